This is an optimization exercise on Yosys and OpenROAD, whose aim is small area and a short achievable clock period, not a production implementation.
Where RTL was checked, it was by simulation tests only, not by an equivalence proof against the original.
The runs stand in the order in which they began. Some may have run side by side, so a run need not build on the results above it, and the first need not be the original design.
Not every run is shown, and edits may drop behaviour that the tests do not exercise.
For runs 2 to 5, 9 to 11, 13 to 15, 18 to 20, 25 to 27 and 42, only the layout was checked, not whether the RTL still works.
No activity file was given, so power comes from the tool's default toggle rates.

## flow/design.v

```verilog
`timescale 1ns / 1ps
module vga_controller(
    input clk_148MHz,
    input reset,     
    input [11:0] sw,  
    input btnU,       
    input btnD,       
    input btnR,     
    input btnL,       
    output hsync,     
    output vsync,    
    output video_on,  
    output reg [11:0] h_count_reg,  
    output reg [11:0] v_count_reg,  
    output reg [3:0] vgaRed,      
    output reg [3:0] vgaGreen,    
    output reg [3:0] vgaBlue      
);
    parameter HD       = 1920;  
    parameter HF       = 88;    
    parameter HR       = 44;    
    parameter HB       = 148;   
    parameter HMAX     = HD+HF+HB+HR;  
    parameter VD       = 1080;  
    parameter VF       = 4;     
    parameter VR       = 5;     
    parameter VB       = 36;    
    parameter VMAX     = VD+VF+VB+VR;  
    parameter R                  = 100;  
    parameter R_SQ               = R*R;  
    parameter CIRC_WIDTH         = 2 * R;  
    parameter ONE_THIRD_CIRC_WIDTH = CIRC_WIDTH / 3;  
    parameter TWO_THIRDS_CIRC_WIDTH = ONE_THIRD_CIRC_WIDTH * 2;  
    parameter BUTTON_MOVE_INTERVAL = 1000;  
    parameter SQUARE_X_START = 1400;
    parameter SQUARE_Y_START = 0;
    parameter SQUARE_LENGTH  = 200;  
    parameter SQUARE_WIDTH   = 1080;  
    parameter SQUARE_X_END   = SQUARE_X_START + SQUARE_LENGTH;  
    parameter SQUARE_Y_END   = SQUARE_Y_START + SQUARE_WIDTH;  
    reg [25:0] button_move_counter;  
    reg [11:0] circ_center_h;  
    reg [11:0] circ_center_v;  
    wire reset_circ_collision;        
    wire [11:0] circ_center_h_reset_val;  
    wire [11:0] circ_center_v_reset_val;  
    wire signed [12:0] dx_circ       = h_count_reg - circ_center_h;  
    wire signed [12:0] dy_circ       = v_count_reg - circ_center_v;  
    wire [25:0] dist_sq_circ         = dx_circ*dx_circ + dy_circ*dy_circ;  
    wire signed [12:0] relative_h    = h_count_reg - (circ_center_h - R);  
    always @(posedge clk_148MHz or posedge reset) begin
        if(reset)
            h_count_reg <= 0;
        else if(h_count_reg == HMAX)
            h_count_reg <= 0;
        else
            h_count_reg <= h_count_reg + 1;
    end
    always @(posedge clk_148MHz or posedge reset) begin
        if(reset)
            v_count_reg <= 0;
        else if (h_count_reg == HMAX) begin  
            if(v_count_reg == VMAX)
                v_count_reg <= 0;
            else
                v_count_reg <= v_count_reg + 1;
        end
    end
    always @(posedge clk_148MHz or posedge reset) begin
        if (reset) begin
            button_move_counter <= 0;
        end else if (sw[2]) begin  
            if (button_move_counter >= BUTTON_MOVE_INTERVAL) begin
                button_move_counter <= 0;  
            end else begin
                button_move_counter <= button_move_counter + 1;  
            end
        end
    end
    always @(posedge clk_148MHz or posedge reset) begin
        if (reset) begin
            circ_center_h <= HD/2;  
        end else if (sw[2]) begin  
            if (reset_circ_collision) begin  
                circ_center_h <= circ_center_h_reset_val;
            end else if (button_move_counter >= BUTTON_MOVE_INTERVAL) begin  
                if (btnL && circ_center_h > R)  
                    circ_center_h <= circ_center_h - 1;
                else if (btnR && circ_center_h < (HD - R))  
                    circ_center_h <= circ_center_h + 1;
            end
        end
    end
    always @(posedge clk_148MHz or posedge reset) begin
        if (reset) begin
            circ_center_v <= VD/2;  
        end else if (sw[2]) begin  
            if (reset_circ_collision) begin  
                circ_center_v <= circ_center_v_reset_val;
            end else if (button_move_counter >= BUTTON_MOVE_INTERVAL) begin  
                if (btnU && circ_center_v > R)  
                    circ_center_v <= circ_center_v - 1;
                else if (btnD && circ_center_v < (VD - R))  
                    circ_center_v <= circ_center_v + 1;
            end
        end
    end
    always @(posedge clk_148MHz or posedge reset) begin
        if(reset) begin
            vgaRed   <= 4'b0000;
            vgaGreen <= 4'b0000;
            vgaBlue  <= 4'b0000;
        end else begin
            if(video_on) begin  
                if(sw[0]) begin  
                    if(h_count_reg < HD/3) begin
                        vgaRed   <= 4'b0000;
                        vgaGreen <= 4'b0000;
                        vgaBlue  <= 4'b1111;  
                    end else if (h_count_reg < (HD*2)/3) begin
                        vgaRed   <= 4'b1111;
                        vgaGreen <= 4'b1100;
                        vgaBlue  <= 4'b0000;  
                    end else begin
                        vgaRed   <= 4'b1111;
                        vgaGreen <= 4'b0000;
                        vgaBlue  <= 4'b0000;  
                    end
                end else if(sw[1]) begin  
                    if(v_count_reg < VD/3) begin
                        vgaRed   <= 4'b0000;
                        vgaGreen <= 4'b0000;
                        vgaBlue  <= 4'b0000;  
                    end else if (v_count_reg < (VD*2)/3) begin
                        vgaRed   <= 4'b1111;
                        vgaGreen <= 4'b0000;
                        vgaBlue  <= 4'b0000;  
                    end else begin
                        vgaRed   <= 4'b1111;
                        vgaGreen <= 4'b1100;
                        vgaBlue  <= 4'b0000;  
                    end
                end else if(sw[2]) begin  
                    if(dist_sq_circ <= R_SQ) begin  
                        if(relative_h < ONE_THIRD_CIRC_WIDTH) begin
                            vgaRed   <= 4'b0000;
                            vgaGreen <= 4'b0000;
                            vgaBlue  <= 4'b1111;  
                        end else if (relative_h < TWO_THIRDS_CIRC_WIDTH) begin
                            vgaRed   <= 4'b1111;
                            vgaGreen <= 4'b1100;
                            vgaBlue  <= 4'b0000;  
                        end else begin
                            vgaRed   <= 4'b1111;
                            vgaGreen <= 4'b0000;
                            vgaBlue  <= 4'b0000;  
                        end
                    end else if(h_count_reg >= SQUARE_X_START && h_count_reg <= SQUARE_X_END &&
                                 ( (v_count_reg >= SQUARE_Y_START && v_count_reg <= 600) ||
                                   (v_count_reg >= 850 && v_count_reg <= SQUARE_Y_END) )
                                ) begin  
                        vgaRed   <= 4'b0110;
                        vgaGreen <= 4'b1000;
                        vgaBlue  <= 4'b1101;  
                    end else begin
                        vgaRed   <= 4'b1111;
                        vgaGreen <= 4'b1111;
                        vgaBlue  <= 4'b1111;  
                    end
                end else begin  
                    vgaRed   <= 4'b1111;
                    vgaGreen <= 4'b0011;
                    vgaBlue  <= 4'b1100;  
                end
            end else begin  
                vgaRed   <= 4'b0000;
                vgaGreen <= 4'b0000;
                vgaBlue  <= 4'b0000;
            end
        end
    end
    assign hsync      = (h_count_reg >= (HD+HF) && h_count_reg <= (HD+HF+HR));
    assign vsync      = (v_count_reg >= (VD+VF) && v_count_reg <= (VD+VF+VR));
    assign video_on   = (h_count_reg < HD) && (v_count_reg < VD);
    assign reset_circ_collision = ( (circ_center_h + R >= SQUARE_X_START && circ_center_h - R <= SQUARE_X_END &&
                                     ( (circ_center_v + R >= SQUARE_Y_START && circ_center_v - R <= 600) ||
                                       (circ_center_v + R >= 850 && circ_center_v - R <= SQUARE_Y_END) ) ) ||
                                   (circ_center_h - R <= 0) ||    
                                   (circ_center_h + R >= HD) ||   
                                   (circ_center_v - R <= 0) ||    
                                   (circ_center_v + R >= VD) );   
    assign circ_center_h_reset_val = HD/2;
    assign circ_center_v_reset_val = VD/2;
endmodule
```

## flow/run.sh

```bash
#!/bin/bash
# synth_recipe.tcl (not shown) runs the flow's synth.tcl, then flattens the netlist and writes it again
# the make line also repeats each setting of config.mk as NAME=value (left out here)
make -C /OpenROAD-flow-scripts/flow DESIGN_CONFIG=/design/flow/config.mk WORK_HOME=/design/flow/orfs CLKGATE_MAP_FILE= SYNTH_SCRIPT=/design/flow/synth_recipe.tcl finish
```

## flow/config.mk

```make
export PLATFORM = sky130hd
export DESIGN_NAME = vga_controller
export DESIGN_NICKNAME = vga_controller
export VERILOG_FILES = /design/flow/design.v
export SDC_FILE = /design/flow/constraint.sdc
export NUM_CORES = 4
export LEC_CHECK = 0
export CAP_MARGIN = 20
export CORE_MARGIN = 2
export CORE_UTILIZATION = 40
export SLEW_MARGIN = 20
```

## flow/constraint.sdc

```tcl
create_clock -name core_clock -period 10.0 [get_ports {clk_148MHz}]
set_input_delay 2.0000 -clock core_clock [delete_from_list [all_inputs] [get_ports {clk_148MHz}]]
set_output_delay 2.0000 -clock core_clock [all_outputs]
set_load 0.01 [all_outputs]
```

==> flow_metrics.py, run 1 <==
metrics = {
    "run_status": {
        "status": "timing/DRC/antenna clean",
    },
    "power_and_ir_drop": {
        "combPwrFrac_pct": 87.2,
        "p_per_area_mw_per_mm2": 249,
        "vdd.ir_drop.worst_v": 0.000769,
        "p_int_uw": 2630,
        "p_leak_uw": 0.0107,
        "p_switching_uw": 2860,
        "seq_power_share_pct": 6.6,
        "swShare_pct": 52.1,
        "clockPowerShare_pct": 6.2,
    },
    "cts": {
        "cts_buffer_depth": 2,
        "cts_root_buf": "clkbuf_16",
        "cts_made_buffers": 9,
        "htree_levels": 3,
        "clk_latency_ps": 350,
        "cts.sinks": 82,
        "cts_hold_buffers": 0,
        "cts_tree": "built",
        "clk_pin_slew_ps": 80,
    },
    "global_routing": {
        "gr-total-overflow": 0,
        "grt_pass1_wl_um": 85700,
        "grt_pass1_vias": 17071,
        "track_usage_pct": 20.3,
        "antenna_found_initial": 0,
        "grt_max_degree": 83,
    },
    "finish": {
        "n_antenna_cell": 0,
        "syn_to_final_growth_pct": 10.1,
        "largest_reg_flops": 26,
        "fill_cells": 4965,
        "final_nets": 2868,
        "drive_gt1_share_pct": 9.20,
        "fin_area_sq_mm": 0.0221,
    },
    "worst_setup_path": {
        "critPathMaxStageDelay_ps": 650,
        "cp_max_fo": 11,
        "cp_common_cell": "fa_1",
        "cpMaxStageDelayCell": "fa_2",
        "crit_arrival_ps": 9730,
        "path_class": "reg2reg",
        "worstReg2RegStart": "circ_center_v[2]$_DFFE_PP1P_",
        "start_kind": "register",
        "end_kind": "register",
        "required_ps": 10220,
        "critPathLaunch": "circ_center_v[2]$_DFFE_PP1P_",
    },
    "placement": {
        "globalplace.congestion": 0.909,
        "hpwl_um": 42800,
        "post-place-ws_ps": -5.60,
        "port_buffers": 47,
        "place_area_sq_mm": 0.0217,
    },
    "synthesis": {
        "synth_edf_count": 0,
        "yosysWarnings": 1,
        "syn_inst": 2264,
        "seq_area_frac_synth_pct": 10.3,
        "synth_cell_type_count": 101,
        "avgSynthCellArea_sq_um": 8.86,
        "synth.cell_area_sq_mm": 0.0201,
        "synth-seq-cells": 82,
        "synth_ff_type": "dfrtp_1",
        "synth_async_sr_flop_share_pct": 100,
    },
    "route": {
        "drt_iter0_markers": 1022,
        "drt_first_pass_iters": 6,
        "via_per_inst": 5.33,
        "post-route-drc-count": 0,
        "wire_per_inst_um": 16.9,
        "drt_wl_total_um": 50800,
        "num_vias": 16033,
        "antenna_left": 0,
    },
    "hold_path": {
        "hp-class": "reg2reg",
        "hp-start": "button_move_counter[25]$_DFFE_PP0P_",
    },
    "sta": {
        "worst-slew-pin-transition_ps": 1070,
        "fmax_ghz": 0.105,
        "maxSlewViolCount": 0,
        "period_minus_slack_ps": 9500,
        "finClkSkew_ps": 15.1,
        "setup_viol": 0,
        "slew-limit-headroom_pct": 28.1,
        "finalWorstSetupSlack_ps": 498,
        "hold_viol": 0,
        "fin_crit_sh_pct": 95.0,
        "setup-tns-final_ps": 0,
    },
    "floorplanning": {
        "dieArea_sq_mm": 0.0519,
        "core_area_sq_mm": 0.0499,
        "die_h_um": 228,
        "rows": 82,
        "die_w_um": 228,
        "initial_core_util_pct": 40.2,
        "io_pins": 57,
    },
    "flow_run": {
        "cap_violations": 0,
    },
}
-- logic make-up (layout without fill, tap and decap cells) --
kind of cell / Yosys count / after routing / synth area share, %
AND/OR/NAND/NOR: 576 / 576 / 14.2
flip-flops: 82 / 82 / 10.3
multiplexers: 7 / 7 / 0.349
adder cells (fa/ha/maj): 518 / 518 / 45.2
AO/OA/AOI/OAI: 390 / 390 / 14.0
XOR/XNOR: 107 / 107 / 4.75
buffers and inverters: 584 / 657 / 11.2
-- through the flow --
| stage | std cells | hold WS [ps] | utilization, % | power, uW |
|---|---|---|---|---|
| after global placement | 2989 | 481 | 43.5 | 5030 |
| after floorplan | 2264 | 463 | - | 3910 |
| after CTS | 3005 | 512 | 44.1 | 5420 |
| after detailed placement | 2989 | 495 | 43.5 | 5050 |
| final | 3009 | 506 | 44.3 | 5490 |
| after global routing | 3009 | 538 | 44.3 | 6150 |
-- cell type report --
cell class,instances,area (sq um),share of cell area [%]
Inverter,499,1880,8.50
Timing Repair Buffer,142,1200,5.43
Clock inverter,7,81.3,0.368
Tap cell,672,841,3.81
Sequential cell,82,2060,9.35
Multi-Input combinational cell,1598,15800,71.5
Clock buffer,9,225,1.02
-- metal layers --
| layer | track usage, % | wire length [um] |
|---|---|---|
| met5 | 0 | 0 |
| met4 | 6.96 | 1610 |
| met3 | 2.45 | 2690 |
| met2 | 35.5 | 25400 |
| met1 | 26.0 | 21100 |
-- worst paths after layout --
check | to | slack (ps) | cells after the start
hold reg to reg | button_move_counter[25]$_DFFE_PP0P_ | 510 | 2
min in group asynchronous | circ_center_v[5]$_DFFE_PP0P_ | 2180 | 3
max in group asynchronous | circ_center_h[0]$_DFFE_PP0P_ | 7220 | 3
setup reg to reg | vgaGreen[2]$_DFF_PP0_ | 500 | 34
setup / recovery | vgaGreen[2]$_DFF_PP0_ | 500 | 34
hold / removal | button_move_counter[25]$_DFFE_PP0P_ | 510 | 2
-- power by group through the flow --
stage / clock network [uW] / registers [uW] / logic [uW]
after CTS: 351 / 362 / 4710
after floorplan: 0 / 362 / 3550
after detailed placement: 0 / 368 / 4680
final: 342 / 362 / 4790
after global routing: 364 / 365 / 5420
after global placement: 0 / 367 / 4660
-- Yosys cell counts, types with 6 or more instances --
| cell | instances | share of area, % |
|---|---|---|
| nor3_1 | 45 | 1.1 |
| xnor2_1 | 72 | 3.1 |
| nor2_1 | 191 | 3.6 |
| a211oi_1 | 16 | 0.60 |
| o21ai_0 | 70 | 1.7 |
| a21o_1 | 28 | 1.0 |
| clkbuf_1 | 53 | 0.99 |
| buf_4 | 7 | 0.26 |
| o2bb2ai_1 | 7 | 0.31 |
| o31ai_1 | 11 | 0.41 |
| ha_1 | 173 | 11 |
| nor4_1 | 15 | 0.47 |
| fa_1 | 345 | 34 |
| inv_1 | 492 | 9.2 |
| and3_1 | 13 | 0.41 |
| nor3b_1 | 10 | 0.37 |
| a21boi_0 | 10 | 0.37 |
| and2_1 | 13 | 0.41 |
| o21a_1 | 9 | 0.34 |
| or3_1 | 16 | 0.50 |
| or2_2 | 27 | 0.84 |
| a41oi_1 | 7 | 0.31 |
| nand2_1 | 113 | 2.1 |
| o2111ai_1 | 7 | 0.31 |
| a31oi_1 | 21 | 0.66 |
| nand2b_1 | 22 | 0.69 |
| xor2_1 | 33 | 1.4 |
| dfstp_2 | 8 | 1.0 |
| o21bai_1 | 6 | 0.22 |
| o211ai_1 | 10 | 0.37 |
| mux2i_1 | 7 | 0.35 |
| buf_2 | 22 | 0.55 |
| a21oi_1 | 82 | 2.0 |
| o21ai_1 | 9 | 0.22 |
| nand4_1 | 16 | 0.50 |
| nor2b_1 | 14 | 0.44 |
| nand3_1 | 50 | 1.2 |
| dfrtp_1 | 74 | 9.2 |
-- placed cells by master, fill, tap and decap left out, drive strengths merged, types with 47 or more instances in the layout --
master / instances
a21oi: 84
nand2: 113
nor3: 48
nor2: 193
nand3: 53
o21ai: 80
dfrtp: 74
fa: 345
ha: 173
xnor2: 72
buf: 95
inv: 497
clkdlybuf4s50: 47
-- critical path: cells and delay by family (launching register included) --
kind	cells	cell delay, ps
fa+ha+maj	9	4530
compound gates	10	2160
simple gates	7	1030
buf+inv	7	920
flops	1	540
xor+xnor	1	160
-- repair_timing --
action	CTS	global route
gates resized for setup	1	22
pin swaps	0	6
setup endpoints to repair	2	8
buffers inserted	0	4
==> run 2: changes to the inputs <==
==> flow/design.v (replaced) <==
`timescale 1ns / 1ps
module vga_controller(
    input clk_148MHz,
    input reset,
    input [11:0] sw,
    input btnU,
    input btnD,
    input btnR,
    input btnL,
    output hsync,
    output vsync,
    output video_on,
    output reg [11:0] h_count_reg,
    output [11:0] v_count_reg,
    output [3:0] vgaRed,
    output [3:0] vgaGreen,
    output [3:0] vgaBlue
);
    function lt12;
        input [11:0] x;
        input [11:0] k;
        integer i;
        reg r;
        begin
            r = 1'b0;
            for (i = 0; i < 12; i = i + 1)
                r = k[i] ? (~x[i] | r) : (~x[i] & r);
            lt12 = r;
        end
    endfunction
    reg [10:0] v;           
    reg [9:0]  lfsr;        
    reg [10:0] ch;          
    reg [9:0]  cv;          
    reg [7:0]  col;
    wire [11:0] h = h_count_reg;
    assign v_count_reg = {1'b0, v};
    wire h_end = h[11] & h[7] & h[4] & h[3];               
    wire v_end = v[10] & v[6] & v[5] & v[2] & v[0];        
    wire move  = (lfsr == 10'b0101100100);
    always @(posedge clk_148MHz or posedge reset) begin
        if (reset)
            h_count_reg <= 12'd0;
        else if (h_end)
            h_count_reg <= 12'd0;
        else
            h_count_reg <= h + 12'd1;
    end
    always @(posedge clk_148MHz or posedge reset) begin
        if (reset)
            v <= 11'd0;
        else if (h_end) begin
            if (v_end)
                v <= 11'd0;
            else
                v <= v + 11'd1;
        end
    end
    always @(posedge clk_148MHz or posedge reset) begin
        if (reset)
            lfsr <= 10'd0;
        else if (sw[2]) begin
            if (move)
                lfsr <= 10'd0;
            else
                lfsr <= {lfsr[8:0], ~(lfsr[9] ^ lfsr[6])};
        end
    end
    wire ch_lo  = lt12({1'b0, ch}, 12'd101);                        
    wire ch_hi  = ~lt12({1'b0, ch}, 12'd1820);
    wire ch_bar = ~lt12({1'b0, ch}, 12'd1300) & lt12({1'b0, ch}, 12'd1701);
    wire cv_lo  = lt12({2'b0, cv}, 12'd101);                        
    wire cv_hi  = ~lt12({2'b0, cv}, 12'd980);
    wire cv_gap = ~lt12({2'b0, cv}, 12'd701) & lt12({2'b0, cv}, 12'd750);
    wire coll = ch_lo | ch_hi | cv_lo | cv_hi | (ch_bar & ~cv_gap);
    always @(posedge clk_148MHz or posedge reset) begin
        if (reset) begin
            ch <= 11'd960;
            cv <= 10'd540;
        end else if (sw[2]) begin
            if (coll) begin
                ch <= 11'd960;
                cv <= 10'd540;
            end else if (move) begin
                if (btnL)
                    ch <= ch - 11'd1;
                else if (btnR)
                    ch <= ch + 11'd1;
                if (btnU)
                    cv <= cv - 10'd1;
                else if (btnD)
                    cv <= cv + 10'd1;
            end
        end
    end
    wire vis = lt12(h, 12'd1920) & lt12({1'b0, v}, 12'd1080);
    wire [11:0] s = {1'b0, h[10:0]} + ~{1'b0, ch};
    wire [10:0] t = v + ~{1'b0, cv};
    wire [10:0] mx = s[10:0] ^ {11{s[11]}};    
    wire [9:0]  my = t[9:0] ^ {10{t[10]}};     
    wire [6:0]  ay = my[6:0] + {6'd0, ~t[10]};  
    reg  [6:0]  wtab;
    always @* begin
        case (ay)
            7'd0  : wtab = 7'd100;
            7'd1  : wtab = 7'd99;
            7'd2  : wtab = 7'd99;
            7'd3  : wtab = 7'd99;
            7'd4  : wtab = 7'd99;
            7'd5  : wtab = 7'd99;
            7'd6  : wtab = 7'd99;
            7'd7  : wtab = 7'd99;
            7'd8  : wtab = 7'd99;
            7'd9  : wtab = 7'd99;
            7'd10 : wtab = 7'd99;
            7'd11 : wtab = 7'd99;
            7'd12 : wtab = 7'd99;
            7'd13 : wtab = 7'd99;
            7'd14 : wtab = 7'd99;
            7'd15 : wtab = 7'd98;
            7'd16 : wtab = 7'd98;
            7'd17 : wtab = 7'd98;
            7'd18 : wtab = 7'd98;
            7'd19 : wtab = 7'd98;
            7'd20 : wtab = 7'd97;
            7'd21 : wtab = 7'd97;
            7'd22 : wtab = 7'd97;
            7'd23 : wtab = 7'd97;
            7'd24 : wtab = 7'd97;
            7'd25 : wtab = 7'd96;
            7'd26 : wtab = 7'd96;
            7'd27 : wtab = 7'd96;
            7'd28 : wtab = 7'd96;
            7'd29 : wtab = 7'd95;
            7'd30 : wtab = 7'd95;
            7'd31 : wtab = 7'd95;
            7'd32 : wtab = 7'd94;
            7'd33 : wtab = 7'd94;
            7'd34 : wtab = 7'd94;
            7'd35 : wtab = 7'd93;
            7'd36 : wtab = 7'd93;
            7'd37 : wtab = 7'd92;
            7'd38 : wtab = 7'd92;
            7'd39 : wtab = 7'd92;
            7'd40 : wtab = 7'd91;
            7'd41 : wtab = 7'd91;
            7'd42 : wtab = 7'd90;
            7'd43 : wtab = 7'd90;
            7'd44 : wtab = 7'd89;
            7'd45 : wtab = 7'd89;
            7'd46 : wtab = 7'd88;
            7'd47 : wtab = 7'd88;
            7'd48 : wtab = 7'd87;
            7'd49 : wtab = 7'd87;
            7'd50 : wtab = 7'd86;
            7'd51 : wtab = 7'd86;
            7'd52 : wtab = 7'd85;
            7'd53 : wtab = 7'd84;
            7'd54 : wtab = 7'd84;
            7'd55 : wtab = 7'd83;
            7'd56 : wtab = 7'd82;
            7'd57 : wtab = 7'd82;
            7'd58 : wtab = 7'd81;
            7'd59 : wtab = 7'd80;
            7'd60 : wtab = 7'd80;
            7'd61 : wtab = 7'd79;
            7'd62 : wtab = 7'd78;
            7'd63 : wtab = 7'd77;
            7'd64 : wtab = 7'd76;
            7'd65 : wtab = 7'd75;
            7'd66 : wtab = 7'd75;
            7'd67 : wtab = 7'd74;
            7'd68 : wtab = 7'd73;
            7'd69 : wtab = 7'd72;
            7'd70 : wtab = 7'd71;
            7'd71 : wtab = 7'd70;
            7'd72 : wtab = 7'd69;
            7'd73 : wtab = 7'd68;
            7'd74 : wtab = 7'd67;
            7'd75 : wtab = 7'd66;
            7'd76 : wtab = 7'd64;
            7'd77 : wtab = 7'd63;
            7'd78 : wtab = 7'd62;
            7'd79 : wtab = 7'd61;
            7'd80 : wtab = 7'd60;
            7'd81 : wtab = 7'd58;
            7'd82 : wtab = 7'd57;
            7'd83 : wtab = 7'd55;
            7'd84 : wtab = 7'd54;
            7'd85 : wtab = 7'd52;
            7'd86 : wtab = 7'd51;
            7'd87 : wtab = 7'd49;
            7'd88 : wtab = 7'd47;
            7'd89 : wtab = 7'd45;
            7'd90 : wtab = 7'd43;
            7'd91 : wtab = 7'd41;
            7'd92 : wtab = 7'd39;
            7'd93 : wtab = 7'd36;
            7'd94 : wtab = 7'd34;
            7'd95 : wtab = 7'd31;
            7'd96 : wtab = 7'd28;
            7'd97 : wtab = 7'd24;
            7'd98 : wtab = 7'd19;
            7'd99 : wtab = 7'd14;
            7'd100: wtab = 7'd0;
            default: wtab = 7'bx;
        endcase
    end
    wire neary = (my[9:7] == 3'd0) & (t[10] ? lt12({5'd0, my[6:0]}, 12'd101) : lt12({5'd0, my[6:0]}, 12'd100));
    wire nearx = (mx[10:7] == 4'd0);
    wire cmpx  = s[11] ? (mx[6:0] <= wtab) : (mx[6:0] < wtab);
    wire in_circ = nearx & neary & cmpx;
    wire left3  = s[11] & ~lt12({5'd0, mx[6:0]}, 12'd35);    
    wire right3 = ~s[11] & ~lt12({5'd0, mx[6:0]}, 12'd31);   
    wire bar = ~lt12(h, 12'd1400) & lt12(h, 12'd1601) &
               (lt12({1'b0, v}, 12'd601) | ~lt12({1'b0, v}, 12'd850));
    localparam [7:0] C_BLACK  = 8'b00000000,
                     C_BLUE   = 8'b00000111,
                     C_YELLOW = 8'b11110000,
                     C_RED    = 8'b11000000,
                     C_BAR    = 8'b01100101,
                     C_WHITE  = 8'b11111111,
                     C_PURPLE = 8'b11001100;
    reg [7:0] col_n;
    always @* begin
        if (!vis)
            col_n = C_BLACK;
        else if (sw[0])
            col_n = lt12(h, 12'd640) ? C_BLUE : lt12(h, 12'd1280) ? C_YELLOW : C_RED;
        else if (sw[1])
            col_n = lt12({1'b0, v}, 12'd360) ? C_BLACK : lt12({1'b0, v}, 12'd720) ? C_RED : C_YELLOW;
        else if (sw[2]) begin
            if (in_circ)
                col_n = left3 ? C_BLUE : right3 ? C_RED : C_YELLOW;
            else if (bar)
                col_n = C_BAR;
            else
                col_n = C_WHITE;
        end else
            col_n = C_PURPLE;
    end
    always @(posedge clk_148MHz or posedge reset) begin
        if (reset)
            col <= 8'd0;
        else
            col <= col_n;
    end
    assign vgaRed   = {col[7], col[6], col[6], col[7]};
    assign vgaGreen = {col[5], col[4], col[3], col[3]};
    assign vgaBlue  = {col[2], col[2], col[1], col[0]};
    assign hsync    = ~lt12(h, 12'd2008) & lt12(h, 12'd2053);
    assign vsync    = ~lt12({1'b0, v}, 12'd1084) & lt12({1'b0, v}, 12'd1090);
    assign video_on = vis;
endmodule
==> run 2 against run 1 <==
Still clean on timing, DRC and antenna. Critical path depth down 6. Die area is 66% lower. Area after synthesis is 67% lower. Register-to-register slack gained 1500 ps. Sequential share of layout area increased by 11 points. Clock power down 5%. Worst hold slack improved by 23 ps. Largest cell class unchanged.
==> flow_metrics.py, run 2 <==
metrics = {
    "cts": {
        "cts_hold_buffers": 0,
        "cts_root_buf": "clkbuf_16",
        "cts.sinks": 62,
        "clk_latency_ps": 340,
        "cts_made_buffers": 9,
        "htree_levels": 3,
        "cts-resized-gates": 0,
        "cts_buffer_depth": 2,
        "cts_tree": "built",
        "postCtsSetupRepairBufs": 0,
        "clk_pin_slew_ps": 60,
    },
    "synthesis": {
        "synthTopCellsByArea": "dfrtp_1, ha_1, xnor2_1",
        "synth_ff_type": "dfrtp_1",
        "seq_area_frac_synth_pct": 23.6,
        "syn_inst": 819,
        "synth_cell_type_count": 90,
        "synth.cell_area_sq_mm": 0.00661,
        "synth.largest_area_cell": "dfrtp_1",
        "yosysWarnings": 1,
        "synthTopCellsByCount": "a21oi_1, inv_1, nor2_1",
        "synth_edf_count": 0,
        "synth_async_sr_flop_share_pct": 100,
        "avgSynthCellArea_sq_um": 8.07,
        "synth.top_cell.area_share_pct": 20.4,
        "synth-seq-cells": 62,
    },
    "worst_setup_path": {
        "crit_arrival_ps": 8170,
        "cp_common_cell": "ha_1",
        "required_ps": 10220,
        "start_kind": "register",
        "cpMaxStageDelayCell": "or4_1",
        "critPathMaxStageDelay_ps": 510,
        "cp_max_fo": 12,
        "end_kind": "register",
        "path_class": "reg2reg",
    },
    "global_routing": {
        "gr-usage-met1_pct": 28.5,
        "grt_max_degree": 63,
        "gr-total-overflow": 0,
        "use_met2_pct": 29.6,
        "grt_pass1_vias": 5503,
        "use_met3_pct": 3.10,
        "busiest_layer": "met2",
        "track_usage_pct": 19.2,
        "grt_pass1_wl_um": 28000,
        "antenna_found_initial": 0,
    },
    "placement": {
        "port_buffers": 46,
        "place_area_sq_mm": 0.00720,
        "globalplace.congestion": 0.843,
        "hpwl_um": 12400,
    },
    "sta": {
        "finClkSkew_ps": 5.52,
        "hold_viol": 0,
        "worst-slew-pin-transition_ps": 854,
        "rsz0062_at_grt": "false",
        "fmax_ghz": 0.126,
        "slew-limit-headroom_pct": 43.0,
        "setup-tns-final_ps": 0,
        "fin_crit_sh_pct": 79.5,
        "period_minus_slack_ps": 7950,
        "setup_viol": 0,
        "maxSlewViolCount": 0,
    },
    "floorplanning": {
        "rows": 46,
        "io_pins": 57,
        "dieArea_sq_mm": 0.0176,
        "initial_core_util_pct": 41.3,
        "core_area_sq_mm": 0.0160,
        "die_w_um": 133,
        "die_h_um": 133,
    },
    "finish": {
        "final_cell_mix": "a21oi_1, inv_1, nor2_1",
        "fin_area_sq_mm": 0.00750,
        "syn_to_final_growth_pct": 13.5,
        "largest_reg_flops": 12,
        "drive_gt1_share_pct": 6.86,
        "final_nets": 920,
        "layout_commonest_cell": "a21oi_1",
        "n_antenna_cell": 0,
    },
    "route": {
        "post-route-drc-count": 0,
        "drt_wl_total_um": 16900,
        "via_per_inst": 5.76,
        "drt_first_pass_iters": 5,
        "wire_per_inst_um": 16.0,
        "drt_iter0_markers": 462,
        "antenna_left": 0,
        "num_vias": 6110,
    },
    "power_and_ir_drop": {
        "vdd.ir_drop.worst_v": 0.000117,
        "p_per_area_mw_per_mm2": 238,
        "p_leak_uw": 0.00319,
    },
    "hold_path": {
        "hp-class": "reg2reg",
    },
    "flow_run": {
        "cap_violations": 0,
    },
    "run_status": {
        "status": "timing/DRC/antenna clean",
    },
}
run 2: cell type report:
cell class	count	area, sq um
multi-input combinational	649	4610
clock buffer	13	260
sequential	62	1560
tap	216	270
inverter	64	240
timing repair buffer	54	520
clock inverter	3	42.5
fill	1621	8500
run 2: critical path, delay by kind of cell, from the launching register on:
family	cells	cell delay [ps]
AOI/OAI and AO/OA	14	3080
adders and majority gates	5	1860
buffers and inverters	4	800
DFF	1	450
and+or+nand+nor	5	1640
run 2: per-stage QoR:
| stage | power (uW) | util [%] | cells | hold WS [ps] | worst slack, ps |
|---|---|---|---|---|---|
| after floorplan | 1230 | - | 819 | 472 | 3290 |
| after global placement | 1450 | 45.0 | 1045 | 499 | 2140 |
| after detailed placement | 1460 | 45.0 | 1045 | 515 | 2150 |
| after CTS | 1790 | 46.9 | 1061 | 524 | 2090 |
| after global routing | 1950 | 46.9 | 1061 | 533 | 1370 |
| final | 1790 | 46.9 | 1061 | 529 | 2050 |
run 2: routing by layer:
layer | wire (um) | part of all wire [%] | vias up
met5 | 0 | 0 | -
met2 | 7520 | 44 | 115
met1 | 8700 | 51 | 2903
li1 | - | - | 3080
met4 | 163 | 0.96 | 0
met3 | 556 | 3.3 | 12
run 2: kinds of logic (layout without fill, tap and decap cells):
| kind of cell | count (synthesis) | in the layout | share of synthesized area [%] |
|---|---|---|---|
| muxes | 9 | 9 | 1.50 |
| adders and majority gates | 62 | 62 | 12.2 |
| other | 1 | 1 | 0.0567 |
| buffers and inverters | 108 | 134 | 6.68 |
| and+or+nand+nor | 257 | 257 | 20.2 |
| DFF | 62 | 62 | 23.6 |
| xor gates and xnor gates | 57 | 57 | 7.78 |
| AOI/OAI and AO/OA | 263 | 263 | 28.0 |
run 2: final timing paths:
check / startpoint / endpoint / slack (ps) / cells past startpoint
max in group asynchronous: reset / h_count_reg[3]$_DFF_PP0_ / 7270 / 3
min in group asynchronous: reset / cv[5]$_DFFE_PP0P_ / 2210 / 3
hold / removal: lfsr[7]$_DFFE_PP0P_ / lfsr[7]$_DFFE_PP0P_ / 530 / 1
setup reg to reg: cv[0]$_DFFE_PP0P_ / col[6]$_DFF_PP0_ / 2050 / 28
setup / recovery: cv[0]$_DFFE_PP0P_ / col[6]$_DFF_PP0_ / 2050 / 28
hold reg to reg: lfsr[7]$_DFFE_PP0P_ / lfsr[7]$_DFFE_PP0P_ / 530 / 1
run 2: power breakdown:
| group | total, uW | leakage (uW) | internal (uW) | switching, uW |
|---|---|---|---|---|
| combinational | 1090 | 0.00227 | 455 | 632 |
| clock | 324 | 0.000146 | 206 | 117 |
| sequential | 375 | 0.000777 | 315 | 60.3 |
==> run 3: changes to the inputs <==
--- a/flow/config.mk
+++ b/flow/config.mk
@@ -5,7 +5,10 @@
 export SDC_FILE = /design/flow/constraint.sdc
 export NUM_CORES = 4
 export LEC_CHECK = 0
+export ABC_CLOCK_PERIOD_IN_PS = 2500
 export CAP_MARGIN = 20
 export CORE_MARGIN = 2
-export CORE_UTILIZATION = 40
+export CORE_UTILIZATION = 60
+export CTS_BUF_LIST = sky130_fd_sc_hd__clkbuf_4 sky130_fd_sc_hd__clkbuf_8
+export CTS_CLUSTER_SIZE = 40
 export SLEW_MARGIN = 20
==> run 3 against run 2 <==
Combinational power hardly changed. Largest power group unchanged. Die area is 32% lower. Critical path depth stayed put. Worst hold slack better by 11 ps.
==> flow_metrics.py, run 3 <==
metrics = {
    "placement": {
        "hpwl_um": 12600,
        "globalplace.congestion": 0.939,
        "dp_cells": 967,
        "place_area_sq_mm": 0.00709,
        "port_buffers": 46,
    },
    "cts": {
        "cts-resized-gates": 0,
        "clk_pin_slew_ps": 80,
        "cts_buffer_depth": 2,
        "cts_root_buf": "clkbuf_8",
        "postCtsSetupRepairBufs": 0,
        "cts_hold_buffers": 0,
        "cts.sinks": 62,
        "cts_tree": "built",
        "cts_made_buffers": 9,
        "htree_levels": 3,
        "clk_latency_ps": 370,
    },
    "hold_path": {
        "hp-class": "reg2reg",
        "hold_path_depth": 1,
    },
    "sta": {
        "setup_viol": 0,
        "hold_viol": 0,
        "rsz0062_at_grt": "false",
        "fmax_ghz": 0.121,
        "slew-limit-headroom_pct": 27.9,
        "setup-tns-final_ps": 0,
        "period_minus_slack_ps": 8230,
        "maxSlewViolCount": 0,
        "worst-slew-pin-transition_ps": 1070,
        "fin_crit_sh_pct": 82.3,
        "finClkSkew_ps": 22.8,
    },
    "synthesis": {
        "yosysWarnings": 1,
        "avgSynthCellArea_sq_um": 8.07,
        "synth.largest_area_cell": "dfrtp_1",
        "synth_async_sr_flop_share_pct": 100,
        "synth_edf_count": 0,
        "synth.cell_area_sq_mm": 0.00661,
        "synth.top_cell.area_share_pct": 20.4,
        "synthTopCellsByArea": "dfrtp_1, ha_1, xnor2_1",
        "synth-seq-cells": 62,
        "synthTopCellsByCount": "a21oi_1, inv_1, nor2_1",
        "seq_area_frac_synth_pct": 23.6,
        "synth_cell_type_count": 90,
        "synth_ff_type": "dfrtp_1",
        "syn_inst": 819,
    },
    "finish": {
        "largest_reg_flops": 12,
        "final_cell_mix": "a21oi_1, inv_1, nor2_1",
        "syn_to_final_growth_pct": 10.6,
        "stdcell_count": 983,
        "layout_commonest_cell": "a21oi_1",
        "fin_util_pct": 67.7,
        "fin_area_sq_mm": 0.00731,
        "final_nets": 918,
        "n_antenna_cell": 0,
        "drive_gt1_share_pct": 6.88,
        "fill_cells": 929,
    },
    "route": {
        "antenna_left": 0,
        "wire_per_inst_um": 17.4,
        "num_vias": 6390,
        "drt_iter0_markers": 546,
        "drt_wl_total_um": 17100,
        "drt_first_pass_iters": 7,
        "via_per_inst": 6.50,
        "post-route-drc-count": 0,
    },
    "worst_setup_path": {
        "cp_max_fo": 13,
        "cpMaxStageDelayCell": "xnor2_1",
        "reg2regPathDepth": 28,
        "start_kind": "register",
        "end_kind": "register",
        "cp_common_cell": "ha_1",
        "path_class": "reg2reg",
        "crit_arrival_ps": 8450,
        "critPathMaxStageDelay_ps": 850,
        "required_ps": 10220,
    },
    "floorplanning": {
        "dieArea_sq_mm": 0.0119,
        "initial_core_util_pct": 61.2,
        "rows": 38,
        "core_area_sq_mm": 0.0108,
        "die_w_um": 109,
        "die_h_um": 109,
        "io_pins": 57,
    },
    "global_routing": {
        "grt_max_degree": 63,
        "gr-total-overflow": 0,
        "antenna_found_initial": 0,
        "grt_pass1_vias": 5874,
        "grt_pass1_wl_um": 28300,
        "track_usage_pct": 29.8,
    },
    "power_and_ir_drop": {
        "p_per_area_mw_per_mm2": 236,
        "p_leak_uw": 0.00315,
        "power_uw": 1720,
        "vdd.ir_drop.worst_v": 0.000166,
    },
    "flow_run": {
        "cap_violations": 0,
    },
    "run_status": {
        "status": "timing/DRC/antenna clean",
    },
}
## run 3: cells by family after synthesis
group           after synthesis  synth area share (%)
buf+inv                     108                  6.68
simple gates                257                  20.2
flops                        62                  23.6
fa+ha+maj                    62                  12.2
other cells                   1                0.0567
compound gates              263                  28.0
mux                           9                  1.50
xor+xnor                     57                  7.78
## run 3: critical path, delay by kind of cell, from the launching register on
| kind | cells | cell delay, ps |
|---|---|---|
| compound gates | 12 | 2550 |
| fa+ha+maj | 5 | 1850 |
| simple gates | 5 | 1310 |
| xor+xnor | 2 | 1120 |
| buf+inv | 4 | 740 |
| flops | 1 | 470 |
## run 3: routing by layer
layer / up-vias / GRT usage [%] / wire (um)
li1: 3068 / - / -
met1: 3087 / 40.0 / 7740
met2: 208 / 49.5 / 8210
met3: 27 / 4.12 / 856
met4: 0 / 10.1 / 326
met5: - / 0 / 0
## run 3: path summary, 6_finish.rpt
kind                                      from                   to  slack, ps
max in group asynchronous                reset     col[5]$_DFF_PP0_       7260
hold reg to reg            lfsr[5]$_DFFE_PP0P_  lfsr[5]$_DFFE_PP0P_        540
min in group asynchronous                reset     v[1]$_DFFE_PP0P_       2200
setup / recovery             cv[0]$_DFFE_PP0P_     col[6]$_DFF_PP0_       1770
setup reg to reg             cv[0]$_DFFE_PP0P_     col[6]$_DFF_PP0_       1770
hold / removal             lfsr[5]$_DFFE_PP0P_  lfsr[5]$_DFFE_PP0P_        540
## run 3: final cells by class
| cell class | instances | area, sq um | share of cell area (%) |
|---|---|---|---|
| Multi-Input combinational cell | 649 | 4610 | 63.0 |
| Sequential cell | 62 | 1560 | 21.4 |
| Timing Repair Buffer | 52 | 505 | 6.92 |
| Inverter | 64 | 240 | 3.29 |
| Tap cell | 140 | 175 | 2.40 |
| Clock buffer | 9 | 124 | 1.69 |
| Clock inverter | 7 | 96.3 | 1.32 |
## run 3: per-stage QoR
| step | hold WS, ps | worst slack (ps) |
|---|---|---|
| floorplan | 472 | 3290 |
| finish | 539 | 1770 |
| global placement | 494 | 2100 |
| global route | 557 | 1220 |
| detailed placement | 519 | 1930 |
| CTS | 537 | 1890 |
## run 3: report_power, final
| group | internal (uW) | total, uW | switching (uW) |
|---|---|---|---|
| Clock | 141 | 255 | 114 |
| Sequential | 314 | 376 | 61.4 |
| Combinational | 452 | 1090 | 642 |
==> run 4: changes to the inputs <==
--- a/flow/config.mk
+++ b/flow/config.mk
@@ -9,6 +9,5 @@
 export CAP_MARGIN = 20
 export CORE_MARGIN = 2
 export CORE_UTILIZATION = 60
-export CTS_BUF_LIST = sky130_fd_sc_hd__clkbuf_4 sky130_fd_sc_hd__clkbuf_8
-export CTS_CLUSTER_SIZE = 40
+export SETUP_SLACK_MARGIN = 5
 export SLEW_MARGIN = 20
==> run 4 against run 3 <==
Synthesized cell count did not move. Fmax rose by 34%. Sequential power fell by 1%. Register-to-register slack improved by 2100 ps. Via count rose by 4.2%. Combinational power rose by 17%. Clock-buffer cell count did not move. Die area did not move. Critical path type unchanged. Critical endpoint unchanged. Largest power group unchanged.
==> flow_metrics.py, run 4 <==
metrics = {
    "finish": {
        "final_cell_mix": "nor2_1, a21oi_1, inv_1",
        "fin_area_sq_mm": 0.00796,
        "n_antenna_cell": 0,
        "final_nets": 951,
        "drive_gt1_share_pct": 16.8,
        "syn_to_final_growth_pct": 20.4,
        "largest_reg_flops": 12,
    },
    "power_and_ir_drop": {
        "vdd.ir_drop.worst_v": 0.000159,
        "p_per_area_mw_per_mm2": 239,
        "p_leak_uw": 0.00338,
    },
    "global_routing": {
        "gr-total-overflow": 0,
        "grt_pass1_wl_um": 29900,
        "grt_max_degree": 63,
        "antenna_found_initial": 0,
        "grt_pass1_vias": 6191,
        "track_usage_pct": 31.5,
    },
    "synthesis": {
        "seq_area_frac_synth_pct": 23.6,
        "avgSynthCellArea_sq_um": 8.07,
        "synth_cell_type_count": 90,
        "yosysWarnings": 1,
        "synth.cell_area_sq_mm": 0.00661,
        "synth_ff_type": "dfrtp_1",
        "synthTopCellsByArea": "dfrtp_1, ha_1, xnor2_1",
        "synth.top_cell.area_share_pct": 20.4,
        "synthTopCellsByCount": "a21oi_1, inv_1, nor2_1",
        "synth.largest_area_cell": "dfrtp_1",
        "synth_edf_count": 0,
        "syn_inst": 819,
        "synth_async_sr_flop_share_pct": 100,
        "synth-seq-cells": 62,
    },
    "floorplanning": {
        "initial_core_util_pct": 61.2,
        "rows": 38,
        "dieArea_sq_mm": 0.0119,
        "die_h_um": 109,
        "die_w_um": 109,
        "core_area_sq_mm": 0.0108,
        "io_pins": 57,
    },
    "run_status": {
        "status": "timing/DRC/antenna clean",
    },
    "worst_setup_path": {
        "crit_arrival_ps": 6380,
        "path_class": "reg2reg",
        "start_kind": "register",
        "critPathMaxStageDelay_ps": 530,
        "end_kind": "register",
        "cpMaxStageDelayCell": "or4_4",
        "cp_max_fo": 7,
        "required_ps": 10220,
    },
    "sta": {
        "finClkSkew_ps": 12.3,
        "finalWorstSetupSlack_ps": 3840,
        "setup_viol": 0,
        "slew-limit-headroom_pct": 45.8,
        "hold_viol": 0,
        "worst-slew-pin-transition_ps": 803,
        "setup-tns-final_ps": 0,
        "maxSlewViolCount": 0,
        "fmax_ghz": 0.162,
        "fin_crit_sh_pct": 61.6,
        "period_minus_slack_ps": 6160,
        "rsz0062_at_grt": "true",
        "whs_ps": 529,
    },
    "cts": {
        "htree_levels": 3,
        "cts_hold_buffers": 0,
        "cts.sinks": 62,
        "clk_pin_slew_ps": 80,
        "clk_latency_ps": 370,
        "cts_tree": "built",
        "cts_made_buffers": 9,
        "cts_root_buf": "clkbuf_8",
        "cts_buffer_depth": 2,
    },
    "placement": {
        "port_buffers": 46,
        "place_area_sq_mm": 0.00721,
        "globalplace.congestion": 0.919,
        "hpwl_um": 12700,
        "post-place-ws_ps": 2580,
    },
    "hold_path": {
        "hp-class": "reg2reg",
    },
    "route": {
        "post-route-drc-count": 0,
        "num_vias": 6659,
        "drt_iter0_markers": 575,
        "via_per_inst": 6.55,
        "antenna_left": 0,
        "drt_first_pass_iters": 6,
        "drt_wl_total_um": 18500,
        "wire_per_inst_um": 18.2,
    },
    "flow_run": {
        "cap_violations": 0,
    },
}
-- run 4: cell counts after synthesis --
No cell type changed its count.
-- run 4: layout make-up --
| type | count | area (sq um) |
|---|---|---|
| clock buffer | 9 | 124 |
| clock inverter | 7 | 96.3 |
| fill | 823 | 2830 |
| inverter | 64 | 255 |
| multi-input combinational | 649 | 4970 |
| sequential | 62 | 1570 |
| tap | 140 | 175 |
| timing repair buffer | 85 | 763 |
-- run 4: per-layer routing --
layer	track usage, %	share of wire, %
met1	41.0	43
met2	52.3	48
met4	11.6	2.7
met3	5.32	6.1
met5	0	0
-- run 4: where the power goes --
part / switching (uW) / total, uW / internal (uW)
sequential: 55.7 / 371 / 315
clock: 112 / 253 / 141
combinational: 731 / 1280 / 552
-- run 4: repair_timing --
item | CTS | global route
hold endpoints to repair | 0 | 0
endpoints found under the setup margin | 8 | 9
pin swaps | 24 | 16
buffers inserted | 27 | 8
gates resized for setup | 34 | 25
-- run 4: final timing paths --
path / endpoint / slack (ps) / cells past startpoint / startpoint
worst max-delay path: col[6]$_DFF_PP0_ / 3840 / 28 / v[0]$_DFFE_PP0P_
worst min-delay path: lfsr[7]$_DFFE_PP0P_ / 530 / 1 / lfsr[7]$_DFFE_PP0P_
worst max register to register: col[6]$_DFF_PP0_ / 3840 / 28 / v[0]$_DFFE_PP0P_
worst min register to register: lfsr[7]$_DFFE_PP0P_ / 530 / 1 / lfsr[7]$_DFFE_PP0P_
max in group asynchronous: v[6]$_DFFE_PP0P_ / 7230 / 3 / reset
min in group asynchronous: cv[7]$_DFFE_PP0P_ / 2220 / 3 / reset
-- run 4: cells by family (layout without fill, tap and decap cells) --
family,after synthesis,count (layout),share of synthesized area [%]
AOI/OAI and AO/OA,263,263,28.0
xor gates and xnor gates,57,57,7.78
adders and majority gates,62,62,12.2
buffers and inverters,108,165,6.68
DFF,62,62,23.6
muxes,9,9,1.50
other,1,1,0.0567
and+or+nand+nor,257,257,20.2
-- run 4: worst max-delay path: cells and delay by family, from the launching register on --
kind,cells,cell delay [ps]
XOR/XNOR,1,160
AO/OA/AOI/OAI,14,2630
buffers and inverters,3,260
adder cells (fa/ha/maj),4,1090
AND/OR/NAND/NOR,6,1480
flip-flops,1,430
-- run 4: per-stage QoR --
| stage | power, uW | instances | utilization [%] |
|---|---|---|---|
| final | 1910 | 1016 | 73.8 |
| after global routing | 2060 | 1016 | 73.8 |
| after CTS | 1840 | 1008 | 72.2 |
| after detailed placement | 1490 | 965 | 66.8 |
| after global placement | 1440 | 965 | 66.8 |
| after floorplan | 1270 | 819 | - |
## Run 5: large edit since run 4, in outline
flow/design.v: 254 -> 2050 lines; modules unchanged: 0
  vga_controller: edited, 253 -> 2050 lines, shown in part
  code outside the modules changed too, not shown
==> module vga_controller as of run 5, first 77 of 2050 lines <==
module vga_controller(clk_148MHz, reset, sw, btnU, btnD, btnR, btnL, hsync, vsync, video_on, h_count_reg, v_count_reg, vgaRed, vgaGreen, vgaBlue);
  input clk_148MHz;
  wire clk_148MHz;
  input reset;
  wire reset;
  input [11:0] sw;
  wire [11:0] sw;
  input btnU;
  wire btnU;
  input btnD;
  wire btnD;
  input btnR;
  wire btnR;
  input btnL;
  wire btnL;
  output hsync;
  wire hsync;
  output vsync;
  wire vsync;
  output video_on;
  wire video_on;
  output [11:0] h_count_reg;
  reg [11:0] h_count_reg;
  output [11:0] v_count_reg;
  wire [11:0] v_count_reg;
  output [3:0] vgaRed;
  wire [3:0] vgaRed;
  output [3:0] vgaGreen;
  wire [3:0] vgaGreen;
  output [3:0] vgaBlue;
  wire [3:0] vgaBlue;
  wire _0000_;
  wire _0001_;
  wire _0002_;
  wire _0003_;
  wire _0004_;
  wire _0005_;
  wire _0006_;
  wire _0007_;
  wire _0008_;
  wire _0009_;
  wire _0010_;
  wire _0011_;
  wire _0012_;
  wire _0013_;
  wire _0014_;
  wire _0015_;
  wire _0016_;
  wire _0017_;
  wire _0018_;
  wire _0019_;
  wire _0020_;
  wire _0021_;
  wire _0022_;
  wire _0023_;
  wire _0024_;
  wire _0025_;
  wire _0026_;
  wire _0027_;
  wire _0028_;
  wire _0029_;
  wire _0030_;
  wire _0031_;
  wire _0032_;
  wire _0033_;
  wire _0034_;
  wire _0035_;
  wire _0036_;
  wire _0037_;
  wire _0038_;
  wire _0039_;
  wire _0040_;
  wire _0041_;
  wire _0042_;
  wire _0043_;
  wire _0044_;
  wire _0045_;
--- a/flow/config.mk
+++ b/flow/config.mk
@@ -5,7 +5,7 @@
 export SDC_FILE = /design/flow/constraint.sdc
 export NUM_CORES = 4
 export LEC_CHECK = 0
-export ABC_CLOCK_PERIOD_IN_PS = 2500
+export ABC_AREA = 1
 export CAP_MARGIN = 20
 export CORE_MARGIN = 2
 export CORE_UTILIZATION = 60
==> run 5 against run 4 <==
Largest power group unchanged. Still clean on timing, DRC and antenna. Final cell count increased by 5.7%. Synthesized cell count increased by 8.1%. Register-to-register slack improved by 1200 ps. Utilization decreased by 2.1 points. First-iteration DRC count decreased by 29%. Worst setup slack improved by 1200 ps. Routed wire length decreased by 7.5%. Global-route usage decreased by 2.3 points. Area after synthesis decreased by 3.5%. Critical path depth increased by 1.
==> flow_metrics.py, run 5 <==
metrics = {
    "floorplanning": {
        "initial_core_util_pct": 61.8,
        "rows": 37,
        "core_area_sq_mm": 0.0103,
        "io_pins": 57,
        "die_w_um": 107,
        "dieArea_sq_mm": 0.0115,
        "die_h_um": 107,
    },
    "power_and_ir_drop": {
        "vdd.ir_drop.worst_v": 0.0000941,
        "p_switching_uw": 588,
        "clockPowerShare_pct": 22.9,
        "p_leak_uw": 0.00364,
        "p_per_area_mw_per_mm2": 177,
        "combPwrFrac_pct": 50.2,
        "p_int_uw": 724,
        "seq_power_share_pct": 27.0,
        "swShare_pct": 44.8,
    },
    "sta": {
        "hold_viol": 0,
        "finClkSkew_ps": 8.99,
        "finalWorstSetupSlack_ps": 5010,
        "fin_crit_sh_pct": 49.9,
        "fmax_ghz": 0.200,
        "setup-tns-final_ps": 0,
        "rsz0062_at_grt": "true",
        "setup_viol": 0,
        "slew-limit-headroom_pct": 41.8,
        "worst-slew-pin-transition_ps": 873,
        "maxSlewViolCount": 0,
        "period_minus_slack_ps": 4990,
    },
    "synthesis": {
        "synth_ff_type": "dfrtp_1",
        "synth_edf_count": 0,
        "yosysMostFrequentCell": "nand2_1",
        "synth_async_sr_flop_share_pct": 100,
        "synth.largest_area_cell": "dfrtp_1",
        "synthTopCellsByCount": "nand2_1, inv_1, nor2_1",
        "seq_area_frac_synth_pct": 27.0,
        "synth.top_cell.area_share_pct": 20.8,
        "synthTopCellsByArea": "dfrtp_1, nand2_1, ha_1",
        "yosysWarnings": 1,
        "synth.cell_area_sq_mm": 0.00638,
        "avgSynthCellArea_sq_um": 7.21,
        "synth_cell_type_count": 59,
        "syn_inst": 885,
        "synth-seq-cells": 68,
    },
    "global_routing": {
        "antenna_found_initial": 0,
        "gr-total-overflow": 0,
        "grt_pass1_vias": 5807,
        "track_usage_pct": 29.2,
        "grt_pass1_wl_um": 26800,
        "grt_max_degree": 69,
    },
    "route": {
        "drt_first_pass_iters": 6,
        "drt_wl_total_um": 17100,
        "antenna_left": 0,
        "wire_per_inst_um": 15.9,
        "post-route-drc-count": 0,
        "num_vias": 6210,
        "drt_iter0_markers": 410,
        "via_per_inst": 5.78,
    },
    "cts": {
        "cts.sinks": 68,
        "clk_pin_slew_ps": 80,
        "cts_made_buffers": 9,
        "htree_levels": 3,
        "clk_latency_ps": 360,
        "cts_root_buf": "clkbuf_8",
        "cts_tree": "built",
        "cts_buffer_depth": 2,
        "cts_hold_buffers": 0,
    },
    "placement": {
        "hpwl_um": 12300,
        "globalplace.congestion": 0.954,
        "post-place-ws_ps": 3740,
        "port_buffers": 46,
    },
    "hold_path": {
        "hold_path_depth": 2,
        "hp-class": "reg2reg",
    },
    "worst_setup_path": {
        "cp_max_fo": 6,
        "critPathMaxStageDelay_ps": 430,
        "path_class": "reg2reg",
        "end_kind": "register",
        "reg2regPathDepth": 29,
        "critPathLaunch": "h_count_reg[0]$_DFF_PP0_",
        "crit_arrival_ps": 5280,
        "worstReg2RegStart": "h_count_reg[0]$_DFF_PP0_",
        "required_ps": 10290,
        "r2r-end": "r3$_DFF_PP0_",
        "cp_common_cell": "fa_2",
        "start_kind": "register",
        "cpMaxStageDelayCell": "dfrtp_1",
        "r2r_slack_ps": 5010,
        "endpoint": "r3$_DFF_PP0_",
    },
    "finish": {
        "drive_gt1_share_pct": 15.2,
        "final_cell_mix": "nand2_1, inv_1, nor2_1",
        "n_antenna_cell": 0,
        "syn_to_final_growth_pct": 15.9,
        "final_nets": 1011,
        "layout_commonest_cell": "nand2_1",
        "largest_reg_flops": 12,
    },
    "run_status": {
        "status": "timing/DRC/antenna clean",
    },
    "flow_run": {
        "cap_violations": 0,
    },
}
==> run 5: cell type report <==
type | instances | area, sq um
sequential | 68 | 1720
tap | 136 | 170
clock buffer | 11 | 151
inverter | 156 | 601
fill | 815 | 2930
timing repair buffer | 71 | 657
clock inverter | 5 | 106
multi-input combinational | 627 | 3990
==> run 5: worst max-delay path: cells and delay by family (launching register included) <==
kind,cells,cell delay [ps]
compound gates,3,480
simple gates,8,530
fa+ha+maj,10,2700
buf+inv,7,590
xor+xnor,1,220
flops,1,430
==> run 5: cells by family (layout without fill, tap and decap cells) <==
kind of cell | after synthesis | in the layout | share of synthesized area [%]
AOI/OAI and AO/OA | 137 | 137 | 12.8
xor gates and xnor gates | 26 | 26 | 4.45
adders and majority gates | 60 | 60 | 13.1
buffers and inverters | 190 | 243 | 13.0
DFF | 68 | 68 | 27.0
other | 1 | 1 | 0.0588
and+or+nand+nor | 403 | 403 | 29.6
==> run 5: stage by stage <==
step           cell area [sq um]  instances  total power, uW  hold WS, ps  util (%)
3_5_place_dp                6820       1036              973          493      66.1
2_1_floorplan               6410        885              855          453         -
4_1_cts                     7150       1058             1270          510      69.3
6_report                    7400       1074             1310          505      71.7
5_1_grt                     7400       1074             1400          560      71.7
3_3_place_gp                6820       1036              962          482      66.1
==> run 5: how the worst min path moves through the flow <==
stage                                   start                  end  slack (ps)
after floorplan           lfsr[7]$_DFFE_PP0P_  lfsr[8]$_DFFE_PP0P_         450
after global placement    lfsr[7]$_DFFE_PP0P_  lfsr[8]$_DFFE_PP0P_         480
after detailed placement  lfsr[7]$_DFFE_PP0P_  lfsr[8]$_DFFE_PP0P_         490
after CTS                 lfsr[7]$_DFFE_PP0P_  lfsr[8]$_DFFE_PP0P_         510
after global routing      lfsr[1]$_DFFE_PP0P_  lfsr[2]$_DFFE_PP0P_         560
final                     lfsr[7]$_DFFE_PP0P_  lfsr[8]$_DFFE_PP0P_         510
==> run 5: what timing repair did <==
item	CTS	global route
setup endpoints to repair	12	4
setup buffers	6	16
resized for setup	20	28
pin swaps	8	10
==> run 5: power groups by stage <==
stage / clock network [uW] / logic (uW) / registers (uW)
after floorplan: 0 / 515 / 339
after global placement: 0 / 607 / 356
after detailed placement: 0 / 616 / 357
after CTS: 299 / 622 / 352
after global routing: 309 / 730 / 357
final: 300 / 659 / 354
==> run 5: layer usage <==
layer / GRT usage (%) / part of all wire (%) / routed length (um) / up-vias
met3: 4.50 / 5.9 / 1010 / 40
met1: 36.9 / 43 / 7290 / 2931
li1: - / - / - / 2990
met2: 50.9 / 49 / 8420 / 249
met4: 9.46 / 2.3 / 388 / 0
met5: 0 / 0 / 0 / -
==> run 6: changes to the inputs <==
==> flow/design.v (replaced) <==
`timescale 1ns / 1ps
module vga_controller(
    input clk_148MHz,
    input reset,
    input [11:0] sw,
    input btnU,
    input btnD,
    input btnR,
    input btnL,
    output hsync,
    output vsync,
    output video_on,
    output reg [11:0] h_count_reg,
    output [11:0] v_count_reg,
    output [3:0] vgaRed,
    output [3:0] vgaGreen,
    output [3:0] vgaBlue
);
    function lt12;
        input [11:0] x;
        input [11:0] k;
        integer i;
        reg r;
        begin
            r = 1'b0;
            for (i = 0; i < 12; i = i + 1)
                r = k[i] ? (~x[i] | r) : (~x[i] & r);
            lt12 = r;
        end
    endfunction
    reg [10:0] v;           
    reg [9:0]  lfsr;        
    reg [10:0] ch;          
    reg [9:0]  cv;          
    reg [10:0] y;           
    reg        r3, g3, b3;
    wire [11:0] h = h_count_reg;
    assign v_count_reg = {1'b0, v};
    wire h_end  = h[11] & h[7] & h[4] & h[3];              
    wire v_end  = v[10] & v[6] & v[5] & v[2] & v[0];       
    wire f_end  = h_end & v_end;
    wire move   = (lfsr == 10'b0101100100);
    wire [11:0] h_inc = h + 12'd1;
    wire [11:0] h_n = h_inc & ~({12{h_end}} & 12'b100010011001);
    wire [10:0] v_inc = v + 11'd1;
    wire [10:0] v_n = h_end ? (v_inc & ~({11{v_end}} & 11'b10001100110)) : v;
    always @(posedge clk_148MHz or posedge reset) begin
        if (reset) begin
            h_count_reg <= 12'd0;
            v <= 11'd0;
        end else begin
            h_count_reg <= h_n;
            v <= v_n;
        end
    end
    always @(posedge clk_148MHz or posedge reset) begin
        if (reset)
            lfsr <= 10'd0;
        else if (sw[2]) begin
            if (move)
                lfsr <= 10'd0;
            else
                lfsr <= {lfsr[8:0], ~(lfsr[9] ^ lfsr[6])};
        end
    end
    wire ch_lo  = lt12({1'b0, ch}, 12'd101);                        
    wire ch_hi  = ~lt12({1'b0, ch}, 12'd1820);
    wire ch_bar = ~lt12({1'b0, ch}, 12'd1300) & lt12({1'b0, ch}, 12'd1701);
    wire cv_lo  = lt12({2'b0, cv}, 12'd101);                        
    wire cv_hi  = ~lt12({2'b0, cv}, 12'd980);
    wire cv_gap = ~lt12({2'b0, cv}, 12'd701) & lt12({2'b0, cv}, 12'd750);
    wire coll = ch_lo | ch_hi | cv_lo | cv_hi | (ch_bar & ~cv_gap);
    wire go_home = sw[2] & coll;
    wire step    = sw[2] & ~coll & move;
    wire up      = step & btnU;              
    wire down    = step & ~btnU & btnD;      
    wire left    = step & btnL;
    wire right   = step & ~btnL & btnR;
    wire [9:0]  cv_n = go_home ? 10'd540 : up ? cv - 10'd1 : down ? cv + 10'd1 : cv;
    wire [10:0] ch_n = go_home ? 11'd960 : left ? ch - 11'd1 : right ? ch + 11'd1 : ch;
    wire [10:0] y_v  = y + {10'd0, h_end};                          
    wire [10:0] y_st = up ? y_v + 11'd1 : down ? y_v - 11'd1 : y_v;  
    wire [10:0] y_n  = go_home ? v_n - 11'd541 : f_end ? ~{1'b0, cv_n} : y_st;
    always @(posedge clk_148MHz or posedge reset) begin
        if (reset) begin
            ch <= 11'd960;
            cv <= 10'd540;
            y  <= 11'd1507;             
        end else begin
            ch <= ch_n;
            cv <= cv_n;
            y  <= y_n;
        end
    end
    wire vis = lt12(h, 12'd1920) & lt12({1'b0, v}, 12'd1080);
    wire [11:0] s = {1'b0, h[10:0]} + ~{1'b0, ch};
    wire [10:0] mx = s[10:0] ^ {11{s[11]}};    
    wire [9:0]  my = y[9:0] ^ {10{y[10]}};     
    wire [6:0]  ay = my[6:0] + {6'd0, ~y[10]};  
    reg  [6:0]  wtab;
    always @* begin
        case (ay)
            7'd0  : wtab = 7'd100;
            7'd1  : wtab = 7'd99;
            7'd2  : wtab = 7'd99;
            7'd3  : wtab = 7'd99;
            7'd4  : wtab = 7'd99;
            7'd5  : wtab = 7'd99;
            7'd6  : wtab = 7'd99;
            7'd7  : wtab = 7'd99;
            7'd8  : wtab = 7'd99;
            7'd9  : wtab = 7'd99;
            7'd10 : wtab = 7'd99;
            7'd11 : wtab = 7'd99;
            7'd12 : wtab = 7'd99;
            7'd13 : wtab = 7'd99;
            7'd14 : wtab = 7'd99;
            7'd15 : wtab = 7'd98;
            7'd16 : wtab = 7'd98;
            7'd17 : wtab = 7'd98;
            7'd18 : wtab = 7'd98;
            7'd19 : wtab = 7'd98;
            7'd20 : wtab = 7'd97;
            7'd21 : wtab = 7'd97;
            7'd22 : wtab = 7'd97;
            7'd23 : wtab = 7'd97;
            7'd24 : wtab = 7'd97;
            7'd25 : wtab = 7'd96;
            7'd26 : wtab = 7'd96;
            7'd27 : wtab = 7'd96;
            7'd28 : wtab = 7'd96;
            7'd29 : wtab = 7'd95;
            7'd30 : wtab = 7'd95;
            7'd31 : wtab = 7'd95;
            7'd32 : wtab = 7'd94;
            7'd33 : wtab = 7'd94;
            7'd34 : wtab = 7'd94;
            7'd35 : wtab = 7'd93;
            7'd36 : wtab = 7'd93;
            7'd37 : wtab = 7'd92;
            7'd38 : wtab = 7'd92;
            7'd39 : wtab = 7'd92;
            7'd40 : wtab = 7'd91;
            7'd41 : wtab = 7'd91;
            7'd42 : wtab = 7'd90;
            7'd43 : wtab = 7'd90;
            7'd44 : wtab = 7'd89;
            7'd45 : wtab = 7'd89;
            7'd46 : wtab = 7'd88;
            7'd47 : wtab = 7'd88;
            7'd48 : wtab = 7'd87;
            7'd49 : wtab = 7'd87;
            7'd50 : wtab = 7'd86;
            7'd51 : wtab = 7'd86;
            7'd52 : wtab = 7'd85;
            7'd53 : wtab = 7'd84;
            7'd54 : wtab = 7'd84;
            7'd55 : wtab = 7'd83;
            7'd56 : wtab = 7'd82;
            7'd57 : wtab = 7'd82;
            7'd58 : wtab = 7'd81;
            7'd59 : wtab = 7'd80;
            7'd60 : wtab = 7'd80;
            7'd61 : wtab = 7'd79;
            7'd62 : wtab = 7'd78;
            7'd63 : wtab = 7'd77;
            7'd64 : wtab = 7'd76;
            7'd65 : wtab = 7'd75;
            7'd66 : wtab = 7'd75;
            7'd67 : wtab = 7'd74;
            7'd68 : wtab = 7'd73;
            7'd69 : wtab = 7'd72;
            7'd70 : wtab = 7'd71;
            7'd71 : wtab = 7'd70;
            7'd72 : wtab = 7'd69;
            7'd73 : wtab = 7'd68;
            7'd74 : wtab = 7'd67;
            7'd75 : wtab = 7'd66;
            7'd76 : wtab = 7'd64;
            7'd77 : wtab = 7'd63;
            7'd78 : wtab = 7'd62;
            7'd79 : wtab = 7'd61;
            7'd80 : wtab = 7'd60;
            7'd81 : wtab = 7'd58;
            7'd82 : wtab = 7'd57;
            7'd83 : wtab = 7'd55;
            7'd84 : wtab = 7'd54;
            7'd85 : wtab = 7'd52;
            7'd86 : wtab = 7'd51;
            7'd87 : wtab = 7'd49;
            7'd88 : wtab = 7'd47;
            7'd89 : wtab = 7'd45;
            7'd90 : wtab = 7'd43;
            7'd91 : wtab = 7'd41;
            7'd92 : wtab = 7'd39;
            7'd93 : wtab = 7'd36;
            7'd94 : wtab = 7'd34;
            7'd95 : wtab = 7'd31;
            7'd96 : wtab = 7'd28;
            7'd97 : wtab = 7'd24;
            7'd98 : wtab = 7'd19;
            7'd99 : wtab = 7'd14;
            7'd100: wtab = 7'd0;
            default: wtab = 7'bx;
        endcase
    end
    wire neary = (my[9:7] == 3'd0) & (y[10] ? lt12({5'd0, my[6:0]}, 12'd101) : lt12({5'd0, my[6:0]}, 12'd100));
    wire nearx = (mx[10:7] == 4'd0);
    wire cmpx  = s[11] ? (mx[6:0] <= wtab) : (mx[6:0] < wtab);
    wire in_circ = nearx & neary & cmpx;
    wire left3  = s[11] & ~lt12({5'd0, mx[6:0]}, 12'd35);    
    wire right3 = ~s[11] & ~lt12({5'd0, mx[6:0]}, 12'd31);   
    wire bar = ~lt12(h, 12'd1400) & lt12(h, 12'd1601) &
               (lt12({1'b0, v}, 12'd601) | ~lt12({1'b0, v}, 12'd850));
    localparam [2:0] C_BLACK  = 3'b000,
                     C_BLUE   = 3'b001,
                     C_YELLOW = 3'b110,
                     C_RED    = 3'b100,
                     C_BAR    = 3'b011,
                     C_WHITE  = 3'b111,
                     C_PURPLE = 3'b101;
    reg [2:0] col_n;
    always @* begin
        if (!vis)
            col_n = C_BLACK;
        else if (sw[0])
            col_n = lt12(h, 12'd640) ? C_BLUE : lt12(h, 12'd1280) ? C_YELLOW : C_RED;
        else if (sw[1])
            col_n = lt12({1'b0, v}, 12'd360) ? C_BLACK : lt12({1'b0, v}, 12'd720) ? C_RED : C_YELLOW;
        else if (sw[2]) begin
            if (in_circ)
                col_n = left3 ? C_BLUE : right3 ? C_RED : C_YELLOW;
            else if (bar)
                col_n = C_BAR;
            else
                col_n = C_WHITE;
        end else
            col_n = C_PURPLE;
    end
    always @(posedge clk_148MHz or posedge reset) begin
        if (reset)
            {r3, g3, b3} <= 3'b000;
        else
            {r3, g3, b3} <= col_n;
    end
    wire r2 = r3 | (g3 & b3);
    wire g2 = r3 & g3;
    wire g1 = r3 & b3;
    wire b1 = b3 & ~(r3 ^ g3);
    wire b0 = b3 & (~r3 | g3);
    assign vgaRed   = {r3, r2, r2, r3};
    assign vgaGreen = {g3, g2, g1, g1};
    assign vgaBlue  = {b3, b3, b1, b0};
    assign hsync    = ~lt12(h, 12'd2008) & lt12(h, 12'd2053);
    assign vsync    = ~lt12({1'b0, v}, 12'd1084) & lt12({1'b0, v}, 12'd1090);
    assign video_on = vis;
endmodule
==> flow/flow/run.sh (new file) <==
#!/bin/bash
# Standard ORFS layout with a tighter timing-repair target (the SDC is unchanged).
bash standard.sh SETUP_SLACK_MARGIN=7 ABC_CLOCK_PERIOD_IN_PS=3000 finish > standard_run.log 2>&1
==> flow/standard.sh (new file) <==
#!/bin/bash
# synth_recipe.tcl (not shown) runs the flow's synth.tcl, then flattens the netlist and writes it again
# the make line also repeats each setting of config.mk as NAME=value (left out here)
make -C /OpenROAD-flow-scripts/flow DESIGN_CONFIG=/design/flow/config.mk WORK_HOME=/design/flow/orfs CLKGATE_MAP_FILE= SYNTH_SCRIPT=/design/flow/synth_recipe.tcl "${@:-finish}"
--- a/flow/config.mk
+++ b/flow/config.mk
@@ -5,9 +5,7 @@
 export SDC_FILE = /design/flow/constraint.sdc
 export NUM_CORES = 4
 export LEC_CHECK = 0
-export ABC_AREA = 1
 export CAP_MARGIN = 20
 export CORE_MARGIN = 2
 export CORE_UTILIZATION = 60
-export SETUP_SLACK_MARGIN = 5
 export SLEW_MARGIN = 20
removed: flow/run.sh
==> run 6 against run 5 <==
Fmax is 11% higher. Combinational power is 2% lower. Largest power group unchanged. Critical path type is now in2reg. Routed wire length is 59% higher. Final cell count is 9.7% higher. Design area is 35% higher. Synthesized cell count is 0.34% higher. Clock skew hardly changed. First-iteration DRC count grew to 2.7 times the previous value. Critical path depth is 13 lower. Still clean.
==> flow_metrics.py, run 6 <==
metrics = {
    "route": {
        "wire_per_inst_um": 23.1,
        "drt_wl_total_um": 27200,
        "drt_iter0_markers": 1099,
        "num_vias": 8303,
        "post-route-drc-count": 0,
        "antenna_left": 0,
        "via_per_inst": 7.05,
        "drt_first_pass_iters": 8,
    },
    "synthesis": {
        "synth_edf_count": 0,
        "synthSimpleGateAreaFrac_pct": 23.1,
        "seq_area_frac_synth_pct": 24.5,
        "syn_inst": 888,
        "synth_xor_area_share_pct": 9.72,
        "synth_compound_area_share_pct": 23.2,
        "synth.cell_area_sq_mm": 0.00703,
        "synth_top_family_by_area": "compound AO/OA/AOI/OAI gates",
        "synth_ff_type": "dfrtp_1",
        "avgSynthCellArea_sq_um": 7.91,
        "synth.top_cell.area_share_pct": 18.9,
        "synthTopCellsByArea": "dfrtp_1, ha_1, xnor2_1",
        "synth_cell_type_count": 87,
        "synth_async_sr_flop_share_pct": 100,
        "synth-seq-cells": 68,
        "synth.largest_area_cell": "dfrtp_1",
        "yosysWarnings": 1,
        "yosys.area_share.adder_pct": 8.58,
        "synthTopCellsByCount": "nand2_1, nor2_1, a21oi_1",
        "yosysMostFrequentCell": "nand2_1",
        "synth_mux_area_share_pct": 3.31,
    },
    "worst_setup_path": {
        "required_ps": 10280,
        "cp_max_fo": 7,
        "path_class": "in2reg",
        "end_kind": "register",
        "crit_arrival_ps": 4780,
        "start_kind": "input port",
    },
    "finish": {
        "stdcell_count": 1178,
        "drive_gt1_share_pct": 38.6,
        "syn_to_final_growth_pct": 42.4,
        "final_cell_mix": "buf_4, buf_6, nand2_1",
        "layout_commonest_cell": "buf_4",
        "final_nets": 1095,
        "largest_reg_flops": 12,
        "n_antenna_cell": 0,
    },
    "power_and_ir_drop": {
        "p_per_area_mw_per_mm2": 137,
        "vdd.ir_drop.worst_v": 0.000122,
        "p_leak_uw": 0.00401,
    },
    "sta": {
        "finalWorstSetupSlack_ps": 5510,
        "setup-tns-final_ps": 0,
        "setup_viol": 0,
        "fin_crit_sh_pct": 44.9,
        "rsz0062_at_grt": "true",
        "slew-limit-headroom_pct": 22.7,
        "worst-slew-pin-transition_ps": 1150,
        "fmax_ghz": 0.223,
        "finClkSkew_ps": 9.12,
        "hold_viol": 0,
        "maxSlewViolCount": 0,
        "period_minus_slack_ps": 4490,
    },
    "cts": {
        "clk_latency_ps": 350,
        "htree_levels": 3,
        "cts_tree": "built",
        "cts_made_buffers": 9,
        "clk_pin_slew_ps": 70,
        "cts_hold_buffers": 0,
        "cts.sinks": 68,
        "cts_root_buf": "clkbuf_16",
        "cts_buffer_depth": 2,
    },
    "placement": {
        "port_buffers": 46,
        "dp_cells": 1016,
        "globalplace.congestion": 0.927,
        "post-place-ws_ps": 4190,
        "hpwl_um": 13800,
    },
    "global_routing": {
        "grt_max_degree": 69,
        "gr-total-overflow": 0,
        "grt_pass1_vias": 7408,
        "antenna_found_initial": 0,
        "grt_pass1_wl_um": 37800,
        "track_usage_pct": 37.0,
    },
    "hold_path": {
        "hp-class": "reg2reg",
    },
    "floorplanning": {
        "core_area_sq_mm": 0.0114,
        "die_h_um": 112,
        "initial_core_util_pct": 61.5,
        "dieArea_sq_mm": 0.0126,
        "die_w_um": 112,
        "rows": 39,
        "io_pins": 57,
    },
    "flow_run": {
        "cap_violations": 0,
    },
    "run_status": {
        "status": "timing/DRC/antenna clean",
    },
}
run 6: cell types whose count changed in the layout (fill, tap and decap cells not counted), moves of 12 or more:
cell	delta
buf_4	+60
buf_6	+77
clkdlybuf4s50_1	-40
dfrtp_1	-23
dfrtp_2	+23
inv_1	-93
inv_2	-15
mux2i_1	+12
nand2_1	-115
nand3_1	-19
xnor2_1	+33
run 6: stage by stage:
step	total power [uW]	utilization, %	hold WS (ps)	cell area, sq um
after floorplan	785	-	487	7350
after global placement	868	66.4	508	7580
after detailed placement	888	66.4	517	7580
after CTS	1280	82.0	526	9360
after global routing	1430	87.7	559	10000
final	1370	87.7	536	10000
run 6: metal layers:
metal	up-vias	part of all wire [%]	GRT usage, %
li1	3541	-	-
met3	196	10	6.05
met5	-	0	0
met4	0	5.9	14.1
met1	3892	37	48.5
met2	674	47	61.8
run 6: worst paths after layout:
| path | start | to | slack (ps) | cells after the start |
|---|---|---|---|---|
| setup / recovery | sw[2] | ch[10]$_DFFE_PP0P_ | 5510 | 16 |
| hold / removal | lfsr[5]$_DFFE_PP0P_ | lfsr[5]$_DFFE_PP0P_ | 540 | 1 |
| setup reg to reg | y[10]$_DFF_PP1_ | g3$_DFF_PP0_ | 5610 | 17 |
| hold reg to reg | lfsr[5]$_DFFE_PP0P_ | lfsr[5]$_DFFE_PP0P_ | 540 | 1 |
| max in group asynchronous | reset | v[10]$_DFF_PP0_ | 7290 | 3 |
| min in group asynchronous | reset | lfsr[9]$_DFFE_PP0P_ | 2220 | 3 |
run 6: repair_timing:
item / 4_1_cts / 5_1_grt
gates resized for setup: 345 / 77
pin swaps: 60 / 39
setup buffers: 102 / 38
endpoints found under the setup margin: 83 / 125
gates cloned: 4 / 1
run 6: logic make-up after synthesis:
group,count (synthesis)
simple gates,323
xor+xnor,78
fa+ha+maj,47
flops,68
mux,21
compound gates,237
other cells,1
buf+inv,113
run 6: cell type report:
class	instances	area (sq um)
clock buffer	10	239
clock inverter	6	47.5
fill	524	1410
inverter	49	208
multi-input combinational	711	5770
sequential	68	1750
tap	143	179
timing repair buffer	191	1810
run 6: critical path, cell delays in order:
cell      delay [ps]
buf_16           110
nand2_8           60
nor3_4           230
and4_4           260
o2111a_2         260
nand2_4          100
inv_8            100
ha_4             210
nor2b_4          130
o21ai_2          150
a21oi_2           90
o21ai_2          200
a21oi_2          110
a31oi_2          290
mux2i_1          300
o22a_1           190
run 6: report_power, final:
part | internal, uW | switching [uW]
sequential | 326 | 79.6
combinational | 294 | 354
clock | 176 | 139
==> run 7: changes to the inputs <==
==> flow/flow/run.sh (replaced) <==
#!/bin/bash
# Standard ORFS layout with a tighter timing-repair target (the SDC is unchanged).
bash standard.sh SETUP_SLACK_MARGIN=6 finish > standard_run.log 2>&1
==> run 7 against run 6 <==
Sequential share of layout area is 3.0 points higher. First-iteration DRC count is 38% lower. Combinational power is 6.6% lower. Fmax is 4.2% higher. Worst hold slack worse by 0.59 ps. Clock skew is 4.0 ps lower. Die area stayed put. Synthesized cell count stayed put. Clock power is 11% higher. Design area is 16% lower. Total power is 1.1% lower. Critical path type is now reg2reg.
==> flow_metrics.py, run 7 <==
metrics = {
    "sta": {
        "finClkSkew_ps": 5.10,
        "setup-tns-final_ps": 0,
        "period_minus_slack_ps": 4310,
        "maxSlewViolCount": 0,
        "slew-limit-headroom_pct": 38.3,
        "worst-slew-pin-transition_ps": 918,
        "fmax_ghz": 0.232,
        "whs_ps": 535,
        "fin_crit_sh_pct": 43.1,
        "hold_viol": 0,
        "rsz0062_at_grt": "true",
        "setup_viol": 0,
    },
    "global_routing": {
        "grt_pass1_vias": 6680,
        "grt_max_degree": 69,
        "antenna_found_initial": 0,
        "track_usage_pct": 31.3,
        "gr-total-overflow": 0,
        "grt_pass1_wl_um": 32600,
    },
    "synthesis": {
        "syn_inst": 888,
        "avgSynthCellArea_sq_um": 7.91,
        "synth.cell_area_sq_mm": 0.00703,
        "synthTopCellsByCount": "nand2_1, nor2_1, a21oi_1",
        "synth-seq-cells": 68,
        "synth.largest_area_cell": "dfrtp_1",
        "synth_edf_count": 0,
        "yosysMostFrequentCell": "nand2_1",
        "synth_ff_type": "dfrtp_1",
        "synth_async_sr_flop_share_pct": 100,
        "synth_cell_type_count": 87,
        "seq_area_frac_synth_pct": 24.5,
        "yosysWarnings": 1,
        "synthTopCellsByArea": "dfrtp_1, ha_1, xnor2_1",
        "synth.top_cell.area_share_pct": 18.9,
    },
    "floorplanning": {
        "initial_core_util_pct": 61.5,
        "die_h_um": 112,
        "die_w_um": 112,
        "core_area_sq_mm": 0.0114,
        "io_pins": 57,
        "dieArea_sq_mm": 0.0126,
        "rows": 39,
    },
    "hold_path": {
        "hold_path_depth": 1,
        "hp-start": "lfsr[5]$_DFFE_PP0P_",
        "hold_end": "lfsr[5]$_DFFE_PP0P_",
        "hp-class": "reg2reg",
    },
    "worst_setup_path": {
        "worstReg2RegStart": "y[10]$_DFF_PP1_",
        "end_kind": "register",
        "required_ps": 10210,
        "path_class": "reg2reg",
        "r2r-end": "b3$_DFF_PP0_",
        "crit_arrival_ps": 4520,
        "start_kind": "register",
        "critPathMaxStageDelay_ps": 670,
        "cpMaxStageDelayCell": "dfstp_4",
        "r2r_slack_ps": 5690,
        "cp_max_fo": 8,
        "reg2regPathDepth": 20,
        "path_cells": "inv_4 -> ha_4 -> ha_4 -> nand2b_4 -> a21oi_2 -> or3_4 -> and2_4 -> a211oi_4 -> o221ai_2 -> o311ai_2 -> o31ai_2 -> ha_1 -> nor2b_4 -> o21ai_2 -> a21oi_2 -> nor4b_4 -> o2111ai_2 -> nor3_2 -> or2_4 -> a41oi_2",
    },
    "cts": {
        "cts_tree": "built",
        "cts_made_buffers": 9,
        "cts_root_buf": "clkbuf_16",
        "clk_latency_ps": 350,
        "cts_buffer_depth": 2,
        "cts.sinks": 68,
        "htree_levels": 3,
        "clk_pin_slew_ps": 60,
    },
    "route": {
        "drt_wl_total_um": 20000,
        "drt_first_pass_iters": 5,
        "post-route-drc-count": 0,
        "num_vias": 7036,
        "wire_per_inst_um": 18.8,
        "drt_iter0_markers": 683,
        "antenna_left": 0,
        "via_per_inst": 6.60,
    },
    "finish": {
        "largest_reg_flops": 12,
        "fill_cells": 884,
        "n_antenna_cell": 0,
        "final_nets": 983,
        "layout_commonest_cell": "nand2_1",
        "final_cell_mix": "nand2_1, nor2_1, xnor2_1, a21oi_1, nand3_1",
        "syn_to_final_growth_pct": 20.2,
        "drive_gt1_share_pct": 19.7,
    },
    "power_and_ir_drop": {
        "p_per_area_mw_per_mm2": 160,
        "vdd.ir_drop.worst_v": 0.000142,
        "p_leak_uw": 0.00325,
    },
    "placement": {
        "port_buffers": 46,
        "globalplace.congestion": 0.946,
        "hpwl_um": 13800,
    },
    "run_status": {
        "status": "timing/DRC/antenna clean",
    },
    "flow_run": {
        "cap_violations": 0,
    },
}
run 7: cell counts after synthesis:
No cell type changed its count.
run 7: critical path, delay by kind of cell, from the launching register on:
kind	cells	cell delay, ps
DFF	1	670
AOI/OAI and AO/OA	9	1180
buffers and inverters	1	50
adders and majority gates	3	680
and+or+nand+nor	7	1580
run 7: worst max path at each step:
stage	cells after the start	endpoint	slack (ps)	startpoint
after detailed placement	16	ch[10]$_DFFE_PP0P_	4110	sw[2]
after floorplan	16	ch[10]$_DFFE_PP0P_	5530	sw[2]
final	20	b3$_DFF_PP0_	5690	y[10]$_DFF_PP1_
after CTS	20	b3$_DFF_PP0_	5660	y[10]$_DFF_PP1_
after global placement	16	ch[10]$_DFFE_PP0P_	4210	sw[2]
after global routing	20	b3$_DFF_PP0_	5490	y[10]$_DFF_PP1_
run 7: cell type report:
cell class              instances  area [sq um]  area share, %
inverters                      49           201           2.38
well taps                     143           179           2.12
clock buffers                  10           229           2.71
clock inverters                 6          88.8           1.05
repair buffers                 83           756           8.95
multi-input cells             707          5260           62.2
flip-flops and latches         68          1740           20.6
run 7: what timing repair did:
item                                    in CTS  in global routing
pin swaps                                   27                 18
cloned                                       1                  0
resized for setup                           64                 36
buffers inserted                            20                 13
endpoints found under the setup margin      38                 19
hold buffers                                 0                  0
run 7: per-stage QoR:
step,setup slack [ps],total power [uW],util [%],instances,area [sq um]
global placement,4210,870,65.4,1016,7470
floorplan,5530,781,-,888,7180
global route,5490,1430,74.0,1066,8450
finish,5690,1350,74.0,1066,8450
CTS,5660,1300,71.7,1053,8190
detailed placement,4110,890,65.4,1016,7470
run 7: per-layer routing:
| layer | wire [um] | vias up | GRT usage [%] |
|---|---|---|---|
| met1 | 8740 | 3380 | 41.3 |
| met4 | 348 | 0 | 7.40 |
| met5 | 0 | - | 0 |
| li1 | - | 3313 | - |
| met3 | 1200 | 42 | 4.86 |
| met2 | 9700 | 301 | 54.4 |
run 7: power breakdown:
part	internal, uW	switching [uW]
Clock	219	131
Sequential	327	74.0
Combinational	276	329
Total	821	534
run 7: kinds of logic after synthesis:
group	synth area share, %
compound gates	23.2
xor+xnor	9.72
fa+ha+maj	8.58
buf+inv	7.50
flops	24.5
mux	3.31
other cells	0.0534
simple gates	23.1
==> run 8: changes to the inputs <==
==> flow/run.sh (new file) <==
#!/bin/bash
# synth_recipe.tcl (not shown) runs the flow's synth.tcl, then flattens the netlist and writes it again
# the make line also repeats each setting of config.mk as NAME=value (left out here)
make -C /OpenROAD-flow-scripts/flow DESIGN_CONFIG=/design/flow/config.mk WORK_HOME=/design/flow/orfs CLKGATE_MAP_FILE= SYNTH_SCRIPT=/design/flow/synth_recipe.tcl finish
--- a/flow/config.mk
+++ b/flow/config.mk
@@ -8,4 +8,5 @@
 export CAP_MARGIN = 20
 export CORE_MARGIN = 2
 export CORE_UTILIZATION = 60
+export SETUP_SLACK_MARGIN = 5
 export SLEW_MARGIN = 20
removed: flow/flow/run.sh
removed: flow/standard.sh
==> run 8 against run 7 <==
Still clean on timing, DRC and antenna. Design area is 7.7% lower. Global-route usage is 1.0 points lower. Utilization is 5.7 points lower. Flip-flop and latch count stayed put. Worst setup slack worse by 450 ps. Clock-buffer cell count stayed put. Clock skew is 2.6 ps higher. First-iteration DRC count is 21% lower. Clock power is 1% higher. Non-clock buffer count is 30 lower. Sequential power is 1% lower. Critical endpoint is now ch[10]$_DFFE_PP0P_. Largest cell class unchanged.
==> flow_metrics.py, run 8 <==
metrics = {
    "run_status": {
        "status": "timing/DRC/antenna clean",
    },
    "global_routing": {
        "gr-usage-met1_pct": 42.1,
        "grt_pass1_wl_um": 31500,
        "grt_max_degree": 69,
        "track_usage_pct": 30.3,
        "use_met2_pct": 47.3,
        "busiest_layer": "met2",
        "antenna_found_initial": 0,
        "gr-total-overflow": 0,
        "grt_pass1_vias": 6456,
        "use_met3_pct": 5.18,
    },
    "worst_setup_path": {
        "start_kind": "input port",
        "path_class": "in2reg",
        "end_kind": "register",
        "crit_arrival_ps": 5040,
        "cp_max_fo": 17,
        "r2r_slack_ps": 5380,
        "required_ps": 10280,
    },
    "finish": {
        "n_antenna_cell": 0,
        "multi_input_comb_area_sq_mm": 0.00485,
        "syn_to_final_growth_pct": 10.9,
        "fin_util_pct": 68.3,
        "drive_gt1_share_pct": 9.85,
        "final_cell_mix": "nand2_1, nor2_1, a21oi_1",
        "final_nets": 953,
        "fill_cells": 927,
        "layout_commonest_cell": "nand2_1",
        "ff_latch_area_sq_mm": 0.00172,
        "stdcell_count": 1036,
        "largest_reg_flops": 12,
    },
    "cts": {
        "cts_root_buf": "clkbuf_16",
        "htree_levels": 3,
        "cts_made_buffers": 9,
        "clk_pin_slew_ps": 60,
        "cts.sinks": 68,
        "clk_latency_ps": 340,
        "cts_tree": "built",
        "cts_buffer_depth": 2,
    },
    "route": {
        "drt_wl_total_um": 19100,
        "num_vias": 6807,
        "drt_iter0_markers": 540,
        "antenna_left": 0,
        "drt_first_pass_iters": 5,
        "via_per_inst": 6.57,
        "wire_per_inst_um": 18.4,
        "post-route-drc-count": 0,
    },
    "synthesis": {
        "synthTopCellsByArea": "dfrtp_1, ha_1, xnor2_1",
        "synth.top_cell.area_share_pct": 18.9,
        "synthTopCellsByCount": "nand2_1, nor2_1, a21oi_1",
        "synth_cell_type_count": 87,
        "synth_edf_count": 0,
        "synth-seq-cells": 68,
        "seq_area_frac_synth_pct": 24.5,
        "synth.cell_area_sq_mm": 0.00703,
        "synth_async_sr_flop_share_pct": 100,
        "synth_ff_type": "dfrtp_1",
        "yosysMostFrequentCell": "nand2_1",
        "yosysWarnings": 1,
        "synth.largest_area_cell": "dfrtp_1",
        "avgSynthCellArea_sq_um": 7.91,
        "syn_inst": 888,
    },
    "sta": {
        "setup_viol": 0,
        "slew-limit-headroom_pct": 23.3,
        "finClkSkew_ps": 7.66,
        "fmax_ghz": 0.210,
        "hold_viol": 0,
        "whs_ps": 526,
        "rsz0062_at_grt": "false",
        "period_minus_slack_ps": 4760,
        "worst-slew-pin-transition_ps": 1140,
        "fin_crit_sh_pct": 47.6,
        "maxSlewViolCount": 0,
        "setup-tns-final_ps": 0,
    },
    "power_and_ir_drop": {
        "swShare_pct": 38.7,
        "p_int_uw": 766,
        "p_switching_uw": 484,
        "clockPowerShare_pct": 28.4,
        "vdd.ir_drop.worst_v": 0.000192,
        "combPwrFrac_pct": 40.0,
        "p_leak_uw": 0.00306,
        "p_per_area_mw_per_mm2": 160,
        "seq_power_share_pct": 31.6,
    },
    "floorplanning": {
        "dieArea_sq_mm": 0.0126,
        "core_area_sq_mm": 0.0114,
        "die_h_um": 112,
        "rows": 39,
        "die_w_um": 112,
        "initial_core_util_pct": 61.5,
        "io_pins": 57,
    },
    "placement": {
        "globalplace.congestion": 0.961,
        "port_buffers": 46,
        "hpwl_um": 14000,
        "dp_cells": 1017,
    },
    "flow_run": {
        "cap_violations": 0,
    },
    "hold_path": {
        "hp-class": "reg2reg",
    },
}
## run 8: critical path: stages
cell and delay [ps]:
buf_6 170, nand2_1 100, nor3_2 140, and4_4 300, o2111a_2 260, nand2_2 140, inv_4 150, ha_1 270
nor2b_1 140, o21ai_0 210, a21oi_1 130, o21ai_1 210, a21oi_1 150, a31oi_2 280, mux2i_1 230, o22a_1 160
## run 8: routing by layer
metal,vias to the layer above,wire length [um]
met4,0,560
met5,-,0
met3,45,1300
met2,260,8730
met1,3242,8520
li1,3260,-
## run 8: final timing paths
kind	startpoint	to	cells after the start
worst max-delay path	sw[2]	ch[10]$_DFFE_PP0P_	16
worst min-delay path	lfsr[8]$_DFFE_PP0P_	lfsr[8]$_DFFE_PP0P_	1
worst max register to register	y[10]$_DFF_PP1_	g3$_DFF_PP0_	18
worst min register to register	lfsr[8]$_DFFE_PP0P_	lfsr[8]$_DFFE_PP0P_	1
max in group asynchronous	reset	v[8]$_DFF_PP0_	3
min in group asynchronous	reset	lfsr[0]$_DFFE_PP0P_	3
## run 8: cells by family after synthesis
group	share of synthesized area, %
AOI/OAI and AO/OA	23.2
xor gates and xnor gates	9.72
adders and majority gates	8.58
buffers and inverters	7.50
DFF	24.5
muxes	3.31
other	0.0534
and+or+nand+nor	23.1
## run 8: repair_timing
| action | in CTS | in global routing |
|---|---|---|
| hold endpoints to repair | 0 | 0 |
| hold buffers | 0 | 0 |
| buffers inserted | 0 | 3 |
| pin swaps | 0 | 3 |
| setup endpoints to repair | 18 | 6 |
| resized for setup | 18 | 13 |
## run 8: power by group through the flow
stage	Combinational (uW)	Sequential (uW)	Clock (uW)
6_report	500	395	355
5_1_grt	551	402	369
4_1_cts	483	392	360
3_5_place_dp	478	395	0
3_3_place_gp	464	392	0
2_1_floorplan	404	360	0
## run 8: stage by stage
stage               worst slack, ps  power, uW  cell area (sq um)
global route                   4960       1320               7790
detailed placement             3300        873               7350
CTS                            5000       1230               7700
global placement               3540        856               7350
floorplan                      5020        764               7030
finish                         5240       1250               7790
## run 8: cell type report
type,count,share of cell area (%)
tap,143,2.30
clock buffer,10,3.07
inverter,49,2.39
multi-input combinational,707,62.3
sequential,68,22.1
clock inverter,6,1.11
timing repair buffer,53,6.76
==> run 9: changes to the inputs <==
==> flow/design.v (replaced) <==
`timescale 1ns / 1ps
module vga_incdec #(parameter W = 11) (
    input  [W-1:0] x,
    output [W-1:0] inc,
    output [W-1:0] dec
);
    assign inc = x + 1'b1;
    assign dec = x - 1'b1;
endmodule
module vga_count (
    input  [11:0] h,
    input  [10:0] v,
    input  [10:0] y,
    output        h_end,
    output        f_end,
    output [11:0] h_n,
    output [10:0] v_n,
    output [10:0] yv,        
    output [10:0] yv_p,      
    output [10:0] yv_m,      
    output [10:0] yh         
);
    assign h_end = h[11] & h[7] & h[4] & h[3];              
    wire   v_end = v[10] & v[6] & v[5] & v[2] & v[0];       
    assign f_end = h_end & v_end;
    wire [11:0] h_inc = h + 12'd1;
    assign h_n = h_inc & ~({12{h_end}} & 12'b100010011001);
    wire [10:0] v_inc = v + 11'd1;
    assign v_n = h_end ? (v_inc & ~({11{v_end}} & 11'b10001100110)) : v;
    wire [10:0] y1 = y + 11'd1;
    assign yv   = h_end ? y1 : y;
    assign yv_p = h_end ? y + 11'd2 : y1;
    assign yv_m = h_end ? y : y - 11'd1;
    assign yh   = v_n - 11'd541;
endmodule
module vga_circle (
    input  [10:0] h,
    input  [10:0] ch,
    input  [10:0] y,
    output        in_circ,
    output        left3,
    output        right3
);
    wire [11:0] s = {1'b0, h} + ~{1'b0, ch};
    wire [6:0]  mx = s[6:0] ^ {7{s[11]}};          
    wire        nearx = (s[11:7] == 5'b00000) | (s[11:7] == 5'b11111);
    wire [9:0]  my = y[9:0] ^ {10{y[10]}};         
    wire [6:0]  ay = my[6:0] + {6'd0, ~y[10]};     
    reg  [6:0]  wtab;
    always @* begin
        case (ay)
            7'd0  : wtab = 7'd100;
            7'd1  : wtab = 7'd99;
            7'd2  : wtab = 7'd99;
            7'd3  : wtab = 7'd99;
            7'd4  : wtab = 7'd99;
            7'd5  : wtab = 7'd99;
            7'd6  : wtab = 7'd99;
            7'd7  : wtab = 7'd99;
            7'd8  : wtab = 7'd99;
            7'd9  : wtab = 7'd99;
            7'd10 : wtab = 7'd99;
            7'd11 : wtab = 7'd99;
            7'd12 : wtab = 7'd99;
            7'd13 : wtab = 7'd99;
            7'd14 : wtab = 7'd99;
            7'd15 : wtab = 7'd98;
            7'd16 : wtab = 7'd98;
            7'd17 : wtab = 7'd98;
            7'd18 : wtab = 7'd98;
            7'd19 : wtab = 7'd98;
            7'd20 : wtab = 7'd97;
            7'd21 : wtab = 7'd97;
            7'd22 : wtab = 7'd97;
            7'd23 : wtab = 7'd97;
            7'd24 : wtab = 7'd97;
            7'd25 : wtab = 7'd96;
            7'd26 : wtab = 7'd96;
            7'd27 : wtab = 7'd96;
            7'd28 : wtab = 7'd96;
            7'd29 : wtab = 7'd95;
            7'd30 : wtab = 7'd95;
            7'd31 : wtab = 7'd95;
            7'd32 : wtab = 7'd94;
            7'd33 : wtab = 7'd94;
            7'd34 : wtab = 7'd94;
            7'd35 : wtab = 7'd93;
            7'd36 : wtab = 7'd93;
            7'd37 : wtab = 7'd92;
            7'd38 : wtab = 7'd92;
            7'd39 : wtab = 7'd92;
            7'd40 : wtab = 7'd91;
            7'd41 : wtab = 7'd91;
            7'd42 : wtab = 7'd90;
            7'd43 : wtab = 7'd90;
            7'd44 : wtab = 7'd89;
            7'd45 : wtab = 7'd89;
            7'd46 : wtab = 7'd88;
            7'd47 : wtab = 7'd88;
            7'd48 : wtab = 7'd87;
            7'd49 : wtab = 7'd87;
            7'd50 : wtab = 7'd86;
            7'd51 : wtab = 7'd86;
            7'd52 : wtab = 7'd85;
            7'd53 : wtab = 7'd84;
            7'd54 : wtab = 7'd84;
            7'd55 : wtab = 7'd83;
            7'd56 : wtab = 7'd82;
            7'd57 : wtab = 7'd82;
            7'd58 : wtab = 7'd81;
            7'd59 : wtab = 7'd80;
            7'd60 : wtab = 7'd80;
            7'd61 : wtab = 7'd79;
            7'd62 : wtab = 7'd78;
            7'd63 : wtab = 7'd77;
            7'd64 : wtab = 7'd76;
            7'd65 : wtab = 7'd75;
            7'd66 : wtab = 7'd75;
            7'd67 : wtab = 7'd74;
            7'd68 : wtab = 7'd73;
            7'd69 : wtab = 7'd72;
            7'd70 : wtab = 7'd71;
            7'd71 : wtab = 7'd70;
            7'd72 : wtab = 7'd69;
            7'd73 : wtab = 7'd68;
            7'd74 : wtab = 7'd67;
            7'd75 : wtab = 7'd66;
            7'd76 : wtab = 7'd64;
            7'd77 : wtab = 7'd63;
            7'd78 : wtab = 7'd62;
            7'd79 : wtab = 7'd61;
            7'd80 : wtab = 7'd60;
            7'd81 : wtab = 7'd58;
            7'd82 : wtab = 7'd57;
            7'd83 : wtab = 7'd55;
            7'd84 : wtab = 7'd54;
            7'd85 : wtab = 7'd52;
            7'd86 : wtab = 7'd51;
            7'd87 : wtab = 7'd49;
            7'd88 : wtab = 7'd47;
            7'd89 : wtab = 7'd45;
            7'd90 : wtab = 7'd43;
            7'd91 : wtab = 7'd41;
            7'd92 : wtab = 7'd39;
            7'd93 : wtab = 7'd36;
            7'd94 : wtab = 7'd34;
            7'd95 : wtab = 7'd31;
            7'd96 : wtab = 7'd28;
            7'd97 : wtab = 7'd24;
            7'd98 : wtab = 7'd19;
            7'd99 : wtab = 7'd14;
            7'd100: wtab = 7'd0;
            default: wtab = 7'bx;
        endcase
    end
    wire neary = (my[9:7] == 3'd0) & (y[10] ? (my[6:0] <= 7'd100) : (my[6:0] <= 7'd99));
    wire cmpx  = s[11] ? (mx <= wtab) : (mx < wtab);
    assign in_circ = nearx & neary & cmpx;
    assign left3  = s[11] & (mx >= 7'd35);          
    assign right3 = ~s[11] & (mx >= 7'd31);         
endmodule
module vga_controller(
    input clk_148MHz,
    input reset,
    input [11:0] sw,
    input btnU,
    input btnD,
    input btnR,
    input btnL,
    output reg hsync,
    output reg vsync,
    output reg video_on,
    output reg [11:0] h_count_reg,
    output [11:0] v_count_reg,
    output [3:0] vgaRed,
    output [3:0] vgaGreen,
    output [3:0] vgaBlue
);
    reg [10:0] v;           
    reg [9:0]  lfsr;        
    reg [10:0] ch;          
    reg [9:0]  cv;          
    reg [10:0] y;           
    reg        r3, g3, b3;
    wire [11:0] h = h_count_reg;
    assign v_count_reg = {1'b0, v};
    wire        h_end, f_end;
    wire [11:0] h_n;
    wire [10:0] v_n, yv, yv_p, yv_m, yh;
    vga_count cnt (.h(h), .v(v), .y(y), .h_end(h_end), .f_end(f_end), .h_n(h_n), .v_n(v_n),
                   .yv(yv), .yv_p(yv_p), .yv_m(yv_m), .yh(yh));
    wire [10:0] ch_p, ch_m;
    wire [9:0]  cv_p, cv_m;
    vga_incdec #(11) chid (.x(ch), .inc(ch_p), .dec(ch_m));
    vga_incdec #(10) cvid (.x(cv), .inc(cv_p), .dec(cv_m));
    wire in_circ, left3, right3;
    vga_circle circ (.h(h[10:0]), .ch(ch), .y(y), .in_circ(in_circ), .left3(left3), .right3(right3));
    wire move = (lfsr == 10'b0101100100);
    wire ch_lo  = (ch <= 11'd100);
    wire ch_hi  = (ch >= 11'd1820);
    wire ch_bar = (ch >= 11'd1300) & (ch <= 11'd1700);
    wire cv_lo  = (cv <= 10'd100);
    wire cv_hi  = (cv >= 10'd980);
    wire cv_gap = (cv >= 10'd701) & (cv <= 10'd749);
    wire coll = ch_lo | ch_hi | cv_lo | cv_hi | (ch_bar & ~cv_gap);
    wire go_home = sw[2] & coll;
    wire step    = sw[2] & ~coll & move;
    wire up      = step & btnU;              
    wire down    = step & ~btnU & btnD;      
    wire left    = step & btnL;
    wire right   = step & ~btnL & btnR;
    wire [9:0]  cv_n = go_home ? 10'd540 : up ? cv_m : down ? cv_p : cv;
    wire [10:0] ch_n = go_home ? 11'd960 : left ? ch_m : right ? ch_p : ch;
    wire [10:0] y_n  = go_home ? yh : f_end ? ~{1'b0, cv_n} : up ? yv_p : down ? yv_m : yv;
    always @(posedge clk_148MHz or posedge reset) begin
        if (reset) begin
            h_count_reg <= 12'd0;
            v <= 11'd0;
        end else begin
            h_count_reg <= h_n;
            v <= v_n;
        end
    end
    always @(posedge clk_148MHz or posedge reset) begin
        if (reset)
            lfsr <= 10'd0;
        else if (sw[2]) begin
            if (move)
                lfsr <= 10'd0;
            else
                lfsr <= {lfsr[8:0], ~(lfsr[9] ^ lfsr[6])};
        end
    end
    always @(posedge clk_148MHz or posedge reset) begin
        if (reset) begin
            ch <= 11'd960;
            cv <= 10'd540;
            y  <= 11'd1507;             
        end else begin
            ch <= ch_n;
            cv <= cv_n;
            y  <= y_n;
        end
    end
    always @(posedge clk_148MHz or posedge reset) begin
        if (reset) begin
            hsync    <= 1'b0;
            vsync    <= 1'b0;
            video_on <= 1'b1;
        end else begin
            hsync    <= (h_n >= 12'd2008) & (h_n <= 12'd2052);
            vsync    <= (v_n >= 11'd1084) & (v_n <= 11'd1089);
            video_on <= (h_n < 12'd1920) & (v_n < 11'd1080);
        end
    end
    wire bar = (h >= 12'd1400) & (h <= 12'd1600) & ((v <= 11'd600) | (v >= 11'd850));
    localparam [2:0] C_BLACK  = 3'b000,
                     C_BLUE   = 3'b001,
                     C_YELLOW = 3'b110,
                     C_RED    = 3'b100,
                     C_BAR    = 3'b011,
                     C_WHITE  = 3'b111,
                     C_PURPLE = 3'b101;
    wire [2:0] c_band_h = (h < 12'd640) ? C_BLUE : (h < 12'd1280) ? C_YELLOW : C_RED;
    wire [2:0] c_band_v = (v < 11'd360) ? C_BLACK : (v < 11'd720) ? C_RED : C_YELLOW;
    wire [2:0] c_circ   = in_circ ? (left3 ? C_BLUE : right3 ? C_RED : C_YELLOW) :
                          bar ? C_BAR : C_WHITE;
    reg [2:0] col_n;
    always @* begin
        if (!video_on)
            col_n = C_BLACK;
        else if (sw[0])
            col_n = c_band_h;
        else if (sw[1])
            col_n = c_band_v;
        else if (sw[2])
            col_n = c_circ;
        else
            col_n = C_PURPLE;
    end
    always @(posedge clk_148MHz or posedge reset) begin
        if (reset)
            {r3, g3, b3} <= 3'b000;
        else
            {r3, g3, b3} <= col_n;
    end
    wire r2 = r3 | (g3 & b3);
    wire g2 = r3 & g3;
    wire g1 = r3 & b3;
    wire b1 = b3 & ~(r3 ^ g3);
    wire b0 = b3 & (~r3 | g3);
    assign vgaRed   = {r3, r2, r2, r3};
    assign vgaGreen = {g3, g2, g1, g1};
    assign vgaBlue  = {b3, b3, b1, b0};
endmodule
--- a/flow/config.mk
+++ b/flow/config.mk
@@ -10,3 +10,5 @@
 export CORE_UTILIZATION = 60
 export SETUP_SLACK_MARGIN = 5
 export SLEW_MARGIN = 20
+export SYNTH_HIERARCHICAL = 1
+export SYNTH_MINIMUM_KEEP_SIZE = 0
==> run 9 against run 8 <==
Still clean on timing, DRC and antenna. Clock-buffer cell count unchanged. Sequential share of layout area shrank 1.8 points. Critical path depth increased by 9. Clock power shrank 9.9%. Sequential power increased by 3%. Design area grew 14%. Synthesized cell count increased by 12%. Worst hold slack got worse by 7.6 ps. Critical endpoint is now g3$_DFF_PP0_.
==> flow_metrics.py, run 9 <==
metrics = {
    "finish": {
        "layout_commonest_cell": "nor2_1",
        "final_nets": 1059,
        "multi_input_comb_area_sq_mm": 0.00572,
        "n_antenna_cell": 0,
        "final_cell_mix": "nor2_1, nand2_1, dfrtp_1",
        "fill_cells": 1082,
        "largest_reg_flops": 12,
        "syn_to_final_growth_pct": 11.8,
        "drive_gt1_share_pct": 12.4,
        "fin_util_pct": 67.8,
        "ff_latch_area_sq_mm": 0.00180,
    },
    "power_and_ir_drop": {
        "vdd.ir_drop.worst_v": 0.000117,
        "p_leak_uw": 0.00358,
        "power_uw": 1200,
        "p_per_area_mw_per_mm2": 135,
    },
    "cts": {
        "htree_levels": 3,
        "cts_buffer_depth": 2,
        "clk_pin_slew_ps": 70,
        "cts_hold_buffers": 0,
        "cts_tree": "built",
        "clk_latency_ps": 350,
        "cts.sinks": 71,
        "cts_made_buffers": 9,
        "cts_root_buf": "clkbuf_16",
    },
    "worst_setup_path": {
        "cpMaxStageDelayCell": "dfstp_4",
        "r2r-end": "g3$_DFF_PP0_",
        "reg2regPathDepth": 25,
        "crit_family": "compound AO/OA/AOI/OAI gates",
        "crit_arrival_ps": 5140,
        "cp_max_fo": 8,
        "start_kind": "register",
        "cp_common_cell": "a21oi_1",
        "r2r_slack_ps": 5100,
        "worstReg2RegStart": "y[10]$_DFF_PP1_",
        "required_ps": 10240,
        "path_class": "reg2reg",
        "timing.critical_path.buf_inv": 0,
        "end_kind": "register",
        "critPathMaxStageDelay_ps": 690,
    },
    "sta": {
        "setup-tns-final_ps": 0,
        "finClkSkew_ps": 10.9,
        "worst-slew-pin-transition_ps": 918,
        "period_minus_slack_ps": 4900,
        "setup_viol": 0,
        "hold_viol": 0,
        "fin_crit_sh_pct": 49.0,
        "rsz0062_at_grt": "true",
        "fmax_ghz": 0.204,
        "slew-limit-headroom_pct": 38.8,
        "maxSlewViolCount": 0,
        "whs_ps": 518,
    },
    "route": {
        "post-route-drc-count": 0,
        "num_vias": 7648,
        "drt_first_pass_iters": 5,
        "drt_wl_total_um": 21200,
        "drt_iter0_markers": 798,
        "wire_per_inst_um": 18.0,
        "via_per_inst": 6.46,
        "antenna_left": 0,
    },
    "synthesis": {
        "synth_cell_type_count": 100,
        "synth_edf_count": 0,
        "synthTopCellsByCount": "nor2_1, nand2_1, xnor2_1",
        "synth.cell_area_sq_mm": 0.00794,
        "synth.top_cell.area_share_pct": 17.3,
        "syn_inst": 991,
        "seq_area_frac_synth_pct": 22.6,
        "synth_async_sr_flop_share_pct": 100,
        "yosys.area_share.adder_pct": 6.24,
        "synth_top_family_by_area": "simple AND/OR/NAND/NOR gates",
        "synth_compound_area_share_pct": 22.2,
        "synth_mux_area_share_pct": 5.09,
        "synth_ff_type": "dfrtp_1",
        "synthTopCellsByArea": "dfrtp_1, xnor2_1, ha_1",
        "synthSimpleGateAreaFrac_pct": 25.3,
        "synth_xor_area_share_pct": 11.2,
        "yosysWarnings": 8,
        "avgSynthCellArea_sq_um": 8.01,
        "synth.largest_area_cell": "dfrtp_1",
        "synth-seq-cells": 71,
        "yosysMostFrequentCell": "nor2_1",
    },
    "hold_path": {
        "hp-start": "video_on$_DFF_PP1_",
        "hold_end": "r3$_DFF_PP0_",
        "hold_path_depth": 2,
        "hp-class": "reg2reg",
    },
    "floorplanning": {
        "die_h_um": 119,
        "io_pins": 57,
        "initial_core_util_pct": 60.7,
        "die_w_um": 119,
        "core_area_sq_mm": 0.0131,
        "rows": 42,
        "dieArea_sq_mm": 0.0142,
    },
    "global_routing": {
        "gr-total-overflow": 0,
        "track_usage_pct": 29.9,
        "grt_max_degree": 72,
        "grt_pass1_wl_um": 34800,
        "antenna_found_initial": 0,
        "grt_pass1_vias": 6966,
    },
    "run_status": {
        "status": "timing/DRC/antenna clean",
    },
    "placement": {
        "port_buffers": 46,
        "hpwl_um": 15000,
        "globalplace.congestion": 0.911,
    },
    "flow_run": {
        "cap_violations": 0,
    },
}
run 9: cell count changes after synthesis, sizes merged, moves of 7 or more:
cell,before,now
a311oi,9,0
ha,45,38
mux2i,12,22
nand2,72,80
nor2,67,97
o211ai,6,16
o21ai,56,42
o22ai,5,14
or4,3,10
xor2,26,44
run 9: power by group:
part / internal [uW] / switching, uW
sequential: 333 / 73.6
combinational: 214 / 259
clock: 178 / 141
total: 726 / 474
run 9: worst register-to-register path, cell delays in order (launching register included):
cell and delay (ps):
dfstp_4 690, xor2_2 190, ha_4 220, or4b_4 510, a211o_1 320, o211a_4 190
xnor2_1 140, nor3_1 60, a21oi_1 140, nor2_1 60, a21oi_1 110, nand2_1 70
o21ai_2 120, ha_2 300, nor3b_1 140, o41ai_1 80, a21boi_1 120, a311o_1 380
a221oi_4 370, o21ai_1 120, nand2_1 80, nor2_1 50, a21oi_1 110, nor2_1 50
a21oi_1 120, nor2b_1 50
run 9: worst max path at each step:
stage	start	end	slack (ps)	cells after the start
after floorplan	y[10]$_DFF_PP1_	g3$_DFF_PP0_	5020	29
after global placement	y[10]$_DFF_PP1_	g3$_DFF_PP0_	4150	23
after detailed placement	y[10]$_DFF_PP1_	g3$_DFF_PP0_	3970	23
after CTS	y[10]$_DFF_PP1_	g3$_DFF_PP0_	4900	27
after global routing	y[10]$_DFF_PP1_	g3$_DFF_PP0_	4830	25
final	y[10]$_DFF_PP1_	g3$_DFF_PP0_	5100	25
run 9: metal layers:
layer	vias to the layer above	share of wire, %	track usage [%]
li1	3620	-	-
met1	3695	45	41.8
met2	305	47	48.6
met3	28	5.8	3.11
met4	0	1.9	9.52
met5	-	0	0
run 9: logic make-up (layout without fill, tap and decap cells):
kind of cell	after synthesis	after routing
AO/OA/AOI/OAI	244	244
XOR/XNOR	101	101
adder cells (fa/ha/maj)	39	39
buffers and inverters	122	138
flip-flops	71	71
multiplexers	37	37
other	1	1
AND/OR/NAND/NOR	376	376
run 9: per-module statistics from Yosys (local to each module, per instance), excerpt:
module          flip-flops and latches  times used
vga_count                            0           1
vga_circle                           0           1
vga_controller                      71           1
run 9: timing repair:
item,in CTS,in global routing
buffers inserted,3,9
cloned,0,1
pin swaps,2,7
resized for setup,18,9
endpoints found under the setup margin,14,14
run 9: metrics by stage:
| step | instances | instance area [sq um] | setup WS (ps) |
|---|---|---|---|
| final | 1183 | 8870 | 5100 |
| after global routing | 1183 | 8870 | 4830 |
| after CTS | 1173 | 8770 | 4900 |
| after detailed placement | 1154 | 8320 | 3970 |
| after global placement | 1154 | 8320 | 4150 |
| after floorplan | 991 | 7940 | 5020 |
run 9: layout make-up:
| type | count | share of cell area [%] |
|---|---|---|
| Clock inverter | 6 | 0.578 |
| Multi-Input combinational cell | 798 | 64.5 |
| Sequential cell | 71 | 20.3 |
| Timing Repair Buffer | 67 | 7.07 |
| Inverter | 55 | 2.37 |
| Clock buffer | 10 | 2.69 |
| Tap cell | 176 | 2.48 |
==> run 10: changes to the inputs <==
==> flow/design.v (replaced) <==
`timescale 1ns / 1ps
module vga_prefix #(parameter W = 11) (
    input  [W-1:0] x,
    output [W-1:0] ones,
    output [W-1:0] zeros
);
    genvar i;
    assign ones[0] = 1'b1;
    assign zeros[0] = 1'b1;
    generate
        for (i = 1; i < W; i = i + 1) begin : g
            assign ones[i]  = &x[i-1:0];
            assign zeros[i] = ~|x[i-1:0];
        end
    endgenerate
endmodule
module vga_count (
    input  [11:0] h,
    input  [10:0] v,
    input  [10:0] y,
    output        h_end,
    output        v_end,
    output [11:0] h_n,
    output [10:0] v_n,
    output [10:0] yv,        
    output [10:0] yh         
);
    assign h_end = h[11] & h[7] & h[4] & h[3];              
    assign v_end = v[10] & v[6] & v[5] & v[2] & v[0];       
    wire [11:0] h_inc = h + 12'd1;
    assign h_n = h_inc & ~({12{h_end}} & 12'b100010011001);
    wire [10:0] v_inc = v + 11'd1;
    assign v_n = h_end ? (v_inc & ~({11{v_end}} & 11'b10001100110)) : v;
    assign yv  = h_end ? y + 11'd1 : y;
    assign yh  = v_n - 11'd541;
endmodule
module vga_circle (
    input  [10:0] h,
    input  [10:0] v,
    input  [10:0] ch,
    input  [10:0] y,
    output [2:0]  c_circ
);
    function lt7;
        input [6:0] a, b;
        integer i;
        reg r;
        begin
            r = 1'b0;
            for (i = 0; i < 7; i = i + 1)
                r = (~a[i] & b[i]) | (~(a[i] & ~b[i]) & r);
            lt7 = r;
        end
    endfunction
    wire [11:0] s = {1'b0, h} + ~{1'b0, ch};
    wire [6:0]  mx = s[6:0] ^ {7{s[11]}};          
    wire        nearx = (s[11:7] == 5'b00000) | (s[11:7] == 5'b11111);
    wire [9:0]  my = y[9:0] ^ {10{y[10]}};         
    reg  [6:0]  wtab;
    always @* begin
        case ({y[10], my[6:0]})
            8'd0  : wtab = 7'd99;
            8'd1  : wtab = 7'd99;
            8'd2  : wtab = 7'd99;
            8'd3  : wtab = 7'd99;
            8'd4  : wtab = 7'd99;
            8'd5  : wtab = 7'd99;
            8'd6  : wtab = 7'd99;
            8'd7  : wtab = 7'd99;
            8'd8  : wtab = 7'd99;
            8'd9  : wtab = 7'd99;
            8'd10 : wtab = 7'd99;
            8'd11 : wtab = 7'd99;
            8'd12 : wtab = 7'd99;
            8'd13 : wtab = 7'd99;
            8'd14 : wtab = 7'd98;
            8'd15 : wtab = 7'd98;
            8'd16 : wtab = 7'd98;
            8'd17 : wtab = 7'd98;
            8'd18 : wtab = 7'd98;
            8'd19 : wtab = 7'd97;
            8'd20 : wtab = 7'd97;
            8'd21 : wtab = 7'd97;
            8'd22 : wtab = 7'd97;
            8'd23 : wtab = 7'd97;
            8'd24 : wtab = 7'd96;
            8'd25 : wtab = 7'd96;
            8'd26 : wtab = 7'd96;
            8'd27 : wtab = 7'd96;
            8'd28 : wtab = 7'd95;
            8'd29 : wtab = 7'd95;
            8'd30 : wtab = 7'd95;
            8'd31 : wtab = 7'd94;
            8'd32 : wtab = 7'd94;
            8'd33 : wtab = 7'd94;
            8'd34 : wtab = 7'd93;
            8'd35 : wtab = 7'd93;
            8'd36 : wtab = 7'd92;
            8'd37 : wtab = 7'd92;
            8'd38 : wtab = 7'd92;
            8'd39 : wtab = 7'd91;
            8'd40 : wtab = 7'd91;
            8'd41 : wtab = 7'd90;
            8'd42 : wtab = 7'd90;
            8'd43 : wtab = 7'd89;
            8'd44 : wtab = 7'd89;
            8'd45 : wtab = 7'd88;
            8'd46 : wtab = 7'd88;
            8'd47 : wtab = 7'd87;
            8'd48 : wtab = 7'd87;
            8'd49 : wtab = 7'd86;
            8'd50 : wtab = 7'd86;
            8'd51 : wtab = 7'd85;
            8'd52 : wtab = 7'd84;
            8'd53 : wtab = 7'd84;
            8'd54 : wtab = 7'd83;
            8'd55 : wtab = 7'd82;
            8'd56 : wtab = 7'd82;
            8'd57 : wtab = 7'd81;
            8'd58 : wtab = 7'd80;
            8'd59 : wtab = 7'd80;
            8'd60 : wtab = 7'd79;
            8'd61 : wtab = 7'd78;
            8'd62 : wtab = 7'd77;
            8'd63 : wtab = 7'd76;
            8'd64 : wtab = 7'd75;
            8'd65 : wtab = 7'd75;
            8'd66 : wtab = 7'd74;
            8'd67 : wtab = 7'd73;
            8'd68 : wtab = 7'd72;
            8'd69 : wtab = 7'd71;
            8'd70 : wtab = 7'd70;
            8'd71 : wtab = 7'd69;
            8'd72 : wtab = 7'd68;
            8'd73 : wtab = 7'd67;
            8'd74 : wtab = 7'd66;
            8'd75 : wtab = 7'd64;
            8'd76 : wtab = 7'd63;
            8'd77 : wtab = 7'd62;
            8'd78 : wtab = 7'd61;
            8'd79 : wtab = 7'd60;
            8'd80 : wtab = 7'd58;
            8'd81 : wtab = 7'd57;
            8'd82 : wtab = 7'd55;
            8'd83 : wtab = 7'd54;
            8'd84 : wtab = 7'd52;
            8'd85 : wtab = 7'd51;
            8'd86 : wtab = 7'd49;
            8'd87 : wtab = 7'd47;
            8'd88 : wtab = 7'd45;
            8'd89 : wtab = 7'd43;
            8'd90 : wtab = 7'd41;
            8'd91 : wtab = 7'd39;
            8'd92 : wtab = 7'd36;
            8'd93 : wtab = 7'd34;
            8'd94 : wtab = 7'd31;
            8'd95 : wtab = 7'd28;
            8'd96 : wtab = 7'd24;
            8'd97 : wtab = 7'd19;
            8'd98 : wtab = 7'd14;
            8'd99 : wtab = 7'd0;
            8'd128: wtab = 7'd100;
            8'd129: wtab = 7'd99;
            8'd130: wtab = 7'd99;
            8'd131: wtab = 7'd99;
            8'd132: wtab = 7'd99;
            8'd133: wtab = 7'd99;
            8'd134: wtab = 7'd99;
            8'd135: wtab = 7'd99;
            8'd136: wtab = 7'd99;
            8'd137: wtab = 7'd99;
            8'd138: wtab = 7'd99;
            8'd139: wtab = 7'd99;
            8'd140: wtab = 7'd99;
            8'd141: wtab = 7'd99;
            8'd142: wtab = 7'd99;
            8'd143: wtab = 7'd98;
            8'd144: wtab = 7'd98;
            8'd145: wtab = 7'd98;
            8'd146: wtab = 7'd98;
            8'd147: wtab = 7'd98;
            8'd148: wtab = 7'd97;
            8'd149: wtab = 7'd97;
            8'd150: wtab = 7'd97;
            8'd151: wtab = 7'd97;
            8'd152: wtab = 7'd97;
            8'd153: wtab = 7'd96;
            8'd154: wtab = 7'd96;
            8'd155: wtab = 7'd96;
            8'd156: wtab = 7'd96;
            8'd157: wtab = 7'd95;
            8'd158: wtab = 7'd95;
            8'd159: wtab = 7'd95;
            8'd160: wtab = 7'd94;
            8'd161: wtab = 7'd94;
            8'd162: wtab = 7'd94;
            8'd163: wtab = 7'd93;
            8'd164: wtab = 7'd93;
            8'd165: wtab = 7'd92;
            8'd166: wtab = 7'd92;
            8'd167: wtab = 7'd92;
            8'd168: wtab = 7'd91;
            8'd169: wtab = 7'd91;
            8'd170: wtab = 7'd90;
            8'd171: wtab = 7'd90;
            8'd172: wtab = 7'd89;
            8'd173: wtab = 7'd89;
            8'd174: wtab = 7'd88;
            8'd175: wtab = 7'd88;
            8'd176: wtab = 7'd87;
            8'd177: wtab = 7'd87;
            8'd178: wtab = 7'd86;
            8'd179: wtab = 7'd86;
            8'd180: wtab = 7'd85;
            8'd181: wtab = 7'd84;
            8'd182: wtab = 7'd84;
            8'd183: wtab = 7'd83;
            8'd184: wtab = 7'd82;
            8'd185: wtab = 7'd82;
            8'd186: wtab = 7'd81;
            8'd187: wtab = 7'd80;
            8'd188: wtab = 7'd80;
            8'd189: wtab = 7'd79;
            8'd190: wtab = 7'd78;
            8'd191: wtab = 7'd77;
            8'd192: wtab = 7'd76;
            8'd193: wtab = 7'd75;
            8'd194: wtab = 7'd75;
            8'd195: wtab = 7'd74;
            8'd196: wtab = 7'd73;
            8'd197: wtab = 7'd72;
            8'd198: wtab = 7'd71;
            8'd199: wtab = 7'd70;
            8'd200: wtab = 7'd69;
            8'd201: wtab = 7'd68;
            8'd202: wtab = 7'd67;
            8'd203: wtab = 7'd66;
            8'd204: wtab = 7'd64;
            8'd205: wtab = 7'd63;
            8'd206: wtab = 7'd62;
            8'd207: wtab = 7'd61;
            8'd208: wtab = 7'd60;
            8'd209: wtab = 7'd58;
            8'd210: wtab = 7'd57;
            8'd211: wtab = 7'd55;
            8'd212: wtab = 7'd54;
            8'd213: wtab = 7'd52;
            8'd214: wtab = 7'd51;
            8'd215: wtab = 7'd49;
            8'd216: wtab = 7'd47;
            8'd217: wtab = 7'd45;
            8'd218: wtab = 7'd43;
            8'd219: wtab = 7'd41;
            8'd220: wtab = 7'd39;
            8'd221: wtab = 7'd36;
            8'd222: wtab = 7'd34;
            8'd223: wtab = 7'd31;
            8'd224: wtab = 7'd28;
            8'd225: wtab = 7'd24;
            8'd226: wtab = 7'd19;
            8'd227: wtab = 7'd14;
            8'd228: wtab = 7'd0;
            default: wtab = 7'bx;
        endcase
    end
    wire neary = (my[9:7] == 3'd0) & (y[10] ? lt7(my[6:0], 7'd101) : lt7(my[6:0], 7'd100));
    wire cmpx  = s[11] ? ~lt7(wtab, mx) : lt7(mx, wtab);
    wire in_circ = nearx & neary & cmpx;
    wire left3  = s[11] & ~lt7(mx, 7'd35);         
    wire right3 = ~s[11] & ~lt7(mx, 7'd31);        
    wire bar = (h >= 11'd1400) & (h <= 11'd1600) & ((v <= 11'd600) | (v >= 11'd850));
    assign c_circ = in_circ ? (left3 ? 3'b001 : right3 ? 3'b100 : 3'b110) :
                    bar ? 3'b011 : 3'b111;
endmodule
module vga_controller(
    input clk_148MHz,
    input reset,
    input [11:0] sw,
    input btnU,
    input btnD,
    input btnR,
    input btnL,
    output reg hsync,
    output reg vsync,
    output reg video_on,
    output reg [11:0] h_count_reg,
    output [11:0] v_count_reg,
    output [3:0] vgaRed,
    output [3:0] vgaGreen,
    output [3:0] vgaBlue
);
    reg [10:0] v;           
    reg [9:0]  lfsr;        
    reg [10:0] ch;          
    reg [9:0]  cv;          
    reg [10:0] y;           
    reg        r3, g3, b3;
    wire [11:0] h = h_count_reg;
    assign v_count_reg = {1'b0, v};
    wire        h_end, v_end;
    wire [11:0] h_n;
    wire [10:0] v_n, yv, yh;
    vga_count cnt (.h(h), .v(v), .y(y), .h_end(h_end), .v_end(v_end), .h_n(h_n), .v_n(v_n),
                   .yv(yv), .yh(yh));
    wire f_end = h_end & v_end;
    wire [10:0] ch_1, ch_0, y_1, y_0;
    wire [9:0]  cv_1, cv_0;
    vga_prefix #(11) chp (.x(ch), .ones(ch_1), .zeros(ch_0));
    vga_prefix #(10) cvp (.x(cv), .ones(cv_1), .zeros(cv_0));
    vga_prefix #(11) yp  (.x(yv), .ones(y_1), .zeros(y_0));
    wire [2:0] c_circ;
    vga_circle circ (.h(h[10:0]), .v(v), .ch(ch), .y(y), .c_circ(c_circ));
    wire move = (lfsr == 10'b0101100100);
    wire ch_lo  = (ch <= 11'd100);
    wire ch_hi  = (ch >= 11'd1820);
    wire ch_bar = (ch >= 11'd1300) & (ch <= 11'd1700);
    wire cv_lo  = (cv <= 10'd100);
    wire cv_hi  = (cv >= 10'd980);
    wire cv_gap = (cv >= 10'd701) & (cv <= 10'd749);
    wire coll = ch_lo | ch_hi | cv_lo | cv_hi | (ch_bar & ~cv_gap);
    wire go_home = sw[2] & coll;
    wire step    = sw[2] & ~coll & move;
    wire up      = step & btnU;              
    wire down    = step & ~btnU & btnD;      
    wire left    = step & btnL;
    wire right   = step & ~btnL & btnR;
    wire [9:0]  cv_n = go_home ? 10'd540 : cv ^ (({10{down}} & cv_1) | ({10{up}} & cv_0));
    wire [10:0] ch_n = go_home ? 11'd960 : ch ^ (({11{right}} & ch_1) | ({11{left}} & ch_0));
    wire [10:0] y_st = yv ^ (({11{up}} & y_1) | ({11{down}} & y_0));
    wire [10:0] y_n  = go_home ? yh : f_end ? ~{1'b0, cv_n} : y_st;
    always @(posedge clk_148MHz or posedge reset) begin
        if (reset) begin
            h_count_reg <= 12'd0;
            v <= 11'd0;
        end else begin
            h_count_reg <= h_n;
            v <= v_n;
        end
    end
    always @(posedge clk_148MHz or posedge reset) begin
        if (reset)
            lfsr <= 10'd0;
        else if (sw[2]) begin
            if (move)
                lfsr <= 10'd0;
            else
                lfsr <= {lfsr[8:0], ~(lfsr[9] ^ lfsr[6])};
        end
    end
    always @(posedge clk_148MHz or posedge reset) begin
        if (reset) begin
            ch <= 11'd960;
            cv <= 10'd540;
            y  <= 11'd1507;             
        end else begin
            ch <= ch_n;
            cv <= cv_n;
            y  <= y_n;
        end
    end
    always @(posedge clk_148MHz or posedge reset) begin
        if (reset) begin
            hsync    <= 1'b0;
            vsync    <= 1'b0;
            video_on <= 1'b1;
        end else begin
            hsync    <= (h >= 12'd2007) & (h <= 12'd2051);
            vsync    <= h_end ? ((v >= 11'd1083) & (v <= 11'd1088)) : vsync;
            video_on <= ((h < 12'd1919) | h_end) & (h_end ? ((v < 11'd1079) | v_end) : (v < 11'd1080));
        end
    end
    localparam [2:0] C_BLACK  = 3'b000,
                     C_BLUE   = 3'b001,
                     C_YELLOW = 3'b110,
                     C_RED    = 3'b100,
                     C_BAR    = 3'b011,
                     C_WHITE  = 3'b111,
                     C_PURPLE = 3'b101;
    wire [2:0] c_band_h = (h < 12'd640) ? C_BLUE : (h < 12'd1280) ? C_YELLOW : C_RED;
    wire [2:0] c_band_v = (v < 11'd360) ? C_BLACK : (v < 11'd720) ? C_RED : C_YELLOW;
    reg [2:0] col_n;
    always @* begin
        if (!video_on)
            col_n = C_BLACK;
        else if (sw[0])
            col_n = c_band_h;
        else if (sw[1])
            col_n = c_band_v;
        else if (sw[2])
            col_n = c_circ;
        else
            col_n = C_PURPLE;
    end
    always @(posedge clk_148MHz or posedge reset) begin
        if (reset)
            {r3, g3, b3} <= 3'b000;
        else
            {r3, g3, b3} <= col_n;
    end
    wire r2 = r3 | (g3 & b3);
    wire g2 = r3 & g3;
    wire g1 = r3 & b3;
    wire b1 = b3 & ~(r3 ^ g3);
    wire b0 = b3 & (~r3 | g3);
    assign vgaRed   = {r3, r2, r2, r3};
    assign vgaGreen = {g3, g2, g1, g1};
    assign vgaBlue  = {b3, b3, b1, b0};
endmodule
==> run 10 against run 9 <==
Still clean on timing, DRC and antenna. Synthesized cell count up 9.2%. Global-route usage increased by 1.1 points. Final cell count increased by 5.8%. Fmax increased by 1.2%. Critical path depth decreased by 7. Clock-buffer cell count up 2. Combinational power increased by 44%. Non-clock buffer count down 9. Flip-flop and latch count did not move. Sequential power up 6.6%. Critical path type unchanged.
==> flow_metrics.py, run 10 <==
metrics = {
    "route": {
        "drt_first_pass_iters": 6,
        "num_vias": 8277,
        "drt_wl_total_um": 24400,
        "post-route-drc-count": 0,
        "via_per_inst": 6.61,
        "drt_iter0_markers": 1020,
        "wire_per_inst_um": 19.5,
        "antenna_left": 0,
    },
    "cts": {
        "htree_levels": 3,
        "cts_root_buf": "clkbuf_16",
        "clk_latency_ps": 340,
        "cts_tree": "built",
        "clk_pin_slew_ps": 60,
        "cts_buffer_depth": 2,
        "cts_made_buffers": 9,
        "cts.sinks": 71,
    },
    "finish": {
        "fill_cells": 1273,
        "syn_to_final_growth_pct": 6.40,
        "final_cell_mix": "nand2_1, nor2_1, inv_1",
        "drive_gt1_share_pct": 12.5,
        "layout_commonest_cell": "nand2_1",
        "largest_reg_flops": 12,
        "n_antenna_cell": 0,
        "final_nets": 1107,
    },
    "floorplanning": {
        "dieArea_sq_mm": 0.0158,
        "die_h_um": 126,
        "initial_core_util_pct": 61.3,
        "core_area_sq_mm": 0.0145,
        "io_pins": 57,
        "die_w_um": 126,
        "rows": 44,
    },
    "sta": {
        "setup_viol": 0,
        "fmax_ghz": 0.206,
        "period_minus_slack_ps": 4840,
        "finalWorstSetupSlack_ps": 5160,
        "fin_crit_sh_pct": 48.4,
        "hold_viol": 0,
        "rsz0062_at_grt": "true",
        "worst-slew-pin-transition_ps": 936,
        "setup-tns-final_ps": 0,
        "maxSlewViolCount": 0,
        "slew-limit-headroom_pct": 37.6,
        "finClkSkew_ps": 5.91,
        "whs_ps": 535,
    },
    "flow_run": {
        "cap_violations": 0,
    },
    "global_routing": {
        "grt_max_degree": 72,
        "gr-total-overflow": 0,
        "track_usage_pct": 30.9,
        "grt_pass1_wl_um": 40100,
        "grt_pass1_vias": 7640,
        "antenna_found_initial": 0,
    },
    "power_and_ir_drop": {
        "combPwrFrac_pct": 47.6,
        "p_per_area_mw_per_mm2": 151,
        "seq_power_share_pct": 30.4,
        "swShare_pct": 44.0,
        "p_leak_uw": 0.00364,
        "vdd.ir_drop.worst_v": 0.000149,
        "clockPowerShare_pct": 22.0,
        "p_switching_uw": 629,
        "p_int_uw": 800,
    },
    "synthesis": {
        "synth_edf_count": 0,
        "synthTopCellsByCount": "nand2_1, nor2_1, inv_1",
        "yosysMostFrequentCell": "nand2_1",
        "yosysWarnings": 8,
        "synth.largest_area_cell": "dfrtp_1",
        "synthTopCellsByArea": "dfrtp_1, dfstp_2, xnor2_1",
        "syn_inst": 1082,
        "synth-seq-cells": 71,
        "seq_area_frac_synth_pct": 20.3,
        "avgSynthCellArea_sq_um": 8.20,
        "synth_ff_type": "dfrtp_1",
        "synth_async_sr_flop_share_pct": 100,
        "synth.cell_area_sq_mm": 0.00887,
        "synth.top_cell.area_share_pct": 15.5,
        "synth_cell_type_count": 109,
    },
    "worst_setup_path": {
        "end_kind": "register",
        "path_class": "reg2reg",
        "cp_max_fo": 25,
        "start_kind": "register",
        "crit_arrival_ps": 5080,
        "required_ps": 10230,
    },
    "hold_path": {
        "hp-class": "reg2reg",
    },
    "placement": {
        "port_buffers": 46,
        "hpwl_um": 16700,
        "globalplace.congestion": 0.927,
        "post-place-ws_ps": 4450,
    },
    "run_status": {
        "status": "timing/DRC/antenna clean",
    },
}
==> run 10: logic make-up (layout without fill, tap and decap cells) <==
group / count (synthesis) / in the layout / share of synthesized area (%)
AOI/OAI and AO/OA: 307 / 307 / 29.0
other: 4 / 7 / 0.169
buffers and inverters: 151 / 134 / 9.48
xor gates and xnor gates: 90 / 90 / 8.89
muxes: 31 / 31 / 3.65
adders and majority gates: 26 / 26 / 3.75
and+or+nand+nor: 402 / 402 / 24.8
DFF: 71 / 71 / 20.3
==> run 10: path summary, 6_finish.rpt <==
check | slack (ps) | cells after the start | endpoint | startpoint
max in group asynchronous | 7070 | 3 | y[2]$_DFF_PP0_ | reset
max | 5160 | 18 | r3$_DFF_PP0_ | y[10]$_DFF_PP1_
min | 530 | 1 | lfsr[1]$_DFFE_PP0P_ | lfsr[0]$_DFFE_PP0P_
min in group asynchronous | 2240 | 3 | ch[0]$_DFF_PP0_ | reset
max reg2reg | 5160 | 18 | r3$_DFF_PP0_ | y[10]$_DFF_PP1_
min reg2reg | 530 | 1 | lfsr[1]$_DFFE_PP0P_ | lfsr[0]$_DFFE_PP0P_
==> run 10: power by group through the flow <==
stage	clock [uW]	sequential (uW)	combinational, uW
2_1_floorplan	0	375	563
3_3_place_gp	0	435	633
3_5_place_dp	0	436	637
4_1_cts	318	431	666
5_1_grt	327	444	735
6_report	315	434	680
==> run 10: worst max-delay path, cell delays in order (launching register included) <==
cell and delay, ps:
dfstp_4 720, buf_6 250, nor2b_1 100, or2_2 390, ha_2 460, inv_1 160, a222oi_1 430, o221ai_1 200
o41ai_2 80, buf_4 200, a21boi_2 60, a2111oi_2 380, o311ai_1 170, nor3_2 340, mux2_4 330, nor3b_1 200
a311oi_1 80, a21oi_1 140, nor2b_1 50
==> run 10: stage by stage <==
stage | area (sq um) | util [%] | std cells | total power [uW]
after global placement | 9050 | 62.5 | 1233 | 1070
final | 9440 | 65.2 | 1252 | 1430
after floorplan | 8880 | - | 1085 | 939
after CTS | 9420 | 65.0 | 1251 | 1410
after detailed placement | 9050 | 62.5 | 1233 | 1070
after global routing | 9440 | 65.2 | 1252 | 1510
==> run 10: what timing repair did <==
| action | in CTS | in global routing |
|---|---|---|
| resized for setup | 11 | 2 |
| setup endpoints to repair | 3 | 13 |
| pin swaps | 1 | 1 |
| hold buffers | 0 | 0 |
| setup buffers | 2 | 1 |
==> run 10: cell type report <==
type,instances,area (sq um),area share (%)
well taps,184,230,2.44
clock buffers,12,267,2.82
clock inverters,4,28.8,0.305
repair buffers,58,558,5.91
multi-input cells,863,6330,67.0
flip-flops and latches,71,1800,19.1
inverters,60,225,2.39
==> run 10: routing by layer <==
layer | part of all wire, % | routed length, um | track usage [%] | vias up
met2 | 45 | 11000 | 46.6 | 331
li1 | - | - | - | 3939
met3 | 6.4 | 1560 | 5.35 | 57
met1 | 45 | 11100 | 44.4 | 3950
met5 | 0 | 0 | 0 | -
met4 | 3.0 | 724 | 11.6 | 0
==> run 10: Yosys stat by module, one instance, submodules excluded, a selection <==
module | cells | flops+latches | area, sq um | copies in the design
vga_circle | 471 | 0 | 3280 | 1
vga_controller | 380 | 71 | 4110 | 1
vga_count | 139 | 0 | 923 | 1
==> run 11: changes to the inputs <==
==> flow/flow/run.sh (new file) <==
#!/bin/bash
# Standard ORFS layout with a tighter timing-repair target (the SDC is unchanged).
bash standard.sh SETUP_SLACK_MARGIN=6.5 finish > standard_run.log 2>&1
==> flow/standard.sh (new file) <==
#!/bin/bash
# synth_recipe.tcl (not shown) runs the flow's synth.tcl, then flattens the netlist and writes it again
# the make line also repeats each setting of config.mk as NAME=value (left out here)
make -C /OpenROAD-flow-scripts/flow DESIGN_CONFIG=/design/flow/config.mk WORK_HOME=/design/flow/orfs CLKGATE_MAP_FILE= SYNTH_SCRIPT=/design/flow/synth_recipe.tcl "${@:-finish}"
removed: flow/run.sh
==> run 11 against run 10 <==
Sequential power about the same. Worst hold slack got worse by 5.0 ps. Clock-buffer cell count unchanged. Design area grew 12%. Fmax up 16%. Largest cell class unchanged. Register-to-register slack better by 650 ps. Sequential share of layout area decreased by 1.8 points. Critical endpoint unchanged. Utilization increased by 8.1 points. Die area is the same. Routed wire length is 8.8% higher.
==> flow_metrics.py, run 11 <==
metrics = {
    "run_status": {
        "status": "timing/DRC/antenna clean",
    },
    "floorplanning": {
        "rows": 44,
        "io_pins": 57,
        "die_w_um": 126,
        "die_h_um": 126,
        "initial_core_util_pct": 61.3,
        "core_area_sq_mm": 0.0145,
        "dieArea_sq_mm": 0.0158,
    },
    "cts": {
        "cts_tree": "built",
        "clk_pin_slew_ps": 60,
        "cts_root_buf": "clkbuf_16",
        "cts_hold_buffers": 0,
        "clk_latency_ps": 340,
        "cts_buffer_depth": 2,
        "cts_made_buffers": 9,
        "cts.sinks": 71,
        "htree_levels": 3,
    },
    "finish": {
        "final_cell_mix": "nand2_1, nor2_1, buf_4",
        "drive_gt1_share_pct": 23.6,
        "fin_area_sq_mm": 0.0106,
        "n_antenna_cell": 0,
        "layout_commonest_cell": "nand2_1",
        "largest_reg_flops": 12,
        "syn_to_final_growth_pct": 19.6,
        "final_nets": 1169,
    },
    "placement": {
        "globalplace.congestion": 0.924,
        "place_area_sq_mm": 0.00916,
        "port_buffers": 46,
        "post-place-ws_ps": 4900,
        "hpwl_um": 16600,
    },
    "worst_setup_path": {
        "crit_arrival_ps": 4410,
        "worstReg2RegStart": "y[10]$_DFF_PP1_",
        "cpMaxStageDelayCell": "dfstp_2",
        "end_kind": "register",
        "critPathMaxStageDelay_ps": 560,
        "path_class": "reg2reg",
        "path_cells": "buf_12 -> nor2b_4 -> or2_4 -> inv_4 -> ha_1 -> inv_1 -> a222oi_1 -> a21oi_1 -> o21bai_2 -> nand2_1 -> a2111oi_4 -> o311ai_1 -> nor3_2 -> buf_4 -> mux2_4 -> nor3b_2 -> a311oi_1 -> a21oi_1 -> nor2b_1",
        "required_ps": 10220,
        "crit_family": "compound AO/OA/AOI/OAI gates",
        "critPathLaunch": "y[10]$_DFF_PP1_",
        "cp_common_cell": "a21oi_1",
        "start_kind": "register",
        "timing.critical_path.buf_inv": 4,
        "cp_max_fo": 6,
    },
    "synthesis": {
        "yosysWarnings": 8,
        "avgSynthCellArea_sq_um": 8.20,
        "synth_edf_count": 0,
        "synthTopCellsByCount": "nand2_1, nor2_1, inv_1",
        "synth.top_cell.area_share_pct": 15.5,
        "yosysMostFrequentCell": "nand2_1",
        "synth.largest_area_cell": "dfrtp_1",
        "synth_async_sr_flop_share_pct": 100,
        "synth.cell_area_sq_mm": 0.00887,
        "synth-seq-cells": 71,
        "synthTopCellsByArea": "dfrtp_1, dfstp_2, xnor2_1",
        "synth_ff_type": "dfrtp_1",
        "synth_cell_type_count": 109,
        "seq_area_frac_synth_pct": 20.3,
        "syn_inst": 1082,
    },
    "route": {
        "antenna_left": 0,
        "via_per_inst": 6.65,
        "drt_wl_total_um": 26500,
        "num_vias": 8742,
        "wire_per_inst_um": 20.2,
        "drt_first_pass_iters": 6,
        "post-route-drc-count": 0,
        "drt_iter0_markers": 1048,
    },
    "sta": {
        "finalWorstSetupSlack_ps": 5810,
        "setup_viol": 0,
        "slew-limit-headroom_pct": 37.0,
        "fmax_ghz": 0.239,
        "hold_viol": 0,
        "finClkSkew_ps": 5.58,
        "worst-slew-pin-transition_ps": 944,
        "fin_crit_sh_pct": 41.9,
        "period_minus_slack_ps": 4190,
        "maxSlewViolCount": 0,
        "rsz0062_at_grt": "true",
        "whs_ps": 530,
        "setup-tns-final_ps": 0,
    },
    "global_routing": {
        "antenna_found_initial": 0,
        "track_usage_pct": 32.4,
        "grt_max_degree": 72,
        "grt_pass1_vias": 7804,
        "grt_pass1_wl_um": 42000,
        "gr-total-overflow": 0,
    },
    "power_and_ir_drop": {
        "vdd.ir_drop.worst_v": 0.000142,
        "seq_power_share_pct": 25.8,
        "p_int_uw": 969,
        "p_per_area_mw_per_mm2": 160,
        "p_switching_uw": 725,
        "clockPowerShare_pct": 20.3,
        "combPwrFrac_pct": 53.9,
        "p_leak_uw": 0.00422,
        "swShare_pct": 42.8,
    },
    "hold_path": {
        "hp-class": "reg2reg",
        "hp-start": "vsync$_DFFE_PP0P_",
    },
    "flow_run": {
        "cap_violations": 0,
    },
}
## run 11: cell counts after synthesis
No cell type changed its count.
## run 11: Yosys stat by module (local to each module, per instance), a selection
module	cells inside	flops+latches	times used
vga_circle	471	0	1
vga_controller	380	71	1
vga_count	139	0	1
## run 11: final timing paths
check / to / slack, ps / depth (start not counted)
worst min-delay path: vsync$_DFFE_PP0P_ / 530 / 2
worst min register to register: vsync$_DFFE_PP0P_ / 530 / 2
max in group asynchronous: h_count_reg[5]$_DFF_PP0_ / 7010 / 3
min in group asynchronous: ch[0]$_DFF_PP0_ / 2300 / 3
worst max register to register: r3$_DFF_PP0_ / 5810 / 19
worst max-delay path: r3$_DFF_PP0_ / 5810 / 19
## run 11: worst min-delay path: stages, from the launching register on
cell     delay (ps)
dfrtp_1         370
inv_1            50
o32ai_1          70
## run 11: cells by family after synthesis
family | Yosys count | synth area share [%]
AND/OR/NAND/NOR | 402 | 24.8
XOR/XNOR | 90 | 8.89
buffers and inverters | 151 | 9.48
adder cells (fa/ha/maj) | 26 | 3.75
multiplexers | 31 | 3.65
flip-flops | 71 | 20.3
other | 4 | 0.169
AO/OA/AOI/OAI | 307 | 29.0
## run 11: power by group through the flow
| stage | Sequential, uW | Clock (uW) | Combinational, uW |
|---|---|---|---|
| 2_1_floorplan | 375 | 0 | 595 |
| 3_3_place_gp | 439 | 0 | 663 |
| 4_1_cts | 427 | 347 | 807 |
| 5_1_grt | 445 | 361 | 968 |
| 3_5_place_dp | 440 | 0 | 665 |
| 6_report | 437 | 344 | 913 |
## run 11: area by class of cell
| class | instances | area (sq um) |
|---|---|---|
| inverter | 60 | 244 |
| fill | 1138 | 3870 |
| timing repair buffer | 119 | 1240 |
| sequential | 71 | 1840 |
| multi-input combinational | 863 | 6720 |
| clock buffer | 12 | 267 |
| timing repair inverter | 1 | 8.76 |
| tap | 184 | 230 |
| clock inverter | 4 | 51.3 |
## run 11: timing repair
action,4_1_cts,5_1_grt
gates cloned,2,5
resized for setup,65,69
pin swaps,28,40
setup endpoints to repair,50,40
setup buffers,28,29
## run 11: per-stage QoR
| stage | util (%) | power (uW) | cells |
|---|---|---|---|
| 2_1_floorplan | - | 971 | 1085 |
| 6_report | 73.3 | 1690 | 1314 |
| 5_1_grt | 73.3 | 1770 | 1314 |
| 3_5_place_dp | 63.2 | 1110 | 1234 |
| 3_3_place_gp | 63.2 | 1100 | 1234 |
| 4_1_cts | 69.0 | 1580 | 1280 |
## run 11: per-layer routing
| layer | GRT usage [%] | vias up | part of all wire, % |
|---|---|---|---|
| met5 | 0 | - | 0 |
| met3 | 6.20 | 72 | 7.5 |
| met2 | 50.6 | 395 | 47 |
| met1 | 45.1 | 4201 | 43 |
| li1 | - | 4074 | - |
| met4 | 10.9 | 0 | 3.2 |
==> run 12: changes to the inputs <==
==> flow/design.v: back to that of run 6 <==
==> flow/flow/run.sh (replaced) <==
#!/bin/bash
# Standard ORFS layout; smaller port buffers, a smaller clock tree without dummy loads,
# and a tighter timing-repair target (the SDC is unchanged).
bash standard.sh SETUP_SLACK_MARGIN=5 \
  "BUFFER_PORTS_ARGS=-buffer_cell sky130_fd_sc_hd__buf_2" \
  "CTS_ARGS=-sink_clustering_enable -repair_clock_nets -dont_use_dummy_load -buf_list sky130_fd_sc_hd__clkbuf_8 -sink_clustering_size 30" \
  finish > standard_run.log 2>&1
--- a/flow/config.mk
+++ b/flow/config.mk
@@ -8,7 +8,4 @@
 export CAP_MARGIN = 20
 export CORE_MARGIN = 2
 export CORE_UTILIZATION = 60
-export SETUP_SLACK_MARGIN = 5
 export SLEW_MARGIN = 20
-export SYNTH_HIERARCHICAL = 1
-export SYNTH_MINIMUM_KEEP_SIZE = 0
==> run 12 against run 11 <==
Still clean on timing, DRC and antenna. Clock-buffer cell count fell by 3. Via count shrank 23%. Synthesized cell count is 18% lower. Clock skew up 16 ps. Total power decreased by 37%. Non-clock buffer count fell by 68. Critical endpoint is now ch[10]$_DFFE_PP0P_. Largest power group unchanged.
==> flow_metrics.py, run 12 <==
metrics = {
    "power_and_ir_drop": {
        "swShare_pct": 41.7,
        "p_per_area_mw_per_mm2": 144,
        "power_uw": 1060,
        "clockPowerShare_pct": 16.7,
        "p_leak_uw": 0.00300,
        "seq_power_share_pct": 37.1,
        "vdd.ir_drop.worst_v": 0.0000970,
        "p_switching_uw": 441,
        "p_int_uw": 618,
        "combPwrFrac_pct": 46.2,
    },
    "worst_setup_path": {
        "end_kind": "register",
        "reg2regPathDepth": 20,
        "start_kind": "input port",
        "required_ps": 10300,
        "crit_arrival_ps": 5060,
        "cp_max_fo": 17,
        "path_class": "in2reg",
    },
    "global_routing": {
        "use_met3_pct": 4.54,
        "busiest_layer": "met2",
        "grt_max_degree": 69,
        "use_met2_pct": 47.6,
        "track_usage_pct": 29.8,
        "gr-usage-met1_pct": 41.6,
        "grt_pass1_wl_um": 31000,
        "antenna_found_initial": 0,
        "grt_pass1_vias": 6255,
        "gr-total-overflow": 0,
    },
    "sta": {
        "hold_viol": 0,
        "fin_crit_sh_pct": 47.6,
        "finalWorstSetupSlack_ps": 5240,
        "slew-limit-headroom_pct": 32.1,
        "period_minus_slack_ps": 4760,
        "setup_viol": 0,
        "maxSlewViolCount": 0,
        "whs_ps": 510,
        "rsz0062_at_grt": "true",
        "finClkSkew_ps": 21.3,
        "worst-slew-pin-transition_ps": 1010,
        "fmax_ghz": 0.210,
        "setup-tns-final_ps": 0,
    },
    "synthesis": {
        "synth_async_sr_flop_share_pct": 100,
        "synth_ff_type": "dfrtp_1",
        "synth-seq-cells": 68,
        "synthTopCellsByCount": "nand2_1, nor2_1, a21oi_1",
        "syn_inst": 888,
        "synth.largest_area_cell": "dfrtp_1",
        "yosysWarnings": 1,
        "synth.cell_area_sq_mm": 0.00703,
        "seq_area_frac_synth_pct": 24.5,
        "synth.top_cell.area_share_pct": 18.9,
        "synth_edf_count": 0,
        "avgSynthCellArea_sq_um": 7.91,
        "synth_cell_type_count": 87,
        "synthTopCellsByArea": "dfrtp_1, ha_1, xnor2_1",
        "yosysMostFrequentCell": "nand2_1",
    },
    "cts": {
        "cts.sinks": 68,
        "cts_root_buf": "clkbuf_8",
        "cts_made_buffers": 9,
        "htree_levels": 3,
        "cts_buffer_depth": 2,
        "cts_tree": "built",
        "clk_pin_slew_ps": 60,
        "cts_hold_buffers": 0,
        "clk_latency_ps": 370,
    },
    "finish": {
        "fill_cells": 1021,
        "n_antenna_cell": 0,
        "syn_to_final_growth_pct": 4.70,
        "final_cell_mix": "nand2_1, nor2_1, a21oi_1",
        "fin_util_pct": 64.4,
        "largest_reg_flops": 12,
        "drive_gt1_share_pct": 14.3,
        "final_nets": 951,
        "layout_commonest_cell": "nand2_1",
    },
    "floorplanning": {
        "die_h_um": 112,
        "rows": 39,
        "initial_core_util_pct": 61.5,
        "die_w_um": 112,
        "dieArea_sq_mm": 0.0126,
        "core_area_sq_mm": 0.0114,
        "io_pins": 57,
    },
    "run_status": {
        "status": "timing/DRC/antenna clean",
    },
    "route": {
        "post-route-drc-count": 0,
        "via_per_inst": 6.52,
        "drt_iter0_markers": 681,
        "drt_first_pass_iters": 5,
        "num_vias": 6698,
        "drt_wl_total_um": 18700,
        "wire_per_inst_um": 18.2,
        "antenna_left": 0,
    },
    "hold_path": {
        "hold_path_depth": 1,
        "hp-class": "reg2reg",
    },
    "placement": {
        "globalplace.congestion": 0.913,
        "hpwl_um": 13800,
        "post-place-ws_ps": 4140,
        "port_buffers": 46,
    },
    "flow_run": {
        "cap_violations": 0,
    },
}
## run 12: cell types whose count changed in the layout (fill, tap and decap cells not counted), moves of 15 or more
cell,before,now
buf_2,1,45
a21oi_1,33,54
nand3_1,25,46
xor2_1,41,26
o21ai_0,27,47
dfrtp_2,25,0
a22oi_1,28,7
nor2_1,86,64
ha_1,21,44
nand2_1,90,70
buf_4,53,6
a2111oi_4,16,1
clkdlybuf4s50_1,36,0
dfrtp_1,30,53
## run 12: cell type report
type	instances	area (sq um)	area share, %
flip-flops and latches	68	1720	23.4
multi-input cells	707	4870	66.2
clock buffers	9	124	1.68
repair buffers	51	270	3.67
inverters	49	186	2.53
well taps	143	179	2.43
## run 12: path summary, 6_finish.rpt
check / slack (ps) / to / start
worst max register to register: 5310 / b3$_DFF_PP0_ / y[10]$_DFF_PP1_
min in group asynchronous: 1910 / y[4]$_DFF_PP0_ / reset
worst max-delay path: 5240 / ch[10]$_DFFE_PP0P_ / sw[2]
worst min register to register: 510 / lfsr[8]$_DFFE_PP0P_ / lfsr[8]$_DFFE_PP0P_
max in group asynchronous: 7520 / v[9]$_DFF_PP0_ / reset
worst min-delay path: 510 / lfsr[8]$_DFFE_PP0P_ / lfsr[8]$_DFFE_PP0P_
## run 12: kinds of logic after synthesis
family,Yosys count,synth area share [%]
adders and majority gates,47,8.58
buffers and inverters,113,7.50
DFF,68,24.5
AOI/OAI and AO/OA,237,23.2
xor gates and xnor gates,78,9.72
other,1,0.0534
and+or+nand+nor,323,23.1
muxes,21,3.31
## run 12: critical path, stage by stage
cell and delay (ps):
buf_4 230, nand2_1 110, nor3_1 200, and4_2 340
o2111a_2 260, nand2_2 130, inv_4 130, ha_1 270
nor2b_1 150, o21ai_1 160, a21oi_1 110, o21ai_1 170
a21oi_1 130, a31oi_2 280, mux2i_1 230, o22a_1 150
## run 12: metal layers
metal  routed length (um)  vias to the layer above
li1                     -                     3236
met1                 8660                     3229
met2                 8590                      204
met3                 1060                       29
met4                  353                        0
met5                    0                        -
## run 12: power groups by stage
stage | clock (uW) | combinational [uW] | sequential (uW)
3_3_place_gp | 0 | 454 | 392
4_1_cts | 182 | 474 | 390
5_1_grt | 191 | 545 | 402
6_report | 177 | 490 | 393
2_1_floorplan | 0 | 404 | 360
3_5_place_dp | 0 | 467 | 394
## run 12: metrics by stage
stage	instances	area, sq um
floorplan	888	7030
global placement	1016	7120
detailed placement	1016	7120
CTS	1025	7280
global route	1027	7360
finish	1027	7360
## run 12: what timing repair did
action,in CTS,in global routing
gates resized for setup,15,14
pin swaps,0,1
buffers inserted,0,2
endpoints found under the setup margin,8,5
gates cloned,0,0
## Run 13: large edit since run 12, in outline
flow/design.v: 257 -> 1722 lines; modules unchanged: 0
  vga_controller: edited, 256 -> 1722 lines, shown in part
  code outside the modules changed too, not shown
==> module vga_controller as of run 13, first 53 of 1722 lines <==
module vga_controller(clk_148MHz, reset, sw, btnU, btnD, btnR, btnL, hsync, vsync, video_on, h_count_reg, v_count_reg, vgaRed, vgaGreen, vgaBlue);
  input clk_148MHz;
  wire clk_148MHz;
  input reset;
  wire reset;
  input [11:0] sw;
  wire [11:0] sw;
  input btnU;
  wire btnU;
  input btnD;
  wire btnD;
  input btnR;
  wire btnR;
  input btnL;
  wire btnL;
  output hsync;
  wire hsync;
  output vsync;
  wire vsync;
  output video_on;
  wire video_on;
  output [11:0] h_count_reg;
  reg [11:0] h_count_reg;
  output [11:0] v_count_reg;
  wire [11:0] v_count_reg;
  output [3:0] vgaRed;
  wire [3:0] vgaRed;
  output [3:0] vgaGreen;
  wire [3:0] vgaGreen;
  output [3:0] vgaBlue;
  wire [3:0] vgaBlue;
  wire [10:0] _0000_;
  wire [9:0] _0001_;
  wire _0002_;
  wire _0003_;
  wire _0004_;
  wire _0005_;
  wire _0006_;
  wire _0007_;
  wire _0008_;
  wire _0009_;
  wire _0010_;
  wire _0011_;
  wire _0012_;
  wire _0013_;
  wire _0014_;
  wire _0015_;
  wire _0016_;
  wire _0017_;
  wire _0018_;
  wire _0019_;
  wire _0020_;
  wire _0021_;
==> flow/flow/run.sh (replaced) <==
#!/bin/bash
# Standard ORFS layout; smaller port buffers, a smaller clock tree without dummy loads,
# and a timing-repair margin of 3 ns (the SDC is unchanged).
bash standard.sh SETUP_SLACK_MARGIN=3 \
  "BUFFER_PORTS_ARGS=-buffer_cell sky130_fd_sc_hd__buf_2" \
  "CTS_ARGS=-sink_clustering_enable -repair_clock_nets -dont_use_dummy_load -buf_list sky130_fd_sc_hd__clkbuf_8 -sink_clustering_size 30" \
  finish > standard_run.log 2>&1
--- a/flow/config.mk
+++ b/flow/config.mk
@@ -5,6 +5,7 @@
 export SDC_FILE = /design/flow/constraint.sdc
 export NUM_CORES = 4
 export LEC_CHECK = 0
+export ABC_AREA = 1
 export CAP_MARGIN = 20
 export CORE_MARGIN = 2
 export CORE_UTILIZATION = 60
==> run 13 against run 12 <==
Largest power group is now registers. First-iteration DRC count fell by 65%. Via count is 30% lower. Fmax decreased by 27%. Critical path type is now reg2reg. Area after synthesis decreased by 27%.
==> flow_metrics.py, run 13 <==
metrics = {
    "floorplanning": {
        "core_area_sq_mm": 0.00826,
        "dieArea_sq_mm": 0.00936,
        "io_pins": 57,
        "die_w_um": 96.7,
        "rows": 33,
        "die_h_um": 96.7,
        "initial_core_util_pct": 62.5,
    },
    "sta": {
        "fin_crit_sh_pct": 65.0,
        "fmax_ghz": 0.154,
        "worst-slew-pin-transition_ps": 708,
        "hold_viol": 0,
        "period_minus_slack_ps": 6500,
        "finClkSkew_ps": 22.0,
        "maxSlewViolCount": 0,
        "setup_viol": 0,
        "setup-tns-final_ps": 0,
        "slew-limit-headroom_pct": 52.8,
        "rsz0062_at_grt": "false",
    },
    "synthesis": {
        "synth.top_cell.area_share_pct": 23.8,
        "synth_compound_area_share_pct": 12.3,
        "yosysWarnings": 1,
        "yosys.area_share.adder_pct": 14.6,
        "synth_xor_area_share_pct": 2.35,
        "synth_cell_type_count": 49,
        "syn_inst": 718,
        "avgSynthCellArea_sq_um": 7.19,
        "synth.cell_area_sq_mm": 0.00516,
        "synthTopCellsByCount": "nand2_1, inv_1, nor2_1",
        "synth_top_family_by_area": "simple AND/OR/NAND/NOR gates",
        "synthSimpleGateAreaFrac_pct": 29.8,
        "synth.largest_area_cell": "dfrtp_1",
        "synthTopCellsByArea": "dfrtp_1, nand2_1, inv_1",
        "seq_area_frac_synth_pct": 27.8,
        "synth_ff_type": "dfrtp_1",
        "synth-seq-cells": 57,
        "synth_edf_count": 0,
        "yosysMostFrequentCell": "nand2_1",
        "synth_async_sr_flop_share_pct": 100,
        "synth_mux_area_share_pct": 0,
    },
    "global_routing": {
        "track_usage_pct": 27.8,
        "grt_pass1_vias": 4636,
        "grt_max_degree": 58,
        "gr-total-overflow": 0,
        "antenna_found_initial": 0,
        "grt_pass1_wl_um": 21400,
    },
    "worst_setup_path": {
        "reg2regPathDepth": 41,
        "r2r_slack_ps": 3500,
        "cp_max_fo": 6,
        "crit_arrival_ps": 6720,
        "cp_common_cell": "nand2_1",
        "path_class": "reg2reg",
        "cpMaxStageDelayCell": "dfrtp_1",
        "start_kind": "register",
        "end_kind": "register",
        "critPathMaxStageDelay_ps": 400,
        "required_ps": 10220,
    },
    "route": {
        "antenna_left": 0,
        "drt_first_pass_iters": 5,
        "wire_per_inst_um": 14.5,
        "drt_iter0_markers": 236,
        "num_vias": 4716,
        "drt_wl_total_um": 12300,
        "via_per_inst": 5.55,
        "post-route-drc-count": 0,
    },
    "cts": {
        "cts_root_buf": "clkbuf_8",
        "cts_made_buffers": 9,
        "clk_pin_slew_ps": 70,
        "postCtsSetupRepairBufs": 0,
        "cts_buffer_depth": 2,
        "htree_levels": 3,
        "cts.sinks": 57,
        "cts_tree": "built",
        "clk_latency_ps": 340,
    },
    "finish": {
        "syn_to_final_growth_pct": 6.62,
        "layout_commonest_cell": "nand2_1",
        "largest_reg_flops": 12,
        "final_nets": 814,
        "stdcell_count": 850,
        "n_antenna_cell": 0,
        "final_cell_mix": "nand2_1, inv_1, nor2_1",
        "fill_cells": 753,
        "drive_gt1_share_pct": 13.8,
    },
    "flow_run": {
        "cap_violations": 0,
    },
    "hold_path": {
        "hp-class": "reg2reg",
        "hold_path_depth": 2,
    },
    "power_and_ir_drop": {
        "power_uw": 656,
        "vdd.ir_drop.worst_v": 0.0000823,
        "p_leak_uw": 0.00293,
        "p_per_area_mw_per_mm2": 119,
    },
    "placement": {
        "globalplace.congestion": 0.921,
        "dp_cells": 841,
        "hpwl_um": 9770,
        "port_buffers": 46,
    },
    "run_status": {
        "status": "timing/DRC/antenna clean",
    },
}
==> run 13: cell count changes in the layout (fill, tap and decap cells not counted), moves of 11 or more <==
cell      previous run  this run
inv_1               47       117
fa_1                 2        17
ha_1                44        29
xnor2_1             50         2
a21oi_1             54        32
xor2_1              26         8
mux2i_1             12         0
nor3_1              36        15
nand2b_1            11         0
nand2_1             70       156
==> run 13: stage by stage <==
| step | worst slack, ps | util [%] | cell area, sq um | hold slack (ps) |
|---|---|---|---|---|
| global placement | 3280 | 64.5 | 5330 | 487 |
| global route | 3030 | 66.6 | 5500 | 523 |
| floorplan | 3940 | - | 5160 | 453 |
| detailed placement | 3200 | 64.5 | 5330 | 486 |
| CTS | 3180 | 66.0 | 5450 | 502 |
| finish | 3500 | 66.6 | 5500 | 502 |
==> run 13: final timing paths <==
| path | start | to |
|---|---|---|
| worst max-delay path | cv[0]$_DFF_PP0_ | r3$_DFF_PP0_ |
| max in group asynchronous | reset | r3$_DFF_PP0_ |
| worst min register to register | lfsr[4]$_DFFE_PP0P_ | lfsr[5]$_DFFE_PP0P_ |
| worst min-delay path | lfsr[4]$_DFFE_PP0P_ | lfsr[5]$_DFFE_PP0P_ |
| worst max register to register | cv[0]$_DFF_PP0_ | r3$_DFF_PP0_ |
| min in group asynchronous | reset | lfsr[8]$_DFFE_PP0P_ |
==> run 13: where the power goes <==
group,switching (uW),internal [uW]
logic,143,71.7
registers,21.6,254
clock network,85.5,80.0
total,250,405
==> run 13: cells by family (layout without fill, tap and decap cells) <==
group           after synthesis  count (layout)
simple gates                336             336
buf+inv                     152             179
compound gates              110             110
flops                        57              57
fa+ha+maj                    49              49
xor+xnor                     13              13
other cells                   1               1
==> run 13: area by class of cell <==
class / count / area [sq um] / share of cell area [%]
clock buffers: 9 / 124 / 2.25
inverters: 122 / 460 / 8.37
multi-input cells: 509 / 3110 / 56.4
flip-flops and latches: 57 / 1440 / 26.1
well taps: 105 / 131 / 2.39
repair buffers: 48 / 245 / 4.46
==> run 13: worst max-delay path, delay by kind of cell (launching register included) <==
kind	cells	cell delay, ps
AND/OR/NAND/NOR	20	1580
flip-flops	1	400
adder cells (fa/ha/maj)	11	3490
buffers and inverters	7	540
AO/OA/AOI/OAI	3	340
==> run 13: timing repair <==
item | CTS | global route
hold buffers | 0 | 0
setup endpoints to repair | 0 | 3
gates resized for setup | 0 | 15
==> run 13: per-layer routing <==
layer / track usage, % / part of all wire [%] / vias up
met5: 0 / 0 / -
met4: 8.45 / 2.1 / 0
met3: 6.21 / 6.5 / 18
met2: 44.2 / 47 / 159
met1: 38.0 / 45 / 2170
li1: - / - / 2369
==> run 14: changes to the inputs <==
==> flow/flow/run.sh (replaced) <==
#!/bin/bash
# Standard ORFS layout; smaller port buffers, a smaller clock tree without dummy loads,
# and a timing-repair margin of 0 ns (the SDC is unchanged).
bash standard.sh SETUP_SLACK_MARGIN=0 \
  "BUFFER_PORTS_ARGS=-buffer_cell sky130_fd_sc_hd__buf_2" \
  "CTS_ARGS=-sink_clustering_enable -repair_clock_nets -dont_use_dummy_load -buf_list sky130_fd_sc_hd__clkbuf_8 -sink_clustering_size 30" \
  finish > standard_run.log 2>&1
==> run 14 against run 13 <==
Largest power group unchanged. Total power is 0.39% lower. Critical endpoint unchanged. Non-clock buffer count stayed put. Via count hardly changed. Sequential power hardly changed.
==> flow_metrics.py, run 14 <==
metrics = {
    "worst_setup_path": {
        "required_ps": 10220,
        "cp_common_cell": "nand2_1",
        "start_kind": "register",
        "critPathMaxStageDelay_ps": 400,
        "end_kind": "register",
        "cpMaxStageDelayCell": "fa_1",
        "crit_arrival_ps": 7090,
        "cp_max_fo": 6,
        "r2r_slack_ps": 3130,
        "crit_family": "adder cells",
        "path_class": "reg2reg",
        "timing.critical_path.buf_inv": 9,
    },
    "global_routing": {
        "grt_pass1_vias": 4636,
        "gr-total-overflow": 0,
        "track_usage_pct": 27.8,
        "grt_max_degree": 58,
        "use_met3_pct": 6.21,
        "grt_pass1_wl_um": 21400,
        "antenna_found_initial": 0,
        "use_met2_pct": 44.2,
        "busiest_layer": "met2",
        "gr-usage-met1_pct": 38.0,
    },
    "sta": {
        "setup-tns-final_ps": 0,
        "setup_viol": 0,
        "finalWorstSetupSlack_ps": 3130,
        "maxSlewViolCount": 0,
        "slew-limit-headroom_pct": 52.9,
        "fmax_ghz": 0.146,
        "finClkSkew_ps": 22.6,
        "rsz0062_at_grt": "false",
        "fin_crit_sh_pct": 68.7,
        "period_minus_slack_ps": 6870,
        "hold_viol": 0,
        "worst-slew-pin-transition_ps": 706,
    },
    "placement": {
        "port_buffers": 46,
        "dp_cells": 841,
        "post-place-ws_ps": 3200,
        "hpwl_um": 9770,
        "globalplace.congestion": 0.921,
    },
    "synthesis": {
        "synthTopCellsByArea": "dfrtp_1, nand2_1, inv_1",
        "seq_area_frac_synth_pct": 27.8,
        "avgSynthCellArea_sq_um": 7.19,
        "synth-seq-cells": 57,
        "synth.cell_area_sq_mm": 0.00516,
        "synth_cell_type_count": 49,
        "synth_edf_count": 0,
        "synth_async_sr_flop_share_pct": 100,
        "yosysMostFrequentCell": "nand2_1",
        "synth_ff_type": "dfrtp_1",
        "yosysWarnings": 1,
        "synth.largest_area_cell": "dfrtp_1",
        "synth.top_cell.area_share_pct": 23.8,
        "synthTopCellsByCount": "nand2_1, inv_1, nor2_1",
        "syn_inst": 718,
    },
    "power_and_ir_drop": {
        "vdd.ir_drop.worst_v": 0.0000822,
        "power_uw": 653,
        "p_int_uw": 405,
        "swShare_pct": 38.1,
        "p_switching_uw": 249,
        "combPwrFrac_pct": 32.6,
        "p_per_area_mw_per_mm2": 120,
        "clockPowerShare_pct": 25.3,
        "seq_power_share_pct": 42.1,
        "p_leak_uw": 0.00292,
    },
    "flow_run": {
        "cap_violations": 0,
    },
    "route": {
        "wire_per_inst_um": 14.5,
        "antenna_left": 0,
        "via_per_inst": 5.55,
        "post-route-drc-count": 0,
        "num_vias": 4714,
        "drt_wl_total_um": 12300,
        "drt_iter0_markers": 265,
        "drt_first_pass_iters": 5,
    },
    "hold_path": {
        "hp-class": "reg2reg",
    },
    "cts": {
        "cts.sinks": 57,
        "cts-resized-gates": 0,
        "cts_made_buffers": 9,
        "cts_root_buf": "clkbuf_8",
        "cts_buffer_depth": 2,
        "postCtsSetupRepairBufs": 0,
        "cts_hold_buffers": 0,
        "htree_levels": 3,
        "clk_pin_slew_ps": 60,
        "cts_tree": "built",
        "clk_latency_ps": 350,
    },
    "finish": {
        "layout_commonest_cell": "nand2_1",
        "n_antenna_cell": 0,
        "largest_reg_flops": 12,
        "syn_to_final_growth_pct": 5.60,
        "stdcell_count": 850,
        "final_nets": 814,
        "final_cell_mix": "nand2_1, inv_1, nor2_1",
        "drive_gt1_share_pct": 12.3,
        "fill_cells": 760,
    },
    "floorplanning": {
        "initial_core_util_pct": 62.5,
        "dieArea_sq_mm": 0.00936,
        "rows": 33,
        "die_w_um": 96.7,
        "core_area_sq_mm": 0.00826,
        "io_pins": 57,
        "die_h_um": 96.7,
    },
    "run_status": {
        "status": "timing/DRC/antenna clean",
    },
}
-- run 14: layout make-up --
type                       instances  area (sq um)  share of cell area, %
inverter                         122           460                   8.45
clock buffer                       9           124                   2.27
timing repair buffer              48           245                   4.50
sequential                        57          1440                   26.4
tap                              105           131                   2.41
multi-input combinational        509          3050                   56.0
-- run 14: routing by layer --
metal | vias up | part of all wire, %
met5 | - | 0
li1 | 2361 | -
met4 | 0 | 2.2
met2 | 157 | 47
met3 | 21 | 6.6
met1 | 2175 | 45
-- run 14: per-stage QoR --
step | cell area, sq um | hold WS [ps] | utilization (%)
5_1_grt | 5450 | 523 | 66.0
2_1_floorplan | 5160 | 453 | -
3_5_place_dp | 5330 | 486 | 64.5
3_3_place_gp | 5330 | 487 | 64.5
4_1_cts | 5450 | 502 | 66.0
6_report | 5450 | 503 | 66.0
-- run 14: cell families (layout without fill, tap and decap cells) --
| group | Yosys count | in the layout | synth area share (%) |
|---|---|---|---|
| flops | 57 | 57 | 27.8 |
| fa+ha+maj | 49 | 49 | 14.6 |
| simple gates | 336 | 336 | 29.8 |
| compound gates | 110 | 110 | 12.3 |
| other cells | 1 | 1 | 0.0727 |
| xor+xnor | 13 | 13 | 2.35 |
| buf+inv | 152 | 179 | 13.0 |
-- run 14: tightest hold or removal path, delay by kind of cell (launching register included) --
kind          cells  cell delay [ps]
flops             1              360
simple gates      2              110
-- run 14: final timing paths --
| check | startpoint | endpoint | depth (start not counted) |
|---|---|---|---|
| worst min register to register | lfsr[1]$_DFFE_PP0P_ | lfsr[1]$_DFFE_PP0P_ | 2 |
| worst max register to register | cv[0]$_DFF_PP0_ | r3$_DFF_PP0_ | 43 |
| max in group asynchronous | reset | r3$_DFF_PP0_ | 3 |
| worst min-delay path | lfsr[1]$_DFFE_PP0P_ | lfsr[1]$_DFFE_PP0P_ | 2 |
| min in group asynchronous | reset | lfsr[8]$_DFFE_PP0P_ | 3 |
| worst max-delay path | cv[0]$_DFF_PP0_ | r3$_DFF_PP0_ | 43 |
-- run 14: power groups by stage --
stage	logic (uW)	clock network [uW]	registers, uW
finish	213	165	275
global route	248	178	278
CTS	212	169	275
detailed placement	212	0	279
global placement	209	0	278
floorplan	170	0	274
==> run 15: changes to the inputs <==
==> flow/flow/run.sh (replaced) <==
#!/bin/bash
# Standard ORFS layout; smaller port buffers, a smaller clock tree without dummy loads,
# and a timing-repair margin of 5 ns (the SDC is unchanged).
bash standard.sh SETUP_SLACK_MARGIN=5 \
  "BUFFER_PORTS_ARGS=-buffer_cell sky130_fd_sc_hd__buf_2" \
  "CTS_ARGS=-sink_clustering_enable -repair_clock_nets -dont_use_dummy_load -buf_list sky130_fd_sc_hd__clkbuf_8 -sink_clustering_size 30" \
  finish > standard_run.log 2>&1
==> run 15 against run 14 <==
Still clean. Worst setup slack improved by 940 ps. Clock-buffer cell count did not move. Worst hold slack got worse by 18 ps. Combinational power rose by 11%. Die area did not move. Area after synthesis did not move. Clock skew fell by 1.5 ps. Sequential power barely moved. Highest routed layer unchanged.
==> flow_metrics.py, run 15 <==
metrics = {
    "worst_setup_path": {
        "cpMaxStageDelayCell": "dfrtp_1",
        "r2r-end": "r3$_DFF_PP0_",
        "path_class": "reg2reg",
        "crit_arrival_ps": 6180,
        "endpoint": "r3$_DFF_PP0_",
        "worstReg2RegStart": "cv[0]$_DFF_PP0_",
        "start_kind": "register",
        "critPathMaxStageDelay_ps": 400,
        "cp_common_cell": "nand2_1",
        "end_kind": "register",
        "critPathLaunch": "cv[0]$_DFF_PP0_",
        "r2r_slack_ps": 4070,
        "reg2regPathDepth": 40,
        "cp_max_fo": 6,
        "required_ps": 10250,
    },
    "synthesis": {
        "synth_async_sr_flop_share_pct": 100,
        "synth_ff_type": "dfrtp_1",
        "syn_inst": 718,
        "synth_edf_count": 0,
        "synthTopCellsByArea": "dfrtp_1, nand2_1, inv_1",
        "yosysWarnings": 1,
        "synth_cell_type_count": 49,
        "synthTopCellsByCount": "nand2_1, inv_1, nor2_1",
        "synth.cell_area_sq_mm": 0.00516,
        "yosysMostFrequentCell": "nand2_1",
        "seq_area_frac_synth_pct": 27.8,
        "synth.largest_area_cell": "dfrtp_1",
        "avgSynthCellArea_sq_um": 7.19,
        "synth.top_cell.area_share_pct": 23.8,
        "synth-seq-cells": 57,
    },
    "sta": {
        "hold_viol": 0,
        "rsz0062_at_grt": "true",
        "fin_crit_sh_pct": 59.3,
        "worst-slew-pin-transition_ps": 754,
        "finClkSkew_ps": 21.1,
        "maxSlewViolCount": 0,
        "period_minus_slack_ps": 5930,
        "finalWorstSetupSlack_ps": 4070,
        "setup-tns-final_ps": 0,
        "setup_viol": 0,
        "slew-limit-headroom_pct": 49.5,
        "fmax_ghz": 0.169,
    },
    "finish": {
        "largest_reg_flops": 12,
        "n_antenna_cell": 0,
        "fin_area_sq_mm": 0.00582,
        "final_nets": 826,
        "fin_util_pct": 70.5,
        "final_cell_mix": "nand2_1, inv_1, nor2_1",
        "syn_to_final_growth_pct": 12.7,
        "layout_commonest_cell": "nand2_1",
        "drive_gt1_share_pct": 21.3,
    },
    "floorplanning": {
        "dieArea_sq_mm": 0.00936,
        "die_h_um": 96.7,
        "initial_core_util_pct": 62.5,
        "core_area_sq_mm": 0.00826,
        "io_pins": 57,
        "rows": 33,
        "die_w_um": 96.7,
    },
    "power_and_ir_drop": {
        "p_per_area_mw_per_mm2": 116,
        "p_leak_uw": 0.00302,
        "vdd.ir_drop.worst_v": 0.0000753,
    },
    "hold_path": {
        "hp-class": "reg2reg",
        "hold_path_depth": 2,
    },
    "route": {
        "drt_first_pass_iters": 5,
        "antenna_left": 0,
        "post-route-drc-count": 0,
        "wire_per_inst_um": 14.2,
        "via_per_inst": 5.56,
        "drt_iter0_markers": 215,
        "num_vias": 4794,
        "drt_wl_total_um": 12200,
    },
    "placement": {
        "place_area_sq_mm": 0.00542,
        "globalplace.congestion": 0.977,
        "port_buffers": 46,
        "post-place-ws_ps": 3880,
        "hpwl_um": 9480,
    },
    "flow_run": {
        "cap_violations": 0,
    },
    "cts": {
        "cts_hold_buffers": 0,
        "cts_tree": "built",
        "clk_pin_slew_ps": 70,
        "cts.sinks": 57,
        "cts_made_buffers": 9,
        "clk_latency_ps": 330,
        "cts_root_buf": "clkbuf_8",
        "cts_buffer_depth": 2,
        "htree_levels": 3,
    },
    "global_routing": {
        "antenna_found_initial": 0,
        "gr-total-overflow": 0,
        "grt_max_degree": 58,
        "grt_pass1_wl_um": 20700,
        "track_usage_pct": 26.7,
        "grt_pass1_vias": 4551,
    },
    "run_status": {
        "status": "timing/DRC/antenna clean",
    },
}
[run 15: changes by cell type in the layout (fill, tap and decap cells not counted), moves of 5 or more]
cell	before	now
fa_2	0	10
inv_2	2	10
fa_1	19	9
nand2_4	5	12
nand2_2	8	13
nand3_1	50	44
inv_1	119	109
nand2_1	159	145
buf_4	2	13
nand3_2	1	7
nor2_1	63	58
[run 15: logic make-up after synthesis]
logic type      synth area share [%]
buf+inv                         13.0
fa+ha+maj                       14.6
xor+xnor                        2.35
simple gates                    29.8
flops                           27.8
other cells                   0.0727
compound gates                  12.3
[run 15: area by class of cell]
| type | instances | area [sq um] |
|---|---|---|
| fill | 724 | 2440 |
| tap | 105 | 131 |
| timing repair buffer | 60 | 339 |
| inverter | 122 | 475 |
| clock buffer | 9 | 124 |
| multi-input combinational | 509 | 3310 |
| sequential | 57 | 1440 |
[run 15: worst min-delay path by stage]
| stage | from | slack, ps | end |
|---|---|---|---|
| finish | lfsr[4]$_DFFE_PP0P_ | 490 | lfsr[5]$_DFFE_PP0P_ |
| CTS | lfsr[4]$_DFFE_PP0P_ | 490 | lfsr[5]$_DFFE_PP0P_ |
| global placement | lfsr[4]$_DFFE_PP0P_ | 470 | lfsr[5]$_DFFE_PP0P_ |
| global route | lfsr[4]$_DFFE_PP0P_ | 530 | lfsr[5]$_DFFE_PP0P_ |
| detailed placement | lfsr[4]$_DFFE_PP0P_ | 490 | lfsr[5]$_DFFE_PP0P_ |
| floorplan | lfsr[4]$_DFFE_PP0P_ | 450 | lfsr[5]$_DFFE_PP0P_ |
[run 15: repair_timing]
action,in CTS,in global routing
pin swaps,14,15
gates resized for setup,26,22
buffers inserted,10,3
setup endpoints to repair,3,3
cloned,0,0
[run 15: metal layers]
metal | wire length, um | track usage (%)
met5 | 0 | 0
met2 | 5660 | 42.9
met1 | 5630 | 36.3
met3 | 643 | 5.13
met4 | 270 | 9.32
[run 15: metrics by stage]
| stage | hold WS, ps | instances | power (uW) |
|---|---|---|---|
| floorplan | 453 | 718 | 448 |
| global placement | 471 | 840 | 487 |
| detailed placement | 488 | 840 | 494 |
| CTS | 487 | 859 | 669 |
| global route | 529 | 862 | 728 |
| finish | 485 | 862 | 674 |
[run 15: where the power goes]
group | total, uW | internal (uW) | leakage, uW | switching (uW)
registers | 275 | 254 | 0.000733 | 21.1
logic | 237 | 82.6 | 0.00222 | 155
clock network | 162 | 80.0 | 0.0000647 | 82.4
total | 674 | 416 | 0.00302 | 258
[run 15: worst max-delay path, delay by kind of cell (launching register included)]
kind | cells | cell delay [ps]
buffers and inverters | 7 | 440
adder cells (fa/ha/maj) | 11 | 3210
AO/OA/AOI/OAI | 3 | 410
flip-flops | 1 | 400
AND/OR/NAND/NOR | 19 | 1370
==> run 16: changes to the inputs <==
==> flow/design.v (replaced) <==
`timescale 1ns / 1ps
module vga_controller(
    input clk_148MHz,
    input reset,
    input [11:0] sw,
    input btnU,
    input btnD,
    input btnR,
    input btnL,
    output hsync,
    output vsync,
    output video_on,
    output reg [11:0] h_count_reg,
    output [11:0] v_count_reg,
    output [3:0] vgaRed,
    output [3:0] vgaGreen,
    output [3:0] vgaBlue
);
    function lt12;
        input [11:0] x;
        input [11:0] k;
        integer i;
        reg r;
        begin
            r = 1'b0;
            for (i = 0; i < 12; i = i + 1)
                r = k[i] ? (~x[i] | r) : (~x[i] & r);
            lt12 = r;
        end
    endfunction
    reg [10:0] v;           
    reg [9:0]  lfsr;        
    reg [10:0] ch;          
    reg [9:0]  cv;          
    reg [9:0]  ya;          
    reg        ys;          
    reg        r3, g3, b3;
    wire [11:0] h = h_count_reg;
    assign v_count_reg = {1'b0, v};
    wire h_end  = h[11] & h[7] & h[4] & h[3];              
    wire v_end  = v[10] & v[6] & v[5] & v[2] & v[0];       
    wire f_end  = h_end & v_end;
    wire move   = (lfsr == 10'b0101100100);
    wire [11:0] h_inc = h + 12'd1;
    wire [11:0] h_n = h_inc & ~({12{h_end}} & 12'b100010011001);
    wire [10:0] v_inc = v + 11'd1;
    wire [10:0] v_n = h_end ? (v_inc & ~({11{v_end}} & 11'b10001100110)) : v;
    always @(posedge clk_148MHz or posedge reset) begin
        if (reset) begin
            h_count_reg <= 12'd0;
            v <= 11'd0;
        end else begin
            h_count_reg <= h_n;
            v <= v_n;
        end
    end
    always @(posedge clk_148MHz or posedge reset) begin
        if (reset)
            lfsr <= 10'd0;
        else if (sw[2]) begin
            if (move)
                lfsr <= 10'd0;
            else
                lfsr <= {lfsr[8:0], ~(lfsr[9] ^ lfsr[6])};
        end
    end
    wire ch_lo  = lt12({1'b0, ch}, 12'd101);                        
    wire ch_hi  = ~lt12({1'b0, ch}, 12'd1820);
    wire ch_bar = ~lt12({1'b0, ch}, 12'd1300) & lt12({1'b0, ch}, 12'd1701);
    wire cv_lo  = lt12({2'b0, cv}, 12'd101);                        
    wire cv_hi  = ~lt12({2'b0, cv}, 12'd980);
    wire cv_gap = ~lt12({2'b0, cv}, 12'd701) & lt12({2'b0, cv}, 12'd750);
    wire coll = ch_lo | ch_hi | cv_lo | cv_hi | (ch_bar & ~cv_gap);
    wire go_home = sw[2] & coll;
    wire step    = sw[2] & ~coll & move;
    wire up      = step & btnU;              
    wire down    = step & ~btnU & btnD;      
    wire left    = step & btnL;              
    wire right   = step & ~btnL & btnR;      
    function [10:0] ones11;
        input [10:0] x;
        integer i;
        begin
            ones11[0] = 1'b1;
            for (i = 1; i < 11; i = i + 1)
                ones11[i] = ones11[i-1] & x[i-1];
        end
    endfunction
    wire [10:0] ch_1 = ones11(ch);
    wire [10:0] ch_0 = ones11(~ch);
    wire [9:0]  cv_1 = ones11({1'b0, cv});
    wire [9:0]  cv_0 = ones11({1'b0, ~cv});
    wire [9:0]  cv_n = go_home ? 10'd540 : cv ^ (({10{down}} & cv_1) | ({10{up}} & cv_0));
    wire [10:0] ch_n = go_home ? 11'd960 : ch ^ (({11{right}} & ch_1) | ({11{left}} & ch_0));
    wire [9:0]  ya_1 = ones11({1'b0, ya});
    wire [9:0]  ya_0 = ones11({1'b0, ~ya});
    wire [9:0]  yv_a = ya ^ ({10{h_end}} & (ys ? ya_0 : ya_1));
    wire        yv_s = ys & ~(h_end & (ya == 10'd1));
    wire [9:0]  yv_1 = ones11({1'b0, yv_a});
    wire [9:0]  yv_0 = ones11({1'b0, ~yv_a});
    wire        yv_z = (yv_a == 10'd0);
    wire        yv_o = (yv_a == 10'd1);
    wire        mag_inc = (up & ~yv_s) | (down & (yv_s | yv_z));
    wire        mag_dec = (up & yv_s) | (down & ~yv_s & ~yv_z);
    wire [9:0]  st_a = yv_a ^ (({10{mag_inc}} & yv_1) | ({10{mag_dec}} & yv_0));
    wire        st_s = up ? (yv_s & ~yv_o) : down ? (yv_s | yv_z) : yv_s;
    wire [11:0] dh = {1'b0, v_n} - 12'd540;
    wire [9:0]  hm_a = dh[11] ? 10'd540 - v_n[9:0] : dh[9:0];
    wire [9:0]  ya_n = f_end ? cv_n : go_home ? hm_a : st_a;
    wire        ys_n = f_end ? 1'b1 : go_home ? dh[11] : st_s;
    always @(posedge clk_148MHz or posedge reset) begin
        if (reset) begin
            ch <= 11'd960;
            cv <= 10'd540;
            ya <= 10'd540;              
            ys <= 1'b1;
        end else begin
            ch <= ch_n;
            cv <= cv_n;
            ya <= ya_n;
            ys <= ys_n;
        end
    end
    wire vis = lt12(h, 12'd1920) & lt12({1'b0, v}, 12'd1080);
    wire [11:0] s = {1'b0, h[10:0]} + ~{1'b0, ch};
    wire [10:0] mx = s[10:0] ^ {11{s[11]}};    
    wire [6:0]  ay = ya[6:0];
    reg  [6:0]  wtab;
    always @* begin
        case (ay)
            7'd0  : wtab = 7'd100;
            7'd1  : wtab = 7'd99;
            7'd2  : wtab = 7'd99;
            7'd3  : wtab = 7'd99;
            7'd4  : wtab = 7'd99;
            7'd5  : wtab = 7'd99;
            7'd6  : wtab = 7'd99;
            7'd7  : wtab = 7'd99;
            7'd8  : wtab = 7'd99;
            7'd9  : wtab = 7'd99;
            7'd10 : wtab = 7'd99;
            7'd11 : wtab = 7'd99;
            7'd12 : wtab = 7'd99;
            7'd13 : wtab = 7'd99;
            7'd14 : wtab = 7'd99;
            7'd15 : wtab = 7'd98;
            7'd16 : wtab = 7'd98;
            7'd17 : wtab = 7'd98;
            7'd18 : wtab = 7'd98;
            7'd19 : wtab = 7'd98;
            7'd20 : wtab = 7'd97;
            7'd21 : wtab = 7'd97;
            7'd22 : wtab = 7'd97;
            7'd23 : wtab = 7'd97;
            7'd24 : wtab = 7'd97;
            7'd25 : wtab = 7'd96;
            7'd26 : wtab = 7'd96;
            7'd27 : wtab = 7'd96;
            7'd28 : wtab = 7'd96;
            7'd29 : wtab = 7'd95;
            7'd30 : wtab = 7'd95;
            7'd31 : wtab = 7'd95;
            7'd32 : wtab = 7'd94;
            7'd33 : wtab = 7'd94;
            7'd34 : wtab = 7'd94;
            7'd35 : wtab = 7'd93;
            7'd36 : wtab = 7'd93;
            7'd37 : wtab = 7'd92;
            7'd38 : wtab = 7'd92;
            7'd39 : wtab = 7'd92;
            7'd40 : wtab = 7'd91;
            7'd41 : wtab = 7'd91;
            7'd42 : wtab = 7'd90;
            7'd43 : wtab = 7'd90;
            7'd44 : wtab = 7'd89;
            7'd45 : wtab = 7'd89;
            7'd46 : wtab = 7'd88;
            7'd47 : wtab = 7'd88;
            7'd48 : wtab = 7'd87;
            7'd49 : wtab = 7'd87;
            7'd50 : wtab = 7'd86;
            7'd51 : wtab = 7'd86;
            7'd52 : wtab = 7'd85;
            7'd53 : wtab = 7'd84;
            7'd54 : wtab = 7'd84;
            7'd55 : wtab = 7'd83;
            7'd56 : wtab = 7'd82;
            7'd57 : wtab = 7'd82;
            7'd58 : wtab = 7'd81;
            7'd59 : wtab = 7'd80;
            7'd60 : wtab = 7'd80;
            7'd61 : wtab = 7'd79;
            7'd62 : wtab = 7'd78;
            7'd63 : wtab = 7'd77;
            7'd64 : wtab = 7'd76;
            7'd65 : wtab = 7'd75;
            7'd66 : wtab = 7'd75;
            7'd67 : wtab = 7'd74;
            7'd68 : wtab = 7'd73;
            7'd69 : wtab = 7'd72;
            7'd70 : wtab = 7'd71;
            7'd71 : wtab = 7'd70;
            7'd72 : wtab = 7'd69;
            7'd73 : wtab = 7'd68;
            7'd74 : wtab = 7'd67;
            7'd75 : wtab = 7'd66;
            7'd76 : wtab = 7'd64;
            7'd77 : wtab = 7'd63;
            7'd78 : wtab = 7'd62;
            7'd79 : wtab = 7'd61;
            7'd80 : wtab = 7'd60;
            7'd81 : wtab = 7'd58;
            7'd82 : wtab = 7'd57;
            7'd83 : wtab = 7'd55;
            7'd84 : wtab = 7'd54;
            7'd85 : wtab = 7'd52;
            7'd86 : wtab = 7'd51;
            7'd87 : wtab = 7'd49;
            7'd88 : wtab = 7'd47;
            7'd89 : wtab = 7'd45;
            7'd90 : wtab = 7'd43;
            7'd91 : wtab = 7'd41;
            7'd92 : wtab = 7'd39;
            7'd93 : wtab = 7'd36;
            7'd94 : wtab = 7'd34;
            7'd95 : wtab = 7'd31;
            7'd96 : wtab = 7'd28;
            7'd97 : wtab = 7'd24;
            7'd98 : wtab = 7'd19;
            7'd99 : wtab = 7'd14;
            7'd100: wtab = 7'd0;
            default: wtab = 7'bx;
        endcase
    end
    wire neary = lt12({2'd0, ya}, 12'd101);
    wire nearx = (mx[10:7] == 4'd0);
    wire cmpx  = s[11] ? (mx[6:0] <= wtab) : (mx[6:0] < wtab);
    wire in_circ = nearx & neary & cmpx;
    wire left3  = s[11] & ~lt12({5'd0, mx[6:0]}, 12'd35);    
    wire right3 = ~s[11] & ~lt12({5'd0, mx[6:0]}, 12'd31);   
    wire bar = ~lt12(h, 12'd1400) & lt12(h, 12'd1601) &
               (lt12({1'b0, v}, 12'd601) | ~lt12({1'b0, v}, 12'd850));
    localparam [2:0] C_BLACK  = 3'b000,
                     C_BLUE   = 3'b001,
                     C_YELLOW = 3'b110,
                     C_RED    = 3'b100,
                     C_BAR    = 3'b011,
                     C_WHITE  = 3'b111,
                     C_PURPLE = 3'b101;
    reg [2:0] col_n;
    always @* begin
        if (!vis)
            col_n = C_BLACK;
        else if (sw[0])
            col_n = lt12(h, 12'd640) ? C_BLUE : lt12(h, 12'd1280) ? C_YELLOW : C_RED;
        else if (sw[1])
            col_n = lt12({1'b0, v}, 12'd360) ? C_BLACK : lt12({1'b0, v}, 12'd720) ? C_RED : C_YELLOW;
        else if (sw[2]) begin
            if (in_circ)
                col_n = left3 ? C_BLUE : right3 ? C_RED : C_YELLOW;
            else if (bar)
                col_n = C_BAR;
            else
                col_n = C_WHITE;
        end else
            col_n = C_PURPLE;
    end
    always @(posedge clk_148MHz or posedge reset) begin
        if (reset)
            {r3, g3, b3} <= 3'b000;
        else
            {r3, g3, b3} <= col_n;
    end
    wire r2 = r3 | (g3 & b3);
    wire g2 = r3 & g3;
    wire g1 = r3 & b3;
    wire b1 = b3 & ~(r3 ^ g3);
    wire b0 = b3 & (~r3 | g3);
    assign vgaRed   = {r3, r2, r2, r3};
    assign vgaGreen = {g3, g2, g1, g1};
    assign vgaBlue  = {b3, b3, b1, b0};
    assign hsync    = ~lt12(h, 12'd2008) & lt12(h, 12'd2053);
    assign vsync    = ~lt12({1'b0, v}, 12'd1084) & lt12({1'b0, v}, 12'd1090);
    assign video_on = vis;
endmodule
==> flow/flow/run.sh (replaced) <==
#!/bin/bash
# Standard ORFS layout; smaller port buffers, a smaller clock tree without dummy loads,
# and a timing-repair margin of 6 ns (the SDC is unchanged).
bash standard.sh SETUP_SLACK_MARGIN=6 \
  "BUFFER_PORTS_ARGS=-buffer_cell sky130_fd_sc_hd__buf_2" \
  "CTS_ARGS=-sink_clustering_enable -repair_clock_nets -dont_use_dummy_load -buf_list sky130_fd_sc_hd__clkbuf_8 -sink_clustering_size 30" \
  finish > standard_run.log 2>&1
--- a/flow/config.mk
+++ b/flow/config.mk
@@ -5,7 +5,6 @@
 export SDC_FILE = /design/flow/constraint.sdc
 export NUM_CORES = 4
 export LEC_CHECK = 0
-export ABC_AREA = 1
 export CAP_MARGIN = 20
 export CORE_MARGIN = 2
 export CORE_UTILIZATION = 60
==> run 16 against run 15 <==
Synthesized cell count is 17% higher. Sequential power is 33% higher. Fmax is 43% higher. Still clean. First-iteration DRC count grew to 2.8 times the previous value. Highest routed layer unchanged.
==> flow_metrics.py, run 16 <==
metrics = {
    "cts": {
        "clk_latency_ps": 380,
        "cts_buffer_depth": 2,
        "clk_pin_slew_ps": 80,
        "cts.sinks": 68,
        "htree_levels": 3,
        "cts_root_buf": "clkbuf_8",
        "cts_tree": "built",
        "cts_hold_buffers": 0,
        "cts_made_buffers": 9,
    },
    "worst_setup_path": {
        "path_class": "reg2reg",
        "timing.critical_path.buf_inv": 3,
        "crit_arrival_ps": 4430,
        "end_kind": "register",
        "path_cells": "inv_4 -> ha_4 -> a211oi_2 -> nor2_2 -> or4_4 -> a2111oi_4 -> o31ai_4 -> buf_6 -> buf_6 -> xnor2_2 -> ha_2 -> a21o_1 -> a21o_1 -> a211oi_2 -> o21bai_1 -> or4_4 -> a21oi_4 -> mux2i_1",
        "crit_family": "compound AO/OA/AOI/OAI gates",
        "cpMaxStageDelayCell": "or4_4",
        "start_kind": "register",
        "required_ps": 10280,
        "cp_max_fo": 5,
        "critPathMaxStageDelay_ps": 440,
    },
    "floorplanning": {
        "dieArea_sq_mm": 0.0118,
        "core_area_sq_mm": 0.0108,
        "rows": 38,
        "io_pins": 57,
        "die_h_um": 109,
        "initial_core_util_pct": 61.0,
        "die_w_um": 109,
    },
    "synthesis": {
        "synth_async_sr_flop_share_pct": 100,
        "synth-seq-cells": 68,
        "synth_edf_count": 0,
        "synth_ff_type": "dfrtp_1",
        "synthTopCellsByArea": "dfrtp_1, xnor2_1, ha_1",
        "yosysMostFrequentCell": "nor2_1",
        "yosysWarnings": 1,
        "synth_cell_type_count": 79,
        "avgSynthCellArea_sq_um": 7.85,
        "synth.top_cell.area_share_pct": 20.9,
        "seq_area_frac_synth_pct": 26.1,
        "synthTopCellsByCount": "nor2_1, nand2_1, a21oi_1",
        "synth.largest_area_cell": "dfrtp_1",
        "synth.cell_area_sq_mm": 0.00659,
        "syn_inst": 839,
    },
    "run_status": {
        "status": "timing/DRC/antenna clean",
    },
    "finish": {
        "layout_commonest_cell": "nor2_1",
        "syn_to_final_growth_pct": 9.88,
        "final_nets": 909,
        "stdcell_count": 994,
        "drive_gt1_share_pct": 18.0,
        "n_antenna_cell": 0,
        "final_cell_mix": "nor2_1, nand2_1, a21oi_1",
        "largest_reg_flops": 12,
    },
    "global_routing": {
        "gr-total-overflow": 0,
        "antenna_found_initial": 0,
        "grt_pass1_wl_um": 28600,
        "grt_max_degree": 69,
        "track_usage_pct": 30.8,
        "grt_pass1_vias": 5937,
    },
    "sta": {
        "slew-limit-headroom_pct": 35.0,
        "hold_viol": 0,
        "rsz0062_at_grt": "true",
        "finClkSkew_ps": 21.0,
        "fin_crit_sh_pct": 41.4,
        "maxSlewViolCount": 0,
        "fmax_ghz": 0.241,
        "period_minus_slack_ps": 4140,
        "setup-tns-final_ps": 0,
        "setup_viol": 0,
        "worst-slew-pin-transition_ps": 967,
    },
    "route": {
        "wire_per_inst_um": 17.9,
        "antenna_left": 0,
        "drt_first_pass_iters": 7,
        "num_vias": 6375,
        "via_per_inst": 6.41,
        "post-route-drc-count": 0,
        "drt_wl_total_um": 17800,
        "drt_iter0_markers": 598,
    },
    "power_and_ir_drop": {
        "p_per_area_mw_per_mm2": 116,
        "p_leak_uw": 0.00294,
        "vdd.ir_drop.worst_v": 0.000131,
    },
    "flow_run": {
        "cap_violations": 0,
    },
    "placement": {
        "globalplace.congestion": 0.955,
        "port_buffers": 46,
        "dp_cells": 966,
        "hpwl_um": 12600,
    },
    "hold_path": {
        "hp-class": "reg2reg",
    },
}
run 16: cell types whose count changed after synthesis, moves of 11 or more:
cell      delta
nand2_1     -91
inv_1       -82
xnor2_1     +55
clkbuf_1    +40
a21oi_1     +28
nand3_1     -20
fa_1        -18
or3_1       +18
a211oi_1    +16
nor2_1      +13
mux2i_1     +12
buf_4       -11
nor2b_1     +11
run 16: final timing paths:
| kind | from | endpoint | slack (ps) | cells past startpoint |
|---|---|---|---|---|
| worst min register to register | lfsr[5]$_DFFE_PP0P_ | lfsr[6]$_DFFE_PP0P_ | 490 | 1 |
| max in group asynchronous | reset | h_count_reg[2]$_DFF_PP0_ | 7480 | 3 |
| worst max-delay path | ch[1]$_DFF_PP0_ | r3$_DFF_PP0_ | 5860 | 18 |
| worst min-delay path | lfsr[5]$_DFFE_PP0P_ | lfsr[6]$_DFFE_PP0P_ | 490 | 1 |
| worst max register to register | ch[1]$_DFF_PP0_ | r3$_DFF_PP0_ | 5860 | 18 |
| min in group asynchronous | reset | ya[0]$_DFF_PP0_ | 1890 | 3 |
run 16: final cells by class:
cell class	instances	area (sq um)
Timing Repair Buffer	71	428
Sequential cell	68	1730
Clock buffer	9	124
Multi-Input combinational cell	666	4630
Inverter	40	153
Tap cell	140	175
Fill cell	919	3560
run 16: layer usage:
metal,vias to the layer above,global-route usage (%),wire length [um],part of all wire [%]
li1,3072,-,-,-
met1,3042,40.5,7830,44
met2,224,50.3,8340,47
met3,37,3.89,1040,5.8
met4,0,14.1,570,3.2
met5,-,0,0,0
run 16: repair_timing:
item                       CTS  global route
setup buffers               17             2
gates resized for setup     26            11
pin swaps                    6             2
setup endpoints to repair    5             6
run 16: cells by family (layout without fill, tap and decap cells):
kind of cell	count (synthesis)	count (layout)	synth area share, %
AO/OA/AOI/OAI	232	232	23.6
AND/OR/NAND/NOR	302	302	23.4
XOR/XNOR	76	76	10.1
buffers and inverters	105	120	6.78
multiplexers	20	20	3.19
flip-flops	68	68	26.1
other	1	1	0.0569
adder cells (fa/ha/maj)	35	35	6.76
run 16: worst register-to-register path: cells and delay by family (launching register included):
kind                       cells  cell delay [ps]
AOI/OAI and AO/OA              8             1590
and+or+nand+nor                3              960
DFF                            1              430
adders and majority gates      2              380
buffers and inverters          3              360
muxes                          1              210
xor gates and xnor gates       1              130
run 16: where the power goes:
part | internal, uW | switching [uW]
clock | 80.1 | 98.6
sequential | 307 | 58.2
combinational | 134 | 161
total | 521 | 318
run 16: metrics by stage:
| stage | total power (uW) | utilization [%] | setup WS (ps) | cell area, sq um | hold slack [ps] |
|---|---|---|---|---|---|
| 3_3_place_gp | 629 | 63.0 | 5450 | 6800 | 485 |
| 5_1_grt | 887 | 67.1 | 5710 | 7240 | 513 |
| 3_5_place_dp | 641 | 63.0 | 5380 | 6800 | 495 |
| 2_1_floorplan | 577 | - | 5860 | 6640 | 472 |
| 4_1_cts | 828 | 66.3 | 5800 | 7150 | 493 |
| 6_report | 839 | 67.1 | 5860 | 7240 | 490 |
==> run 17: changes to the inputs <==
==> flow/flow/run.sh (replaced) <==
#!/bin/bash
# Standard ORFS layout; smaller port buffers, a smaller clock tree without dummy loads,
# and a timing-repair margin of 7 ns (the SDC is unchanged).
bash standard.sh SETUP_SLACK_MARGIN=7 \
  "BUFFER_PORTS_ARGS=-buffer_cell sky130_fd_sc_hd__buf_2" \
  "CTS_ARGS=-sink_clustering_enable -repair_clock_nets -dont_use_dummy_load -buf_list sky130_fd_sc_hd__clkbuf_8 -sink_clustering_size 30" \
  finish > standard_run.log 2>&1
==> run 17 against run 16 <==
Sequential share of layout area down 2.6 points. Total power up 5.1%. Clock power up 2%. Still clean. Synthesized cell count unchanged. Critical path type unchanged. Clock skew up 11 ps. Global-route usage up 3.5 points. Utilization up 9.8 points.
==> flow_metrics.py, run 17 <==
metrics = {
    "cts": {
        "clk_latency_ps": 370,
        "htree_levels": 3,
        "cts_root_buf": "clkbuf_8",
        "cts.sinks": 68,
        "clk_pin_slew_ps": 90,
        "cts_hold_buffers": 0,
        "cts_made_buffers": 9,
        "cts_buffer_depth": 2,
        "cts_tree": "built",
    },
    "hold_path": {
        "hp-class": "reg2reg",
        "hold_path_depth": 1,
        "hold_end": "lfsr[9]$_DFFE_PP0P_",
        "hp-start": "lfsr[8]$_DFFE_PP0P_",
    },
    "route": {
        "via_per_inst": 6.50,
        "drt_wl_total_um": 20700,
        "drt_first_pass_iters": 5,
        "num_vias": 6897,
        "post-route-drc-count": 0,
        "drt_iter0_markers": 633,
        "antenna_left": 0,
        "wire_per_inst_um": 19.5,
    },
    "power_and_ir_drop": {
        "p_leak_uw": 0.00334,
        "power_uw": 881,
        "vdd.ir_drop.worst_v": 0.000128,
        "p_per_area_mw_per_mm2": 106,
    },
    "sta": {
        "finClkSkew_ps": 31.8,
        "fmax_ghz": 0.242,
        "hold_viol": 0,
        "setup-tns-final_ps": 0,
        "slew-limit-headroom_pct": 36.7,
        "whs_ps": 525,
        "period_minus_slack_ps": 4130,
        "finalWorstSetupSlack_ps": 5870,
        "setup_viol": 0,
        "maxSlewViolCount": 0,
        "fin_crit_sh_pct": 41.3,
        "worst-slew-pin-transition_ps": 942,
        "rsz0062_at_grt": "true",
    },
    "synthesis": {
        "synth_top_family_by_area": "compound AO/OA/AOI/OAI gates",
        "synth_async_sr_flop_share_pct": 100,
        "synth_compound_area_share_pct": 23.6,
        "synth_xor_area_share_pct": 10.1,
        "yosysWarnings": 1,
        "synth_cell_type_count": 79,
        "synth.largest_area_cell": "dfrtp_1",
        "yosysMostFrequentCell": "nor2_1",
        "synth.top_cell.area_share_pct": 20.9,
        "synth.cell_area_sq_mm": 0.00659,
        "syn_inst": 839,
        "synth_mux_area_share_pct": 3.19,
        "synthTopCellsByCount": "nor2_1, nand2_1, a21oi_1",
        "synth_edf_count": 0,
        "avgSynthCellArea_sq_um": 7.85,
        "synthTopCellsByArea": "dfrtp_1, xnor2_1, ha_1",
        "synth-seq-cells": 68,
        "synthSimpleGateAreaFrac_pct": 23.4,
        "seq_area_frac_synth_pct": 26.1,
        "synth_ff_type": "dfrtp_1",
        "yosys.area_share.adder_pct": 6.76,
    },
    "finish": {
        "fill_cells": 792,
        "final_cell_mix": "nor2_1, nand2_1, buf_4",
        "final_nets": 976,
        "syn_to_final_growth_pct": 26.0,
        "n_antenna_cell": 0,
        "fin_util_pct": 76.9,
        "layout_commonest_cell": "nor2_1",
        "largest_reg_flops": 12,
        "drive_gt1_share_pct": 31.5,
    },
    "floorplanning": {
        "initial_core_util_pct": 61.0,
        "die_w_um": 109,
        "rows": 38,
        "dieArea_sq_mm": 0.0118,
        "io_pins": 57,
        "die_h_um": 109,
        "core_area_sq_mm": 0.0108,
    },
    "worst_setup_path": {
        "r2r_slack_ps": 5870,
        "critPathLaunch": "ch[1]$_DFF_PP0_",
        "path_class": "reg2reg",
        "end_kind": "register",
        "crit_arrival_ps": 4420,
        "reg2regPathDepth": 17,
        "start_kind": "register",
        "required_ps": 10290,
        "r2r-end": "r3$_DFF_PP0_",
        "cp_max_fo": 5,
        "worstReg2RegStart": "ch[1]$_DFF_PP0_",
    },
    "placement": {
        "post-place-ws_ps": 5380,
        "globalplace.congestion": 0.951,
        "hpwl_um": 13100,
        "port_buffers": 46,
    },
    "global_routing": {
        "gr-total-overflow": 0,
        "antenna_found_initial": 0,
        "track_usage_pct": 34.3,
        "grt_max_degree": 69,
        "grt_pass1_wl_um": 31500,
        "grt_pass1_vias": 6181,
    },
    "run_status": {
        "status": "timing/DRC/antenna clean",
    },
    "flow_run": {
        "cap_violations": 0,
    },
}
==> run 17: per-stage QoR <==
step | cells | cell area [sq um]
floorplan | 839 | 6850
finish | 1061 | 8300
CTS | 1024 | 7830
global route | 1061 | 8300
global placement | 965 | 6930
detailed placement | 965 | 6930
==> run 17: per-layer routing <==
metal / up-vias / track usage (%) / part of all wire (%)
met2: 325 / 53.5 / 46
met1: 3318 / 46.7 / 43
met5: - / 0 / 0
li1: 3206 / - / -
met4: 0 / 12.7 / 2.8
met3: 48 / 7.53 / 7.8
==> run 17: area by class of cell <==
| cell class | instances | area (sq um) | area share (%) |
|---|---|---|---|
| repair buffers | 138 | 1160 | 14.0 |
| well taps | 140 | 175 | 2.11 |
| flip-flops and latches | 68 | 1770 | 21.3 |
| inverters | 40 | 156 | 1.88 |
| clock buffers | 9 | 124 | 1.49 |
| multi-input cells | 666 | 4910 | 59.2 |
==> run 17: cell families (layout without fill, tap and decap cells) <==
kind of cell / Yosys count / count (layout)
DFF: 68 / 68
muxes: 20 / 20
xor gates and xnor gates: 76 / 76
buffers and inverters: 105 / 187
and+or+nand+nor: 302 / 302
other: 1 / 1
AOI/OAI and AO/OA: 232 / 232
adders and majority gates: 35 / 35
==> run 17: worst max-delay path by stage <==
stage	end	depth (start not counted)
2_1_floorplan	ya[9]$_DFF_PP1_	8
3_3_place_gp	ya[9]$_DFF_PP1_	9
3_5_place_dp	ya[9]$_DFF_PP1_	9
4_1_cts	r3$_DFF_PP0_	17
5_1_grt	r3$_DFF_PP0_	16
6_report	r3$_DFF_PP0_	17
==> run 17: critical path: stages, from the launching register on <==
cell,delay (ps)
dfrtp_2,430
inv_4,80
ha_4,200
a211oi_2,180
nor2_1,80
or4_4,450
a2111oi_4,360
o31ai_2,110
buf_4,170
xnor2_1,130
ha_1,300
a21o_1,180
a21o_1,170
a211oi_2,250
o21bai_1,120
or4_1,430
a21oi_2,210
mux2i_1,210
==> run 17: report_power, final <==
part	total, uW	switching, uW	internal (uW)
Clock	183	102	80.3
Combinational	341	188	153
Sequential	358	48.5	309
Total	881	339	543
==> run 17: repair_timing <==
| item | in CTS | in global routing |
|---|---|---|
| gates resized for setup | 100 | 47 |
| setup endpoints to repair | 64 | 61 |
| pin swaps | 13 | 14 |
| hold endpoints to repair | 0 | 0 |
| gates cloned | 1 | 0 |
| buffers inserted | 49 | 37 |
==> run 18: changes to the inputs <==
--- a/flow/design.v
+++ b/flow/design.v
@@ -32,6 +32,8 @@
     reg [9:0]  lfsr;        
     reg [10:0] ch;          
     reg [9:0]  cv;          
+    reg [11:0] xa;          
+    reg        xs;          
     reg [9:0]  ya;          
     reg        ys;          
     reg        r3, g3, b3;
@@ -77,27 +79,27 @@
     wire down    = step & ~btnU & btnD;      
     wire left    = step & btnL;              
     wire right   = step & ~btnL & btnR;      
-    function [10:0] ones11;
-        input [10:0] x;
+    function [11:0] ones12;
+        input [11:0] x;
         integer i;
         begin
-            ones11[0] = 1'b1;
-            for (i = 1; i < 11; i = i + 1)
-                ones11[i] = ones11[i-1] & x[i-1];
+            ones12[0] = 1'b1;
+            for (i = 1; i < 12; i = i + 1)
+                ones12[i] = ones12[i-1] & x[i-1];
         end
     endfunction
-    wire [10:0] ch_1 = ones11(ch);
-    wire [10:0] ch_0 = ones11(~ch);
-    wire [9:0]  cv_1 = ones11({1'b0, cv});
-    wire [9:0]  cv_0 = ones11({1'b0, ~cv});
+    wire [10:0] ch_1 = ones12({1'b0, ch});
+    wire [10:0] ch_0 = ones12({1'b0, ~ch});
+    wire [9:0]  cv_1 = ones12({2'b0, cv});
+    wire [9:0]  cv_0 = ones12({2'b0, ~cv});
     wire [9:0]  cv_n = go_home ? 10'd540 : cv ^ (({10{down}} & cv_1) | ({10{up}} & cv_0));
     wire [10:0] ch_n = go_home ? 11'd960 : ch ^ (({11{right}} & ch_1) | ({11{left}} & ch_0));
-    wire [9:0]  ya_1 = ones11({1'b0, ya});
-    wire [9:0]  ya_0 = ones11({1'b0, ~ya});
+    wire [9:0]  ya_1 = ones12({2'b0, ya});
+    wire [9:0]  ya_0 = ones12({2'b0, ~ya});
     wire [9:0]  yv_a = ya ^ ({10{h_end}} & (ys ? ya_0 : ya_1));
     wire        yv_s = ys & ~(h_end & (ya == 10'd1));
-    wire [9:0]  yv_1 = ones11({1'b0, yv_a});
-    wire [9:0]  yv_0 = ones11({1'b0, ~yv_a});
+    wire [9:0]  yv_1 = ones12({2'b0, yv_a});
+    wire [9:0]  yv_0 = ones12({2'b0, ~yv_a});
     wire        yv_z = (yv_a == 10'd0);
     wire        yv_o = (yv_a == 10'd1);
     wire        mag_inc = (up & ~yv_s) | (down & (yv_s | yv_z));
@@ -108,13 +110,33 @@
     wire [9:0]  hm_a = dh[11] ? 10'd540 - v_n[9:0] : dh[9:0];
     wire [9:0]  ya_n = f_end ? cv_n : go_home ? hm_a : st_a;
     wire        ys_n = f_end ? 1'b1 : go_home ? dh[11] : st_s;
+    wire [11:0] xa_1 = ones12(xa);
+    wire [11:0] xa_0 = ones12(~xa);
+    wire [11:0] xh_a = xa ^ (xs ? xa_0 : xa_1);
+    wire        xh_s = xs & ~(xa == 12'd1);
+    wire [11:0] xh_1 = ones12(xh_a);
+    wire [11:0] xh_0 = ones12(~xh_a);
+    wire        xh_z = (xh_a == 12'd0);
+    wire        xh_o = (xh_a == 12'd1);
+    wire        xmag_inc = (left & ~xh_s) | (right & (xh_s | xh_z));
+    wire        xmag_dec = (left & xh_s) | (right & ~xh_s & ~xh_z);
+    wire [11:0] xst_a = xh_a ^ (({12{xmag_inc}} & xh_1) | ({12{xmag_dec}} & xh_0));
+    wire        xst_s = left ? (xh_s & ~xh_o) : right ? (xh_s | xh_z) : xh_s;
+    wire        xhm_s = (h < 12'd959);
+    wire [11:0] xhm_a = xhm_s ? 12'd959 - h : h - 12'd959;
+    wire [11:0] xa_n = h_end ? {1'b0, ch_n} : go_home ? xhm_a : xst_a;
+    wire        xs_n = h_end ? 1'b1 : go_home ? xhm_s : xst_s;
     always @(posedge clk_148MHz or posedge reset) begin
         if (reset) begin
             ch <= 11'd960;
             cv <= 10'd540;
             ya <= 10'd540;              
             ys <= 1'b1;
+            xa <= 12'd960;              
+            xs <= 1'b1;
         end else begin
+            xa <= xa_n;
+            xs <= xs_n;
             ch <= ch_n;
             cv <= cv_n;
             ya <= ya_n;
@@ -122,8 +144,6 @@
         end
     end
     wire vis = lt12(h, 12'd1920) & lt12({1'b0, v}, 12'd1080);
-    wire [11:0] s = {1'b0, h[10:0]} + ~{1'b0, ch};
-    wire [10:0] mx = s[10:0] ^ {11{s[11]}};    
     wire [6:0]  ay = ya[6:0];
     reg  [6:0]  wtab;
     always @* begin
@@ -233,11 +253,11 @@
         endcase
     end
     wire neary = lt12({2'd0, ya}, 12'd101);
-    wire nearx = (mx[10:7] == 4'd0);
-    wire cmpx  = s[11] ? (mx[6:0] <= wtab) : (mx[6:0] < wtab);
+    wire nearx = (xa[11:7] == 5'd0);
+    wire cmpx  = (xa[6:0] <= wtab);
     wire in_circ = nearx & neary & cmpx;
-    wire left3  = s[11] & ~lt12({5'd0, mx[6:0]}, 12'd35);    
-    wire right3 = ~s[11] & ~lt12({5'd0, mx[6:0]}, 12'd31);   
+    wire left3  = xs & (xa[6:0] >= 7'd35);       
+    wire right3 = ~xs & (xa[6:0] >= 7'd32);      
     wire bar = ~lt12(h, 12'd1400) & lt12(h, 12'd1601) &
                (lt12({1'b0, v}, 12'd601) | ~lt12({1'b0, v}, 12'd850));
     localparam [2:0] C_BLACK  = 3'b000,
==> run 18 against run 17 <==
Final cell count grew 21%. Die area grew 20%. Design area grew 26%. Sequential power grew 59%. Clock skew grew 0.77 ps. Fmax grew 3.4%. Routed wire length grew 37%. Via count grew 29%. Critical endpoint is now xa[9]$_DFF_PP1_.
==> flow_metrics.py, run 18 <==
metrics = {
    "global_routing": {
        "track_usage_pct": 36.5,
        "grt_max_degree": 78,
        "gr-total-overflow": 0,
        "grt_pass1_wl_um": 41700,
        "grt_pass1_vias": 8066,
        "antenna_found_initial": 0,
    },
    "floorplanning": {
        "dieArea_sq_mm": 0.0141,
        "io_pins": 57,
        "die_w_um": 119,
        "initial_core_util_pct": 62.0,
        "core_area_sq_mm": 0.0128,
        "rows": 41,
        "die_h_um": 119,
    },
    "finish": {
        "final_cell_mix": "nand2_1, nor2_1, buf_4",
        "stdcell_count": 1287,
        "syn_to_final_growth_pct": 31.6,
        "final_nets": 1160,
        "layout_commonest_cell": "nand2_1",
        "n_antenna_cell": 0,
        "drive_gt1_share_pct": 34.2,
        "fill_cells": 773,
    },
    "worst_setup_path": {
        "required_ps": 10290,
        "start_kind": "input port",
        "path_class": "in2reg",
        "critPathMaxStageDelay_ps": 460,
        "crit_arrival_ps": 4280,
        "cp_common_cell": "or3_4",
        "path_cells": "buf_12 -> or4b_4 -> or3_4 -> nand2b_4 -> or3_4 -> mux2i_1 -> nand2_1 -> buf_4 -> xor2_2 -> a31o_2 -> nor2_2",
        "r2r_slack_ps": 6310,
        "cpMaxStageDelayCell": "or4b_4",
        "end_kind": "register",
        "cp_max_fo": 3,
        "reg2regPathDepth": 18,
    },
    "route": {
        "wire_per_inst_um": 22.1,
        "post-route-drc-count": 0,
        "antenna_left": 0,
        "num_vias": 8898,
        "drt_first_pass_iters": 6,
        "drt_iter0_markers": 1234,
        "via_per_inst": 6.91,
        "drt_wl_total_um": 28400,
    },
    "synthesis": {
        "synth_async_sr_flop_share_pct": 100,
        "synth-seq-cells": 81,
        "synth.cell_area_sq_mm": 0.00792,
        "synthTopCellsByArea": "dfrtp_1, xnor2_1, dfstp_2",
        "synth_edf_count": 0,
        "yosysWarnings": 1,
        "syn_inst": 1026,
        "synthTopCellsByCount": "nand2_1, nor2_1, clkbuf_1, dfrtp_1",
        "yosysMostFrequentCell": "nand2_1",
        "synth.largest_area_cell": "dfrtp_1",
        "synth_ff_type": "dfrtp_1",
        "seq_area_frac_synth_pct": 25.9,
        "synth_cell_type_count": 83,
        "synth.top_cell.area_share_pct": 19.9,
        "avgSynthCellArea_sq_um": 7.72,
    },
    "placement": {
        "dp_cells": 1161,
        "port_buffers": 46,
        "globalplace.congestion": 0.940,
        "hpwl_um": 16100,
    },
    "hold_path": {
        "hold_path_depth": 1,
        "hp-class": "reg2reg",
    },
    "flow_run": {
        "cap_violations": 0,
    },
    "sta": {
        "setup-tns-final_ps": 0,
        "setup_viol": 0,
        "rsz0062_at_grt": "true",
        "worst-slew-pin-transition_ps": 867,
        "fin_crit_sh_pct": 39.9,
        "hold_viol": 0,
        "fmax_ghz": 0.250,
        "period_minus_slack_ps": 3990,
        "maxSlewViolCount": 0,
        "finClkSkew_ps": 32.6,
        "slew-limit-headroom_pct": 41.4,
    },
    "cts": {
        "cts_buffer_depth": 2,
        "cts.sinks": 81,
        "clk_latency_ps": 390,
        "clk_pin_slew_ps": 80,
        "cts_tree": "built",
        "cts_made_buffers": 9,
        "cts_root_buf": "clkbuf_8",
        "htree_levels": 3,
    },
    "power_and_ir_drop": {
        "vdd.ir_drop.worst_v": 0.000141,
        "p_int_uw": 849,
        "p_switching_uw": 699,
        "clockPowerShare_pct": 13.2,
        "seq_power_share_pct": 36.8,
        "swShare_pct": 45.2,
        "p_per_area_mw_per_mm2": 148,
        "p_leak_uw": 0.00411,
        "combPwrFrac_pct": 50.0,
    },
    "run_status": {
        "status": "timing/DRC/antenna clean",
    },
}
run 18: critical path, delay by kind of cell:
kind / cells / cell delay [ps]
buf+inv: 2 / 240
xor+xnor: 1 / 170
mux: 1 / 140
simple gates: 6 / 1510
compound gates: 1 / 230
run 18: path summary, 6_finish.rpt:
kind,to,from
setup / recovery,xa[9]$_DFF_PP1_,btnL
hold / removal,h_count_reg[0]$_DFF_PP0_,h_count_reg[0]$_DFF_PP0_
setup reg to reg,r3$_DFF_PP0_,ya[3]$_DFF_PP1_
hold reg to reg,h_count_reg[0]$_DFF_PP0_,h_count_reg[0]$_DFF_PP0_
max in group asynchronous,v[2]$_DFF_PP0_,reset
min in group asynchronous,xa[11]$_DFF_PP0_,reset
run 18: through the flow:
stage	instance area [sq um]	worst slack (ps)	hold slack, ps	utilization, %	total power, uW
6_report	10400	6010	538	81.7	1550
5_1_grt	10400	5970	560	81.7	1630
4_1_cts	9720	6080	540	76.1	1460
3_5_place_dp	8310	5300	530	65.1	1190
3_3_place_gp	8310	5340	505	65.1	1150
2_1_floorplan	8430	5720	494	-	1050
run 18: layout make-up:
| type | instances | area (sq um) | area share, % |
|---|---|---|---|
| sequential | 81 | 2090 | 20.1 |
| inverter | 37 | 163 | 1.56 |
| multi-input combinational | 818 | 6210 | 59.5 |
| timing repair buffer | 170 | 1630 | 15.6 |
| clock buffer | 9 | 124 | 1.19 |
| tap | 172 | 215 | 2.06 |
run 18: timing repair:
item	in CTS	in global routing
buffers inserted	76	40
endpoints found under the setup margin	83	86
pin swaps	46	37
gates cloned	0	1
resized for setup	164	78
hold buffers	0	0
run 18: power groups by stage:
stage	Sequential (uW)	Combinational, uW	Clock (uW)
2_1_floorplan	462	586	0
3_3_place_gp	564	589	0
3_5_place_dp	573	612	0
4_1_cts	556	701	202
5_1_grt	582	833	214
6_report	569	774	205
run 18: layer usage:
| layer | GRT usage, % | vias up | share of wire, % |
|---|---|---|---|
| li1 | - | 3893 | - |
| met1 | 48.1 | 4344 | 39 |
| met2 | 59.3 | 543 | 49 |
| met3 | 6.27 | 118 | 8.3 |
| met4 | 15.0 | 0 | 4.2 |
| met5 | 0 | - | 0 |
run 18: cell families (layout without fill, tap and decap cells):
family | after synthesis | after routing | synth area share, %
and+or+nand+nor | 417 | 417 | 27.4
AOI/OAI and AO/OA | 249 | 249 | 21.2
buffers and inverters | 127 | 216 | 6.81
xor gates and xnor gates | 89 | 89 | 9.84
DFF | 81 | 81 | 25.9
muxes | 37 | 37 | 4.93
adders and majority gates | 25 | 25 | 3.95
other | 1 | 1 | 0.0473
==> run 19: changes to the inputs <==
==> flow/design.v (replaced) <==
`timescale 1ns / 1ps
module vga_early (
    input  [11:0] h,
    input  [10:0] v,
    input  [9:0]  lfsr,
    input  [10:0] ch,
    input  [9:0]  cv,
    input  [11:0] xa,
    input         xs,
    input  [9:0]  ya,
    input         ys,
    output        h_end,
    output        f_end,
    output [11:0] h_n,
    output [10:0] v_n,
    output        move,
    output        coll,
    output [10:0] ch_1, ch_0,      
    output [9:0]  cv_1, cv_0,
    output [11:0] xh_a,            
    output        xh_s, xh_z, xh_o,
    output [11:0] xh_1, xh_0,
    output [11:0] xhm_a,           
    output        xhm_s,
    output [9:0]  yv_a,            
    output        yv_s, yv_z, yv_o,
    output [9:0]  yv_1, yv_0,
    output [9:0]  hm_a,            
    output        hm_s,
    output        vis,
    output [2:0]  c_band_h, c_band_v, c_circ
);
    function lt12;
        input [11:0] x;
        input [11:0] k;
        integer i;
        reg r;
        begin
            r = 1'b0;
            for (i = 0; i < 12; i = i + 1)
                r = k[i] ? (~x[i] | r) : (~x[i] & r);
            lt12 = r;
        end
    endfunction
    function [11:0] ones12;
        input [11:0] x;
        integer i;
        begin
            ones12[0] = 1'b1;
            for (i = 1; i < 12; i = i + 1)
                ones12[i] = ones12[i-1] & x[i-1];
        end
    endfunction
    assign h_end = h[11] & h[7] & h[4] & h[3];              
    wire   v_end = v[10] & v[6] & v[5] & v[2] & v[0];       
    assign f_end = h_end & v_end;
    assign move  = (lfsr == 10'b0101100100);
    wire [11:0] h_inc = h + 12'd1;
    assign h_n = h_inc & ~({12{h_end}} & 12'b100010011001);
    wire [10:0] v_inc = v + 11'd1;
    assign v_n = h_end ? (v_inc & ~({11{v_end}} & 11'b10001100110)) : v;
    wire ch_lo  = lt12({1'b0, ch}, 12'd101);                        
    wire ch_hi  = ~lt12({1'b0, ch}, 12'd1820);
    wire ch_bar = ~lt12({1'b0, ch}, 12'd1300) & lt12({1'b0, ch}, 12'd1701);
    wire cv_lo  = lt12({2'b0, cv}, 12'd101);                        
    wire cv_hi  = ~lt12({2'b0, cv}, 12'd980);
    wire cv_gap = ~lt12({2'b0, cv}, 12'd701) & lt12({2'b0, cv}, 12'd750);
    assign coll = ch_lo | ch_hi | cv_lo | cv_hi | (ch_bar & ~cv_gap);
    assign ch_1 = ones12({1'b0, ch});
    assign ch_0 = ones12({1'b0, ~ch});
    assign cv_1 = ones12({2'b0, cv});
    assign cv_0 = ones12({2'b0, ~cv});
    wire [11:0] xa_1 = ones12(xa);
    wire [11:0] xa_0 = ones12(~xa);
    assign xh_a = xa ^ (xs ? xa_0 : xa_1);
    assign xh_s = xs & ~(xa == 12'd1);
    assign xh_1 = ones12(xh_a);
    assign xh_0 = ones12(~xh_a);
    assign xh_z = (xh_a == 12'd0);
    assign xh_o = (xh_a == 12'd1);
    assign xhm_s = lt12(h, 12'd959);
    assign xhm_a = xhm_s ? 12'd959 - h : h - 12'd959;
    wire [9:0]  ya_1 = ones12({2'b0, ya});
    wire [9:0]  ya_0 = ones12({2'b0, ~ya});
    assign yv_a = ya ^ ({10{h_end}} & (ys ? ya_0 : ya_1));
    assign yv_s = ys & ~(h_end & (ya == 10'd1));
    assign yv_1 = ones12({2'b0, yv_a});
    assign yv_0 = ones12({2'b0, ~yv_a});
    assign yv_z = (yv_a == 10'd0);
    assign yv_o = (yv_a == 10'd1);
    assign hm_s = lt12({1'b0, v_n}, 12'd540);
    assign hm_a = hm_s ? 10'd540 - v_n[9:0] : v_n[9:0] - 10'd540;
    assign vis = lt12(h, 12'd1920) & lt12({1'b0, v}, 12'd1080);
    wire [6:0]  ay = ya[6:0];
    reg  [6:0]  wtab;
    always @* begin
        case (ay)
            7'd0  : wtab = 7'd100;
            7'd1  : wtab = 7'd99;
            7'd2  : wtab = 7'd99;
            7'd3  : wtab = 7'd99;
            7'd4  : wtab = 7'd99;
            7'd5  : wtab = 7'd99;
            7'd6  : wtab = 7'd99;
            7'd7  : wtab = 7'd99;
            7'd8  : wtab = 7'd99;
            7'd9  : wtab = 7'd99;
            7'd10 : wtab = 7'd99;
            7'd11 : wtab = 7'd99;
            7'd12 : wtab = 7'd99;
            7'd13 : wtab = 7'd99;
            7'd14 : wtab = 7'd99;
            7'd15 : wtab = 7'd98;
            7'd16 : wtab = 7'd98;
            7'd17 : wtab = 7'd98;
            7'd18 : wtab = 7'd98;
            7'd19 : wtab = 7'd98;
            7'd20 : wtab = 7'd97;
            7'd21 : wtab = 7'd97;
            7'd22 : wtab = 7'd97;
            7'd23 : wtab = 7'd97;
            7'd24 : wtab = 7'd97;
            7'd25 : wtab = 7'd96;
            7'd26 : wtab = 7'd96;
            7'd27 : wtab = 7'd96;
            7'd28 : wtab = 7'd96;
            7'd29 : wtab = 7'd95;
            7'd30 : wtab = 7'd95;
            7'd31 : wtab = 7'd95;
            7'd32 : wtab = 7'd94;
            7'd33 : wtab = 7'd94;
            7'd34 : wtab = 7'd94;
            7'd35 : wtab = 7'd93;
            7'd36 : wtab = 7'd93;
            7'd37 : wtab = 7'd92;
            7'd38 : wtab = 7'd92;
            7'd39 : wtab = 7'd92;
            7'd40 : wtab = 7'd91;
            7'd41 : wtab = 7'd91;
            7'd42 : wtab = 7'd90;
            7'd43 : wtab = 7'd90;
            7'd44 : wtab = 7'd89;
            7'd45 : wtab = 7'd89;
            7'd46 : wtab = 7'd88;
            7'd47 : wtab = 7'd88;
            7'd48 : wtab = 7'd87;
            7'd49 : wtab = 7'd87;
            7'd50 : wtab = 7'd86;
            7'd51 : wtab = 7'd86;
            7'd52 : wtab = 7'd85;
            7'd53 : wtab = 7'd84;
            7'd54 : wtab = 7'd84;
            7'd55 : wtab = 7'd83;
            7'd56 : wtab = 7'd82;
            7'd57 : wtab = 7'd82;
            7'd58 : wtab = 7'd81;
            7'd59 : wtab = 7'd80;
            7'd60 : wtab = 7'd80;
            7'd61 : wtab = 7'd79;
            7'd62 : wtab = 7'd78;
            7'd63 : wtab = 7'd77;
            7'd64 : wtab = 7'd76;
            7'd65 : wtab = 7'd75;
            7'd66 : wtab = 7'd75;
            7'd67 : wtab = 7'd74;
            7'd68 : wtab = 7'd73;
            7'd69 : wtab = 7'd72;
            7'd70 : wtab = 7'd71;
            7'd71 : wtab = 7'd70;
            7'd72 : wtab = 7'd69;
            7'd73 : wtab = 7'd68;
            7'd74 : wtab = 7'd67;
            7'd75 : wtab = 7'd66;
            7'd76 : wtab = 7'd64;
            7'd77 : wtab = 7'd63;
            7'd78 : wtab = 7'd62;
            7'd79 : wtab = 7'd61;
            7'd80 : wtab = 7'd60;
            7'd81 : wtab = 7'd58;
            7'd82 : wtab = 7'd57;
            7'd83 : wtab = 7'd55;
            7'd84 : wtab = 7'd54;
            7'd85 : wtab = 7'd52;
            7'd86 : wtab = 7'd51;
            7'd87 : wtab = 7'd49;
            7'd88 : wtab = 7'd47;
            7'd89 : wtab = 7'd45;
            7'd90 : wtab = 7'd43;
            7'd91 : wtab = 7'd41;
            7'd92 : wtab = 7'd39;
            7'd93 : wtab = 7'd36;
            7'd94 : wtab = 7'd34;
            7'd95 : wtab = 7'd31;
            7'd96 : wtab = 7'd28;
            7'd97 : wtab = 7'd24;
            7'd98 : wtab = 7'd19;
            7'd99 : wtab = 7'd14;
            7'd100: wtab = 7'd0;
            default: wtab = 7'bx;
        endcase
    end
    wire neary = lt12({2'd0, ya}, 12'd101);
    wire nearx = (xa[11:7] == 5'd0);
    wire cmpx  = (xa[6:0] <= wtab);
    wire in_circ = nearx & neary & cmpx;
    wire left3  = xs & (xa[6:0] >= 7'd35);       
    wire right3 = ~xs & (xa[6:0] >= 7'd32);      
    wire bar = ~lt12(h, 12'd1400) & lt12(h, 12'd1601) &
               (lt12({1'b0, v}, 12'd601) | ~lt12({1'b0, v}, 12'd850));
    assign c_band_h = lt12(h, 12'd640) ? 3'b001 : lt12(h, 12'd1280) ? 3'b110 : 3'b100;
    assign c_band_v = lt12({1'b0, v}, 12'd360) ? 3'b000 : lt12({1'b0, v}, 12'd720) ? 3'b100 : 3'b110;
    assign c_circ   = in_circ ? (left3 ? 3'b001 : right3 ? 3'b100 : 3'b110) :
                      bar ? 3'b011 : 3'b111;
endmodule
module vga_controller(
    input clk_148MHz,
    input reset,
    input [11:0] sw,
    input btnU,
    input btnD,
    input btnR,
    input btnL,
    output hsync,
    output vsync,
    output video_on,
    output reg [11:0] h_count_reg,
    output [11:0] v_count_reg,
    output [3:0] vgaRed,
    output [3:0] vgaGreen,
    output [3:0] vgaBlue
);
    reg [10:0] v;           
    reg [9:0]  lfsr;        
    reg [10:0] ch;          
    reg [9:0]  cv;          
    reg [11:0] xa;          
    reg        xs;          
    reg [9:0]  ya;          
    reg        ys;          
    reg        r3, g3, b3;
    wire [11:0] h = h_count_reg;
    assign v_count_reg = {1'b0, v};
    wire        h_end, f_end, move, coll, vis;
    wire [11:0] h_n;
    wire [10:0] v_n;
    wire [10:0] ch_1, ch_0;
    wire [9:0]  cv_1, cv_0;
    wire [11:0] xh_a, xh_1, xh_0, xhm_a;
    wire        xh_s, xh_z, xh_o, xhm_s;
    wire [9:0]  yv_a, yv_1, yv_0, hm_a;
    wire        yv_s, yv_z, yv_o, hm_s;
    wire [2:0]  c_band_h, c_band_v, c_circ;
    vga_early early (
        .h(h), .v(v), .lfsr(lfsr), .ch(ch), .cv(cv), .xa(xa), .xs(xs), .ya(ya), .ys(ys),
        .h_end(h_end), .f_end(f_end), .h_n(h_n), .v_n(v_n), .move(move), .coll(coll),
        .ch_1(ch_1), .ch_0(ch_0), .cv_1(cv_1), .cv_0(cv_0),
        .xh_a(xh_a), .xh_s(xh_s), .xh_z(xh_z), .xh_o(xh_o), .xh_1(xh_1), .xh_0(xh_0),
        .xhm_a(xhm_a), .xhm_s(xhm_s),
        .yv_a(yv_a), .yv_s(yv_s), .yv_z(yv_z), .yv_o(yv_o), .yv_1(yv_1), .yv_0(yv_0),
        .hm_a(hm_a), .hm_s(hm_s),
        .vis(vis), .c_band_h(c_band_h), .c_band_v(c_band_v), .c_circ(c_circ));
    wire go_home = sw[2] & coll;
    wire step    = sw[2] & ~coll & move;
    wire up      = step & btnU;              
    wire down    = step & ~btnU & btnD;      
    wire left    = step & btnL;              
    wire right   = step & ~btnL & btnR;      
    wire [9:0]  cv_n = go_home ? 10'd540 : cv ^ (({10{down}} & cv_1) | ({10{up}} & cv_0));
    wire [10:0] ch_n = go_home ? 11'd960 : ch ^ (({11{right}} & ch_1) | ({11{left}} & ch_0));
    wire        xmag_inc = (left & ~xh_s) | (right & (xh_s | xh_z));
    wire        xmag_dec = (left & xh_s) | (right & ~xh_s & ~xh_z);
    wire [11:0] xst_a = xh_a ^ (({12{xmag_inc}} & xh_1) | ({12{xmag_dec}} & xh_0));
    wire        xst_s = left ? (xh_s & ~xh_o) : right ? (xh_s | xh_z) : xh_s;
    wire        ymag_inc = (up & ~yv_s) | (down & (yv_s | yv_z));
    wire        ymag_dec = (up & yv_s) | (down & ~yv_s & ~yv_z);
    wire [9:0]  yst_a = yv_a ^ (({10{ymag_inc}} & yv_1) | ({10{ymag_dec}} & yv_0));
    wire        yst_s = up ? (yv_s & ~yv_o) : down ? (yv_s | yv_z) : yv_s;
    wire [11:0] xa_n = h_end ? {1'b0, ch_n} : go_home ? xhm_a : xst_a;
    wire        xs_n = h_end ? 1'b1 : go_home ? xhm_s : xst_s;
    wire [9:0]  ya_n = f_end ? cv_n : go_home ? hm_a : yst_a;
    wire        ys_n = f_end ? 1'b1 : go_home ? hm_s : yst_s;
    always @(posedge clk_148MHz or posedge reset) begin
        if (reset) begin
            h_count_reg <= 12'd0;
            v <= 11'd0;
        end else begin
            h_count_reg <= h_n;
            v <= v_n;
        end
    end
    always @(posedge clk_148MHz or posedge reset) begin
        if (reset)
            lfsr <= 10'd0;
        else if (sw[2]) begin
            if (move)
                lfsr <= 10'd0;
            else
                lfsr <= {lfsr[8:0], ~(lfsr[9] ^ lfsr[6])};
        end
    end
    always @(posedge clk_148MHz or posedge reset) begin
        if (reset) begin
            ch <= 11'd960;
            cv <= 10'd540;
            xa <= 12'd960;              
            xs <= 1'b1;
            ya <= 10'd540;              
            ys <= 1'b1;
        end else begin
            ch <= ch_n;
            cv <= cv_n;
            xa <= xa_n;
            xs <= xs_n;
            ya <= ya_n;
            ys <= ys_n;
        end
    end
    reg [2:0] col_n;
    always @* begin
        if (!vis)
            col_n = 3'b000;
        else if (sw[0])
            col_n = c_band_h;
        else if (sw[1])
            col_n = c_band_v;
        else if (sw[2])
            col_n = c_circ;
        else
            col_n = 3'b101;             
    end
    always @(posedge clk_148MHz or posedge reset) begin
        if (reset)
            {r3, g3, b3} <= 3'b000;
        else
            {r3, g3, b3} <= col_n;
    end
    wire r2 = r3 | (g3 & b3);
    wire g2 = r3 & g3;
    wire g1 = r3 & b3;
    wire b1 = b3 & ~(r3 ^ g3);
    wire b0 = b3 & (~r3 | g3);
    assign vgaRed   = {r3, r2, r2, r3};
    assign vgaGreen = {g3, g2, g1, g1};
    assign vgaBlue  = {b3, b3, b1, b0};
    assign hsync    = (h >= 12'd2008) & (h <= 12'd2052);
    assign vsync    = (v >= 11'd1084) & (v <= 11'd1089);
    assign video_on = vis;
endmodule
==> flow/flow/run.sh (replaced) <==
#!/bin/bash
# Standard ORFS layout; smaller port buffers, a smaller clock tree without dummy loads,
# and a timing-repair margin of 6 ns (the SDC is unchanged).
bash standard.sh SETUP_SLACK_MARGIN=6 \
  "BUFFER_PORTS_ARGS=-buffer_cell sky130_fd_sc_hd__buf_2" \
  "CTS_ARGS=-sink_clustering_enable -repair_clock_nets -dont_use_dummy_load -buf_list sky130_fd_sc_hd__clkbuf_8 -sink_clustering_size 30" \
  finish > standard_run.log 2>&1
--- a/flow/config.mk
+++ b/flow/config.mk
@@ -9,3 +9,5 @@
 export CORE_MARGIN = 2
 export CORE_UTILIZATION = 60
 export SLEW_MARGIN = 20
+export SYNTH_HIERARCHICAL = 1
+export SYNTH_MINIMUM_KEEP_SIZE = 0
==> run 19 against run 18 <==
Combinational power decreased by 54%. Area after synthesis increased by 6.8%. Still clean on timing, DRC and antenna. First-iteration DRC count decreased by 31%. Largest power group is now registers.
==> flow_metrics.py, run 19 <==
metrics = {
    "worst_setup_path": {
        "cp_max_fo": 2,
        "r2r-end": "r3$_DFF_PP0_",
        "end_kind": "output port",
        "r2r_slack_ps": 6170,
        "crit_family": "simple AND/OR/NAND/NOR gates",
        "reg2regPathDepth": 18,
        "start_kind": "register",
        "timing.critical_path.buf_inv": 1,
        "critPathMaxStageDelay_ps": 550,
        "worstReg2RegStart": "ya[1]$_DFF_PP0_",
        "cpMaxStageDelayCell": "or4b_4",
        "path_class": "reg2out",
        "required_ps": 8000,
        "crit_arrival_ps": 1970,
        "path_cells": "or4b_4 -> nor3_4 -> a21oi_2 -> nor4_1 -> buf_2",
    },
    "hold_path": {
        "hold_path_depth": 2,
        "hold_end": "lfsr[6]$_DFFE_PP0P_",
        "hp-class": "reg2reg",
        "hp-start": "lfsr[5]$_DFFE_PP0P_",
    },
    "route": {
        "antenna_left": 0,
        "drt_iter0_markers": 852,
        "drt_first_pass_iters": 6,
        "wire_per_inst_um": 18.0,
        "via_per_inst": 6.27,
        "drt_wl_total_um": 23300,
        "post-route-drc-count": 0,
        "num_vias": 8087,
    },
    "power_and_ir_drop": {
        "p_per_area_mw_per_mm2": 111,
        "p_leak_uw": 0.00382,
        "power_uw": 1020,
        "vdd.ir_drop.worst_v": 0.0000888,
    },
    "synthesis": {
        "synthTopCellsByArea": "dfrtp_1, dfstp_2, nor2_1",
        "synth.cell_area_sq_mm": 0.00846,
        "synth_edf_count": 0,
        "yosysWarnings": 8,
        "yosysMostFrequentCell": "nor2_1",
        "synth-seq-cells": 81,
        "synthTopCellsByCount": "nor2_1, nand2_1, o21ai_0",
        "synth.largest_area_cell": "dfrtp_1",
        "syn_inst": 1102,
        "synth.top_cell.area_share_pct": 18.6,
        "synth_ff_type": "dfrtp_1",
        "synth_cell_type_count": 80,
        "synth_async_sr_flop_share_pct": 100,
        "seq_area_frac_synth_pct": 24.2,
        "avgSynthCellArea_sq_um": 7.68,
    },
    "global_routing": {
        "track_usage_pct": 30.1,
        "grt_max_degree": 82,
        "gr-total-overflow": 0,
        "grt_pass1_vias": 7134,
        "grt_pass1_wl_um": 36200,
        "antenna_found_initial": 0,
    },
    "cts": {
        "cts_buffer_depth": 2,
        "cts_root_buf": "clkbuf_8",
        "cts_tree": "built",
        "clk_pin_slew_ps": 90,
        "cts_hold_buffers": 0,
        "htree_levels": 3,
        "cts_made_buffers": 9,
        "clk_latency_ps": 370,
        "cts.sinks": 81,
    },
    "placement": {
        "globalplace.congestion": 0.921,
        "port_buffers": 46,
        "hpwl_um": 15500,
        "place_area_sq_mm": 0.00849,
    },
    "floorplanning": {
        "dieArea_sq_mm": 0.0151,
        "core_area_sq_mm": 0.0138,
        "rows": 43,
        "die_h_um": 123,
        "io_pins": 57,
        "die_w_um": 123,
        "initial_core_util_pct": 61.2,
    },
    "finish": {
        "drive_gt1_share_pct": 18.8,
        "final_cell_mix": "nor2_1, nand2_1, o21ai_0",
        "final_nets": 1157,
        "fin_util_pct": 66.3,
        "layout_commonest_cell": "nor2_1",
        "fin_area_sq_mm": 0.00916,
        "syn_to_final_growth_pct": 8.33,
        "n_antenna_cell": 0,
    },
    "sta": {
        "setup-tns-final_ps": 0,
        "period_minus_slack_ps": 3970,
        "slew-limit-headroom_pct": 48.5,
        "rsz0062_at_grt": "true",
        "setup_viol": 0,
        "fmax_ghz": 0.252,
        "fin_crit_sh_pct": 39.7,
        "hold_viol": 0,
        "finClkSkew_ps": 28.0,
        "worst-slew-pin-transition_ps": 773,
        "maxSlewViolCount": 0,
    },
    "run_status": {
        "status": "timing/DRC/antenna clean",
    },
    "flow_run": {
        "cap_violations": 0,
    },
}
==> run 19: power by group <==
part | leakage (uW) | total [uW] | switching [uW] | internal, uW
Combinational | 0.00275 | 356 | 190 | 166
Clock | 0.0000647 | 194 | 113 | 80.6
Sequential | 0.00100 | 467 | 90.5 | 376
Total | 0.00382 | 1020 | 394 | 623
==> run 19: cell families after synthesis <==
| logic type | Yosys count | synth area share [%] |
|---|---|---|
| simple gates | 425 | 25.4 |
| compound gates | 280 | 23.6 |
| buf+inv | 163 | 8.98 |
| xor+xnor | 98 | 10.1 |
| flops | 81 | 24.2 |
| fa+ha+maj | 28 | 4.14 |
| mux | 24 | 3.36 |
| other cells | 3 | 0.133 |
==> run 19: what timing repair did <==
item / CTS / global route
gates cloned: 0 / 2
pin swaps: 3 / 15
setup buffers: 12 / 26
setup endpoints to repair: 27 / 26
gates resized for setup: 29 / 38
==> run 19: layout make-up <==
type,instances,area (sq um)
tap,180,225
multi-input combinational,867,5870
fill,1282,4660
timing repair buffer,92,616
inverter,60,245
sequential,81,2080
clock buffer,9,124
==> run 19: worst max path at each step <==
stage | startpoint | depth (start not counted) | end
finish | v[4]$_DFF_PP0_ | 5 | vsync
floorplan | ya[0]$_DFF_PP0_ | 18 | r3$_DFF_PP0_
global placement | h_count_reg[7]$_DFF_PP0_ | 12 | ya[8]$_DFF_PP0_
detailed placement | h_count_reg[7]$_DFF_PP0_ | 14 | ya[4]$_DFF_PP1_
global route | v[4]$_DFF_PP0_ | 5 | vsync
CTS | h_count_reg[3]$_DFF_PP0_ | 14 | ya[4]$_DFF_PP1_
==> run 19: metrics by stage <==
stage               hold slack (ps)  worst slack, ps  std cells
floorplan                       463             5980       1109
global placement                488             5100       1240
detailed placement              497             5250       1240
CTS                             518             5950       1261
global route                    551             5930       1289
finish                          512             6030       1289
==> run 19: per-layer routing <==
metal  wire, um  share of wire, %  vias to the layer above  track usage, %
li1           -                 -                     3929               -
met1      10700                46                     3814            42.8
met2      10700                46                      292            46.7
met3       1330               5.7                       52            4.14
met4        573               2.5                        0            10.9
met5          0                 0                        -               0
==> run 19: tightest hold or removal path: cells and delay by family (launching register included) <==
kind / cells / cell delay, ps
flops: 1 / 360
compound gates: 1 / 70
simple gates: 1 / 50
==> run 19: modules after synthesis, one instance, submodules excluded <==
module / cells / copies in the design / cell area (sq um) / flops+latches
vga_early: 663 / 1 / 4060 / 0
vga_controller: 439 / 1 / 4400 / 81
==> run 20: changes to the inputs <==
==> flow/flow/run.sh (replaced) <==
#!/bin/bash
# Standard ORFS layout; smaller port buffers, a smaller clock tree without dummy loads,
# and a timing-repair margin of 7 ns (the SDC is unchanged).
bash standard.sh SETUP_SLACK_MARGIN=7 \
  "BUFFER_PORTS_ARGS=-buffer_cell sky130_fd_sc_hd__buf_2" \
  "CTS_ARGS=-sink_clustering_enable -repair_clock_nets -dont_use_dummy_load -buf_list sky130_fd_sc_hd__clkbuf_8 -sink_clustering_size 30" \
  finish > standard_run.log 2>&1
==> run 20 against run 19 <==
Non-clock buffer count rose by 109. Total power up 9.0%. Routed wire length rose by 17%. Critical path depth rose by 12. Worst hold slack got worse by 2.0 ps. Largest cell class unchanged. Final cell count grew 8.9%. Flip-flop and latch count stayed put. Via count grew 12%. Critical path type is now reg2reg. Sequential share of layout area down 3.4 points.
==> flow_metrics.py, run 20 <==
metrics = {
    "cts": {
        "cts.sinks": 81,
        "htree_levels": 3,
        "clk_latency_ps": 370,
        "clk_pin_slew_ps": 90,
        "cts_tree": "built",
        "cts_made_buffers": 9,
        "cts_root_buf": "clkbuf_8",
        "cts_buffer_depth": 2,
    },
    "finish": {
        "final_cell_mix": "nor2_1, buf_4, nand2_1",
        "syn_to_final_growth_pct": 29.0,
        "final_nets": 1272,
        "drive_gt1_share_pct": 34.9,
        "n_antenna_cell": 0,
        "multi_input_comb_area_sq_mm": 0.00652,
        "fill_cells": 934,
        "ff_latch_area_sq_mm": 0.00210,
        "fin_area_sq_mm": 0.0109,
    },
    "run_status": {
        "status": "timing/DRC/antenna clean",
    },
    "sta": {
        "finClkSkew_ps": 17.2,
        "fin_crit_sh_pct": 38.2,
        "maxSlewViolCount": 0,
        "rsz0062_at_grt": "true",
        "hold_viol": 0,
        "period_minus_slack_ps": 3820,
        "whs_ps": 510,
        "slew-limit-headroom_pct": 24.4,
        "setup_viol": 0,
        "finalWorstSetupSlack_ps": 6180,
        "fmax_ghz": 0.262,
        "setup-tns-final_ps": 0,
        "worst-slew-pin-transition_ps": 1120,
    },
    "worst_setup_path": {
        "crit_family": "compound AO/OA/AOI/OAI gates",
        "critPathMaxStageDelay_ps": 670,
        "path_class": "reg2reg",
        "end_kind": "register",
        "crit_arrival_ps": 4070,
        "required_ps": 10250,
        "cpMaxStageDelayCell": "dfstp_4",
        "cp_common_cell": "o21ai_1",
        "cp_max_fo": 7,
        "start_kind": "register",
        "path_cells": "nor2_1 -> o21bai_1 -> mux4_2 -> a221oi_2 -> o21ai_1 -> ha_1 -> nor2b_4 -> o21a_1 -> o21a_1 -> o21ai_2 -> a21oi_2 -> nor4_4 -> o21ai_1 -> and3_1 -> a21oi_2 -> o21ai_1 -> and2_1",
        "timing.critical_path.buf_inv": 0,
    },
    "placement": {
        "post-place-ws_ps": 5210,
        "globalplace.congestion": 0.848,
        "hpwl_um": 15300,
        "place_area_sq_mm": 0.00869,
        "port_buffers": 46,
    },
    "synthesis": {
        "synth_async_sr_flop_share_pct": 100,
        "synthTopCellsByCount": "nor2_1, nand2_1, o21ai_0",
        "synth_xor_area_share_pct": 10.1,
        "synth.cell_area_sq_mm": 0.00846,
        "synth_compound_area_share_pct": 23.6,
        "yosysWarnings": 8,
        "synth_top_family_by_area": "simple AND/OR/NAND/NOR gates",
        "synthSimpleGateAreaFrac_pct": 25.4,
        "synth_mux_area_share_pct": 3.36,
        "yosys.area_share.adder_pct": 4.14,
        "synth_cell_type_count": 80,
        "synth_ff_type": "dfrtp_1",
        "avgSynthCellArea_sq_um": 7.68,
        "synthTopCellsByArea": "dfrtp_1, dfstp_2, nor2_1",
        "seq_area_frac_synth_pct": 24.2,
        "synth.largest_area_cell": "dfrtp_1",
        "syn_inst": 1102,
        "synth.top_cell.area_share_pct": 18.6,
        "yosysMostFrequentCell": "nor2_1",
        "synth_edf_count": 0,
        "synth-seq-cells": 81,
    },
    "global_routing": {
        "track_usage_pct": 34.1,
        "gr-total-overflow": 0,
        "grt_pass1_wl_um": 40300,
        "grt_max_degree": 82,
        "grt_pass1_vias": 8030,
        "antenna_found_initial": 0,
    },
    "flow_run": {
        "cap_violations": 0,
    },
    "power_and_ir_drop": {
        "p_per_area_mw_per_mm2": 102,
        "power_uw": 1110,
        "vdd.ir_drop.worst_v": 0.0000755,
        "p_leak_uw": 0.00456,
    },
    "route": {
        "drt_wl_total_um": 27300,
        "post-route-drc-count": 0,
        "num_vias": 9053,
        "via_per_inst": 6.45,
        "drt_first_pass_iters": 5,
        "wire_per_inst_um": 19.5,
        "antenna_left": 0,
        "drt_iter0_markers": 975,
    },
    "floorplanning": {
        "io_pins": 57,
        "die_w_um": 123,
        "core_area_sq_mm": 0.0138,
        "dieArea_sq_mm": 0.0151,
        "die_h_um": 123,
        "initial_core_util_pct": 61.2,
        "rows": 43,
    },
    "hold_path": {
        "hp-class": "reg2reg",
    },
}
==> run 20: repair_timing <==
item	in CTS	in global routing
setup buffers	100	45
hold buffers	0	0
cloned	8	1
pin swaps	56	52
gates resized for setup	131	96
setup endpoints to repair	81	82
endpoints found under the hold margin	0	0
==> run 20: per-layer routing <==
metal | share of wire [%] | track usage [%] | up-vias | routed length, um
met5 | 0 | 0 | - | 0
met4 | 3.8 | 15.2 | 0 | 1040
met3 | 7.1 | 4.32 | 91 | 1940
met2 | 48 | 55.2 | 451 | 13000
met1 | 41 | 45.5 | 4334 | 11300
li1 | - | - | 4177 | -
==> run 20: worst paths after layout <==
| check | start | end | slack, ps | cells past startpoint |
|---|---|---|---|---|
| max | ya[3]$_DFF_PP1_ | g3$_DFF_PP0_ | 6180 | 17 |
| min | lfsr[5]$_DFFE_PP0P_ | lfsr[6]$_DFFE_PP0P_ | 510 | 2 |
| max reg2reg | ya[3]$_DFF_PP1_ | g3$_DFF_PP0_ | 6180 | 17 |
| min reg2reg | lfsr[5]$_DFFE_PP0P_ | lfsr[6]$_DFFE_PP0P_ | 510 | 2 |
| max in group asynchronous | reset | v[8]$_DFF_PP0_ | 7550 | 3 |
| min in group asynchronous | reset | h_count_reg[7]$_DFF_PP0_ | 1820 | 3 |
==> run 20: Yosys stat by module (local to each module, per instance) <==
module,copies in the design,cells,flip-flops and latches
vga_early,1,663,0
vga_controller,1,439,81
==> run 20: area by class of cell <==
type / instances / area share, %
Timing Repair Buffer: 201 / 15.5
Sequential cell: 81 / 19.3
Timing Repair inverter: 1 / 0.0573
Clock buffer: 9 / 1.14
Tap cell: 180 / 2.06
Inverter: 60 / 2.20
Multi-Input combinational cell: 872 / 59.7
==> run 20: where the power goes <==
group / internal, uW / switching [uW] / leakage [uW]
Combinational: 212 / 238 / 0.00352
Sequential: 379 / 84.7 / 0.000979
Clock: 80.6 / 113 / 0.0000647
==> run 20: per-stage QoR <==
| step | utilization (%) | cells |
|---|---|---|
| final | 78.9 | 1404 |
| after global routing | 78.9 | 1404 |
| after CTS | 73.4 | 1358 |
| after detailed placement | 62.8 | 1241 |
| after global placement | 62.8 | 1241 |
| after floorplan | - | 1109 |
==> run 20: logic make-up after synthesis <==
| group | Yosys count |
|---|---|
| AOI/OAI and AO/OA | 280 |
| other | 3 |
| and+or+nand+nor | 425 |
| muxes | 24 |
| adders and majority gates | 28 |
| DFF | 81 |
| buffers and inverters | 163 |
| xor gates and xnor gates | 98 |
==> run 20: worst min-delay path: stages (launching register included) <==
cell     delay, ps
dfrtp_1        360
nand2_1         50
o21ai_0         70
==> run 21: changes to the inputs <==
==> flow/design.v: back to that of run 16 <==
==> flow/flow/run.sh (replaced) <==
#!/bin/bash
# Standard ORFS layout; smaller port buffers, a smaller clock tree without dummy loads,
# and a timing-repair margin of 5 ns (the SDC is unchanged).
bash standard.sh SETUP_SLACK_MARGIN=5 \
  "BUFFER_PORTS_ARGS=-buffer_cell sky130_fd_sc_hd__buf_2" \
  "CTS_ARGS=-sink_clustering_enable -repair_clock_nets -dont_use_dummy_load -buf_list sky130_fd_sc_hd__clkbuf_8 -sink_clustering_size 30" \
  finish > standard_run.log 2>&1
--- a/flow/config.mk
+++ b/flow/config.mk
@@ -9,5 +9,3 @@
 export CORE_MARGIN = 2
 export CORE_UTILIZATION = 60
 export SLEW_MARGIN = 20
-export SYNTH_HIERARCHICAL = 1
-export SYNTH_MINIMUM_KEEP_SIZE = 0
==> run 21 against run 20 <==
Still clean on timing, DRC and antenna. Worst hold slack lost 2.0 ps. Sequential share of layout area rose by 5.6 points. Synthesized cell count shrank 24%. Sequential power is 21% lower. Total power is 26% lower. Utilization is 15 points lower. Routed wire length shrank 35%. Design area is 37% lower. First-iteration DRC count shrank 40%. Clock power down 6%. Clock-buffer cell count did not move. Critical path type unchanged. Largest cell class unchanged. Largest power group unchanged.
==> flow_metrics.py, run 21 <==
metrics = {
    "finish": {
        "layout_commonest_cell": "nor2_1",
        "drive_gt1_share_pct": 12.6,
        "syn_to_final_growth_pct": 4.90,
        "largest_reg_flops": 12,
        "n_antenna_cell": 0,
        "final_cell_mix": "nor2_1, nand2_1, a21oi_1",
        "stdcell_count": 976,
        "final_nets": 891,
    },
    "sta": {
        "maxSlewViolCount": 0,
        "slew-limit-headroom_pct": 39.6,
        "finalWorstSetupSlack_ps": 5250,
        "setup_viol": 0,
        "worst-slew-pin-transition_ps": 906,
        "fin_crit_sh_pct": 47.5,
        "hold_viol": 0,
        "period_minus_slack_ps": 4750,
        "rsz0062_at_grt": "false",
        "finClkSkew_ps": 28.2,
        "fmax_ghz": 0.210,
        "setup-tns-final_ps": 0,
    },
    "floorplanning": {
        "die_h_um": 109,
        "die_w_um": 109,
        "initial_core_util_pct": 61.0,
        "core_area_sq_mm": 0.0108,
        "io_pins": 57,
        "rows": 38,
        "dieArea_sq_mm": 0.0118,
    },
    "power_and_ir_drop": {
        "combPwrFrac_pct": 33.3,
        "p_int_uw": 511,
        "p_leak_uw": 0.00282,
        "vdd.ir_drop.worst_v": 0.0000816,
        "p_switching_uw": 311,
        "clockPowerShare_pct": 22.1,
        "p_per_area_mw_per_mm2": 119,
        "swShare_pct": 37.9,
        "seq_power_share_pct": 44.6,
    },
    "cts": {
        "clk_latency_ps": 380,
        "cts.sinks": 68,
        "htree_levels": 3,
        "cts_buffer_depth": 2,
        "cts_tree": "built",
        "cts_root_buf": "clkbuf_8",
        "clk_pin_slew_ps": 80,
        "cts_made_buffers": 9,
    },
    "worst_setup_path": {
        "path_class": "reg2reg",
        "end_kind": "register",
        "required_ps": 10260,
        "start_kind": "register",
        "path_cells": "inv_1 -> ha_1 -> a211oi_1 -> nor2_1 -> or4_1 -> a2111oi_4 -> o31ai_2 -> buf_4 -> xnor2_1 -> ha_1 -> a21o_1 -> a21o_1 -> a211oi_2 -> o21bai_1 -> or4_1 -> a21oi_2 -> mux2i_1",
        "cpMaxStageDelayCell": "or4_1",
        "crit_arrival_ps": 5020,
        "timing.critical_path.buf_inv": 2,
        "crit_family": "compound AO/OA/AOI/OAI gates",
        "critPathMaxStageDelay_ps": 500,
        "cp_max_fo": 7,
    },
    "synthesis": {
        "synth_ff_type": "dfrtp_1",
        "yosys.area_share.adder_pct": 6.76,
        "synth-seq-cells": 68,
        "synth_cell_type_count": 79,
        "synthTopCellsByCount": "nor2_1, nand2_1, a21oi_1",
        "yosysMostFrequentCell": "nor2_1",
        "synth_top_family_by_area": "compound AO/OA/AOI/OAI gates",
        "synthSimpleGateAreaFrac_pct": 23.4,
        "synth_async_sr_flop_share_pct": 100,
        "synth.top_cell.area_share_pct": 20.9,
        "synth_xor_area_share_pct": 10.1,
        "avgSynthCellArea_sq_um": 7.85,
        "syn_inst": 839,
        "synth.largest_area_cell": "dfrtp_1",
        "synth_mux_area_share_pct": 3.19,
        "seq_area_frac_synth_pct": 26.1,
        "synth.cell_area_sq_mm": 0.00659,
        "synth_edf_count": 0,
        "yosysWarnings": 1,
        "synthTopCellsByArea": "dfrtp_1, xnor2_1, ha_1",
        "synth_compound_area_share_pct": 23.6,
    },
    "route": {
        "wire_per_inst_um": 18.2,
        "via_per_inst": 6.44,
        "antenna_left": 0,
        "num_vias": 6288,
        "drt_iter0_markers": 585,
        "post-route-drc-count": 0,
        "drt_wl_total_um": 17800,
        "drt_first_pass_iters": 5,
    },
    "placement": {
        "port_buffers": 46,
        "dp_cells": 966,
        "hpwl_um": 12800,
        "globalplace.congestion": 0.923,
        "post-place-ws_ps": 4900,
    },
    "global_routing": {
        "grt_pass1_vias": 5738,
        "gr-total-overflow": 0,
        "grt_max_degree": 69,
        "antenna_found_initial": 0,
        "track_usage_pct": 31.1,
        "grt_pass1_wl_um": 28900,
    },
    "hold_path": {
        "hp-class": "reg2reg",
    },
    "flow_run": {
        "cap_violations": 0,
    },
    "run_status": {
        "status": "timing/DRC/antenna clean",
    },
}
==> run 21: cells by family (layout without fill, tap and decap cells) <==
family,after synthesis,count (layout)
and+or+nand+nor,302,302
muxes,20,20
buffers and inverters,105,102
other,1,1
DFF,68,68
AOI/OAI and AO/OA,232,232
xor gates and xnor gates,76,76
adders and majority gates,35,35
==> run 21: final timing paths <==
path	from	endpoint	slack (ps)	cells after the start
setup reg to reg	ch[1]$_DFF_PP0_	r3$_DFF_PP0_	5250	17
setup / recovery	ch[1]$_DFF_PP0_	r3$_DFF_PP0_	5250	17
max in group asynchronous	reset	h_count_reg[7]$_DFF_PP0_	7500	3
min in group asynchronous	reset	ya[1]$_DFF_PP0_	1900	3
hold reg to reg	lfsr[8]$_DFFE_PP0P_	lfsr[9]$_DFFE_PP0P_	510	1
hold / removal	lfsr[8]$_DFFE_PP0P_	lfsr[9]$_DFFE_PP0P_	510	1
==> run 21: what timing repair did <==
item,CTS,global route
endpoints found under the hold margin,0,0
buffers inserted,0,0
endpoints found under the setup margin,3,3
gates resized for setup,3,3
gates cloned,0,0
hold buffers,0,0
==> run 21: stage by stage <==
step	utilization (%)	hold WS [ps]	cell area, sq um	power, uW
finish	64.0	508	6910	822
floorplan	-	472	6590	574
global placement	62.5	488	6750	626
global route	64.0	540	6910	875
detailed placement	62.5	497	6750	637
CTS	63.8	513	6880	822
==> run 21: area by class of cell <==
| cell class | instances | area [sq um] |
|---|---|---|
| Timing Repair Buffer | 53 | 280 |
| Tap cell | 140 | 175 |
| Fill cell | 942 | 3880 |
| Clock buffer | 9 | 124 |
| Multi-Input combinational cell | 666 | 4460 |
| Inverter | 40 | 150 |
| Sequential cell | 68 | 1720 |
==> run 21: layer usage <==
layer	track usage (%)	wire, um	vias up
met5	0	0	-
met4	11.6	486	0
met3	5.56	1020	29
met2	50.4	8430	232
met1	41.3	7840	2989
li1	-	-	3038
==> run 21: power groups by stage <==
stage	Combinational, uW	Sequential [uW]	Clock (uW)
2_1_floorplan	244	331	0
3_3_place_gp	260	367	0
3_5_place_dp	268	369	0
4_1_cts	271	364	187
5_1_grt	309	372	194
6_report	274	366	182
==> run 21: worst register-to-register path, delay by kind of cell, from the launching register on <==
family                     cells  cell delay, ps
buffers and inverters          2             340
and+or+nand+nor                3            1070
xor gates and xnor gates       1             130
AOI/OAI and AO/OA              8            1790
adders and majority gates      2             640
DFF                            1             460
muxes                          1             230
==> run 22: changes to the inputs <==
==> flow/flow/run.sh (replaced) <==
#!/bin/bash
# Standard ORFS layout; smaller port buffers, a smaller clock tree without dummy loads,
# and a timing-repair margin of 7 ns (the SDC is unchanged).
bash standard.sh SETUP_SLACK_MARGIN=7 \
  "BUFFER_PORTS_ARGS=-buffer_cell sky130_fd_sc_hd__buf_2" \
  "CTS_ARGS=-sink_clustering_enable -repair_clock_nets -dont_use_dummy_load -buf_list sky130_fd_sc_hd__clkbuf_8 -sink_clustering_size 30" \
  finish > standard_run.log 2>&1
--- a/flow/config.mk
+++ b/flow/config.mk
@@ -5,6 +5,7 @@
 export SDC_FILE = /design/flow/constraint.sdc
 export NUM_CORES = 4
 export LEC_CHECK = 0
+export ABC_AREA = 1
 export CAP_MARGIN = 20
 export CORE_MARGIN = 2
 export CORE_UTILIZATION = 60
==> run 22 against run 21 <==
Utilization grew 18 points. Worst setup slack better by 1100 ps. Area after synthesis up 5.6%. Clock power about the same. Global-route usage grew 3.3 points. Worst hold slack improved by 1.0 ps. Critical path type is now reg2out.
==> flow_metrics.py, run 22 <==
metrics = {
    "run_status": {
        "status": "timing/DRC/antenna clean",
    },
    "worst_setup_path": {
        "cp_max_fo": 4,
        "r2r_slack_ps": 6400,
        "worstReg2RegStart": "ch[0]$_DFF_PP0_",
        "start_kind": "register",
        "end_kind": "output port",
        "path_cells": "nand2_2 -> inv_2 -> nand2_4 -> nand2_2 -> o21ai_2 -> nand3_2 -> inv_2 -> buf_6",
        "path_class": "reg2out",
        "cpMaxStageDelayCell": "dfrtp_2",
        "r2r-end": "b3$_DFF_PP0_",
        "reg2regPathDepth": 18,
        "crit_family": "flip-flops",
        "crit_arrival_ps": 1650,
        "timing.critical_path.buf_inv": 3,
        "critPathMaxStageDelay_ps": 480,
        "required_ps": 8000,
    },
    "route": {
        "post-route-drc-count": 0,
        "drt_wl_total_um": 23800,
        "num_vias": 8133,
        "antenna_left": 0,
        "drt_iter0_markers": 971,
        "drt_first_pass_iters": 7,
        "via_per_inst": 5.99,
        "wire_per_inst_um": 17.6,
    },
    "sta": {
        "fin_crit_sh_pct": 36.5,
        "period_minus_slack_ps": 3650,
        "slew-limit-headroom_pct": 37.9,
        "finClkSkew_ps": 34.0,
        "setup_viol": 0,
        "whs_ps": 509,
        "fmax_ghz": 0.274,
        "setup-tns-final_ps": 0,
        "maxSlewViolCount": 0,
        "rsz0062_at_grt": "true",
        "worst-slew-pin-transition_ps": 931,
        "hold_viol": 0,
    },
    "finish": {
        "layout_commonest_cell": "nand2_1",
        "n_antenna_cell": 0,
        "syn_to_final_growth_pct": 34.7,
        "fill_cells": 760,
        "largest_reg_flops": 12,
        "final_nets": 1269,
        "drive_gt1_share_pct": 33.5,
        "final_cell_mix": "nand2_1, inv_1, nor2_1",
    },
    "floorplanning": {
        "initial_core_util_pct": 61.2,
        "core_area_sq_mm": 0.0114,
        "die_h_um": 112,
        "rows": 39,
        "dieArea_sq_mm": 0.0125,
        "io_pins": 57,
        "die_w_um": 112,
    },
    "placement": {
        "port_buffers": 46,
        "hpwl_um": 14300,
        "globalplace.congestion": 0.945,
    },
    "cts": {
        "clk_pin_slew_ps": 90,
        "cts_root_buf": "clkbuf_8",
        "cts_buffer_depth": 2,
        "clk_latency_ps": 380,
        "cts_tree": "built",
        "cts_made_buffers": 9,
        "htree_levels": 3,
        "cts.sinks": 68,
        "cts_hold_buffers": 0,
    },
    "global_routing": {
        "antenna_found_initial": 0,
        "gr-total-overflow": 0,
        "track_usage_pct": 34.4,
        "grt_max_degree": 69,
        "grt_pass1_vias": 7283,
        "grt_pass1_wl_um": 35000,
    },
    "hold_path": {
        "hp-class": "reg2reg",
        "hold_path_depth": 2,
        "hp-start": "lfsr[2]$_DFFE_PP0P_",
        "hold_end": "lfsr[3]$_DFFE_PP0P_",
    },
    "synthesis": {
        "yosysMostFrequentCell": "nand2_1",
        "synth_async_sr_flop_share_pct": 100,
        "synth.largest_area_cell": "dfrtp_1",
        "yosysWarnings": 1,
        "seq_area_frac_synth_pct": 24.7,
        "avgSynthCellArea_sq_um": 6.39,
        "synthTopCellsByCount": "nand2_1, inv_1, nor2_1",
        "synth_ff_type": "dfrtp_1",
        "syn_inst": 1089,
        "synthTopCellsByArea": "dfrtp_1, nand2_1, inv_1",
        "synth.top_cell.area_share_pct": 19.8,
        "synth.cell_area_sq_mm": 0.00696,
        "synth_cell_type_count": 58,
        "synth_edf_count": 0,
        "synth-seq-cells": 68,
    },
    "flow_run": {
        "cap_violations": 0,
    },
    "power_and_ir_drop": {
        "p_int_uw": 558,
        "p_per_area_mw_per_mm2": 108,
        "seq_power_share_pct": 36.5,
        "p_switching_uw": 450,
        "clockPowerShare_pct": 18.3,
        "swShare_pct": 44.6,
        "p_leak_uw": 0.00478,
        "vdd.ir_drop.worst_v": 0.0000857,
        "combPwrFrac_pct": 45.2,
    },
}
==> run 22: cells by family (layout without fill, tap and decap cells) <==
logic type | after synthesis | in the layout | share of synthesized area (%)
other cells | 1 | 1 | 0.0539
fa+ha+maj | 35 | 35 | 6.40
xor+xnor | 41 | 41 | 5.27
buf+inv | 202 | 325 | 12.0
compound gates | 170 | 170 | 14.4
flops | 68 | 68 | 24.7
simple gates | 572 | 574 | 37.2
==> run 22: metrics by stage <==
stage / total power, uW / worst slack (ps) / util [%] / cells / instance area (sq um)
after global routing: 1070 / 6220 / 82.4 / 1357 / 9370
final: 1010 / 6350 / 82.4 / 1357 / 9370
after detailed placement: 721 / 5440 / 65.0 / 1247 / 7390
after floorplan: 641 / 6640 / - / 1089 / 7200
after global placement: 720 / 5460 / 65.0 / 1247 / 7390
after CTS: 936 / 6410 / 74.0 / 1313 / 8410
==> run 22: how the worst max path moves through the flow <==
stage | from | end | slack (ps) | depth (start not counted)
6_report | v[3]$_DFF_PP0_ | video_on | 6350 | 8
5_1_grt | h_count_reg[4]$_DFF_PP0_ | ya[9]$_DFF_PP1_ | 6220 | 18
4_1_cts | v[3]$_DFF_PP0_ | vsync | 6410 | 4
3_3_place_gp | sw[2] | ya[1]$_DFF_PP0_ | 5460 | 7
2_1_floorplan | sw[2] | ya[6]$_DFF_PP0_ | 6640 | 14
3_5_place_dp | sw[2] | ya[1]$_DFF_PP0_ | 5440 | 7
==> run 22: worst register-to-register path, delay by kind of cell, from the launching register on <==
family	cells	cell delay [ps]
adder cells (fa/ha/maj)	3	890
AO/OA/AOI/OAI	5	590
flip-flops	1	470
AND/OR/NAND/NOR	6	720
buffers and inverters	2	290
XOR/XNOR	2	460
==> run 22: layout make-up <==
cell class | count | area [sq um] | area share, %
clock buffers | 9 | 124 | 1.32
inverters | 170 | 694 | 7.41
multi-input cells | 821 | 5370 | 57.3
flip-flops and latches | 68 | 1750 | 18.7
well taps | 143 | 179 | 1.91
repair buffers | 146 | 1250 | 13.4
==> run 22: timing repair <==
| item | 4_1_cts | 5_1_grt |
|---|---|---|
| pin swaps | 47 | 59 |
| resized for setup | 127 | 152 |
| buffers inserted | 55 | 44 |
| endpoints found under the setup margin | 59 | 61 |
| gates cloned | 2 | 0 |
==> run 22: power by group through the flow <==
stage	sequential, uW	clock, uW	combinational [uW]
after global placement	367	0	354
after detailed placement	366	0	355
after global routing	372	195	502
final	368	185	455
after floorplan	337	0	304
after CTS	361	185	390
==> run 22: layer usage <==
layer,up-vias,track usage [%],share of wire (%)
met5,-,0,0
met2,421,57.1,48
met1,3813,46.2,40
li1,3819,-,-
met3,80,4.52,8.0
met4,0,12.4,3.3
==> run 23: changes to the inputs <==
==> flow/flow/run.sh (replaced) <==
#!/bin/bash
# Standard ORFS layout; smaller port buffers, a smaller clock tree without dummy loads,
# and a timing-repair margin of 6.5 ns (the SDC is unchanged).
bash standard.sh SETUP_SLACK_MARGIN=6.5 \
  "BUFFER_PORTS_ARGS=-buffer_cell sky130_fd_sc_hd__buf_2" \
  "CTS_ARGS=-sink_clustering_enable -repair_clock_nets -dont_use_dummy_load -buf_list sky130_fd_sc_hd__clkbuf_8 -sink_clustering_size 30" \
  finish > standard_run.log 2>&1
==> run 23 against run 22 <==
Synthesized cell count unchanged. Worst hold slack worse by 8.0 ps. Register-to-register slack improved by 30 ps. Fmax rose by 0.20%. Design area is 15% lower. Via count is 9.0% lower. Final cell count down 5.2%. Still clean. Critical path type unchanged. Flip-flop and latch count unchanged. First-iteration DRC count down 20%. Sequential power down 2%.
==> flow_metrics.py, run 23 <==
metrics = {
    "run_status": {
        "status": "timing/DRC/antenna clean",
    },
    "power_and_ir_drop": {
        "p_leak_uw": 0.00415,
        "p_per_area_mw_per_mm2": 117,
        "vdd.ir_drop.worst_v": 0.0000695,
    },
    "sta": {
        "worst-slew-pin-transition_ps": 913,
        "rsz0062_at_grt": "true",
        "finClkSkew_ps": 29.2,
        "hold_viol": 0,
        "fin_crit_sh_pct": 36.4,
        "fmax_ghz": 0.275,
        "finalWorstSetupSlack_ps": 6360,
        "maxSlewViolCount": 0,
        "setup_viol": 0,
        "slew-limit-headroom_pct": 39.1,
        "period_minus_slack_ps": 3640,
        "setup-tns-final_ps": 0,
    },
    "placement": {
        "hpwl_um": 14200,
        "post-place-ws_ps": 5710,
        "globalplace.congestion": 0.932,
        "port_buffers": 46,
    },
    "cts": {
        "cts_tree": "built",
        "cts_made_buffers": 9,
        "cts.sinks": 68,
        "htree_levels": 3,
        "clk_latency_ps": 390,
        "clk_pin_slew_ps": 90,
        "cts_root_buf": "clkbuf_8",
        "cts_buffer_depth": 2,
    },
    "route": {
        "antenna_left": 0,
        "via_per_inst": 5.75,
        "highest_layer": "met4",
        "num_vias": 7405,
        "drt_iter0_markers": 774,
        "wl_met1_um": 8890,
        "wl_met2_um": 9490,
        "drt_wl_total_um": 20100,
        "post-route-drc-count": 0,
        "dr_wl_met3_um": 1290,
        "drt_first_pass_iters": 7,
        "wire_per_inst_um": 15.6,
    },
    "floorplanning": {
        "rows": 39,
        "initial_core_util_pct": 61.2,
        "die_w_um": 112,
        "io_pins": 57,
        "core_area_sq_mm": 0.0114,
        "dieArea_sq_mm": 0.0125,
        "die_h_um": 112,
    },
    "worst_setup_path": {
        "start_kind": "register",
        "r2r-end": "g3$_DFF_PP0_",
        "r2r_slack_ps": 6430,
        "path_cells": "nor2_2 -> nand2_1 -> a2111oi_4 -> buf_2",
        "end_kind": "output port",
        "cpMaxStageDelayCell": "dfrtp_1",
        "critPathMaxStageDelay_ps": 480,
        "critPathLaunch": "v[5]$_DFF_PP0_",
        "required_ps": 8000,
        "endpoint": "vsync",
        "cp_max_fo": 5,
        "path_class": "reg2out",
        "worstReg2RegStart": "ch[8]$_DFF_PP1_",
        "reg2regPathDepth": 19,
        "crit_arrival_ps": 1640,
    },
    "global_routing": {
        "grt_pass1_wl_um": 32100,
        "antenna_found_initial": 0,
        "track_usage_pct": 31.2,
        "gr-total-overflow": 0,
        "grt_max_degree": 69,
        "grt_pass1_vias": 6574,
    },
    "synthesis": {
        "synth_cell_type_count": 58,
        "synth.top_cell.area_share_pct": 19.8,
        "synthTopCellsByArea": "dfrtp_1, nand2_1, inv_1",
        "syn_inst": 1089,
        "synth.largest_area_cell": "dfrtp_1",
        "synth.cell_area_sq_mm": 0.00696,
        "synth_edf_count": 0,
        "seq_area_frac_synth_pct": 24.7,
        "yosysWarnings": 1,
        "yosysMostFrequentCell": "nand2_1",
        "synthTopCellsByCount": "nand2_1, inv_1, nor2_1",
        "avgSynthCellArea_sq_um": 6.39,
        "synth-seq-cells": 68,
        "synth_async_sr_flop_share_pct": 100,
        "synth_ff_type": "dfrtp_1",
    },
    "finish": {
        "final_nets": 1199,
        "multi_input_comb_area_sq_mm": 0.00474,
        "drive_gt1_share_pct": 19.0,
        "fin_util_pct": 69.8,
        "final_cell_mix": "nand2_1, inv_1, nand3_1",
        "fill_cells": 1004,
        "largest_reg_flops": 12,
        "n_antenna_cell": 0,
        "layout_commonest_cell": "nand2_1",
        "ff_latch_area_sq_mm": 0.00174,
        "syn_to_final_growth_pct": 14.1,
    },
    "flow_run": {
        "cap_violations": 0,
    },
    "hold_path": {
        "hp-class": "reg2reg",
    },
}
-- run 23: metal layers --
| layer | vias to the layer above | track usage, % |
|---|---|---|
| li1 | 3677 | - |
| met1 | 3416 | 44.2 |
| met2 | 275 | 49.8 |
| met3 | 37 | 5.39 |
| met4 | 0 | 7.98 |
| met5 | - | 0 |
-- run 23: layout make-up --
type                    count  share of cell area, %
clock buffers               9                   1.56
inverters                 170                   8.42
multi-input cells         820                   59.8
flip-flops and latches     68                   21.9
well taps                 143                   2.25
repair buffers             77                   6.10
-- run 23: worst max-delay path, delay by kind of cell (launching register included) --
| family | cells | cell delay (ps) |
|---|---|---|
| and+or+nand+nor | 2 | 330 |
| buffers and inverters | 1 | 180 |
| AOI/OAI and AO/OA | 1 | 290 |
| DFF | 1 | 480 |
-- run 23: timing repair --
item,in CTS,in global routing
endpoints found under the setup margin,35,17
hold buffers,0,0
cloned,0,1
pin swaps,4,19
gates resized for setup,40,59
setup buffers,12,17
-- run 23: kinds of logic (layout without fill, tap and decap cells) --
| logic type | Yosys count | after routing | synth area share, % |
|---|---|---|---|
| flip-flops | 68 | 68 | 24.7 |
| other | 1 | 1 | 0.0539 |
| AND/OR/NAND/NOR | 572 | 573 | 37.2 |
| XOR/XNOR | 41 | 41 | 5.27 |
| AO/OA/AOI/OAI | 170 | 170 | 14.4 |
| buffers and inverters | 202 | 256 | 12.0 |
| adder cells (fa/ha/maj) | 35 | 35 | 6.40 |
-- run 23: where the power goes --
part           internal, uW  total [uW]  switching, uW
clock network          80.3         185            105
registers               311         362           51.6
logic                   133         381            248
-- run 23: worst min-delay path by stage --
stage          cells after the start  slack (ps)                 from             endpoint
4_1_cts                            2         500  lfsr[5]$_DFFE_PP0P_  lfsr[6]$_DFFE_PP0P_
3_3_place_gp                       2         470  lfsr[5]$_DFFE_PP0P_  lfsr[6]$_DFFE_PP0P_
5_1_grt                            2         520  lfsr[5]$_DFFE_PP0P_  lfsr[6]$_DFFE_PP0P_
2_1_floorplan                      2         460  lfsr[2]$_DFFE_PP0P_  lfsr[3]$_DFFE_PP0P_
3_5_place_dp                       2         480  lfsr[5]$_DFFE_PP0P_  lfsr[6]$_DFFE_PP0P_
6_report                           2         500  lfsr[5]$_DFFE_PP0P_  lfsr[6]$_DFFE_PP0P_
-- run 23: through the flow --
step | std cells | cell area, sq um | power, uW | hold slack [ps]
after global routing | 1287 | 7940 | 999 | 524
after CTS | 1269 | 7570 | 908 | 498
after detailed placement | 1248 | 7200 | 720 | 477
after floorplan | 1089 | 6970 | 638 | 464
final | 1287 | 7940 | 929 | 501
after global placement | 1248 | 7200 | 719 | 471
==> run 24: changes to the inputs <==
==> flow/flow/run.sh (replaced) <==
#!/bin/bash
# Standard ORFS layout; smaller port buffers, a smaller clock tree without dummy loads,
# and a timing-repair margin of 6 ns (the SDC is unchanged).
bash standard.sh SETUP_SLACK_MARGIN=6 \
  "BUFFER_PORTS_ARGS=-buffer_cell sky130_fd_sc_hd__buf_2" \
  "CTS_ARGS=-sink_clustering_enable -repair_clock_nets -dont_use_dummy_load -buf_list sky130_fd_sc_hd__clkbuf_8 -sink_clustering_size 30" \
  finish > standard_run.log 2>&1
==> run 24 against run 23 <==
Worst hold slack lost 6.7 ps. Clock-buffer cell count did not move. Clock power fell by 3%. Area after synthesis is the same. Clock skew fell by 8.7 ps. Via count down 3.8%. Worst setup slack lost 190 ps. Synthesized cell count stayed put. Die area unchanged. First-iteration DRC count fell by 28%. Largest cell class unchanged.
==> flow_metrics.py, run 24 <==
metrics = {
    "route": {
        "drt_iter0_markers": 558,
        "num_vias": 7127,
        "post-route-drc-count": 0,
        "antenna_left": 0,
        "wire_per_inst_um": 15.0,
        "drt_wl_total_um": 18800,
        "drt_first_pass_iters": 5,
        "via_per_inst": 5.67,
    },
    "cts": {
        "cts_hold_buffers": 0,
        "clk_pin_slew_ps": 80,
        "postCtsSetupRepairBufs": 0,
        "cts.sinks": 68,
        "cts_buffer_depth": 2,
        "cts_made_buffers": 9,
        "htree_levels": 3,
        "cts-resized-gates": 7,
        "cts_root_buf": "clkbuf_8",
        "cts_tree": "built",
        "clk_latency_ps": 380,
    },
    "finish": {
        "multi_input_comb_area_sq_mm": 0.00447,
        "fill_cells": 1117,
        "n_antenna_cell": 0,
        "ff_latch_area_sq_mm": 0.00172,
        "drive_gt1_share_pct": 11.3,
        "syn_to_final_growth_pct": 6.13,
        "largest_reg_flops": 12,
        "final_cell_mix": "nand2_1, inv_1, nor2_1",
        "fin_util_pct": 64.9,
        "final_nets": 1169,
        "layout_commonest_cell": "nand2_1",
    },
    "global_routing": {
        "gr-total-overflow": 0,
        "track_usage_pct": 30.7,
        "grt_max_degree": 69,
        "antenna_found_initial": 0,
        "grt_pass1_wl_um": 31200,
        "grt_pass1_vias": 6461,
    },
    "synthesis": {
        "synth.largest_area_cell": "dfrtp_1",
        "synth_async_sr_flop_share_pct": 100,
        "synth.cell_area_sq_mm": 0.00696,
        "yosysWarnings": 1,
        "syn_inst": 1089,
        "avgSynthCellArea_sq_um": 6.39,
        "synth-seq-cells": 68,
        "seq_area_frac_synth_pct": 24.7,
        "synthTopCellsByCount": "nand2_1, inv_1, nor2_1",
        "synth_ff_type": "dfrtp_1",
        "yosysMostFrequentCell": "nand2_1",
        "synthTopCellsByArea": "dfrtp_1, nand2_1, inv_1",
        "synth.top_cell.area_share_pct": 19.8,
        "synth_cell_type_count": 58,
        "synth_edf_count": 0,
    },
    "floorplanning": {
        "die_h_um": 112,
        "io_pins": 57,
        "core_area_sq_mm": 0.0114,
        "die_w_um": 112,
        "dieArea_sq_mm": 0.0125,
        "initial_core_util_pct": 61.2,
        "rows": 39,
    },
    "sta": {
        "maxSlewViolCount": 0,
        "fmax_ghz": 0.261,
        "worst-slew-pin-transition_ps": 930,
        "period_minus_slack_ps": 3830,
        "fin_crit_sh_pct": 38.3,
        "setup_viol": 0,
        "setup-tns-final_ps": 0,
        "finClkSkew_ps": 20.5,
        "rsz0062_at_grt": "false",
        "hold_viol": 0,
        "slew-limit-headroom_pct": 38.0,
    },
    "power_and_ir_drop": {
        "swShare_pct": 43.3,
        "clockPowerShare_pct": 19.8,
        "seq_power_share_pct": 39.9,
        "combPwrFrac_pct": 40.3,
        "p_int_uw": 515,
        "p_switching_uw": 393,
        "p_leak_uw": 0.00396,
        "vdd.ir_drop.worst_v": 0.000102,
        "power_uw": 908,
        "p_per_area_mw_per_mm2": 123,
    },
    "worst_setup_path": {
        "crit_arrival_ps": 1830,
        "start_kind": "register",
        "end_kind": "output port",
        "required_ps": 8000,
        "path_class": "reg2out",
        "cp_max_fo": 5,
    },
    "placement": {
        "hpwl_um": 14300,
        "globalplace.congestion": 0.949,
        "port_buffers": 46,
    },
    "hold_path": {
        "hp-class": "reg2reg",
    },
    "run_status": {
        "status": "timing/DRC/antenna clean",
    },
    "flow_run": {
        "cap_violations": 0,
    },
}
[run 24: cell counts after synthesis]
No cell type changed its count.
[run 24: power groups by stage]
stage / registers, uW / logic, uW / clock network, uW
floorplan: 337 / 301 / 0
global placement: 367 / 354 / 0
detailed placement: 366 / 355 / 0
CTS: 361 / 357 / 187
global route: 369 / 416 / 193
finish: 362 / 366 / 180
[run 24: layout make-up]
cell class                 instances  area share, %
clock buffer                       9           1.68
multi-input combinational        819           60.5
inverter                         170           8.76
sequential                        68           23.3
tap                              143           2.42
timing repair buffer              48           3.36
[run 24: path summary, 6_finish.rpt]
| check | slack (ps) | to | depth (start not counted) | startpoint |
|---|---|---|---|---|
| worst max-delay path | 6170 | hsync | 5 | h_count_reg[11]$_DFF_PP0_ |
| worst min-delay path | 490 | lfsr[6]$_DFFE_PP0P_ | 2 | lfsr[5]$_DFFE_PP0P_ |
| worst max register to register | 6380 | b3$_DFF_PP0_ | 18 | ch[8]$_DFF_PP1_ |
| worst min register to register | 490 | lfsr[6]$_DFFE_PP0P_ | 2 | lfsr[5]$_DFFE_PP0P_ |
| max in group asynchronous | 7430 | v[4]$_DFF_PP0_ | 3 | reset |
| min in group asynchronous | 1920 | b3$_DFF_PP0_ | 3 | reset |
[run 24: metal layers]
layer	vias to the layer above	track usage, %	share of wire, %
li1	3624	-	-
met1	3250	43.0	47
met2	224	48.6	45
met3	29	5.39	5.7
met4	0	9.47	2.0
met5	-	0	0
[run 24: kinds of logic after synthesis]
family	after synthesis	synth area share, %
other cells	1	0.0539
xor+xnor	41	5.27
fa+ha+maj	35	6.40
flops	68	24.7
buf+inv	202	12.0
compound gates	170	14.4
simple gates	572	37.2
[run 24: through the flow]
| stage | hold slack [ps] | instances | worst slack (ps) | area [sq um] |
|---|---|---|---|---|
| floorplan | 464 | 1089 | 6270 | 6960 |
| global placement | 474 | 1248 | 5230 | 7190 |
| detailed placement | 476 | 1248 | 5240 | 7190 |
| CTS | 497 | 1257 | 6030 | 7330 |
| global route | 532 | 1257 | 6000 | 7380 |
| finish | 494 | 1257 | 6170 | 7380 |
[run 24: worst max-delay path, cell delays in order (launching register included)]
cell and delay [ps]:
dfrtp_1 470, inv_1 140, nor4_1 320, nand3_1 110
o41ai_1 240, buf_2 190
==> run 25: changes to the inputs <==
--- a/flow/design.v
+++ b/flow/design.v
@@ -7,9 +7,9 @@
     input btnD,
     input btnR,
     input btnL,
-    output hsync,
-    output vsync,
-    output video_on,
+    output reg hsync,
+    output reg vsync,
+    output reg video_on,
     output reg [11:0] h_count_reg,
     output [11:0] v_count_reg,
     output [3:0] vgaRed,
@@ -121,7 +121,18 @@
             ys <= ys_n;
         end
     end
-    wire vis = lt12(h, 12'd1920) & lt12({1'b0, v}, 12'd1080);
+    always @(posedge clk_148MHz or posedge reset) begin
+        if (reset) begin
+            hsync    <= 1'b0;
+            vsync    <= 1'b0;
+            video_on <= 1'b1;
+        end else begin
+            hsync    <= ~lt12(h, 12'd2007) & lt12(h, 12'd2052);
+            vsync    <= h_end ? (~lt12({1'b0, v}, 12'd1083) & lt12({1'b0, v}, 12'd1089)) : vsync;
+            video_on <= (lt12(h, 12'd1919) | h_end) & (h_end ? (lt12({1'b0, v}, 12'd1079) | v_end) : lt12({1'b0, v}, 12'd1080));
+        end
+    end
+    wire vis = video_on;
     wire [11:0] s = {1'b0, h[10:0]} + ~{1'b0, ch};
     wire [10:0] mx = s[10:0] ^ {11{s[11]}};    
     wire [6:0]  ay = ya[6:0];
@@ -279,7 +290,4 @@
     assign vgaRed   = {r3, r2, r2, r3};
     assign vgaGreen = {g3, g2, g1, g1};
     assign vgaBlue  = {b3, b3, b1, b0};
-    assign hsync    = ~lt12(h, 12'd2008) & lt12(h, 12'd2053);
-    assign vsync    = ~lt12({1'b0, v}, 12'd1084) & lt12({1'b0, v}, 12'd1090);
-    assign video_on = vis;
 endmodule
==> flow/flow/run.sh (replaced) <==
#!/bin/bash
# Standard ORFS layout; smaller port buffers, a smaller clock tree without dummy loads,
# and a timing-repair margin of 6.5 ns (the SDC is unchanged).
bash standard.sh SETUP_SLACK_MARGIN=6.5 \
  "BUFFER_PORTS_ARGS=-buffer_cell sky130_fd_sc_hd__buf_2" \
  "CTS_ARGS=-sink_clustering_enable -repair_clock_nets -dont_use_dummy_load -buf_list sky130_fd_sc_hd__clkbuf_8 -sink_clustering_size 30" \
  finish > standard_run.log 2>&1
==> run 25 against run 24 <==
Still clean on timing, DRC and antenna. Fmax increased by 7.5%. Sequential share of layout area decreased by 1.2 points. Critical path depth increased by 15. Final cell count increased by 4.5%. Clock-buffer cell count unchanged. Worst setup slack improved by 270 ps. First-iteration DRC count increased by 6.8%. Total power decreased by 6.5%. Global-route usage increased by 0.93 points. Design area increased by 10%. Clock power increased by 4%. Largest power group is now registers. Highest routed layer unchanged.
==> flow_metrics.py, run 25 <==
metrics = {
    "run_status": {
        "status": "timing/DRC/antenna clean",
    },
    "cts": {
        "cts.sinks": 71,
        "clk_pin_slew_ps": 80,
        "cts_tree": "built",
        "cts_buffer_depth": 2,
        "cts_root_buf": "clkbuf_8",
        "cts_made_buffers": 9,
        "clk_latency_ps": 380,
        "htree_levels": 3,
    },
    "synthesis": {
        "yosysMostFrequentCell": "nand2_1",
        "synth_async_sr_flop_share_pct": 100,
        "synth-seq-cells": 71,
        "synth_xor_area_share_pct": 4.70,
        "synth.cell_area_sq_mm": 0.00711,
        "synthTopCellsByArea": "dfrtp_1, nand2_1, inv_1",
        "yosys.area_share.adder_pct": 6.80,
        "yosysWarnings": 1,
        "seq_area_frac_synth_pct": 25.2,
        "synth_compound_area_share_pct": 15.2,
        "synth_edf_count": 0,
        "synth_mux_area_share_pct": 0,
        "synthTopCellsByCount": "nand2_1, inv_1, nor2_1",
        "synth.largest_area_cell": "dfrtp_1",
        "avgSynthCellArea_sq_um": 6.38,
        "synth_cell_type_count": 58,
        "syn_inst": 1114,
        "synth_top_family_by_area": "simple AND/OR/NAND/NOR gates",
        "synthSimpleGateAreaFrac_pct": 36.4,
        "synth.top_cell.area_share_pct": 20.1,
        "synth_ff_type": "dfrtp_1",
    },
    "floorplanning": {
        "die_h_um": 113,
        "core_area_sq_mm": 0.0115,
        "io_pins": 57,
        "dieArea_sq_mm": 0.0127,
        "die_w_um": 113,
        "initial_core_util_pct": 62.0,
        "rows": 39,
    },
    "power_and_ir_drop": {
        "p_leak_uw": 0.00412,
        "p_per_area_mw_per_mm2": 104,
        "power_uw": 850,
        "vdd.ir_drop.worst_v": 0.0000803,
    },
    "placement": {
        "dp_cells": 1273,
        "port_buffers": 46,
        "hpwl_um": 14800,
        "place_area_sq_mm": 0.00739,
        "globalplace.congestion": 0.942,
    },
    "global_routing": {
        "grt_pass1_wl_um": 32700,
        "antenna_found_initial": 0,
        "grt_pass1_vias": 6891,
        "grt_max_degree": 72,
        "gr-total-overflow": 0,
        "track_usage_pct": 31.6,
    },
    "sta": {
        "maxSlewViolCount": 0,
        "rsz0062_at_grt": "true",
        "hold_viol": 0,
        "period_minus_slack_ps": 3570,
        "setup_viol": 0,
        "fin_crit_sh_pct": 35.7,
        "finClkSkew_ps": 28.5,
        "worst-slew-pin-transition_ps": 937,
        "setup-tns-final_ps": 0,
        "slew-limit-headroom_pct": 37.5,
        "whs_ps": 494,
        "fmax_ghz": 0.280,
    },
    "finish": {
        "stdcell_count": 1313,
        "largest_reg_flops": 12,
        "final_cell_mix": "nand2_1, inv_1, nor2_1",
        "syn_to_final_growth_pct": 14.7,
        "n_antenna_cell": 0,
        "layout_commonest_cell": "nand2_1",
        "fin_area_sq_mm": 0.00815,
        "final_nets": 1228,
        "drive_gt1_share_pct": 19.3,
        "fill_cells": 1020,
    },
    "worst_setup_path": {
        "start_kind": "register",
        "path_class": "reg2reg",
        "crit_arrival_ps": 3830,
        "required_ps": 10270,
        "end_kind": "register",
        "cp_max_fo": 5,
    },
    "route": {
        "wire_per_inst_um": 15.6,
        "num_vias": 7621,
        "drt_first_pass_iters": 6,
        "drt_iter0_markers": 596,
        "drt_wl_total_um": 20500,
        "via_per_inst": 5.80,
        "post-route-drc-count": 0,
        "antenna_left": 0,
    },
    "flow_run": {
        "cap_violations": 0,
    },
    "hold_path": {
        "hp-class": "reg2reg",
    },
}
run 25: cell types whose count changed after synthesis, moves of 3 or more:
cell,before,now
o2111ai_1,4,1
clkinv_1,3,6
or2_2,5,9
a21oi_1,57,66
nand2_1,265,244
nor2_1,110,127
nand2_4,4,1
nor3_1,18,22
nand2_2,5,10
a31oi_1,4,8
o211ai_1,14,9
xor2_1,33,28
ha_1,34,37
inv_1,161,158
run 25: repair_timing:
item                                    CTS  global route
setup buffers                            12            18
pin swaps                                 5            28
hold buffers                              0             0
cloned                                    1             0
resized for setup                        32            63
endpoints found under the setup margin   17            17
run 25: cell families after synthesis:
family                     after synthesis
adders and majority gates               38
AOI/OAI and AO/OA                      188
and+or+nand+nor                        577
DFF                                     71
xor gates and xnor gates                36
buffers and inverters                  203
other                                    1
run 25: cell type report:
class	instances	area [sq um]	area share, %
Tap cell	143	179	2.20
Clock buffer	9	124	1.52
Multi-Input combinational cell	841	4870	59.8
Inverter	170	674	8.27
Sequential cell	71	1800	22.1
Timing Repair Buffer	79	497	6.09
run 25: final timing paths:
| path | from | endpoint | slack [ps] | cells after the start |
|---|---|---|---|---|
| min in group asynchronous | reset | r3$_DFF_PP0_ | 1920 | 3 |
| max | ch[8]$_DFF_PP1_ | b3$_DFF_PP0_ | 6430 | 20 |
| max reg2reg | ch[8]$_DFF_PP1_ | b3$_DFF_PP0_ | 6430 | 20 |
| min reg2reg | ch[2]$_DFF_PP0_ | ch[2]$_DFF_PP0_ | 490 | 1 |
| max in group asynchronous | reset | ch[1]$_DFF_PP0_ | 7400 | 3 |
| min | ch[2]$_DFF_PP0_ | ch[2]$_DFF_PP0_ | 490 | 1 |
run 25: layer usage:
metal  wire [um]  track usage, %  vias up
li1            -               -     3774
met1        9070            42.2     3544
met2        9530            52.8      256
met3        1190            4.87       47
met4         678            10.5        0
met5           0               0        -
run 25: through the flow:
stage | utilization (%) | worst slack (ps)
finish | 71.1 | 6430
detailed placement | 64.5 | 5810
global placement | 64.5 | 5810
CTS | 67.8 | 6500
floorplan | - | 6470
global route | 71.1 | 6280
run 25: worst max-delay path: stages (launching register included):
cell and delay (ps):
dfstp_2 590, clkinv_4 100, ha_4 250, a21oi_2 150, o21bai_1 90, a21oi_2 260, buf_4 180, nand3_4 90
or2_2 290, nand2_1 70, ha_1 240, nand2_2 100, o21ai_1 70, nand3_1 90, o211ai_1 140, a21oi_2 170
nand4_1 180, inv_2 110, nand2_2 80, o21ai_1 120, a21boi_0 90
run 25: where the power goes:
group          switching (uW)  total [uW]  leakage [uW]  internal, uW
clock                     107         188     0.0000647          80.3
sequential               40.2         351      0.000895           311
combinational             202         311       0.00316           109
--- run 26: outline of the changes from run 25 ---
flow/design.v: 293 -> 2130 lines; modules unchanged: 0
  vga_controller: edited, 292 -> 2130 lines, shown in part
  code outside the modules changed too, not shown
==> module vga_controller as of run 26, first 69 of 2130 lines <==
module vga_controller(clk_148MHz, reset, sw, btnU, btnD, btnR, btnL, hsync, vsync, video_on, h_count_reg, v_count_reg, vgaRed, vgaGreen, vgaBlue);
  input clk_148MHz;
  wire clk_148MHz;
  input reset;
  wire reset;
  input [11:0] sw;
  wire [11:0] sw;
  input btnU;
  wire btnU;
  input btnD;
  wire btnD;
  input btnR;
  wire btnR;
  input btnL;
  wire btnL;
  output hsync;
  reg hsync;
  output vsync;
  reg vsync;
  output video_on;
  reg video_on;
  output [11:0] h_count_reg;
  reg [11:0] h_count_reg;
  output [11:0] v_count_reg;
  wire [11:0] v_count_reg;
  output [3:0] vgaRed;
  wire [3:0] vgaRed;
  output [3:0] vgaGreen;
  wire [3:0] vgaGreen;
  output [3:0] vgaBlue;
  wire [3:0] vgaBlue;
  wire _0000_;
  wire _0001_;
  wire _0002_;
  wire _0003_;
  wire _0004_;
  wire _0005_;
  wire _0006_;
  wire _0007_;
  wire _0008_;
  wire _0009_;
  wire _0010_;
  wire _0011_;
  wire _0012_;
  wire _0013_;
  wire _0014_;
  wire _0015_;
  wire _0016_;
  wire _0017_;
  wire _0018_;
  wire _0019_;
  wire _0020_;
  wire _0021_;
  wire _0022_;
  wire _0023_;
  wire _0024_;
  wire _0025_;
  wire _0026_;
  wire _0027_;
  wire _0028_;
  wire _0029_;
  wire _0030_;
  wire _0031_;
  wire _0032_;
  wire _0033_;
  wire _0034_;
  wire _0035_;
  wire _0036_;
  wire _0037_;
==> flow/flow/run.sh (replaced) <==
#!/bin/bash
# Standard ORFS layout; smaller port buffers, a smaller clock tree without dummy loads,
# and a timing-repair margin of 6 ns (the SDC is unchanged).
bash standard.sh SETUP_SLACK_MARGIN=6 \
  "BUFFER_PORTS_ARGS=-buffer_cell sky130_fd_sc_hd__buf_2" \
  "CTS_ARGS=-sink_clustering_enable -repair_clock_nets -dont_use_dummy_load -buf_list sky130_fd_sc_hd__clkbuf_8 -sink_clustering_size 30" \
  finish > standard_run.log 2>&1
==> run 26 against run 25 <==
Final cell count decreased by 19%. Via count down 20%. Sequential share of layout area is 4.3 points higher. Critical path depth grew 6. Still clean on timing, DRC and antenna. Highest routed layer unchanged. Die area decreased by 12%. Critical path type unchanged. Fmax shrank 26%.
==> flow_metrics.py, run 26 <==
metrics = {
    "worst_setup_path": {
        "required_ps": 10290,
        "path_class": "reg2reg",
        "cp_max_fo": 5,
        "end_kind": "register",
        "crit_arrival_ps": 5120,
        "start_kind": "register",
    },
    "run_status": {
        "status": "timing/DRC/antenna clean",
    },
    "power_and_ir_drop": {
        "swShare_pct": 47.4,
        "clockPowerShare_pct": 15.1,
        "p_switching_uw": 577,
        "p_leak_uw": 0.00331,
        "combPwrFrac_pct": 48.6,
        "vdd.ir_drop.worst_v": 0.000114,
        "seq_power_share_pct": 36.3,
        "p_per_area_mw_per_mm2": 179,
        "p_int_uw": 639,
    },
    "finish": {
        "final_cell_mix": "nand2_1, inv_1, nor2_1",
        "largest_reg_flops": 12,
        "layout_commonest_cell": "nand2_1",
        "n_antenna_cell": 0,
        "syn_to_final_growth_pct": 8.56,
        "final_nets": 979,
        "drive_gt1_share_pct": 19.7,
        "stdcell_count": 1062,
    },
    "global_routing": {
        "grt_max_degree": 72,
        "track_usage_pct": 30.9,
        "gr-total-overflow": 0,
        "grt_pass1_wl_um": 27800,
        "grt_pass1_vias": 5807,
        "antenna_found_initial": 1,
    },
    "flow_run": {
        "cap_violations": 0,
    },
    "route": {
        "antenna_left": 0,
        "drt_wl_total_um": 16600,
        "via_per_inst": 5.72,
        "wire_per_inst_um": 15.7,
        "num_vias": 6071,
        "post-route-drc-count": 0,
        "drt_first_pass_iters": 5,
        "drt_iter0_markers": 489,
    },
    "floorplanning": {
        "dieArea_sq_mm": 0.0113,
        "die_w_um": 106,
        "initial_core_util_pct": 61.1,
        "core_area_sq_mm": 0.0102,
        "io_pins": 57,
        "die_h_um": 106,
        "rows": 37,
    },
    "placement": {
        "port_buffers": 46,
        "hpwl_um": 12300,
        "post-place-ws_ps": 5010,
        "dp_cells": 1041,
        "globalplace.congestion": 0.953,
    },
    "synthesis": {
        "avgSynthCellArea_sq_um": 6.96,
        "synth_async_sr_flop_share_pct": 100,
        "seq_area_frac_synth_pct": 28.7,
        "synth_ff_type": "dfrtp_1",
        "synth.largest_area_cell": "dfrtp_1",
        "yosysMostFrequentCell": "nand2_1",
        "synth.top_cell.area_share_pct": 22.8,
        "synth-seq-cells": 71,
        "synthTopCellsByArea": "dfrtp_1, nand2_1, inv_1",
        "yosysWarnings": 1,
        "synth.cell_area_sq_mm": 0.00625,
        "synth_cell_type_count": 61,
        "synthTopCellsByCount": "nand2_1, inv_1, nor2_1",
        "syn_inst": 899,
        "synth_edf_count": 0,
    },
    "sta": {
        "finalWorstSetupSlack_ps": 5170,
        "maxSlewViolCount": 0,
        "rsz0062_at_grt": "true",
        "slew-limit-headroom_pct": 37.8,
        "hold_viol": 0,
        "setup_viol": 0,
        "whs_ps": 487,
        "finClkSkew_ps": 26.8,
        "worst-slew-pin-transition_ps": 933,
        "fmax_ghz": 0.207,
        "setup-tns-final_ps": 0,
        "period_minus_slack_ps": 4830,
        "fin_crit_sh_pct": 48.3,
    },
    "hold_path": {
        "hp-class": "reg2reg",
    },
    "cts": {
        "cts_buffer_depth": 2,
        "clk_latency_ps": 370,
        "cts_made_buffers": 9,
        "htree_levels": 3,
        "cts.sinks": 71,
        "clk_pin_slew_ps": 80,
        "cts_root_buf": "clkbuf_8",
        "cts_tree": "built",
    },
}
[run 26: changes by cell type after synthesis, moves of 13 or more]
cell	before	now
nand2_1	244	187
nand3_1	107	64
nor2_1	127	92
inv_1	158	126
a21oi_1	66	38
xor2_1	28	13
ha_1	37	24
[run 26: path summary, 6_finish.rpt]
check | startpoint | end | slack [ps] | cells past startpoint
max | ch[0]$_DFF_PP0_ | r3$_DFF_PP0_ | 5170 | 26
min | vsync$_DFFE_PP0P_ | vsync$_DFFE_PP0P_ | 490 | 2
max reg2reg | ch[0]$_DFF_PP0_ | r3$_DFF_PP0_ | 5170 | 26
min reg2reg | vsync$_DFFE_PP0P_ | vsync$_DFFE_PP0P_ | 490 | 2
max in group asynchronous | reset | lfsr[3]$_DFFE_PP0P_ | 7460 | 3
min in group asynchronous | reset | h_count_reg[7]$_DFF_PP0_ | 1910 | 3
[run 26: area by class of cell]
type | instances | area (sq um)
repair buffers | 59 | 334
multi-input cells | 644 | 3820
clock buffers | 9 | 124
inverters | 143 | 547
fillers | 920 | 3440
well taps | 136 | 170
flip-flops and latches | 71 | 1790
[run 26: timing repair]
action / in CTS / in global routing
setup buffers: 9 / 2
gates cloned: 1 / 0
hold buffers: 0 / 0
pin swaps: 8 / 7
endpoints found under the setup margin: 13 / 11
resized for setup: 20 / 13
[run 26: critical path, stage by stage (launching register included)]
cell and delay [ps]:
dfrtp_1 370, inv_2 70, ha_4 160, fa_2 340, inv_2 70, fa_2 200
inv_2 40, fa_2 330, inv_2 70, fa_2 190, inv_2 40, fa_2 330
fa_2 340, inv_2 70, fa_2 200, fa_2 190, inv_2 40, fa_2 370
nand2_4 110, nand2_8 100, ha_4 260, o21ai_1 140, nor4b_4 280, nand3_2 150
nand3_1 110, nand2_1 60, a21oi_2 150
[run 26: layer usage]
metal / global-route usage, % / wire (um) / vias up
met2: 52.4 / 8040 / 216
li1: - / - / 2977
met1: 39.7 / 7130 / 2836
met5: 0 / 0 / -
met3: 3.86 / 983 / 42
met4: 12.9 / 471 / 0
[run 26: power groups by stage]
| stage | sequential [uW] | combinational, uW | clock, uW |
|---|---|---|---|
| finish | 442 | 591 | 183 |
| floorplan | 391 | 490 | 0 |
| global placement | 443 | 548 | 0 |
| global route | 450 | 671 | 196 |
| CTS | 438 | 578 | 186 |
| detailed placement | 443 | 558 | 0 |
[run 26: cells by family after synthesis]
group           share of synthesized area (%)
compound gates                           15.6
fa+ha+maj                                7.68
buf+inv                                  13.1
xor+xnor                                 4.48
simple gates                             30.4
flops                                    28.7
other cells                            0.0600
[run 26: stage by stage]
step	util (%)	power [uW]	instance area, sq um
after global routing	66.4	1320	6790
final	66.4	1220	6790
after detailed placement	63.1	1000	6450
after global placement	63.1	990	6450
after floorplan	-	881	6320
after CTS	65.9	1200	6740
==> run 27: changes to the inputs <==
==> flow/design.v: back to that of run 25 <==
==> run 27 against run 26 <==
Routed wire length is 18% higher. Fmax rose by 29%. Global-route usage grew 0.099 points. Sequential power decreased by 21%. Clock-buffer cell count is the same. Flip-flop and latch count unchanged. Clock skew shrank 2.7 ps. Utilization barely moved. Area after synthesis grew 14%. Combinational power shrank 52%. First-iteration DRC count rose by 18%. Largest cell class unchanged.
==> flow_metrics.py, run 27 <==
metrics = {
    "run_status": {
        "status": "timing/DRC/antenna clean",
    },
    "worst_setup_path": {
        "required_ps": 10300,
        "crit_arrival_ps": 4050,
        "crit_family": "simple AND/OR/NAND/NOR gates",
        "reg2regPathDepth": 19,
        "path_depth": 13,
        "worstReg2RegStart": "ch[9]$_DFF_PP1_",
        "path_cells": "buf_4 -> inv_4 -> nor4_2 -> nand3_1 -> inv_1 -> nand3_2 -> nor2_4 -> nand2_1 -> or2_1 -> nand3_1 -> nand3_1 -> nor2_1 -> a21oi_1",
        "end_kind": "register",
        "path_class": "in2reg",
        "critPathMaxStageDelay_ps": 250,
        "cpMaxStageDelayCell": "or2_1",
        "endpoint": "ya[4]$_DFF_PP1_",
        "timing.critical_path.buf_inv": 3,
        "r2r-end": "b3$_DFF_PP0_",
        "cp_common_cell": "nand3_1",
        "r2r_slack_ps": 6280,
        "cp_max_fo": 19,
        "start_kind": "input port",
        "critPathLaunch": "sw[2]",
    },
    "power_and_ir_drop": {
        "vdd.ir_drop.worst_v": 0.0000859,
        "p_per_area_mw_per_mm2": 108,
        "clockPowerShare_pct": 22.4,
        "combPwrFrac_pct": 34.9,
        "p_switching_uw": 333,
        "swShare_pct": 40.6,
        "p_int_uw": 488,
        "power_uw": 821,
        "seq_power_share_pct": 42.8,
        "p_leak_uw": 0.00397,
    },
    "cts": {
        "htree_levels": 3,
        "cts_buffer_depth": 2,
        "cts_hold_buffers": 0,
        "cts_tree": "built",
        "cts_root_buf": "clkbuf_8",
        "clk_pin_slew_ps": 70,
        "clk_latency_ps": 380,
        "cts_made_buffers": 9,
        "cts.sinks": 71,
    },
    "sta": {
        "hold_viol": 0,
        "slew-limit-headroom_pct": 31.7,
        "whs_ps": 504,
        "rsz0062_at_grt": "true",
        "setup_viol": 0,
        "fmax_ghz": 0.267,
        "maxSlewViolCount": 0,
        "finClkSkew_ps": 24.0,
        "fin_crit_sh_pct": 37.5,
        "setup-tns-final_ps": 0,
        "period_minus_slack_ps": 3750,
        "worst-slew-pin-transition_ps": 1020,
    },
    "floorplanning": {
        "core_area_sq_mm": 0.0115,
        "initial_core_util_pct": 62.0,
        "io_pins": 57,
        "rows": 39,
        "die_w_um": 113,
        "die_h_um": 113,
        "dieArea_sq_mm": 0.0127,
    },
    "finish": {
        "drive_gt1_share_pct": 12.2,
        "n_antenna_cell": 0,
        "final_cell_mix": "nand2_1, inv_1, nor2_1",
        "final_nets": 1199,
        "largest_reg_flops": 12,
        "stdcell_count": 1284,
        "layout_commonest_cell": "nand2_1",
        "fill_cells": 1090,
        "syn_to_final_growth_pct": 7.15,
    },
    "synthesis": {
        "synth_xor_area_share_pct": 4.70,
        "synth_top_family_by_area": "simple AND/OR/NAND/NOR gates",
        "yosys.area_share.adder_pct": 6.80,
        "seq_area_frac_synth_pct": 25.2,
        "synth.cell_area_sq_mm": 0.00711,
        "yosysWarnings": 1,
        "synth_ff_type": "dfrtp_1",
        "synth_cell_type_count": 58,
        "synthTopCellsByCount": "nand2_1, inv_1, nor2_1",
        "synth-seq-cells": 71,
        "yosysMostFrequentCell": "nand2_1",
        "synthSimpleGateAreaFrac_pct": 36.4,
        "synth_async_sr_flop_share_pct": 100,
        "synth_edf_count": 0,
        "synthTopCellsByArea": "dfrtp_1, nand2_1, inv_1",
        "avgSynthCellArea_sq_um": 6.38,
        "syn_inst": 1114,
        "synth.top_cell.area_share_pct": 20.1,
        "synth.largest_area_cell": "dfrtp_1",
        "synth_mux_area_share_pct": 0,
        "synth_compound_area_share_pct": 15.2,
    },
    "route": {
        "drt_first_pass_iters": 7,
        "drt_wl_total_um": 19600,
        "drt_iter0_markers": 578,
        "post-route-drc-count": 0,
        "via_per_inst": 5.73,
        "num_vias": 7361,
        "wire_per_inst_um": 15.2,
        "antenna_left": 0,
    },
    "hold_path": {
        "hp-class": "reg2reg",
        "hold_path_depth": 1,
    },
    "global_routing": {
        "grt_pass1_wl_um": 31700,
        "antenna_found_initial": 0,
        "grt_max_degree": 72,
        "track_usage_pct": 31.0,
        "grt_pass1_vias": 6513,
        "gr-total-overflow": 0,
    },
    "placement": {
        "hpwl_um": 14800,
        "globalplace.congestion": 0.937,
        "dp_cells": 1272,
        "port_buffers": 46,
    },
    "flow_run": {
        "cap_violations": 0,
    },
}
==> run 27: cell count changes after synthesis, moves of 10 or more <==
cell	before	now
xor2_1	13	28
nand2_1	187	244
a21oi_1	38	66
buf_4	26	14
inv_1	126	158
nand3_1	64	107
nand4_1	15	25
nor2_1	92	127
ha_1	24	37
==> run 27: area by class of cell <==
class | instances | area [sq um] | share of cell area, %
clock buffer | 9 | 124 | 1.63
inverter | 170 | 648 | 8.51
multi-input combinational | 841 | 4600 | 60.5
sequential | 71 | 1800 | 23.6
tap | 143 | 179 | 2.35
timing repair buffer | 50 | 263 | 3.45
==> run 27: per-stage QoR <==
step / utilization [%] / area, sq um / setup WS [ps]
2_1_floorplan: - / 7110 / 6220
3_3_place_gp: 64.0 / 7340 / 5380
3_5_place_dp: 64.0 / 7340 / 5380
4_1_cts: 65.3 / 7480 / 6090
5_1_grt: 66.4 / 7610 / 5910
6_report: 66.4 / 7610 / 6250
==> run 27: how the worst min path moves through the flow <==
stage	start	endpoint	slack [ps]
after floorplan	lfsr[2]$_DFFE_PP0P_	lfsr[3]$_DFFE_PP0P_	460
after global placement	vsync$_DFFE_PP0P_	vsync$_DFFE_PP0P_	480
after detailed placement	lfsr[5]$_DFFE_PP0P_	lfsr[6]$_DFFE_PP0P_	490
after CTS	video_on$_DFF_PP1_	r3$_DFF_PP0_	510
after global routing	vsync$_DFFE_PP0P_	vsync$_DFFE_PP0P_	530
final	vsync$_DFFE_PP0P_	vsync$_DFFE_PP0P_	500
==> run 27: logic make-up after synthesis <==
family,count (synthesis)
AND/OR/NAND/NOR,577
buffers and inverters,203
AO/OA/AOI/OAI,188
flip-flops,71
adder cells (fa/ha/maj),38
XOR/XNOR,36
other,1
==> run 27: worst reg2reg max path, delay by kind of cell, from the launching register on <==
family                   cells  cell delay [ps]
XOR/XNOR                     1              210
AO/OA/AOI/OAI                6              750
buffers and inverters        4              460
adder cells (fa/ha/maj)      2              650
AND/OR/NAND/NOR              6              940
flip-flops                   1              580
==> run 27: power groups by stage <==
stage	Sequential [uW]	Clock (uW)	Combinational (uW)
after floorplan	328	0	242
after global placement	355	0	275
after detailed placement	355	0	277
after CTS	350	190	278
after global routing	355	200	321
final	351	184	286
==> run 27: timing repair <==
item | 4_1_cts | 5_1_grt
gates resized for setup | 6 | 21
cloned | 0 | 1
pin swaps | 0 | 1
buffers inserted | 0 | 2
endpoints found under the hold margin | 0 | 0
endpoints found under the setup margin | 11 | 11
==> run 27: routing by layer <==
metal,wire [um],track usage (%),vias up
li1,-,-,3708
met1,9200,44.0,3360
met2,8710,48.2,245
met3,924,3.59,48
met4,719,12.7,0
met5,0,0,-
==> run 28: changes to the inputs <==
--- a/flow/design.v
+++ b/flow/design.v
@@ -7,9 +7,9 @@
     input btnD,
     input btnR,
     input btnL,
-    output reg hsync,
-    output reg vsync,
-    output reg video_on,
+    output hsync,
+    output vsync,
+    output video_on,
     output reg [11:0] h_count_reg,
     output [11:0] v_count_reg,
     output [3:0] vgaRed,
@@ -121,18 +121,7 @@
             ys <= ys_n;
         end
     end
-    always @(posedge clk_148MHz or posedge reset) begin
-        if (reset) begin
-            hsync    <= 1'b0;
-            vsync    <= 1'b0;
-            video_on <= 1'b1;
-        end else begin
-            hsync    <= ~lt12(h, 12'd2007) & lt12(h, 12'd2052);
-            vsync    <= h_end ? (~lt12({1'b0, v}, 12'd1083) & lt12({1'b0, v}, 12'd1089)) : vsync;
-            video_on <= (lt12(h, 12'd1919) | h_end) & (h_end ? (lt12({1'b0, v}, 12'd1079) | v_end) : lt12({1'b0, v}, 12'd1080));
-        end
-    end
-    wire vis = video_on;
+    wire vis = lt12(h, 12'd1920) & lt12({1'b0, v}, 12'd1080);
     wire [11:0] s = {1'b0, h[10:0]} + ~{1'b0, ch};
     wire [10:0] mx = s[10:0] ^ {11{s[11]}};    
     wire [6:0]  ay = ya[6:0];
@@ -290,4 +279,7 @@
     assign vgaRed   = {r3, r2, r2, r3};
     assign vgaGreen = {g3, g2, g1, g1};
     assign vgaBlue  = {b3, b3, b1, b0};
+    assign hsync    = ~lt12(h, 12'd2008) & lt12(h, 12'd2053);
+    assign vsync    = ~lt12({1'b0, v}, 12'd1084) & lt12({1'b0, v}, 12'd1090);
+    assign video_on = vis;
 endmodule
==> flow/flow/run.sh (replaced) <==
#!/bin/bash
# Standard ORFS layout; smaller port buffers, a smaller clock tree without dummy loads,
# and a timing-repair margin of 6 ns (the SDC is unchanged).
bash standard.sh SETUP_SLACK_MARGIN=6 \
  "BUFFER_PORTS_ARGS=-buffer_cell sky130_fd_sc_hd__buf_2" \
  "CTS_ARGS=-sink_clustering_enable -repair_clock_nets -dont_use_dummy_load -buf_list sky130_fd_sc_hd__clkbuf_16 -sink_clustering_size 100 -sink_clustering_max_diameter 500" \
  finish > standard_run.log 2>&1
==> run 28 against run 27 <==
Still clean. Clock power up 46%. Worst setup slack worse by 95 ps. Die area down 2.0%. Flip-flop and latch count down 3. Area after synthesis down 2.1%. Utilization down 0.60 points. Sequential share of layout area down 0.64 points. Final cell count down 2.1%. Critical path depth down 6. Non-clock buffer count down 2. Total power up 22%. Critical path type is now reg2out. Largest cell class unchanged. Highest routed layer unchanged.
==> flow_metrics.py, run 28 <==
metrics = {
    "worst_setup_path": {
        "cp_common_cell": "nand2_1",
        "cp_max_fo": 5,
        "crit_arrival_ps": 1850,
        "path_cells": "nand2_1 -> inv_1 -> nand2_1 -> nor2_2 -> nor2_1 -> a2111oi_2 -> buf_2",
        "crit_family": "simple AND/OR/NAND/NOR gates",
        "timing.critical_path.buf_inv": 2,
        "start_kind": "register",
        "required_ps": 8000,
        "critPathMaxStageDelay_ps": 460,
        "path_class": "reg2out",
        "end_kind": "output port",
        "cpMaxStageDelayCell": "dfrtp_1",
    },
    "sta": {
        "rsz0062_at_grt": "false",
        "fin_crit_sh_pct": 38.5,
        "finClkSkew_ps": 13.0,
        "slew-limit-headroom_pct": 36.9,
        "period_minus_slack_ps": 3850,
        "setup-tns-final_ps": 0,
        "fmax_ghz": 0.260,
        "hold_viol": 0,
        "maxSlewViolCount": 0,
        "worst-slew-pin-transition_ps": 946,
        "setup_viol": 0,
    },
    "flow_run": {
        "cap_violations": 0,
    },
    "power_and_ir_drop": {
        "combPwrFrac_pct": 36.8,
        "p_leak_uw": 0.00401,
        "p_switching_uw": 407,
        "power_uw": 1000,
        "vdd.ir_drop.worst_v": 0.000112,
        "p_int_uw": 593,
        "p_per_area_mw_per_mm2": 134,
        "seq_power_share_pct": 36.3,
        "clockPowerShare_pct": 26.9,
        "swShare_pct": 40.7,
    },
    "placement": {
        "dp_cells": 1248,
        "hpwl_um": 14300,
        "port_buffers": 46,
        "globalplace.congestion": 0.949,
    },
    "route": {
        "drt_wl_total_um": 19100,
        "antenna_left": 0,
        "drt_first_pass_iters": 5,
        "wire_per_inst_um": 15.2,
        "via_per_inst": 5.70,
        "post-route-drc-count": 0,
        "num_vias": 7169,
        "drt_iter0_markers": 532,
    },
    "finish": {
        "fill_cells": 1104,
        "ff_latch_area_sq_mm": 0.00172,
        "final_cell_mix": "nand2_1, inv_1, nor2_1",
        "drive_gt1_share_pct": 11.1,
        "stdcell_count": 1257,
        "multi_input_comb_area_sq_mm": 0.00447,
        "largest_reg_flops": 12,
        "layout_commonest_cell": "nand2_1",
        "n_antenna_cell": 0,
        "syn_to_final_growth_pct": 7.55,
        "final_nets": 1169,
    },
    "cts": {
        "cts.sinks": 68,
        "clk_pin_slew_ps": 60,
        "cts_buffer_depth": 2,
        "clk_latency_ps": 350,
        "cts_hold_buffers": 0,
        "cts_root_buf": "clkbuf_16",
        "cts_made_buffers": 9,
        "htree_levels": 3,
        "cts_tree": "built",
    },
    "global_routing": {
        "grt_pass1_wl_um": 31500,
        "antenna_found_initial": 0,
        "track_usage_pct": 31.0,
        "gr-total-overflow": 0,
        "grt_pass1_vias": 6524,
        "grt_max_degree": 69,
    },
    "synthesis": {
        "synth.largest_area_cell": "dfrtp_1",
        "synthTopCellsByCount": "nand2_1, inv_1, nor2_1",
        "synth.top_cell.area_share_pct": 19.8,
        "seq_area_frac_synth_pct": 24.7,
        "synth_edf_count": 0,
        "synth-seq-cells": 68,
        "synth_ff_type": "dfrtp_1",
        "syn_inst": 1089,
        "synthTopCellsByArea": "dfrtp_1, nand2_1, inv_1",
        "yosysMostFrequentCell": "nand2_1",
        "avgSynthCellArea_sq_um": 6.39,
        "synth.cell_area_sq_mm": 0.00696,
        "synth_async_sr_flop_share_pct": 100,
        "yosysWarnings": 1,
        "synth_cell_type_count": 58,
    },
    "floorplanning": {
        "io_pins": 57,
        "initial_core_util_pct": 61.2,
        "die_w_um": 112,
        "core_area_sq_mm": 0.0114,
        "rows": 39,
        "dieArea_sq_mm": 0.0125,
        "die_h_um": 112,
    },
    "hold_path": {
        "hp-class": "reg2reg",
    },
    "run_status": {
        "status": "timing/DRC/antenna clean",
    },
}
==> run 28: cell types whose count changed in the layout (fill, tap and decap cells not counted), moves of 5 or more <==
cell	change
clkbuf_16	+9
nor2_1	-18
nand2_1	+20
clkbuf_8	-9
o211ai_1	+5
nand2_2	-5
a21oi_1	-9
==> run 28: repair_timing <==
action / 4_1_cts / 5_1_grt
resized for setup: 6 / 14
buffers inserted: 0 / 0
endpoints found under the setup margin: 18 / 12
endpoints found under the hold margin: 0 / 0
==> run 28: logic make-up after synthesis <==
| logic type | count (synthesis) | share of synthesized area, % |
|---|---|---|
| buffers and inverters | 202 | 12.0 |
| xor gates and xnor gates | 41 | 5.27 |
| and+or+nand+nor | 572 | 37.2 |
| other | 1 | 0.0539 |
| AOI/OAI and AO/OA | 170 | 14.4 |
| DFF | 68 | 24.7 |
| adders and majority gates | 35 | 6.40 |
==> run 28: layout make-up <==
| type | instances | share of cell area [%] |
|---|---|---|
| clock buffers | 9 | 3.01 |
| inverters | 170 | 8.65 |
| multi-input cells | 819 | 59.7 |
| flip-flops and latches | 68 | 23.0 |
| well taps | 143 | 2.39 |
| repair buffers | 48 | 3.31 |
==> run 28: layer usage <==
layer / vias to the layer above / global-route usage (%) / part of all wire [%]
met2: 225 / 49.3 / 46
met1: 3302 / 43.0 / 47
li1: 3616 / - / -
met3: 26 / 5.06 / 5.5
met4: 0 / 10.6 / 1.8
met5: - / 0 / 0
==> run 28: stage by stage <==
stage	hold WS (ps)	worst slack (ps)	area, sq um	utilization [%]
floorplan	464	6270	6960	-
global placement	474	5230	7190	63.2
detailed placement	476	5240	7190	63.2
CTS	491	6030	7430	65.3
global route	525	5990	7480	65.8
finish	489	6150	7480	65.8
==> run 28: worst reg2reg max path: stages (launching register included) <==
cell and delay [ps]:
dfstp_2 580, inv_1 150, ha_1 380, a21oi_2 220
o21bai_1 100, a21oi_2 190, nand2_4 150, xnor2_2 190
inv_1 60, ha_1 290, nand2_1 60, nor2_1 140
nand4_1 80, o21ai_0 190, nand4_1 160, nor3_2 150
nand2_1 120, o21ai_0 180, a21oi_1 100
==> run 28: final timing paths <==
path | from | end | slack, ps | cells after the start
max | v[3]$_DFF_PP0_ | vsync | 6150 | 7
min in group asynchronous | reset | v[8]$_DFF_PP0_ | 1950 | 3
max reg2reg | ch[8]$_DFF_PP1_ | b3$_DFF_PP0_ | 6390 | 18
max in group asynchronous | reset | ch[2]$_DFF_PP0_ | 7450 | 3
min reg2reg | lfsr[5]$_DFFE_PP0P_ | lfsr[6]$_DFFE_PP0P_ | 490 | 2
min | lfsr[5]$_DFFE_PP0P_ | lfsr[6]$_DFFE_PP0P_ | 490 | 2
==> run 28: power groups by stage <==
| stage | registers (uW) | logic [uW] | clock network, uW |
|---|---|---|---|
| 2_1_floorplan | 337 | 301 | 0 |
| 3_3_place_gp | 367 | 354 | 0 |
| 3_5_place_dp | 366 | 355 | 0 |
| 4_1_cts | 361 | 359 | 274 |
| 5_1_grt | 370 | 418 | 280 |
| 6_report | 363 | 368 | 269 |
==> run 29: changes to the inputs <==
==> flow/flow/run.sh (replaced) <==
#!/bin/bash
# Standard ORFS layout; smaller port buffers, a smaller clock tree without dummy loads,
# and a timing-repair margin of 6 ns (the SDC is unchanged).
bash standard.sh SETUP_SLACK_MARGIN=6 \
  "BUFFER_PORTS_ARGS=-buffer_cell sky130_fd_sc_hd__buf_2" \
  "CTS_ARGS=-sink_clustering_enable -repair_clock_nets -dont_use_dummy_load -buf_list sky130_fd_sc_hd__clkbuf_8 -sink_clustering_size 100 -sink_clustering_max_diameter 500" \
  finish > standard_run.log 2>&1
==> run 29 against run 28 <==
Sequential power barely moved. Clock-buffer cell count stayed put. Routed wire length is 1.3% lower.
==> flow_metrics.py, run 29 <==
metrics = {
    "cts": {
        "clk_pin_slew_ps": 80,
        "htree_levels": 3,
        "cts_tree": "built",
        "cts.sinks": 68,
        "clk_latency_ps": 380,
        "cts_buffer_depth": 2,
        "cts_made_buffers": 9,
        "cts_root_buf": "clkbuf_8",
        "postCtsSetupRepairBufs": 0,
        "cts_hold_buffers": 0,
        "cts-resized-gates": 7,
    },
    "synthesis": {
        "synthTopCellsByArea": "dfrtp_1, nand2_1, inv_1",
        "synth-seq-cells": 68,
        "synth_cell_type_count": 58,
        "synth_async_sr_flop_share_pct": 100,
        "avgSynthCellArea_sq_um": 6.39,
        "synthTopCellsByCount": "nand2_1, inv_1, nor2_1",
        "seq_area_frac_synth_pct": 24.7,
        "yosysWarnings": 1,
        "synth.top_cell.area_share_pct": 19.8,
        "synth_edf_count": 0,
        "syn_inst": 1089,
        "yosysMostFrequentCell": "nand2_1",
        "synth.largest_area_cell": "dfrtp_1",
        "synth.cell_area_sq_mm": 0.00696,
        "synth_ff_type": "dfrtp_1",
    },
    "route": {
        "num_vias": 7127,
        "post-route-drc-count": 0,
        "drt_iter0_markers": 558,
        "via_per_inst": 5.67,
        "antenna_left": 0,
        "drt_wl_total_um": 18800,
        "drt_first_pass_iters": 5,
        "wire_per_inst_um": 15.0,
    },
    "power_and_ir_drop": {
        "swShare_pct": 43.3,
        "vdd.ir_drop.worst_v": 0.000102,
        "p_leak_uw": 0.00396,
        "seq_power_share_pct": 39.9,
        "p_per_area_mw_per_mm2": 123,
        "p_switching_uw": 393,
        "combPwrFrac_pct": 40.3,
        "p_int_uw": 515,
        "clockPowerShare_pct": 19.8,
    },
    "sta": {
        "hold_viol": 0,
        "worst-slew-pin-transition_ps": 930,
        "setup-tns-final_ps": 0,
        "fin_crit_sh_pct": 38.3,
        "maxSlewViolCount": 0,
        "period_minus_slack_ps": 3830,
        "slew-limit-headroom_pct": 38.0,
        "setup_viol": 0,
        "whs_ps": 494,
        "rsz0062_at_grt": "false",
        "finClkSkew_ps": 20.5,
        "fmax_ghz": 0.261,
    },
    "finish": {
        "syn_to_final_growth_pct": 6.13,
        "largest_reg_flops": 12,
        "final_cell_mix": "nand2_1, inv_1, nor2_1",
        "drive_gt1_share_pct": 11.3,
        "final_nets": 1169,
        "n_antenna_cell": 0,
        "layout_commonest_cell": "nand2_1",
        "fill_cells": 1117,
    },
    "floorplanning": {
        "initial_core_util_pct": 61.2,
        "core_area_sq_mm": 0.0114,
        "dieArea_sq_mm": 0.0125,
        "die_w_um": 112,
        "die_h_um": 112,
        "io_pins": 57,
        "rows": 39,
    },
    "global_routing": {
        "grt_pass1_wl_um": 31200,
        "gr-total-overflow": 0,
        "grt_pass1_vias": 6461,
        "grt_max_degree": 69,
        "antenna_found_initial": 0,
        "track_usage_pct": 30.7,
    },
    "worst_setup_path": {
        "crit_arrival_ps": 1830,
        "reg2regPathDepth": 18,
        "crit_family": "flip-flops",
        "cpMaxStageDelayCell": "dfrtp_1",
        "critPathMaxStageDelay_ps": 470,
        "timing.critical_path.buf_inv": 2,
        "worstReg2RegStart": "ch[8]$_DFF_PP1_",
        "cp_max_fo": 5,
        "critPathLaunch": "h_count_reg[11]$_DFF_PP0_",
        "path_cells": "inv_1 -> nor4_1 -> nand3_1 -> o41ai_1 -> buf_2",
        "start_kind": "register",
        "end_kind": "output port",
        "r2r-end": "b3$_DFF_PP0_",
        "r2r_slack_ps": 6380,
        "required_ps": 8000,
        "path_class": "reg2out",
    },
    "placement": {
        "globalplace.congestion": 0.949,
        "port_buffers": 46,
        "hpwl_um": 14300,
    },
    "hold_path": {
        "hp-class": "reg2reg",
        "hold_end": "lfsr[6]$_DFFE_PP0P_",
        "hold_path_depth": 2,
        "hp-start": "lfsr[5]$_DFFE_PP0P_",
    },
    "run_status": {
        "status": "timing/DRC/antenna clean",
    },
    "flow_run": {
        "cap_violations": 0,
    },
}
run 29: cell counts after synthesis:
Identical to the previous run, type by type.
run 29: tightest hold or removal path: cells and delay by family (launching register included):
| family | cells | cell delay, ps |
|---|---|---|
| AO/OA/AOI/OAI | 1 | 80 |
| flip-flops | 1 | 350 |
| buffers and inverters | 1 | 40 |
run 29: how the worst max path moves through the flow:
stage,endpoint,slack [ps],cells after the start
after detailed placement,ya[6]$_DFF_PP0_,5240,14
after global placement,ya[6]$_DFF_PP0_,5230,14
after global routing,b3$_DFF_PP0_,6000,21
after floorplan,ya[4]$_DFF_PP1_,6270,14
final,hsync,6170,5
after CTS,vsync,6030,7
run 29: cell families (layout without fill, tap and decap cells):
kind of cell             count (synthesis)  after routing  share of synthesized area, %
AO/OA/AOI/OAI                          170            170                          14.4
XOR/XNOR                                41             41                          5.27
adder cells (fa/ha/maj)                 35             35                          6.40
buffers and inverters                  202            227                          12.0
flip-flops                              68             68                          24.7
other                                    1              1                        0.0539
AND/OR/NAND/NOR                        572            572                          37.2
run 29: cell type report:
| class | instances | area, sq um | share of cell area, % |
|---|---|---|---|
| Inverter | 170 | 647 | 8.76 |
| Sequential cell | 68 | 1720 | 23.3 |
| Multi-Input combinational cell | 819 | 4470 | 60.5 |
| Timing Repair Buffer | 48 | 248 | 3.36 |
| Tap cell | 143 | 179 | 2.42 |
| Clock buffer | 9 | 124 | 1.68 |
run 29: per-layer routing:
layer / track usage, % / routed length [um] / vias up
met5: 0 / 0 / -
met1: 43.0 / 8810 / 3250
met4: 9.47 / 378 / 0
met2: 48.6 / 8550 / 224
li1: - / - / 3624
met3: 5.39 / 1080 / 29
run 29: power groups by stage:
stage	combinational (uW)	sequential (uW)	clock [uW]
2_1_floorplan	301	337	0
3_3_place_gp	354	367	0
3_5_place_dp	355	366	0
4_1_cts	357	361	187
5_1_grt	416	369	193
6_report	366	362	180
run 29: metrics by stage:
step | setup slack (ps) | area (sq um) | total power (uW) | util [%] | instances
2_1_floorplan | 6270 | 6960 | 637 | - | 1089
3_3_place_gp | 5230 | 7190 | 721 | 63.2 | 1248
3_5_place_dp | 5240 | 7190 | 721 | 63.2 | 1248
4_1_cts | 6030 | 7330 | 905 | 64.5 | 1257
5_1_grt | 6000 | 7380 | 978 | 64.9 | 1257
6_report | 6170 | 7380 | 908 | 64.9 | 1257
==> run 30: changes to the inputs <==
==> flow/flow/run.sh (replaced) <==
#!/bin/bash
# Standard ORFS layout; smaller port buffers, a smaller clock tree without dummy loads,
# and a timing-repair margin of 6 ns (the SDC is unchanged).
bash standard.sh SETUP_SLACK_MARGIN=6 \
  "BUFFER_PORTS_ARGS=-buffer_cell sky130_fd_sc_hd__buf_2" \
  "CTS_ARGS=-sink_clustering_enable -repair_clock_nets -dont_use_dummy_load -buf_list sky130_fd_sc_hd__clkbuf_8 -sink_clustering_size 30" \
  finish > standard_run.log 2>&1
--- a/flow/config.mk
+++ b/flow/config.mk
@@ -8,5 +8,5 @@
 export ABC_AREA = 1
 export CAP_MARGIN = 20
 export CORE_MARGIN = 2
-export CORE_UTILIZATION = 60
+export CORE_UTILIZATION = 75
 export SLEW_MARGIN = 20
==> run 30 against run 29 <==
Synthesized cell count did not move. Still clean. Register-to-register slack got worse by 100 ps. Largest cell class unchanged. Worst setup slack got worse by 38 ps. Fmax fell by 0.98%. Die area fell by 19%. Combinational power barely moved. Sequential share of layout area barely moved. Via count rose by 4.2%. Critical path depth rose by 3. Largest power group unchanged. Total power rose by 0.78%. Utilization rose by 16 points.
==> flow_metrics.py, run 30 <==
metrics = {
    "run_status": {
        "status": "timing/DRC/antenna clean",
    },
    "synthesis": {
        "avgSynthCellArea_sq_um": 6.39,
        "synth.top_cell.area_share_pct": 19.8,
        "yosysMostFrequentCell": "nand2_1",
        "synth.cell_area_sq_mm": 0.00696,
        "synth.largest_area_cell": "dfrtp_1",
        "synth_edf_count": 0,
        "synth_top_family_by_area": "simple AND/OR/NAND/NOR gates",
        "synth_mux_area_share_pct": 0,
        "syn_inst": 1089,
        "synthTopCellsByArea": "dfrtp_1, nand2_1, inv_1",
        "synth_cell_type_count": 58,
        "synth-seq-cells": 68,
        "yosysWarnings": 1,
        "synth_compound_area_share_pct": 14.4,
        "synth_async_sr_flop_share_pct": 100,
        "synth_ff_type": "dfrtp_1",
        "synthTopCellsByCount": "nand2_1, inv_1, nor2_1",
        "yosys.area_share.adder_pct": 6.40,
        "seq_area_frac_synth_pct": 24.7,
        "synth_xor_area_share_pct": 5.27,
        "synthSimpleGateAreaFrac_pct": 37.2,
    },
    "worst_setup_path": {
        "required_ps": 8000,
        "path_cells": "nand2_1 -> inv_1 -> nand2_1 -> nand2_1 -> o21ai_0 -> nand3_1 -> inv_1 -> buf_2",
        "end_kind": "output port",
        "cpMaxStageDelayCell": "dfrtp_2",
        "crit_arrival_ps": 1870,
        "critPathMaxStageDelay_ps": 440,
        "start_kind": "register",
        "cp_common_cell": "nand2_1",
        "cp_max_fo": 5,
        "path_class": "reg2out",
    },
    "sta": {
        "setup-tns-final_ps": 0,
        "slew-limit-headroom_pct": 40.1,
        "worst-slew-pin-transition_ps": 899,
        "finClkSkew_ps": 28.2,
        "rsz0062_at_grt": "true",
        "setup_viol": 0,
        "hold_viol": 0,
        "maxSlewViolCount": 0,
        "whs_ps": 501,
        "fin_crit_sh_pct": 38.7,
        "fmax_ghz": 0.258,
        "period_minus_slack_ps": 3870,
    },
    "route": {
        "drt_iter0_markers": 767,
        "drt_first_pass_iters": 6,
        "antenna_left": 0,
        "post-route-drc-count": 0,
        "drt_wl_total_um": 18600,
        "num_vias": 7424,
        "via_per_inst": 6.04,
        "wire_per_inst_um": 15.1,
    },
    "floorplanning": {
        "dieArea_sq_mm": 0.0101,
        "io_pins": 57,
        "core_area_sq_mm": 0.00911,
        "initial_core_util_pct": 76.4,
        "rows": 35,
        "die_w_um": 100,
        "die_h_um": 100,
    },
    "power_and_ir_drop": {
        "p_per_area_mw_per_mm2": 124,
        "combPwrFrac_pct": 40.0,
        "clockPowerShare_pct": 20.3,
        "p_leak_uw": 0.00399,
        "seq_power_share_pct": 39.8,
        "p_int_uw": 516,
        "vdd.ir_drop.worst_v": 0.0000913,
        "p_switching_uw": 400,
        "swShare_pct": 43.7,
    },
    "finish": {
        "syn_to_final_growth_pct": 6.35,
        "final_nets": 1173,
        "drive_gt1_share_pct": 12.0,
        "n_antenna_cell": 0,
        "final_cell_mix": "nand2_1, inv_1, nor2_1",
        "largest_reg_flops": 12,
        "fin_area_sq_mm": 0.00740,
        "layout_commonest_cell": "nand2_1",
        "fin_util_pct": 81.2,
    },
    "cts": {
        "clk_latency_ps": 370,
        "cts_hold_buffers": 0,
        "clk_pin_slew_ps": 90,
        "cts_buffer_depth": 2,
        "cts.sinks": 68,
        "htree_levels": 3,
        "cts_tree": "built",
        "cts_root_buf": "clkbuf_8",
        "cts_made_buffers": 9,
    },
    "global_routing": {
        "gr-total-overflow": 0,
        "track_usage_pct": 38.0,
        "grt_pass1_wl_um": 30800,
        "antenna_found_initial": 0,
        "grt_max_degree": 69,
        "grt_pass1_vias": 6686,
    },
    "placement": {
        "globalplace.congestion": 0.981,
        "hpwl_um": 13700,
        "place_area_sq_mm": 0.00714,
        "port_buffers": 46,
    },
    "flow_run": {
        "cap_violations": 0,
    },
    "hold_path": {
        "hp-class": "reg2reg",
    },
}
==> run 30: worst max-delay path: cells and delay by family (launching register included) <==
family | cells | cell delay (ps)
AND/OR/NAND/NOR | 4 | 440
buffers and inverters | 3 | 360
AO/OA/AOI/OAI | 1 | 280
flip-flops | 1 | 440
==> run 30: path summary, 6_finish.rpt <==
kind	end	startpoint	slack [ps]	cells after the start
setup / recovery	video_on	v[4]$_DFF_PP0_	6130	8
hold / removal	lfsr[6]$_DFFE_PP0P_	lfsr[5]$_DFFE_PP0P_	500	2
setup reg to reg	b3$_DFF_PP0_	ch[2]$_DFF_PP0_	6280	20
hold reg to reg	lfsr[6]$_DFFE_PP0P_	lfsr[5]$_DFFE_PP0P_	500	2
max in group asynchronous	ch[5]$_DFF_PP0_	reset	7460	3
min in group asynchronous	h_count_reg[9]$_DFF_PP0_	reset	1910	3
==> run 30: area by class of cell <==
cell class | instances | area, sq um
clock buffers | 9 | 124
fillers | 696 | 1710
inverters | 170 | 648
multi-input cells | 819 | 4490
flip-flops and latches | 68 | 1720
well taps | 111 | 139
repair buffers | 52 | 278
==> run 30: repair_timing <==
item                       CTS  global route
pin swaps                    0             1
setup endpoints to repair   28            13
gates resized for setup      7            20
buffers inserted             0             5
==> run 30: metal layers <==
layer | wire, um | vias up | global-route usage [%]
met4 | 576 | 0 | 15.2
met5 | 0 | - | 0
li1 | - | 3612 | -
met3 | 1710 | 66 | 6.62
met2 | 8600 | 395 | 61.8
met1 | 7730 | 3351 | 50.4
==> run 30: power groups by stage <==
stage	Clock, uW	Sequential (uW)	Combinational, uW
final	186	364	366
after global routing	196	367	414
after CTS	184	360	352
after detailed placement	0	366	348
after global placement	0	366	341
after floorplan	0	337	301
==> run 30: through the flow <==
| stage | cells | total power [uW] | setup slack [ps] |
|---|---|---|---|
| after detailed placement | 1215 | 714 | 4920 |
| after CTS | 1224 | 897 | 6000 |
| after global placement | 1215 | 707 | 4890 |
| final | 1229 | 915 | 6130 |
| after floorplan | 1089 | 637 | 6270 |
| after global routing | 1229 | 977 | 5930 |
==> run 30: cells by family after synthesis <==
logic type               count (synthesis)
XOR/XNOR                                41
buffers and inverters                  202
AO/OA/AOI/OAI                          170
AND/OR/NAND/NOR                        572
flip-flops                              68
other                                    1
adder cells (fa/ha/maj)                 35
==> run 31: changes to the inputs <==
--- a/flow/config.mk
+++ b/flow/config.mk
@@ -8,5 +8,6 @@
 export ABC_AREA = 1
 export CAP_MARGIN = 20
 export CORE_MARGIN = 2
-export CORE_UTILIZATION = 75
+export CORE_UTILIZATION = 85
+export PLACE_DENSITY = 0.9
 export SLEW_MARGIN = 20
==> run 31 against run 30 <==
The run now fails in global placement without I/O. Area after synthesis is the same. Synthesized cell count is the same.
==> flow_metrics.py, run 31 <==
metrics = {
    "synthesis": {
        "synthTopCellsByArea": "dfrtp_1, nand2_1, inv_1",
        "synth.top_cell.area_share_pct": 19.8,
        "avgSynthCellArea_sq_um": 6.39,
        "synth.largest_area_cell": "dfrtp_1",
        "synth.cell_area_sq_mm": 0.00696,
        "synth-seq-cells": 68,
        "synth_edf_count": 0,
        "synth_ff_type": "dfrtp_1",
        "yosysMostFrequentCell": "nand2_1",
        "syn_inst": 1089,
        "synth_cell_type_count": 58,
        "synthTopCellsByCount": "nand2_1, inv_1, nor2_1",
        "seq_area_frac_synth_pct": 24.7,
        "synth_async_sr_flop_share_pct": 100,
        "yosysWarnings": 1,
    },
    "run_status": {
        "firstError": "[ERROR GPL-0301] Utilization 104.250 % exceeds 100%.",
        "haltStage": "global placement without I/O",
        "status": "stopped before the end",
    },
    "floorplanning": {
        "initial_core_util_pct": 88.6,
        "die_w_um": 94.5,
        "rows": 32,
        "die_h_um": 94.5,
    },
}
==> run 31: cells by family after synthesis <==
| group | after synthesis | synth area share [%] |
|---|---|---|
| flops | 68 | 24.7 |
| fa+ha+maj | 35 | 6.40 |
| simple gates | 572 | 37.2 |
| buf+inv | 202 | 12.0 |
| compound gates | 170 | 14.4 |
| other cells | 1 | 0.0539 |
| xor+xnor | 41 | 5.27 |
## Run 32: large edit since run 31, in outline
flow/design.v: 285 -> 1746 lines; modules unchanged: 0
  vga_controller: edited, 284 -> 1746 lines, shown in part
  code outside the modules changed too, not shown
==> module vga_controller as of run 32, first 75 of 1746 lines <==
module vga_controller(clk_148MHz, reset, sw, btnU, btnD, btnR, btnL, hsync, vsync, video_on, h_count_reg, v_count_reg, vgaRed, vgaGreen, vgaBlue);
  input clk_148MHz;
  wire clk_148MHz;
  input reset;
  wire reset;
  input [11:0] sw;
  wire [11:0] sw;
  input btnU;
  wire btnU;
  input btnD;
  wire btnD;
  input btnR;
  wire btnR;
  input btnL;
  wire btnL;
  output hsync;
  wire hsync;
  output vsync;
  wire vsync;
  output video_on;
  wire video_on;
  output [11:0] h_count_reg;
  reg [11:0] h_count_reg;
  output [11:0] v_count_reg;
  wire [11:0] v_count_reg;
  output [3:0] vgaRed;
  wire [3:0] vgaRed;
  output [3:0] vgaGreen;
  wire [3:0] vgaGreen;
  output [3:0] vgaBlue;
  wire [3:0] vgaBlue;
  wire _0000_;
  wire _0001_;
  wire _0002_;
  wire _0003_;
  wire _0004_;
  wire _0005_;
  wire _0006_;
  wire _0007_;
  wire _0008_;
  wire _0009_;
  wire _0010_;
  wire _0011_;
  wire _0012_;
  wire _0013_;
  wire _0014_;
  wire _0015_;
  wire _0016_;
  wire _0017_;
  wire _0018_;
  wire _0019_;
  wire _0020_;
  wire _0021_;
  wire _0022_;
  wire _0023_;
  wire _0024_;
  wire _0025_;
  wire _0026_;
  wire _0027_;
  wire _0028_;
  wire _0029_;
  wire _0030_;
  wire _0031_;
  wire _0032_;
  wire _0033_;
  wire _0034_;
  wire _0035_;
  wire _0036_;
  wire _0037_;
  wire _0038_;
  wire _0039_;
  wire _0040_;
  wire _0041_;
  wire _0042_;
  wire _0043_;
--- a/flow/config.mk
+++ b/flow/config.mk
@@ -5,9 +5,7 @@
 export SDC_FILE = /design/flow/constraint.sdc
 export NUM_CORES = 4
 export LEC_CHECK = 0
-export ABC_AREA = 1
 export CAP_MARGIN = 20
 export CORE_MARGIN = 2
-export CORE_UTILIZATION = 85
-export PLACE_DENSITY = 0.9
+export CORE_UTILIZATION = 60
 export SLEW_MARGIN = 20
==> run 32 against run 31 <==
Now clean on timing, DRC and antenna. Area after synthesis down 13%. Synthesized cell count decreased by 34%.
==> flow_metrics.py, run 32 <==
metrics = {
    "synthesis": {
        "synth_cell_type_count": 81,
        "synthTopCellsByArea": "dfrtp_1, ha_1, dfstp_2",
        "yosysMostFrequentCell": "nor2_1",
        "synthTopCellsByCount": "nor2_1, dfrtp_1, inv_1",
        "seq_area_frac_synth_pct": 28.3,
        "synth-seq-cells": 68,
        "synth_edf_count": 0,
        "synth.largest_area_cell": "dfrtp_1",
        "synth_async_sr_flop_share_pct": 100,
        "yosysWarnings": 1,
        "avgSynthCellArea_sq_um": 8.44,
        "synth.top_cell.area_share_pct": 22.6,
        "syn_inst": 720,
        "synth.cell_area_sq_mm": 0.00608,
        "synth_ff_type": "dfrtp_1",
    },
    "cts": {
        "clk_pin_slew_ps": 80,
        "cts_buffer_depth": 2,
        "cts_made_buffers": 9,
        "cts_root_buf": "clkbuf_8",
        "htree_levels": 3,
        "cts_tree": "built",
        "clk_latency_ps": 350,
        "cts_hold_buffers": 0,
        "cts.sinks": 68,
    },
    "finish": {
        "fin_util_pct": 72.7,
        "largest_reg_flops": 12,
        "n_antenna_cell": 0,
        "syn_to_final_growth_pct": 17.4,
        "layout_commonest_cell": "nor2_1",
        "drive_gt1_share_pct": 28.3,
        "final_nets": 847,
        "final_cell_mix": "nor2_1, inv_1, dfrtp_1, buf_2, buf_4",
    },
    "route": {
        "post-route-drc-count": 0,
        "drt_first_pass_iters": 4,
        "wire_per_inst_um": 18.2,
        "drt_wl_total_um": 16500,
        "num_vias": 5544,
        "drt_iter0_markers": 350,
        "antenna_left": 0,
        "via_per_inst": 6.12,
    },
    "power_and_ir_drop": {
        "p_leak_uw": 0.00326,
        "p_per_area_mw_per_mm2": 170,
        "vdd.ir_drop.worst_v": 0.000133,
    },
    "worst_setup_path": {
        "cp_common_cell": "fa_2",
        "crit_family": "adder cells",
        "start_kind": "register",
        "path_depth": 18,
        "cpMaxStageDelayCell": "fa_2",
        "reg2regPathDepth": 18,
        "path_class": "reg2reg",
        "path_cells": "inv_2 -> ha_4 -> fa_2 -> inv_2 -> fa_2 -> fa_2 -> fa_2 -> inv_2 -> fa_2 -> fa_2 -> o32ai_2 -> and3_1 -> a21oi_1 -> a31oi_1 -> o211ai_1 -> a21o_1 -> o311a_1 -> a21o_1",
        "critPathMaxStageDelay_ps": 450,
        "crit_arrival_ps": 4550,
        "timing.critical_path.buf_inv": 3,
        "cp_max_fo": 6,
        "end_kind": "register",
        "required_ps": 10240,
    },
    "global_routing": {
        "track_usage_pct": 29.5,
        "antenna_found_initial": 0,
        "grt_max_degree": 69,
        "grt_pass1_vias": 5184,
        "grt_pass1_wl_um": 26100,
        "gr-total-overflow": 0,
    },
    "run_status": {
        "status": "timing/DRC/antenna clean",
    },
    "placement": {
        "port_buffers": 46,
        "globalplace.congestion": 0.921,
        "hpwl_um": 11700,
    },
    "floorplanning": {
        "die_h_um": 105,
        "rows": 36,
        "initial_core_util_pct": 61.9,
        "dieArea_sq_mm": 0.0110,
        "die_w_um": 105,
        "core_area_sq_mm": 0.00982,
        "io_pins": 57,
    },
    "sta": {
        "slew-limit-headroom_pct": 38.1,
        "hold_viol": 0,
        "setup_viol": 0,
        "fin_crit_sh_pct": 43.2,
        "finClkSkew_ps": 30.0,
        "fmax_ghz": 0.232,
        "worst-slew-pin-transition_ps": 929,
        "setup-tns-final_ps": 0,
        "period_minus_slack_ps": 4320,
        "maxSlewViolCount": 0,
        "rsz0062_at_grt": "true",
    },
    "flow_run": {
        "cap_violations": 0,
    },
    "hold_path": {
        "hold_path_depth": 1,
        "hp-class": "reg2reg",
    },
}
[run 32: cell types whose count changed after synthesis, moves of 23 or more]
cell	delta
inv_1	-106
nand2_1	-232
nand3_1	-86
nor2_1	-42
xnor2_1	+27
xor2_1	-23
[run 32: repair_timing]
action | 4_1_cts | 5_1_grt
hold endpoints to repair | 0 | 0
cloned | 0 | 0
buffers inserted | 23 | 24
pin swaps | 24 | 22
gates resized for setup | 40 | 36
setup endpoints to repair | 14 | 11
[run 32: cells by family (layout without fill, tap and decap cells)]
group                      count (synthesis)  in the layout  synth area share [%]
xor gates and xnor gates                  44             44                  6.34
adders and majority gates                 56             56                  12.2
muxes                                     25             25                  4.36
and+or+nand+nor                          233            233                  19.6
other                                      1              1                0.0617
AOI/OAI and AO/OA                        184            184                  20.6
DFF                                       68             68                  28.3
buffers and inverters                    109            162                  8.54
[run 32: area by class of cell]
type,instances,area [sq um]
sequential,68,1730
tap,133,166
multi-input combinational,543,4240
timing repair buffer,96,656
inverter,57,221
clock buffer,9,124
fill,795,2680
[run 32: path summary, 6_finish.rpt]
kind	start	to	slack (ps)
worst max-delay path	ch[0]$_DFF_PP0_	r3$_DFF_PP0_	5680
min in group asynchronous	reset	v_count_reg_reg[3]$_DFF_PP0_	1900
worst min register to register	lfsr[4]$_DFFE_PP0P_	lfsr[5]$_DFFE_PP0P_	530
worst min-delay path	lfsr[4]$_DFFE_PP0P_	lfsr[5]$_DFFE_PP0P_	530
worst max register to register	ch[0]$_DFF_PP0_	r3$_DFF_PP0_	5680
max in group asynchronous	reset	v_count_reg_reg[5]$_DFF_PP0_	7480
[run 32: worst register-to-register path: stages (launching register included)]
cell	delay, ps
dfrtp_2	380
inv_2	60
ha_4	150
fa_2	330
inv_2	60
fa_2	190
fa_2	200
fa_2	190
inv_2	40
fa_2	350
fa_2	450
o32ai_2	410
and3_1	210
a21oi_1	60
a31oi_1	260
o211ai_1	130
a21o_1	210
o311a_1	340
a21o_1	200
[run 32: stage by stage]
step | power, uW | instance area [sq um] | hold WS (ps) | std cells | setup WS (ps)
4_1_cts | 1170 | 6790 | 525 | 882 | 5720
6_report | 1220 | 7140 | 529 | 906 | 5680
3_5_place_dp | 960 | 6300 | 516 | 850 | 4900
3_3_place_gp | 942 | 6300 | 510 | 850 | 4980
5_1_grt | 1290 | 7140 | 545 | 906 | 5590
2_1_floorplan | 841 | 6180 | 486 | 720 | 5750
[run 32: routing by layer]
| layer | GRT usage [%] | up-vias | share of wire, % |
|---|---|---|---|
| li1 | - | 2643 | - |
| met1 | 40.2 | 2697 | 44 |
| met2 | 47.9 | 175 | 48 |
| met3 | 4.99 | 29 | 5.5 |
| met4 | 9.43 | 0 | 1.9 |
| met5 | 0 | - | 0 |
[run 32: report_power, final]
part	internal [uW]	leakage (uW)	switching, uW
sequential	325	0.000836	101
clock	80.2	0.0000647	95.9
combinational	272	0.00236	342
total	677	0.00326	539
==> run 33: changes to the inputs <==
--- a/flow/config.mk
+++ b/flow/config.mk
@@ -5,6 +5,7 @@
 export SDC_FILE = /design/flow/constraint.sdc
 export NUM_CORES = 4
 export LEC_CHECK = 0
+export ABC_AREA = 1
 export CAP_MARGIN = 20
 export CORE_MARGIN = 2
 export CORE_UTILIZATION = 60
==> run 33 against run 32 <==
Final cell count up 11%. Non-clock buffer count down 11. First-iteration DRC count up 20%. Worst setup slack better by 420 ps. Utilization down 1.5 points. Fmax up 11%. Register-to-register slack better by 420 ps. Largest cell class unchanged. Die area down 5.0%. Clock-buffer cell count unchanged. Total power down 20%. Combinational power down 28%. Still clean. Design area down 7.3%.
==> flow_metrics.py, run 33 <==
metrics = {
    "synthesis": {
        "synth_mux_area_share_pct": 0.174,
        "synth_edf_count": 0,
        "synth_compound_area_share_pct": 13.5,
        "yosys.area_share.adder_pct": 12.5,
        "synth.cell_area_sq_mm": 0.00577,
        "synth.top_cell.area_share_pct": 23.9,
        "synth_top_family_by_area": "simple AND/OR/NAND/NOR gates",
        "synthTopCellsByCount": "nand2_1, inv_1, nor2_1",
        "synth-seq-cells": 68,
        "seq_area_frac_synth_pct": 29.8,
        "synthTopCellsByArea": "dfrtp_1, nand2_1, ha_1",
        "avgSynthCellArea_sq_um": 7.04,
        "synth.largest_area_cell": "dfrtp_1",
        "yosysMostFrequentCell": "nand2_1",
        "synth_ff_type": "dfrtp_1",
        "synth_async_sr_flop_share_pct": 100,
        "synth_xor_area_share_pct": 2.43,
        "syn_inst": 819,
        "synth_cell_type_count": 51,
        "synthSimpleGateAreaFrac_pct": 29.2,
        "yosysWarnings": 1,
    },
    "route": {
        "highest_layer": "met4",
        "drt_wl_total_um": 15600,
        "post-route-drc-count": 0,
        "drt_iter0_markers": 421,
        "antenna_left": 0,
        "wl_met2_um": 7510,
        "drt_first_pass_iters": 6,
        "num_vias": 5688,
        "wl_met1_um": 6820,
        "wire_per_inst_um": 15.5,
        "via_per_inst": 5.65,
        "dr_wl_met3_um": 913,
    },
    "sta": {
        "fin_crit_sh_pct": 38.9,
        "finClkSkew_ps": 24.6,
        "setup_viol": 0,
        "maxSlewViolCount": 0,
        "setup-tns-final_ps": 0,
        "slew-limit-headroom_pct": 42.4,
        "fmax_ghz": 0.257,
        "hold_viol": 0,
        "period_minus_slack_ps": 3890,
        "finalWorstSetupSlack_ps": 6110,
        "rsz0062_at_grt": "true",
        "worst-slew-pin-transition_ps": 864,
    },
    "finish": {
        "final_cell_mix": "nand2_1, inv_1, nor2_1",
        "layout_commonest_cell": "nand2_1",
        "drive_gt1_share_pct": 21.0,
        "fill_cells": 803,
        "multi_input_comb_area_sq_mm": 0.00359,
        "final_nets": 951,
        "n_antenna_cell": 0,
        "ff_latch_area_sq_mm": 0.00172,
        "largest_reg_flops": 12,
        "syn_to_final_growth_pct": 14.7,
    },
    "run_status": {
        "status": "timing/DRC/antenna clean",
    },
    "worst_setup_path": {
        "timing.critical_path.buf_inv": 4,
        "r2r_slack_ps": 6110,
        "path_cells": "inv_2 -> ha_4 -> fa_2 -> inv_2 -> fa_2 -> fa_2 -> fa_2 -> inv_2 -> fa_2 -> fa_2 -> xnor2_2 -> a21o_1 -> nand2_2 -> inv_2 -> o21ai_2 -> a32oi_2 -> a2111oi_4 -> nand3_2 -> o21ai_1 -> nand2_1",
        "cp_common_cell": "fa_2",
        "critPathMaxStageDelay_ps": 400,
        "cp_max_fo": 3,
        "crit_arrival_ps": 4130,
        "crit_family": "adder cells",
        "end_kind": "register",
        "start_kind": "register",
        "cpMaxStageDelayCell": "fa_2",
        "required_ps": 10230,
        "path_class": "reg2reg",
    },
    "floorplanning": {
        "core_area_sq_mm": 0.00928,
        "io_pins": 57,
        "die_h_um": 102,
        "rows": 35,
        "die_w_um": 102,
        "dieArea_sq_mm": 0.0104,
        "initial_core_util_pct": 62.1,
    },
    "power_and_ir_drop": {
        "swShare_pct": 44.6,
        "combPwrFrac_pct": 45.1,
        "vdd.ir_drop.worst_v": 0.0000892,
        "clockPowerShare_pct": 18.1,
        "p_leak_uw": 0.00359,
        "p_int_uw": 541,
        "p_per_area_mw_per_mm2": 148,
        "p_switching_uw": 435,
        "seq_power_share_pct": 36.7,
    },
    "global_routing": {
        "grt_max_degree": 69,
        "antenna_found_initial": 0,
        "track_usage_pct": 29.5,
        "grt_pass1_vias": 5242,
        "grt_pass1_wl_um": 24300,
        "gr-total-overflow": 0,
    },
    "cts": {
        "clk_latency_ps": 340,
        "cts_made_buffers": 9,
        "cts.sinks": 68,
        "cts_hold_buffers": 0,
        "cts_buffer_depth": 2,
        "clk_pin_slew_ps": 80,
        "cts_root_buf": "clkbuf_8",
        "htree_levels": 3,
        "cts_tree": "built",
    },
    "placement": {
        "port_buffers": 46,
        "hpwl_um": 11100,
        "post-place-ws_ps": 5150,
        "globalplace.congestion": 0.920,
    },
    "hold_path": {
        "hp-class": "reg2reg",
    },
    "flow_run": {
        "cap_violations": 0,
    },
}
## run 33: cell count changes after synthesis, moves of 15 or more
cell      before  now
clkbuf_1      18    3
inv_1         55  119
nand3_1       20   61
a21oi_1       42   24
nand2_1       33  199
xnor2_1       34    2
nand2b_1      16    0
## run 33: final cells by class
cell class	instances	share of cell area, %
clock buffer	9	1.87
inverter	125	7.19
multi-input combinational	590	54.4
sequential	68	26.0
tap	129	2.44
timing repair buffer	85	8.14
## run 33: power by group through the flow
| stage | registers (uW) | logic (uW) | clock network (uW) |
|---|---|---|---|
| floorplan | 329 | 350 | 0 |
| global placement | 362 | 400 | 0 |
| detailed placement | 362 | 408 | 0 |
| CTS | 357 | 414 | 178 |
| global route | 363 | 507 | 190 |
| finish | 359 | 441 | 177 |
## run 33: what timing repair did
item | CTS | global route
pin swaps | 11 | 31
setup buffers | 13 | 25
gates resized for setup | 21 | 46
setup endpoints to repair | 17 | 12
## run 33: path summary, 6_finish.rpt
kind	start	depth (start not counted)	end
max in group asynchronous	reset	3	h_count_reg[7]$_DFFE_PP0P_
setup / recovery	ch[0]$_DFF_PP0_	20	b3$_DFF_PP0_
hold reg to reg	lfsr[0]$_DFFE_PP0P_	2	lfsr[1]$_DFFE_PP0P_
setup reg to reg	ch[0]$_DFF_PP0_	20	b3$_DFF_PP0_
min in group asynchronous	reset	3	lfsr[2]$_DFFE_PP0P_
hold / removal	lfsr[0]$_DFFE_PP0P_	2	lfsr[1]$_DFFE_PP0P_
## run 33: cells by family (layout without fill, tap and decap cells)
family | Yosys count | after routing
adder cells (fa/ha/maj) | 54 | 54
buffers and inverters | 161 | 219
XOR/XNOR | 16 | 16
flip-flops | 68 | 68
other | 1 | 1
multiplexers | 1 | 1
AND/OR/NAND/NOR | 390 | 390
AO/OA/AOI/OAI | 128 | 128
## run 33: per-layer routing
metal	track usage (%)	up-vias
met5	0	-
met4	9.85	0
met3	3.49	30
met2	48.9	206
met1	40.6	2686
li1	-	2766
## run 33: tightest hold or removal path, stage by stage (launching register included)
cell	delay (ps)
dfrtp_1	350
nand2_1	50
o21ai_0	60
## run 33: through the flow
| step | hold slack, ps | power, uW | utilization (%) | cell area (sq um) | instances |
|---|---|---|---|---|---|
| after detailed placement | 483 | 771 | 63.9 | 5930 | 959 |
| after global placement | 462 | 762 | 63.9 | 5930 | 959 |
| after CTS | 485 | 949 | 67.0 | 6220 | 981 |
| after floorplan | 450 | 679 | - | 5770 | 819 |
| final | 479 | 976 | 71.2 | 6610 | 1006 |
| after global routing | 517 | 1060 | 71.2 | 6610 | 1006 |
==> run 34: changes to the inputs <==
==> flow/flow/run.sh (replaced) <==
#!/bin/bash
# Standard ORFS layout; smaller port buffers, a smaller clock tree without dummy loads,
# and a timing-repair margin of 6.5 ns (the SDC is unchanged).
bash standard.sh SETUP_SLACK_MARGIN=6.5 \
  "BUFFER_PORTS_ARGS=-buffer_cell sky130_fd_sc_hd__buf_2" \
  "CTS_ARGS=-sink_clustering_enable -repair_clock_nets -dont_use_dummy_load -buf_list sky130_fd_sc_hd__clkbuf_8 -sink_clustering_size 30" \
  finish > standard_run.log 2>&1
==> run 34 against run 33 <==
Routed wire length up 2.3%. Still clean. Clock power about the same. Synthesized cell count unchanged. Design area up 5.5%. Die area unchanged. Sequential power about the same. Fmax up 1.8%. Largest cell class unchanged. Utilization up 3.9 points. Clock skew up 4.3 ps.
==> flow_metrics.py, run 34 <==
metrics = {
    "run_status": {
        "status": "timing/DRC/antenna clean",
    },
    "finish": {
        "fill_cells": 731,
        "drive_gt1_share_pct": 28.0,
        "final_nets": 971,
        "n_antenna_cell": 0,
        "layout_commonest_cell": "nand2_1",
        "largest_reg_flops": 12,
        "syn_to_final_growth_pct": 21.0,
        "stdcell_count": 1026,
        "final_cell_mix": "nand2_1, inv_1, nor2_1",
    },
    "worst_setup_path": {
        "critPathMaxStageDelay_ps": 440,
        "cpMaxStageDelayCell": "dfrtp_2",
        "path_class": "reg2reg",
        "worstReg2RegStart": "h_count_reg[0]$_DFF_PP0_",
        "cp_common_cell": "fa_2",
        "timing.critical_path.buf_inv": 3,
        "r2r_slack_ps": 6180,
        "crit_arrival_ps": 4050,
        "end_kind": "register",
        "path_cells": "ha_4 -> fa_2 -> inv_2 -> fa_2 -> fa_2 -> fa_2 -> inv_2 -> fa_2 -> fa_2 -> xnor2_2 -> a21o_1 -> nand2_2 -> inv_4 -> o21ai_4 -> a32oi_2 -> a2111oi_4 -> nand3_2 -> o21ai_1 -> nand2_1",
        "endpoint": "b3$_DFF_PP0_",
        "crit_family": "adder cells",
        "start_kind": "register",
        "reg2regPathDepth": 19,
        "r2r-end": "b3$_DFF_PP0_",
        "critPathLaunch": "h_count_reg[0]$_DFF_PP0_",
        "path_depth": 19,
        "cp_max_fo": 3,
        "required_ps": 10220,
    },
    "sta": {
        "fin_crit_sh_pct": 38.2,
        "maxSlewViolCount": 0,
        "setup-tns-final_ps": 0,
        "finClkSkew_ps": 29.0,
        "worst-slew-pin-transition_ps": 886,
        "period_minus_slack_ps": 3820,
        "fmax_ghz": 0.262,
        "slew-limit-headroom_pct": 41.0,
        "hold_viol": 0,
        "finalWorstSetupSlack_ps": 6180,
        "setup_viol": 0,
        "rsz0062_at_grt": "true",
    },
    "synthesis": {
        "synth-seq-cells": 68,
        "synth.top_cell.area_share_pct": 23.9,
        "synth.cell_area_sq_mm": 0.00577,
        "synth_edf_count": 0,
        "syn_inst": 819,
        "synth_cell_type_count": 51,
        "synth_async_sr_flop_share_pct": 100,
        "synth.largest_area_cell": "dfrtp_1",
        "yosysMostFrequentCell": "nand2_1",
        "synth_ff_type": "dfrtp_1",
        "synthTopCellsByArea": "dfrtp_1, nand2_1, ha_1",
        "synthTopCellsByCount": "nand2_1, inv_1, nor2_1",
        "seq_area_frac_synth_pct": 29.8,
        "yosysWarnings": 1,
        "avgSynthCellArea_sq_um": 7.04,
    },
    "cts": {
        "clk_pin_slew_ps": 70,
        "clk_latency_ps": 350,
        "cts_made_buffers": 9,
        "htree_levels": 3,
        "cts.sinks": 68,
        "cts_buffer_depth": 2,
        "cts_root_buf": "clkbuf_8",
        "cts_tree": "built",
        "cts_hold_buffers": 0,
    },
    "route": {
        "drt_iter0_markers": 341,
        "via_per_inst": 5.57,
        "drt_first_pass_iters": 5,
        "wl_met2_um": 7610,
        "drt_wl_total_um": 15900,
        "dr_wl_met3_um": 857,
        "post-route-drc-count": 0,
        "wire_per_inst_um": 15.5,
        "wl_met1_um": 6960,
        "num_vias": 5714,
        "antenna_left": 0,
        "highest_layer": "met4",
    },
    "global_routing": {
        "grt_pass1_wl_um": 25300,
        "gr-total-overflow": 0,
        "track_usage_pct": 31.2,
        "grt_pass1_vias": 5313,
        "antenna_found_initial": 0,
        "grt_max_degree": 69,
    },
    "placement": {
        "post-place-ws_ps": 5410,
        "globalplace.congestion": 0.953,
        "port_buffers": 46,
        "hpwl_um": 11100,
        "dp_cells": 959,
    },
    "floorplanning": {
        "dieArea_sq_mm": 0.0104,
        "core_area_sq_mm": 0.00928,
        "die_w_um": 102,
        "initial_core_util_pct": 62.1,
        "io_pins": 57,
        "rows": 35,
        "die_h_um": 102,
    },
    "power_and_ir_drop": {
        "vdd.ir_drop.worst_v": 0.0000812,
        "p_leak_uw": 0.00370,
        "p_per_area_mw_per_mm2": 146,
        "power_uw": 1020,
    },
    "flow_run": {
        "cap_violations": 0,
    },
    "hold_path": {
        "hp-class": "reg2reg",
    },
}
==> run 34: report_power, final <==
part | leakage (uW) | switching, uW | internal [uW]
Sequential | 0.000826 | 48.8 | 308
Combinational | 0.00281 | 312 | 172
Clock | 0.0000647 | 97.5 | 80.4
==> run 34: per-stage QoR <==
step                util (%)  instance area (sq um)  hold WS, ps
finish                  75.2                   6980          508
global route            75.2                   6980          545
CTS                     71.1                   6600          507
detailed placement      64.5                   5990          489
global placement        64.5                   5990          464
floorplan                  -                   5830          450
==> run 34: routing by layer <==
metal	up-vias	GRT usage (%)
li1	2818	-
met1	2655	42.3
met2	205	51.0
met3	36	4.51
met4	0	11.5
met5	-	0
==> run 34: logic make-up (layout without fill, tap and decap cells) <==
family,count (synthesis),count (layout),share of synthesized area (%)
xor gates and xnor gates,16,16,2.43
other,1,1,0.0650
muxes,1,1,0.174
adders and majority gates,54,54,12.5
and+or+nand+nor,390,390,29.2
AOI/OAI and AO/OA,128,128,13.5
buffers and inverters,161,239,12.3
DFF,68,68,29.8
==> run 34: final cells by class <==
cell class | instances | area, sq um | area share (%)
clock buffer | 9 | 124 | 1.78
sequential | 68 | 1730 | 24.7
timing repair buffer | 105 | 707 | 10.1
tap | 129 | 161 | 2.31
inverter | 125 | 492 | 7.05
multi-input combinational | 590 | 3770 | 54.0
==> run 34: worst min-delay path by stage <==
stage               slack [ps]                   to  cells past startpoint                 from
floorplan                  450  lfsr[1]$_DFFE_PP0P_                      2  lfsr[0]$_DFFE_PP0P_
global placement           460  lfsr[1]$_DFFE_PP0P_                      2  lfsr[0]$_DFFE_PP0P_
detailed placement         490  lfsr[8]$_DFFE_PP0P_                      2  lfsr[8]$_DFFE_PP0P_
CTS                        510  lfsr[5]$_DFFE_PP0P_                      2  lfsr[5]$_DFFE_PP0P_
global route               540  lfsr[4]$_DFFE_PP0P_                      2  lfsr[4]$_DFFE_PP0P_
finish                     510  lfsr[5]$_DFFE_PP0P_                      2  lfsr[5]$_DFFE_PP0P_
==> run 34: what timing repair did <==
action / in CTS / in global routing
pin swaps: 31 / 40
resized for setup: 60 / 51
buffers inserted: 35 / 23
endpoints found under the setup margin: 22 / 18
==> run 34: worst register-to-register path: cells and delay by family, from the launching register on <==
kind	cells	cell delay, ps
XOR/XNOR	1	160
buffers and inverters	3	140
flip-flops	1	440
AND/OR/NAND/NOR	3	340
adder cells (fa/ha/maj)	7	1780
AO/OA/AOI/OAI	5	860
==> run 35: too many edits to list; what changed since run 34 <==
flow/design.v: 1746 -> 1820 lines; modules unchanged: 0
  vga_controller: edited, 1746 -> 1820 lines, shown in part
==> module vga_controller, changes in run 35, first 70 of 1664 lines <==
@@ -14,11 +14,11 @@
   input btnL;
   wire btnL;
   output hsync;
-  wire hsync;
+  reg hsync;
   output vsync;
-  wire vsync;
+  reg vsync;
   output video_on;
-  wire video_on;
+  reg video_on;
   output [11:0] h_count_reg;
   reg [11:0] h_count_reg;
   output [11:0] v_count_reg;
@@ -722,6 +722,39 @@
   wire _0690_;
   wire _0691_;
   wire _0692_;
+  wire _0693_;
+  wire _0694_;
+  wire _0695_;
+  wire _0696_;
+  wire _0697_;
+  wire _0698_;
+  wire _0699_;
+  wire _0700_;
+  wire _0701_;
+  wire _0702_;
+  wire _0703_;
+  wire _0704_;
+  wire _0705_;
+  wire _0706_;
+  wire _0707_;
+  wire _0708_;
+  wire _0709_;
+  wire _0710_;
+  wire _0711_;
+  wire _0712_;
+  wire _0713_;
+  wire _0714_;
+  wire _0715_;
+  wire _0716_;
+  wire _0717_;
+  wire _0718_;
+  wire _0719_;
+  wire _0720_;
+  wire _0721_;
+  wire _0722_;
+  wire _0723_;
+  wire _0724_;
+  wire _0725_;
   reg [6:0] ay;
   wire b0;
   wire b1;
@@ -735,6 +768,7 @@
   wire g1;
   wire g2;
   reg g3;
+  wire h_end;
   wire [11:0] h_inc;
   wire [11:0] h_n;
   reg [9:0] lfsr;
@@ -745,768 +779,799 @@
   wire [9:0] ya_n;
   reg ys;
   wire ys_n;
-  assign _0005_ = 4'h8 >> h_count_reg[4:3];
-  assign _0006_ = 4'h8 >> { h_count_reg[11], _0005_ };
-  assign _0007_ = 4'h8 >> { h_count_reg[7], _0006_ };
==> flow/flow/run.sh (replaced) <==
#!/bin/bash
# Standard ORFS layout; smaller port buffers, a smaller clock tree without dummy loads,
# and a timing-repair margin of 6 ns (the SDC is unchanged).
bash standard.sh SETUP_SLACK_MARGIN=6 \
  "BUFFER_PORTS_ARGS=-buffer_cell sky130_fd_sc_hd__buf_2" \
  "CTS_ARGS=-sink_clustering_enable -repair_clock_nets -dont_use_dummy_load -buf_list sky130_fd_sc_hd__clkbuf_8 -sink_clustering_size 30" \
  finish > standard_run.log 2>&1
==> run 35 against run 34 <==
Critical endpoint is now ya_reg[7]$_DFF_PP0_. Global-route usage shrank 1.9 points. Area after synthesis increased by 3.4%. Total power rose by 19%. Largest cell class unchanged.
==> flow_metrics.py, run 35 <==
metrics = {
    "run_status": {
        "status": "timing/DRC/antenna clean",
    },
    "synthesis": {
        "yosysWarnings": 1,
        "yosysMostFrequentCell": "nand2_1",
        "synth.largest_area_cell": "dfrtp_1",
        "synth_edf_count": 0,
        "synth_async_sr_flop_share_pct": 100,
        "seq_area_frac_synth_pct": 30.1,
        "syn_inst": 816,
        "avgSynthCellArea_sq_um": 7.31,
        "synthTopCellsByArea": "dfrtp_1, nand2_1, ha_1",
        "synth.cell_area_sq_mm": 0.00597,
        "synth_cell_type_count": 67,
        "synth-seq-cells": 71,
        "synth.top_cell.area_share_pct": 23.9,
        "synthTopCellsByCount": "nand2_1, inv_1, nor2_1",
        "synth_ff_type": "dfrtp_1",
    },
    "route": {
        "post-route-drc-count": 0,
        "via_per_inst": 5.56,
        "drt_first_pass_iters": 7,
        "drt_iter0_markers": 455,
        "wire_per_inst_um": 15.3,
        "num_vias": 5497,
        "antenna_left": 0,
        "drt_wl_total_um": 15100,
    },
    "placement": {
        "globalplace.congestion": 0.942,
        "port_buffers": 46,
        "hpwl_um": 11500,
        "place_area_sq_mm": 0.00613,
    },
    "sta": {
        "setup-tns-final_ps": 0,
        "period_minus_slack_ps": 3800,
        "rsz0062_at_grt": "true",
        "slew-limit-headroom_pct": 38.3,
        "setup_viol": 0,
        "worst-slew-pin-transition_ps": 926,
        "fin_crit_sh_pct": 38.0,
        "maxSlewViolCount": 0,
        "fmax_ghz": 0.263,
        "finClkSkew_ps": 14.6,
        "hold_viol": 0,
    },
    "cts": {
        "cts_tree": "built",
        "cts.sinks": 71,
        "clk_latency_ps": 350,
        "cts_root_buf": "clkbuf_8",
        "clk_pin_slew_ps": 70,
        "cts_buffer_depth": 2,
        "htree_levels": 3,
        "cts_made_buffers": 9,
    },
    "hold_path": {
        "hold_path_depth": 2,
        "hp-class": "reg2reg",
        "hold_end": "lfsr[4]$_DFFE_PP0P_",
        "hp-start": "lfsr[3]$_DFFE_PP0P_",
    },
    "floorplanning": {
        "io_pins": 57,
        "core_area_sq_mm": 0.00973,
        "die_w_um": 104,
        "rows": 36,
        "dieArea_sq_mm": 0.0108,
        "initial_core_util_pct": 61.3,
        "die_h_um": 104,
    },
    "finish": {
        "syn_to_final_growth_pct": 8.77,
        "n_antenna_cell": 0,
        "fin_area_sq_mm": 0.00649,
        "largest_reg_flops": 12,
        "final_cell_mix": "nand2_1, inv_1, nor2_1",
        "layout_commonest_cell": "nand2_1",
        "drive_gt1_share_pct": 18.5,
        "final_nets": 926,
    },
    "worst_setup_path": {
        "r2r_slack_ps": 6200,
        "worstReg2RegStart": "h_count_reg[0]$_DFF_PP0_",
        "cp_max_fo": 23,
        "crit_arrival_ps": 4040,
        "required_ps": 10240,
        "path_class": "in2reg",
        "reg2regPathDepth": 21,
        "end_kind": "register",
        "start_kind": "input port",
        "r2r-end": "r3$_DFF_PP0_",
    },
    "flow_run": {
        "cap_violations": 0,
    },
    "power_and_ir_drop": {
        "clockPowerShare_pct": 15.1,
        "p_leak_uw": 0.00346,
        "seq_power_share_pct": 33.2,
        "p_per_area_mw_per_mm2": 186,
        "p_switching_uw": 575,
        "p_int_uw": 633,
        "vdd.ir_drop.worst_v": 0.0000908,
        "combPwrFrac_pct": 51.7,
        "swShare_pct": 47.6,
    },
    "global_routing": {
        "grt_pass1_wl_um": 25400,
        "grt_pass1_vias": 5293,
        "track_usage_pct": 29.3,
        "antenna_found_initial": 0,
        "grt_max_degree": 72,
        "gr-total-overflow": 0,
    },
}
run 35: timing repair:
| item | in CTS | in global routing |
|---|---|---|
| setup buffers | 1 | 17 |
| resized for setup | 9 | 22 |
| pin swaps | 1 | 7 |
| endpoints found under the setup margin | 13 | 14 |
| hold buffers | 0 | 0 |
run 35: metrics by stage:
stage / hold slack, ps / power, uW / setup WS, ps / cells / util (%)
2_1_floorplan: 464 / 871 / 6210 / 816 / -
3_3_place_gp: 479 / 984 / 5470 / 961 / 63.0
3_5_place_dp: 487 / 1000 / 5430 / 961 / 63.0
4_1_cts: 503 / 1190 / 5970 / 971 / 64.6
5_1_grt: 530 / 1320 / 5980 / 988 / 66.7
6_report: 499 / 1210 / 6200 / 988 / 66.7
run 35: kinds of logic (layout without fill, tap and decap cells):
logic type / Yosys count / count (layout) / synth area share (%)
compound gates: 148 / 148 / 15.3
xor+xnor: 23 / 23 / 3.50
fa+ha+maj: 51 / 51 / 11.5
buf+inv: 175 / 214 / 13.0
flops: 71 / 71 / 30.1
mux: 1 / 1 / 0.189
other cells: 1 / 1 / 0.0629
simple gates: 346 / 346 / 26.4
run 35: metal layers:
layer	global-route usage [%]	part of all wire [%]	wire length, um
met1	39.9	46	6980
met2	46.9	46	6900
met3	5.48	5.4	825
met4	10.3	2.9	446
met5	0	0	0
run 35: area by class of cell:
type / count / area [sq um]
Timing Repair Buffer: 65 / 379
Sequential cell: 71 / 1800
Fill cell: 909 / 3240
Tap cell: 133 / 166
Multi-Input combinational cell: 570 / 3480
Clock buffer: 9 / 124
Inverter: 140 / 537
run 35: critical path, cell delays in order:
cell,delay (ps)
buf_6,180
nand2_4,140
nor2_4,130
nand2_2,100
o21ai_2,110
o21ai_1,80
nand2_2,70
xor2_2,220
xor2_2,260
nand3_1,120
nand2_2,170
nand3_2,100
clkinv_2,70
nand2_1,40
nand2_1,50
nand3_1,60
nand2_1,70
inv_1,30
run 35: how the worst max path moves through the flow:
stage                        startpoint             endpoint  cells past startpoint
4_1_cts                           sw[2]  ya_reg[7]$_DFF_PP0_                     18
3_3_place_gp                      sw[2]      ay[0]$_DFF_PP0_                      7
6_report                          sw[2]  ya_reg[7]$_DFF_PP0_                     18
5_1_grt        h_count_reg[4]$_DFF_PP0_  ya_reg[7]$_DFF_PP0_                     28
2_1_floorplan  h_count_reg[0]$_DFF_PP0_         g3$_DFF_PP0_                     20
3_5_place_dp                      sw[2]  ya_reg[7]$_DFF_PP0_                     18
run 35: power by group through the flow:
stage | sequential [uW] | clock, uW | combinational, uW
after detailed placement | 409 | 0 | 594
after global routing | 409 | 198 | 716
after floorplan | 369 | 0 | 502
final | 401 | 182 | 625
after CTS | 403 | 186 | 600
after global placement | 407 | 0 | 576
==> run 36: changes to the inputs <==
==> flow/flow/run.sh (replaced) <==
#!/bin/bash
# Standard ORFS layout; smaller port buffers, a smaller clock tree without dummy loads,
# and a timing-repair margin of 6.5 ns (the SDC is unchanged).
bash standard.sh SETUP_SLACK_MARGIN=6.5 \
  "BUFFER_PORTS_ARGS=-buffer_cell sky130_fd_sc_hd__buf_2" \
  "CTS_ARGS=-sink_clustering_enable -repair_clock_nets -dont_use_dummy_load -buf_list sky130_fd_sc_hd__clkbuf_8 -sink_clustering_size 30" \
  finish > standard_run.log 2>&1
==> run 36 against run 35 <==
Still clean. Global-route usage increased by 1.9 points. Highest routed layer unchanged. Sequential power barely moved. Worst hold slack gained 7.8 ps.
==> flow_metrics.py, run 36 <==
metrics = {
    "power_and_ir_drop": {
        "clockPowerShare_pct": 13.7,
        "swShare_pct": 48.6,
        "p_leak_uw": 0.00367,
        "vdd.ir_drop.worst_v": 0.000175,
        "seq_power_share_pct": 30.8,
        "p_int_uw": 675,
        "combPwrFrac_pct": 55.5,
        "p_per_area_mw_per_mm2": 184,
        "p_switching_uw": 637,
    },
    "finish": {
        "multi_input_comb_area_sq_mm": 0.00378,
        "largest_reg_flops": 12,
        "fill_cells": 792,
        "final_cell_mix": "nand2_1, inv_1, nor2_1",
        "ff_latch_area_sq_mm": 0.00180,
        "n_antenna_cell": 0,
        "fin_util_pct": 73.2,
        "layout_commonest_cell": "nand2_1",
        "syn_to_final_growth_pct": 19.4,
        "final_nets": 958,
        "drive_gt1_share_pct": 28.7,
    },
    "synthesis": {
        "synth_ff_type": "dfrtp_1",
        "synth.top_cell.area_share_pct": 23.9,
        "synth.cell_area_sq_mm": 0.00597,
        "synth-seq-cells": 71,
        "avgSynthCellArea_sq_um": 7.31,
        "synth_edf_count": 0,
        "yosysWarnings": 1,
        "yosysMostFrequentCell": "nand2_1",
        "synth.largest_area_cell": "dfrtp_1",
        "synthTopCellsByArea": "dfrtp_1, nand2_1, ha_1",
        "synth_async_sr_flop_share_pct": 100,
        "synthTopCellsByCount": "nand2_1, inv_1, nor2_1",
        "synth_cell_type_count": 67,
        "syn_inst": 816,
        "seq_area_frac_synth_pct": 30.1,
    },
    "route": {
        "drt_first_pass_iters": 7,
        "post-route-drc-count": 0,
        "drt_iter0_markers": 445,
        "antenna_left": 0,
        "drt_wl_total_um": 16900,
        "via_per_inst": 5.70,
        "wire_per_inst_um": 16.6,
        "num_vias": 5818,
    },
    "global_routing": {
        "grt_max_degree": 72,
        "track_usage_pct": 31.2,
        "gr-total-overflow": 0,
        "grt_pass1_vias": 5550,
        "antenna_found_initial": 0,
        "grt_pass1_wl_um": 27100,
    },
    "cts": {
        "cts_tree": "built",
        "clk_pin_slew_ps": 70,
        "cts_made_buffers": 9,
        "cts_buffer_depth": 2,
        "clk_latency_ps": 350,
        "cts_hold_buffers": 0,
        "cts.sinks": 71,
        "cts_root_buf": "clkbuf_8",
        "htree_levels": 3,
    },
    "floorplanning": {
        "io_pins": 57,
        "die_w_um": 104,
        "core_area_sq_mm": 0.00973,
        "initial_core_util_pct": 61.3,
        "dieArea_sq_mm": 0.0108,
        "rows": 36,
        "die_h_um": 104,
    },
    "placement": {
        "globalplace.congestion": 0.889,
        "hpwl_um": 11800,
        "port_buffers": 46,
    },
    "worst_setup_path": {
        "start_kind": "register",
        "cp_max_fo": 4,
        "required_ps": 10230,
        "crit_arrival_ps": 3950,
        "cp_common_cell": "fa_2",
        "path_cells": "inv_2 -> nor2_2 -> fa_2 -> fa_2 -> fa_2 -> inv_2 -> fa_2 -> inv_2 -> fa_2 -> fa_2 -> inv_2 -> nand2_1 -> a31oi_4 -> o2111ai_1 -> inv_1 -> nand2_1 -> nand2_2 -> nand2_2 -> o21ai_2 -> a21oi_1",
        "end_kind": "register",
        "path_class": "reg2reg",
        "critPathMaxStageDelay_ps": 430,
        "cpMaxStageDelayCell": "dfrtp_2",
    },
    "run_status": {
        "status": "timing/DRC/antenna clean",
    },
    "sta": {
        "slew-limit-headroom_pct": 38.6,
        "finClkSkew_ps": 23.3,
        "period_minus_slack_ps": 3730,
        "worst-slew-pin-transition_ps": 921,
        "setup-tns-final_ps": 0,
        "hold_viol": 0,
        "setup_viol": 0,
        "maxSlewViolCount": 0,
        "rsz0062_at_grt": "true",
        "fmax_ghz": 0.268,
        "fin_crit_sh_pct": 37.3,
    },
    "hold_path": {
        "hp-class": "reg2reg",
    },
    "flow_run": {
        "cap_violations": 0,
    },
}
[run 36: cell counts after synthesis]
No cell type changed its count.
[run 36: worst paths after layout]
check	start	end	slack, ps	depth (start not counted)
worst max-delay path	h_count_reg[0]$_DFF_PP0_	g3$_DFF_PP0_	6270	20
worst min-delay path	vsync$_DFFE_PP0P_	vsync$_DFFE_PP0P_	510	1
worst max register to register	h_count_reg[0]$_DFF_PP0_	g3$_DFF_PP0_	6270	20
worst min register to register	vsync$_DFFE_PP0P_	vsync$_DFFE_PP0P_	510	1
max in group asynchronous	reset	ay[5]$_DFF_PP0_	7380	3
min in group asynchronous	reset	lfsr[5]$_DFFE_PP0P_	1940	3
[run 36: cells by family after synthesis]
kind of cell | after synthesis | share of synthesized area (%)
compound gates | 148 | 15.3
other cells | 1 | 0.0629
xor+xnor | 23 | 3.50
mux | 1 | 0.189
simple gates | 346 | 26.4
fa+ha+maj | 51 | 11.5
flops | 71 | 30.1
buf+inv | 175 | 13.0
[run 36: power groups by stage]
stage	registers (uW)	logic, uW	clock network (uW)
after floorplan	369	505	0
after global placement	410	591	0
after detailed placement	410	606	0
after CTS	407	645	181
after global routing	410	811	193
final	404	728	179
[run 36: final cells by class]
cell class / instances / share of cell area (%)
multi-input combinational: 570 / 53.0
sequential: 71 / 25.3
timing repair buffer: 97 / 9.80
inverter: 140 / 7.80
tap: 133 / 2.34
clock buffer: 9 / 1.74
[run 36: critical path, delay by kind of cell (launching register included)]
family | cells | cell delay [ps]
buf+inv | 5 | 330
fa+ha+maj | 6 | 1940
flops | 1 | 430
simple gates | 5 | 370
compound gates | 4 | 560
[run 36: stage by stage]
step           total power [uW]  cell area [sq um]  hold WS (ps)  cells  worst slack (ps)
6_report                   1310               7120           507   1020              6270
5_1_grt                    1410               7120           536   1020              6110
4_1_cts                    1230               6780           510    998              6320
3_5_place_dp               1020               6200           495    961              5300
3_3_place_gp               1000               6200           490    961              5300
2_1_floorplan               873               6040           464    816              6410
[run 36: what timing repair did]
item,4_1_cts,5_1_grt
endpoints found under the setup margin,27,16
resized for setup,53,47
pin swaps,18,26
setup buffers,27,22
cloned,1,0
[run 36: layer usage]
layer / track usage, % / wire length, um
met2: 52.0 / 8220
met1: 41.8 / 7250
met5: 0 / 0
met4: 10.6 / 340
met3: 4.72 / 1090
==> run 37: changes to the inputs <==
==> flow/flow/run.sh (replaced) <==
#!/bin/bash
# Standard ORFS layout; smallest port buffers, a clock tree of small buffers without
# dummy loads, and a timing-repair margin of 6 ns (the SDC is unchanged).
bash standard.sh SETUP_SLACK_MARGIN=6 \
  "BUFFER_PORTS_ARGS=-buffer_cell sky130_fd_sc_hd__buf_1" \
  "CTS_ARGS=-sink_clustering_enable -repair_clock_nets -dont_use_dummy_load -buf_list sky130_fd_sc_hd__clkbuf_4 -sink_clustering_size 30" \
  finish > standard_run.log 2>&1
==> run 37 against run 36 <==
Fmax decreased by 2.2%. Clock power decreased by 22%. Final cell count decreased by 3.9%. Worst hold slack improved by 2.8 ps. Flip-flop and latch count unchanged. Critical path depth decreased by 2. Routed wire length decreased by 9.5%. Combinational power decreased by 15%. Area after synthesis unchanged. Total power decreased by 12%. Synthesized cell count unchanged. Sequential power about the same. Critical path type is now in2reg. Critical endpoint is now ya_reg[7]$_DFF_PP0_. Highest routed layer unchanged.
==> flow_metrics.py, run 37 <==
metrics = {
    "run_status": {
        "status": "timing/DRC/antenna clean",
    },
    "synthesis": {
        "yosysWarnings": 1,
        "synth_cell_type_count": 67,
        "synth_ff_type": "dfrtp_1",
        "syn_inst": 816,
        "avgSynthCellArea_sq_um": 7.31,
        "synthTopCellsByCount": "nand2_1, inv_1, nor2_1",
        "seq_area_frac_synth_pct": 30.1,
        "synth-seq-cells": 71,
        "synth.largest_area_cell": "dfrtp_1",
        "synth.top_cell.area_share_pct": 23.9,
        "synth_edf_count": 0,
        "synth_async_sr_flop_share_pct": 100,
        "synth.cell_area_sq_mm": 0.00597,
        "yosysMostFrequentCell": "nand2_1",
        "synthTopCellsByArea": "dfrtp_1, nand2_1, ha_1",
    },
    "worst_setup_path": {
        "cp_max_fo": 23,
        "required_ps": 10300,
        "path_cells": "buf_4 -> nand2_4 -> nor2_4 -> nand2_2 -> o21ai_2 -> o21ai_1 -> nand2_2 -> xor2_2 -> xor2_2 -> nand3_1 -> nand2_2 -> nand3_2 -> clkinv_2 -> nand2_1 -> nand2_1 -> nand3_1 -> nand2_1 -> inv_1",
        "timing.critical_path.buf_inv": 3,
        "end_kind": "register",
        "start_kind": "input port",
        "critPathMaxStageDelay_ps": 250,
        "path_class": "in2reg",
        "crit_family": "simple AND/OR/NAND/NOR gates",
        "crit_arrival_ps": 4110,
        "cpMaxStageDelayCell": "buf_4",
    },
    "power_and_ir_drop": {
        "vdd.ir_drop.worst_v": 0.000100,
        "p_leak_uw": 0.00325,
        "power_uw": 1160,
        "p_per_area_mw_per_mm2": 183,
    },
    "cts": {
        "clk_pin_slew_ps": 110,
        "cts_made_buffers": 9,
        "cts_tree": "built",
        "cts_buffer_depth": 2,
        "clk_latency_ps": 430,
        "htree_levels": 3,
        "cts_root_buf": "clkbuf_4",
        "cts_hold_buffers": 0,
        "cts.sinks": 71,
    },
    "route": {
        "via_per_inst": 5.63,
        "num_vias": 5517,
        "drt_iter0_markers": 439,
        "post-route-drc-count": 0,
        "wire_per_inst_um": 15.6,
        "antenna_left": 0,
        "drt_wl_total_um": 15300,
        "drt_first_pass_iters": 7,
    },
    "sta": {
        "maxSlewViolCount": 0,
        "fmax_ghz": 0.262,
        "finClkSkew_ps": 32.5,
        "setup_viol": 0,
        "fin_crit_sh_pct": 38.1,
        "worst-slew-pin-transition_ps": 921,
        "setup-tns-final_ps": 0,
        "hold_viol": 0,
        "period_minus_slack_ps": 3810,
        "rsz0062_at_grt": "true",
        "slew-limit-headroom_pct": 38.6,
    },
    "finish": {
        "ff_latch_area_sq_mm": 0.00180,
        "multi_input_comb_area_sq_mm": 0.00349,
        "n_antenna_cell": 0,
        "final_nets": 918,
        "fin_area_sq_mm": 0.00631,
        "final_cell_mix": "nand2_1, inv_1, nor2_1",
        "largest_reg_flops": 12,
        "syn_to_final_growth_pct": 5.85,
        "drive_gt1_share_pct": 12.6,
        "layout_commonest_cell": "nand2_1",
        "fill_cells": 923,
    },
    "floorplanning": {
        "die_h_um": 104,
        "io_pins": 57,
        "initial_core_util_pct": 61.3,
        "dieArea_sq_mm": 0.0108,
        "core_area_sq_mm": 0.00973,
        "die_w_um": 104,
        "rows": 36,
    },
    "global_routing": {
        "antenna_found_initial": 0,
        "grt_pass1_wl_um": 25400,
        "gr-total-overflow": 0,
        "grt_pass1_vias": 5230,
        "track_usage_pct": 29.1,
        "grt_max_degree": 72,
    },
    "placement": {
        "port_buffers": 46,
        "globalplace.congestion": 0.956,
        "hpwl_um": 11400,
        "place_area_sq_mm": 0.00607,
    },
    "flow_run": {
        "cap_violations": 0,
    },
    "hold_path": {
        "hp-class": "reg2reg",
    },
}
[run 37: cell counts after synthesis]
Identical to the previous run, type by type.
[run 37: metrics by stage]
stage,hold slack (ps),setup slack (ps),std cells,utilization [%]
2_1_floorplan,464,6210,816,-
3_3_place_gp,480,5020,961,62.4
3_5_place_dp,486,4960,961,62.4
4_1_cts,511,6000,971,63.6
5_1_grt,537,5950,980,64.9
6_report,510,6190,980,64.9
[run 37: power breakdown]
group          switching, uW  internal [uW]
Sequential              69.4            334
Clock                   97.1           41.9
Combinational            406            210
[run 37: what timing repair did]
item | CTS | global route
setup endpoints to repair | 20 | 12
buffers inserted | 1 | 9
resized for setup | 15 | 20
pin swaps | 1 | 8
[run 37: final timing paths]
kind                                           from                       end  slack (ps)  cells after the start
setup / recovery                              sw[2]       ya_reg[7]$_DFF_PP0_        6190                     18
hold / removal                  lfsr[3]$_DFFE_PP0P_       lfsr[4]$_DFFE_PP0P_         510                      2
setup reg to reg           h_count_reg[0]$_DFF_PP0_              r3$_DFF_PP0_        6200                     21
hold reg to reg                 lfsr[3]$_DFFE_PP0P_       lfsr[4]$_DFFE_PP0P_         510                      2
max in group asynchronous                     reset           ch[0]$_DFF_PP0_        7540                      3
min in group asynchronous                     reset  h_count_reg[6]$_DFF_PP0_        1820                      3
[run 37: cell families (layout without fill, tap and decap cells)]
logic type                 count (synthesis)  in the layout  synth area share (%)
AOI/OAI and AO/OA                        148            148                  15.3
xor gates and xnor gates                  23             23                  3.50
adders and majority gates                 51             51                  11.5
buffers and inverters                    175            206                  13.0
DFF                                       71             71                  30.1
muxes                                      1              1                 0.189
other                                      1              1                0.0629
and+or+nand+nor                          346            346                  26.4
[run 37: area by class of cell]
class / count / share of cell area (%)
Multi-Input combinational cell: 570 / 55.3
Inverter: 140 / 8.44
Sequential cell: 71 / 28.5
Clock buffer: 9 / 1.07
Timing Repair Buffer: 57 / 4.10
Tap cell: 133 / 2.64
[run 37: metal layers]
layer	global-route usage (%)	wire (um)	share of wire [%]
met1	40.6	7000	46
met2	45.4	6980	46
met3	3.08	867	5.7
met4	13.8	439	2.9
met5	0	0	0
[run 37: tightest hold or removal path: stages, from the launching register on]
cell and delay (ps):
dfrtp_1 370, nand2_1 50, o21ai_0 60
==> run 38: changes to the inputs <==
==> flow/flow/run.sh (replaced) <==
#!/bin/bash
# Standard ORFS layout; smaller port buffers, a smaller clock tree without dummy loads,
# and a timing-repair margin of 5.5 ns (the SDC is unchanged).
bash standard.sh SETUP_SLACK_MARGIN=5.5 \
  "BUFFER_PORTS_ARGS=-buffer_cell sky130_fd_sc_hd__buf_2" \
  "CTS_ARGS=-sink_clustering_enable -repair_clock_nets -dont_use_dummy_load -buf_list sky130_fd_sc_hd__clkbuf_8 -sink_clustering_size 30" \
  finish > standard_run.log 2>&1
==> run 38 against run 37 <==
Final cell count shrank 1.0%. Routed wire length is 1.8% lower. Register-to-register slack worse by 340 ps. Via count fell by 1.4%. Sequential share of layout area is 0.22 points higher. Critical path depth unchanged. Clock skew decreased by 23 ps. Design area fell by 1.0%. Combinational power shrank 2%. Critical endpoint unchanged. Highest routed layer unchanged.
==> flow_metrics.py, run 38 <==
metrics = {
    "finish": {
        "final_nets": 908,
        "fin_area_sq_mm": 0.00625,
        "final_cell_mix": "nand2_1, inv_1, nor2_1",
        "layout_commonest_cell": "nand2_1",
        "multi_input_comb_area_sq_mm": 0.00339,
        "ff_latch_area_sq_mm": 0.00179,
        "stdcell_count": 970,
        "n_antenna_cell": 0,
        "largest_reg_flops": 12,
        "drive_gt1_share_pct": 14.3,
        "fill_cells": 943,
        "syn_to_final_growth_pct": 4.76,
    },
    "synthesis": {
        "synth-seq-cells": 71,
        "synth.top_cell.area_share_pct": 23.9,
        "synth.largest_area_cell": "dfrtp_1",
        "avgSynthCellArea_sq_um": 7.31,
        "synthTopCellsByArea": "dfrtp_1, nand2_1, ha_1",
        "synth_async_sr_flop_share_pct": 100,
        "seq_area_frac_synth_pct": 30.1,
        "synth.cell_area_sq_mm": 0.00597,
        "syn_inst": 816,
        "synth_cell_type_count": 67,
        "synthTopCellsByCount": "nand2_1, inv_1, nor2_1",
        "synth_edf_count": 0,
        "yosysWarnings": 1,
        "synth_ff_type": "dfrtp_1",
        "yosysMostFrequentCell": "nand2_1",
    },
    "placement": {
        "globalplace.congestion": 0.942,
        "dp_cells": 961,
        "port_buffers": 46,
        "place_area_sq_mm": 0.00613,
        "hpwl_um": 11500,
    },
    "cts": {
        "cts_buffer_depth": 2,
        "cts_root_buf": "clkbuf_8",
        "cts_made_buffers": 9,
        "cts.sinks": 71,
        "clk_pin_slew_ps": 70,
        "clk_latency_ps": 350,
        "htree_levels": 3,
        "postCtsSetupRepairBufs": 0,
        "cts_hold_buffers": 0,
        "cts-resized-gates": 0,
        "cts_tree": "built",
    },
    "power_and_ir_drop": {
        "vdd.ir_drop.worst_v": 0.0000905,
        "p_per_area_mw_per_mm2": 190,
        "p_leak_uw": 0.00337,
        "power_uw": 1190,
    },
    "global_routing": {
        "antenna_found_initial": 0,
        "gr-total-overflow": 0,
        "grt_max_degree": 72,
        "grt_pass1_vias": 5296,
        "track_usage_pct": 29.2,
        "grt_pass1_wl_um": 25400,
    },
    "sta": {
        "fmax_ghz": 0.238,
        "slew-limit-headroom_pct": 37.0,
        "whs_ps": 505,
        "hold_viol": 0,
        "worst-slew-pin-transition_ps": 945,
        "setup_viol": 0,
        "maxSlewViolCount": 0,
        "fin_crit_sh_pct": 42.1,
        "finClkSkew_ps": 9.95,
        "rsz0062_at_grt": "false",
        "setup-tns-final_ps": 0,
        "period_minus_slack_ps": 4210,
    },
    "worst_setup_path": {
        "path_class": "in2reg",
        "reg2regPathDepth": 20,
        "cp_max_fo": 23,
        "critPathMaxStageDelay_ps": 360,
        "end_kind": "register",
        "crit_family": "simple AND/OR/NAND/NOR gates",
        "r2r_slack_ps": 5860,
        "path_cells": "buf_2 -> nand2_2 -> nor2_4 -> nand2_2 -> o21ai_2 -> o21ai_1 -> nand2_2 -> xor2_2 -> xor2_1 -> nand3_1 -> nand2_2 -> nand3_2 -> clkinv_2 -> nand2_1 -> nand2_1 -> nand3_1 -> nand2_1 -> inv_1",
        "r2r-end": "g3$_DFF_PP0_",
        "cpMaxStageDelayCell": "buf_2",
        "cp_common_cell": "nand2_2",
        "start_kind": "input port",
        "timing.critical_path.buf_inv": 3,
        "worstReg2RegStart": "h_count_reg[0]$_DFF_PP0_",
        "required_ps": 10240,
        "crit_arrival_ps": 4450,
    },
    "route": {
        "num_vias": 5442,
        "post-route-drc-count": 0,
        "drt_wl_total_um": 15000,
        "wire_per_inst_um": 15.5,
        "drt_iter0_markers": 421,
        "drt_first_pass_iters": 5,
        "via_per_inst": 5.61,
        "antenna_left": 0,
    },
    "hold_path": {
        "hold_end": "lfsr[4]$_DFFE_PP0P_",
        "hp-start": "lfsr[3]$_DFFE_PP0P_",
        "hp-class": "reg2reg",
        "hold_path_depth": 2,
    },
    "floorplanning": {
        "core_area_sq_mm": 0.00973,
        "rows": 36,
        "dieArea_sq_mm": 0.0108,
        "die_w_um": 104,
        "io_pins": 57,
        "die_h_um": 104,
        "initial_core_util_pct": 61.3,
    },
    "flow_run": {
        "cap_violations": 0,
    },
    "run_status": {
        "status": "timing/DRC/antenna clean",
    },
}
==> run 38: area by class of cell <==
class,instances,area share (%)
well taps,133,2.66
multi-input cells,570,54.3
repair buffers,47,3.80
flip-flops and latches,71,28.7
inverters,140,8.53
clock buffers,9,1.98
==> run 38: worst max-delay path by stage <==
stage / start / end / slack (ps) / cells past startpoint
final: sw[2] / ya_reg[7]$_DFF_PP0_ / 5790 / 18
after global routing: sw[2] / ya_reg[7]$_DFF_PP0_ / 5530 / 18
after CTS: sw[2] / ya_reg[7]$_DFF_PP0_ / 5790 / 18
after global placement: sw[2] / ay[0]$_DFF_PP0_ / 5470 / 7
after detailed placement: sw[2] / ya_reg[7]$_DFF_PP0_ / 5430 / 18
after floorplan: h_count_reg[0]$_DFF_PP0_ / g3$_DFF_PP0_ / 6210 / 20
==> run 38: cell families (layout without fill, tap and decap cells) <==
family / Yosys count / in the layout / synth area share (%)
adders and majority gates: 51 / 51 / 11.5
AOI/OAI and AO/OA: 148 / 148 / 15.3
xor gates and xnor gates: 23 / 23 / 3.50
buffers and inverters: 175 / 196 / 13.0
muxes: 1 / 1 / 0.189
other: 1 / 1 / 0.0629
and+or+nand+nor: 346 / 346 / 26.4
DFF: 71 / 71 / 30.1
==> run 38: worst register-to-register path: cells and delay by family, from the launching register on <==
kind            cells  cell delay [ps]
fa+ha+maj           6             2060
compound gates      4              740
flops               1              420
buf+inv             5              420
simple gates        5              400
==> run 38: metrics by stage <==
step | utilization [%] | worst slack (ps)
3_5_place_dp | 63.0 | 5430
4_1_cts | 64.2 | 5790
6_report | 64.2 | 5790
2_1_floorplan | - | 6210
5_1_grt | 64.2 | 5530
3_3_place_gp | 63.0 | 5470
==> run 38: routing by layer <==
metal | routed length [um] | vias up | global-route usage [%]
met5 | 0 | - | 0
met1 | 6910 | 2541 | 39.8
met4 | 406 | 0 | 10.6
li1 | - | 2686 | -
met3 | 830 | 30 | 5.48
met2 | 6860 | 185 | 46.6
==> run 38: report_power, final <==
| part | total, uW | internal [uW] | switching [uW] |
|---|---|---|---|
| logic | 602 | 206 | 396 |
| clock network | 182 | 80.5 | 102 |
| registers | 406 | 335 | 71.8 |
| total | 1190 | 621 | 570 |
==> run 39: changes to the inputs <==
==> flow/flow/run.sh (replaced) <==
#!/bin/bash
# Standard ORFS layout; smallest port buffers, a smaller clock tree without
# dummy loads, and a timing-repair margin of 6 ns (the SDC is unchanged).
bash standard.sh SETUP_SLACK_MARGIN=6 \
  "BUFFER_PORTS_ARGS=-buffer_cell sky130_fd_sc_hd__buf_1" \
  "CTS_ARGS=-sink_clustering_enable -repair_clock_nets -dont_use_dummy_load -buf_list sky130_fd_sc_hd__clkbuf_8 -sink_clustering_size 30" \
  finish > standard_run.log 2>&1
==> run 39 against run 38 <==
Die area unchanged. Final cell count increased by 1.0%. Clock skew increased by 11 ps. Via count increased by 2.1%. Still clean on timing, DRC and antenna. Clock-buffer cell count unchanged. Fmax increased by 10%. Total power increased by 0.94%. First-iteration DRC count increased by 3.3%.
==> flow_metrics.py, run 39 <==
metrics = {
    "run_status": {
        "status": "timing/DRC/antenna clean",
    },
    "cts": {
        "cts.sinks": 71,
        "cts_root_buf": "clkbuf_8",
        "cts_made_buffers": 9,
        "clk_latency_ps": 350,
        "cts_buffer_depth": 2,
        "cts_tree": "built",
        "clk_pin_slew_ps": 70,
        "htree_levels": 3,
    },
    "synthesis": {
        "synth_cell_type_count": 67,
        "synth_ff_type": "dfrtp_1",
        "synthTopCellsByArea": "dfrtp_1, nand2_1, ha_1",
        "syn_inst": 816,
        "synth_edf_count": 0,
        "yosysMostFrequentCell": "nand2_1",
        "synth_async_sr_flop_share_pct": 100,
        "synthTopCellsByCount": "nand2_1, inv_1, nor2_1",
        "synth.top_cell.area_share_pct": 23.9,
        "synth-seq-cells": 71,
        "yosysWarnings": 1,
        "avgSynthCellArea_sq_um": 7.31,
        "seq_area_frac_synth_pct": 30.1,
        "synth.largest_area_cell": "dfrtp_1",
        "synth.cell_area_sq_mm": 0.00597,
    },
    "hold_path": {
        "hold_path_depth": 2,
        "hp-class": "reg2reg",
    },
    "sta": {
        "fin_crit_sh_pct": 38.1,
        "maxSlewViolCount": 0,
        "finClkSkew_ps": 21.1,
        "worst-slew-pin-transition_ps": 913,
        "finalWorstSetupSlack_ps": 6190,
        "slew-limit-headroom_pct": 39.1,
        "rsz0062_at_grt": "true",
        "hold_viol": 0,
        "setup_viol": 0,
        "setup-tns-final_ps": 0,
        "fmax_ghz": 0.262,
        "period_minus_slack_ps": 3810,
    },
    "floorplanning": {
        "rows": 36,
        "die_w_um": 104,
        "die_h_um": 104,
        "core_area_sq_mm": 0.00973,
        "dieArea_sq_mm": 0.0108,
        "io_pins": 57,
        "initial_core_util_pct": 61.3,
    },
    "power_and_ir_drop": {
        "p_leak_uw": 0.00327,
        "power_uw": 1200,
        "vdd.ir_drop.worst_v": 0.0000996,
        "p_per_area_mw_per_mm2": 188,
    },
    "worst_setup_path": {
        "required_ps": 10230,
        "cp_max_fo": 23,
        "path_class": "in2reg",
        "start_kind": "input port",
        "crit_arrival_ps": 4040,
        "r2r_slack_ps": 6250,
        "end_kind": "register",
        "reg2regPathDepth": 21,
    },
    "finish": {
        "layout_commonest_cell": "nand2_1",
        "n_antenna_cell": 0,
        "final_cell_mix": "nand2_1, inv_1, nor2_1",
        "drive_gt1_share_pct": 12.8,
        "largest_reg_flops": 12,
        "syn_to_final_growth_pct": 6.90,
        "final_nets": 918,
        "stdcell_count": 980,
    },
    "route": {
        "highest_layer": "met4",
        "antenna_left": 0,
        "dr_wl_met3_um": 895,
        "wl_met1_um": 6880,
        "via_per_inst": 5.67,
        "drt_first_pass_iters": 5,
        "drt_wl_total_um": 15200,
        "drt_iter0_markers": 435,
        "wire_per_inst_um": 15.6,
        "wl_met2_um": 6970,
        "post-route-drc-count": 0,
        "num_vias": 5554,
    },
    "placement": {
        "hpwl_um": 11400,
        "dp_cells": 961,
        "port_buffers": 46,
        "globalplace.congestion": 0.956,
        "post-place-ws_ps": 4960,
    },
    "global_routing": {
        "grt_pass1_wl_um": 25400,
        "grt_max_degree": 72,
        "grt_pass1_vias": 5273,
        "antenna_found_initial": 0,
        "gr-total-overflow": 0,
        "track_usage_pct": 29.2,
    },
    "flow_run": {
        "cap_violations": 0,
    },
}
## run 39: cell counts after synthesis
Identical to the previous run, type by type.
## run 39: path summary, 6_finish.rpt
| path | from | end |
|---|---|---|
| max reg2reg | h_count_reg[0]$_DFF_PP0_ | r3$_DFF_PP0_ |
| min in group asynchronous | reset | h_count_reg[6]$_DFF_PP0_ |
| min reg2reg | lfsr[3]$_DFFE_PP0P_ | lfsr[4]$_DFFE_PP0P_ |
| max in group asynchronous | reset | ch[0]$_DFF_PP0_ |
| max | sw[2] | ya_reg[7]$_DFF_PP0_ |
| min | lfsr[3]$_DFFE_PP0P_ | lfsr[4]$_DFFE_PP0P_ |
## run 39: area by class of cell
cell class / instances / area (sq um)
clock buffer: 9 / 124
fill: 912 / 3350
inverter: 140 / 533
multi-input combinational: 570 / 3490
sequential: 71 / 1800
tap: 133 / 166
timing repair buffer: 57 / 263
## run 39: power breakdown
part           leakage [uW]  switching [uW]  internal [uW]
sequential         0.000881            69.2            335
clock             0.0000647             102           80.4
combinational       0.00232             405            210
## run 39: critical path, stage by stage
cell and delay, ps:
buf_6 190, nand2_4 140, nor2_4 120, nand2_2 90, o21ai_2 110, o21ai_1 80, nand2_2 80, xor2_2 220
xor2_2 250, nand3_1 120, nand2_2 160, nand3_2 100, clkinv_2 70, nand2_1 40, nand2_1 60, nand3_1 70
nand2_1 80, inv_1 30
## run 39: what timing repair did
action | CTS | global route
gates resized for setup | 15 | 22
setup buffers | 1 | 9
pin swaps | 1 | 7
endpoints found under the setup margin | 22 | 13
hold buffers | 0 | 0
## run 39: kinds of logic (layout without fill, tap and decap cells)
family,after synthesis,count (layout),share of synthesized area [%]
AOI/OAI and AO/OA,148,148,15.3
buffers and inverters,175,206,13.0
muxes,1,1,0.189
DFF,71,71,30.1
and+or+nand+nor,346,346,26.4
adders and majority gates,51,51,11.5
other,1,1,0.0629
xor gates and xnor gates,23,23,3.50
## run 39: metal layers
layer	GRT usage [%]	up-vias
met1	39.9	2609
li1	-	2702
met2	46.4	207
met4	12.9	0
met5	0	-
met3	4.09	36
## run 39: stage by stage
| step | util (%) | instance area [sq um] | hold WS (ps) |
|---|---|---|---|
| finish | 65.5 | 6380 | 499 |
| global route | 65.5 | 6380 | 541 |
| CTS | 64.2 | 6240 | 502 |
| detailed placement | 62.4 | 6070 | 486 |
| global placement | 62.4 | 6070 | 480 |
| floorplan | - | 5970 | 464 |
==> run 40: changes to the inputs <==
--- a/flow/config.mk
+++ b/flow/config.mk
@@ -9,4 +9,5 @@
 export CAP_MARGIN = 20
 export CORE_MARGIN = 2
 export CORE_UTILIZATION = 60
+export GPL_TIMING_DRIVEN = 0
 export SLEW_MARGIN = 20
==> run 40 against run 39 <==
Clock-buffer cell count unchanged. Global-route usage increased by 0.61 points. Die area unchanged. Fmax decreased by 0.27%. First-iteration DRC count decreased by 22%. Worst setup slack got worse by 10 ps. Total power increased by 1.2%. Sequential share of layout area decreased by 1.1 points. Largest cell class unchanged.
==> flow_metrics.py, run 40 <==
metrics = {
    "global_routing": {
        "grt_pass1_wl_um": 26200,
        "antenna_found_initial": 0,
        "track_usage_pct": 29.8,
        "grt_max_degree": 38,
        "gr-total-overflow": 0,
        "grt_pass1_vias": 5522,
    },
    "worst_setup_path": {
        "r2r-end": "g3$_DFF_PP0_",
        "r2r_slack_ps": 6190,
        "required_ps": 10230,
        "end_kind": "register",
        "reg2regPathDepth": 20,
        "path_class": "in2reg",
        "crit_arrival_ps": 4060,
        "start_kind": "input port",
        "cp_max_fo": 7,
        "worstReg2RegStart": "h_count_reg[0]$_DFF_PP0_",
    },
    "placement": {
        "dp_cells": 996,
        "hpwl_um": 12000,
        "port_buffers": 46,
        "globalplace.congestion": 0.966,
    },
    "finish": {
        "syn_to_final_growth_pct": 11.4,
        "final_nets": 955,
        "final_cell_mix": "nand2_1, inv_1, nor2_1",
        "fin_util_pct": 68.3,
        "n_antenna_cell": 0,
        "drive_gt1_share_pct": 15.8,
        "largest_reg_flops": 12,
        "layout_commonest_cell": "nand2_1",
        "stdcell_count": 1017,
    },
    "floorplanning": {
        "dieArea_sq_mm": 0.0108,
        "initial_core_util_pct": 61.3,
        "die_w_um": 104,
        "core_area_sq_mm": 0.00973,
        "rows": 36,
        "io_pins": 57,
        "die_h_um": 104,
    },
    "synthesis": {
        "synth_cell_type_count": 67,
        "syn_inst": 816,
        "synth.cell_area_sq_mm": 0.00597,
        "synth_async_sr_flop_share_pct": 100,
        "synth_ff_type": "dfrtp_1",
        "synthTopCellsByCount": "nand2_1, inv_1, nor2_1",
        "synth-seq-cells": 71,
        "yosysMostFrequentCell": "nand2_1",
        "synth_edf_count": 0,
        "synth.top_cell.area_share_pct": 23.9,
        "synth.largest_area_cell": "dfrtp_1",
        "synthTopCellsByArea": "dfrtp_1, nand2_1, ha_1",
        "yosysWarnings": 1,
        "avgSynthCellArea_sq_um": 7.31,
        "seq_area_frac_synth_pct": 30.1,
    },
    "route": {
        "post-route-drc-count": 0,
        "antenna_left": 0,
        "num_vias": 5644,
        "drt_wl_total_um": 15600,
        "drt_iter0_markers": 339,
        "wire_per_inst_um": 15.3,
        "via_per_inst": 5.55,
        "drt_first_pass_iters": 5,
    },
    "power_and_ir_drop": {
        "p_per_area_mw_per_mm2": 183,
        "seq_power_share_pct": 31.0,
        "clockPowerShare_pct": 14.7,
        "vdd.ir_drop.worst_v": 0.0000888,
        "combPwrFrac_pct": 54.3,
        "swShare_pct": 47.3,
        "p_switching_uw": 576,
        "p_leak_uw": 0.00344,
        "p_int_uw": 641,
    },
    "sta": {
        "slew-limit-headroom_pct": 61.0,
        "setup-tns-final_ps": 0,
        "worst-slew-pin-transition_ps": 585,
        "fmax_ghz": 0.262,
        "maxSlewViolCount": 0,
        "finClkSkew_ps": 25.6,
        "hold_viol": 0,
        "period_minus_slack_ps": 3820,
        "fin_crit_sh_pct": 38.2,
        "rsz0062_at_grt": "false",
        "setup_viol": 0,
    },
    "cts": {
        "cts.sinks": 71,
        "htree_levels": 3,
        "clk_pin_slew_ps": 50,
        "cts_made_buffers": 9,
        "cts_tree": "built",
        "clk_latency_ps": 360,
        "cts_root_buf": "clkbuf_8",
        "cts_buffer_depth": 2,
        "cts_hold_buffers": 0,
    },
    "hold_path": {
        "hp-class": "reg2reg",
        "hp-start": "vsync$_DFFE_PP0P_",
        "hold_end": "vsync$_DFFE_PP0P_",
        "hold_path_depth": 1,
    },
    "flow_run": {
        "cap_violations": 0,
    },
    "run_status": {
        "status": "timing/DRC/antenna clean",
    },
}
==> run 40: layout make-up <==
cell class | instances | area (sq um)
Tap cell | 133 | 166
Fill cell | 861 | 3090
Timing Repair Buffer | 59 | 284
Sequential cell | 71 | 1800
Inverter | 140 | 536
Multi-Input combinational cell | 570 | 3490
Clock buffer | 9 | 124
Buffer | 35 | 246
==> run 40: worst max-delay path, cell delays in order <==
cell and delay [ps]:
clkbuf_2 170, nand2_4 150, nor2_4 130, nand2_2 90, o21ai_2 120, o21ai_1 80, nand2_2 80, xor2_2 190
xor2_1 280, nand3_1 130, nand2_2 170, nand3_2 100, clkinv_2 70, nand2_1 40, nand2_1 60, nand3_1 80
nand2_1 70, inv_1 30
==> run 40: timing repair <==
item / in CTS / in global routing
buffers inserted: 4 / 8
pin swaps: 2 / 7
resized for setup: 6 / 26
setup endpoints to repair: 8 / 11
==> run 40: per-stage QoR <==
step	hold slack (ps)	power (uW)	cell area, sq um	setup slack (ps)
floorplan	464	871	5970	6210
global placement	484	1010	6300	5350
detailed placement	489	1030	6330	5640
CTS	510	1210	6510	5970
global route	523	1330	6640	5960
finish	512	1220	6640	6180
==> run 40: power by group through the flow <==
stage          logic [uW]  clock network [uW]  registers, uW
3_5_place_dp          644                   0            381
6_report              661                 179            377
3_3_place_gp          632                   0            380
2_1_floorplan         502                   0            369
5_1_grt               754                 192            383
4_1_cts               649                 181            376
==> run 40: kinds of logic (layout without fill, tap and decap cells) <==
logic type	Yosys count	count (layout)	share of synthesized area, %
xor gates and xnor gates	23	23	3.50
AOI/OAI and AO/OA	148	148	15.3
buffers and inverters	175	243	13.0
DFF	71	71	30.1
adders and majority gates	51	51	11.5
other	1	1	0.0629
muxes	1	1	0.189
and+or+nand+nor	346	346	26.4
==> run 40: routing by layer <==
layer  track usage, %  routed length, um  vias up
met5                0                  0        -
met3             4.41                969       34
met4             11.4                358        0
li1                 -                  -     2782
met1             38.5               6760     2629
met2             50.6               7490      199
==> run 40: worst max path at each step <==
stage,from,endpoint,depth (start not counted)
floorplan,h_count_reg[0]$_DFF_PP0_,g3$_DFF_PP0_,20
global placement,reset,ch[0]$_DFF_PP0_,2
detailed placement,sw[2],ya_reg[7]$_DFF_PP0_,18
CTS,ch[0]$_DFF_PP0_,g3$_DFF_PP0_,19
global route,h_count_reg[4]$_DFF_PP0_,ya_reg[8]$_DFF_PP0_,26
finish,sw[2],ya_reg[7]$_DFF_PP0_,18
==> run 41: changes to the inputs <==
--- a/flow/config.mk
+++ b/flow/config.mk
@@ -8,6 +8,5 @@
 export ABC_AREA = 1
 export CAP_MARGIN = 20
 export CORE_MARGIN = 2
-export CORE_UTILIZATION = 60
-export GPL_TIMING_DRIVEN = 0
+export CORE_UTILIZATION = 70
 export SLEW_MARGIN = 20
==> run 41 against run 40 <==
Area after synthesis did not move. Clock skew rose by 13 ps. Combinational power decreased by 6.1%. Non-clock buffer count is 33 lower. Clock power about the same. Largest cell class unchanged. Largest power group unchanged.
==> flow_metrics.py, run 41 <==
metrics = {
    "floorplanning": {
        "die_h_um": 96.3,
        "die_w_um": 96.3,
        "io_pins": 57,
        "initial_core_util_pct": 72.2,
        "dieArea_sq_mm": 0.00928,
        "rows": 33,
        "core_area_sq_mm": 0.00826,
    },
    "synthesis": {
        "synth_top_family_by_area": "simple AND/OR/NAND/NOR gates",
        "synthSimpleGateAreaFrac_pct": 26.4,
        "avgSynthCellArea_sq_um": 7.31,
        "synth_compound_area_share_pct": 15.3,
        "synth_mux_area_share_pct": 0.189,
        "synthTopCellsByCount": "nand2_1, inv_1, nor2_1",
        "yosysMostFrequentCell": "nand2_1",
        "synth_ff_type": "dfrtp_1",
        "synth_xor_area_share_pct": 3.50,
        "yosys.area_share.adder_pct": 11.5,
        "synth_cell_type_count": 67,
        "synth.top_cell.area_share_pct": 23.9,
        "synthTopCellsByArea": "dfrtp_1, nand2_1, ha_1",
        "synth.largest_area_cell": "dfrtp_1",
        "synth_edf_count": 0,
        "yosysWarnings": 1,
        "synth-seq-cells": 71,
        "syn_inst": 816,
        "synth_async_sr_flop_share_pct": 100,
        "seq_area_frac_synth_pct": 30.1,
        "synth.cell_area_sq_mm": 0.00597,
    },
    "global_routing": {
        "gr-total-overflow": 0,
        "antenna_found_initial": 0,
        "grt_max_degree": 72,
        "grt_pass1_wl_um": 24300,
        "grt_pass1_vias": 5173,
        "track_usage_pct": 33.9,
    },
    "finish": {
        "layout_commonest_cell": "nand2_1",
        "n_antenna_cell": 0,
        "final_nets": 922,
        "largest_reg_flops": 12,
        "fin_util_pct": 77.8,
        "stdcell_count": 956,
        "fill_cells": 608,
        "syn_to_final_growth_pct": 7.63,
        "final_cell_mix": "nand2_1, inv_1, nor2_1",
        "drive_gt1_share_pct": 14.0,
    },
    "placement": {
        "globalplace.congestion": 0.977,
        "dp_cells": 933,
        "post-place-ws_ps": 5080,
        "hpwl_um": 11500,
        "port_buffers": 46,
    },
    "power_and_ir_drop": {
        "p_leak_uw": 0.00327,
        "p_per_area_mw_per_mm2": 188,
        "vdd.ir_drop.worst_v": 0.000101,
        "power_uw": 1200,
    },
    "worst_setup_path": {
        "timing.critical_path.buf_inv": 4,
        "cpMaxStageDelayCell": "dfrtp_1",
        "required_ps": 10250,
        "path_class": "reg2reg",
        "cp_max_fo": 4,
        "crit_arrival_ps": 4120,
        "critPathMaxStageDelay_ps": 400,
        "crit_family": "adder cells",
        "worstReg2RegStart": "h_count_reg[0]$_DFF_PP0_",
        "reg2regPathDepth": 20,
        "r2r_slack_ps": 6130,
        "start_kind": "register",
        "cp_common_cell": "fa_2",
        "end_kind": "register",
        "r2r-end": "g3$_DFF_PP0_",
        "path_cells": "inv_2 -> nor2_2 -> fa_2 -> fa_2 -> fa_2 -> inv_2 -> fa_2 -> inv_1 -> fa_2 -> fa_2 -> nand2_2 -> a31oi_4 -> nor4_2 -> o21ai_1 -> inv_1 -> nand2_1 -> nand2_2 -> nand2_2 -> o21ai_2 -> a21oi_2",
    },
    "cts": {
        "cts_buffer_depth": 2,
        "cts_made_buffers": 9,
        "clk_pin_slew_ps": 90,
        "cts.sinks": 71,
        "cts_root_buf": "clkbuf_8",
        "htree_levels": 3,
        "cts_tree": "built",
        "cts_hold_buffers": 0,
        "clk_latency_ps": 350,
    },
    "sta": {
        "slew-limit-headroom_pct": 40.8,
        "finClkSkew_ps": 38.7,
        "fmax_ghz": 0.258,
        "worst-slew-pin-transition_ps": 889,
        "maxSlewViolCount": 0,
        "setup-tns-final_ps": 0,
        "setup_viol": 0,
        "fin_crit_sh_pct": 38.7,
        "rsz0062_at_grt": "true",
        "period_minus_slack_ps": 3870,
        "hold_viol": 0,
        "finalWorstSetupSlack_ps": 6130,
    },
    "route": {
        "drt_wl_total_um": 15500,
        "num_vias": 5581,
        "antenna_left": 0,
        "drt_first_pass_iters": 7,
        "drt_iter0_markers": 393,
        "post-route-drc-count": 0,
        "wire_per_inst_um": 16.3,
        "via_per_inst": 5.84,
    },
    "hold_path": {
        "hold_end": "lfsr[5]$_DFFE_PP0P_",
        "hold_path_depth": 2,
        "hp-start": "lfsr[4]$_DFFE_PP0P_",
        "hp-class": "reg2reg",
    },
    "flow_run": {
        "cap_violations": 0,
    },
    "run_status": {
        "status": "timing/DRC/antenna clean",
    },
}
## run 41: layout make-up
type | instances | area, sq um | area share, %
sequential | 71 | 1800 | 28.0
multi-input combinational | 570 | 3530 | 55.0
timing repair buffer | 61 | 293 | 4.56
tap | 105 | 131 | 2.05
clock buffer | 9 | 124 | 1.93
inverter | 140 | 541 | 8.42
## run 41: where the power goes
| part | switching [uW] | leakage, uW | internal, uW |
|---|---|---|---|
| Combinational | 408 | 0.00232 | 212 |
| Sequential | 72.3 | 0.000881 | 335 |
| Clock | 96.5 | 0.0000647 | 80.2 |
| Total | 577 | 0.00327 | 627 |
## run 41: worst min-delay path, cell delays in order, from the launching register on
cell	delay (ps)
dfrtp_1	370
inv_1	60
a21oi_1	50
## run 41: per-stage QoR
step,hold slack (ps),area (sq um)
floorplan,464,5970
global placement,484,6030
detailed placement,493,6030
CTS,510,6200
global route,529,6420
finish,512,6420
## run 41: cell families after synthesis
group | count (synthesis)
and+or+nand+nor | 346
buffers and inverters | 175
AOI/OAI and AO/OA | 148
DFF | 71
adders and majority gates | 51
xor gates and xnor gates | 23
other | 1
muxes | 1
## run 41: how the worst max path moves through the flow
stage | slack (ps) | cells past startpoint | endpoint | from
CTS | 5910 | 28 | ya_reg[7]$_DFF_PP0_ | h_count_reg[3]$_DFF_PP0_
global route | 5970 | 27 | ya_reg[7]$_DFF_PP0_ | h_count_reg[3]$_DFF_PP0_
global placement | 5160 | 18 | ya_reg[7]$_DFF_PP0_ | sw[2]
floorplan | 6210 | 20 | g3$_DFF_PP0_ | h_count_reg[0]$_DFF_PP0_
detailed placement | 5080 | 18 | ya_reg[7]$_DFF_PP0_ | sw[2]
finish | 6130 | 20 | g3$_DFF_PP0_ | h_count_reg[0]$_DFF_PP0_
## run 41: routing by layer
layer	track usage [%]	part of all wire (%)	wire length, um
met2	57.2	49	7540
met3	5.01	8.2	1270
met4	13.1	2.5	390
met1	43.8	41	6340
met5	0	0	0
## run 41: what timing repair did
action	in CTS	in global routing
pin swaps	0	12
gates resized for setup	10	33
setup endpoints to repair	20	14
buffers inserted	1	13
--- run 42: outline of the changes from run 41 ---
flow/design.v: 1820 -> 1812 lines; modules unchanged: 0
  vga_controller: edited, 1820 -> 1812 lines, shown in part
==> module vga_controller as of run 42, first 82 of 1812 lines <==
module vga_controller(clk_148MHz, reset, sw, btnU, btnD, btnR, btnL, hsync, vsync, video_on, h_count_reg, v_count_reg, vgaRed, vgaGreen, vgaBlue);
  input clk_148MHz;
  wire clk_148MHz;
  input reset;
  wire reset;
  input [11:0] sw;
  wire [11:0] sw;
  input btnU;
  wire btnU;
  input btnD;
  wire btnD;
  input btnR;
  wire btnR;
  input btnL;
  wire btnL;
  output hsync;
  reg hsync;
  output vsync;
  reg vsync;
  output video_on;
  reg video_on;
  output [11:0] h_count_reg;
  reg [11:0] h_count_reg;
  output [11:0] v_count_reg;
  wire [11:0] v_count_reg;
  output [3:0] vgaRed;
  wire [3:0] vgaRed;
  output [3:0] vgaGreen;
  wire [3:0] vgaGreen;
  output [3:0] vgaBlue;
  wire [3:0] vgaBlue;
  wire _0000_;
  wire _0001_;
  wire _0002_;
  wire _0003_;
  wire _0004_;
  wire _0005_;
  wire _0006_;
  wire _0007_;
  wire _0008_;
  wire _0009_;
  wire _0010_;
  wire _0011_;
  wire _0012_;
  wire _0013_;
  wire _0014_;
  wire _0015_;
  wire _0016_;
  wire _0017_;
  wire _0018_;
  wire _0019_;
  wire _0020_;
  wire _0021_;
  wire _0022_;
  wire _0023_;
  wire _0024_;
  wire _0025_;
  wire _0026_;
  wire _0027_;
  wire _0028_;
  wire _0029_;
  wire _0030_;
  wire _0031_;
  wire _0032_;
  wire _0033_;
  wire _0034_;
  wire _0035_;
  wire _0036_;
  wire _0037_;
  wire _0038_;
  wire _0039_;
  wire _0040_;
  wire _0041_;
  wire _0042_;
  wire _0043_;
  wire _0044_;
  wire _0045_;
  wire _0046_;
  wire _0047_;
  wire _0048_;
  wire _0049_;
  wire _0050_;
--- a/flow/config.mk
+++ b/flow/config.mk
@@ -8,5 +8,5 @@
 export ABC_AREA = 1
 export CAP_MARGIN = 20
 export CORE_MARGIN = 2
-export CORE_UTILIZATION = 70
+export CORE_UTILIZATION = 60
 export SLEW_MARGIN = 20
==> run 42 against run 41 <==
Fmax shrank 16%. Highest routed layer unchanged. Flip-flop and latch count is the same. Still clean on timing, DRC and antenna. Total power shrank 35%. First-iteration DRC count shrank 24%. Area after synthesis shrank 0.96%. Clock skew shrank 5.7 ps.
==> flow_metrics.py, run 42 <==
metrics = {
    "finish": {
        "multi_input_comb_area_sq_mm": 0.00355,
        "layout_commonest_cell": "nand2_1",
        "final_nets": 932,
        "final_cell_mix": "nand2_1, inv_1, nor2_1",
        "fill_cells": 865,
        "n_antenna_cell": 0,
        "drive_gt1_share_pct": 18.4,
        "syn_to_final_growth_pct": 11.7,
        "ff_latch_area_sq_mm": 0.00180,
        "fin_area_sq_mm": 0.00660,
        "largest_reg_flops": 12,
        "fin_util_pct": 68.2,
    },
    "sta": {
        "setup_viol": 0,
        "maxSlewViolCount": 0,
        "whs_ps": 510,
        "worst-slew-pin-transition_ps": 902,
        "fin_crit_sh_pct": 45.9,
        "rsz0062_at_grt": "true",
        "hold_viol": 0,
        "fmax_ghz": 0.218,
        "finClkSkew_ps": 33.0,
        "finalWorstSetupSlack_ps": 5410,
        "period_minus_slack_ps": 4590,
        "setup-tns-final_ps": 0,
        "slew-limit-headroom_pct": 39.8,
    },
    "route": {
        "num_vias": 5561,
        "via_per_inst": 5.59,
        "post-route-drc-count": 0,
        "antenna_left": 0,
        "drt_first_pass_iters": 9,
        "drt_wl_total_um": 15800,
        "drt_iter0_markers": 297,
        "wire_per_inst_um": 15.9,
    },
    "worst_setup_path": {
        "required_ps": 10240,
        "path_class": "in2reg",
        "worstReg2RegStart": "ay[4]$_DFF_PP1_",
        "r2r_slack_ps": 5680,
        "start_kind": "input port",
        "cp_max_fo": 3,
        "crit_arrival_ps": 4820,
        "reg2regPathDepth": 20,
        "end_kind": "register",
        "r2r-end": "ya_reg[9]$_DFF_PP1_",
    },
    "hold_path": {
        "hold_end": "lfsr[4]$_DFFE_PP0P_",
        "hp-class": "reg2reg",
        "hp-start": "lfsr[3]$_DFFE_PP0P_",
        "hold_path_depth": 2,
    },
    "synthesis": {
        "yosysWarnings": 1,
        "synth_edf_count": 0,
        "syn_inst": 809,
        "synth-seq-cells": 71,
        "seq_area_frac_synth_pct": 30.4,
        "synth_cell_type_count": 55,
        "synth_ff_type": "dfrtp_1",
        "synth.cell_area_sq_mm": 0.00591,
        "yosysMostFrequentCell": "nand2_1",
        "synth_async_sr_flop_share_pct": 100,
        "synth.top_cell.area_share_pct": 24.1,
        "synthTopCellsByArea": "dfrtp_1, nand2_1, ha_1",
        "synth.largest_area_cell": "dfrtp_1",
        "avgSynthCellArea_sq_um": 7.30,
        "synthTopCellsByCount": "nand2_1, inv_1, nor2_1",
    },
    "global_routing": {
        "grt_max_degree": 72,
        "grt_pass1_vias": 5209,
        "gr-total-overflow": 0,
        "track_usage_pct": 30.4,
        "grt_pass1_wl_um": 25200,
        "antenna_found_initial": 0,
    },
    "floorplanning": {
        "io_pins": 57,
        "dieArea_sq_mm": 0.0107,
        "die_h_um": 103,
        "initial_core_util_pct": 61.0,
        "die_w_um": 103,
        "core_area_sq_mm": 0.00968,
        "rows": 36,
    },
    "cts": {
        "cts_tree": "built",
        "clk_latency_ps": 370,
        "cts.sinks": 71,
        "htree_levels": 3,
        "cts_buffer_depth": 2,
        "cts_made_buffers": 9,
        "cts_hold_buffers": 0,
        "cts_root_buf": "clkbuf_8",
        "clk_pin_slew_ps": 70,
    },
    "placement": {
        "globalplace.congestion": 0.950,
        "post-place-ws_ps": 4260,
        "place_area_sq_mm": 0.00605,
        "hpwl_um": 11600,
        "port_buffers": 46,
    },
    "power_and_ir_drop": {
        "p_leak_uw": 0.00326,
        "p_per_area_mw_per_mm2": 118,
        "vdd.ir_drop.worst_v": 0.0000797,
    },
    "flow_run": {
        "cap_violations": 0,
    },
    "run_status": {
        "status": "timing/DRC/antenna clean",
    },
}
## run 42: cell count changes in the layout (fill, tap and decap cells not counted), moves of 6 or more
cell     previous run  this run
buf_4              15        31
o21ai_0            38        50
inv_1             126       114
nand3_1            48        39
inv_2               8        18
a21oi_1            40        34
nand2_1           154       143
nand2_2             8        18
nor2_1             77        65
## run 42: stage by stage
stage / instances / total power (uW)
5_1_grt: 995 / 831
3_3_place_gp: 955 / 585
3_5_place_dp: 955 / 592
4_1_cts: 983 / 775
2_1_floorplan: 809 / 540
6_report: 995 / 780
## run 42: logic make-up (layout without fill, tap and decap cells)
| family | after synthesis | count (layout) | share of synthesized area (%) |
|---|---|---|---|
| AOI/OAI and AO/OA | 155 | 155 | 15.5 |
| adders and majority gates | 50 | 50 | 11.4 |
| and+or+nand+nor | 334 | 334 | 25.7 |
| xor gates and xnor gates | 26 | 26 | 3.85 |
| muxes | 1 | 1 | 0.169 |
| DFF | 71 | 71 | 30.4 |
| other | 1 | 1 | 0.0635 |
| buffers and inverters | 171 | 224 | 13.0 |
## run 42: power breakdown
group | switching [uW] | internal, uW | total (uW)
clock | 98.6 | 80.3 | 179
sequential | 33.4 | 309 | 342
combinational | 168 | 91.1 | 259
## run 42: how the worst max path moves through the flow
stage                     startpoint             endpoint  slack, ps  cells after the start
final                          sw[2]  ya_reg[9]$_DFF_PP1_       5410                     25
after global routing           sw[2]  ya_reg[9]$_DFF_PP1_       5210                     25
after CTS                      sw[2]  ya_reg[9]$_DFF_PP1_       5210                     25
after detailed placement       sw[2]  ya_reg[9]$_DFF_PP1_       4260                     25
after global placement         sw[2]  ya_reg[9]$_DFF_PP1_       4410                     25
after floorplan                sw[2]  ya_reg[9]$_DFF_PP1_       5320                     25
## run 42: critical path, cell delays in order
cell      delay, ps
buf_12           90
nand2_4          50
nor3_4          120
nand3_2         100
nor2_4          140
nand2_2          60
nor2_2           90
inv_2            70
o21ai_2         110
o21ai_1          80
nand2_1         110
xor2_2          220
xor2_2          120
buf_4           160
o21ai_2         140
ha_2            180
or2_4           120
o21ai_4          50
nor2_2          120
inv_1            60
nor2_2          100
inv_2            60
a211oi_2        180
xnor2_1         160
o221ai_1        150
## run 42: metal layers
layer / up-vias / part of all wire [%] / track usage, %
met3: 31 / 5.8 / 4.17
met4: 0 / 2.2 / 10.6
met2: 191 / 47 / 49.3
met1: 2603 / 45 / 42.1
met5: - / 0 / 0
li1: 2736 / - / -
## run 42: cell type report
class,count,share of cell area (%)
timing repair buffer,79,6.73
tap,133,2.52
sequential,71,27.2
clock buffer,9,1.88
multi-input combinational,567,53.8
inverter,136,7.87
## run 42: timing repair
action,4_1_cts,5_1_grt
gates resized for setup,20,36
buffers inserted,19,12
endpoints found under the setup margin,19,17
pin swaps,19,20
==> run 43: changes to the inputs <==
==> flow/design.v: back to that of run 35 <==
--- a/flow/config.mk
+++ b/flow/config.mk
@@ -5,7 +5,6 @@
 export SDC_FILE = /design/flow/constraint.sdc
 export NUM_CORES = 4
 export LEC_CHECK = 0
-export ABC_AREA = 1
 export CAP_MARGIN = 20
 export CORE_MARGIN = 2
 export CORE_UTILIZATION = 60
==> run 43 against run 42 <==
Still clean. Register-to-register slack better by 440 ps. Clock power hardly changed. Clock skew is 14 ps lower. Critical path depth is 12 lower. Sequential power is 8.8% higher. Fmax is 17% higher. Non-clock buffer count is 1 lower. Die area is 2.0% higher.
==> flow_metrics.py, run 43 <==
metrics = {
    "floorplanning": {
        "rows": 36,
        "die_w_um": 104,
        "core_area_sq_mm": 0.00977,
        "dieArea_sq_mm": 0.0109,
        "die_h_um": 104,
        "io_pins": 57,
        "initial_core_util_pct": 61.7,
    },
    "finish": {
        "ff_latch_area_sq_mm": 0.00181,
        "largest_reg_flops": 12,
        "multi_input_comb_area_sq_mm": 0.00395,
        "n_antenna_cell": 0,
        "drive_gt1_share_pct": 16.8,
        "final_cell_mix": "nor2_1, inv_1, dfrtp_1",
        "final_nets": 828,
        "fin_util_pct": 68.3,
        "layout_commonest_cell": "nor2_1",
        "fill_cells": 831,
        "syn_to_final_growth_pct": 10.7,
        "fin_area_sq_mm": 0.00668,
    },
    "synthesis": {
        "syn_inst": 720,
        "synth_edf_count": 0,
        "yosysWarnings": 1,
        "synth.cell_area_sq_mm": 0.00603,
        "synthTopCellsByArea": "dfrtp_1, ha_1, dfstp_2",
        "synth_ff_type": "dfrtp_1",
        "seq_area_frac_synth_pct": 29.7,
        "synth.top_cell.area_share_pct": 23.6,
        "synth_cell_type_count": 83,
        "synth.largest_area_cell": "dfrtp_1",
        "synth-seq-cells": 71,
        "synthTopCellsByCount": "nor2_1, dfrtp_1, inv_1",
        "yosysMostFrequentCell": "nor2_1",
        "synth_async_sr_flop_share_pct": 100,
        "avgSynthCellArea_sq_um": 8.38,
    },
    "cts": {
        "clk_latency_ps": 360,
        "htree_levels": 3,
        "cts_root_buf": "clkbuf_8",
        "cts.sinks": 71,
        "cts_tree": "built",
        "cts_made_buffers": 9,
        "cts_hold_buffers": 0,
        "cts_buffer_depth": 2,
        "clk_pin_slew_ps": 60,
    },
    "sta": {
        "maxSlewViolCount": 0,
        "period_minus_slack_ps": 3910,
        "slew-limit-headroom_pct": 40.0,
        "fmax_ghz": 0.256,
        "finClkSkew_ps": 19.3,
        "hold_viol": 0,
        "rsz0062_at_grt": "true",
        "setup_viol": 0,
        "fin_crit_sh_pct": 39.1,
        "worst-slew-pin-transition_ps": 900,
        "setup-tns-final_ps": 0,
    },
    "worst_setup_path": {
        "start_kind": "input port",
        "end_kind": "register",
        "worstReg2RegStart": "h_count_reg[0]$_DFF_PP0_",
        "reg2regPathDepth": 16,
        "path_class": "in2reg",
        "required_ps": 10290,
        "r2r-end": "b3$_DFF_PP0_",
        "critPathLaunch": "sw[2]",
        "r2r_slack_ps": 6120,
        "crit_arrival_ps": 4190,
        "cp_max_fo": 4,
        "endpoint": "ya_reg[9]$_DFF_PP1_",
    },
    "route": {
        "drt_iter0_markers": 308,
        "wire_per_inst_um": 17.3,
        "post-route-drc-count": 0,
        "num_vias": 5394,
        "drt_first_pass_iters": 5,
        "via_per_inst": 6.06,
        "antenna_left": 0,
        "drt_wl_total_um": 15400,
    },
    "placement": {
        "globalplace.congestion": 0.920,
        "place_area_sq_mm": 0.00612,
        "hpwl_um": 11000,
        "port_buffers": 46,
    },
    "global_routing": {
        "grt_pass1_wl_um": 25400,
        "gr-total-overflow": 0,
        "antenna_found_initial": 0,
        "track_usage_pct": 29.1,
        "grt_max_degree": 72,
        "grt_pass1_vias": 5134,
    },
    "power_and_ir_drop": {
        "p_leak_uw": 0.00289,
        "vdd.ir_drop.worst_v": 0.000128,
        "p_per_area_mw_per_mm2": 138,
    },
    "run_status": {
        "status": "timing/DRC/antenna clean",
    },
    "flow_run": {
        "cap_violations": 0,
    },
    "hold_path": {
        "hp-class": "reg2reg",
    },
}
-- run 43: kinds of logic (layout without fill, tap and decap cells) --
kind of cell | count (synthesis) | in the layout | synth area share, %
AOI/OAI and AO/OA | 181 | 181 | 20.2
buffers and inverters | 105 | 142 | 8.19
adders and majority gates | 53 | 53 | 11.7
DFF | 71 | 71 | 29.7
xor gates and xnor gates | 46 | 46 | 6.68
other | 1 | 1 | 0.0622
muxes | 14 | 14 | 2.45
and+or+nand+nor | 249 | 249 | 21.0
-- run 43: timing repair --
item,4_1_cts,5_1_grt
gates cloned,0,0
resized for setup,27,29
pin swaps,10,13
setup buffers,12,16
endpoints found under the setup margin,16,11
-- run 43: worst max-delay path: stages --
cell	delay [ps]
buf_1	90
buf_6	110
nand2_4	50
nor4_4	210
nand2_1	140
mux2i_1	210
o21ai_2	90
xnor2_2	160
or4_4	540
a211oi_2	190
xor2_1	210
a22oi_1	90
nand2_1	110
-- run 43: cell type report --
type / count / area share, %
flip-flops and latches: 71 / 27.1
repair buffers: 78 / 6.29
inverters: 55 / 3.17
well taps: 133 / 2.49
clock buffers: 9 / 1.85
multi-input cells: 544 / 59.1
-- run 43: power breakdown --
group	switching (uW)	internal (uW)	total (uW)	leakage, uW
registers	46.0	326	372	0.000877
clock network	98.8	80.3	179	0.0000647
logic	211	157	368	0.00195
total	355	564	919	0.00289
-- run 43: how the worst min path moves through the flow --
stage	startpoint	to	slack, ps	cells after the start
6_report	vsync$_DFFE_PP0P_	vsync$_DFFE_PP0P_	490	2
5_1_grt	vsync$_DFFE_PP0P_	vsync$_DFFE_PP0P_	540	2
4_1_cts	vsync$_DFFE_PP0P_	vsync$_DFFE_PP0P_	490	2
3_5_place_dp	vsync$_DFFE_PP0P_	vsync$_DFFE_PP0P_	480	2
3_3_place_gp	vsync$_DFFE_PP0P_	vsync$_DFFE_PP0P_	470	2
2_1_floorplan	v_count_reg_reg[10]$_DFF_PP0_	video_on$_DFF_PP1_	470	1
-- run 43: per-layer routing --
metal | up-vias | track usage (%) | share of wire, %
met5 | - | 0 | 0
met1 | 2631 | 40.7 | 46
li1 | 2597 | - | -
met3 | 25 | 4.14 | 4.3
met4 | 0 | 10.7 | 2.0
met2 | 141 | 45.8 | 48
-- run 43: metrics by stage --
step | cells | power [uW] | hold WS [ps] | setup slack, ps
floorplan | 720 | 629 | 471 | 6040
global placement | 853 | 692 | 470 | 5000
detailed placement | 853 | 703 | 479 | 4960
CTS | 874 | 901 | 494 | 5970
global route | 890 | 975 | 537 | 5950
finish | 890 | 919 | 490 | 6090
==> run 44: changes to the inputs <==
--- a/flow/config.mk
+++ b/flow/config.mk
@@ -5,7 +5,8 @@
 export SDC_FILE = /design/flow/constraint.sdc
 export NUM_CORES = 4
 export LEC_CHECK = 0
-export CAP_MARGIN = 20
+export ABC_AREA = 1
+export CAP_MARGIN = 0
 export CORE_MARGIN = 2
 export CORE_UTILIZATION = 60
-export SLEW_MARGIN = 20
+export SLEW_MARGIN = 0
==> run 44 against run 43 <==
Still clean on timing, DRC and antenna. Combinational power grew 67%. Via count grew 3.0%. Total power grew 31%. Fmax grew 2.5%. Final cell count grew 10%. Sequential share of layout area grew 1.1 points. Critical path type unchanged. Critical endpoint is now ya_reg[7]$_DFF_PP0_.
==> flow_metrics.py, run 44 <==
metrics = {
    "route": {
        "via_per_inst": 5.67,
        "wire_per_inst_um": 15.6,
        "drt_iter0_markers": 435,
        "antenna_left": 0,
        "post-route-drc-count": 0,
        "drt_first_pass_iters": 5,
        "drt_wl_total_um": 15200,
        "num_vias": 5554,
    },
    "synthesis": {
        "syn_inst": 816,
        "synth-seq-cells": 71,
        "synth.top_cell.area_share_pct": 23.9,
        "synth_async_sr_flop_share_pct": 100,
        "seq_area_frac_synth_pct": 30.1,
        "synth_edf_count": 0,
        "yosysWarnings": 1,
        "yosysMostFrequentCell": "nand2_1",
        "synth_ff_type": "dfrtp_1",
        "avgSynthCellArea_sq_um": 7.31,
        "synth.largest_area_cell": "dfrtp_1",
        "synthTopCellsByArea": "dfrtp_1, nand2_1, ha_1",
        "synthTopCellsByCount": "nand2_1, inv_1, nor2_1",
        "synth_cell_type_count": 67,
        "synth.cell_area_sq_mm": 0.00597,
    },
    "cts": {
        "cts_hold_buffers": 0,
        "cts_root_buf": "clkbuf_8",
        "htree_levels": 3,
        "cts_made_buffers": 9,
        "clk_latency_ps": 350,
        "cts_buffer_depth": 2,
        "clk_pin_slew_ps": 70,
        "cts.sinks": 71,
        "cts_tree": "built",
    },
    "worst_setup_path": {
        "r2r-end": "r3$_DFF_PP0_",
        "worstReg2RegStart": "h_count_reg[0]$_DFF_PP0_",
        "path_class": "in2reg",
        "critPathLaunch": "sw[2]",
        "end_kind": "register",
        "start_kind": "input port",
        "required_ps": 10230,
        "cp_max_fo": 23,
        "crit_arrival_ps": 4040,
        "reg2regPathDepth": 21,
        "r2r_slack_ps": 6250,
        "endpoint": "ya_reg[7]$_DFF_PP0_",
    },
    "finish": {
        "n_antenna_cell": 0,
        "largest_reg_flops": 12,
        "final_nets": 918,
        "drive_gt1_share_pct": 12.8,
        "stdcell_count": 980,
        "layout_commonest_cell": "nand2_1",
        "final_cell_mix": "nand2_1, inv_1, nor2_1",
        "syn_to_final_growth_pct": 6.90,
    },
    "placement": {
        "globalplace.congestion": 0.956,
        "hpwl_um": 11400,
        "dp_cells": 961,
        "port_buffers": 46,
    },
    "global_routing": {
        "busiest_layer": "met2",
        "track_usage_pct": 29.2,
        "gr-total-overflow": 0,
        "use_met3_pct": 4.09,
        "use_met2_pct": 46.4,
        "antenna_found_initial": 0,
        "grt_max_degree": 72,
        "gr-usage-met1_pct": 39.9,
        "grt_pass1_wl_um": 25400,
        "grt_pass1_vias": 5273,
    },
    "power_and_ir_drop": {
        "p_leak_uw": 0.00327,
        "vdd.ir_drop.worst_v": 0.0000996,
        "p_per_area_mw_per_mm2": 188,
    },
    "sta": {
        "hold_viol": 0,
        "period_minus_slack_ps": 3810,
        "maxSlewViolCount": 0,
        "fin_crit_sh_pct": 38.1,
        "slew-limit-headroom_pct": 39.1,
        "worst-slew-pin-transition_ps": 913,
        "fmax_ghz": 0.262,
        "finClkSkew_ps": 21.1,
        "setup_viol": 0,
        "rsz0062_at_grt": "true",
        "setup-tns-final_ps": 0,
    },
    "flow_run": {
        "cap_violations": 0,
    },
    "hold_path": {
        "hold_path_depth": 2,
        "hp-start": "lfsr[3]$_DFFE_PP0P_",
        "hp-class": "reg2reg",
    },
    "run_status": {
        "status": "timing/DRC/antenna clean",
    },
    "floorplanning": {
        "dieArea_sq_mm": 0.0108,
        "core_area_sq_mm": 0.00973,
        "io_pins": 57,
        "die_w_um": 104,
        "initial_core_util_pct": 61.3,
        "rows": 36,
        "die_h_um": 104,
    },
}
[run 44: cell count changes in the layout (fill, tap and decap cells not counted), sizes merged, moves of 19 or more]
cell and change:
buf -21, inv +83, nand2 +121, nand2b -19, nand3 +32, xnor2 -30
[run 44: cells by family (layout without fill, tap and decap cells)]
group	after synthesis	count (layout)	synth area share (%)
buffers and inverters	175	206	13.0
other	1	1	0.0629
AOI/OAI and AO/OA	148	148	15.3
xor gates and xnor gates	23	23	3.50
adders and majority gates	51	51	11.5
muxes	1	1	0.189
DFF	71	71	30.1
and+or+nand+nor	346	346	26.4
[run 44: worst max-delay path, stage by stage]
cell      delay (ps)
buf_6            190
nand2_4          140
nor2_4           120
nand2_2           90
o21ai_2          110
o21ai_1           80
nand2_2           80
xor2_2           220
xor2_2           250
nand3_1          120
nand2_2          160
nand3_2          100
clkinv_2          70
nand2_1           40
nand2_1           60
nand3_1           70
nand2_1           80
inv_1             30
[run 44: metal layers]
metal  routed length [um]  part of all wire [%]
met4                  503                   3.3
met1                 6880                    45
met3                  895                   5.9
met2                 6970                    46
met5                    0                     0
[run 44: where the power goes]
group	leakage [uW]	switching [uW]	internal, uW
clock network	0.0000647	102	80.4
registers	0.000881	69.2	335
logic	0.00232	405	210
[run 44: worst min-delay path by stage]
| stage | end | slack (ps) |
|---|---|---|
| after CTS | lfsr[4]$_DFFE_PP0P_ | 500 |
| after floorplan | lfsr[4]$_DFFE_PP0P_ | 460 |
| final | lfsr[4]$_DFFE_PP0P_ | 500 |
| after detailed placement | lfsr[4]$_DFFE_PP0P_ | 490 |
| after global routing | g3$_DFF_PP0_ | 540 |
| after global placement | lfsr[4]$_DFFE_PP0P_ | 480 |
[run 44: final cells by class]
class | instances | area, sq um
repair buffers | 57 | 263
clock buffers | 9 | 124
fillers | 912 | 3350
inverters | 140 | 533
multi-input cells | 570 | 3490
well taps | 133 | 166
flip-flops and latches | 71 | 1800
[run 44: through the flow]
stage          hold slack [ps]  power [uW]  worst slack [ps]  utilization (%)  cell area (sq um)
3_5_place_dp               486         999              4960             62.4               6070
5_1_grt                    541        1310              5940             65.5               6380
2_1_floorplan              464         871              6210                -               5970
3_3_place_gp               480         984              5020             62.4               6070
4_1_cts                    502        1190              5990             64.2               6240
6_report                   499        1200              6190             65.5               6380
[run 44: repair_timing]
action / CTS / global route
buffers inserted: 1 / 9
resized for setup: 15 / 22
endpoints found under the setup margin: 22 / 13
pin swaps: 1 / 7
==> run 45: changes to the inputs <==
--- a/flow/config.mk
+++ b/flow/config.mk
@@ -6,7 +6,8 @@
 export NUM_CORES = 4
 export LEC_CHECK = 0
 export ABC_AREA = 1
-export CAP_MARGIN = 0
+export CAP_MARGIN = 20
 export CORE_MARGIN = 2
 export CORE_UTILIZATION = 60
-export SLEW_MARGIN = 0
+export PLACE_DENSITY = 0.65
+export SLEW_MARGIN = 20
==> run 45 against run 44 <==
Clock skew unchanged. Utilization unchanged. Fmax unchanged. Critical path depth unchanged. Largest cell class unchanged. Largest power group unchanged.
==> flow_metrics.py, run 45 <==
metrics = {
    "run_status": {
        "status": "timing/DRC/antenna clean",
    },
    "floorplanning": {
        "rows": 36,
        "dieArea_sq_mm": 0.0108,
        "die_h_um": 104,
        "initial_core_util_pct": 61.3,
        "die_w_um": 104,
        "core_area_sq_mm": 0.00973,
        "io_pins": 57,
    },
    "route": {
        "via_per_inst": 5.67,
        "drt_first_pass_iters": 5,
        "post-route-drc-count": 0,
        "drt_iter0_markers": 435,
        "antenna_left": 0,
        "wire_per_inst_um": 15.6,
        "num_vias": 5554,
        "drt_wl_total_um": 15200,
    },
    "worst_setup_path": {
        "cp_max_fo": 23,
        "required_ps": 10230,
        "r2r_slack_ps": 6250,
        "endpoint": "ya_reg[7]$_DFF_PP0_",
        "path_cells": "buf_6 -> nand2_4 -> nor2_4 -> nand2_2 -> o21ai_2 -> o21ai_1 -> nand2_2 -> xor2_2 -> xor2_2 -> nand3_1 -> nand2_2 -> nand3_2 -> clkinv_2 -> nand2_1 -> nand2_1 -> nand3_1 -> nand2_1 -> inv_1",
        "critPathLaunch": "sw[2]",
        "timing.critical_path.buf_inv": 3,
        "reg2regPathDepth": 21,
        "r2r-end": "r3$_DFF_PP0_",
        "crit_arrival_ps": 4040,
        "end_kind": "register",
        "path_depth": 18,
        "start_kind": "input port",
        "cpMaxStageDelayCell": "xor2_2",
        "crit_family": "simple AND/OR/NAND/NOR gates",
        "worstReg2RegStart": "h_count_reg[0]$_DFF_PP0_",
        "critPathMaxStageDelay_ps": 250,
        "path_class": "in2reg",
    },
    "synthesis": {
        "syn_inst": 816,
        "avgSynthCellArea_sq_um": 7.31,
        "yosysWarnings": 1,
        "synth.largest_area_cell": "dfrtp_1",
        "synth-seq-cells": 71,
        "synthTopCellsByArea": "dfrtp_1, nand2_1, ha_1",
        "synth_cell_type_count": 67,
        "seq_area_frac_synth_pct": 30.1,
        "synth.cell_area_sq_mm": 0.00597,
        "yosysMostFrequentCell": "nand2_1",
        "synth_ff_type": "dfrtp_1",
        "synth_async_sr_flop_share_pct": 100,
        "synthTopCellsByCount": "nand2_1, inv_1, nor2_1",
        "synth.top_cell.area_share_pct": 23.9,
        "synth_edf_count": 0,
    },
    "sta": {
        "slew-limit-headroom_pct": 39.1,
        "period_minus_slack_ps": 3810,
        "fin_crit_sh_pct": 38.1,
        "finClkSkew_ps": 21.1,
        "fmax_ghz": 0.262,
        "finalWorstSetupSlack_ps": 6190,
        "setup_viol": 0,
        "maxSlewViolCount": 0,
        "worst-slew-pin-transition_ps": 913,
        "setup-tns-final_ps": 0,
        "rsz0062_at_grt": "true",
        "hold_viol": 0,
    },
    "cts": {
        "cts_root_buf": "clkbuf_8",
        "cts.sinks": 71,
        "cts_made_buffers": 9,
        "clk_latency_ps": 350,
        "htree_levels": 3,
        "clk_pin_slew_ps": 70,
        "cts_tree": "built",
        "cts_buffer_depth": 2,
    },
    "finish": {
        "ff_latch_area_sq_mm": 0.00180,
        "layout_commonest_cell": "nand2_1",
        "final_cell_mix": "nand2_1, inv_1, nor2_1",
        "fill_cells": 912,
        "multi_input_comb_area_sq_mm": 0.00349,
        "n_antenna_cell": 0,
        "final_nets": 918,
        "drive_gt1_share_pct": 12.8,
        "syn_to_final_growth_pct": 6.90,
        "largest_reg_flops": 12,
    },
    "power_and_ir_drop": {
        "vdd.ir_drop.worst_v": 0.0000996,
        "p_leak_uw": 0.00327,
        "p_per_area_mw_per_mm2": 188,
        "power_uw": 1200,
    },
    "global_routing": {
        "grt_pass1_vias": 5273,
        "track_usage_pct": 29.2,
        "gr-total-overflow": 0,
        "grt_max_degree": 72,
        "antenna_found_initial": 0,
        "grt_pass1_wl_um": 25400,
    },
    "placement": {
        "hpwl_um": 11400,
        "port_buffers": 46,
        "globalplace.congestion": 0.956,
        "post-place-ws_ps": 4960,
    },
    "flow_run": {
        "cap_violations": 0,
    },
    "hold_path": {
        "hp-class": "reg2reg",
    },
}
==> run 45: cell counts after synthesis <==
No cell type changed its count.
==> run 45: kinds of logic (layout without fill, tap and decap cells) <==
family          Yosys count  in the layout  synth area share (%)
buf+inv                 175            206                  13.0
flops                    71             71                  30.1
other cells               1              1                0.0629
simple gates            346            346                  26.4
fa+ha+maj                51             51                  11.5
compound gates          148            148                  15.3
mux                       1              1                 0.189
xor+xnor                 23             23                  3.50
==> run 45: layer usage <==
| metal | GRT usage, % | share of wire (%) |
|---|---|---|
| met5 | 0 | 0 |
| met4 | 12.9 | 3.3 |
| met3 | 4.09 | 5.9 |
| met2 | 46.4 | 46 |
| met1 | 39.9 | 45 |
==> run 45: what timing repair did <==
item                       in CTS  in global routing
setup buffers                   1                  9
pin swaps                       1                  7
cloned                          0                  0
hold buffers                    0                  0
gates resized for setup        15                 22
setup endpoints to repair      22                 13
==> run 45: stage by stage <==
stage          hold WS [ps]  cells  instance area, sq um  util (%)
2_1_floorplan           464    816                  5970         -
3_3_place_gp            480    961                  6070      62.4
3_5_place_dp            486    961                  6070      62.4
4_1_cts                 502    971                  6240      64.2
5_1_grt                 541    980                  6380      65.5
6_report                499    980                  6380      65.5
==> run 45: cell type report <==
cell class                      count  area share [%]
Clock buffer                        9            1.94
Tap cell                          133            2.61
Multi-Input combinational cell    570            54.8
Sequential cell                    71            28.2
Timing Repair Buffer               57            4.12
Inverter                          140            8.36
==> run 45: power breakdown <==
part	switching (uW)	internal, uW
logic	405	210
registers	69.2	335
clock network	102	80.4
==> run 45: worst min-delay path by stage <==
stage	start	endpoint	slack (ps)	cells after the start
2_1_floorplan	lfsr[3]$_DFFE_PP0P_	lfsr[4]$_DFFE_PP0P_	460	2
3_3_place_gp	lfsr[3]$_DFFE_PP0P_	lfsr[4]$_DFFE_PP0P_	480	2
3_5_place_dp	lfsr[3]$_DFFE_PP0P_	lfsr[4]$_DFFE_PP0P_	490	2
4_1_cts	lfsr[3]$_DFFE_PP0P_	lfsr[4]$_DFFE_PP0P_	500	2
5_1_grt	video_on$_DFF_PP1_	g3$_DFF_PP0_	540	2
6_report	lfsr[3]$_DFFE_PP0P_	lfsr[4]$_DFFE_PP0P_	500	2
==> run 45: worst reg2reg max path: stages, from the launching register on <==
cell and delay (ps):
dfrtp_1 410, inv_2 80, nor2_1 60, fa_2 340, fa_2 340, fa_1 360, inv_1 70, fa_1 150
inv_1 50, fa_2 340, fa_2 390, nand2_2 100, a31oi_4 120, nor4_4 240, o21ai_1 90, inv_1 60
nand2_1 60, nand2_2 110, nand3_1 80, nand2_1 80, nor2_1 40, nor2_1 150

-- separate check: timing with driven ports --
Ports are ideal in the flow. The routed layouts listed here were re-timed in OpenROAD. Step 1 sets driving cells, clkbuf_16 on the clock port and buf_2 on the other inputs (assumed; they add their load-dependent delay and slew). Step 2 also shifts input and output timing later by t, the mid clock arrival at the registers, as if the neighbouring blocks saw the same clock. Slacks: ideal ports / drivers / drivers and shift; pairs: ideal ports / drivers.
run	t (ns)	setup slack, ns	slew at the worst register clock pin (ns)
run 1	0.398	0.498 / 0.498 / 0.498	0.08 / 0.08
run 2	0.374	2.047 / 2.047 / 2.047	0.06 / 0.06
run 3	0.399	1.769 / 1.769 / 1.769	0.09 / 0.09
run 4	0.397	3.841 / 3.841 / 3.841	0.08 / 0.08
run 5	0.395	5.006 / 5.006 / 4.720	0.08 / 0.08
run 6	0.384	5.508 / 5.461 / 5.077	0.07 / 0.07
run 7	0.381	5.689 / 5.655 / 5.274	0.06 / 0.06
run 8	0.378	5.241 / 5.242 / 4.864	0.06 / 0.06
run 9	0.388	5.100 / 5.100 / 4.900	0.07 / 0.07
run 10	0.380	5.155 / 5.155 / 4.983	0.06 / 0.06
run 11	0.387	5.809 / 5.809 / 5.809	0.06 / 0.06
run 12	0.399	5.241 / 5.225 / 4.826	0.08 / 0.08
run 13	0.367	3.498 / 3.498 / 3.498	0.07 / 0.07
run 14	0.369	3.134 / 3.134 / 3.134	0.07 / 0.07
run 15	0.356	4.074 / 4.074 / 4.074	0.07 / 0.07
run 16	0.403	5.858 / 5.858 / 5.539	0.08 / 0.08
run 17	0.391	5.870 / 5.870 / 5.513	0.09 / 0.09
run 18	0.407	6.007 / 5.977 / 5.569	0.09 / 0.09
run 19	0.396	6.033 / 5.996 / 5.839	0.09 / 0.09
run 20	0.400	6.181 / 6.146 / 6.181	0.09 / 0.09
run 21	0.396	5.245 / 5.245 / 5.245	0.08 / 0.08
run 22	0.398	6.352 / 6.313 / 6.196	0.09 / 0.09
run 23	0.405	6.359 / 6.325 / 6.174	0.09 / 0.09
run 24	0.404	6.168 / 6.132 / 5.794	0.08 / 0.08
run 25	0.406	6.434 / 6.434 / 6.169	0.08 / 0.08
run 26	0.389	5.172 / 5.172 / 5.172	0.08 / 0.08
run 27	0.404	6.250 / 6.245 / 5.841	0.08 / 0.08
run 28	0.385	6.155 / 6.112 / 5.784	0.06 / 0.06
run 29	0.404	6.168 / 6.132 / 5.794	0.08 / 0.08
run 30	0.389	6.130 / 6.094 / 5.748	0.09 / 0.09
run 32	0.375	5.683 / 5.683 / 5.387	0.08 / 0.08
run 33	0.366	6.107 / 6.098 / 5.732	0.08 / 0.08
run 34	0.374	6.176 / 6.176 / 5.808	0.09 / 0.09
run 35	0.378	6.200 / 6.193 / 5.815	0.07 / 0.07
run 36	0.374	6.272 / 6.272 / 5.959	0.08 / 0.08
run 37	0.448	6.189 / 6.196 / 5.751	0.12 / 0.12
run 38	0.377	5.793 / 5.801 / 5.424	0.07 / 0.07
run 39	0.378	6.187 / 6.184 / 5.806	0.08 / 0.08
run 40	0.380	6.177 / 6.185 / 5.805	0.08 / 0.08
run 41	0.368	6.130 / 6.129 / 5.760	0.09 / 0.09
run 42	0.383	5.414 / 5.387 / 5.005	0.09 / 0.09
run 43	0.381	6.093 / 6.099 / 5.718	0.08 / 0.08
run 44	0.378	6.187 / 6.184 / 5.806	0.08 / 0.08
run 45	0.378	6.187 / 6.184 / 5.806	0.08 / 0.08
After both steps setup and hold are still met in every run listed.
